This is an optimization exercise on Yosys and OpenROAD, whose aim is small area, not a production implementation.
At most, simulation tests tie the RTL to the original design; equivalence was not proved.
Runs are listed by start time; runs that overlapped did not see each other's results, and the first one shown may already differ from the original design.
The series may have gaps, and a smaller design here may also do less where the tests do not look.
No functional check of the RTL was part of runs 2 to 4, 6, 7, 14, 19, 21, 28, 33, 35 and 39.

==> flow/design.v <==
module fir_filter (
    input CLK_Filter,
    input rst_n,
    input wire [7:0] filter_in,		 
    output reg [19:0] filter_out	 
);
    parameter word_width = 8;		  
    parameter order = 21;		 
    parameter output_width   = 20;
    integer i;
    reg[word_width-1:0] delay_pipeline[order:0];  
    wire[word_width-1:0] coef[order:0];
    assign coef[0]=2;
		assign coef[1]=10;
		assign coef[2]=16;
		assign coef[3]=28;
    assign coef[4]=44;
		assign coef[5]=60;
		assign coef[6]=78;
		assign coef[7]=95;
    assign coef[8]=111;
		assign coef[9]=122;
		assign coef[10]=128;
		assign coef[11]=128;
    assign coef[12]=122;
		assign coef[13]=111;
		assign coef[14]=95;
		assign coef[15]=78;
    assign coef[16]=60;
		assign coef[17]=44;
		assign coef[18]=28;
		assign coef[19]=16;
    assign coef[20]=10;
		assign coef[21]=2;
    reg [output_width-1:0] product [order:0];
    reg [output_width-1:0] sum_buf;
		reg [output_width-1:0] acc;  
    always @(posedge CLK_Filter or negedge rst_n) begin
        if (!rst_n) begin
            for (i = 0; i <= order; i = i + 1)
                delay_pipeline[i] <= 0;
        end else begin
            delay_pipeline[0] <= filter_in;
            for (i = 1; i <= order; i = i + 1)
                delay_pipeline[i] <= delay_pipeline[i - 1];
        end
    end
    always @(posedge CLK_Filter or negedge rst_n) begin
        if (!rst_n) begin
            for (i = 0; i <= order; i = i + 1)
                product[i] <= 0;
        end else begin
            for (i = 0; i <= order; i = i + 1)
                product[i] <= coef[i] * delay_pipeline[i];
        end
    end
    always @(posedge CLK_Filter or negedge rst_n) begin
    		if (!rst_n)
        sum_buf <= 0;
    		else begin
        		acc = 0;
        		for (i = 0; i <= order; i = i + 1)
            		acc = acc + product[i];
        		sum_buf <= acc;
    		end
		end
    always @(posedge CLK_Filter or negedge rst_n) begin
        if (!rst_n)
            filter_out <= 0;
        else
            filter_out <= sum_buf;
    end
endmodule
==> flow/run.sh <==
#!/bin/bash
# synth_recipe.tcl (not shown) runs the flow's synth.tcl, then flattens the netlist and writes it again
# the make line also repeats each setting of config.mk as NAME=value (left out here)
make -C /OpenROAD-flow-scripts/flow DESIGN_CONFIG=/design/flow/config.mk WORK_HOME=/design/flow/orfs CLKGATE_MAP_FILE= SYNTH_SCRIPT=/design/flow/synth_recipe.tcl finish
==> flow/config.mk <==
export PLATFORM = sky130hd
export DESIGN_NAME = fir_filter
export DESIGN_NICKNAME = fir_filter
export VERILOG_FILES = /design/flow/design.v
export SDC_FILE = /design/flow/constraint.sdc
export NUM_CORES = 4
export LEC_CHECK = 0
export CAP_MARGIN = 20
export CORE_MARGIN = 2
export CORE_UTILIZATION = 40
export SLEW_MARGIN = 20
==> flow/constraint.sdc <==
create_clock -name core_clock -period 8.0 [get_ports {CLK_Filter}]
set_input_delay 1.6000 -clock core_clock [delete_from_list [all_inputs] [get_ports {CLK_Filter}]]
set_output_delay 1.6000 -clock core_clock [all_outputs]
set_load 0.01 [all_outputs]
==> results.toml, run 1 <==
[worst_setup_path]
reg2regPathDepth = 18
worst_ep_arrival_time_ns = 6.52
cp-start-kind = "flip-flop"
cpMostUsedCell = "fa_1"
critical_path_class = "reg2reg"
critical_path_depth = 18
slowest_delay_ns = 0.52
critPathCaptureType = "flip-flop"
crit_fanout = 5
critPathBufInv = 4
crit_family = "adder cells"
slowest_stage = "fa_1"
path_cells = "inv_1, fa_1, fa_1, inv_1, fa_1, inv_1, fa_1, fa_1, inv_1, fa_1, ha_1, ha_1, fa_1, a21oi_1, o211ai_1, o221ai_1, nor4b_1, or3_1"
cp.required_ns = 8.46

[sta]
hold_violations = 0
finalSetupTns_ns = 0
setup_violations = 0
maxSlewViolCount = 0
min_period_ns = 6.05
min_period_over_period_pct = 75.7
clock_skew_ns = 0.0176
slew_headroom_pct = 41.9
worst_pin_slew_ns = 0.872
clock.fmax_mhz = 165
rsz0062_at_grt = "no"

[floorplanning]
row_count = 101
start_util_pct = 40.2
die_x_um = 280
dieArea_um2 = 78200
fp.coreArea_um2 = 75600
io_pins = 30
die_h_um = 280

[routing]
drc = 0
firstDrtPassIters = 5
drt_wl_total_um = 61900
vias = 17390
wl_per_cell_um = 17.0
via_per_inst = 4.79
ant_nets = 0
drt_iter0_drc = 790

[place]
globalplace.congestion = 0.854
dp.final_hpwl_um = 50200
io_buffers = 29

[cts]
cts_tree = "built"
clkSinkCount = 412
htreeDepth = 2
clockBufferDepth = 3
cts_root_buf = "clkbuf_16"
clk_pin_slew_ns = 0.07
postCtsSetupBuffers = 0
holdBufCountCts = 0
worst_skew_pair.late_latency_ns = 0.59
ctsResizeCount = 0
numCtsBuffers = 46

[global_routing]
first_global_vias = 19500
antenna_found_initial = 0
grt_max_degree = 156
grt.total_usage_pct = 16.9
grt_pass1_wl_um = 104000
grt_overflow_total = 0

[finish]
antenna_cells = 0
final_nets = 3453
syn2layout_area_growth_pct = 9.99
layout-drive-gt1-share_pct = 3.69
nFillCells = 6844

[synthesis]
synth-async-reset-ratio_pct = 100
seq_area_frac_synth_pct = 33.9
synth-edff-count = 0
yosysWarnings = 3
syn_inst = 2545
synth_area_um2 = 30400
ys_seq_elements = 412
syn_avg_cell_area_um2 = 11.9
yosys.cell_types.count = 59
yosys_most_used_dff = "dfrtp_1"

[flow_run]
maxCapViolCount = 0

[run_status]
status = "no timing/DRC/antenna violations"

[hold_path]
hold_path_class = "reg2reg"
holdPathStages = 0
-- flip-flops by register name (all words and copies together) (netlist names) --
| signal | count |
|---|---|
| product | 201 |
| delay_pipeline | 171 |
| sum_buf | 20 |
| filter_out | 20 |
-- cells in the mapped netlist (22+ instances only) --
cell type	instances	area share, %
fa_1	421	28
a21oi_1	83	1.4
inv_1	634	7.8
xnor2_1	88	2.5
nor2_1	97	1.2
ha_1	400	16
o21ai_0	39	0.64
nand3_1	37	0.61
nor2b_1	22	0.45
nor3_1	32	0.53
a21o_1	25	0.62
xor2_1	35	1.0
dfrtp_1	412	34
nand2_1	49	0.61
-- placed cells by master, fill, tap and decap left out, types with 4 or more instances in the layout --
master           count
a21boi_0             5
o211ai_1            16
o21a_1              10
dfrtp_1            412
inv_1              634
clkdlybuf4s50_1     28
a311oi_1             4
nand3b_1             4
clkbuf_16           46
o22ai_1              6
o21ai_0             39
a21o_1              25
or2_2                4
nor2b_1             22
fa_1               421
xnor2_1             88
o21bai_1            10
nor3_1              32
nand2_1             49
a211oi_1            16
nor2_1              97
clkinv_2            10
clkbuf_1             7
nand3_1             37
ha_1               400
a31o_2               6
and3_1               6
a21oi_1             83
o2111ai_1            8
or3_1               12
xor2_1              35
clkbuf_8            10
-- path summary, 6_finish.rpt --
path                                        from               endpoint  slack (ns)
min in group asynchronous                  rst_n   delay_pipeline[0][6]        1.03
max                        delay_pipeline[13][1]            sum_buf[19]        1.95
min reg2reg                delay_pipeline[19][2]  delay_pipeline[20][2]        0.34
max reg2reg                delay_pipeline[13][1]            sum_buf[19]        1.95
max in group asynchronous                  rst_n  delay_pipeline[14][6]        5.55
min                        delay_pipeline[19][2]  delay_pipeline[20][2]        0.34
-- stage by stage --
stage / cell area (um2) / hold slack, ns / util (%) / std cells / setup slack [ns]
2_1_floorplan: 30400 / 0.331 / - / 2545 / 2.44
3_3_place_gp: 31900 / 0.332 / 42.2 / 3552 / 2.09
3_5_place_dp: 31900 / 0.335 / 42.2 / 3552 / 1.97
4_1_cts: 33400 / 0.338 / 44.2 / 3633 / 1.99
5_1_grt: 33400 / 0.347 / 44.2 / 3633 / 1.67
6_report: 33400 / 0.340 / 44.2 / 3633 / 1.95
-- kinds of logic after synthesis --
logic type	Yosys count	share of synthesized area [%]
adder cells (fa/ha/maj)	821	44.2
buffers and inverters	636	7.86
AND/OR/NAND/NOR	280	4.35
AO/OA/AOI/OAI	269	5.93
flip-flops	412	33.9
multiplexers	4	0.140
XOR/XNOR	123	3.55
-- area by class of cell --
| type | instances | area [um2] | area share (%) |
|---|---|---|---|
| Tap cell | 978 | 1220 | 3.66 |
| Multi-Input combinational cell | 1497 | 17700 | 52.9 |
| Clock buffer | 63 | 1320 | 3.94 |
| Sequential cell | 412 | 10300 | 30.9 |
| Inverter | 634 | 2380 | 7.12 |
| Timing Repair Buffer | 31 | 335 | 1.00 |
| Clock inverter | 18 | 168 | 0.502 |
-- per-layer routing --
layer	track usage, %	part of all wire [%]	vias to the layer above
met2	28.5	49	236
li1	-	-	8140
met5	0	0	-
met1	23.2	46	8927
met3	1.90	2.6	87
met4	4.73	2.6	0
Power of run 1 is left out: the tool's default activity adds up to more than one toggle a clock period on the data nets, which glitch-free logic cannot reach.
==> run 2, diff against run 1 <==
==> flow/design.v (replaced) <==
module fir_filter (
    input CLK_Filter,
    input rst_n,
    input wire [7:0] filter_in,
    output reg [19:0] filter_out
);
  reg [7:0] d0;
  reg [7:0] d1;
  reg [7:0] d2;
  reg [7:0] d3;
  reg [7:0] d4;
  reg [7:0] d5;
  reg [7:0] d6;
  reg [7:0] d7;
  reg [7:0] d8;
  reg [7:0] d9;
  reg [7:0] d10;
  reg [7:0] d11;
  reg [7:0] d12;
  reg [7:0] d13;
  reg [7:0] d14;
  reg [7:0] d15;
  reg [7:0] d16;
  reg [7:0] d17;
  reg [7:0] d18;
  reg [7:0] d19;
  reg [7:0] d20;
  reg [7:0] d21;
  reg [7:0] d22;
  reg [7:0] d23;
  always @(posedge CLK_Filter or negedge rst_n) begin
    if (!rst_n) begin
      d0 <= 8'd0;
      d1 <= 8'd0;
      d2 <= 8'd0;
      d3 <= 8'd0;
      d4 <= 8'd0;
      d5 <= 8'd0;
      d6 <= 8'd0;
      d7 <= 8'd0;
      d8 <= 8'd0;
      d9 <= 8'd0;
      d10 <= 8'd0;
      d11 <= 8'd0;
      d12 <= 8'd0;
      d13 <= 8'd0;
      d14 <= 8'd0;
      d15 <= 8'd0;
      d16 <= 8'd0;
      d17 <= 8'd0;
      d18 <= 8'd0;
      d19 <= 8'd0;
      d20 <= 8'd0;
      d21 <= 8'd0;
      d22 <= 8'd0;
      d23 <= 8'd0;
    end else begin
      d0 <= filter_in;
      d1 <= d0;
      d2 <= d1;
      d3 <= d2;
      d4 <= d3;
      d5 <= d4;
      d6 <= d5;
      d7 <= d6;
      d8 <= d7;
      d9 <= d8;
      d10 <= d9;
      d11 <= d10;
      d12 <= d11;
      d13 <= d12;
      d14 <= d13;
      d15 <= d14;
      d16 <= d15;
      d17 <= d16;
      d18 <= d17;
      d19 <= d18;
      d20 <= d19;
      d21 <= d20;
      d22 <= d21;
      d23 <= d22;
    end
  end
  wire s0 = d3[0] ^ d22[0];
  wire c1 = d3[0] & d22[0];
  wire s2 = d3[1] ^ d22[1] ^ c1;
  wire c3 = (d3[1] & d22[1]) | (d3[1] & c1) | (d22[1] & c1);
  wire s4 = d3[2] ^ d22[2] ^ c3;
  wire c5 = (d3[2] & d22[2]) | (d3[2] & c3) | (d22[2] & c3);
  wire s6 = d3[3] ^ d22[3] ^ c5;
  wire c7 = (d3[3] & d22[3]) | (d3[3] & c5) | (d22[3] & c5);
  wire s8 = d3[4] ^ d22[4] ^ c7;
  wire c9 = (d3[4] & d22[4]) | (d3[4] & c7) | (d22[4] & c7);
  wire s10 = d3[5] ^ d22[5] ^ c9;
  wire c11 = (d3[5] & d22[5]) | (d3[5] & c9) | (d22[5] & c9);
  wire s12 = d3[6] ^ d22[6] ^ c11;
  wire c13 = (d3[6] & d22[6]) | (d3[6] & c11) | (d22[6] & c11);
  wire s14 = d3[7] ^ d22[7] ^ c13;
  wire c15 = (d3[7] & d22[7]) | (d3[7] & c13) | (d22[7] & c13);
  wire s16 = d5[0] ^ d20[0];
  wire c17 = d5[0] & d20[0];
  wire s18 = d5[1] ^ d20[1] ^ c17;
  wire c19 = (d5[1] & d20[1]) | (d5[1] & c17) | (d20[1] & c17);
  wire s20 = d5[2] ^ d20[2] ^ c19;
  wire c21 = (d5[2] & d20[2]) | (d5[2] & c19) | (d20[2] & c19);
  wire s22 = d5[3] ^ d20[3] ^ c21;
  wire c23 = (d5[3] & d20[3]) | (d5[3] & c21) | (d20[3] & c21);
  wire s24 = d5[4] ^ d20[4] ^ c23;
  wire c25 = (d5[4] & d20[4]) | (d5[4] & c23) | (d20[4] & c23);
  wire s26 = d5[5] ^ d20[5] ^ c25;
  wire c27 = (d5[5] & d20[5]) | (d5[5] & c25) | (d20[5] & c25);
  wire s28 = d5[6] ^ d20[6] ^ c27;
  wire c29 = (d5[6] & d20[6]) | (d5[6] & c27) | (d20[6] & c27);
  wire s30 = d5[7] ^ d20[7] ^ c29;
  wire c31 = (d5[7] & d20[7]) | (d5[7] & c29) | (d20[7] & c29);
  wire n32 = ~s16;
  wire n33 = ~s18;
  wire n34 = ~s20;
  wire n35 = ~s22;
  wire n36 = ~s24;
  wire n37 = ~s26;
  wire n38 = ~s28;
  wire n39 = ~s30;
  wire n40 = ~c31;
  wire s41 = d6[0] ^ d19[0];
  wire c42 = d6[0] & d19[0];
  wire s43 = d6[1] ^ d19[1] ^ c42;
  wire c44 = (d6[1] & d19[1]) | (d6[1] & c42) | (d19[1] & c42);
  wire s45 = d6[2] ^ d19[2] ^ c44;
  wire c46 = (d6[2] & d19[2]) | (d6[2] & c44) | (d19[2] & c44);
  wire s47 = d6[3] ^ d19[3] ^ c46;
  wire c48 = (d6[3] & d19[3]) | (d6[3] & c46) | (d19[3] & c46);
  wire s49 = d6[4] ^ d19[4] ^ c48;
  wire c50 = (d6[4] & d19[4]) | (d6[4] & c48) | (d19[4] & c48);
  wire s51 = d6[5] ^ d19[5] ^ c50;
  wire c52 = (d6[5] & d19[5]) | (d6[5] & c50) | (d19[5] & c50);
  wire s53 = d6[6] ^ d19[6] ^ c52;
  wire c54 = (d6[6] & d19[6]) | (d6[6] & c52) | (d19[6] & c52);
  wire s55 = d6[7] ^ d19[7] ^ c54;
  wire c56 = (d6[7] & d19[7]) | (d6[7] & c54) | (d19[7] & c54);
  wire s57 = d7[0] ^ d18[0];
  wire c58 = d7[0] & d18[0];
  wire s59 = d7[1] ^ d18[1] ^ c58;
  wire c60 = (d7[1] & d18[1]) | (d7[1] & c58) | (d18[1] & c58);
  wire s61 = d7[2] ^ d18[2] ^ c60;
  wire c62 = (d7[2] & d18[2]) | (d7[2] & c60) | (d18[2] & c60);
  wire s63 = d7[3] ^ d18[3] ^ c62;
  wire c64 = (d7[3] & d18[3]) | (d7[3] & c62) | (d18[3] & c62);
  wire s65 = d7[4] ^ d18[4] ^ c64;
  wire c66 = (d7[4] & d18[4]) | (d7[4] & c64) | (d18[4] & c64);
  wire s67 = d7[5] ^ d18[5] ^ c66;
  wire c68 = (d7[5] & d18[5]) | (d7[5] & c66) | (d18[5] & c66);
  wire s69 = d7[6] ^ d18[6] ^ c68;
  wire c70 = (d7[6] & d18[6]) | (d7[6] & c68) | (d18[6] & c68);
  wire s71 = d7[7] ^ d18[7] ^ c70;
  wire c72 = (d7[7] & d18[7]) | (d7[7] & c70) | (d18[7] & c70);
  wire n73 = ~s57;
  wire n74 = ~s59;
  wire n75 = ~s61;
  wire n76 = ~s63;
  wire n77 = ~s65;
  wire n78 = ~s67;
  wire n79 = ~s69;
  wire n80 = ~s71;
  wire n81 = ~c72;
  wire s82 = d8[0] ^ d17[0];
  wire c83 = d8[0] & d17[0];
  wire s84 = d8[1] ^ d17[1] ^ c83;
  wire c85 = (d8[1] & d17[1]) | (d8[1] & c83) | (d17[1] & c83);
  wire s86 = d8[2] ^ d17[2] ^ c85;
  wire c87 = (d8[2] & d17[2]) | (d8[2] & c85) | (d17[2] & c85);
  wire s88 = d8[3] ^ d17[3] ^ c87;
  wire c89 = (d8[3] & d17[3]) | (d8[3] & c87) | (d17[3] & c87);
  wire s90 = d8[4] ^ d17[4] ^ c89;
  wire c91 = (d8[4] & d17[4]) | (d8[4] & c89) | (d17[4] & c89);
  wire s92 = d8[5] ^ d17[5] ^ c91;
  wire c93 = (d8[5] & d17[5]) | (d8[5] & c91) | (d17[5] & c91);
  wire s94 = d8[6] ^ d17[6] ^ c93;
  wire c95 = (d8[6] & d17[6]) | (d8[6] & c93) | (d17[6] & c93);
  wire s96 = d8[7] ^ d17[7] ^ c95;
  wire c97 = (d8[7] & d17[7]) | (d8[7] & c95) | (d17[7] & c95);
  wire n98 = ~s82;
  wire n99 = ~s84;
  wire n100 = ~s86;
  wire n101 = ~s88;
  wire n102 = ~s90;
  wire n103 = ~s92;
  wire n104 = ~s94;
  wire n105 = ~s96;
  wire n106 = ~c97;
  wire s107 = d9[0] ^ d16[0];
  wire c108 = d9[0] & d16[0];
  wire s109 = d9[1] ^ d16[1] ^ c108;
  wire c110 = (d9[1] & d16[1]) | (d9[1] & c108) | (d16[1] & c108);
  wire s111 = d9[2] ^ d16[2] ^ c110;
  wire c112 = (d9[2] & d16[2]) | (d9[2] & c110) | (d16[2] & c110);
  wire s113 = d9[3] ^ d16[3] ^ c112;
  wire c114 = (d9[3] & d16[3]) | (d9[3] & c112) | (d16[3] & c112);
  wire s115 = d9[4] ^ d16[4] ^ c114;
  wire c116 = (d9[4] & d16[4]) | (d9[4] & c114) | (d16[4] & c114);
  wire s117 = d9[5] ^ d16[5] ^ c116;
  wire c118 = (d9[5] & d16[5]) | (d9[5] & c116) | (d16[5] & c116);
  wire s119 = d9[6] ^ d16[6] ^ c118;
  wire c120 = (d9[6] & d16[6]) | (d9[6] & c118) | (d16[6] & c118);
  wire s121 = d9[7] ^ d16[7] ^ c120;
  wire c122 = (d9[7] & d16[7]) | (d9[7] & c120) | (d16[7] & c120);
  wire n123 = ~s107;
  wire n124 = ~s109;
  wire n125 = ~s111;
  wire n126 = ~s113;
  wire n127 = ~s115;
  wire n128 = ~s117;
  wire n129 = ~s119;
  wire n130 = ~s121;
  wire n131 = ~c122;
  wire s132 = d10[0] ^ d15[0];
  wire c133 = d10[0] & d15[0];
  wire s134 = d10[1] ^ d15[1] ^ c133;
  wire c135 = (d10[1] & d15[1]) | (d10[1] & c133) | (d15[1] & c133);
  wire s136 = d10[2] ^ d15[2] ^ c135;
  wire c137 = (d10[2] & d15[2]) | (d10[2] & c135) | (d15[2] & c135);
  wire s138 = d10[3] ^ d15[3] ^ c137;
  wire c139 = (d10[3] & d15[3]) | (d10[3] & c137) | (d15[3] & c137);
  wire s140 = d10[4] ^ d15[4] ^ c139;
  wire c141 = (d10[4] & d15[4]) | (d10[4] & c139) | (d15[4] & c139);
  wire s142 = d10[5] ^ d15[5] ^ c141;
  wire c143 = (d10[5] & d15[5]) | (d10[5] & c141) | (d15[5] & c141);
  wire s144 = d10[6] ^ d15[6] ^ c143;
  wire c145 = (d10[6] & d15[6]) | (d10[6] & c143) | (d15[6] & c143);
  wire s146 = d10[7] ^ d15[7] ^ c145;
  wire c147 = (d10[7] & d15[7]) | (d10[7] & c145) | (d15[7] & c145);
  wire n148 = ~s132;
  wire n149 = ~s134;
  wire n150 = ~s136;
  wire n151 = ~s138;
  wire n152 = ~s140;
  wire n153 = ~s142;
  wire n154 = ~s144;
  wire n155 = ~s146;
  wire n156 = ~c147;
  wire s157 = d11[0] ^ d14[0];
  wire c158 = d11[0] & d14[0];
  wire s159 = d11[1] ^ d14[1] ^ c158;
  wire c160 = (d11[1] & d14[1]) | (d11[1] & c158) | (d14[1] & c158);
  wire s161 = d11[2] ^ d14[2] ^ c160;
  wire c162 = (d11[2] & d14[2]) | (d11[2] & c160) | (d14[2] & c160);
  wire s163 = d11[3] ^ d14[3] ^ c162;
  wire c164 = (d11[3] & d14[3]) | (d11[3] & c162) | (d14[3] & c162);
  wire s165 = d11[4] ^ d14[4] ^ c164;
  wire c166 = (d11[4] & d14[4]) | (d11[4] & c164) | (d14[4] & c164);
  wire s167 = d11[5] ^ d14[5] ^ c166;
  wire c168 = (d11[5] & d14[5]) | (d11[5] & c166) | (d14[5] & c166);
  wire s169 = d11[6] ^ d14[6] ^ c168;
  wire c170 = (d11[6] & d14[6]) | (d11[6] & c168) | (d14[6] & c168);
  wire s171 = d11[7] ^ d14[7] ^ c170;
  wire c172 = (d11[7] & d14[7]) | (d11[7] & c170) | (d14[7] & c170);
  wire n173 = ~s157;
  wire n174 = ~s159;
  wire n175 = ~s161;
  wire n176 = ~s163;
  wire n177 = ~s165;
  wire n178 = ~s167;
  wire n179 = ~s169;
  wire n180 = ~s171;
  wire n181 = ~c172;
  wire s182 = n123 ^ n148;
  wire c183 = n123 & n148;
  wire s184 = d2[0] ^ d23[0] ^ s0;
  wire c185 = (d2[0] & d23[0]) | (d2[0] & s0) | (d23[0] & s0);
  wire s186 = s157 ^ n98 ^ c183;
  wire c187 = (s157 & n98) | (s157 & c183) | (n98 & c183);
  wire s188 = s184 ^ n124 ^ n149;
  wire c189 = (s184 & n124) | (s184 & n149) | (n124 & n149);
  wire s190 = s186 ^ s188;
  wire c191 = s186 & s188;
  wire s192 = 1'b1 ^ d2[1] ^ d23[1];
  wire c193 = (1'b1 & d2[1]) | (1'b1 & d23[1]) | (d2[1] & d23[1]);
  wire s194 = s41 ^ n32 ^ n73;
  wire c195 = (s41 & n32) | (s41 & n73) | (n32 & n73);
  wire s196 = s192 ^ c185 ^ s2;
  wire c197 = (s192 & c185) | (s192 & s2) | (c185 & s2);
  wire s198 = s159 ^ n99 ^ s194;
  wire c199 = (s159 & n99) | (s159 & s194) | (n99 & s194);
  wire s200 = c187 ^ s196 ^ n125;
  wire c201 = (c187 & s196) | (c187 & n125) | (s196 & n125);
  wire s202 = n150 ^ c189 ^ s198;
  wire c203 = (n150 & c189) | (n150 & s198) | (c189 & s198);
  wire s204 = c191 ^ s200 ^ s202;
  wire c205 = (c191 & s200) | (c191 & s202) | (s200 & s202);
  wire s206 = d2[2] ^ d23[2] ^ s0;
  wire c207 = (d2[2] & d23[2]) | (d2[2] & s0) | (d23[2] & s0);
  wire s208 = s41 ^ n173 ^ c193;
  wire c209 = (s41 & n173) | (s41 & c193) | (n173 & c193);
  wire s210 = s43 ^ s206 ^ c195;
  wire c211 = (s43 & s206) | (s43 & c195) | (s206 & c195);
  wire s212 = n33 ^ n74 ^ s208;
  wire c213 = (n33 & n74) | (n33 & s208) | (n74 & s208);
  wire s214 = s4 ^ s161 ^ c197;
  wire c215 = (s4 & s161) | (s4 & c197) | (s161 & c197);
  wire s216 = n100 ^ c199 ^ s210;
  wire c217 = (n100 & c199) | (n100 & s210) | (c199 & s210);
  wire s218 = s212 ^ s214 ^ n126;
  wire c219 = (s212 & s214) | (s212 & n126) | (s214 & n126);
  wire s220 = n151 ^ c201 ^ c203;
  wire c221 = (n151 & c201) | (n151 & c203) | (c201 & c203);
  wire s222 = s216 ^ s218 ^ c205;
  wire c223 = (s216 & s218) | (s216 & c205) | (s218 & c205);
  wire s224 = s220 ^ s222;
  wire c225 = s220 & s222;
  wire s226 = d2[3] ^ d23[3] ^ d4[0];
  wire c227 = (d2[3] & d23[3]) | (d2[3] & d4[0]) | (d23[3] & d4[0]);
  wire s228 = d21[0] ^ s82 ^ n148;
  wire c229 = (d21[0] & s82) | (d21[0] & n148) | (s82 & n148);
  wire s230 = s226 ^ c207 ^ s2;
  wire c231 = (s226 & c207) | (s226 & s2) | (c207 & s2);
  wire s232 = s43 ^ n174 ^ c209;
  wire c233 = (s43 & n174) | (s43 & c209) | (n174 & c209);
  wire s234 = s228 ^ s45 ^ s230;
  wire c235 = (s228 & s45) | (s228 & s230) | (s45 & s230);
  wire s236 = c211 ^ n34 ^ n75;
  wire c237 = (c211 & n34) | (c211 & n75) | (n34 & n75);
  wire s238 = c213 ^ s232 ^ s6;
  wire c239 = (c213 & s232) | (c213 & s6) | (s232 & s6);
  wire s240 = s163 ^ c215 ^ n101;
  wire c241 = (s163 & c215) | (s163 & n101) | (c215 & n101);
  wire s242 = s234 ^ c217 ^ s236;
  wire c243 = (s234 & c217) | (s234 & s236) | (c217 & s236);
  wire s244 = s238 ^ n127 ^ n152;
  wire c245 = (s238 & n127) | (s238 & n152) | (n127 & n152);
  wire s246 = c219 ^ s240 ^ c221;
  wire c247 = (c219 & s240) | (c219 & c221) | (s240 & c221);
  wire s248 = s242 ^ s244 ^ c223;
  wire c249 = (s242 & s244) | (s242 & c223) | (s244 & c223);
  wire s250 = s246 ^ c225 ^ s248;
  wire c251 = (s246 & c225) | (s246 & s248) | (c225 & s248);
  wire s252 = 1'b1 ^ d2[4] ^ d23[4];
  wire c253 = (1'b1 & d2[4]) | (1'b1 & d23[4]) | (d2[4] & d23[4]);
  wire s254 = d4[1] ^ d21[1] ^ s16;
  wire c255 = (d4[1] & d21[1]) | (d4[1] & s16) | (d21[1] & s16);
  wire s256 = s41 ^ s107 ^ c227;
  wire c257 = (s41 & s107) | (s41 & c227) | (s107 & c227);
  wire s258 = s252 ^ s84 ^ s254;
  wire c259 = (s252 & s84) | (s252 & s254) | (s84 & s254);
  wire s260 = c229 ^ n149 ^ s256;
  wire c261 = (c229 & n149) | (c229 & s256) | (n149 & s256);
  wire s262 = s4 ^ s45 ^ c231;
  wire c263 = (s4 & s45) | (s4 & c231) | (s45 & c231);
  wire s264 = n175 ^ c233 ^ s258;
  wire c265 = (n175 & c233) | (n175 & s258) | (c233 & s258);
  wire s266 = s260 ^ s47 ^ c235;
  wire c267 = (s260 & s47) | (s260 & c235) | (s47 & c235);
  wire s268 = s262 ^ n35 ^ n76;
  wire c269 = (s262 & n35) | (s262 & n76) | (n35 & n76);
  wire s270 = c237 ^ s264 ^ s8;
  wire c271 = (c237 & s264) | (c237 & s8) | (s264 & s8);
  wire s272 = s165 ^ c239 ^ n102;
  wire c273 = (s165 & c239) | (s165 & n102) | (c239 & n102);
  wire s274 = c241 ^ s266 ^ c243;
  wire c275 = (c241 & s266) | (c241 & c243) | (s266 & c243);
  wire s276 = s268 ^ s270 ^ n128;
  wire c277 = (s268 & s270) | (s268 & n128) | (s270 & n128);
  wire s278 = n153 ^ c245 ^ s272;
  wire c279 = (n153 & c245) | (n153 & s272) | (c245 & s272);
  wire s280 = c247 ^ s274 ^ s276;
  wire c281 = (c247 & s274) | (c247 & s276) | (s274 & s276);
  wire s282 = s278 ^ c249 ^ s280;
  wire c283 = (s278 & c249) | (s278 & s280) | (c249 & s280);
  wire s284 = c251 ^ s282;
  wire c285 = c251 & s282;
  wire s286 = d2[5] ^ d23[5] ^ d4[2];
  wire c287 = (d2[5] & d23[5]) | (d2[5] & d4[2]) | (d23[5] & d4[2]);
  wire s288 = d21[2] ^ s57 ^ s82;
  wire c289 = (d21[2] & s57) | (d21[2] & s82) | (s57 & s82);
  wire s290 = s107 ^ c253 ^ s286;
  wire c291 = (s107 & c253) | (s107 & s286) | (c253 & s286);
  wire s292 = c255 ^ s18 ^ s43;
  wire c293 = (c255 & s18) | (c255 & s43) | (s18 & s43);
  wire s294 = s109 ^ s288 ^ c257;
  wire c295 = (s109 & s288) | (s109 & c257) | (s288 & c257);
  wire s296 = s290 ^ s86 ^ c259;
  wire c297 = (s290 & s86) | (s290 & c259) | (s86 & c259);
  wire s298 = s292 ^ n150 ^ c261;
  wire c299 = (s292 & n150) | (s292 & c261) | (n150 & c261);
  wire s300 = s294 ^ s6 ^ s47;
  wire c301 = (s294 & s6) | (s294 & s47) | (s6 & s47);
  wire s302 = c263 ^ n176 ^ c265;
  wire c303 = (c263 & n176) | (c263 & c265) | (n176 & c265);
  wire s304 = s296 ^ s298 ^ s49;
  wire c305 = (s296 & s298) | (s296 & s49) | (s298 & s49);
  wire s306 = c267 ^ s300 ^ n36;
  wire c307 = (c267 & s300) | (c267 & n36) | (s300 & n36);
  wire s308 = n77 ^ c269 ^ s302;
  wire c309 = (n77 & c269) | (n77 & s302) | (c269 & s302);
  wire s310 = s10 ^ s167 ^ c271;
  wire c311 = (s10 & s167) | (s10 & c271) | (s167 & c271);
  wire s312 = s304 ^ n103 ^ c273;
  wire c313 = (s304 & n103) | (s304 & c273) | (n103 & c273);
  wire s314 = c275 ^ s306 ^ s308;
  wire c315 = (c275 & s306) | (c275 & s308) | (s306 & s308);
  wire s316 = s310 ^ n129 ^ n154;
  wire c317 = (s310 & n129) | (s310 & n154) | (n129 & n154);
  wire s318 = c277 ^ c279 ^ s312;
  wire c319 = (c277 & c279) | (c277 & s312) | (c279 & s312);
  wire s320 = s314 ^ c281 ^ s316;
  wire c321 = (s314 & c281) | (s314 & s316) | (c281 & s316);
  wire s322 = s318 ^ c283 ^ s320;
  wire c323 = (s318 & c283) | (s318 & s320) | (c283 & s320);
  wire s324 = c285 ^ s322;
  wire c325 = c285 & s322;
  wire s326 = d2[6] ^ d23[6] ^ d4[3];
  wire c327 = (d2[6] & d23[6]) | (d2[6] & d4[3]) | (d23[6] & d4[3]);
  wire s328 = d21[3] ^ d12[0] ^ d13[0];
  wire c329 = (d21[3] & d12[0]) | (d21[3] & d13[0]) | (d12[0] & d13[0]);
  wire s330 = s132 ^ s157 ^ c287;
  wire c331 = (s132 & s157) | (s132 & c287) | (s157 & c287);
  wire s332 = s326 ^ s328 ^ c289;
  wire c333 = (s326 & s328) | (s326 & c289) | (s328 & c289);
  wire s334 = s59 ^ s84 ^ s109;
  wire c335 = (s59 & s84) | (s59 & s109) | (s84 & s109);
  wire s336 = c291 ^ s330 ^ s20;
  wire c337 = (c291 & s330) | (c291 & s20) | (s330 & s20);
  wire s338 = s45 ^ s111 ^ c293;
  wire c339 = (s45 & s111) | (s45 & c293) | (s111 & c293);
  wire s340 = s332 ^ s334 ^ c295;
  wire c341 = (s332 & s334) | (s332 & c295) | (s334 & c295);
  wire s342 = s88 ^ c297 ^ s336;
  wire c343 = (s88 & c297) | (s88 & s336) | (c297 & s336);
  wire s344 = s338 ^ n151 ^ c299;
  wire c345 = (s338 & n151) | (s338 & c299) | (n151 & c299);
  wire s346 = s340 ^ s8 ^ s49;
  wire c347 = (s340 & s8) | (s340 & s49) | (s8 & s49);
  wire s348 = c301 ^ n177 ^ c303;
  wire c349 = (c301 & n177) | (c301 & c303) | (n177 & c303);
  wire s350 = s342 ^ s344 ^ s51;
  wire c351 = (s342 & s344) | (s342 & s51) | (s344 & s51);
  wire s352 = c305 ^ s346 ^ n37;
  wire c353 = (c305 & s346) | (c305 & n37) | (s346 & n37);
  wire s354 = n78 ^ c307 ^ c309;
  wire c355 = (n78 & c307) | (n78 & c309) | (c307 & c309);
  wire s356 = s348 ^ s12 ^ s169;
  wire c357 = (s348 & s12) | (s348 & s169) | (s12 & s169);
  wire s358 = c311 ^ s350 ^ n104;
  wire c359 = (c311 & s350) | (c311 & n104) | (s350 & n104);
  wire s360 = c313 ^ s352 ^ c315;
  wire c361 = (c313 & s352) | (c313 & c315) | (s352 & c315);
  wire s362 = s354 ^ s356 ^ n130;
  wire c363 = (s354 & s356) | (s354 & n130) | (s356 & n130);
  wire s364 = n155 ^ c317 ^ c319;
  wire c365 = (n155 & c317) | (n155 & c319) | (c317 & c319);
  wire s366 = s358 ^ s360 ^ s362;
  wire c367 = (s358 & s360) | (s358 & s362) | (s360 & s362);
  wire s368 = c321 ^ s364 ^ c323;
  wire c369 = (c321 & s364) | (c321 & c323) | (s364 & c323);
  wire s370 = s366 ^ c325 ^ s368;
  wire c371 = (s366 & c325) | (s366 & s368) | (c325 & s368);
  wire s372 = d2[7] ^ d23[7] ^ d4[4];
  wire c373 = (d2[7] & d23[7]) | (d2[7] & d4[4]) | (d23[7] & d4[4]);
  wire s374 = d21[4] ^ d12[1] ^ d13[1];
  wire c375 = (d21[4] & d12[1]) | (d21[4] & d13[1]) | (d12[1] & d13[1]);
  wire s376 = c327 ^ c329 ^ s372;
  wire c377 = (c327 & c329) | (c327 & s372) | (c329 & s372);
  wire s378 = s374 ^ s134 ^ s159;
  wire c379 = (s374 & s134) | (s374 & s159) | (s134 & s159);
  wire s380 = c331 ^ s376 ^ c333;
  wire c381 = (c331 & s376) | (c331 & c333) | (s376 & c333);
  wire s382 = s61 ^ s86 ^ s111;
  wire c383 = (s61 & s86) | (s61 & s111) | (s86 & s111);
  wire s384 = c335 ^ s378 ^ s22;
  wire c385 = (c335 & s378) | (c335 & s22) | (s378 & s22);
  wire s386 = s47 ^ s113 ^ c337;
  wire c387 = (s47 & s113) | (s47 & c337) | (s113 & c337);
  wire s388 = c339 ^ s380 ^ s382;
  wire c389 = (c339 & s380) | (c339 & s382) | (s380 & s382);
  wire s390 = c341 ^ s90 ^ c343;
  wire c391 = (c341 & s90) | (c341 & c343) | (s90 & c343);
  wire s392 = s384 ^ s386 ^ n152;
  wire c393 = (s384 & s386) | (s384 & n152) | (s386 & n152);
  wire s394 = s388 ^ c345 ^ s10;
  wire c395 = (s388 & c345) | (s388 & s10) | (c345 & s10);
  wire s396 = s51 ^ c347 ^ n178;
  wire c397 = (s51 & c347) | (s51 & n178) | (c347 & n178);
  wire s398 = c349 ^ s390 ^ s392;
  wire c399 = (c349 & s390) | (c349 & s392) | (s390 & s392);
  wire s400 = s53 ^ c351 ^ s394;
  wire c401 = (s53 & c351) | (s53 & s394) | (c351 & s394);
  wire s402 = n38 ^ n79 ^ c353;
  wire c403 = (n38 & n79) | (n38 & c353) | (n79 & c353);
  wire s404 = s396 ^ c355 ^ s398;
  wire c405 = (s396 & c355) | (s396 & s398) | (c355 & s398);
  wire s406 = s14 ^ s171 ^ c357;
  wire c407 = (s14 & s171) | (s14 & c357) | (s171 & c357);
  wire s408 = n131 ^ n156 ^ n105;
  wire c409 = (n131 & n156) | (n131 & n105) | (n156 & n105);
  wire s410 = c359 ^ s400 ^ s402;
  wire c411 = (c359 & s400) | (c359 & s402) | (s400 & s402);
  wire s412 = c361 ^ s404 ^ s406;
  wire c413 = (c361 & s404) | (c361 & s406) | (s404 & s406);
  wire s414 = c363 ^ s408 ^ c365;
  wire c415 = (c363 & s408) | (c363 & c365) | (s408 & c365);
  wire s416 = s410 ^ s412 ^ c367;
  wire c417 = (s410 & s412) | (s410 & c367) | (s412 & c367);
  wire s418 = s414 ^ c369 ^ s416;
  wire c419 = (s414 & c369) | (s414 & s416) | (c369 & s416);
  wire s420 = c371 ^ s418;
  wire c421 = c371 & s418;
  wire s422 = d4[5] ^ d21[5] ^ d12[2];
  wire c423 = (d4[5] & d21[5]) | (d4[5] & d12[2]) | (d21[5] & d12[2]);
  wire s424 = d13[2] ^ c373 ^ c375;
  wire c425 = (d13[2] & c373) | (d13[2] & c375) | (c373 & c375);
  wire s426 = s422 ^ c377 ^ s424;
  wire c427 = (s422 & c377) | (s422 & s424) | (c377 & s424);
  wire s428 = s136 ^ s161 ^ c379;
  wire c429 = (s136 & s161) | (s136 & c379) | (s161 & c379);
  wire s430 = s426 ^ c381 ^ s63;
  wire c431 = (s426 & c381) | (s426 & s63) | (c381 & s63);
  wire s432 = s88 ^ s113 ^ c383;
  wire c433 = (s88 & s113) | (s88 & c383) | (s113 & c383);
  wire s434 = s428 ^ s24 ^ s49;
  wire c435 = (s428 & s24) | (s428 & s49) | (s24 & s49);
  wire s436 = s115 ^ c385 ^ c387;
  wire c437 = (s115 & c385) | (s115 & c387) | (c385 & c387);
  wire s438 = c389 ^ s430 ^ s432;
  wire c439 = (c389 & s430) | (c389 & s432) | (s430 & s432);
  wire s440 = s92 ^ c391 ^ s434;
  wire c441 = (s92 & c391) | (s92 & s434) | (c391 & s434);
  wire s442 = s436 ^ n153 ^ c393;
  wire c443 = (s436 & n153) | (s436 & c393) | (n153 & c393);
  wire s444 = s438 ^ s12 ^ s53;
  wire c445 = (s438 & s12) | (s438 & s53) | (s12 & s53);
  wire s446 = c395 ^ n179 ^ c397;
  wire c447 = (c395 & n179) | (c395 & c397) | (n179 & c397);
  wire s448 = s440 ^ c399 ^ s442;
  wire c449 = (s440 & c399) | (s440 & s442) | (c399 & s442);
  wire s450 = c15 ^ c172 ^ s55;
  wire c451 = (c15 & c172) | (c15 & s55) | (c172 & s55);
  wire s452 = n106 ^ c401 ^ s444;
  wire c453 = (n106 & c401) | (n106 & s444) | (c401 & s444);
  wire s454 = n39 ^ n80 ^ c403;
  wire c455 = (n39 & n80) | (n39 & c403) | (n80 & c403);
  wire s456 = s446 ^ s448 ^ c405;
  wire c457 = (s446 & s448) | (s446 & c405) | (s448 & c405);
  wire s458 = c407 ^ s450 ^ c409;
  wire c459 = (c407 & s450) | (c407 & c409) | (s450 & c409);
  wire s460 = s452 ^ c411 ^ s454;
  wire c461 = (s452 & c411) | (s452 & s454) | (c411 & s454);
  wire s462 = s456 ^ c413 ^ s458;
  wire c463 = (s456 & c413) | (s456 & s458) | (c413 & s458);
  wire s464 = c415 ^ s460 ^ c417;
  wire c465 = (c415 & s460) | (c415 & c417) | (s460 & c417);
  wire s466 = s462 ^ c419 ^ s464;
  wire c467 = (s462 & c419) | (s462 & s464) | (c419 & s464);
  wire s468 = c421 ^ s466;
  wire c469 = c421 & s466;
  wire s470 = d4[6] ^ d21[6] ^ d12[3];
  wire c471 = (d4[6] & d21[6]) | (d4[6] & d12[3]) | (d21[6] & d12[3]);
  wire s472 = d13[3] ^ c423 ^ s470;
  wire c473 = (d13[3] & c423) | (d13[3] & s470) | (c423 & s470);
  wire s474 = c425 ^ s472 ^ c427;
  wire c475 = (c425 & s472) | (c425 & c427) | (s472 & c427);
  wire s476 = s138 ^ s163 ^ c429;
  wire c477 = (s138 & s163) | (s138 & c429) | (s163 & c429);
  wire s478 = s474 ^ s65 ^ s90;
  wire c479 = (s474 & s65) | (s474 & s90) | (s65 & s90);
  wire s480 = s115 ^ c431 ^ c433;
  wire c481 = (s115 & c431) | (s115 & c433) | (c431 & c433);
  wire s482 = s476 ^ s26 ^ s51;
  wire c483 = (s476 & s26) | (s476 & s51) | (s26 & s51);
  wire s484 = s117 ^ c435 ^ c437;
  wire c485 = (s117 & c435) | (s117 & c437) | (c435 & c437);
  wire s486 = c439 ^ s478 ^ s480;
  wire c487 = (c439 & s478) | (c439 & s480) | (s478 & s480);
  wire s488 = s94 ^ c441 ^ s482;
  wire c489 = (s94 & c441) | (s94 & s482) | (c441 & s482);
  wire s490 = s484 ^ n154 ^ c443;
  wire c491 = (s484 & n154) | (s484 & c443) | (n154 & c443);
  wire s492 = s486 ^ c56 ^ s14;
  wire c493 = (s486 & c56) | (s486 & s14) | (c56 & s14);
  wire s494 = s55 ^ c445 ^ n40;
  wire c495 = (s55 & c445) | (s55 & n40) | (c445 & n40);
  wire s496 = n81 ^ n180 ^ c447;
  wire c497 = (n81 & n180) | (n81 & c447) | (n180 & c447);
  wire s498 = s488 ^ c449 ^ s490;
  wire c499 = (s488 & c449) | (s488 & s490) | (c449 & s490);
  wire s500 = c451 ^ c453 ^ s492;
  wire c501 = (c451 & c453) | (c451 & s492) | (c453 & s492);
  wire s502 = c455 ^ s494 ^ s496;
  wire c503 = (c455 & s494) | (c455 & s496) | (s494 & s496);
  wire s504 = s498 ^ c457 ^ c459;
  wire c505 = (s498 & c457) | (s498 & c459) | (c457 & c459);
  wire s506 = s500 ^ c461 ^ s502;
  wire c507 = (s500 & c461) | (s500 & s502) | (c461 & s502);
  wire s508 = c463 ^ s504 ^ s506;
  wire c509 = (c463 & s504) | (c463 & s506) | (s504 & s506);
  wire s510 = c465 ^ s508 ^ c467;
  wire c511 = (c465 & s508) | (c465 & c467) | (s508 & c467);
  wire s512 = c469 ^ s510;
  wire c513 = c469 & s510;
  wire s514 = 1'b1 ^ d4[7] ^ d21[7];
  wire c515 = (1'b1 & d4[7]) | (1'b1 & d21[7]) | (d4[7] & d21[7]);
  wire s516 = d12[4] ^ d13[4] ^ c471;
  wire c517 = (d12[4] & d13[4]) | (d12[4] & c471) | (d13[4] & c471);
  wire s518 = s514 ^ c473 ^ s516;
  wire c519 = (s514 & c473) | (s514 & s516) | (c473 & s516);
  wire s520 = s518 ^ c475 ^ s140;
  wire c521 = (s518 & c475) | (s518 & s140) | (c475 & s140);
  wire s522 = s165 ^ c477 ^ s67;
  wire c523 = (s165 & c477) | (s165 & s67) | (c477 & s67);
  wire s524 = s92 ^ s117 ^ c479;
  wire c525 = (s92 & s117) | (s92 & c479) | (s117 & c479);
  wire s526 = c481 ^ s520 ^ s28;
  wire c527 = (c481 & s520) | (c481 & s28) | (s520 & s28);
  wire s528 = s53 ^ s119 ^ c483;
  wire c529 = (s53 & s119) | (s53 & c483) | (s119 & c483);
  wire s530 = c485 ^ c487 ^ s522;
  wire c531 = (c485 & c487) | (c485 & s522) | (c487 & s522);
  wire s532 = s524 ^ c15 ^ c56;
  wire c533 = (s524 & c15) | (s524 & c56) | (c15 & c56);
  wire s534 = s96 ^ n181 ^ c489;
  wire c535 = (s96 & n181) | (s96 & c489) | (n181 & c489);
  wire s536 = s526 ^ s528 ^ n155;
  wire c537 = (s526 & s528) | (s526 & n155) | (s528 & n155);
  wire s538 = c491 ^ s530 ^ c493;
  wire c539 = (c491 & s530) | (c491 & c493) | (s530 & c493);
  wire s540 = s532 ^ c495 ^ c497;
  wire c541 = (s532 & c495) | (s532 & c497) | (c495 & c497);
  wire s542 = s534 ^ s536 ^ c499;
  wire c543 = (s534 & s536) | (s534 & c499) | (s536 & c499);
  wire s544 = c501 ^ s538 ^ c503;
  wire c545 = (c501 & s538) | (c501 & c503) | (s538 & c503);
  wire s546 = s540 ^ s542 ^ c505;
  wire c547 = (s540 & s542) | (s540 & c505) | (s542 & c505);
  wire s548 = c507 ^ s544 ^ s546;
  wire c549 = (c507 & s544) | (c507 & s546) | (s544 & s546);
  wire s550 = c509 ^ s548 ^ c511;
  wire c551 = (c509 & s548) | (c509 & c511) | (s548 & c511);
  wire s552 = c513 ^ s550;
  wire c553 = c513 & s550;
  wire s554 = 1'b1 ^ d12[5] ^ d13[5];
  wire c555 = (1'b1 & d12[5]) | (1'b1 & d13[5]) | (d12[5] & d13[5]);
  wire s556 = c515 ^ s554 ^ c517;
  wire c557 = (c515 & s554) | (c515 & c517) | (s554 & c517);
  wire s558 = c519 ^ s556 ^ s142;
  wire c559 = (c519 & s556) | (c519 & s142) | (s556 & s142);
  wire s560 = s167 ^ c521 ^ s69;
  wire c561 = (s167 & c521) | (s167 & s69) | (c521 & s69);
  wire s562 = s94 ^ s119 ^ c523;
  wire c563 = (s94 & s119) | (s94 & c523) | (s119 & c523);
  wire s564 = c525 ^ s558 ^ c97;
  wire c565 = (c525 & s558) | (c525 & c97) | (s558 & c97);
  wire s566 = s30 ^ s55 ^ s121;
  wire c567 = (s30 & s55) | (s30 & s121) | (s55 & s121);
  wire s568 = c527 ^ c529 ^ n156;
  wire c569 = (c527 & c529) | (c527 & n156) | (c529 & n156);
  wire s570 = c531 ^ s560 ^ s562;
  wire c571 = (c531 & s560) | (c531 & s562) | (s560 & s562);
  wire s572 = c533 ^ s564 ^ c535;
  wire c573 = (c533 & s564) | (c533 & c535) | (s564 & c535);
  wire s574 = s566 ^ c537 ^ s568;
  wire c575 = (s566 & c537) | (s566 & s568) | (c537 & s568);
  wire s576 = s570 ^ c539 ^ c541;
  wire c577 = (s570 & c539) | (s570 & c541) | (c539 & c541);
  wire s578 = s572 ^ c543 ^ s574;
  wire c579 = (s572 & c543) | (s572 & s574) | (c543 & s574);
  wire s580 = c545 ^ s576 ^ s578;
  wire c581 = (c545 & s576) | (c545 & s578) | (s576 & s578);
  wire s582 = c547 ^ s580 ^ c549;
  wire c583 = (c547 & s580) | (c547 & c549) | (s580 & c549);
  wire s584 = s582 ^ c551 ^ c553;
  wire c585 = (s582 & c551) | (s582 & c553) | (c551 & c553);
  wire s586 = 1'b1 ^ d12[6] ^ d13[6];
  wire c587 = (1'b1 & d12[6]) | (1'b1 & d13[6]) | (d12[6] & d13[6]);
  wire s588 = c555 ^ s586 ^ c557;
  wire c589 = (c555 & s586) | (c555 & c557) | (s586 & c557);
  wire s590 = s588 ^ s144 ^ s169;
  wire c591 = (s588 & s144) | (s588 & s169) | (s144 & s169);
  wire s592 = c559 ^ c31 ^ c56;
  wire c593 = (c559 & c31) | (c559 & c56) | (c31 & c56);
  wire s594 = c122 ^ s71 ^ s96;
  wire c595 = (c122 & s71) | (c122 & s96) | (s71 & s96);
  wire s596 = s121 ^ c561 ^ c563;
  wire c597 = (s121 & c561) | (s121 & c563) | (c561 & c563);
  wire s598 = s590 ^ c565 ^ c567;
  wire c599 = (s590 & c565) | (s590 & c567) | (c565 & c567);
  wire s600 = s592 ^ c569 ^ c571;
  wire c601 = (s592 & c569) | (s592 & c571) | (c569 & c571);
  wire s602 = s594 ^ s596 ^ c573;
  wire c603 = (s594 & s596) | (s594 & c573) | (s596 & c573);
  wire s604 = s598 ^ c575 ^ s600;
  wire c605 = (s598 & c575) | (s598 & s600) | (c575 & s600);
  wire s606 = c577 ^ s602 ^ c579;
  wire c607 = (c577 & s602) | (c577 & c579) | (s602 & c579);
  wire s608 = s604 ^ c581 ^ s606;
  wire c609 = (s604 & c581) | (s604 & s606) | (c581 & s606);
  wire s610 = s608 ^ c583 ^ c585;
  wire c611 = (s608 & c583) | (s608 & c585) | (c583 & c585);
  wire s612 = d12[7] ^ d13[7] ^ c587;
  wire c613 = (d12[7] & d13[7]) | (d12[7] & c587) | (d13[7] & c587);
  wire s614 = s612 ^ c589 ^ c72;
  wire c615 = (s612 & c589) | (s612 & c72) | (c589 & c72);
  wire s616 = c97 ^ c122 ^ s146;
  wire c617 = (c97 & c122) | (c97 & s146) | (c122 & s146);
  wire s618 = s171 ^ c591 ^ c593;
  wire c619 = (s171 & c591) | (s171 & c593) | (c591 & c593);
  wire s620 = c595 ^ c597 ^ s614;
  wire c621 = (c595 & c597) | (c595 & s614) | (c597 & s614);
  wire s622 = s616 ^ c599 ^ s618;
  wire c623 = (s616 & c599) | (s616 & s618) | (c599 & s618);
  wire s624 = c601 ^ s620 ^ c603;
  wire c625 = (c601 & s620) | (c601 & c603) | (s620 & c603);
  wire s626 = s622 ^ c605 ^ s624;
  wire c627 = (s622 & c605) | (s622 & s624) | (c605 & s624);
  wire s628 = c607 ^ s626 ^ c609;
  wire c629 = (c607 & s626) | (c607 & c609) | (s626 & c609);
  wire s630 = s628 ^ c611;
  wire c631 = s628 & c611;
  wire s632 = 1'b1 ^ c613 ^ c147;
  wire c633 = (1'b1 & c613) | (1'b1 & c147) | (c613 & c147);
  wire s634 = c172 ^ c615 ^ c617;
  wire c635 = (c172 & c615) | (c172 & c617) | (c615 & c617);
  wire s636 = s632 ^ c619 ^ c621;
  wire c637 = (s632 & c619) | (s632 & c621) | (c619 & c621);
  wire s638 = s634 ^ c623 ^ s636;
  wire c639 = (s634 & c623) | (s634 & s636) | (c623 & s636);
  wire s640 = c625 ^ s638 ^ c627;
  wire c641 = (c625 & s638) | (c625 & c627) | (s638 & c627);
  wire s642 = s640 ^ c629 ^ c631;
  wire c643 = (s640 & c629) | (s640 & c631) | (c629 & c631);
  wire s644 = 1'b1 ^ c633 ^ c635;
  wire c645 = (1'b1 & c633) | (1'b1 & c635) | (c633 & c635);
  wire s646 = c637 ^ s644 ^ c639;
  wire c647 = (c637 & s644) | (c637 & c639) | (s644 & c639);
  wire s648 = s646 ^ c641 ^ c643;
  wire c649 = (s646 & c641) | (s646 & c643) | (c641 & c643);
  wire s650 = 1'b1 ^ c645 ^ c647;
  wire c651 = (1'b1 & c645) | (1'b1 & c647) | (c645 & c647);
  wire s652 = s650 ^ c649;
  wire c653 = s650 & c649;
  wire s654 = 1'b1 ^ c651 ^ c653;
  wire c655 = (1'b1 & c651) | (1'b1 & c653) | (c651 & c653);
  wire s656 = 1'b1 ^ c655;
  wire c657 = 1'b1 & c655;
  wire [19:0] y = {s656, s654, s652, s648, s642, s630, s610, s584, s552, s512, s468, s420, s370, s324, s284, s250, s224, s204, s190, s182};
  always @(posedge CLK_Filter or negedge rst_n) begin
    if (!rst_n) filter_out <= 20'd0;
    else filter_out <= y;
  end
endmodule
==> run 2 against run 1 <==
Compared with the run above: synthesized cell count shrank 64%; largest cell class unchanged; die area shrank 58%; the layout now fails its checks (negative setup slack); utilization grew 4.3 points; maximum frequency shrank 33%.
==> results.toml, run 2 <==
[run_status]
status = "failed layout checks"
violations = "negative setup slack"

[worst_setup_path]
r2r_end = "filter_out[18]"
crit_fanout = 2
worst_ep_arrival_time_ns = 9.42
r2r_start = "d8[0]"
critPathCaptureType = "flip-flop"
reg2regPathDepth = 34
slowest_stage = "fa_1"
slowest_delay_ns = 0.55
cp.required_ns = 8.44
regToRegSetupSlack_ns = -0.99
cp-start-kind = "flip-flop"
critical_path_class = "reg2reg"

[sta]
min_period_ns = 8.99
setup_slack_ns = -0.986
clock_skew_ns = 0.0172
maxSlewViolCount = 0
hold_ws_ns = 0.346
clock.fmax_mhz = 111
rsz0062_at_grt = "yes"
hold_violations = 0
setup_violations = 5
worst_pin_slew_ns = 0.976
slew_headroom_pct = 35.0
min_period_over_period_pct = 112

[place]
dp_cells = 1448
dp.final_hpwl_um = 20100
io_buffers = 29
globalplace.congestion = 0.861

[routing]
firstDrtPassIters = 4
ant_nets = 0
drt_wl_total_um = 24800
drc = 0
wl_per_cell_um = 16.5
drt_iter0_drc = 245
via_per_inst = 4.15
vias = 6219

[synthesis]
synth_most_common_cell = "inv_1"
synth-simple-area-share_pct = 0.128
syn_avg_cell_area_um2 = 13.7
synth-compound-area-share_pct = 0.138
yosysWarnings = 1
synth.area.mux_share_pct = 0
synthTopCellsByCount = "395 x inv_1, 265 x fa_1, 212 x dfrtp_1"
seq_area_frac_synth_pct = 41.8
synth.largest_area_cell = "fa_1"
netlist.area_leader.share_pct = 41.8
synth_area_um2 = 12700
synth_adder_area_share_pct = 45.3
syn_inst = 927
synth.area.top_cells = "fa_1 42%, dfrtp_1 42%, inv_1 12%, ha_1 3.1%, xnor2_1 0.69%"
synth-edff-count = 0
synth-async-reset-ratio_pct = 100
synth-xor-area-share_pct = 0.898
synth_top_family_by_area = "adder cells"
yosys_most_used_dff = "dfrtp_1"
ys_seq_elements = 212
yosys.cell_types.count = 12

[flow_run]
maxCapViolCount = 0

[global_routing]
first_global_vias = 7603
antenna_found_initial = 0
grt_pass1_wl_um = 41800
grt_max_degree = 131
grt_overflow_total = 0
grt.total_usage_pct = 16.9

[cts]
cts_root_buf = "clkbuf_16"
clk_pin_slew_ns = 0.06
numCtsBuffers = 25
clockBufferDepth = 3
htreeDepth = 1
worst_skew_pair.late_latency_ns = 0.54
clkSinkCount = 212
cts_tree = "built"

[finish]
largest_reg_flops = 20
layout-drive-gt1-share_pct = 19.9
nFillCells = 2749
syn2layout_area_growth_pct = 20.1
largest_register = "filter_out"
final_common_cell = "inv_1"
antenna_cells = 0
final_cells = 1498
final_nets = 1384
layout_common_cells = "373 x inv_1, 216 x fa_1, 212 x dfrtp_1"

[floorplanning]
start_util_pct = 40.4
die_h_um = 182
fp.coreArea_um2 = 31400
die_x_um = 182
io_pins = 30
dieArea_um2 = 33100
row_count = 65

[hold_path]
min_from = "d1[5]"
hold_path_class = "reg2reg"
holdPathStages = 0
hold_end = "d2[5]"
-- run 2: cell types whose count changed after synthesis, moves of 32 or more --
| cell | delta |
|---|---|
| a21oi_1 | -83 |
| dfrtp_1 | -200 |
| fa_1 | -156 |
| ha_1 | -369 |
| inv_1 | -239 |
| nand2_1 | -49 |
| nand3_1 | -37 |
| nor2_1 | -96 |
| nor3_1 | -32 |
| o21ai_0 | -37 |
| xnor2_1 | -78 |
| xor2_1 | -32 |
-- run 2: routing by layer --
layer	wire, um	up-vias	track usage, %
li1	-	2759	-
met1	11300	3335	24.4
met2	11900	93	27.8
met3	1090	32	2.55
met4	410	0	3.42
met5	0	-	0
-- run 2: logic make-up after synthesis --
| logic type | count (synthesis) |
|---|---|
| compound gates | 3 |
| xor+xnor | 13 |
| fa+ha+maj | 301 |
| buf+inv | 395 |
| flops | 212 |
| simple gates | 3 |
-- run 2: repair_timing --
action	in CTS	in global routing
endpoints found under the setup margin	7	7
setup buffers	2	2
gates resized for setup	30	32
hold buffers	0	0
pin swaps	26	15
-- run 2: worst max-delay path, delay by kind of cell (launching register included) --
kind	cells	cell delay [ns]
flip-flops	1	0.41
adder cells (fa/ha/maj)	22	7.93
buffers and inverters	12	0.55
-- run 2: metrics by stage --
step	util (%)	worst slack (ns)	setup TNS, ns	instance area (um2)
5_1_grt	48.5	-1.28	-4.97	15200
6_report	48.5	-0.986	-3.62	15200
3_5_place_dp	45.3	-1.23	-5.02	14200
2_1_floorplan	-	-0.798	-2.77	12700
3_3_place_gp	45.3	-1.20	-4.80	14200
4_1_cts	48.2	-1.04	-3.94	15100
-- run 2: worst max path at each step --
stage / from / to / slack [ns] / cells after the start
floorplan: d17[0] / filter_out[18] / -0.80 / 34
global placement: d2[3] / filter_out[18] / -1.20 / 31
detailed placement: d2[3] / filter_out[18] / -1.23 / 31
CTS: d5[0] / filter_out[18] / -1.04 / 32
global route: d8[0] / filter_out[18] / -1.28 / 34
finish: d8[0] / filter_out[18] / -0.99 / 34
-- run 2: final cells by class --
cell class	count	area [um2]	area share, %
well taps	402	503	3.30
clock inverters	9	97.6	0.641
multi-input cells	320	6090	40.0
flip-flops and latches	212	5310	34.8
repair buffers	124	1030	6.75
clock buffers	36	717	4.71
inverters	395	1480	9.74
Power of run 2 is left out for the same reason.
==> run 3, diff against run 2 <==
--- a/flow/design.v
+++ b/flow/design.v
@@ -4,3 +4,3 @@
     input wire [7:0] filter_in,
-    output reg [19:0] filter_out
+    output wire [19:0] filter_out
 );
@@ -30,2 +30,3 @@
   reg [7:0] d23;
+  reg [7:0] d24;
   always @(posedge CLK_Filter or negedge rst_n) begin
@@ -56,2 +57,3 @@
       d23 <= 8'd0;
+      d24 <= 8'd0;
     end else begin
@@ -81,36 +83,37 @@
       d23 <= d22;
+      d24 <= d23;
     end
   end
-  wire s0 = d3[0] ^ d22[0];
-  wire c1 = d3[0] & d22[0];
-  wire s2 = d3[1] ^ d22[1] ^ c1;
-  wire c3 = (d3[1] & d22[1]) | (d3[1] & c1) | (d22[1] & c1);
-  wire s4 = d3[2] ^ d22[2] ^ c3;
-  wire c5 = (d3[2] & d22[2]) | (d3[2] & c3) | (d22[2] & c3);
-  wire s6 = d3[3] ^ d22[3] ^ c5;
-  wire c7 = (d3[3] & d22[3]) | (d3[3] & c5) | (d22[3] & c5);
-  wire s8 = d3[4] ^ d22[4] ^ c7;
-  wire c9 = (d3[4] & d22[4]) | (d3[4] & c7) | (d22[4] & c7);
-  wire s10 = d3[5] ^ d22[5] ^ c9;
-  wire c11 = (d3[5] & d22[5]) | (d3[5] & c9) | (d22[5] & c9);
-  wire s12 = d3[6] ^ d22[6] ^ c11;
-  wire c13 = (d3[6] & d22[6]) | (d3[6] & c11) | (d22[6] & c11);
-  wire s14 = d3[7] ^ d22[7] ^ c13;
-  wire c15 = (d3[7] & d22[7]) | (d3[7] & c13) | (d22[7] & c13);
-  wire s16 = d5[0] ^ d20[0];
-  wire c17 = d5[0] & d20[0];
-  wire s18 = d5[1] ^ d20[1] ^ c17;
-  wire c19 = (d5[1] & d20[1]) | (d5[1] & c17) | (d20[1] & c17);
-  wire s20 = d5[2] ^ d20[2] ^ c19;
-  wire c21 = (d5[2] & d20[2]) | (d5[2] & c19) | (d20[2] & c19);
-  wire s22 = d5[3] ^ d20[3] ^ c21;
-  wire c23 = (d5[3] & d20[3]) | (d5[3] & c21) | (d20[3] & c21);
-  wire s24 = d5[4] ^ d20[4] ^ c23;
-  wire c25 = (d5[4] & d20[4]) | (d5[4] & c23) | (d20[4] & c23);
-  wire s26 = d5[5] ^ d20[5] ^ c25;
-  wire c27 = (d5[5] & d20[5]) | (d5[5] & c25) | (d20[5] & c25);
-  wire s28 = d5[6] ^ d20[6] ^ c27;
-  wire c29 = (d5[6] & d20[6]) | (d5[6] & c27) | (d20[6] & c27);
-  wire s30 = d5[7] ^ d20[7] ^ c29;
-  wire c31 = (d5[7] & d20[7]) | (d5[7] & c29) | (d20[7] & c29);
+  wire s0 = d4[0] ^ d23[0];
+  wire c1 = d4[0] & d23[0];
+  wire s2 = d4[1] ^ d23[1] ^ c1;
+  wire c3 = (d4[1] & d23[1]) | (d4[1] & c1) | (d23[1] & c1);
+  wire s4 = d4[2] ^ d23[2] ^ c3;
+  wire c5 = (d4[2] & d23[2]) | (d4[2] & c3) | (d23[2] & c3);
+  wire s6 = d4[3] ^ d23[3] ^ c5;
+  wire c7 = (d4[3] & d23[3]) | (d4[3] & c5) | (d23[3] & c5);
+  wire s8 = d4[4] ^ d23[4] ^ c7;
+  wire c9 = (d4[4] & d23[4]) | (d4[4] & c7) | (d23[4] & c7);
+  wire s10 = d4[5] ^ d23[5] ^ c9;
+  wire c11 = (d4[5] & d23[5]) | (d4[5] & c9) | (d23[5] & c9);
+  wire s12 = d4[6] ^ d23[6] ^ c11;
+  wire c13 = (d4[6] & d23[6]) | (d4[6] & c11) | (d23[6] & c11);
+  wire s14 = d4[7] ^ d23[7] ^ c13;
+  wire c15 = (d4[7] & d23[7]) | (d4[7] & c13) | (d23[7] & c13);
+  wire s16 = d6[0] ^ d21[0];
+  wire c17 = d6[0] & d21[0];
+  wire s18 = d6[1] ^ d21[1] ^ c17;
+  wire c19 = (d6[1] & d21[1]) | (d6[1] & c17) | (d21[1] & c17);
+  wire s20 = d6[2] ^ d21[2] ^ c19;
+  wire c21 = (d6[2] & d21[2]) | (d6[2] & c19) | (d21[2] & c19);
+  wire s22 = d6[3] ^ d21[3] ^ c21;
+  wire c23 = (d6[3] & d21[3]) | (d6[3] & c21) | (d21[3] & c21);
+  wire s24 = d6[4] ^ d21[4] ^ c23;
+  wire c25 = (d6[4] & d21[4]) | (d6[4] & c23) | (d21[4] & c23);
+  wire s26 = d6[5] ^ d21[5] ^ c25;
+  wire c27 = (d6[5] & d21[5]) | (d6[5] & c25) | (d21[5] & c25);
+  wire s28 = d6[6] ^ d21[6] ^ c27;
+  wire c29 = (d6[6] & d21[6]) | (d6[6] & c27) | (d21[6] & c27);
+  wire s30 = d6[7] ^ d21[7] ^ c29;
+  wire c31 = (d6[7] & d21[7]) | (d6[7] & c29) | (d21[7] & c29);
   wire n32 = ~s16;
@@ -124,34 +127,34 @@
   wire n40 = ~c31;
-  wire s41 = d6[0] ^ d19[0];
-  wire c42 = d6[0] & d19[0];
-  wire s43 = d6[1] ^ d19[1] ^ c42;
-  wire c44 = (d6[1] & d19[1]) | (d6[1] & c42) | (d19[1] & c42);
-  wire s45 = d6[2] ^ d19[2] ^ c44;
-  wire c46 = (d6[2] & d19[2]) | (d6[2] & c44) | (d19[2] & c44);
-  wire s47 = d6[3] ^ d19[3] ^ c46;
-  wire c48 = (d6[3] & d19[3]) | (d6[3] & c46) | (d19[3] & c46);
-  wire s49 = d6[4] ^ d19[4] ^ c48;
-  wire c50 = (d6[4] & d19[4]) | (d6[4] & c48) | (d19[4] & c48);
-  wire s51 = d6[5] ^ d19[5] ^ c50;
-  wire c52 = (d6[5] & d19[5]) | (d6[5] & c50) | (d19[5] & c50);
-  wire s53 = d6[6] ^ d19[6] ^ c52;
-  wire c54 = (d6[6] & d19[6]) | (d6[6] & c52) | (d19[6] & c52);
-  wire s55 = d6[7] ^ d19[7] ^ c54;
-  wire c56 = (d6[7] & d19[7]) | (d6[7] & c54) | (d19[7] & c54);
-  wire s57 = d7[0] ^ d18[0];
-  wire c58 = d7[0] & d18[0];
-  wire s59 = d7[1] ^ d18[1] ^ c58;
-  wire c60 = (d7[1] & d18[1]) | (d7[1] & c58) | (d18[1] & c58);
-  wire s61 = d7[2] ^ d18[2] ^ c60;
-  wire c62 = (d7[2] & d18[2]) | (d7[2] & c60) | (d18[2] & c60);
-  wire s63 = d7[3] ^ d18[3] ^ c62;
-  wire c64 = (d7[3] & d18[3]) | (d7[3] & c62) | (d18[3] & c62);
-  wire s65 = d7[4] ^ d18[4] ^ c64;
-  wire c66 = (d7[4] & d18[4]) | (d7[4] & c64) | (d18[4] & c64);
-  wire s67 = d7[5] ^ d18[5] ^ c66;
-  wire c68 = (d7[5] & d18[5]) | (d7[5] & c66) | (d18[5] & c66);
-  wire s69 = d7[6] ^ d18[6] ^ c68;
-  wire c70 = (d7[6] & d18[6]) | (d7[6] & c68) | (d18[6] & c68);
-  wire s71 = d7[7] ^ d18[7] ^ c70;
-  wire c72 = (d7[7] & d18[7]) | (d7[7] & c70) | (d18[7] & c70);
+  wire s41 = d7[0] ^ d20[0];
+  wire c42 = d7[0] & d20[0];
+  wire s43 = d7[1] ^ d20[1] ^ c42;
+  wire c44 = (d7[1] & d20[1]) | (d7[1] & c42) | (d20[1] & c42);
+  wire s45 = d7[2] ^ d20[2] ^ c44;
+  wire c46 = (d7[2] & d20[2]) | (d7[2] & c44) | (d20[2] & c44);
+  wire s47 = d7[3] ^ d20[3] ^ c46;
+  wire c48 = (d7[3] & d20[3]) | (d7[3] & c46) | (d20[3] & c46);
+  wire s49 = d7[4] ^ d20[4] ^ c48;
+  wire c50 = (d7[4] & d20[4]) | (d7[4] & c48) | (d20[4] & c48);
+  wire s51 = d7[5] ^ d20[5] ^ c50;
+  wire c52 = (d7[5] & d20[5]) | (d7[5] & c50) | (d20[5] & c50);
+  wire s53 = d7[6] ^ d20[6] ^ c52;
+  wire c54 = (d7[6] & d20[6]) | (d7[6] & c52) | (d20[6] & c52);
+  wire s55 = d7[7] ^ d20[7] ^ c54;
+  wire c56 = (d7[7] & d20[7]) | (d7[7] & c54) | (d20[7] & c54);
+  wire s57 = d8[0] ^ d19[0];
+  wire c58 = d8[0] & d19[0];
+  wire s59 = d8[1] ^ d19[1] ^ c58;
+  wire c60 = (d8[1] & d19[1]) | (d8[1] & c58) | (d19[1] & c58);
+  wire s61 = d8[2] ^ d19[2] ^ c60;
+  wire c62 = (d8[2] & d19[2]) | (d8[2] & c60) | (d19[2] & c60);
+  wire s63 = d8[3] ^ d19[3] ^ c62;
+  wire c64 = (d8[3] & d19[3]) | (d8[3] & c62) | (d19[3] & c62);
+  wire s65 = d8[4] ^ d19[4] ^ c64;
+  wire c66 = (d8[4] & d19[4]) | (d8[4] & c64) | (d19[4] & c64);
+  wire s67 = d8[5] ^ d19[5] ^ c66;
+  wire c68 = (d8[5] & d19[5]) | (d8[5] & c66) | (d19[5] & c66);
+  wire s69 = d8[6] ^ d19[6] ^ c68;
+  wire c70 = (d8[6] & d19[6]) | (d8[6] & c68) | (d19[6] & c68);
+  wire s71 = d8[7] ^ d19[7] ^ c70;
+  wire c72 = (d8[7] & d19[7]) | (d8[7] & c70) | (d19[7] & c70);
   wire n73 = ~s57;
@@ -165,18 +168,18 @@
   wire n81 = ~c72;
-  wire s82 = d8[0] ^ d17[0];
-  wire c83 = d8[0] & d17[0];
-  wire s84 = d8[1] ^ d17[1] ^ c83;
-  wire c85 = (d8[1] & d17[1]) | (d8[1] & c83) | (d17[1] & c83);
-  wire s86 = d8[2] ^ d17[2] ^ c85;
-  wire c87 = (d8[2] & d17[2]) | (d8[2] & c85) | (d17[2] & c85);
-  wire s88 = d8[3] ^ d17[3] ^ c87;
-  wire c89 = (d8[3] & d17[3]) | (d8[3] & c87) | (d17[3] & c87);
-  wire s90 = d8[4] ^ d17[4] ^ c89;
-  wire c91 = (d8[4] & d17[4]) | (d8[4] & c89) | (d17[4] & c89);
-  wire s92 = d8[5] ^ d17[5] ^ c91;
-  wire c93 = (d8[5] & d17[5]) | (d8[5] & c91) | (d17[5] & c91);
-  wire s94 = d8[6] ^ d17[6] ^ c93;
-  wire c95 = (d8[6] & d17[6]) | (d8[6] & c93) | (d17[6] & c93);
-  wire s96 = d8[7] ^ d17[7] ^ c95;
-  wire c97 = (d8[7] & d17[7]) | (d8[7] & c95) | (d17[7] & c95);
+  wire s82 = d9[0] ^ d18[0];
+  wire c83 = d9[0] & d18[0];
+  wire s84 = d9[1] ^ d18[1] ^ c83;
+  wire c85 = (d9[1] & d18[1]) | (d9[1] & c83) | (d18[1] & c83);
+  wire s86 = d9[2] ^ d18[2] ^ c85;
+  wire c87 = (d9[2] & d18[2]) | (d9[2] & c85) | (d18[2] & c85);
+  wire s88 = d9[3] ^ d18[3] ^ c87;
+  wire c89 = (d9[3] & d18[3]) | (d9[3] & c87) | (d18[3] & c87);
+  wire s90 = d9[4] ^ d18[4] ^ c89;
+  wire c91 = (d9[4] & d18[4]) | (d9[4] & c89) | (d18[4] & c89);
+  wire s92 = d9[5] ^ d18[5] ^ c91;
+  wire c93 = (d9[5] & d18[5]) | (d9[5] & c91) | (d18[5] & c91);
+  wire s94 = d9[6] ^ d18[6] ^ c93;
+  wire c95 = (d9[6] & d18[6]) | (d9[6] & c93) | (d18[6] & c93);
+  wire s96 = d9[7] ^ d18[7] ^ c95;
+  wire c97 = (d9[7] & d18[7]) | (d9[7] & c95) | (d18[7] & c95);
   wire n98 = ~s82;
@@ -190,18 +193,18 @@
   wire n106 = ~c97;
-  wire s107 = d9[0] ^ d16[0];
-  wire c108 = d9[0] & d16[0];
-  wire s109 = d9[1] ^ d16[1] ^ c108;
-  wire c110 = (d9[1] & d16[1]) | (d9[1] & c108) | (d16[1] & c108);
-  wire s111 = d9[2] ^ d16[2] ^ c110;
-  wire c112 = (d9[2] & d16[2]) | (d9[2] & c110) | (d16[2] & c110);
-  wire s113 = d9[3] ^ d16[3] ^ c112;
-  wire c114 = (d9[3] & d16[3]) | (d9[3] & c112) | (d16[3] & c112);
-  wire s115 = d9[4] ^ d16[4] ^ c114;
-  wire c116 = (d9[4] & d16[4]) | (d9[4] & c114) | (d16[4] & c114);
-  wire s117 = d9[5] ^ d16[5] ^ c116;
-  wire c118 = (d9[5] & d16[5]) | (d9[5] & c116) | (d16[5] & c116);
-  wire s119 = d9[6] ^ d16[6] ^ c118;
-  wire c120 = (d9[6] & d16[6]) | (d9[6] & c118) | (d16[6] & c118);
-  wire s121 = d9[7] ^ d16[7] ^ c120;
-  wire c122 = (d9[7] & d16[7]) | (d9[7] & c120) | (d16[7] & c120);
+  wire s107 = d10[0] ^ d17[0];
+  wire c108 = d10[0] & d17[0];
+  wire s109 = d10[1] ^ d17[1] ^ c108;
+  wire c110 = (d10[1] & d17[1]) | (d10[1] & c108) | (d17[1] & c108);
+  wire s111 = d10[2] ^ d17[2] ^ c110;
+  wire c112 = (d10[2] & d17[2]) | (d10[2] & c110) | (d17[2] & c110);
+  wire s113 = d10[3] ^ d17[3] ^ c112;
+  wire c114 = (d10[3] & d17[3]) | (d10[3] & c112) | (d17[3] & c112);
+  wire s115 = d10[4] ^ d17[4] ^ c114;
+  wire c116 = (d10[4] & d17[4]) | (d10[4] & c114) | (d17[4] & c114);
+  wire s117 = d10[5] ^ d17[5] ^ c116;
+  wire c118 = (d10[5] & d17[5]) | (d10[5] & c116) | (d17[5] & c116);
+  wire s119 = d10[6] ^ d17[6] ^ c118;
+  wire c120 = (d10[6] & d17[6]) | (d10[6] & c118) | (d17[6] & c118);
+  wire s121 = d10[7] ^ d17[7] ^ c120;
+  wire c122 = (d10[7] & d17[7]) | (d10[7] & c120) | (d17[7] & c120);
   wire n123 = ~s107;
@@ -215,18 +218,18 @@
   wire n131 = ~c122;
-  wire s132 = d10[0] ^ d15[0];
-  wire c133 = d10[0] & d15[0];
-  wire s134 = d10[1] ^ d15[1] ^ c133;
-  wire c135 = (d10[1] & d15[1]) | (d10[1] & c133) | (d15[1] & c133);
-  wire s136 = d10[2] ^ d15[2] ^ c135;
-  wire c137 = (d10[2] & d15[2]) | (d10[2] & c135) | (d15[2] & c135);
-  wire s138 = d10[3] ^ d15[3] ^ c137;
-  wire c139 = (d10[3] & d15[3]) | (d10[3] & c137) | (d15[3] & c137);
-  wire s140 = d10[4] ^ d15[4] ^ c139;
-  wire c141 = (d10[4] & d15[4]) | (d10[4] & c139) | (d15[4] & c139);
-  wire s142 = d10[5] ^ d15[5] ^ c141;
-  wire c143 = (d10[5] & d15[5]) | (d10[5] & c141) | (d15[5] & c141);
-  wire s144 = d10[6] ^ d15[6] ^ c143;
-  wire c145 = (d10[6] & d15[6]) | (d10[6] & c143) | (d15[6] & c143);
-  wire s146 = d10[7] ^ d15[7] ^ c145;
-  wire c147 = (d10[7] & d15[7]) | (d10[7] & c145) | (d15[7] & c145);
+  wire s132 = d11[0] ^ d16[0];
+  wire c133 = d11[0] & d16[0];
+  wire s134 = d11[1] ^ d16[1] ^ c133;
+  wire c135 = (d11[1] & d16[1]) | (d11[1] & c133) | (d16[1] & c133);
+  wire s136 = d11[2] ^ d16[2] ^ c135;
+  wire c137 = (d11[2] & d16[2]) | (d11[2] & c135) | (d16[2] & c135);
+  wire s138 = d11[3] ^ d16[3] ^ c137;
+  wire c139 = (d11[3] & d16[3]) | (d11[3] & c137) | (d16[3] & c137);
+  wire s140 = d11[4] ^ d16[4] ^ c139;
+  wire c141 = (d11[4] & d16[4]) | (d11[4] & c139) | (d16[4] & c139);
+  wire s142 = d11[5] ^ d16[5] ^ c141;
+  wire c143 = (d11[5] & d16[5]) | (d11[5] & c141) | (d16[5] & c141);
+  wire s144 = d11[6] ^ d16[6] ^ c143;
+  wire c145 = (d11[6] & d16[6]) | (d11[6] & c143) | (d16[6] & c143);
+  wire s146 = d11[7] ^ d16[7] ^ c145;
+  wire c147 = (d11[7] & d16[7]) | (d11[7] & c145) | (d16[7] & c145);
   wire n148 = ~s132;
@@ -240,18 +243,18 @@
   wire n156 = ~c147;
-  wire s157 = d11[0] ^ d14[0];
-  wire c158 = d11[0] & d14[0];
-  wire s159 = d11[1] ^ d14[1] ^ c158;
-  wire c160 = (d11[1] & d14[1]) | (d11[1] & c158) | (d14[1] & c158);
-  wire s161 = d11[2] ^ d14[2] ^ c160;
-  wire c162 = (d11[2] & d14[2]) | (d11[2] & c160) | (d14[2] & c160);
-  wire s163 = d11[3] ^ d14[3] ^ c162;
-  wire c164 = (d11[3] & d14[3]) | (d11[3] & c162) | (d14[3] & c162);
-  wire s165 = d11[4] ^ d14[4] ^ c164;
-  wire c166 = (d11[4] & d14[4]) | (d11[4] & c164) | (d14[4] & c164);
-  wire s167 = d11[5] ^ d14[5] ^ c166;
-  wire c168 = (d11[5] & d14[5]) | (d11[5] & c166) | (d14[5] & c166);
-  wire s169 = d11[6] ^ d14[6] ^ c168;
-  wire c170 = (d11[6] & d14[6]) | (d11[6] & c168) | (d14[6] & c168);
-  wire s171 = d11[7] ^ d14[7] ^ c170;
-  wire c172 = (d11[7] & d14[7]) | (d11[7] & c170) | (d14[7] & c170);
+  wire s157 = d12[0] ^ d15[0];
+  wire c158 = d12[0] & d15[0];
+  wire s159 = d12[1] ^ d15[1] ^ c158;
+  wire c160 = (d12[1] & d15[1]) | (d12[1] & c158) | (d15[1] & c158);
+  wire s161 = d12[2] ^ d15[2] ^ c160;
+  wire c162 = (d12[2] & d15[2]) | (d12[2] & c160) | (d15[2] & c160);
+  wire s163 = d12[3] ^ d15[3] ^ c162;
+  wire c164 = (d12[3] & d15[3]) | (d12[3] & c162) | (d15[3] & c162);
+  wire s165 = d12[4] ^ d15[4] ^ c164;
+  wire c166 = (d12[4] & d15[4]) | (d12[4] & c164) | (d15[4] & c164);
+  wire s167 = d12[5] ^ d15[5] ^ c166;
+  wire c168 = (d12[5] & d15[5]) | (d12[5] & c166) | (d15[5] & c166);
+  wire s169 = d12[6] ^ d15[6] ^ c168;
+  wire c170 = (d12[6] & d15[6]) | (d12[6] & c168) | (d15[6] & c168);
+  wire s171 = d12[7] ^ d15[7] ^ c170;
+  wire c172 = (d12[7] & d15[7]) | (d12[7] & c170) | (d15[7] & c170);
   wire n173 = ~s157;
@@ -267,4 +270,4 @@
   wire c183 = n123 & n148;
-  wire s184 = d2[0] ^ d23[0] ^ s0;
-  wire c185 = (d2[0] & d23[0]) | (d2[0] & s0) | (d23[0] & s0);
+  wire s184 = d3[0] ^ d24[0] ^ s0;
+  wire c185 = (d3[0] & d24[0]) | (d3[0] & s0) | (d24[0] & s0);
   wire s186 = s157 ^ n98 ^ c183;
@@ -275,4 +278,4 @@
   wire c191 = s186 & s188;
-  wire s192 = 1'b1 ^ d2[1] ^ d23[1];
-  wire c193 = (1'b1 & d2[1]) | (1'b1 & d23[1]) | (d2[1] & d23[1]);
+  wire s192 = 1'b1 ^ d3[1] ^ d24[1];
+  wire c193 = (1'b1 & d3[1]) | (1'b1 & d24[1]) | (d3[1] & d24[1]);
   wire s194 = s41 ^ n32 ^ n73;
@@ -289,4 +292,4 @@
   wire c205 = (c191 & s200) | (c191 & s202) | (s200 & s202);
-  wire s206 = d2[2] ^ d23[2] ^ s0;
-  wire c207 = (d2[2] & d23[2]) | (d2[2] & s0) | (d23[2] & s0);
+  wire s206 = d3[2] ^ d24[2] ^ s0;
+  wire c207 = (d3[2] & d24[2]) | (d3[2] & s0) | (d24[2] & s0);
   wire s208 = s41 ^ n173 ^ c193;
@@ -309,6 +312,6 @@
   wire c225 = s220 & s222;
-  wire s226 = d2[3] ^ d23[3] ^ d4[0];
-  wire c227 = (d2[3] & d23[3]) | (d2[3] & d4[0]) | (d23[3] & d4[0]);
-  wire s228 = d21[0] ^ s82 ^ n148;
-  wire c229 = (d21[0] & s82) | (d21[0] & n148) | (s82 & n148);
+  wire s226 = d3[3] ^ d24[3] ^ d5[0];
+  wire c227 = (d3[3] & d24[3]) | (d3[3] & d5[0]) | (d24[3] & d5[0]);
+  wire s228 = d22[0] ^ s82 ^ n148;
+  wire c229 = (d22[0] & s82) | (d22[0] & n148) | (s82 & n148);
   wire s230 = s226 ^ c207 ^ s2;
@@ -335,6 +338,6 @@
   wire c251 = (s246 & c225) | (s246 & s248) | (c225 & s248);
-  wire s252 = 1'b1 ^ d2[4] ^ d23[4];
-  wire c253 = (1'b1 & d2[4]) | (1'b1 & d23[4]) | (d2[4] & d23[4]);
-  wire s254 = d4[1] ^ d21[1] ^ s16;
-  wire c255 = (d4[1] & d21[1]) | (d4[1] & s16) | (d21[1] & s16);
+  wire s252 = 1'b1 ^ d3[4] ^ d24[4];
+  wire c253 = (1'b1 & d3[4]) | (1'b1 & d24[4]) | (d3[4] & d24[4]);
+  wire s254 = d5[1] ^ d22[1] ^ s16;
+  wire c255 = (d5[1] & d22[1]) | (d5[1] & s16) | (d22[1] & s16);
   wire s256 = s41 ^ s107 ^ c227;
@@ -369,6 +372,6 @@
   wire c285 = c251 & s282;
-  wire s286 = d2[5] ^ d23[5] ^ d4[2];
-  wire c287 = (d2[5] & d23[5]) | (d2[5] & d4[2]) | (d23[5] & d4[2]);
-  wire s288 = d21[2] ^ s57 ^ s82;
-  wire c289 = (d21[2] & s57) | (d21[2] & s82) | (s57 & s82);
+  wire s286 = d3[5] ^ d24[5] ^ d5[2];
+  wire c287 = (d3[5] & d24[5]) | (d3[5] & d5[2]) | (d24[5] & d5[2]);
+  wire s288 = d22[2] ^ s57 ^ s82;
+  wire c289 = (d22[2] & s57) | (d22[2] & s82) | (s57 & s82);
   wire s290 = s107 ^ c253 ^ s286;
@@ -409,6 +412,6 @@
   wire c325 = c285 & s322;
-  wire s326 = d2[6] ^ d23[6] ^ d4[3];
-  wire c327 = (d2[6] & d23[6]) | (d2[6] & d4[3]) | (d23[6] & d4[3]);
-  wire s328 = d21[3] ^ d12[0] ^ d13[0];
-  wire c329 = (d21[3] & d12[0]) | (d21[3] & d13[0]) | (d12[0] & d13[0]);
+  wire s326 = d3[6] ^ d24[6] ^ d5[3];
+  wire c327 = (d3[6] & d24[6]) | (d3[6] & d5[3]) | (d24[6] & d5[3]);
+  wire s328 = d22[3] ^ d13[0] ^ d14[0];
+  wire c329 = (d22[3] & d13[0]) | (d22[3] & d14[0]) | (d13[0] & d14[0]);
   wire s330 = s132 ^ s157 ^ c287;
@@ -455,6 +458,6 @@
   wire c371 = (s366 & c325) | (s366 & s368) | (c325 & s368);
-  wire s372 = d2[7] ^ d23[7] ^ d4[4];
-  wire c373 = (d2[7] & d23[7]) | (d2[7] & d4[4]) | (d23[7] & d4[4]);
-  wire s374 = d21[4] ^ d12[1] ^ d13[1];
-  wire c375 = (d21[4] & d12[1]) | (d21[4] & d13[1]) | (d12[1] & d13[1]);
+  wire s372 = d3[7] ^ d24[7] ^ d5[4];
+  wire c373 = (d3[7] & d24[7]) | (d3[7] & d5[4]) | (d24[7] & d5[4]);
+  wire s374 = d22[4] ^ d13[1] ^ d14[1];
+  wire c375 = (d22[4] & d13[1]) | (d22[4] & d14[1]) | (d13[1] & d14[1]);
   wire s376 = c327 ^ c329 ^ s372;
@@ -505,6 +508,6 @@
   wire c421 = c371 & s418;
-  wire s422 = d4[5] ^ d21[5] ^ d12[2];
-  wire c423 = (d4[5] & d21[5]) | (d4[5] & d12[2]) | (d21[5] & d12[2]);
-  wire s424 = d13[2] ^ c373 ^ c375;
-  wire c425 = (d13[2] & c373) | (d13[2] & c375) | (c373 & c375);
+  wire s422 = d5[5] ^ d22[5] ^ d13[2];
+  wire c423 = (d5[5] & d22[5]) | (d5[5] & d13[2]) | (d22[5] & d13[2]);
+  wire s424 = d14[2] ^ c373 ^ c375;
+  wire c425 = (d14[2] & c373) | (d14[2] & c375) | (c373 & c375);
   wire s426 = s422 ^ c377 ^ s424;
@@ -553,6 +556,6 @@
   wire c469 = c421 & s466;
-  wire s470 = d4[6] ^ d21[6] ^ d12[3];
-  wire c471 = (d4[6] & d21[6]) | (d4[6] & d12[3]) | (d21[6] & d12[3]);
-  wire s472 = d13[3] ^ c423 ^ s470;
-  wire c473 = (d13[3] & c423) | (d13[3] & s470) | (c423 & s470);
+  wire s470 = d5[6] ^ d22[6] ^ d13[3];
+  wire c471 = (d5[6] & d22[6]) | (d5[6] & d13[3]) | (d22[6] & d13[3]);
+  wire s472 = d14[3] ^ c423 ^ s470;
+  wire c473 = (d14[3] & c423) | (d14[3] & s470) | (c423 & s470);
   wire s474 = c425 ^ s472 ^ c427;
@@ -597,6 +600,6 @@
   wire c513 = c469 & s510;
-  wire s514 = 1'b1 ^ d4[7] ^ d21[7];
-  wire c515 = (1'b1 & d4[7]) | (1'b1 & d21[7]) | (d4[7] & d21[7]);
-  wire s516 = d12[4] ^ d13[4] ^ c471;
-  wire c517 = (d12[4] & d13[4]) | (d12[4] & c471) | (d13[4] & c471);
+  wire s514 = 1'b1 ^ d5[7] ^ d22[7];
+  wire c515 = (1'b1 & d5[7]) | (1'b1 & d22[7]) | (d5[7] & d22[7]);
+  wire s516 = d13[4] ^ d14[4] ^ c471;
+  wire c517 = (d13[4] & d14[4]) | (d13[4] & c471) | (d14[4] & c471);
   wire s518 = s514 ^ c473 ^ s516;
@@ -637,4 +640,4 @@
   wire c553 = c513 & s550;
-  wire s554 = 1'b1 ^ d12[5] ^ d13[5];
-  wire c555 = (1'b1 & d12[5]) | (1'b1 & d13[5]) | (d12[5] & d13[5]);
+  wire s554 = 1'b1 ^ d13[5] ^ d14[5];
+  wire c555 = (1'b1 & d13[5]) | (1'b1 & d14[5]) | (d13[5] & d14[5]);
   wire s556 = c515 ^ s554 ^ c517;
@@ -669,4 +672,4 @@
   wire c585 = (s582 & c551) | (s582 & c553) | (c551 & c553);
-  wire s586 = 1'b1 ^ d12[6] ^ d13[6];
-  wire c587 = (1'b1 & d12[6]) | (1'b1 & d13[6]) | (d12[6] & d13[6]);
+  wire s586 = 1'b1 ^ d13[6] ^ d14[6];
+  wire c587 = (1'b1 & d13[6]) | (1'b1 & d14[6]) | (d13[6] & d14[6]);
   wire s588 = c555 ^ s586 ^ c557;
@@ -695,4 +698,4 @@
   wire c611 = (s608 & c583) | (s608 & c585) | (c583 & c585);
-  wire s612 = d12[7] ^ d13[7] ^ c587;
-  wire c613 = (d12[7] & d13[7]) | (d12[7] & c587) | (d13[7] & c587);
+  wire s612 = d13[7] ^ d14[7] ^ c587;
+  wire c613 = (d13[7] & d14[7]) | (d13[7] & c587) | (d14[7] & c587);
   wire s614 = s612 ^ c589 ^ c72;
@@ -742,6 +745,3 @@
   wire [19:0] y = {s656, s654, s652, s648, s642, s630, s610, s584, s552, s512, s468, s420, s370, s324, s284, s250, s224, s204, s190, s182};
-  always @(posedge CLK_Filter or negedge rst_n) begin
-    if (!rst_n) filter_out <= 20'd0;
-    else filter_out <= y;
-  end
+  assign filter_out = y;
 endmodule
==> run 3 against run 2 <==
Compared with the run above: still fails the layout checks on negative setup slack; utilization up 0.11 points; clock skew grew 0.0028 ns; cell area decreased by 1.8%; via count down 0.39%; largest cell class unchanged; clock-buffer cell count decreased by 19; synthesized cell count increased by 0.86%.
==> results.toml, run 3 <==
[run_status]
status = "failed layout checks"
violations = "negative setup slack"

[synthesis]
yosys.cell_types.count = 13
yosys_most_used_dff = "dfrtp_1"
syn_avg_cell_area_um2 = 13.4
synthTopCellsByCount = "395 x inv_1, 265 x fa_1, 200 x dfrtp_1"
ys_seq_elements = 200
synth.area.top_cells = "fa_1 42%, dfrtp_1 40%, inv_1 12%, ha_1 3.1%, buf_4 1.2%"
synth-edff-count = 0
synth_area_um2 = 12500
syn_inst = 935
yosysWarnings = 1
seq_area_frac_synth_pct = 39.9
netlist.area_leader.share_pct = 42.3
synth_most_common_cell = "inv_1"
synth-async-reset-ratio_pct = 100
synth.largest_area_cell = "fa_1"

[finish]
nFillCells = 2720
antenna_cells = 0
final_common_cell = "inv_1"
ff_latch_area_um2 = 5010
final_nets = 1399
layout-drive-gt1-share_pct = 21.5
layout_common_cells = "379 x inv_1, 232 x fa_1, 199 x dfrtp_1"
multi_input_area_um2 = 6070
syn2layout_area_growth_pct = 19.3

[worst_setup_path]
critPathBufInv = 13
cp.required_ns = 6.40
crit_fanout = 2
cp-start-kind = "flip-flop"
crit_family = "adder cells"
worst_ep_arrival_time_ns = 9.48
slowest_delay_ns = 0.58
critical_path_class = "reg2out"
slowest_stage = "fa_1"
critPathCaptureType = "primary output"
cpMostUsedCell = "fa_2"

[routing]
drt_wl_total_um = 24400
drc = 0
vias = 6195
wl_per_cell_um = 16.2
drt_iter0_drc = 316
ant_nets = 0
wl_met3_um = 986
met2WireLength_um = 12000
wl_met1_um = 11100
maxUsedRoutingLayer = "met4"
firstDrtPassIters = 4
via_per_inst = 4.12

[global_routing]
grt.total_usage_pct = 17.1
first_global_vias = 7731
grt_max_degree = 120
antenna_found_initial = 0
grt_pass1_wl_um = 41200
grt_overflow_total = 0

[sta]
clock_skew_ns = 0.0200
min_period_ns = 11.08
rsz0062_at_grt = "yes"
clock.fmax_mhz = 90.2
maxSlewViolCount = 0
slew_headroom_pct = 38.2
hold_violations = 0
setup_violations = 11
setup_slack_ns = -3.08
hold_ws_ns = 0.343
worst_pin_slew_ns = 0.927
min_period_over_period_pct = 139

[place]
io_buffers = 29
globalplace.congestion = 0.851
dp.final_hpwl_um = 20600

[floorplanning]
die_x_um = 181
dieArea_um2 = 32800
io_pins = 30
die_h_um = 181
start_util_pct = 40.8
fp.coreArea_um2 = 30700
row_count = 64

[hold_path]
hold_path_class = "reg2reg"

[cts]
cts_tree = "built"
numCtsBuffers = 17
clk_pin_slew_ns = 0.09
worst_skew_pair.late_latency_ns = 0.44
clockBufferDepth = 2
clkSinkCount = 200
cts_root_buf = "clkbuf_16"
holdBufCountCts = 0
htreeDepth = 4

[flow_run]
maxCapViolCount = 0
[run 3: through the flow]
step                      worst slack (ns)  instance area (um2)  instances  util (%)  setup TNS (ns)
after detailed placement             -3.19                14200       1466      46.2          -22.05
after global placement               -3.17                14200       1466      46.2          -21.99
after global routing                 -3.41                14900       1502      48.6          -24.63
after floorplan                      -2.40                12700        935         -          -14.59
final                                -3.08                14900       1502      48.6          -21.40
after CTS                            -3.16                14900       1501      48.5          -22.10
[run 3: layout make-up]
class | count | share of cell area (%)
Tap cell | 396 | 3.31
Sequential cell | 200 | 33.5
Multi-Input combinational cell | 320 | 40.6
Clock buffer | 17 | 2.85
Clock inverter | 15 | 1.41
Inverter | 395 | 9.92
Timing Repair Buffer | 159 | 8.42
[run 3: worst register-to-register path, delay by kind of cell (launching register included)]
| kind | cells | cell delay [ns] |
|---|---|---|
| buf+inv | 2 | 0.26 |
| flops | 1 | 0.41 |
[run 3: what timing repair did]
action	in CTS	in global routing
gates resized for setup	77	14
endpoints found under the hold margin	0	0
buffers inserted	3	1
pin swaps	24	3
endpoints found under the setup margin	13	13
[run 3: path summary, 6_finish.rpt]
path | startpoint | cells after the start | slack [ns] | endpoint
setup / recovery | d9[0] | 35 | -3.08 | filter_out[18]
hold / removal | d0[0] | 0 | 0.34 | d1[0]
setup reg to reg | d9[0] | 2 | 7.22 | d10[0]
hold reg to reg | d0[0] | 0 | 0.34 | d1[0]
max in group asynchronous | rst_n | 2 | 5.49 | d15[0]
min in group asynchronous | rst_n | 1 | 1.28 | d1[0]
[run 3: logic make-up after synthesis]
family	count (synthesis)	share of synthesized area, %
simple gates	3	0.130
compound gates	3	0.140
flops	200	39.9
xor+xnor	13	0.909
fa+ha+maj	301	45.9
buf+inv	415	13.0
[run 3: per-layer routing]
metal / vias up / global-route usage, %
met5: - / 0
met4: 0 / 3.90
met3: 19 / 3.23
met2: 76 / 28.5
met1: 3322 / 23.5
li1: 2778 / -
Power of run 3 is left out for the same reason.
--- run 4: outline of the changes from run 3 ---
flow/design.v: 747 -> 755 lines; modules unchanged: 0
  fir_filter: edited, 747 -> 747 lines, not shown
  fa_cell: new, 4 lines
  ha_cell: new, 4 lines
==> module fa_cell as of run 4 <==
module fa_cell (input a, input b, input c, output s, output co);
  assign s = a ^ b ^ c;
  assign co = (a & b) | (a & c) | (b & c);
endmodule
==> module ha_cell as of run 4 <==
module ha_cell (input a, input b, output s, output co);
  assign s = a ^ b;
  assign co = a & b;
endmodule
--- a/flow/config.mk
+++ b/flow/config.mk
@@ -11 +11,3 @@
 export SLEW_MARGIN = 20
+export SYNTH_HIERARCHICAL = 1
+export SYNTH_MINIMUM_KEEP_SIZE = 0
==> run 4 against run 3 <==
Compared with the run above: the layout still fails its checks (negative setup slack); non-clock buffer count is 46 lower; sequential share of layout area is 4.7 points higher; via count is 20% lower; wire length is 7.7% lower; clock-buffer cell count is 8 higher; clock skew is 0.0064 ns lower; setup slack better by 2.1 ns; cell area is 7.2% lower; maximum frequency is 23% higher; register-to-register slack worse by 8.2 ns; critical path depth is 12 lower; die area is 8.8% lower.
==> results.toml, run 4 <==
[run_status]
status = "failed layout checks"
violations = "negative setup slack"

[cts]
clk_pin_slew_ns = 0.06
clockBufferDepth = 3
worst_skew_pair.late_latency_ns = 0.53
numCtsBuffers = 23
holdBufCountCts = 0
clkSinkCount = 212
cts_tree = "built"
cts_root_buf = "clkbuf_16"
htreeDepth = 1

[worst_setup_path]
critical_path_class = "reg2reg"
crit_fanout = 3
regToRegSetupSlack_ns = -0.99
cp.required_ns = 8.46
reg2regPathDepth = 23
cp-start-kind = "flip-flop"
critPathCaptureType = "flip-flop"
worst_ep_arrival_time_ns = 9.45

[sta]
maxSlewViolCount = 0
setup_slack_ns = -0.988
setup_violations = 4
rsz0062_at_grt = "yes"
min_period_ns = 8.99
clock_skew_ns = 0.0136
clock.fmax_mhz = 111
worst_pin_slew_ns = 0.956
slew_headroom_pct = 36.2
hold_violations = 0
min_period_over_period_pct = 112

[finish]
ff_latch_area_um2 = 5310
largest_register = "filter_out"
multi_input_area_um2 = 6160
antenna_cells = 0
fin_area_um2 = 13900
largest_reg_flops = 20
layout_common_cells = "224 x fa_1, 212 x dfrtp_1, 83 x buf_4"
final_nets = 1028
nFillCells = 2325
layout-drive-gt1-share_pct = 26.6
final_common_cell = "fa_1"
syn2layout_area_growth_pct = 21.6

[floorplanning]
die_x_um = 173
io_pins = 30
die_h_um = 173
dieArea_um2 = 29900
row_count = 61
start_util_pct = 40.8
fp.coreArea_um2 = 27900

[routing]
wl_met3_um = 1040
drt_iter0_drc = 267
wl_met1_um = 9970
met2WireLength_um = 11100
via_per_inst = 4.45
drt_wl_total_um = 22500
ant_nets = 0
vias = 4949
firstDrtPassIters = 4
maxUsedRoutingLayer = "met4"
wl_per_cell_um = 20.3
drc = 0

[synthesis]
synth-edff-count = 0
netlist.area_leader.share_pct = 49.5
synth.area.top_cells = "fa_1 49%, dfrtp_1 47%, ha_1 2.2%, inv_1 1.8%, conb_1 0.033%"
synth_most_common_cell = "fa_1"
seq_area_frac_synth_pct = 46.5
synth_area_um2 = 11400
yosys_most_used_dff = "dfrtp_1"
ys_seq_elements = 212
synth-async-reset-ratio_pct = 100
syn_avg_cell_area_um2 = 20.0
syn_inst = 569
yosys.cell_types.count = 5
synthTopCellsByCount = "282 x fa_1, 212 x dfrtp_1, 54 x inv_1"
yosysWarnings = 7
synth.largest_area_cell = "fa_1"

[global_routing]
antenna_found_initial = 0
first_global_vias = 6391
grt_max_degree = 127
grt_pass1_wl_um = 36700
grt_overflow_total = 0
grt.total_usage_pct = 16.5

[place]
dp.final_hpwl_um = 19000
io_buffers = 29
dp_slack_ns = -1.24
place_area_um2 = 12900
globalplace.congestion = 0.860

[hold_path]
holdPathStages = 0
hold_path_class = "reg2reg"

[flow_run]
maxCapViolCount = 0
[run 4: cell count changes in the layout (fill, tap and decap cells not counted), moves of 6 or more]
cell	change
buf_6	-8
fa_1	-8
clkinv_8	-8
ha_1	-11
fa_2	+25
clkdlybuf4s50_1	+13
inv_2	-15
clkbuf_16	+6
inv_1	-326
xnor2_1	-10
buf_4	-46
conb_1	+10
dfrtp_1	+13
[run 4: path summary, 6_finish.rpt]
kind                             from        endpoint
worst max-delay path            d6[0]  filter_out[19]
worst max register to register  d6[0]  filter_out[19]
worst min-delay path            d1[6]           d2[6]
max in group asynchronous       rst_n          d13[0]
worst min register to register  d1[6]           d2[6]
min in group asynchronous       rst_n   filter_out[6]
[run 4: what timing repair did]
item / CTS / global route
gates resized for setup: 26 / 5
buffers inserted: 3 / 1
pin swaps: 18 / 2
endpoints found under the setup margin: 5 / 5
cloned: 0 / 0
[run 4: worst max-delay path, cell delays in order, from the launching register on]
cell and delay [ns]:
dfrtp_1 0.39, ha_1 0.21, fa_2 0.34, fa_2 0.37
fa_2 0.61, fa_1 0.43, fa_1 0.50, fa_1 0.53
fa_1 0.44, fa_1 0.55, fa_2 0.46, fa_2 0.37
fa_2 0.34, fa_2 0.34, fa_1 0.44, ha_2 0.19
fa_2 0.35, fa_2 0.36, ha_4 0.17, fa_2 0.33
fa_2 0.36, ha_4 0.17, fa_2 0.39, ha_4 0.27
[run 4: cell type report]
type	count	share of cell area [%]
Clock inverter	17	1.45
Inverter	54	1.46
Timing Repair Buffer	113	6.70
Multi-Input combinational cell	312	44.4
Clock buffer	25	4.35
Tap cell	378	3.41
Sequential cell	212	38.2
[run 4: logic make-up (layout without fill, tap and decap cells)]
| family | count (synthesis) | count (layout) | synth area share [%] |
|---|---|---|---|
| buf+inv | 54 | 209 | 1.78 |
| flops | 212 | 212 | 46.5 |
| fa+ha+maj | 302 | 302 | 51.7 |
| other cells | 1 | 10 | 0.0329 |
[run 4: per-stage QoR]
stage	utilization (%)	setup TNS, ns	cells	hold WS (ns)
floorplan	-	-0.435	578	0.331
detailed placement	46.3	-3.61	1065	0.335
global placement	46.3	-3.44	1065	0.336
CTS	49.5	-2.80	1110	0.349
global route	49.7	-3.61	1111	0.350
finish	49.7	-2.64	1111	0.347
[run 4: per-module statistics from Yosys (local to each module, per instance)]
module	times used	cells inside	flip-flops and latches	area, um2
fa_cell	282	1	0	20.0
ha_cell	20	1	0	12.5
fir_filter	1	267	212	5510
[run 4: metal layers]
| metal | up-vias | global-route usage (%) |
|---|---|---|
| li1 | 1996 | - |
| met1 | 2845 | 24.0 |
| met2 | 79 | 26.4 |
| met3 | 29 | 3.10 |
| met4 | 0 | 3.46 |
| met5 | - | 0 |
Power of run 4 is left out for the same reason.
--- run 5: outline of the changes from run 4 ---
flow/design.v: 755 -> 814 lines; modules unchanged: 0
  fir_filter: edited, 747 -> 806 lines, not shown
  fir_fa: new, 4 lines
  fir_ha: new, 4 lines
  removed: fa_cell, ha_cell
==> module fir_fa as of run 5 <==
module fir_fa (input a, input b, input ci, output s, output co);
  assign s = a ^ b ^ ci;
  assign co = (a & b) | (a & ci) | (b & ci);
endmodule
==> module fir_ha as of run 5 <==
module fir_ha (input a, input b, output s, output co);
  assign s = a ^ b;
  assign co = a & b;
endmodule
==> run 5 against run 4 <==
Compared with the run above: now clean on timing, DRC and antenna; wire length is 13% higher; hold slack worse by 0.0042 ns; register-to-register slack better by 1.3 ns; synthesized cell count grew 11%; die area grew 4.1%; clock skew grew 0.0035 ns; clock-buffer cell count is 7 higher; sequential share of layout area down 0.65 points; area after synthesis grew 4.2%; critical endpoint unchanged; utilization is 1.8 points lower; first-iteration DRC count decreased by 1.1%.
==> results.toml, run 5 <==
[run_status]
status = "no timing/DRC/antenna violations"

[cts]
clockBufferDepth = 3
cts_tree = "built"
worst_skew_pair.late_latency_ns = 0.52
numCtsBuffers = 24
clkSinkCount = 212
cts_root_buf = "clkbuf_16"
clk_pin_slew_ns = 0.06
htreeDepth = 1

[sta]
worst_pin_slew_ns = 0.907
clock_skew_ns = 0.0171
maxSlewViolCount = 0
min_period_ns = 7.70
rsz0062_at_grt = "no"
slew_headroom_pct = 39.5
clock.fmax_mhz = 130
hold_violations = 0
setup_violations = 0
min_period_over_period_pct = 96.3

[routing]
drt_iter0_drc = 264
ant_nets = 0
firstDrtPassIters = 4
wl_per_cell_um = 22.3
vias = 5146
via_per_inst = 4.49
drt_wl_total_um = 25500
drc = 0

[floorplanning]
io_pins = 30
dieArea_um2 = 31100
row_count = 63
fp.coreArea_um2 = 29500
die_h_um = 176
start_util_pct = 40.3
die_x_um = 176

[synthesis]
synthTopCellsByCount = "284 x fa_1, 212 x dfrtp_1, 92 x inv_1"
synth.largest_area_cell = "fa_1"
synth-edff-count = 0
synth.area.top_cells = "fa_1 48%, dfrtp_1 45%, ha_1 4.5%, inv_1 2.9%, xor2_1 0.074%"
synth_area_um2 = 11900
yosysWarnings = 7
synth_most_common_cell = "fa_1"
yosys.cell_types.count = 6
syn_avg_cell_area_um2 = 18.8
netlist.area_leader.share_pct = 47.8
synth-async-reset-ratio_pct = 100
yosys_most_used_dff = "dfrtp_1"
seq_area_frac_synth_pct = 44.6
syn_inst = 633
ys_seq_elements = 212

[global_routing]
grt_pass1_wl_um = 40700
grt_max_degree = 78
grt_overflow_total = 0
first_global_vias = 6691
grt.total_usage_pct = 18.1
antenna_found_initial = 0

[finish]
final_nets = 1078
final_common_cell = "fa_1"
layout_common_cells = "224 x fa_1, 212 x dfrtp_1, 89 x inv_1"
final_cells = 1147
largest_register = "filter_out"
largest_reg_flops = 20
antenna_cells = 0
syn2layout_area_growth_pct = 18.7
nFillCells = 2507
layout-drive-gt1-share_pct = 21.7

[worst_setup_path]
critPathCaptureType = "flip-flop"
r2r_start = "d10[3]"
reg2regPathDepth = 23
path_cells = "ha_1, fa_2, inv_1, fa_2, fa_2, fa_2, fa_2, fa_1, fa_1, fa_1, fa_1, fa_2, fa_2, fa_2, fa_1, ha_1, ha_1, or2_1, ha_1, ha_1, ha_1, ha_1, xor2_1"
slowest_stage = "fa_2"
cp.required_ns = 8.40
regToRegSetupSlack_ns = 0.30
startpoint = "d10[3]"
crit_fanout = 2
cpMostUsedCell = "fa_2"
slowest_delay_ns = 0.55
critical_path_class = "reg2reg"
worst_ep_arrival_time_ns = 8.10
r2r_end = "filter_out[19]"
endpoint = "filter_out[19]"
cp-start-kind = "flip-flop"

[hold_path]
hold_path_class = "reg2reg"

[place]
dp_cells = 1103
globalplace.congestion = 0.870
dp.final_hpwl_um = 21600
io_buffers = 29

[flow_run]
maxCapViolCount = 0
## run 5: cell count changes in the layout (fill, tap and decap cells not counted), moves of 2 or more
cell        change
clkinvlp_4      -2
inv_2           +2
clkbuf_8        +4
clkinv_2        -2
clkbuf_16       +2
conb_1         -10
fa_2            +2
ha_1           +26
inv_1          +36
buf_4          -30
ha_2            -2
## run 5: what timing repair did
action | 4_1_cts | 5_1_grt
setup endpoints to repair | 2 | 2
hold buffers | 0 | 0
endpoints found under the hold margin | 0 | 0
pin swaps | 3 | 8
resized for setup | 17 | 53
setup buffers | 0 | 2
## run 5: worst min path at each step
stage          cells past startpoint  start     to
6_report                           0  d0[2]  d1[2]
5_1_grt                            0  d0[5]  d1[5]
4_1_cts                            0  d0[2]  d1[2]
3_5_place_dp                       0  d0[2]  d1[2]
3_3_place_gp                       0  d1[7]  d2[7]
2_1_floorplan                      0  d0[0]  d1[0]
## run 5: final cells by class
type / instances / area [um2] / area share (%)
Multi-Input combinational cell: 329 / 6450 / 45.7
Sequential cell: 212 / 5310 / 37.6
Clock buffer: 32 / 712 / 5.04
Timing Repair Buffer: 82 / 693 / 4.91
Tap cell: 390 / 488 / 3.46
Inverter: 92 / 345 / 2.45
Clock inverter: 10 / 118 / 0.833
## run 5: critical path: cells and delay by family (launching register included)
kind	cells	cell delay, ns
XOR/XNOR	1	0.16
adder cells (fa/ha/maj)	20	6.67
buffers and inverters	1	0.11
flip-flops	1	0.40
AND/OR/NAND/NOR	1	0.24
## run 5: kinds of logic after synthesis
kind of cell               after synthesis  share of synthesized area, %
adders and majority gates              327                          52.3
DFF                                    212                          44.6
buffers and inverters                   92                          2.90
xor gates and xnor gates                 1                        0.0737
and+or+nand+nor                          1                        0.0527
## run 5: modules after synthesis, one instance, submodules excluded
module      flip-flops and latches  cell area [um2]
fir_filter                     212             5900
fir_fa                           0             20.0
fir_ha                           0             12.5
## run 5: metal layers
layer	wire (um)	vias up	track usage, %
li1	-	2101	-
met1	10900	2910	25.2
met4	552	0	4.10
met2	13100	106	30.3
met5	0	-	0
met3	1010	29	2.93
## run 5: through the flow
| stage | hold slack (ns) | util [%] | setup slack, ns | setup TNS (ns) | instance area, um2 |
|---|---|---|---|---|---|
| after global placement | 0.335 | 44.3 | -0.0807 | -0.0881 | 13100 |
| after CTS | 0.347 | 47.3 | 0.00200 | 0 | 13900 |
| after detailed placement | 0.335 | 44.3 | -0.156 | -0.234 | 13100 |
| after floorplan | 0.331 | - | 0.272 | 0 | 11900 |
| after global routing | 0.354 | 47.9 | 0.00776 | 0 | 14100 |
| final | 0.343 | 47.9 | 0.299 | 0 | 14100 |
Power of run 5 is left out for the same reason.
==> run 6: too many edits to list; what changed since run 5 <==
flow/design.v: 814 -> 768 lines; modules unchanged: 2
  fir_filter: edited, 806 -> 760 lines, not shown
==> run 6 against run 5 <==
Compared with the run above: now fails the layout checks on negative setup slack; maximum frequency down 7.3%; critical path depth up 1; clock skew up 0.0062 ns; die area down 3.2%; clock-buffer cell count up 3; final cell count down 1.6%; global-route usage down 1.1 points; cell area down 1.1%; area after synthesis down 3.2%; setup slack worse by 0.60 ns; hold slack better by 0.0021 ns; first-iteration DRC count down 18%; critical path type unchanged; highest routed layer unchanged.
==> results.toml, run 6 <==
[synthesis]
syn_inst = 603
synth-edff-count = 0
syn_avg_cell_area_um2 = 19.1
yosys.cell_types.count = 6
ys_seq_elements = 212
yosys_most_used_dff = "dfrtp_1"
synth-compound-area-share_pct = 0
synth_most_common_cell = "fa_1"
synth_adder_area_share_pct = 51.1
netlist.area_leader.share_pct = 47.2
synth-xor-area-share_pct = 0.0761
synth-async-reset-ratio_pct = 100
seq_area_frac_synth_pct = 46.1
yosysWarnings = 7
synth.area.top_cells = "fa_1 47%, dfrtp_1 46%, ha_1 3.9%, inv_1 2.7%, xor2_1 0.076%"
synth.largest_area_cell = "fa_1"
synthTopCellsByCount = "271 x fa_1, 212 x dfrtp_1, 82 x inv_1"
synth.area.mux_share_pct = 0
synth-simple-area-share_pct = 0.0544
synth_area_um2 = 11500
synth_top_family_by_area = "adder cells"

[sta]
worst_pin_slew_ns = 0.895
min_period_over_period_pct = 104
rsz0062_at_grt = "yes"
min_period_ns = 8.30
setup_violations = 3
hold_violations = 0
clock.fmax_mhz = 120
setup_slack_ns = -0.303
maxSlewViolCount = 0
clock_skew_ns = 0.0233
slew_headroom_pct = 40.3

[finish]
final_nets = 1044
final_cells = 1129
nFillCells = 2420
layout-drive-gt1-share_pct = 27.8
largest_reg_flops = 20
final_common_cell = "dfrtp_1"
syn2layout_area_growth_pct = 21.4
largest_register = "filter_out"
layout_common_cells = "212 x dfrtp_1, 191 x fa_1, 80 x fa_2"

[worst_setup_path]
crit_fanout = 2
cpMostUsedCell = "fa_2"
path_cells = "ha_1, fa_2, fa_2, fa_2, fa_2, fa_2, fa_2, fa_2, fa_2, fa_1, fa_1, fa_1, fa_2, fa_2, ha_4, fa_1, ha_2, or2_4, ha_4, ha_4, ha_4, ha_4, ha_4, xor2_1"
cp-start-kind = "flip-flop"
crit_family = "adder cells"
cp.required_ns = 8.42
critPathCaptureType = "flip-flop"
slowest_stage = "fa_2"
worst_ep_arrival_time_ns = 8.73
critPathBufInv = 0
critical_path_class = "reg2reg"
regToRegSetupSlack_ns = -0.30
slowest_delay_ns = 0.67

[floorplanning]
fp.coreArea_um2 = 28500
row_count = 62
io_pins = 30
die_x_um = 174
start_util_pct = 40.3
die_h_um = 174
dieArea_um2 = 30100

[cts]
holdBufCountCts = 0
htreeDepth = 1
clkSinkCount = 212
numCtsBuffers = 24
cts_root_buf = "clkbuf_16"
worst_skew_pair.late_latency_ns = 0.53
clockBufferDepth = 3
cts_tree = "built"
clk_pin_slew_ns = 0.06

[routing]
firstDrtPassIters = 4
via_per_inst = 4.40
met2WireLength_um = 11700
drc = 0
wl_per_cell_um = 20.6
drt_wl_total_um = 23300
vias = 4967
drt_iter0_drc = 217
maxUsedRoutingLayer = "met4"
wl_met3_um = 1180
ant_nets = 0
wl_met1_um = 10100

[global_routing]
antenna_found_initial = 0
first_global_vias = 6398
grt.total_usage_pct = 16.9
grt_pass1_wl_um = 37500
grt_max_degree = 83
grt_overflow_total = 0

[place]
io_buffers = 29
dp.final_hpwl_um = 20000
dp_cells = 1085
globalplace.congestion = 0.871

[run_status]
status = "failed layout checks"
violations = "negative setup slack"

[hold_path]
hold_path_class = "reg2reg"

[flow_run]
maxCapViolCount = 0
==> run 6: changes by cell type after synthesis, sizes merged <==
| cell | before | now |
|---|---|---|
| fa | 284 | 271 |
| ha | 43 | 36 |
| inv | 92 | 82 |
==> run 6: cell families after synthesis <==
group         Yosys count
buf+inv                82
xor+xnor                1
flops                 212
fa+ha+maj             307
simple gates            1
==> run 6: final cells by class <==
| type | count | area [um2] | area share, % |
|---|---|---|---|
| clock inverters | 8 | 130 | 0.932 |
| multi-input cells | 309 | 6210 | 44.5 |
| well taps | 384 | 480 | 3.44 |
| diodes | 1 | 2.50 | 0.0179 |
| inverters | 82 | 308 | 2.20 |
| flip-flops and latches | 212 | 5310 | 38.0 |
| clock buffers | 35 | 712 | 5.10 |
| repair buffers | 98 | 816 | 5.84 |
==> run 6: path summary, 6_finish.rpt <==
path	startpoint	endpoint	depth (start not counted)
max	d3[0]	filter_out[19]	24
max in group asynchronous	rst_n	d20[4]	2
max reg2reg	d3[0]	filter_out[19]	24
min reg2reg	d0[6]	d1[6]	0
min	d0[6]	d1[6]	0
min in group asynchronous	rst_n	filter_out[11]	1
==> run 6: through the flow <==
| step | setup slack, ns | setup TNS, ns | hold WS, ns | utilization (%) | instance area, um2 |
|---|---|---|---|---|---|
| 2_1_floorplan | -0.0636 | -0.0636 | 0.331 | - | 11700 |
| 3_3_place_gp | -0.572 | -1.54 | 0.335 | 45.5 | 13000 |
| 3_5_place_dp | -0.609 | -1.71 | 0.335 | 45.5 | 13000 |
| 4_1_cts | -0.365 | -0.748 | 0.346 | 48.8 | 13900 |
| 5_1_grt | -0.473 | -1.08 | 0.353 | 48.9 | 14000 |
| 6_report | -0.303 | -0.567 | 0.345 | 48.9 | 14000 |
==> run 6: timing repair <==
item | 4_1_cts | 5_1_grt
setup endpoints to repair | 5 | 4
buffers inserted | 0 | 0
gates resized for setup | 40 | 5
cloned | 0 | 0
pin swaps | 17 | 1
==> run 6: modules after synthesis (local to each module, per instance) <==
module / flops+latches / times used / cells inside / cell area [um2]
fir_ha: 0 / 16 / 1 / 12.5
fir_filter: 212 / 1 / 316 / 5880
fir_fa: 0 / 271 / 1 / 20.0
==> run 6: layer usage <==
metal | vias up | track usage, %
met5 | - | 0
met3 | 27 | 3.60
met1 | 2803 | 24.1
li1 | 2047 | -
met2 | 90 | 27.4
met4 | 0 | 3.50
Power of run 6 is left out for the same reason.
## Run 7: large edit since run 6, in outline
flow/design.v: 768 -> 827 lines; modules unchanged: 2
  fir_filter: edited, 760 -> 819 lines, not shown
==> run 7 against run 6 <==
Compared with the run above: the run now finishes clean; clock skew shrank 0.0056 ns; setup slack gained 0.57 ns; utilization shrank 0.79 points; flip-flop and latch count is the same; non-clock buffer count shrank 23; clock-buffer cell count shrank 2; register-to-register slack gained 0.57 ns; critical path depth shrank 2; cell area grew 1.9%; maximum frequency grew 7.4%; sequential share of layout area shrank 0.70 points; global-route usage grew 0.79 points; critical path type unchanged.
==> results.toml, run 7 <==
[flow_run]
maxCapViolCount = 0

[cts]
cts_tree = "built"
htreeDepth = 1
holdBufCountCts = 0
clk_pin_slew_ns = 0.06
cts_root_buf = "clkbuf_16"
numCtsBuffers = 25
clkSinkCount = 212
worst_skew_pair.late_latency_ns = 0.53
clockBufferDepth = 3

[synthesis]
synth.area.top_cells = "fa_1 47%, dfrtp_1 44%, ha_1 5.2%, inv_1 3.1%, or2_1 0.10%"
syn_avg_cell_area_um2 = 18.5
yosys_most_used_dff = "dfrtp_1"
ys_seq_elements = 212
netlist.area_leader.share_pct = 47.2
seq_area_frac_synth_pct = 44.2
yosys.cell_types.count = 6
synth_most_common_cell = "fa_1"
synth.largest_area_cell = "fa_1"
synth-edff-count = 0
yosysWarnings = 7
synth_area_um2 = 12000
synthTopCellsByCount = "283 x fa_1, 212 x dfrtp_1, 100 x inv_1"
synth-async-reset-ratio_pct = 100
syn_inst = 648

[sta]
min_period_over_period_pct = 96.6
clock.fmax_mhz = 129
setup_violations = 0
slew_headroom_pct = 49.0
hold_violations = 0
setup_slack_ns = 0.269
min_period_ns = 7.73
worst_pin_slew_ns = 0.765
hold_ws_ns = 0.345
maxSlewViolCount = 0
clock_skew_ns = 0.0177
finalSetupTns_ns = 0

[worst_setup_path]
crit_family = "adder cells"
critPathCaptureType = "flip-flop"
slowest_delay_ns = 0.51
crit_fanout = 2
critPathBufInv = 1
slowest_stage = "fa_1"
path_cells = "ha_1, fa_2, fa_2, fa_1, buf_4, fa_1, fa_2, fa_1, fa_1, fa_1, fa_2, fa_1, fa_1, ha_1, fa_1, fa_1, ha_1, or2_1, ha_1, ha_1, ha_1, xor2_1"
worst_ep_arrival_time_ns = 8.14
critical_path_class = "reg2reg"
cp-start-kind = "flip-flop"
cpMostUsedCell = "fa_1"
cp.required_ns = 8.41

[routing]
ant_nets = 0
wl_met1_um = 10300
drt_wl_total_um = 25000
vias = 5245
maxUsedRoutingLayer = "met4"
drc = 0
via_per_inst = 4.53
met2WireLength_um = 12900
wl_met3_um = 841
drt_iter0_drc = 277
wl_per_cell_um = 21.5
firstDrtPassIters = 4

[floorplanning]
io_pins = 30
dieArea_um2 = 31400
start_util_pct = 40.6
fp.coreArea_um2 = 29600
die_x_um = 177
die_h_um = 177
row_count = 63

[place]
dp.final_hpwl_um = 21100
globalplace.congestion = 0.890
io_buffers = 29
dp_slack_ns = -0.0501

[finish]
largest_reg_flops = 20
final_nets = 1093
layout_common_cells = "212 x fa_1, 212 x dfrtp_1, 97 x inv_1"
nFillCells = 2513
antenna_cells = 0
syn2layout_area_growth_pct = 18.6
largest_register = "filter_out"
layout-drive-gt1-share_pct = 22.5

[hold_path]
hold_path_class = "reg2reg"

[global_routing]
first_global_vias = 6808
grt_pass1_wl_um = 40300
grt_max_degree = 102
antenna_found_initial = 0
grt_overflow_total = 0
grt.total_usage_pct = 17.7

[run_status]
status = "no timing/DRC/antenna violations"
[run 7: cell count changes in the layout (fill, tap and decap cells not counted), sizes merged, moves of 3 or more]
cell | previous run | this run
buf | 69 | 47
inv | 82 | 104
ha | 36 | 50
fa | 271 | 283
clkbuf | 36 | 33
[run 7: logic make-up after synthesis]
group,Yosys count,synth area share (%)
adder cells (fa/ha/maj),333,52.5
flip-flops,212,44.2
buffers and inverters,100,3.13
AND/OR/NAND/NOR,2,0.104
XOR/XNOR,1,0.0730
[run 7: metal layers]
metal	vias up	GRT usage, %
li1	2138	-
met1	2971	24.2
met2	91	29.9
met3	45	2.13
met4	0	5.58
met5	-	0
[run 7: path summary, 6_finish.rpt]
kind / to / depth (start not counted) / from / slack, ns
setup / recovery: filter_out[19] / 22 / d9[0] / 0.27
hold / removal: d1[3] / 0 / d0[3] / 0.35
setup reg to reg: filter_out[19] / 22 / d9[0] / 0.27
hold reg to reg: d1[3] / 0 / d0[3] / 0.35
max in group asynchronous: d14[6] / 2 / rst_n / 5.67
min in group asynchronous: filter_out[10] / 1 / rst_n / 1.10
[run 7: layout make-up]
type | instances | area, um2 | share of cell area (%)
Clock inverter | 13 | 165 | 1.16
Timing Repair Buffer | 75 | 641 | 4.50
Sequential cell | 212 | 5310 | 37.3
Inverter | 100 | 375 | 2.64
Tap cell | 390 | 488 | 3.43
Multi-Input combinational cell | 336 | 6530 | 45.9
Clock buffer | 33 | 726 | 5.10
[run 7: modules after synthesis (local to each module, per instance)]
module | times used | cells inside | flops+latches | area, um2
fir_ha | 28 | 1 | 0 | 12.5
fir_fa | 283 | 1 | 0 | 20.0
fir_filter | 1 | 337 | 212 | 5980
[run 7: timing repair]
action / in CTS / in global routing
hold endpoints to repair: 0 / 0
pin swaps: 1 / 17
endpoints found under the setup margin: 2 / 3
resized for setup: 11 / 70
buffers inserted: 1 / 4
[run 7: worst reg2reg max path, cell delays in order, from the launching register on]
cell     delay [ns]
dfrtp_1        0.39
ha_1           0.22
fa_2           0.37
fa_2           0.37
fa_1           0.49
buf_4          0.17
fa_1           0.43
fa_2           0.40
fa_1           0.41
fa_1           0.47
fa_1           0.51
fa_2           0.36
fa_1           0.41
fa_1           0.44
ha_1           0.20
fa_1           0.37
fa_1           0.44
ha_1           0.20
or2_1          0.24
ha_1           0.19
ha_1           0.18
ha_1           0.18
xor2_1         0.16
[run 7: through the flow]
step	instances	area (um2)	utilization [%]
after floorplan	648	12000	-
final	1159	14200	48.1
after detailed placement	1108	13100	44.3
after global placement	1108	13100	44.3
after CTS	1155	14000	47.4
after global routing	1159	14200	48.1
Power of run 7 is left out for the same reason.
==> run 8, diff against run 7 <==
==> flow/design.v: back to that of run 5 <==
--- a/flow/config.mk
+++ b/flow/config.mk
@@ -9,3 +9,5 @@
 export CORE_MARGIN = 2
-export CORE_UTILIZATION = 40
+export CORE_UTILIZATION = 60
+export CTS_BUF_LIST = sky130_fd_sc_hd__clkbuf_4
+export GPL_TIMING_DRIVEN = 0
 export SLEW_MARGIN = 20
==> run 8 against run 7 <==
Compared with the run above: register-to-register slack about the same; final cell count fell by 11%; clock-buffer cell count increased by 41; die area down 33%; critical path type unchanged; non-clock buffer count fell by 26; sequential share of layout area rose by 1.9 points; maximum frequency about the same; via count down 1.1%; flip-flop and latch count did not move; wire length shrank 4.5%; utilization rose by 21 points; area after synthesis decreased by 0.87%.
==> results.toml, run 8 <==
[synthesis]
synth_area_um2 = 11900
syn_inst = 633
synth-async-reset-ratio_pct = 100
yosys_most_used_dff = "dfrtp_1"
yosysWarnings = 7
syn_avg_cell_area_um2 = 18.8
synth-edff-count = 0
synth.area.top_cells = "fa_1 48%, dfrtp_1 45%, ha_1 4.5%, inv_1 2.9%, xor2_1 0.074%"
netlist.area_leader.share_pct = 47.8
synth.largest_area_cell = "fa_1"
ys_seq_elements = 212
synth_most_common_cell = "fa_1"
seq_area_frac_synth_pct = 44.6
yosys.cell_types.count = 6
synthTopCellsByCount = "284 x fa_1, 212 x dfrtp_1, 92 x inv_1"

[finish]
utilization_pct = 69.6
final_common_cell = "fa_1"
largest_reg_flops = 20
largest_register = "filter_out"
layout-drive-gt1-share_pct = 21.7
syn2layout_area_growth_pct = 13.9
final_cells = 1035
layout_common_cells = "227 x fa_1, 212 x dfrtp_1, 89 x inv_1"
final_nets = 1074

[worst_setup_path]
reg2regPathDepth = 25
crit_fanout = 2
worst_ep_arrival_time_ns = 8.29
regToRegSetupSlack_ns = 0.26
cp.required_ns = 8.55
cp-start-kind = "flip-flop"
r2r_start = "d11[0]"
r2r_end = "filter_out[19]"
critPathCaptureType = "flip-flop"
critical_path_class = "reg2reg"

[cts]
worst_skew_pair.late_latency_ns = 0.66
clkSinkCount = 212
numCtsBuffers = 53
clockBufferDepth = 3
clk_pin_slew_ns = 0.06
holdBufCountCts = 0
cts_root_buf = "clkbuf_4"
htreeDepth = 2
cts_tree = "built"

[place]
dp_cells = 929
io_buffers = 29
dp.final_hpwl_um = 19900
globalplace.congestion = 0.924

[sta]
min_period_over_period_pct = 96.7
hold_ws_ns = 0.347
setup_violations = 0
slew_headroom_pct = 67.7
clock.fmax_mhz = 129
clock_skew_ns = 0.0338
worst_pin_slew_ns = 0.484
min_period_ns = 7.74
maxSlewViolCount = 0
hold_violations = 0

[floorplanning]
row_count = 51
die_x_um = 145
fp.coreArea_um2 = 19500
start_util_pct = 61.1
io_pins = 30
die_h_um = 145
dieArea_um2 = 21000

[hold_path]
hold_end = "d1[6]"
holdPathStages = 0
hold_path_class = "reg2reg"
min_from = "d0[6]"

[routing]
vias = 5185
firstDrtPassIters = 4
wl_per_cell_um = 23.0
drc = 0
drt_wl_total_um = 23800
via_per_inst = 5.01
wl_met1_um = 9180
ant_nets = 0
wl_met3_um = 1130
maxUsedRoutingLayer = "met4"
drt_iter0_drc = 218
met2WireLength_um = 12900

[flow_run]
maxCapViolCount = 0

[global_routing]
grt_overflow_total = 0
antenna_found_initial = 1
grt_max_degree = 81
grt.total_usage_pct = 25.9
first_global_vias = 6567
grt_pass1_wl_um = 37400

[run_status]
status = "no timing/DRC/antenna violations"
==> run 8: changes by cell type in the layout (fill, tap and decap cells not counted), sizes merged, moves of 2 or more <==
cell | before | now
clkinvlp | 4 | 0
bufinv | 3 | 1
ha | 50 | 43
clkinv | 2 | 10
inv | 104 | 94
clkbuf | 33 | 74
buf | 47 | 21
==> run 8: how the worst max path moves through the flow <==
stage	startpoint	to	slack, ns	cells past startpoint
global placement	rst_n	d0[5]	-2.97	1
finish	d11[0]	filter_out[19]	0.26	25
CTS	d16[3]	filter_out[19]	0.002	23
detailed placement	d9[3]	filter_out[19]	-0.27	23
global route	d11[0]	filter_out[19]	-0.02	25
floorplan	d3[3]	filter_out[19]	0.27	22
==> run 8: final cells by class <==
class | count | area [um2]
diodes | 1 | 2.50
fillers | 1283 | 5920
flip-flops and latches | 212 | 5310
inverters | 92 | 345
repair buffers | 49 | 485
clock buffers | 74 | 556
clock inverters | 13 | 82.6
well taps | 265 | 332
multi-input cells | 329 | 6440
==> run 8: cell families after synthesis <==
logic type    count (synthesis)  share of synthesized area [%]
buf+inv                      92                           2.90
xor+xnor                      1                         0.0737
simple gates                  1                         0.0527
fa+ha+maj                   327                           52.3
flops                       212                           44.6
==> run 8: stage by stage <==
stage / area, um2 / TNS, ns / setup WS [ns]
after global routing: 13500 / -0.0198 / -0.0198
after floorplan: 11900 / 0 / 0.272
after detailed placement: 12600 / -0.458 / -0.267
after CTS: 13400 / 0 / 0.00214
final: 13500 / 0 / 0.264
after global placement: 12500 / -627.19 / -2.97
==> run 8: critical path, stage by stage, from the launching register on <==
cell	delay [ns]
dfrtp_1	0.40
ha_1	0.23
fa_2	0.39
fa_2	0.48
buf_4	0.17
fa_1	0.39
fa_1	0.51
fa_1	0.43
fa_1	0.54
fa_1	0.42
ha_1	0.22
fa_1	0.38
fa_1	0.38
ha_1	0.21
fa_1	0.37
ha_1	0.20
ha_1	0.18
ha_1	0.21
ha_1	0.20
ha_1	0.17
or2_1	0.24
ha_1	0.19
ha_1	0.19
ha_1	0.18
ha_1	0.19
xor2_1	0.16
==> run 8: per-module statistics from Yosys (local to each module, per instance) <==
module / copies in the design / flip-flops and latches / cells
fir_ha: 24 / 0 / 1
fir_filter: 1 / 212 / 325
fir_fa: 284 / 0 / 1
==> run 8: metal layers <==
metal  GRT usage, %  vias up
met5              0        -
met2           43.8      111
li1               -     2113
met1           34.4     2927
met4           8.12        0
met3           5.73       34
==> run 8: repair_timing <==
item,in CTS,in global routing
endpoints found under the setup margin,3,2
setup buffers,12,6
resized for setup,39,31
pin swaps,13,11
Power of run 8 is left out for the same reason.
==> run 9, diff against run 8 <==
--- a/flow/config.mk
+++ b/flow/config.mk
@@ -10,3 +10,4 @@
 export CORE_UTILIZATION = 60
-export CTS_BUF_LIST = sky130_fd_sc_hd__clkbuf_4
+export CTS_BUF_LIST = sky130_fd_sc_hd__clkbuf_8
+export CTS_CLUSTER_SIZE = 40
 export GPL_TIMING_DRIVEN = 0
==> run 9 against run 8 <==
Compared with the run above: highest routed layer unchanged; critical path depth decreased by 4; largest cell class unchanged; cell area increased by 1.4%; still clean; non-clock buffer count increased by 1; die area unchanged.
==> results.toml, run 9 <==
[synthesis]
syn_inst = 633
ys_seq_elements = 212
synth-edff-count = 0
yosysWarnings = 7
yosys_most_used_dff = "dfrtp_1"
syn_avg_cell_area_um2 = 18.8
yosys.cell_types.count = 6
synthTopCellsByCount = "284 x fa_1, 212 x dfrtp_1, 92 x inv_1"
seq_area_frac_synth_pct = 44.6
synth_area_um2 = 11900
synth-async-reset-ratio_pct = 100
synth.largest_area_cell = "fa_1"
synth.area.top_cells = "fa_1 48%, dfrtp_1 45%, ha_1 4.5%, inv_1 2.9%, xor2_1 0.074%"
synth_most_common_cell = "fa_1"
netlist.area_leader.share_pct = 47.8

[finish]
final_common_cell = "fa_1"
largest_reg_flops = 20
layout_common_cells = "226 x fa_1, 212 x dfrtp_1, 96 x inv_1"
final_nets = 1058
largest_register = "filter_out"
layout-drive-gt1-share_pct = 19.7
syn2layout_area_growth_pct = 15.5
ff_latch_area_um2 = 5310
final_cells = 1012
multi_input_area_um2 = 6440
nFillCells = 1255
antenna_cells = 0

[floorplanning]
start_util_pct = 61.1
die_h_um = 145
io_pins = 30
dieArea_um2 = 21000
die_x_um = 145
row_count = 51
fp.coreArea_um2 = 19500

[worst_setup_path]
critPathCaptureType = "flip-flop"
crit_family = "adder cells"
slowest_stage = "fa_1"
worst_ep_arrival_time_ns = 8.18
cpMostUsedCell = "fa_1"
critPathBufInv = 0
slowest_delay_ns = 0.56
path_cells = "ha_1, fa_1, fa_1, fa_1, fa_1, fa_1, fa_1, fa_1, fa_1, fa_1, fa_2, fa_2, fa_2, ha_1, ha_1, or2_1, ha_1, ha_1, ha_1, ha_1, xor2_1"
cp.required_ns = 8.43
crit_fanout = 2
cp-start-kind = "flip-flop"
critical_path_class = "reg2reg"

[routing]
ant_nets = 0
via_per_inst = 5.08
drt_wl_total_um = 24000
wl_per_cell_um = 23.7
drc = 0
firstDrtPassIters = 4
drt_iter0_drc = 203
vias = 5140

[cts]
clkSinkCount = 212
clockBufferDepth = 3
cts_root_buf = "clkbuf_8"
htreeDepth = 2
numCtsBuffers = 36
worst_skew_pair.late_latency_ns = 0.55
clk_pin_slew_ns = 0.06
cts_tree = "built"

[sta]
clock.fmax_mhz = 129
slew_headroom_pct = 68.0
clock_skew_ns = 0.0304
min_period_over_period_pct = 96.8
setup_violations = 0
worst_pin_slew_ns = 0.480
min_period_ns = 7.75
hold_violations = 0
maxSlewViolCount = 0
rsz0062_at_grt = "yes"

[global_routing]
grt_pass1_wl_um = 37600
antenna_found_initial = 0
grt.total_usage_pct = 26.2
grt_max_degree = 81
first_global_vias = 6508
grt_overflow_total = 0

[place]
dp.final_hpwl_um = 19900
dp_cells = 929
globalplace.congestion = 0.924
io_buffers = 29

[run_status]
status = "no timing/DRC/antenna violations"

[flow_run]
maxCapViolCount = 0

[hold_path]
hold_path_class = "reg2reg"
-- run 9: cell counts after synthesis --
No cell type changed its count.
-- run 9: cell type report --
type,count,share of cell area (%)
repair buffers,50,3.59
well taps,265,2.41
multi-input cells,329,46.9
clock buffers,47,4.71
clock inverters,17,1.25
inverters,92,2.51
flip-flops and latches,212,38.6
-- run 9: final timing paths --
check / startpoint / to / slack, ns / cells after the start
max: d7[0] / filter_out[19] / 0.25 / 21
min: d1[7] / d2[7] / 0.35 / 0
max reg2reg: d7[0] / filter_out[19] / 0.25 / 21
min reg2reg: d1[7] / d2[7] / 0.35 / 0
max in group asynchronous: rst_n / d10[0] / 5.95 / 3
min in group asynchronous: rst_n / filter_out[12] / 0.97 / 1
-- run 9: repair_timing --
action / in CTS / in global routing
gates cloned: 0 / 0
buffers inserted: 11 / 8
pin swaps: 12 / 9
hold buffers: 0 / 0
gates resized for setup: 41 / 30
setup endpoints to repair: 3 / 3
endpoints found under the hold margin: 0 / 0
-- run 9: per-stage QoR --
step	util, %	cell area, um2	setup slack, ns	hold WS [ns]	TNS (ns)
after floorplan	-	11900	0.272	0.331	0
after global placement	64.3	12500	-2.97	0.332	-627.19
after global routing	70.6	13700	-0.0292	0.353	-0.0292
after detailed placement	64.6	12600	-0.267	0.336	-0.458
final	70.6	13700	0.255	0.348	0
after CTS	69.8	13600	0.00193	0.348	0
-- run 9: cells by family (layout without fill, tap and decap cells) --
group	count (synthesis)	after routing	share of synthesized area (%)
simple gates	1	1	0.0527
buf+inv	92	206	2.90
fa+ha+maj	327	327	52.3
xor+xnor	1	1	0.0737
flops	212	212	44.6
-- run 9: layer usage --
layer / GRT usage, % / routed length (um) / part of all wire, %
met1: 35.0 / 9370 / 39
met2: 44.4 / 13000 / 54
met3: 4.44 / 930 / 3.9
met4: 9.04 / 704 / 2.9
met5: 0 / 0 / 0
-- run 9: per-module statistics from Yosys (local to each module, per instance) --
| module | cells | flops+latches |
|---|---|---|
| fir_ha | 1 | 0 |
| fir_filter | 325 | 212 |
| fir_fa | 1 | 0 |
Power of run 9 is left out for the same reason.
==> run 10, diff against run 9 <==
--- a/flow/config.mk
+++ b/flow/config.mk
@@ -10,4 +10,5 @@
 export CORE_UTILIZATION = 60
-export CTS_BUF_LIST = sky130_fd_sc_hd__clkbuf_8
-export CTS_CLUSTER_SIZE = 40
+export CTS_BUF_LIST = sky130_fd_sc_hd__clkbuf_8 sky130_fd_sc_hd__clkbuf_16
+export CTS_CLUSTER_DIAMETER = 150
+export CTS_CLUSTER_SIZE = 30
 export GPL_TIMING_DRIVEN = 0
==> run 10 against run 9 <==
Compared with the run above: maximum frequency hardly changed; clock-buffer cell count decreased by 36; synthesized cell count unchanged; still clean; setup slack lost 0.0023 ns; critical path type unchanged; highest routed layer unchanged; non-clock buffer count is 3 higher; die area did not move.
==> results.toml, run 10 <==
[run_status]
status = "no timing/DRC/antenna violations"

[synthesis]
syn_inst = 633
synth_adder_area_share_pct = 52.3
ys_seq_elements = 212
synth-async-reset-ratio_pct = 100
seq_area_frac_synth_pct = 44.6
synth-simple-area-share_pct = 0.0526
synth.area.mux_share_pct = 0
yosysWarnings = 7
syn_avg_cell_area_um2 = 18.8
synth_most_common_cell = "fa_1"
synth-edff-count = 0
synth.area.top_cells = "fa_1 48%, dfrtp_1 45%, ha_1 4.5%, inv_1 2.9%, xor2_1 0.074%"
synth-compound-area-share_pct = 0
synth_top_family_by_area = "adder cells"
synthTopCellsByCount = "284 x fa_1, 212 x dfrtp_1, 92 x inv_1"
synth-xor-area-share_pct = 0.0737
yosys_most_used_dff = "dfrtp_1"
yosys.cell_types.count = 6
netlist.area_leader.share_pct = 47.8
synth_area_um2 = 11900
synth.largest_area_cell = "fa_1"

[flow_run]
maxCapViolCount = 0

[cts]
cts_tree = "built"
clkSinkCount = 212
worst_skew_pair.late_latency_ns = 0.48
cts_root_buf = "clkbuf_16"
numCtsBuffers = 11
htreeDepth = 1
clk_pin_slew_ns = 0.10
clockBufferDepth = 3
holdBufCountCts = 0

[worst_setup_path]
worst_ep_arrival_time_ns = 8.11
slowest_stage = "fa_2"
cp.required_ns = 8.37
crit_fanout = 2
critical_path_class = "reg2reg"
path_cells = "ha_4, fa_2, fa_2, inv_1, fa_1, fa_2, fa_2, fa_2, fa_1, fa_2, fa_2, fa_2, fa_2, fa_2, fa_2, ha_1, ha_1, or2_1, ha_1, ha_1, ha_1, ha_1, xor2_1"
cp-start-kind = "flip-flop"
cpMostUsedCell = "fa_2"
slowest_delay_ns = 0.60
critPathCaptureType = "flip-flop"

[global_routing]
grt_max_degree = 81
grt_overflow_total = 0
grt.total_usage_pct = 25.3
grt_pass1_wl_um = 36600
antenna_found_initial = 0
first_global_vias = 6216

[finish]
final_nets = 1036
syn2layout_area_growth_pct = 11.6
largest_reg_flops = 20
layout_common_cells = "220 x fa_1, 212 x dfrtp_1, 89 x inv_1"
final_cells = 964
nFillCells = 1302
fin_area_um2 = 13300
layout-drive-gt1-share_pct = 16.2
final_common_cell = "fa_1"
antenna_cells = 0
largest_register = "filter_out"

[sta]
clock_skew_ns = 0.0250
min_period_over_period_pct = 96.8
worst_pin_slew_ns = 0.475
min_period_ns = 7.75
maxSlewViolCount = 0
setup_slack_ns = 0.253
slew_headroom_pct = 68.3
hold_violations = 0
setup_violations = 0
clock.fmax_mhz = 129

[floorplanning]
row_count = 51
dieArea_um2 = 21000
io_pins = 30
die_x_um = 145
die_h_um = 145
start_util_pct = 61.1
fp.coreArea_um2 = 19500

[routing]
wl_per_cell_um = 24.2
ant_nets = 0
drt_iter0_drc = 208
vias = 4970
drt_wl_total_um = 23300
drc = 0
via_per_inst = 5.16
firstDrtPassIters = 4

[place]
dp_cells = 929
globalplace.congestion = 0.924
dp_slack_ns = -0.267
place_area_um2 = 12600
io_buffers = 29
dp.final_hpwl_um = 19900

[hold_path]
hold_path_class = "reg2reg"
## run 10: cell counts after synthesis
Identical to the previous run, type by type.
## run 10: cell type report
cell class                 count  area (um2)  area share [%]
clock buffer                  11         275            2.08
clock inverter                 2        32.5           0.245
inverter                      92         345            2.60
multi-input combinational    329        6460            48.7
sequential                   212        5310            40.0
tap                          265         332            2.50
timing repair buffer          53         515            3.89
## run 10: modules after synthesis (local to each module, per instance)
module / flip-flops and latches / cell area, um2
fir_filter: 212 / 5900
fir_fa: 0 / 20.0
fir_ha: 0 / 12.5
## run 10: stage by stage
stage                     util [%]  hold WS (ns)  TNS [ns]
after global placement        64.3         0.332   -627.19
after floorplan                  -         0.331         0
after CTS                     67.5         0.360         0
final                         68.2         0.358         0
after global routing          68.2         0.364   -0.0153
after detailed placement      64.6         0.336    -0.458
## run 10: cell families after synthesis
kind of cell             Yosys count
adder cells (fa/ha/maj)          327
flip-flops                       212
buffers and inverters             92
XOR/XNOR                           1
AND/OR/NAND/NOR                    1
## run 10: what timing repair did
item	CTS	global route
gates resized for setup	50	28
setup buffers	15	7
setup endpoints to repair	3	3
pin swaps	19	12
## run 10: worst max-delay path, delay by kind of cell (launching register included)
kind | cells | cell delay, ns
xor+xnor | 1 | 0.16
fa+ha+maj | 20 | 6.72
buf+inv | 1 | 0.08
flops | 1 | 0.43
simple gates | 1 | 0.24
## run 10: final timing paths
path	cells after the start	slack, ns	to	startpoint
worst max-delay path	23	0.25	filter_out[19]	d8[3]
worst min-delay path	0	0.36	d2[6]	d1[6]
worst max register to register	23	0.25	filter_out[19]	d8[3]
worst min register to register	0	0.36	d2[6]	d1[6]
max in group asynchronous	3	5.91	d20[3]	rst_n
min in group asynchronous	1	1.03	filter_out[9]	rst_n
## run 10: layer usage
metal  track usage (%)  part of all wire (%)  vias up
met5                 0                     0        -
met2              43.5                    54       85
li1                  -                     -     1999
met3              2.86                   3.3       33
met1              35.3                    40     2853
met4              6.95                   2.8        0
Power of run 10 is left out for the same reason.
## Run 11: large edit since run 10, in outline
flow/design.v: 814 -> 781 lines; modules unchanged: 2
  fir_filter: edited, 806 -> 773 lines, not shown
==> run 11 against run 10 <==
Compared with the run above: still clean; via count shrank 5.4%; clock-buffer cell count unchanged; non-clock buffer count down 16; hold slack worse by 0.00066 ns; wire length decreased by 12%; cell area fell by 4.7%; area after synthesis down 3.0%; critical path depth shrank 2; first-iteration DRC count rose by 29%; flip-flop and latch count did not move; largest cell class unchanged.
==> results.toml, run 11 <==
[worst_setup_path]
reg2regPathDepth = 21
worst_ep_arrival_time_ns = 8.11
crit_fanout = 3
cp-start-kind = "flip-flop"
critical_path_class = "reg2reg"
critPathCaptureType = "flip-flop"
cpMostUsedCell = "fa_2"
path_cells = "ha_4, fa_2, fa_1, fa_2, fa_2, fa_2, inv_2, fa_2, fa_1, fa_1, fa_1, fa_1, fa_1, fa_2, fa_2, fa_2, ha_4, and4_1, a221o_1, a31o_1, xnor2_2"
slowest_delay_ns = 0.60
cp.required_ns = 8.38
regToRegSetupSlack_ns = 0.28
slowest_stage = "fa_1"

[floorplanning]
row_count = 50
die_h_um = 143
fp.coreArea_um2 = 18800
die_x_um = 143
dieArea_um2 = 20300
start_util_pct = 61.4
io_pins = 30

[flow_run]
maxCapViolCount = 0

[place]
globalplace.congestion = 0.858
dp.final_hpwl_um = 17600
dp_slack_ns = -0.291
io_buffers = 29

[sta]
min_period_over_period_pct = 96.6
hold_ws_ns = 0.357
slew_headroom_pct = 70.6
clock.fmax_mhz = 129
rsz0062_at_grt = "no"
setup_violations = 0
setup_slack_ns = 0.275
hold_violations = 0
worst_pin_slew_ns = 0.440
clock_skew_ns = 0.0391
min_period_ns = 7.72
maxSlewViolCount = 0

[run_status]
status = "no timing/DRC/antenna violations"

[synthesis]
netlist.area_leader.share_pct = 46.7
synth.area.top_cells = "fa_1 47%, dfrtp_1 46%, ha_1 3.3%, inv_1 2.6%, xnor2_1 0.23%"
syn_inst = 613
ys_seq_elements = 212
synthTopCellsByCount = "269 x fa_1, 212 x dfrtp_1, 81 x inv_1"
synth-edff-count = 0
yosys_most_used_dff = "dfrtp_1"
synth_area_um2 = 11500
yosysWarnings = 7
synth_most_common_cell = "fa_1"
seq_area_frac_synth_pct = 46.0
yosys.cell_types.count = 18
synth.largest_area_cell = "fa_1"
syn_avg_cell_area_um2 = 18.8
synth-async-reset-ratio_pct = 100

[finish]
largest_register = "filter_out"
syn2layout_area_growth_pct = 9.63
final_nets = 972
antenna_cells = 0
layout-drive-gt1-share_pct = 9.05
final_common_cell = "fa_1"
largest_reg_flops = 20
utilization_pct = 67.3
nFillCells = 1264
layout_common_cells = "240 x fa_1, 212 x dfrtp_1, 80 x inv_1"

[routing]
via_per_inst = 5.24
drt_wl_total_um = 20400
firstDrtPassIters = 4
drc = 0
drt_iter0_drc = 268
wl_per_cell_um = 22.8
ant_nets = 0
vias = 4700

[hold_path]
hold_path_class = "reg2reg"
holdPathStages = 0

[cts]
worst_skew_pair.late_latency_ns = 0.48
clkSinkCount = 212
holdBufCountCts = 0
numCtsBuffers = 11
htreeDepth = 1
clk_pin_slew_ns = 0.11
cts_root_buf = "clkbuf_16"
cts_tree = "built"
clockBufferDepth = 3

[global_routing]
first_global_vias = 5849
grt_max_degree = 84
grt_pass1_wl_um = 33000
antenna_found_initial = 0
grt_overflow_total = 0
grt.total_usage_pct = 22.8
## run 11: path summary, 6_finish.rpt
kind | start | endpoint
setup / recovery | d10[0] | filter_out[17]
hold / removal | d1[5] | d2[5]
setup reg to reg | d10[0] | filter_out[17]
hold reg to reg | d1[5] | d2[5]
max in group asynchronous | rst_n | d23[4]
min in group asynchronous | rst_n | filter_out[17]
## run 11: final cells by class
| type | instances | area [um2] | share of cell area [%] |
|---|---|---|---|
| Sequential cell | 212 | 5310 | 42.0 |
| Clock buffer | 11 | 275 | 2.18 |
| Multi-Input combinational cell | 320 | 6030 | 47.7 |
| Timing Repair Buffer | 37 | 395 | 3.13 |
| Clock inverter | 2 | 38.8 | 0.307 |
| Inverter | 81 | 304 | 2.41 |
| Tap cell | 234 | 293 | 2.32 |
## run 11: cell families (layout without fill, tap and decap cells)
logic type / after synthesis / after routing / share of synthesized area [%]
AO/OA/AOI/OAI: 8 / 8 / 0.510
XOR/XNOR: 7 / 7 / 0.597
adder cells (fa/ha/maj): 299 / 299 / 50.0
buffers and inverters: 81 / 131 / 2.64
flip-flops: 212 / 212 / 46.0
AND/OR/NAND/NOR: 6 / 6 / 0.282
## run 11: repair_timing
action	in CTS	in global routing
hold endpoints to repair	0	0
pin swaps	6	6
gates resized for setup	19	18
gates cloned	0	0
setup endpoints to repair	5	5
buffers inserted	2	4
## run 11: through the flow
step           cell area (um2)  cells  setup TNS (ns)
6_report                 12600    897               0
5_1_grt                  12600    897               0
4_1_cts                  12600    893               0
3_5_place_dp             12200    878           -1.14
3_3_place_gp             12100    876         -621.32
2_1_floorplan            11500    613               0
## run 11: worst max-delay path, delay by kind of cell (launching register included)
kind            cells  cell delay (ns)
compound gates      2             0.65
flops               1             0.43
fa+ha+maj          16             6.13
buf+inv             1             0.08
simple gates        1             0.20
xor+xnor            1             0.14
## run 11: modules after synthesis, one instance, submodules excluded
module | times used | area [um2] | cells inside
fir_ha | 17 | 12.5 | 1
fir_filter | 1 | 5930 | 327
fir_fa | 269 | 20.0 | 1
## run 11: layer usage
metal  global-route usage [%]  wire length [um]  vias to the layer above
met4                     3.07               206                        0
met5                        0                 0                        -
met3                     2.82               883                       13
met2                     34.6              9740                       76
li1                         -                 -                     1918
met1                     37.9              9600                     2693
Power of run 11 is left out for the same reason.
--- run 12: outline of the changes from run 11 ---
flow/design.v: 781 -> 796 lines; modules unchanged: 2
  fir_filter: edited, 773 -> 788 lines, shown in part
==> module fir_filter, changes in run 12, first 56 of 1355 lines <==
@@ -30,54 +30,34 @@
   reg [7:0] d23;
+  reg [1:0] st;
   always @(posedge CLK_Filter or negedge rst_n) begin
-    if (!rst_n) begin
-      d0 <= 8'd0;
-      d1 <= 8'd0;
-      d2 <= 8'd0;
-      d3 <= 8'd0;
-      d4 <= 8'd0;
-      d5 <= 8'd0;
-      d6 <= 8'd0;
-      d7 <= 8'd0;
-      d8 <= 8'd0;
-      d9 <= 8'd0;
-      d10 <= 8'd0;
-      d11 <= 8'd0;
-      d12 <= 8'd0;
-      d13 <= 8'd0;
-      d14 <= 8'd0;
-      d15 <= 8'd0;
-      d16 <= 8'd0;
-      d17 <= 8'd0;
-      d18 <= 8'd0;
-      d19 <= 8'd0;
-      d20 <= 8'd0;
-      d21 <= 8'd0;
-      d22 <= 8'd0;
-      d23 <= 8'd0;
-    end else begin
-      d0 <= filter_in;
-      d1 <= d0;
-      d2 <= d1;
-      d3 <= d2;
-      d4 <= d3;
-      d5 <= d4;
-      d6 <= d5;
-      d7 <= d6;
-      d8 <= d7;
-      d9 <= d8;
-      d10 <= d9;
-      d11 <= d10;
-      d12 <= d11;
-      d13 <= d12;
-      d14 <= d13;
-      d15 <= d14;
-      d16 <= d15;
-      d17 <= d16;
-      d18 <= d17;
-      d19 <= d18;
-      d20 <= d19;
-      d21 <= d20;
-      d22 <= d21;
-      d23 <= d22;
-    end
+    if (!rst_n) st <= 2'd0;
==> run 12 against run 11 <==
Compared with the run above: critical path depth stayed put; first-iteration DRC count rose by 21%; flip-flop and latch count is 2 higher; clock skew fell by 0.0022 ns; non-clock buffer count increased by 1; maximum frequency fell by 0.57%; critical endpoint unchanged; sequential share of layout area fell by 5.9 points; area after synthesis shrank 2.4%; die area decreased by 2.3%; register-to-register slack worse by 0.04 ns; setup slack got worse by 0.044 ns; highest routed layer unchanged; hold slack worse by 0.022 ns.
==> results.toml, run 12 <==
[worst_setup_path]
crit_fanout = 3
critPathCaptureType = "flip-flop"
cp-start-kind = "flip-flop"
worst_ep_arrival_time_ns = 8.18
cp.required_ns = 8.41
critical_path_class = "reg2reg"

[routing]
vias = 5345
firstDrtPassIters = 4
drt_wl_total_um = 21700
via_per_inst = 5.14
wl_per_cell_um = 20.9
drc = 0
ant_nets = 0
drt_iter0_drc = 324

[finish]
final_common_cell = "fa_1"
multi_input_area_um2 = 6430
largest_reg_flops = 20
antenna_cells = 0
final_cells = 1040
layout-drive-gt1-share_pct = 4.22
nFillCells = 1379
final_nets = 1118
layout_common_cells = "255 x fa_1, 192 x dfxtp_1, 119 x inv_1"
ff_latch_area_um2 = 4390
largest_register = "filter_out"
syn2layout_area_growth_pct = 8.33

[synthesis]
yosysWarnings = 7
netlist.area_leader.share_pct = 47.3
synth.area.top_cells = "fa_1 47%, dfxtp_1 34%, dfrtp_1 4.9%, ha_1 4.0%, inv_1 4.0%"
seq_area_frac_synth_pct = 39.0
synth_area_um2 = 11300
synth-edff-count = 0
syn_avg_cell_area_um2 = 14.7
synth-async-reset-ratio_pct = 10.3
yosys.cell_types.count = 31
syn_inst = 764
synth_most_common_cell = "fa_1"
synthTopCellsByCount = "266 x fa_1, 192 x dfxtp_1, 120 x inv_1"
ys_seq_elements = 214
yosys_most_used_dff = "dfxtp_1"
synth.largest_area_cell = "fa_1"

[global_routing]
grt_overflow_total = 0
first_global_vias = 6419
grt_max_degree = 31
grt.total_usage_pct = 23.9
antenna_found_initial = 0
grt_pass1_wl_um = 34500

[floorplanning]
start_util_pct = 60.6
dieArea_um2 = 19900
die_x_um = 141
io_pins = 30
fp.coreArea_um2 = 18600
row_count = 50
die_h_um = 141

[cts]
numCtsBuffers = 11
htreeDepth = 1
cts_tree = "built"
worst_skew_pair.late_latency_ns = 0.48
clk_pin_slew_ns = 0.11
cts_root_buf = "clkbuf_16"
holdBufCountCts = 0
clkSinkCount = 214
clockBufferDepth = 3

[sta]
worst_pin_slew_ns = 0.906
clock.fmax_mhz = 129
maxSlewViolCount = 0
slew_headroom_pct = 39.4
setup_violations = 0
min_period_ns = 7.77
hold_violations = 0
rsz0062_at_grt = "no"
min_period_over_period_pct = 97.1
clock_skew_ns = 0.0369

[place]
globalplace.congestion = 0.918
dp_cells = 1027
io_buffers = 29
dp.final_hpwl_um = 19200

[run_status]
status = "no timing/DRC/antenna violations"

[hold_path]
hold_path_class = "reg2reg"

[flow_run]
maxCapViolCount = 0
run 12: changes by cell type after synthesis, moves of 3 or more:
cell	change
dfxtp_1	+192
dfrtp_1	-190
inv_1	+39
nor2_1	+37
nand2_1	+35
and3_1	+10
clkbuf_1	+9
ha_1	+6
fa_1	-3
nand2b_1	+3
xnor2_1	-3
run 12: layer usage:
metal | part of all wire (%) | up-vias | track usage [%]
li1 | - | 2342 | -
met1 | 47 | 2862 | 36.7
met2 | 47 | 116 | 37.7
met3 | 4.5 | 25 | 2.89
met4 | 2.0 | 0 | 5.37
met5 | 0 | - | 0
run 12: kinds of logic after synthesis:
family	after synthesis	synth area share, %
buffers and inverters	129	4.30
multiplexers	2	0.178
flip-flops	214	39.0
AND/OR/NAND/NOR	101	4.05
XOR/XNOR	3	0.233
adder cells (fa/ha/maj)	302	51.3
AO/OA/AOI/OAI	13	0.900
run 12: path summary, 6_finish.rpt:
| kind | startpoint | to | slack [ns] | cells after the start |
|---|---|---|---|---|
| min reg2reg | d1[4] | d2[4] | 0.34 | 0 |
| min | d1[4] | d2[4] | 0.34 | 0 |
| max reg2reg | d3[0] | filter_out[17] | 0.23 | 21 |
| min in group asynchronous | rst_n | filter_out[17] | 1.62 | 1 |
| max | d3[0] | filter_out[17] | 0.23 | 21 |
| max in group asynchronous | rst_n | filter_out[15] | 5.83 | 1 |
run 12: cell type report:
class	instances	share of cell area (%)
clock inverter	2	0.236
inverter	120	3.69
buffer	9	0.277
tap	234	2.40
timing repair buffer	29	2.38
sequential	214	36.0
clock buffer	11	2.26
multi-input combinational	421	52.7
run 12: modules after synthesis (local to each module, per instance):
module / copies in the design / cell area [um2] / flip-flops and latches / cells inside
fir_filter: 1 / 5680 / 214 / 478
fir_fa: 266 / 20.0 / 0 / 1
fir_ha: 20 / 12.5 / 0 / 1
run 12: what timing repair did:
action,CTS,global route
buffers inserted,0,0
pin swaps,0,0
gates resized for setup,2,16
setup endpoints to repair,3,4
run 12: per-stage QoR:
| step | TNS [ns] | setup slack (ns) | instance area [um2] | hold WS, ns | util (%) |
|---|---|---|---|---|---|
| after global routing | 0 | 0.00270 | 12200 | 0.335 | 65.6 |
| after detailed placement | -0.00790 | -0.00790 | 11800 | 0.313 | 63.7 |
| final | 0 | 0.231 | 12200 | 0.335 | 65.6 |
| after CTS | 0 | 0.00878 | 12100 | 0.337 | 65.4 |
| after global placement | 0 | 0.0965 | 11800 | 0.311 | 63.7 |
| after floorplan | 0 | 0.528 | 11300 | 0.310 | - |
run 12: critical path: stages, from the launching register on:
cell and delay [ns]:
dfxtp_1 0.35, ha_1 0.22, fa_1 0.38, fa_1 0.42
fa_1 0.41, fa_1 0.54, inv_1 0.10, fa_1 0.46
fa_1 0.44, fa_2 0.39, fa_1 0.43, fa_1 0.44
fa_1 0.42, fa_1 0.39, fa_1 0.39, fa_1 0.39
fa_1 0.39, ha_1 0.34, nand2_1 0.13, nor3b_2 0.06
or4_1 0.48, a21oi_2 0.14
Power of run 12 is left out for the same reason.
==> run 13, diff against run 12 <==
==> flow/flow/run.sh (new file) <==
#!/bin/bash
# The standard ORFS flow (standard.sh), with two placement/CTS arguments changed:
# the port buffers use the smallest buffer cell, and CTS inserts no dummy loads.
set -euo pipefail
bash standard.sh \
  'BUFFER_PORTS_ARGS=-buffer_cell sky130_fd_sc_hd__buf_1' \
  'CTS_ARGS=-sink_clustering_enable -repair_clock_nets -sink_clustering_size 30 -sink_clustering_max_diameter 150 -buf_list {sky130_fd_sc_hd__clkbuf_8 sky130_fd_sc_hd__clkbuf_16} -dont_use_dummy_load' \
  finish > standard.log 2>&1
==> flow/standard.sh (new file) <==
#!/bin/bash
# synth_recipe.tcl (not shown) runs the flow's synth.tcl, then flattens the netlist and writes it again
# the make line also repeats each setting of config.mk as NAME=value (left out here)
make -C /OpenROAD-flow-scripts/flow DESIGN_CONFIG=/design/flow/config.mk WORK_HOME=/design/flow/orfs CLKGATE_MAP_FILE= SYNTH_SCRIPT=/design/flow/synth_recipe.tcl "${@:-finish}"
removed: flow/run.sh
==> run 13 against run 12 <==
Compared with the run above: still clean; sequential share of layout area up 0.60 points; die area did not move; hold slack got worse by 0.0075 ns; flip-flop and latch count unchanged; non-clock buffer count stayed put; setup slack improved by 0.045 ns; utilization is 1.1 points lower; global-route usage rose by 0.24 points; synthesized cell count did not move; final cell count down 0.19%; area after synthesis is the same; highest routed layer unchanged.
==> results.toml, run 13 <==
[synthesis]
yosys.cell_types.count = 31
seq_area_frac_synth_pct = 39.0
synth.area.top_cells = "fa_1 47%, dfxtp_1 34%, dfrtp_1 4.9%, ha_1 4.0%, inv_1 4.0%"
synth_most_common_cell = "fa_1"
yosys_most_used_dff = "dfxtp_1"
ys_seq_elements = 214
netlist.area_leader.share_pct = 47.3
synth-async-reset-ratio_pct = 10.3
syn_avg_cell_area_um2 = 14.7
yosysWarnings = 7
syn_inst = 764
synth_area_um2 = 11300
synth.largest_area_cell = "fa_1"
synthTopCellsByCount = "266 x fa_1, 192 x dfxtp_1, 120 x inv_1"
synth-edff-count = 0

[finish]
largest_reg_flops = 20
final_common_cell = "fa_1"
final_nets = 1118
fin_area_um2 = 12000
largest_register = "filter_out"
antenna_cells = 0
syn2layout_area_growth_pct = 6.56
nFillCells = 1395
layout-drive-gt1-share_pct = 3.61
layout_common_cells = "260 x fa_1, 192 x dfxtp_1, 119 x inv_1"

[sta]
finalSetupTns_ns = 0
setup_violations = 0
clock_skew_ns = 0.0736
slew_headroom_pct = 38.9
hold_ws_ns = 0.328
rsz0062_at_grt = "no"
clock.fmax_mhz = 129
maxSlewViolCount = 0
worst_pin_slew_ns = 0.916
hold_violations = 0
min_period_ns = 7.72
min_period_over_period_pct = 96.5

[cts]
clkSinkCount = 214
worst_skew_pair.late_latency_ns = 0.48
htreeDepth = 1
cts_tree = "built"
holdBufCountCts = 0
numCtsBuffers = 11
clockBufferDepth = 3
clk_pin_slew_ns = 0.11
cts_root_buf = "clkbuf_16"

[floorplanning]
die_h_um = 141
dieArea_um2 = 19900
die_x_um = 141
fp.coreArea_um2 = 18600
io_pins = 30
row_count = 50
start_util_pct = 60.6

[global_routing]
first_global_vias = 6277
grt.total_usage_pct = 24.1
grt_pass1_wl_um = 34600
grt_max_degree = 31
antenna_found_initial = 0
grt_overflow_total = 0

[worst_setup_path]
slowest_delay_ns = 0.62
slowest_stage = "fa_2"
crit_fanout = 3
path_cells = "ha_1, fa_2, fa_2, inv_1, fa_1, fa_1, fa_1, fa_1, fa_1, fa_2, fa_1, fa_1, fa_1, fa_1, fa_1, fa_2, ha_4, a21oi_2, inv_1, or4_1, a21oi_1"
cp.required_ns = 8.40
critical_path_depth = 21
worst_ep_arrival_time_ns = 8.13
r2r_start = "d11[0]"
crit_family = "adder cells"
critical_path_class = "reg2reg"
cpMostUsedCell = "fa_1"
startpoint = "d11[0]"
cp-start-kind = "flip-flop"
critPathCaptureType = "flip-flop"
critPathBufInv = 2
reg2regPathDepth = 21

[routing]
drc = 0
maxUsedRoutingLayer = "met4"
wl_met3_um = 1630
ant_nets = 0
drt_iter0_drc = 311
vias = 5339
via_per_inst = 5.14
wl_met1_um = 9790
drt_wl_total_um = 22100
wl_per_cell_um = 21.3
met2WireLength_um = 10300
firstDrtPassIters = 7

[flow_run]
maxCapViolCount = 0

[hold_path]
min_from = "d13[4]"
hold_path_class = "reg2reg"
holdPathStages = 1

[place]
place_area_um2 = 11700
io_buffers = 29
dp.final_hpwl_um = 19400
globalplace.congestion = 0.917

[run_status]
status = "no timing/DRC/antenna violations"
[run 13: cell counts after synthesis]
No cell type changed its count.
[run 13: final cells by class]
class	count	area [um2]	area share, %
sequential	214	4390	36.6
buffer	9	33.8	0.282
multi-input combinational	421	6440	53.7
tap	234	293	2.44
inverter	120	450	3.76
clock buffer	11	275	2.29
timing repair buffer	29	110	0.918
[run 13: worst paths after layout]
path                                       end  slack, ns
worst max-delay path            filter_out[17]       0.28
worst max register to register  filter_out[17]       0.28
worst min-delay path                    d14[4]       0.33
min in group asynchronous       filter_out[19]       1.06
max in group asynchronous        filter_out[1]       6.61
worst min register to register          d14[4]       0.33
[run 13: per-layer routing]
layer  vias to the layer above  GRT usage (%)
met5                         -              0
met3                        25           3.84
met4                         0           4.21
met2                       128           38.6
li1                       2336              -
met1                      2850           36.4
[run 13: per-module statistics from Yosys (local to each module, per instance)]
module | times used | flip-flops and latches | cells inside
fir_filter | 1 | 214 | 478
fir_fa | 266 | 0 | 1
fir_ha | 20 | 0 | 1
[run 13: worst register-to-register path, stage by stage, from the launching register on]
cell,delay (ns)
dfxtp_1,0.34
ha_1,0.21
fa_2,0.35
fa_2,0.62
inv_1,0.14
fa_1,0.45
fa_1,0.40
fa_1,0.43
fa_1,0.40
fa_1,0.44
fa_2,0.39
fa_1,0.42
fa_1,0.42
fa_1,0.39
fa_1,0.40
fa_1,0.39
fa_2,0.38
ha_4,0.18
a21oi_2,0.16
inv_1,0.09
or4_1,0.50
a21oi_1,0.16
[run 13: cell families after synthesis]
group	count (synthesis)	synth area share [%]
AOI/OAI and AO/OA	13	0.900
xor gates and xnor gates	3	0.233
adders and majority gates	302	51.3
buffers and inverters	129	4.30
DFF	214	39.0
muxes	2	0.178
and+or+nand+nor	101	4.05
[run 13: stage by stage]
step | setup WS [ns] | std cells | util (%)
finish | 0.276 | 1038 | 64.6
global route | 0.000496 | 1038 | 64.6
CTS | 0.00661 | 1038 | 64.2
detailed placement | 0.00994 | 1027 | 62.7
global placement | 0.0908 | 1027 | 62.7
floorplan | 0.528 | 764 | -
[run 13: what timing repair did]
item	CTS	global route
buffers inserted	0	0
resized for setup	1	14
setup endpoints to repair	2	5
Power of run 13 is left out for the same reason.
--- run 14: outline of the changes from run 13 ---
flow/design.v: 796 -> 753 lines; modules unchanged: 2
  fir_filter: edited, 788 -> 745 lines, not shown
removed: flow/flow/run.sh
removed: flow/standard.sh
==> flow/run.sh (new file) <==
#!/bin/bash
# synth_recipe.tcl (not shown) runs the flow's synth.tcl, then flattens the netlist and writes it again
# the make line also repeats each setting of config.mk as NAME=value (left out here)
make -C /OpenROAD-flow-scripts/flow DESIGN_CONFIG=/design/flow/config.mk WORK_HOME=/design/flow/orfs CLKGATE_MAP_FILE= SYNTH_SCRIPT=/design/flow/synth_recipe.tcl finish
==> run 14 against run 13 <==
Compared with the run above: sequential share of layout area fell by 0.44 points; still clean; critical path type unchanged; via count fell by 3.4%; first-iteration DRC count is 21% lower; synthesized cell count decreased by 5.6%; critical path depth unchanged; largest cell class unchanged; clock skew shrank 0.048 ns; final cell count is 3.9% lower; clock-buffer cell count is 1 higher; register-to-register slack barely moved.
==> results.toml, run 14 <==
[synthesis]
yosys.cell_types.count = 31
synth.largest_area_cell = "fa_1"
synth_area_um2 = 11100
netlist.area_leader.share_pct = 48.0
synth.area.top_cells = "fa_1 48%, dfxtp_1 35%, dfrtp_1 5.0%, ha_1 4.1%, inv_1 2.6%"
synth-edff-count = 0
syn_inst = 721
synth-async-reset-ratio_pct = 10.3
ys_seq_elements = 214
yosys_most_used_dff = "dfxtp_1"
synthTopCellsByCount = "266 x fa_1, 192 x dfxtp_1, 77 x inv_1"
synth_most_common_cell = "fa_1"
yosysWarnings = 7
seq_area_frac_synth_pct = 39.6
syn_avg_cell_area_um2 = 15.4

[cts]
worst_skew_pair.late_latency_ns = 0.47
clk_pin_slew_ns = 0.11
cts_tree = "built"
clkSinkCount = 214
htreeDepth = 1
clockBufferDepth = 3
cts_root_buf = "clkbuf_16"
numCtsBuffers = 11

[worst_setup_path]
r2r_end = "filter_out[17]"
critical_path_class = "reg2reg"
r2r_start = "d11[0]"
critPathCaptureType = "flip-flop"
cp-start-kind = "flip-flop"
worst_ep_arrival_time_ns = 8.13
cp.required_ns = 8.39
reg2regPathDepth = 21
regToRegSetupSlack_ns = 0.26
crit_fanout = 3

[hold_path]
holdPathStages = 0
hold_end = "d1[3]"
hold_path_class = "reg2reg"
min_from = "d0[3]"

[sta]
rsz0062_at_grt = "no"
clock_skew_ns = 0.0258
clock.fmax_mhz = 129
setup_violations = 0
hold_violations = 0
slew_headroom_pct = 39.8
maxSlewViolCount = 0
worst_pin_slew_ns = 0.900
min_period_ns = 7.74
min_period_over_period_pct = 96.7

[routing]
vias = 5159
drt_wl_total_um = 21400
drc = 0
firstDrtPassIters = 4
drt_iter0_drc = 246
wl_per_cell_um = 21.4
ant_nets = 0
via_per_inst = 5.17

[global_routing]
grt_max_degree = 31
grt_pass1_wl_um = 33900
antenna_found_initial = 0
grt.total_usage_pct = 23.6
grt_overflow_total = 0
first_global_vias = 6099

[finish]
layout_common_cells = "248 x fa_1, 192 x dfxtp_1, 77 x inv_1"
syn2layout_area_growth_pct = 9.42
utilization_pct = 67.4
antenna_cells = 0
final_nets = 1081
multi_input_area_um2 = 6470
largest_register = "filter_out"
final_common_cell = "fa_1"
ff_latch_area_um2 = 4390
largest_reg_flops = 20
layout-drive-gt1-share_pct = 6.24
nFillCells = 1268

[floorplanning]
fp.coreArea_um2 = 18000
row_count = 49
start_util_pct = 61.6
die_h_um = 140
die_x_um = 140
io_pins = 30
dieArea_um2 = 19600

[flow_run]
maxCapViolCount = 0

[run_status]
status = "no timing/DRC/antenna violations"

[place]
dp.final_hpwl_um = 18700
globalplace.congestion = 0.871
io_buffers = 29
run 14: changes by cell type in the layout (fill, tap and decap cells not counted):
cell,change
ha_1,-1
ha_2,+1
buf_4,+6
clkdlybuf4s50_1,+29
inv_2,-1
fa_2,+12
inv_1,-42
fa_1,-12
buf_1,-28
clkinv_16,+1
clkbuf_2,-1
clkbuf_16,+1
run 14: kinds of logic after synthesis:
| logic type | Yosys count | share of synthesized area, % |
|---|---|---|
| adder cells (fa/ha/maj) | 302 | 52.1 |
| flip-flops | 214 | 39.6 |
| AND/OR/NAND/NOR | 101 | 4.10 |
| buffers and inverters | 86 | 2.91 |
| AO/OA/AOI/OAI | 13 | 0.913 |
| XOR/XNOR | 3 | 0.237 |
| multiplexers | 2 | 0.180 |
run 14: worst max-delay path by stage:
| stage | start | end | slack, ns | depth (start not counted) |
|---|---|---|---|---|
| floorplan | d2[3] | filter_out[17] | 0.34 | 22 |
| global placement | d8[0] | filter_out[17] | -0.04 | 20 |
| detailed placement | d8[0] | filter_out[16] | -0.11 | 22 |
| CTS | d9[0] | filter_out[17] | 0.004 | 21 |
| global route | d5[0] | filter_out[17] | 0.02 | 20 |
| finish | d11[0] | filter_out[17] | 0.26 | 21 |
run 14: what timing repair did:
action                     CTS  global route
setup buffers                0             6
setup endpoints to repair    3             5
resized for setup            6            21
hold buffers                 0             0
pin swaps                    0             3
run 14: cell type report:
cell class | count | share of cell area (%)
flip-flops and latches | 214 | 36.2
inverters | 77 | 2.38
well taps | 229 | 2.36
multi-input cells | 421 | 53.3
clock inverters | 1 | 0.247
clock buffers | 12 | 2.47
plain buffers | 9 | 0.278
repair buffers | 35 | 2.76
run 14: per-layer routing:
layer  global-route usage, %  wire, um  vias up  part of all wire [%]
li1                        -         -     2264                     -
met1                    36.1      9650     2780                    45
met2                    37.7     10300       96                    48
met3                    3.79      1230       19                   5.7
met4                    3.63       197        0                  0.92
met5                       0         0        -                     0
run 14: metrics by stage:
| stage | hold WS, ns | worst slack, ns | instance area [um2] | std cells | TNS [ns] |
|---|---|---|---|---|---|
| global placement | 0.310 | -0.0401 | 11700 | 979 | -0.0401 |
| detailed placement | 0.312 | -0.113 | 11700 | 979 | -0.250 |
| floorplan | 0.310 | 0.344 | 11100 | 721 | 0 |
| finish | 0.331 | 0.263 | 12100 | 998 | 0 |
| global route | 0.345 | 0.0226 | 12100 | 998 | 0 |
| CTS | 0.336 | 0.00382 | 12000 | 992 | 0 |
run 14: critical path, stage by stage (launching register included):
cell     delay [ns]
dfxtp_1        0.33
ha_1           0.22
fa_2           0.63
buf_4          0.14
fa_1           0.41
fa_1           0.40
fa_1           0.40
fa_1           0.41
fa_1           0.49
fa_2           0.41
fa_1           0.42
fa_1           0.39
fa_1           0.39
fa_1           0.40
fa_1           0.40
fa_1           0.41
fa_2           0.37
ha_4           0.17
a21oi_2        0.13
inv_1          0.08
or4_1          0.49
a21oi_1        0.17
run 14: per-module statistics from Yosys (local to each module, per instance):
module      flip-flops and latches  area, um2  cells
fir_filter                     214       5520    435
fir_fa                           0       20.0      1
fir_ha                           0       12.5      1
Power of run 14 is left out for the same reason.
==> run 15, diff against run 14 <==
==> flow/design.v: back to that of run 12 <==
==> flow/flow/run.sh (new file) <==
#!/bin/bash
# The standard ORFS flow (standard.sh) with two arguments changed:
# the port buffers use the smallest buffer cell, and the clock tree is built
# from smaller clusters of smaller buffers, without dummy loads.
set -euo pipefail
bash standard.sh \
  'BUFFER_PORTS_ARGS=-buffer_cell sky130_fd_sc_hd__buf_1' \
  'CTS_ARGS=-sink_clustering_enable -repair_clock_nets -sink_clustering_size 20 -sink_clustering_max_diameter 100 -sink_buffer_max_cap_derate 1.0 -buf_list {sky130_fd_sc_hd__clkbuf_8} -dont_use_dummy_load' \
  finish > standard.log 2>&1
==> flow/standard.sh (new file) <==
#!/bin/bash
# synth_recipe.tcl (not shown) runs the flow's synth.tcl, then flattens the netlist and writes it again
# the make line also repeats each setting of config.mk as NAME=value (left out here)
make -C /OpenROAD-flow-scripts/flow DESIGN_CONFIG=/design/flow/config.mk WORK_HOME=/design/flow/orfs CLKGATE_MAP_FILE= SYNTH_SCRIPT=/design/flow/synth_recipe.tcl "${@:-finish}"
removed: flow/run.sh
==> run 15 against run 14 <==
Compared with the run above: hold slack better by 0.0036 ns; non-clock buffer count is 5 lower; register-to-register slack worse by 0.02 ns; clock skew is 0.028 ns higher; area after synthesis is 1.5% higher; largest cell class unchanged.
==> results.toml, run 15 <==
[run_status]
status = "no timing/DRC/antenna violations"

[synthesis]
synth.area.top_cells = "fa_1 47%, dfxtp_1 34%, dfrtp_1 4.9%, ha_1 4.0%, inv_1 4.0%"
syn_inst = 764
seq_area_frac_synth_pct = 39.0
yosys.cell_types.count = 31
netlist.area_leader.share_pct = 47.3
synthTopCellsByCount = "266 x fa_1, 192 x dfxtp_1, 120 x inv_1"
syn_avg_cell_area_um2 = 14.7
synth-edff-count = 0
synth_area_um2 = 11300
yosys_most_used_dff = "dfxtp_1"
ys_seq_elements = 214
synth_most_common_cell = "fa_1"
synth.largest_area_cell = "fa_1"
synth-async-reset-ratio_pct = 10.3
yosysWarnings = 7

[finish]
final_nets = 1122
fin_area_um2 = 11900
nFillCells = 1409
largest_reg_flops = 20
layout_common_cells = "256 x fa_1, 192 x dfxtp_1, 119 x inv_1"
antenna_cells = 0
final_cells = 1042
largest_register = "filter_out"
syn2layout_area_growth_pct = 6.01
layout-drive-gt1-share_pct = 4.70
final_common_cell = "fa_1"

[worst_setup_path]
slowest_delay_ns = 0.65
cp-start-kind = "flip-flop"
slowest_stage = "fa_1"
path_cells = "ha_1, fa_2, fa_2, fa_2, fa_1, fa_2, fa_1, inv_1, fa_1, fa_2, fa_1, fa_1, fa_1, fa_1, fa_1, fa_2, ha_4, a21oi_2, inv_1, or4_1, a21oi_2"
crit_fanout = 3
cpMostUsedCell = "fa_1"
critical_path_class = "reg2reg"
cp.required_ns = 8.39
worst_ep_arrival_time_ns = 8.15
critPathCaptureType = "flip-flop"

[place]
place_area_um2 = 11700
dp.final_hpwl_um = 19400
globalplace.congestion = 0.917
dp_cells = 1027
dp_slack_ns = 0.00994
io_buffers = 29

[routing]
wl_met3_um = 1360
drt_wl_total_um = 22000
maxUsedRoutingLayer = "met4"
drt_iter0_drc = 291
firstDrtPassIters = 6
via_per_inst = 5.12
wl_per_cell_um = 21.1
drc = 0
ant_nets = 0
vias = 5332
wl_met1_um = 9950
met2WireLength_um = 10300

[sta]
setup_violations = 0
min_period_over_period_pct = 96.9
maxSlewViolCount = 0
min_period_ns = 7.75
worst_pin_slew_ns = 0.913
slew_headroom_pct = 39.1
clock_skew_ns = 0.0542
setup_slack_ns = 0.247
hold_violations = 0
clock.fmax_mhz = 129
hold_ws_ns = 0.335

[hold_path]
hold_path_class = "reg2reg"

[cts]
cts_root_buf = "clkbuf_8"
worst_skew_pair.late_latency_ns = 0.52
clockBufferDepth = 3
clkSinkCount = 214
numCtsBuffers = 14
htreeDepth = 1
cts_tree = "built"
clk_pin_slew_ns = 0.11

[floorplanning]
start_util_pct = 60.6
dieArea_um2 = 19900
die_x_um = 141
die_h_um = 141
row_count = 50
fp.coreArea_um2 = 18600
io_pins = 30

[global_routing]
grt_pass1_wl_um = 34800
grt_max_degree = 23
grt.total_usage_pct = 24.2
first_global_vias = 6335
antenna_found_initial = 0
grt_overflow_total = 0

[flow_run]
maxCapViolCount = 0
==> run 15: final cells by class <==
type / instances / area (um2) / area share, %
plain buffers: 9 / 33.8 / 0.283
clock buffers: 14 / 193 / 1.61
inverters: 120 / 450 / 3.77
multi-input cells: 421 / 6450 / 54.1
flip-flops and latches: 214 / 4390 / 36.8
well taps: 234 / 293 / 2.45
repair buffers: 30 / 118 / 0.986
==> run 15: metal layers <==
metal  vias up  GRT usage (%)
li1       2348              -
met1      2846           36.2
met2       115           38.9
met3        23           4.31
met4         0           4.11
met5         -              0
==> run 15: per-module statistics from Yosys, one instance, submodules excluded <==
module / times used / flops+latches / cells inside
fir_fa: 266 / 0 / 1
fir_ha: 20 / 0 / 1
fir_filter: 1 / 214 / 478
==> run 15: logic make-up (layout without fill, tap and decap cells) <==
family / count (synthesis) / in the layout / share of synthesized area [%]
compound gates: 13 / 13 / 0.900
buf+inv: 129 / 173 / 4.30
xor+xnor: 3 / 3 / 0.233
flops: 214 / 214 / 39.0
fa+ha+maj: 302 / 302 / 51.3
simple gates: 101 / 101 / 4.05
mux: 2 / 2 / 0.178
==> run 15: final timing paths <==
path	slack, ns	cells past startpoint	end	from
max	0.25	21	filter_out[17]	d11[0]
min	0.33	0	d2[3]	d1[3]
max reg2reg	0.25	21	filter_out[17]	d11[0]
min reg2reg	0.33	0	d2[3]	d1[3]
max in group asynchronous	6.58	1	filter_out[15]	rst_n
min in group asynchronous	1.06	1	filter_out[7]	rst_n
==> run 15: timing repair <==
action,CTS,global route
pin swaps,0,2
gates cloned,0,0
hold buffers,0,0
endpoints found under the setup margin,4,5
buffers inserted,0,1
gates resized for setup,6,14
==> run 15: through the flow <==
| stage | TNS, ns | utilization, % |
|---|---|---|
| 3_5_place_dp | 0 | 62.7 |
| 4_1_cts | 0 | 63.9 |
| 3_3_place_gp | 0 | 62.7 |
| 2_1_floorplan | 0 | - |
| 6_report | 0 | 64.2 |
| 5_1_grt | -0.00758 | 64.2 |
==> run 15: worst max-delay path: cells and delay by family (launching register included) <==
| kind | cells | cell delay (ns) |
|---|---|---|
| flops | 1 | 0.34 |
| fa+ha+maj | 16 | 6.20 |
| buf+inv | 2 | 0.26 |
| simple gates | 1 | 0.53 |
| compound gates | 2 | 0.31 |
Power of run 15 is left out for the same reason.
==> run 16, diff against run 15 <==
==> flow/flow/run.sh (replaced) <==
#!/bin/bash
# The standard ORFS flow (standard.sh) with two arguments changed:
# the port buffers use the smallest buffer cell, and the clock tree is built
# from smaller clusters of smaller buffers, without dummy loads.
set -euo pipefail
bash standard.sh \
  'BUFFER_PORTS_ARGS=-buffer_cell sky130_fd_sc_hd__buf_1' \
  'CTS_ARGS=-sink_clustering_enable -repair_clock_nets -sink_clustering_size 12 -sink_clustering_max_diameter 60 -sink_buffer_max_cap_derate 1.0 -buf_list {sky130_fd_sc_hd__clkbuf_4} -dont_use_dummy_load' \
  finish > standard.log 2>&1
==> run 16 against run 15 <==
Compared with the run above: via count rose by 1.7%; wire length up 0.40%; maximum frequency grew 0.42%; final cell count is 1.2% higher; critical path depth down 2; cell area increased by 0.15%; global-route usage rose by 0.12 points; die area stayed put; sequential share of layout area down 0.054 points; register-to-register slack better by 0.03 ns; critical path type unchanged; highest routed layer unchanged.
==> results.toml, run 16 <==
[run_status]
status = "no timing/DRC/antenna violations"

[finish]
syn2layout_area_growth_pct = 6.17
final_common_cell = "fa_1"
final_nets = 1133
layout_common_cells = "249 x fa_1, 192 x dfxtp_1, 118 x inv_1"
layout-drive-gt1-share_pct = 6.96
fin_area_um2 = 12000
largest_register = "filter_out"
largest_reg_flops = 20
utilization_pct = 64.3

[sta]
slew_headroom_pct = 42.1
clock_skew_ns = 0.0828
maxSlewViolCount = 0
setup_violations = 0
clock.fmax_mhz = 130
min_period_ns = 7.72
min_period_over_period_pct = 96.5
rsz0062_at_grt = "no"
worst_pin_slew_ns = 0.869
setup_slack_ns = 0.279
finalSetupTns_ns = 0
hold_violations = 0

[worst_setup_path]
regToRegSetupSlack_ns = 0.28
worst_ep_arrival_time_ns = 8.22
cpMostUsedCell = "fa_1"
crit_family = "adder cells"
r2r_end = "filter_out[17]"
critPathBufInv = 1
path_cells = "ha_1, fa_1, fa_1, fa_1, fa_1, fa_1, fa_1, fa_1, fa_1, fa_1, fa_1, fa_1, fa_1, fa_2, ha_4, a21oi_2, inv_1, or4_1, a21oi_2"
slowest_delay_ns = 0.58
cp.required_ns = 8.50
cp-start-kind = "flip-flop"
critical_path_class = "reg2reg"
r2r_start = "d6[0]"
slowest_stage = "fa_1"
critPathCaptureType = "flip-flop"
crit_fanout = 3
reg2regPathDepth = 19

[synthesis]
yosys.cell_types.count = 31
synth-compound-area-share_pct = 0.900
synth-xor-area-share_pct = 0.233
synth.area.top_cells = "fa_1 47%, dfxtp_1 34%, dfrtp_1 4.9%, ha_1 4.0%, inv_1 4.0%"
synth-async-reset-ratio_pct = 10.3
synthTopCellsByCount = "266 x fa_1, 192 x dfxtp_1, 120 x inv_1"
yosysWarnings = 7
seq_area_frac_synth_pct = 39.0
synth_most_common_cell = "fa_1"
syn_inst = 764
ys_seq_elements = 214
synth-edff-count = 0
synth_top_family_by_area = "adder cells"
yosys_most_used_dff = "dfxtp_1"
synth-simple-area-share_pct = 4.05
synth_area_um2 = 11300
synth_adder_area_share_pct = 51.3
syn_avg_cell_area_um2 = 14.7
synth.largest_area_cell = "fa_1"
synth.area.mux_share_pct = 0.178
netlist.area_leader.share_pct = 47.3

[routing]
firstDrtPassIters = 4
wl_per_cell_um = 20.9
vias = 5424
drt_iter0_drc = 231
drt_wl_total_um = 22100
ant_nets = 0
via_per_inst = 5.14
drc = 0

[cts]
clk_pin_slew_ns = 0.12
cts_root_buf = "clkbuf_4"
holdBufCountCts = 0
numCtsBuffers = 22
clkSinkCount = 214
cts_tree = "built"
worst_skew_pair.late_latency_ns = 0.66
clockBufferDepth = 3
htreeDepth = 1

[floorplanning]
die_x_um = 141
die_h_um = 141
fp.coreArea_um2 = 18600
start_util_pct = 60.6
io_pins = 30
row_count = 50
dieArea_um2 = 19900

[global_routing]
grt.total_usage_pct = 24.4
antenna_found_initial = 1
first_global_vias = 6389
grt_overflow_total = 0
grt_max_degree = 23
grt_pass1_wl_um = 34900

[hold_path]
holdPathStages = 0
min_from = "d21[4]"
hold_path_class = "reg2reg"
hold_end = "d22[4]"

[flow_run]
maxCapViolCount = 0

[place]
dp.final_hpwl_um = 19400
io_buffers = 29
dp_slack_ns = 0.00994
globalplace.congestion = 0.917
place_area_um2 = 11700
## run 16: modules after synthesis, one instance, submodules excluded
module      times used  cell area, um2  cells
fir_fa             266            20.0      1
fir_filter           1            5680    478
fir_ha              20            12.5      1
## run 16: kinds of logic after synthesis
family / count (synthesis)
compound gates: 13
fa+ha+maj: 302
mux: 2
buf+inv: 129
xor+xnor: 3
simple gates: 101
flops: 214
## run 16: worst max-delay path by stage
stage               depth (start not counted)  slack (ns)   start              to
global placement                           21        0.09   d8[0]  filter_out[17]
CTS                                        21        0.01  d11[0]  filter_out[17]
global route                               21       0.003   d2[3]  filter_out[17]
finish                                     19        0.28   d6[0]  filter_out[17]
detailed placement                         23        0.01   d8[0]  filter_out[16]
floorplan                                  21        0.53   d8[0]  filter_out[17]
## run 16: timing repair
action	in CTS	in global routing
setup endpoints to repair	4	6
pin swaps	0	4
buffers inserted	0	4
cloned	0	0
resized for setup	7	21
## run 16: area by class of cell
type                            instances  area [um2]
Buffer                                  9        33.8
Antenna cell                            2        5.00
Multi-Input combinational cell        421        6470
Tap cell                              234         293
Inverter                              120         450
Fill cell                            1410        6630
Timing Repair Buffer                   33         140
Clock buffer                           22         165
Sequential cell                       214        4390
## run 16: through the flow
step | hold WS, ns | std cells
floorplan | 0.310 | 764
global placement | 0.310 | 1027
detailed placement | 0.312 | 1027
CTS | 0.289 | 1049
global route | 0.297 | 1055
finish | 0.280 | 1055
## run 16: metal layers
| metal | wire length, um | part of all wire (%) | global-route usage [%] |
|---|---|---|---|
| met4 | 422 | 1.9 | 5.00 |
| met2 | 10300 | 47 | 39.1 |
| met5 | 0 | 0 | 0 |
| met1 | 10100 | 46 | 36.0 |
| met3 | 1230 | 5.6 | 4.28 |
Power of run 16 is left out for the same reason.
## Run 17: large edit since run 16, in outline
flow/design.v: 796 -> 743 lines; modules unchanged: 2
  fir_filter: edited, 788 -> 735 lines, not shown
==> flow/flow/run.sh (replaced) <==
#!/bin/bash
# The standard ORFS flow (standard.sh) with two arguments changed:
# the port buffers use the smallest buffer cell, and the clock tree is built
# from smaller clusters of smaller buffers, without dummy loads.
set -euo pipefail
bash standard.sh \
  'BUFFER_PORTS_ARGS=-buffer_cell sky130_fd_sc_hd__buf_1' \
  'CTS_ARGS=-sink_clustering_enable -repair_clock_nets -sink_clustering_size 16 -sink_clustering_max_diameter 80 -sink_buffer_max_cap_derate 1.0 -buf_list {sky130_fd_sc_hd__clkbuf_8} -dont_use_dummy_load' \
  finish > standard.log 2>&1
==> run 17 against run 16 <==
Compared with the run above: highest routed layer unchanged; non-clock buffer count increased by 10; die area decreased by 2.8%; synthesized cell count shrank 12%; area after synthesis is 2.9% lower; cell area decreased by 1.6%; still clean on timing, DRC and antenna; flip-flop and latch count stayed put; critical endpoint is now filter_out[18]; maximum frequency is 0.50% lower; clock-buffer cell count down 5.
==> results.toml, run 17 <==
[run_status]
status = "no timing/DRC/antenna violations"

[cts]
clockBufferDepth = 3
worst_skew_pair.late_latency_ns = 0.52
holdBufCountCts = 0
htreeDepth = 1
cts_tree = "built"
cts_root_buf = "clkbuf_8"
clkSinkCount = 214
numCtsBuffers = 17
clk_pin_slew_ns = 0.09

[global_routing]
grt.total_usage_pct = 24.1
grt_max_degree = 23
grt_overflow_total = 0
antenna_found_initial = 0
grt_pass1_wl_um = 34100
first_global_vias = 6214

[synthesis]
synthTopCellsByCount = "277 x fa_1, 192 x dfxtp_1, 41 x nor2_1"
syn_inst = 674
synth.largest_area_cell = "fa_1"
syn_avg_cell_area_um2 = 16.2
synth-edff-count = 0
netlist.area_leader.share_pct = 50.7
synth-async-reset-ratio_pct = 10.3
seq_area_frac_synth_pct = 40.2
synth_most_common_cell = "fa_1"
synth.area.top_cells = "fa_1 51%, dfxtp_1 35%, dfrtp_1 5.0%, ha_1 2.3%, nor2_1 1.4%"
synth_area_um2 = 10900
yosys.cell_types.count = 28
yosys_most_used_dff = "dfxtp_1"
yosysWarnings = 7
ys_seq_elements = 214

[finish]
final_cells = 971
layout_common_cells = "256 x fa_1, 192 x dfxtp_1, 41 x nor2_1"
nFillCells = 1351
multi_input_area_um2 = 6460
final_common_cell = "fa_1"
syn2layout_area_growth_pct = 7.56
largest_reg_flops = 20
ff_latch_area_um2 = 4390
final_nets = 1051
utilization_pct = 65.7
antenna_cells = 0
layout-drive-gt1-share_pct = 8.36
largest_register = "filter_out"

[hold_path]
hold_path_class = "reg2reg"
min_from = "d1[7]"
hold_end = "d2[7]"
holdPathStages = 0

[routing]
ant_nets = 0
wl_met3_um = 1250
wl_per_cell_um = 22.0
wl_met1_um = 9490
drt_iter0_drc = 295
met2WireLength_um = 10300
via_per_inst = 5.16
maxUsedRoutingLayer = "met4"
drc = 0
vias = 5010
firstDrtPassIters = 5
drt_wl_total_um = 21400

[place]
dp_cells = 941
io_buffers = 29
dp.final_hpwl_um = 18500
globalplace.congestion = 0.880

[sta]
clock.fmax_mhz = 129
hold_violations = 0
hold_ws_ns = 0.334
worst_pin_slew_ns = 0.936
maxSlewViolCount = 0
min_period_ns = 7.76
slew_headroom_pct = 37.6
clock_skew_ns = 0.0339
min_period_over_period_pct = 97.0
setup_violations = 0
rsz0062_at_grt = "no"

[worst_setup_path]
reg2regPathDepth = 22
regToRegSetupSlack_ns = 0.24
cp-start-kind = "flip-flop"
worst_ep_arrival_time_ns = 8.10
crit_fanout = 5
crit_family = "adder cells"
cpMostUsedCell = "fa_1"
r2r_end = "filter_out[18]"
critical_path_class = "reg2reg"
cp.required_ns = 8.34
critPathCaptureType = "flip-flop"
critPathBufInv = 2
path_cells = "ha_1, fa_1, fa_2, fa_1, fa_1, fa_1, fa_1, fa_1, fa_1, inv_1, fa_1, fa_1, fa_1, fa_2, fa_1, fa_1, ha_1, a21oi_2, inv_1, a211oi_4, o21a_2, nor3_2"
r2r_start = "d9[0]"
slowest_delay_ns = 0.62
slowest_stage = "fa_2"

[floorplanning]
io_pins = 30
fp.coreArea_um2 = 17900
start_util_pct = 61.1
dieArea_um2 = 19300
die_h_um = 139
row_count = 49
die_x_um = 139

[flow_run]
maxCapViolCount = 0
[run 17: routing by layer]
metal,track usage [%],vias to the layer above
li1,-,2163
met1,36.4,2707
met2,38.7,114
met3,3.90,26
met4,4.15,0
met5,0,-
[run 17: layout make-up]
| class | instances | share of cell area, % |
|---|---|---|
| Buffer | 10 | 0.319 |
| Clock buffer | 17 | 1.99 |
| Inverter | 38 | 1.21 |
| Multi-Input combinational cell | 421 | 54.9 |
| Sequential cell | 214 | 37.4 |
| Tap cell | 229 | 2.44 |
| Timing Repair Buffer | 42 | 1.77 |
[run 17: timing repair]
item                                    in CTS  in global routing
resized for setup                            5                 19
setup buffers                                0                 13
endpoints found under the setup margin       5                  5
pin swaps                                    1                 10
[run 17: logic make-up after synthesis]
| family | synth area share, % |
|---|---|
| AOI/OAI and AO/OA | 0.904 |
| xor gates and xnor gates | 0.400 |
| adders and majority gates | 53.0 |
| buffers and inverters | 1.65 |
| DFF | 40.2 |
| other | 0.0343 |
| and+or+nand+nor | 3.83 |
[run 17: stage by stage]
step	setup WS (ns)	setup TNS [ns]	area (um2)
final	0.241	0	11800
after global routing	0.0115	0	11800
after CTS	0.00117	0	11600
after detailed placement	-0.0777	-0.261	11400
after global placement	-0.000811	-0.000811	11400
after floorplan	0.422	0	11000
[run 17: worst max-delay path by stage]
stage,to,cells after the start,startpoint
floorplan,filter_out[17],23,d11[0]
global placement,filter_out[17],23,d11[0]
detailed placement,filter_out[17],23,d11[0]
CTS,filter_out[17],23,d11[0]
global route,filter_out[16],24,d3[0]
finish,filter_out[18],22,d9[0]
[run 17: worst register-to-register path, delay by kind of cell, from the launching register on]
kind,cells,cell delay (ns)
flops,1,0.33
simple gates,1,0.03
compound gates,3,0.57
fa+ha+maj,16,6.53
buf+inv,2,0.14
[run 17: modules after synthesis, one instance, submodules excluded]
module	flops+latches	times used	cells
fir_ha	0	16	1
fir_fa	0	277	1
fir_filter	214	1	381
Power of run 17 is left out for the same reason.
==> run 18, diff against run 17 <==
--- a/flow/config.mk
+++ b/flow/config.mk
@@ -9,6 +9,3 @@
 export CORE_MARGIN = 2
-export CORE_UTILIZATION = 60
-export CTS_BUF_LIST = sky130_fd_sc_hd__clkbuf_8 sky130_fd_sc_hd__clkbuf_16
-export CTS_CLUSTER_DIAMETER = 150
-export CTS_CLUSTER_SIZE = 30
+export CORE_UTILIZATION = 75
 export GPL_TIMING_DRIVEN = 0
==> run 18 against run 17 <==
Compared with the run above: still clean on timing, DRC and antenna; area after synthesis did not move; critical path depth unchanged; utilization rose by 15 points; maximum frequency up 0.23%; sequential share of layout area is 0.32 points higher; wire length is 1.7% higher; die area down 19%; critical path type unchanged.
==> results.toml, run 18 <==
[synthesis]
seq_area_frac_synth_pct = 40.2
yosysWarnings = 7
synth-edff-count = 0
synth.area.top_cells = "fa_1 51%, dfxtp_1 35%, dfrtp_1 5.0%, ha_1 2.3%, nor2_1 1.4%"
synthTopCellsByCount = "277 x fa_1, 192 x dfxtp_1, 41 x nor2_1"
netlist.area_leader.share_pct = 50.7
syn_avg_cell_area_um2 = 16.2
synth.largest_area_cell = "fa_1"
synth-async-reset-ratio_pct = 10.3
synth_most_common_cell = "fa_1"
syn_inst = 674
ys_seq_elements = 214
yosys.cell_types.count = 28
yosys_most_used_dff = "dfxtp_1"
synth_area_um2 = 10900

[finish]
utilization_pct = 81.2
layout_common_cells = "257 x fa_1, 192 x dfxtp_1, 41 x nor2_1"
ff_latch_area_um2 = 4390
final_cells = 921
multi_input_area_um2 = 6450
largest_register = "filter_out"
final_common_cell = "fa_1"
layout-drive-gt1-share_pct = 7.46
nFillCells = 748
largest_reg_flops = 20
syn2layout_area_growth_pct = 6.64
antenna_cells = 0
final_nets = 1046
fin_area_um2 = 11700

[cts]
cts_tree = "built"
clkSinkCount = 214
cts_root_buf = "clkbuf_8"
worst_skew_pair.late_latency_ns = 0.50
htreeDepth = 1
clockBufferDepth = 3
numCtsBuffers = 17
clk_pin_slew_ns = 0.10

[sta]
clock_skew_ns = 0.0192
min_period_ns = 7.74
finalSetupTns_ns = 0
min_period_over_period_pct = 96.8
maxSlewViolCount = 0
hold_violations = 0
slew_headroom_pct = 38.8
worst_pin_slew_ns = 0.918
setup_violations = 0
rsz0062_at_grt = "no"
clock.fmax_mhz = 129

[routing]
drc = 0
firstDrtPassIters = 4
via_per_inst = 5.60
drt_wl_total_um = 21700
ant_nets = 0
wl_per_cell_um = 23.6
drt_iter0_drc = 357
vias = 5156

[place]
dp_cells = 896
io_buffers = 29
dp.final_hpwl_um = 18600
globalplace.congestion = 0.903
place_area_um2 = 11300

[global_routing]
grt_max_degree = 23
grt_overflow_total = 0
first_global_vias = 6319
antenna_found_initial = 0
grt.total_usage_pct = 30.2
grt_pass1_wl_um = 34100

[worst_setup_path]
cpMostUsedCell = "fa_1"
critical_path_class = "reg2reg"
slowest_delay_ns = 0.60
crit_fanout = 5
slowest_stage = "fa_1"
crit_family = "adder cells"
critPathCaptureType = "flip-flop"
cp-start-kind = "flip-flop"
worst_ep_arrival_time_ns = 8.12
regToRegSetupSlack_ns = 0.26
critPathBufInv = 2
path_cells = "ha_1, fa_1, fa_2, fa_1, fa_1, fa_1, fa_1, fa_1, fa_1, fa_1, fa_1, inv_1, fa_1, fa_1, fa_1, fa_1, ha_1, a21oi_2, inv_1, a211oi_4, nor3_1, o21a_1"
cp.required_ns = 8.38

[flow_run]
maxCapViolCount = 0

[floorplanning]
die_h_um = 125
fp.coreArea_um2 = 14400
dieArea_um2 = 15600
die_x_um = 125
io_pins = 30
start_util_pct = 76.1
row_count = 44

[hold_path]
hold_path_class = "reg2reg"

[run_status]
status = "no timing/DRC/antenna violations"
run 18: cell types whose count changed in the layout (fill, tap and decap cells not counted), sizes merged:
cell	previous run	this run
buf	41	36
run 18: cell type report:
type / count / area share, %
buffer: 10 / 0.322
inverter: 38 / 1.22
sequential: 214 / 37.7
timing repair buffer: 37 / 1.46
clock buffer: 17 / 2.01
multi-input combinational: 421 / 55.3
tap: 184 / 1.97
run 18: kinds of logic (layout without fill, tap and decap cells):
family          Yosys count  count (layout)  share of synthesized area, %
other cells               1              10                        0.0343
compound gates           11              11                         0.904
xor+xnor                  5               5                         0.400
flops                   214             214                          40.2
simple gates             98              98                          3.83
fa+ha+maj               297             297                          53.0
buf+inv                  48             102                          1.65
run 18: Yosys stat by module, one instance, submodules excluded:
module      flops+latches  cell area (um2)  copies in the design
fir_ha                  0             12.5                    16
fir_fa                  0             20.0                   277
fir_filter            214             5190                     1
run 18: worst reg2reg max path, delay by kind of cell (launching register included):
kind            cells  cell delay, ns
flops               1            0.36
fa+ha+maj          16            6.46
compound gates      3            0.56
simple gates        1            0.09
buf+inv             2            0.15
run 18: stage by stage:
stage | hold slack, ns | setup WS, ns
5_1_grt | 0.339 | 0.00562
3_3_place_gp | 0.310 | 0.0398
6_report | 0.331 | 0.258
4_1_cts | 0.334 | 0.00307
3_5_place_dp | 0.312 | -0.0871
2_1_floorplan | 0.310 | 0.422
run 18: timing repair:
item                       CTS  global route
setup endpoints to repair    5             5
hold buffers                 0             0
pin swaps                    0             9
setup buffers                0             8
gates resized for setup      4            18
run 18: final timing paths:
| kind | from | endpoint | cells past startpoint |
|---|---|---|---|
| worst min-delay path | d0[7] | d1[7] | 0 |
| worst max-delay path | d5[0] | filter_out[17] | 22 |
| min in group asynchronous | rst_n | filter_out[9] | 1 |
| worst min register to register | d0[7] | d1[7] | 0 |
| max in group asynchronous | rst_n | filter_out[10] | 1 |
| worst max register to register | d5[0] | filter_out[17] | 22 |
run 18: layer usage:
metal	up-vias	global-route usage, %	wire length [um]
met5	-	0	0
met4	0	5.75	195
met3	14	6.36	1520
met2	149	48.9	11100
met1	2838	44.5	8870
li1	2155	-	-
Power of run 18 is left out for the same reason.
==> run 19: too many edits to list; what changed since run 18 <==
flow/design.v: 743 -> 739 lines; modules unchanged: 2
  fir_filter: edited, 735 -> 731 lines, not shown
==> run 19 against run 18 <==
Compared with the run above: via count is 7.6% higher; final cell count grew 0.87%; global-route usage is 2.1 points higher; utilization is 2.0 points higher; critical path depth fell by 1; non-clock buffer count increased by 12; critical path type unchanged; hold slack worse by 0.027 ns; die area fell by 0.24%.
==> results.toml, run 19 <==
[synthesis]
synth_area_um2 = 10900
ys_seq_elements = 214
synth.largest_area_cell = "fa_1"
syn_inst = 668
synth_most_common_cell = "fa_1"
yosys_most_used_dff = "dfxtp_1"
seq_area_frac_synth_pct = 40.3
synth-edff-count = 0
syn_avg_cell_area_um2 = 16.3
synthTopCellsByCount = "280 x fa_1, 192 x dfxtp_1, 38 x inv_1"
synth-async-reset-ratio_pct = 10.3
yosysWarnings = 7
yosys.cell_types.count = 27
synth.area.top_cells = "fa_1 51%, dfxtp_1 35%, dfrtp_1 5.0%, ha_1 1.8%, inv_1 1.3%"
netlist.area_leader.share_pct = 51.4

[finish]
final_common_cell = "fa_1"
layout_common_cells = "212 x fa_1, 187 x dfxtp_1, 68 x fa_2"
fin_area_um2 = 11900
syn2layout_area_growth_pct = 9.48
final_cells = 929
largest_reg_flops = 20
final_nets = 1053
layout-drive-gt1-share_pct = 16.8
largest_register = "filter_out"
antenna_cells = 0

[place]
dp_cells = 891
dp.final_hpwl_um = 18600
globalplace.congestion = 0.947
place_area_um2 = 11300
io_buffers = 29

[worst_setup_path]
cp-start-kind = "flip-flop"
cp.required_ns = 8.31
critical_path_class = "reg2reg"
critPathCaptureType = "flip-flop"
worst_ep_arrival_time_ns = 8.20
crit_fanout = 3
regToRegSetupSlack_ns = 0.11

[floorplanning]
io_pins = 30
dieArea_um2 = 15500
row_count = 44
fp.coreArea_um2 = 14400
die_x_um = 125
die_h_um = 125
start_util_pct = 75.9

[routing]
firstDrtPassIters = 5
drt_iter0_drc = 386
vias = 5546
ant_nets = 0
wl_per_cell_um = 27.4
drt_wl_total_um = 25400
via_per_inst = 5.97
drc = 0

[sta]
rsz0062_at_grt = "yes"
hold_violations = 0
setup_violations = 0
clock.fmax_mhz = 127
min_period_over_period_pct = 98.6
clock_skew_ns = 0.101
worst_pin_slew_ns = 0.772
min_period_ns = 7.89
maxSlewViolCount = 0
slew_headroom_pct = 48.5

[global_routing]
grt_overflow_total = 0
grt_max_degree = 23
grt.total_usage_pct = 32.3
first_global_vias = 6483
grt_pass1_wl_um = 36200
antenna_found_initial = 0

[cts]
cts_root_buf = "clkbuf_8"
clk_pin_slew_ns = 0.09
cts_tree = "built"
numCtsBuffers = 18
clockBufferDepth = 3
worst_skew_pair.late_latency_ns = 0.54
clkSinkCount = 214
htreeDepth = 1
holdBufCountCts = 0

[hold_path]
hold_path_class = "reg2reg"

[flow_run]
maxCapViolCount = 0

[run_status]
status = "no timing/DRC/antenna violations"
==> run 19: cell count changes after synthesis, sizes merged, moves of 3 or more <==
| cell | change |
|---|---|
| buf | +3 |
| clkbuf | -3 |
| fa | +3 |
| ha | -4 |
| nand4 | +3 |
| nor2 | -4 |
| o21a | -3 |
==> run 19: per-stage QoR <==
| stage | util, % | hold WS (ns) | worst slack (ns) | TNS (ns) |
|---|---|---|---|---|
| floorplan | - | 0.310 | 0.199 | 0 |
| global placement | 78.5 | 0.310 | -0.246 | -0.862 |
| detailed placement | 78.5 | 0.312 | -0.370 | -1.46 |
| CTS | 81.4 | 0.314 | 0.0146 | 0 |
| global route | 83.1 | 0.307 | -0.129 | -0.283 |
| finish | 83.1 | 0.304 | 0.109 | 0 |
==> run 19: area by class of cell <==
class / instances / area [um2]
Buffer: 10 / 41.3
Clock buffer: 18 / 248
Fill cell: 657 / 2430
Inverter: 38 / 143
Multi-Input combinational cell: 416 / 6590
Sequential cell: 214 / 4400
Tap cell: 184 / 230
Timing Repair Buffer: 49 / 289
==> run 19: critical path, cell delays in order (launching register included) <==
cell	delay [ns]
dfxtp_1	0.35
ha_1	0.22
fa_1	0.43
fa_1	0.41
fa_1	0.43
fa_1	0.45
fa_1	0.40
fa_1	0.42
fa_1	0.63
fa_1	0.49
fa_1	0.42
fa_1	0.46
fa_1	0.42
fa_2	0.36
fa_2	0.37
fa_2	0.62
nand4_1	0.18
o22ai_2	0.21
ha_2	0.20
nor2_1	0.05
xor2_1	0.13
nor2_1	0.05
==> run 19: worst paths after layout <==
check	startpoint	endpoint	cells after the start
worst max-delay path	d5[0]	filter_out[16]	21
worst min-delay path	d1[0]	d2[0]	0
worst max register to register	d5[0]	filter_out[16]	21
worst min register to register	d1[0]	d2[0]	0
max in group asynchronous	rst_n	filter_out[4]	1
min in group asynchronous	rst_n	filter_out[15]	1
==> run 19: modules after synthesis, one instance, submodules excluded <==
| module | cell area (um2) | cells inside | times used |
|---|---|---|---|
| fir_ha | 12.5 | 1 | 12 |
| fir_filter | 5150 | 376 | 1 |
| fir_fa | 20.0 | 1 | 280 |
==> run 19: kinds of logic after synthesis <==
family / Yosys count / synth area share [%]
buffers and inverters: 48 / 1.69
AOI/OAI and AO/OA: 7 / 0.436
other: 1 / 0.0344
adders and majority gates: 296 / 53.2
and+or+nand+nor: 98 / 4.01
DFF: 214 / 40.3
xor gates and xnor gates: 4 / 0.321
==> run 19: layer usage <==
layer	up-vias	global-route usage, %	part of all wire (%)
li1	2171	-	-
met1	3019	45.2	37
met2	279	52.9	50
met3	77	7.99	8.7
met4	0	8.00	4.0
met5	-	0	0
==> run 19: what timing repair did <==
item | CTS | global route
gates resized for setup | 29 | 53
endpoints found under the hold margin | 0 | 0
buffers inserted | 8 | 12
endpoints found under the setup margin | 7 | 6
pin swaps | 10 | 36
Power of run 19 is left out for the same reason.
==> run 20, diff against run 19 <==
==> flow/design.v: back to that of run 17 <==
--- a/flow/config.mk
+++ b/flow/config.mk
@@ -9,3 +9,3 @@
 export CORE_MARGIN = 2
-export CORE_UTILIZATION = 75
+export CORE_UTILIZATION = 85
 export GPL_TIMING_DRIVEN = 0
==> run 20 against run 19 <==
Compared with the run above: the flow now stops in 3_5_place_dp; area after synthesis up 0.25%; synthesized cell count grew 0.90%.
==> results.toml, run 20 <==
[run_status]
status = "aborted with a tool error"
haltStage = "3_5_place_dp"
firstError = "[ERROR DPL-0033] detailed placement checks failed during check placement."

[synthesis]
synthTopCellsByCount = "277 x fa_1, 192 x dfxtp_1, 41 x nor2_1"
synth.largest_area_cell = "fa_1"
yosys.cell_types.count = 28
netlist.area_leader.share_pct = 50.7
synth-edff-count = 0
synth-async-reset-ratio_pct = 10.3
yosysWarnings = 7
syn_inst = 674
ys_seq_elements = 214
yosys_most_used_dff = "dfxtp_1"
syn_avg_cell_area_um2 = 16.2
synth.area.top_cells = "fa_1 51%, dfxtp_1 35%, dfrtp_1 5.0%, ha_1 2.3%, nor2_1 1.4%"
synth_most_common_cell = "fa_1"
synth_area_um2 = 10900
seq_area_frac_synth_pct = 40.2

[floorplanning]
start_util_pct = 87.0
die_h_um = 117
row_count = 41
io_pins = 30
die_x_um = 117

[place]
dp.final_hpwl_um = 27300
globalplace.congestion = 0.913
io_buffers = 29
run 20: how the worst max path moves through the flow:
stage                               to  cells after the start
after floorplan         filter_out[17]                     23
after global placement  filter_out[17]                     23
run 20: cell families after synthesis:
family / after synthesis / share of synthesized area, %
fa+ha+maj: 297 / 53.0
flops: 214 / 40.2
simple gates: 98 / 3.83
buf+inv: 48 / 1.65
compound gates: 11 / 0.904
xor+xnor: 5 / 0.400
other cells: 1 / 0.0343
run 20: Yosys stat by module (local to each module, per instance):
module      cells inside  times used
fir_filter           381           1
fir_fa                 1         277
fir_ha                 1          16
run 20: stage by stage:
stage	instances	instance area, um2	hold slack [ns]	setup slack (ns)
3_3_place_gp	884	11300	0.310	0.0388
2_1_floorplan	683	11000	0.310	0.422
## Run 21: large edit since run 20, in outline
flow/design.v: 743 -> 732 lines; modules unchanged: 2
  fir_filter: edited, 735 -> 724 lines, shown in part
==> module fir_filter, changes in run 21, first 29 of 1043 lines <==
@@ -4,3 +4,3 @@
     input wire [7:0] filter_in,
-    output reg [19:0] filter_out
+    output wire [19:0] filter_out
 );
@@ -191,545 +191,534 @@
   fir_fa us126 (.a(d11[7]), .b(d14[7]), .ci(c125), .s(s126), .co(c127));
-  wire n128 = ~s0;
-  wire n129 = ~s64;
-  wire n130 = ~s112;
+  wire s128, c129;
+  fir_fa us128 (.a(s0), .b(s112), .ci(s64), .s(s128), .co(c129));
+  wire n130 = ~s128;
   wire s131, c132;
   fir_fa us131 (.a(s48), .b(s2), .ci(s114), .s(s131), .co(c132));
-  wire n133 = ~s66;
-  wire n134 = ~s131;
-  wire s135, c136;
-  fir_fa us135 (.a(s0), .b(s50), .ci(s4), .s(s135), .co(c136));
-  wire s137, c138;
-  fir_fa us137 (.a(s116), .b(c132), .ci(s68), .s(s137), .co(c138));
-  wire n139 = ~s135;
-  wire n140 = ~s137;
-  wire s141, c142;
-  fir_fa us141 (.a(d4[0]), .b(d21[0]), .ci(s2), .s(s141), .co(c142));
+  wire s133, c134;
+  fir_fa us133 (.a(s66), .b(c129), .ci(s131), .s(s133), .co(c134));
+  wire n135 = ~s133;
+  wire s136, c137;
--- a/flow/config.mk
+++ b/flow/config.mk
@@ -9,3 +9,3 @@
 export CORE_MARGIN = 2
-export CORE_UTILIZATION = 85
+export CORE_UTILIZATION = 75
 export GPL_TIMING_DRIVEN = 0
==> run 21 against run 20 <==
Compared with the run above: the layout now fails its checks (negative setup slack); area after synthesis down 1.2%; synthesized cell count down 2.2%.
==> results.toml, run 21 <==
[floorplanning]
die_h_um = 124
dieArea_um2 = 15400
io_pins = 30
fp.coreArea_um2 = 14000
die_x_um = 124
start_util_pct = 77.3
row_count = 43

[global_routing]
grt_overflow_total = 0
antenna_found_initial = 0
grt_max_degree = 17
use_met3_pct = 11.0
first_global_vias = 6404
grt.total_usage_pct = 35.2
grt.busiest_layer = "met2"
grt_pass1_wl_um = 36500
use_met2_pct = 58.7
grt_use_met1_pct = 44.2

[worst_setup_path]
slowest_delay_ns = 0.58
cp.required_ns = 8.40
critPathBufInv = 1
cp-start-kind = "flip-flop"
path_cells = "ha_1, fa_2, fa_1, fa_2, fa_2, fa_2, fa_2, fa_2, fa_2, fa_1, fa_2, fa_2, fa_2, fa_2, fa_1, inv_1, fa_2, fa_2, ha_4, nand4_4, o211ai_1, or2_1, xor2_1"
worst_ep_arrival_time_ns = 8.52
slowest_stage = "fa_2"
cpMostUsedCell = "fa_2"
crit_family = "adder cells"
crit_fanout = 3
critPathCaptureType = "flip-flop"
critical_path_class = "reg2reg"

[sta]
maxSlewViolCount = 0
rsz0062_at_grt = "yes"
setup_violations = 3
slew_headroom_pct = 49.7
min_period_ns = 8.12
min_period_over_period_pct = 102
setup_slack_ns = -0.125
worst_pin_slew_ns = 0.755
clock_skew_ns = 0.0348
hold_violations = 0
clock.fmax_mhz = 123
finalSetupTns_ns = -0.223

[place]
io_buffers = 29
dp.final_hpwl_um = 19200
globalplace.congestion = 0.893

[cts]
holdBufCountCts = 0
numCtsBuffers = 17
cts_root_buf = "clkbuf_8"
clockBufferDepth = 3
worst_skew_pair.late_latency_ns = 0.50
clkSinkCount = 215
cts_tree = "built"
htreeDepth = 1
clk_pin_slew_ns = 0.09

[finish]
antenna_cells = 0
layout_common_cells = "227 x fa_1, 210 x dfxtp_1, 50 x fa_2"
largest_reg_flops = 20
largest_register = "q"
final_nets = 1034
layout-drive-gt1-share_pct = 12.7
final_common_cell = "fa_1"
syn2layout_area_growth_pct = 8.12

[synthesis]
synth_area_um2 = 10800
synth-async-reset-ratio_pct = 1.40
synth.area.top_cells = "fa_1 51%, dfxtp_1 39%, ha_1 2.3%, nand2_1 1.3%, nor2_1 1.2%"
yosysWarnings = 7
ys_seq_elements = 215
syn_inst = 659
synth_top_family_by_area = "adder cells"
syn_avg_cell_area_um2 = 16.4
synth-compound-area-share_pct = 0.567
synth.largest_area_cell = "fa_1"
synth.area.mux_share_pct = 0
netlist.area_leader.share_pct = 51.3
synth-simple-area-share_pct = 4.17
synth_most_common_cell = "fa_1"
synthTopCellsByCount = "277 x fa_1, 212 x dfxtp_1, 36 x nand2_1"
synth-xor-area-share_pct = 0.567
synth_adder_area_share_pct = 53.6
synth-edff-count = 0
yosys_most_used_dff = "dfxtp_1"
seq_area_frac_synth_pct = 40.0
yosys.cell_types.count = 25

[run_status]
status = "failed layout checks"
violations = "negative setup slack"

[routing]
drt_wl_total_um = 25400
drc = 0
firstDrtPassIters = 5
via_per_inst = 5.88
ant_nets = 0
vias = 5322
wl_per_cell_um = 28.1
drt_iter0_drc = 349

[hold_path]
hold_path_class = "reg2reg"

[flow_run]
maxCapViolCount = 0
[run 21: cell types whose count changed after synthesis, moves of 2 or more]
cell and delta:
and2_1 +19, o21a_1 -2, and3_1 -12, clkbuf_1 -5, nand3_1 +2, dfxtp_1 +20
inv_1 -16, nor2_1 -6, dfrtp_1 -19, buf_2 +3, a21oi_1 +2, xnor2_1 +3
nor3_1 -3
[run 21: worst paths after layout]
check	from	to	slack, ns	depth (start not counted)
max	d11[0]	q[17]	-0.12	23
min	d0[5]	d1[5]	0.33	0
max reg2reg	d11[0]	q[17]	-0.12	23
min reg2reg	d0[5]	d1[5]	0.33	0
max in group asynchronous	rst_n	st[1]	6.91	1
min in group asynchronous	rst_n	en2	0.92	1
[run 21: what timing repair did]
item	in CTS	in global routing
setup buffers	6	5
endpoints found under the setup margin	5	5
gates resized for setup	44	12
pin swaps	22	6
[run 21: cells by family (layout without fill, tap and decap cells)]
group / Yosys count / count (layout)
AND/OR/NAND/NOR: 100 / 100
adder cells (fa/ha/maj): 297 / 297
AO/OA/AOI/OAI: 9 / 9
XOR/XNOR: 7 / 7
other: 1 / 10
flip-flops: 215 / 215
buffers and inverters: 30 / 87
[run 21: stage by stage]
| stage | std cells | hold slack [ns] | setup WS [ns] | util, % | area (um2) |
|---|---|---|---|---|---|
| 2_1_floorplan | 668 | 0.310 | 0.0235 | - | 10900 |
| 3_3_place_gp | 877 | 0.310 | -0.334 | 80.1 | 11200 |
| 3_5_place_dp | 877 | 0.314 | -0.479 | 80.1 | 11200 |
| 4_1_cts | 900 | 0.335 | -0.0426 | 82.9 | 11600 |
| 5_1_grt | 905 | 0.341 | -0.327 | 83.5 | 11700 |
| 6_report | 905 | 0.333 | -0.125 | 83.5 | 11700 |
[run 21: area by class of cell]
| type | count | area, um2 |
|---|---|---|
| Sequential cell | 215 | 4320 |
| Timing Repair Buffer | 40 | 191 |
| Buffer | 8 | 33.8 |
| Clock buffer | 17 | 234 |
| Fill cell | 635 | 2300 |
| Inverter | 22 | 82.6 |
| Multi-Input combinational cell | 423 | 6600 |
| Tap cell | 180 | 225 |
[run 21: modules after synthesis (local to each module, per instance)]
module      copies in the design  cells  cell area (um2)
fir_fa                       277      1             20.0
fir_filter                     1    366             5060
fir_ha                        16      1             12.5
[run 21: metal layers]
layer | up-vias | routed length [um]
li1 | 2127 | -
met1 | 2849 | 8900
met2 | 267 | 12800
met3 | 79 | 2560
met4 | 0 | 1120
met5 | - | 0
Power of run 21 is left out for the same reason.
## Run 22: large edit since run 21, in outline
flow/design.v: 732 -> 747 lines; modules unchanged: 2
  fir_filter: edited, 724 -> 739 lines, shown in part
==> module fir_filter, changes in run 22, first 31 of 1028 lines <==
@@ -191,526 +191,541 @@
   fir_fa us126 (.a(d11[7]), .b(d14[7]), .ci(c125), .s(s126), .co(c127));
-  wire s128, c129;
-  fir_fa us128 (.a(s0), .b(s112), .ci(s64), .s(s128), .co(c129));
-  wire n130 = ~s128;
+  wire n128 = ~s0;
+  wire n129 = ~s64;
+  wire n130 = ~s112;
   wire s131, c132;
   fir_fa us131 (.a(s48), .b(s2), .ci(s114), .s(s131), .co(c132));
-  wire s133, c134;
-  fir_fa us133 (.a(s66), .b(c129), .ci(s131), .s(s133), .co(c134));
-  wire n135 = ~s133;
-  wire s136, c137;
-  fir_fa us136 (.a(s0), .b(s50), .ci(s4), .s(s136), .co(c137));
-  wire s138, c139;
-  fir_fa us138 (.a(s116), .b(c132), .ci(s68), .s(s138), .co(c139));
-  wire s140, c141;
-  fir_fa us140 (.a(c134), .b(s136), .ci(s138), .s(s140), .co(c141));
-  wire n142 = ~s140;
+  wire n133 = ~s66;
+  wire n134 = ~s131;
+  wire s135, c136;
+  fir_fa us135 (.a(s0), .b(s50), .ci(s4), .s(s135), .co(c136));
+  wire s137, c138;
+  fir_fa us137 (.a(s116), .b(c132), .ci(s68), .s(s137), .co(c138));
+  wire n139 = ~s135;
+  wire n140 = ~s137;
+  wire s141, c142;
+  fir_fa us141 (.a(d4[0]), .b(d21[0]), .ci(s2), .s(s141), .co(c142));
   wire s143, c144;
==> run 22 against run 21 <==
Compared with the run above: the run now finishes clean; clock-buffer cell count unchanged; setup slack improved by 0.22 ns; cell area decreased by 0.20%; critical path depth decreased by 2; utilization decreased by 0.17 points; synthesized cell count increased by 2.3%; area after synthesis increased by 0.52%; hold slack about the same; non-clock buffer count unchanged; maximum frequency increased by 2.8%; global-route usage decreased by 1.7 points; first-iteration DRC count increased by 0.86%; critical endpoint unchanged; highest routed layer unchanged.
==> results.toml, run 22 <==
[run_status]
status = "no timing/DRC/antenna violations"

[sta]
hold_ws_ns = 0.333
clock.fmax_mhz = 127
setup_violations = 0
min_period_ns = 7.90
maxSlewViolCount = 0
worst_pin_slew_ns = 0.739
min_period_over_period_pct = 98.8
hold_violations = 0
slew_headroom_pct = 50.7
clock_skew_ns = 0.0311

[routing]
firstDrtPassIters = 4
drc = 0
vias = 5361
drt_iter0_drc = 352
ant_nets = 0
wl_per_cell_um = 26.6
drt_wl_total_um = 24500
via_per_inst = 5.82

[global_routing]
grt.total_usage_pct = 33.5
grt_overflow_total = 0
first_global_vias = 6643
grt_max_degree = 17
antenna_found_initial = 0
grt_pass1_wl_um = 37300

[finish]
nFillCells = 633
layout_common_cells = "244 x fa_1, 212 x dfxtp_1, 37 x inv_1"
utilization_pct = 83.4
layout-drive-gt1-share_pct = 9.59
fin_area_um2 = 11700
final_nets = 1049
largest_reg_flops = 20
final_common_cell = "fa_1"
syn2layout_area_growth_pct = 7.34
largest_register = "q"

[synthesis]
synth_most_common_cell = "fa_1"
synth.largest_area_cell = "fa_1"
synth.area.top_cells = "fa_1 51%, dfxtp_1 39%, ha_1 2.3%, inv_1 1.3%, nand2_1 1.2%"
synthTopCellsByCount = "277 x fa_1, 212 x dfxtp_1, 37 x inv_1"
syn_inst = 674
yosysWarnings = 7
seq_area_frac_synth_pct = 39.8
synth_area_um2 = 10900
netlist.area_leader.share_pct = 51.0
yosys.cell_types.count = 25
syn_avg_cell_area_um2 = 16.1
synth-edff-count = 0
ys_seq_elements = 215
yosys_most_used_dff = "dfxtp_1"
synth-async-reset-ratio_pct = 1.40

[floorplanning]
io_pins = 30
die_h_um = 124
start_util_pct = 77.7
row_count = 43
fp.coreArea_um2 = 14000
dieArea_um2 = 15500
die_x_um = 124

[worst_setup_path]
regToRegSetupSlack_ns = 0.1
slowest_delay_ns = 0.59
slowest_stage = "fa_1"
crit_fanout = 3
reg2regPathDepth = 21
cp.required_ns = 8.41
endpoint = "q[17]"
cp-start-kind = "flip-flop"
critical_path_class = "reg2reg"
startpoint = "d5[0]"
critPathCaptureType = "flip-flop"
path_cells = "ha_1, fa_2, fa_2, fa_1, fa_1, fa_1, fa_2, fa_1, fa_1, inv_1, fa_1, fa_1, fa_2, fa_2, fa_2, fa_2, ha_4, nand4_2, o211ai_1, or2_1, xor2_1"
r2r_start = "d5[0]"
worst_ep_arrival_time_ns = 8.31
r2r_end = "q[17]"

[place]
dp.final_hpwl_um = 19100
io_buffers = 29
place_area_um2 = 11200
globalplace.congestion = 0.901

[cts]
worst_skew_pair.late_latency_ns = 0.51
holdBufCountCts = 0
htreeDepth = 1
clkSinkCount = 215
cts_tree = "built"
clk_pin_slew_ns = 0.10
cts_root_buf = "clkbuf_8"
clockBufferDepth = 3
numCtsBuffers = 17

[flow_run]
maxCapViolCount = 0

[hold_path]
hold_path_class = "reg2reg"
-- run 22: layer usage --
metal	share of wire (%)	global-route usage [%]	vias up
li1	-	-	2160
met1	38	44.7	2871
met2	50	55.6	243
met3	7.4	6.74	87
met4	4.6	13.0	0
met5	0	0	-
-- run 22: logic make-up after synthesis --
family,synth area share (%)
compound gates,0.564
xor+xnor,0.564
fa+ha+maj,53.3
buf+inv,1.59
flops,39.8
other cells,0.0345
simple gates,4.15
-- run 22: how the worst min path moves through the flow --
stage | startpoint | end | slack, ns | cells after the start
2_1_floorplan | d0[0] | d1[0] | 0.31 | 0
3_3_place_gp | d0[3] | d1[3] | 0.31 | 0
3_5_place_dp | d1[4] | d2[4] | 0.31 | 0
4_1_cts | d0[7] | d1[7] | 0.33 | 0
5_1_grt | d1[5] | d2[5] | 0.34 | 0
6_report | d0[7] | d1[7] | 0.33 | 0
-- run 22: critical path: cells and delay by family, from the launching register on --
kind,cells,cell delay (ns)
adders and majority gates,16,6.67
DFF,1,0.35
and+or+nand+nor,2,0.29
AOI/OAI and AO/OA,1,0.27
xor gates and xnor gates,1,0.16
buffers and inverters,1,0.06
-- run 22: cell type report --
class | count | area, um2 | share of cell area [%]
Antenna cell | 1 | 2.50 | 0.0215
Buffer | 8 | 33.8 | 0.290
Clock buffer | 17 | 234 | 2.01
Inverter | 37 | 139 | 1.19
Multi-Input combinational cell | 423 | 6520 | 55.9
Sequential cell | 215 | 4320 | 37.0
Tap cell | 180 | 225 | 1.93
Timing Repair Buffer | 40 | 191 | 1.64
-- run 22: modules after synthesis (local to each module, per instance) --
module / cell area, um2 / cells inside
fir_filter: 5120 / 381
fir_fa: 20.0 / 1
fir_ha: 12.5 / 1
-- run 22: through the flow --
step	setup slack [ns]	instances	setup TNS [ns]
after floorplan	0.441	683	0
after global placement	0.0373	892	0
after detailed placement	-0.0596	892	-0.122
after CTS	0.00767	910	0
after global routing	-0.0794	920	-0.201
final	0.0997	921	0
-- run 22: what timing repair did --
item,CTS,global route
endpoints found under the setup margin,5,5
gates resized for setup,8,29
buffers inserted,1,10
pin swaps,2,15
Power of run 22 is left out for the same reason.
==> run 23, diff against run 22 <==
--- a/flow/config.mk
+++ b/flow/config.mk
@@ -9,3 +9,3 @@
 export CORE_MARGIN = 2
-export CORE_UTILIZATION = 75
+export CORE_UTILIZATION = 80
 export GPL_TIMING_DRIVEN = 0
==> run 23 against run 22 <==
Compared with the run above: the run now fails in 3_5_place_dp; area after synthesis unchanged; synthesized cell count unchanged.
==> results.toml, run 23 <==
[floorplanning]
die_h_um = 121
row_count = 42
start_util_pct = 82.0
die_x_um = 121
io_pins = 30

[run_status]
firstError = "[ERROR DPL-0033] detailed placement checks failed during check placement."
status = "aborted with a tool error"
haltStage = "3_5_place_dp"

[synthesis]
ys_seq_elements = 215
syn_inst = 674
synth.area.top_cells = "fa_1 51%, dfxtp_1 39%, ha_1 2.3%, inv_1 1.3%, nand2_1 1.2%"
yosys.cell_types.count = 25
synth_area_um2 = 10900
synth-async-reset-ratio_pct = 1.40
synthTopCellsByCount = "277 x fa_1, 212 x dfxtp_1, 37 x inv_1"
synth_most_common_cell = "fa_1"
synth-edff-count = 0
seq_area_frac_synth_pct = 39.8
syn_avg_cell_area_um2 = 16.1
netlist.area_leader.share_pct = 51.0
yosysWarnings = 7
synth.largest_area_cell = "fa_1"
yosys_most_used_dff = "dfxtp_1"

[place]
globalplace.congestion = 0.940
io_buffers = 29
dp.final_hpwl_um = 21900
==> run 23: how the worst max path moves through the flow <==
| stage | to | slack (ns) | cells past startpoint |
|---|---|---|---|
| global placement | q[18] | 0.06 | 22 |
| floorplan | q[18] | 0.44 | 22 |
==> run 23: per-module statistics from Yosys, one instance, submodules excluded <==
| module | flip-flops and latches | cell area, um2 |
|---|---|---|
| fir_filter | 215 | 5120 |
| fir_fa | 0 | 20.0 |
| fir_ha | 0 | 12.5 |
==> run 23: per-stage QoR <==
step / hold slack (ns) / instance area, um2 / setup slack, ns / std cells
floorplan: 0.310 / 10900 / 0.441 / 683
global placement: 0.310 / 11200 / 0.0599 / 888
==> run 23: logic make-up after synthesis <==
logic type / Yosys count / synth area share [%]
other: 1 / 0.0345
DFF: 215 / 39.8
AOI/OAI and AO/OA: 9 / 0.564
and+or+nand+nor: 100 / 4.15
adders and majority gates: 297 / 53.3
xor gates and xnor gates: 7 / 0.564
buffers and inverters: 45 / 1.59
==> run 24, diff against run 23 <==
--- a/flow/config.mk
+++ b/flow/config.mk
@@ -9,3 +9,3 @@
 export CORE_MARGIN = 2
-export CORE_UTILIZATION = 80
+export CORE_UTILIZATION = 70
 export GPL_TIMING_DRIVEN = 0
==> run 24 against run 23 <==
Compared with the run above: now clean on timing, DRC and antenna; area after synthesis did not move; synthesized cell count unchanged.
==> results.toml, run 24 <==
[sta]
rsz0062_at_grt = "no"
hold_ws_ns = 0.331
min_period_over_period_pct = 96.7
clock_skew_ns = 0.0248
maxSlewViolCount = 0
hold_violations = 0
setup_violations = 0
worst_pin_slew_ns = 0.743
clock.fmax_mhz = 129
slew_headroom_pct = 50.5
min_period_ns = 7.74

[routing]
via_per_inst = 5.36
firstDrtPassIters = 4
vias = 4956
drt_wl_total_um = 20200
drt_iter0_drc = 259
ant_nets = 0
wl_per_cell_um = 21.9
drc = 0

[worst_setup_path]
regToRegSetupSlack_ns = 0.26
cp.required_ns = 8.42
crit_fanout = 3
slowest_stage = "fa_1"
path_cells = "fa_1, fa_1, fa_1, fa_1, fa_1, fa_1, fa_2, fa_1, fa_1, inv_1, fa_1, fa_1, fa_1, fa_1, fa_1, fa_2, ha_4, nand4_2, o211ai_1, or2_1, xor2_1"
critical_path_class = "reg2reg"
critPathCaptureType = "flip-flop"
worst_ep_arrival_time_ns = 8.16
cpMostUsedCell = "fa_1"
slowest_delay_ns = 0.54
cp-start-kind = "flip-flop"
critPathBufInv = 1
crit_family = "adder cells"

[place]
dp.final_hpwl_um = 17900
io_buffers = 29
globalplace.congestion = 0.923

[synthesis]
netlist.area_leader.share_pct = 51.0
synthTopCellsByCount = "277 x fa_1, 212 x dfxtp_1, 37 x inv_1"
synth-async-reset-ratio_pct = 1.40
syn_avg_cell_area_um2 = 16.1
seq_area_frac_synth_pct = 39.8
yosys_most_used_dff = "dfxtp_1"
ys_seq_elements = 215
syn_inst = 674
yosysWarnings = 7
yosys.cell_types.count = 25
synth_area_um2 = 10900
synth_most_common_cell = "fa_1"
synth.largest_area_cell = "fa_1"
synth-edff-count = 0
synth.area.top_cells = "fa_1 51%, dfxtp_1 39%, ha_1 2.3%, inv_1 1.3%, nand2_1 1.2%"

[run_status]
status = "no timing/DRC/antenna violations"

[cts]
cts_tree = "built"
htreeDepth = 1
worst_skew_pair.late_latency_ns = 0.51
clockBufferDepth = 3
numCtsBuffers = 17
clk_pin_slew_ns = 0.09
clkSinkCount = 215
cts_root_buf = "clkbuf_8"

[finish]
ff_latch_area_um2 = 4320
antenna_cells = 0
layout-drive-gt1-share_pct = 7.07
final_common_cell = "fa_1"
multi_input_area_um2 = 6470
final_nets = 1045
nFillCells = 943
utilization_pct = 76.2
syn2layout_area_growth_pct = 6.69
largest_reg_flops = 20
largest_register = "q"
layout_common_cells = "257 x fa_1, 212 x dfxtp_1, 37 x inv_1"

[floorplanning]
fp.coreArea_um2 = 15200
row_count = 45
start_util_pct = 71.5
io_pins = 30
dieArea_um2 = 16500
die_x_um = 129
die_h_um = 129

[global_routing]
first_global_vias = 6016
grt.total_usage_pct = 27.1
antenna_found_initial = 0
grt_overflow_total = 0
grt_max_degree = 17
grt_pass1_wl_um = 31900

[hold_path]
hold_path_class = "reg2reg"

[flow_run]
maxCapViolCount = 0
[run 24: cell counts after synthesis]
Identical to the previous run, type by type.
[run 24: per-stage QoR]
step                      setup TNS [ns]  setup slack [ns]  instance area, um2  std cells
after floorplan                        0             0.441               10900        683
after global placement                 0            0.0258               11200        900
after detailed placement          -0.243            -0.122               11200        900
after CTS                              0            0.0560               11500        919
after global routing                   0           0.00808               11600        924
final                                  0             0.262               11600        924
[run 24: cell type report]
| class | instances | area share, % |
|---|---|---|
| well taps | 188 | 2.03 |
| multi-input cells | 423 | 55.8 |
| flip-flops and latches | 215 | 37.3 |
| clock buffers | 17 | 2.02 |
| repair buffers | 36 | 1.39 |
| plain buffers | 8 | 0.291 |
| inverters | 37 | 1.20 |
[run 24: modules after synthesis (local to each module, per instance)]
module,flops+latches,times used,cells
fir_fa,0,277,1
fir_ha,0,16,1
fir_filter,215,1,381
[run 24: layer usage]
metal / global-route usage [%] / share of wire, % / vias to the layer above
met2: 45.0 / 50 / 139
met3: 4.78 / 6.7 / 26
met4: 4.60 / 1.7 / 0
met1: 39.6 / 42 / 2642
met5: 0 / 0 / -
li1: - / - / 2149
[run 24: logic make-up (layout without fill, tap and decap cells)]
group | after synthesis | after routing | share of synthesized area (%)
other | 1 | 10 | 0.0345
AO/OA/AOI/OAI | 9 | 9 | 0.564
XOR/XNOR | 7 | 7 | 0.564
adder cells (fa/ha/maj) | 297 | 297 | 53.3
flip-flops | 215 | 215 | 39.8
buffers and inverters | 45 | 98 | 1.59
AND/OR/NAND/NOR | 100 | 100 | 4.15
[run 24: final timing paths]
path                       startpoint     to  cells past startpoint
max                             d7[0]  q[17]                     21
min                             d1[6]  d2[6]                      0
max reg2reg                     d7[0]  q[17]                     21
min reg2reg                     d1[6]  d2[6]                      0
max in group asynchronous       rst_n  st[1]                      1
min in group asynchronous       rst_n  st[0]                      1
[run 24: timing repair]
| item | in CTS | in global routing |
|---|---|---|
| buffers inserted | 2 | 5 |
| pin swaps | 2 | 8 |
| gates resized for setup | 6 | 16 |
| endpoints found under the setup margin | 3 | 5 |
| hold buffers | 0 | 0 |
Power of run 24 is left out for the same reason.
==> run 25, diff against run 24 <==
--- a/flow/config.mk
+++ b/flow/config.mk
@@ -10,3 +10,3 @@
 export CORE_UTILIZATION = 70
-export GPL_TIMING_DRIVEN = 0
+export GPL_TIMING_DRIVEN = 1
 export SLEW_MARGIN = 20
==> run 25 against run 24 <==
Compared with the run above: critical path depth fell by 2; setup slack got worse by 0.028 ns; maximum frequency fell by 0.36%; register-to-register slack got worse by 0.03 ns; cell area barely moved; synthesized cell count did not move; hold slack improved by 0.0023 ns; wire length rose by 1.2%; first-iteration DRC count rose by 37%; final cell count fell by 0.11%; largest cell class unchanged; highest routed layer unchanged.
==> results.toml, run 25 <==
[global_routing]
grt_pass1_wl_um = 32600
grt.total_usage_pct = 27.6
grt_overflow_total = 0
antenna_found_initial = 0
grt_max_degree = 34
first_global_vias = 5977

[sta]
min_period_ns = 7.77
clock.fmax_mhz = 129
hold_violations = 0
worst_pin_slew_ns = 0.734
slew_headroom_pct = 51.0
finalSetupTns_ns = 0
setup_slack_ns = 0.234
rsz0062_at_grt = "no"
setup_violations = 0
clock_skew_ns = 0.0342
maxSlewViolCount = 0
min_period_over_period_pct = 97.1

[synthesis]
yosys.cell_types.count = 25
synth_top_family_by_area = "adder cells"
synth-simple-area-share_pct = 4.15
synth_most_common_cell = "fa_1"
yosys_most_used_dff = "dfxtp_1"
synth.largest_area_cell = "fa_1"
synth-xor-area-share_pct = 0.564
ys_seq_elements = 215
synth_area_um2 = 10900
synthTopCellsByCount = "277 x fa_1, 212 x dfxtp_1, 37 x inv_1"
synth-compound-area-share_pct = 0.564
netlist.area_leader.share_pct = 51.0
synth-edff-count = 0
seq_area_frac_synth_pct = 39.8
yosysWarnings = 7
synth_adder_area_share_pct = 53.3
syn_avg_cell_area_um2 = 16.1
synth.area.top_cells = "fa_1 51%, dfxtp_1 39%, ha_1 2.3%, inv_1 1.3%, nand2_1 1.2%"
synth.area.mux_share_pct = 0
syn_inst = 674
synth-async-reset-ratio_pct = 1.40

[worst_setup_path]
cpMostUsedCell = "fa_1"
slowest_stage = "fa_2"
r2r_start = "d6[0]"
critical_path_class = "reg2reg"
worst_ep_arrival_time_ns = 8.12
cp.required_ns = 8.35
critPathCaptureType = "flip-flop"
regToRegSetupSlack_ns = 0.23
reg2regPathDepth = 19
r2r_end = "q[17]"
cp-start-kind = "flip-flop"
path_cells = "fa_1, fa_1, fa_2, fa_1, fa_1, fa_1, fa_1, fa_1, fa_1, fa_1, fa_1, fa_1, fa_1, fa_1, ha_1, a21oi_1, o211ai_1, or2_1, xor2_1"
slowest_delay_ns = 0.64
crit_fanout = 4

[cts]
clkSinkCount = 215
clk_pin_slew_ns = 0.09
clockBufferDepth = 3
holdBufCountCts = 0
cts_root_buf = "clkbuf_8"
htreeDepth = 1
cts_tree = "built"
worst_skew_pair.late_latency_ns = 0.49
numCtsBuffers = 17

[finish]
final_nets = 1044
antenna_cells = 0
final_common_cell = "fa_1"
layout_common_cells = "269 x fa_1, 212 x dfxtp_1, 37 x inv_1"
syn2layout_area_growth_pct = 6.59
layout-drive-gt1-share_pct = 5.99
fin_area_um2 = 11600
largest_reg_flops = 20
largest_register = "q"
final_cells = 923

[routing]
firstDrtPassIters = 4
ant_nets = 0
via_per_inst = 5.45
wl_per_cell_um = 22.2
drc = 0
drt_wl_total_um = 20500
drt_iter0_drc = 354
vias = 5030

[floorplanning]
dieArea_um2 = 16500
die_x_um = 129
die_h_um = 129
row_count = 45
io_pins = 30
fp.coreArea_um2 = 15200
start_util_pct = 71.5

[flow_run]
maxCapViolCount = 0

[run_status]
status = "no timing/DRC/antenna violations"

[place]
dp_cells = 905
dp_slack_ns = -0.00348
place_area_um2 = 11300
globalplace.congestion = 0.922
io_buffers = 29
dp.final_hpwl_um = 17900

[hold_path]
hold_path_class = "reg2reg"
holdPathStages = 0
min_from = "d1[3]"
hold_end = "d2[3]"
## run 25: cell types whose count changed in the layout (fill, tap and decap cells not counted)
cell      previous run  this run
buf_4                7        14
fa_1               257       269
o21ai_1              1         0
o21ai_0              0         1
fa_2                20         8
buf_2                3         0
clkbuf_1             5         0
## run 25: layout make-up
type | count | area [um2]
multi-input cells | 423 | 6440
flip-flops and latches | 215 | 4320
fillers | 918 | 3620
well taps | 188 | 235
clock buffers | 17 | 234
repair buffers | 43 | 214
inverters | 37 | 139
## run 25: critical path, delay by kind of cell (launching register included)
family,cells,cell delay [ns]
fa+ha+maj,15,6.56
flops,1,0.35
xor+xnor,1,0.14
simple gates,1,0.26
compound gates,2,0.32
## run 25: logic make-up after synthesis
group	Yosys count
DFF	215
AOI/OAI and AO/OA	9
xor gates and xnor gates	7
adders and majority gates	297
buffers and inverters	45
and+or+nand+nor	100
other	1
## run 25: worst max-delay path by stage
stage	start	cells after the start	to	slack [ns]
detailed placement	d3[0]	22	q[18]	-0.003
CTS	d3[0]	22	q[18]	0.01
global route	d11[0]	22	q[17]	0.001
floorplan	d11[0]	22	q[18]	0.44
global placement	d3[0]	22	q[18]	0.14
finish	d6[0]	19	q[17]	0.23
## run 25: Yosys stat by module (local to each module, per instance)
module      cell area [um2]  times used  flip-flops and latches
fir_fa                 20.0         277                       0
fir_filter             5120           1                     215
fir_ha                 12.5          16                       0
## run 25: timing repair
action / CTS / global route
pin swaps: 1 / 5
gates cloned: 0 / 0
endpoints found under the setup margin: 2 / 5
buffers inserted: 1 / 0
gates resized for setup: 2 / 7
## run 25: through the flow
step,utilization [%],hold WS [ns]
after floorplan,-,0.310
after global placement,74.4,0.310
after detailed placement,74.4,0.313
after CTS,76.1,0.335
after global routing,76.2,0.342
final,76.2,0.334
## run 25: layer usage
metal	GRT usage (%)	wire, um	part of all wire, %	vias up
met5	0	0	0	-
met4	4.41	288	1.4	0
met3	6.32	1420	6.9	23
met2	43.5	9750	48	143
met1	41.6	9020	44	2722
li1	-	-	-	2142
Power of run 25 is left out for the same reason.
==> run 26: too many edits to list; what changed since run 25 <==
flow/design.v: 747 -> 662 lines; modules unchanged: 2
  fir_filter: edited, 739 -> 654 lines, not shown
--- a/flow/config.mk
+++ b/flow/config.mk
@@ -9,4 +9,4 @@
 export CORE_MARGIN = 2
-export CORE_UTILIZATION = 70
-export GPL_TIMING_DRIVEN = 1
+export CORE_UTILIZATION = 75
+export GPL_TIMING_DRIVEN = 0
 export SLEW_MARGIN = 20
==> run 26 against run 25 <==
Compared with the run above: synthesized cell count fell by 1.3%; still clean on timing, DRC and antenna; hold slack got worse by 0.0050 ns; utilization rose by 5.1 points; die area fell by 10%; setup slack got worse by 0.067 ns; wire length rose by 13%; maximum frequency fell by 0.85%; clock skew rose by 0.028 ns; via count rose by 2.4%.
==> results.toml, run 26 <==
[run_status]
status = "no timing/DRC/antenna violations"

[place]
dp_cells = 881
dp_slack_ns = -0.201
globalplace.congestion = 0.930
io_buffers = 29
dp.final_hpwl_um = 19100

[global_routing]
antenna_found_initial = 0
grt_use_met1_pct = 43.3
grt_pass1_wl_um = 36100
first_global_vias = 6214
grt.total_usage_pct = 35.1
use_met3_pct = 5.43
grt_overflow_total = 0
grt.busiest_layer = "met2"
use_met2_pct = 59.5
grt_max_degree = 23

[finish]
antenna_cells = 0
largest_reg_flops = 20
layout-drive-gt1-share_pct = 8.01
multi_input_area_um2 = 5800
largest_register = "q"
final_common_cell = "fa_1"
final_cells = 904
syn2layout_area_growth_pct = 6.90
final_nets = 994
ff_latch_area_um2 = 4550
nFillCells = 694
layout_common_cells = "222 x fa_1, 200 x dfxtp_1, 45 x nand2_1"

[worst_setup_path]
r2r_end = "q[15]"
reg2regPathDepth = 21
startpoint = "d9[0]"
crit_fanout = 4
critPathCaptureType = "flip-flop"
critical_path_class = "reg2reg"
regToRegSetupSlack_ns = 0.17
cp-start-kind = "flip-flop"
r2r_start = "d9[0]"
cp.required_ns = 8.38
worst_ep_arrival_time_ns = 8.22

[cts]
clkSinkCount = 222
clk_pin_slew_ns = 0.10
htreeDepth = 1
numCtsBuffers = 18
clockBufferDepth = 3
cts_tree = "built"
cts_root_buf = "clkbuf_8"
holdBufCountCts = 0
worst_skew_pair.late_latency_ns = 0.54

[synthesis]
syn_avg_cell_area_um2 = 15.7
synth_adder_area_share_pct = 48.1
synth-async-reset-ratio_pct = 9.91
synth_area_um2 = 10400
synth.area.mux_share_pct = 0
synth-xor-area-share_pct = 0.252
yosys.cell_types.count = 37
yosys_most_used_dff = "dfxtp_1"
synth-simple-area-share_pct = 4.96
synth-edff-count = 0
synth.largest_area_cell = "fa_1"
yosysWarnings = 7
seq_area_frac_synth_pct = 43.7
synth-compound-area-share_pct = 1.28
netlist.area_leader.share_pct = 45.7
synth_most_common_cell = "fa_1"
synthTopCellsByCount = "238 x fa_1, 200 x dfxtp_1, 45 x nand2_1"
synth.area.top_cells = "fa_1 46%, dfxtp_1 38%, dfrtp_1 5.3%, ha_1 2.4%, nand2_1 1.6%"
syn_inst = 665
synth_top_family_by_area = "adder cells"
ys_seq_elements = 222

[routing]
drc = 0
via_per_inst = 5.70
drt_wl_total_um = 23100
wl_per_cell_um = 25.5
drt_iter0_drc = 309
firstDrtPassIters = 4
ant_nets = 0
vias = 5151

[sta]
clock_skew_ns = 0.0624
clock.fmax_mhz = 128
rsz0062_at_grt = "no"
min_period_ns = 7.83
hold_violations = 0
setup_violations = 0
setup_slack_ns = 0.167
slew_headroom_pct = 37.1
maxSlewViolCount = 0
min_period_over_period_pct = 97.9
worst_pin_slew_ns = 0.944

[floorplanning]
io_pins = 30
dieArea_um2 = 14900
row_count = 43
die_h_um = 122
die_x_um = 122
start_util_pct = 76.1
fp.coreArea_um2 = 13700

[flow_run]
maxCapViolCount = 0

[hold_path]
holdPathStages = 0
hold_end = "d4[3]"
min_from = "d3[3]"
hold_path_class = "reg2reg"
==> run 26: changes by cell type after synthesis, sizes merged, moves of 6 or more <==
cell,before,now
dfrtp,3,22
nand2,36,45
nor3,0,6
dfxtp,212,200
and3,0,12
fa,277,238
and2,20,1
==> run 26: worst max path at each step <==
stage | slack, ns | end | depth (start not counted)
after floorplan | 0.47 | q[19] | 20
after global placement | -0.06 | q[19] | 20
after detailed placement | -0.20 | q[19] | 20
after CTS | 0.01 | q[19] | 21
after global routing | 0.01 | q[16] | 22
final | 0.17 | q[15] | 21
==> run 26: layout make-up <==
cell class / instances / area share (%)
Clock buffer: 18 / 2.22
Tap cell: 180 / 2.02
Multi-Input combinational cell: 403 / 52.0
Sequential cell: 222 / 40.8
Buffer: 11 / 0.426
Timing Repair Buffer: 34 / 1.32
Inverter: 36 / 1.21
==> run 26: worst max-delay path, stage by stage (launching register included) <==
cell	delay, ns
dfxtp_1	0.33
ha_1	0.21
fa_1	0.45
fa_1	0.46
fa_1	0.40
fa_1	0.42
fa_1	0.40
fa_1	0.39
fa_1	0.50
fa_1	0.49
fa_1	0.55
inv_1	0.05
fa_1	0.42
fa_1	0.50
fa_1	0.51
ha_2	0.32
a21oi_4	0.22
a21oi_1	0.15
o21a_1	0.24
or2_1	0.25
ha_1	0.30
and3_1	0.15
==> run 26: cells by family (layout without fill, tap and decap cells) <==
family          count (synthesis)  in the layout
simple gates                  116            116
buf+inv                        47             99
flops                         222            222
fa+ha+maj                     258            258
compound gates                 18             18
xor+xnor                        3              3
other cells                     1              8
==> run 26: repair_timing <==
item | 4_1_cts | 5_1_grt
resized for setup | 6 | 15
buffers inserted | 1 | 4
endpoints found under the setup margin | 1 | 3
pin swaps | 1 | 7
==> run 26: metrics by stage <==
step	setup TNS (ns)	util, %	cell area, um2	hold slack, ns
6_report	0	81.3	11200	0.329
5_1_grt	0	81.3	11200	0.344
4_1_cts	0	80.7	11100	0.334
3_5_place_dp	-0.201	78.7	10800	0.313
3_3_place_gp	-0.0621	78.7	10800	0.310
2_1_floorplan	0	-	10500	0.310
==> run 26: per-module statistics from Yosys, one instance, submodules excluded <==
| module | copies in the design | flip-flops and latches |
|---|---|---|
| fir_filter | 1 | 222 |
| fir_ha | 16 | 0 |
| fir_fa | 238 | 0 |
==> run 26: routing by layer <==
layer	vias up	wire length, um
li1	2148	-
met1	2713	8110
met2	191	11900
met3	99	1280
met4	0	1780
met5	-	0
Power of run 26 is left out for the same reason.
==> run 27, diff against run 26 <==
--- a/flow/config.mk
+++ b/flow/config.mk
@@ -9,3 +9,3 @@
 export CORE_MARGIN = 2
-export CORE_UTILIZATION = 75
+export CORE_UTILIZATION = 70
 export GPL_TIMING_DRIVEN = 0
==> run 27 against run 26 <==
Compared with the run above: via count decreased by 4.3%; clock skew grew 0.011 ns; setup slack improved by 0.051 ns; register-to-register slack gained 0.05 ns; synthesized cell count is the same; critical path type unchanged; largest cell class unchanged.
==> results.toml, run 27 <==
[run_status]
status = "no timing/DRC/antenna violations"

[routing]
firstDrtPassIters = 4
wl_met3_um = 976
vias = 4928
drt_iter0_drc = 255
via_per_inst = 5.45
maxUsedRoutingLayer = "met4"
met2WireLength_um = 10600
ant_nets = 0
drc = 0
wl_per_cell_um = 23.0
wl_met1_um = 8480
drt_wl_total_um = 20800

[cts]
clkSinkCount = 222
clockBufferDepth = 3
cts_tree = "built"
numCtsBuffers = 18
clk_pin_slew_ns = 0.11
worst_skew_pair.late_latency_ns = 0.53
htreeDepth = 1
cts_root_buf = "clkbuf_8"
holdBufCountCts = 0

[place]
dp.final_hpwl_um = 17400
io_buffers = 29
globalplace.congestion = 0.886

[synthesis]
seq_area_frac_synth_pct = 43.7
yosys.cell_types.count = 37
synth-async-reset-ratio_pct = 9.91
ys_seq_elements = 222
synth-edff-count = 0
netlist.area_leader.share_pct = 45.7
synth_most_common_cell = "fa_1"
synthTopCellsByCount = "238 x fa_1, 200 x dfxtp_1, 45 x nand2_1"
yosysWarnings = 7
synth.largest_area_cell = "fa_1"
synth_area_um2 = 10400
syn_avg_cell_area_um2 = 15.7
synth.area.top_cells = "fa_1 46%, dfxtp_1 38%, dfrtp_1 5.3%, ha_1 2.4%, nand2_1 1.6%"
syn_inst = 665
yosys_most_used_dff = "dfxtp_1"

[floorplanning]
dieArea_um2 = 15900
start_util_pct = 71.8
die_h_um = 126
die_x_um = 126
io_pins = 30
row_count = 44
fp.coreArea_um2 = 14500

[finish]
utilization_pct = 76.4
antenna_cells = 0
largest_reg_flops = 20
multi_input_area_um2 = 5760
syn2layout_area_growth_pct = 6.39
final_nets = 991
ff_latch_area_um2 = 4550
layout_common_cells = "225 x fa_1, 200 x dfxtp_1, 45 x nand2_1"
layout-drive-gt1-share_pct = 6.80
final_common_cell = "fa_1"
largest_register = "q"
nFillCells = 913

[sta]
slew_headroom_pct = 35.8
worst_pin_slew_ns = 0.962
hold_violations = 0
hold_ws_ns = 0.331
min_period_ns = 7.78
min_period_over_period_pct = 97.3
rsz0062_at_grt = "no"
setup_violations = 0
clock_skew_ns = 0.0738
clock.fmax_mhz = 128
maxSlewViolCount = 0

[worst_setup_path]
critPathCaptureType = "flip-flop"
cp-start-kind = "flip-flop"
worst_ep_arrival_time_ns = 8.18
crit_fanout = 3
cp.required_ns = 8.40
critical_path_class = "reg2reg"

[global_routing]
grt.total_usage_pct = 29.0
grt_pass1_wl_um = 33300
first_global_vias = 6066
grt_overflow_total = 0
grt_max_degree = 23
antenna_found_initial = 0

[flow_run]
maxCapViolCount = 0

[hold_path]
hold_path_class = "reg2reg"
==> run 27: cell counts after synthesis <==
No cell type changed its count.
==> run 27: cells by family (layout without fill, tap and decap cells) <==
kind of cell,after synthesis,after routing,synth area share [%]
AOI/OAI and AO/OA,18,18,1.28
xor gates and xnor gates,3,3,0.252
adders and majority gates,258,258,48.1
buffers and inverters,47,96,1.75
DFF,222,222,43.7
other,1,8,0.0359
and+or+nand+nor,116,116,4.96
==> run 27: Yosys stat by module, one instance, submodules excluded <==
module / area [um2] / copies in the design / cells inside / flip-flops and latches
fir_filter: 5470 / 1 / 411 / 222
fir_ha: 12.5 / 16 / 1 / 0
fir_fa: 20.0 / 238 / 1 / 0
==> run 27: worst max-delay path, stage by stage (launching register included) <==
cell and delay, ns:
dfxtp_1 0.33, ha_1 0.22, fa_2 0.38, fa_1 0.43, fa_2 0.37, fa_2 0.37
fa_2 0.41, fa_2 0.50, fa_2 0.39, fa_1 0.41, fa_1 0.40, fa_2 0.39
fa_2 0.38, fa_1 0.43, fa_2 0.39, fa_1 0.43, fa_1 0.43, fa_1 0.57
inv_1 0.07, a211oi_2 0.23, a21oi_1 0.07, o211ai_1 0.09
==> run 27: repair_timing <==
action | 4_1_cts | 5_1_grt
setup endpoints to repair | 2 | 3
gates resized for setup | 8 | 6
cloned | 0 | 0
pin swaps | 1 | 1
setup buffers | 1 | 1
==> run 27: per-stage QoR <==
stage / std cells / setup slack [ns] / setup TNS (ns) / area (um2)
CTS: 904 / 0.0421 / 0 / 11100
global route: 905 / 0.00253 / 0 / 11100
global placement: 885 / -0.104 / -0.104 / 10800
finish: 905 / 0.217 / 0 / 11100
detailed placement: 885 / -0.301 / -0.301 / 10800
floorplan: 672 / 0.467 / 0 / 10500
==> run 27: area by class of cell <==
cell class | count | share of cell area [%]
buffer | 11 | 0.428
clock buffer | 18 | 2.23
timing repair buffer | 31 | 1.13
tap | 184 | 2.07
inverter | 36 | 1.22
multi-input combinational | 403 | 51.9
sequential | 222 | 41.0
==> run 27: worst paths after layout <==
path | endpoint | cells past startpoint | startpoint | slack, ns
hold / removal | d23[2] | 0 | d22[2] | 0.33
setup / recovery | q[19] | 21 | d8[0] | 0.22
min in group asynchronous | q[9] | 1 | rst_n | 1.07
hold reg to reg | d23[2] | 0 | d22[2] | 0.33
max in group asynchronous | q[17] | 1 | rst_n | 6.47
setup reg to reg | q[19] | 21 | d8[0] | 0.22
==> run 27: per-layer routing <==
layer,vias to the layer above,GRT usage (%)
met2,120,49.6
met4,0,9.11
met3,38,3.91
li1,2141,-
met5,-,0
met1,2629,39.5
Power of run 27 is left out for the same reason.
==> run 28: too many edits to list; what changed since run 27 <==
flow/design.v: 662 -> 654 lines; modules unchanged: 2
  fir_filter: edited, 654 -> 646 lines, shown in part
==> module fir_filter, changes in run 28, first 23 of 457 lines <==
@@ -99,3 +99,3 @@
   wire s32, c33;
-  fir_ha us32 (.a(d8[0]), .b(d18[0]), .s(s32), .co(c33));
+  fir_fa us32 (.a(d8[0]), .b(d18[0]), .ci(1'b1), .s(s32), .co(c33));
   wire s34, c35;
@@ -357,293 +357,285 @@
   wire s290, c291;
-  fir_fa us290 (.a(q[1]), .b(d2[0]), .ci(1'b1), .s(s290), .co(c291));
+  fir_fa us290 (.a(q[1]), .b(d2[0]), .ci(d24[0]), .s(s290), .co(c291));
   wire s292, c293;
-  fir_fa us292 (.a(d24[0]), .b(s32), .ci(s80), .s(s292), .co(c293));
+  fir_fa us292 (.a(s80), .b(s32), .ci(s290), .s(s292), .co(c293));
   wire s294, c295;
-  fir_fa us294 (.a(s290), .b(c289), .ci(n100), .s(s294), .co(c295));
+  fir_fa us294 (.a(c289), .b(n100), .ci(s292), .s(s294), .co(c295));
   wire s296, c297;
-  fir_fa us296 (.a(s292), .b(n101), .ci(s294), .s(s296), .co(c297));
+  fir_fa us296 (.a(q[2]), .b(d2[1]), .ci(d24[1]), .s(s296), .co(c297));
   wire s298, c299;
-  fir_fa us298 (.a(q[2]), .b(d2[1]), .ci(d24[1]), .s(s298), .co(c299));
+  fir_fa us298 (.a(s80), .b(c291), .ci(s296), .s(s298), .co(c299));
   wire s300, c301;
-  fir_fa us300 (.a(s80), .b(c291), .ci(s298), .s(s300), .co(c301));
==> run 28 against run 27 <==
Compared with the run above: maximum frequency hardly changed; setup slack better by 0.0012 ns; flip-flop and latch count stayed put; area after synthesis is 1.4% lower; clock-buffer cell count is 1 lower; register-to-register slack hardly changed; synthesized cell count is 3.6% lower; via count is 4.1% lower; global-route usage is 0.36 points lower; critical path type unchanged.
==> results.toml, run 28 <==
[run_status]
status = "no timing/DRC/antenna violations"

[global_routing]
grt_max_degree = 23
grt_overflow_total = 0
grt_pass1_wl_um = 32400
antenna_found_initial = 0
grt.total_usage_pct = 28.6
first_global_vias = 5828

[worst_setup_path]
worst_ep_arrival_time_ns = 8.16
regToRegSetupSlack_ns = 0.22
crit_fanout = 4
critPathCaptureType = "flip-flop"
cp-start-kind = "flip-flop"
r2r_end = "q[18]"
critical_path_class = "reg2reg"
cp.required_ns = 8.38
r2r_start = "d8[0]"
reg2regPathDepth = 22

[synthesis]
yosysWarnings = 7
synth-edff-count = 0
synth-async-reset-ratio_pct = 9.91
syn_inst = 641
synth.largest_area_cell = "fa_1"
synth.area.top_cells = "fa_1 47%, dfxtp_1 39%, dfrtp_1 5.4%, ha_1 2.3%, nand2_1 1.6%"
yosys.cell_types.count = 25
seq_area_frac_synth_pct = 44.3
synth_most_common_cell = "fa_1"
syn_avg_cell_area_um2 = 16.0
ys_seq_elements = 222
netlist.area_leader.share_pct = 46.5
synth_area_um2 = 10300
synthTopCellsByCount = "239 x fa_1, 200 x dfxtp_1, 43 x nand2_1"
yosys_most_used_dff = "dfxtp_1"

[sta]
setup_violations = 0
min_period_ns = 7.78
slew_headroom_pct = 37.5
hold_violations = 0
maxSlewViolCount = 0
min_period_over_period_pct = 97.3
clock_skew_ns = 0.0133
worst_pin_slew_ns = 0.937
clock.fmax_mhz = 129

[cts]
worst_skew_pair.late_latency_ns = 0.50
clockBufferDepth = 3
htreeDepth = 1
clk_pin_slew_ns = 0.10
holdBufCountCts = 0
numCtsBuffers = 17
cts_tree = "built"
cts_root_buf = "clkbuf_8"
clkSinkCount = 222

[hold_path]
hold_path_class = "reg2reg"
min_from = "d1[3]"
hold_end = "d2[3]"
holdPathStages = 0

[place]
globalplace.congestion = 0.890
dp_cells = 860
dp.final_hpwl_um = 17100
io_buffers = 29

[finish]
antenna_cells = 0
nFillCells = 858
utilization_pct = 76.1
layout-drive-gt1-share_pct = 7.59
syn2layout_area_growth_pct = 6.73
final_nets = 968
final_cells = 882
multi_input_area_um2 = 5640
final_common_cell = "fa_1"
largest_reg_flops = 20
largest_register = "q"
layout_common_cells = "216 x fa_1, 200 x dfxtp_1, 43 x nand2_1"
ff_latch_area_um2 = 4550

[routing]
ant_nets = 0
drt_iter0_drc = 226
via_per_inst = 5.36
wl_per_cell_um = 22.9
drt_wl_total_um = 20200
vias = 4726
firstDrtPassIters = 4
drc = 0

[floorplanning]
dieArea_um2 = 15700
die_h_um = 125
io_pins = 30
start_util_pct = 71.3
die_x_um = 125
fp.coreArea_um2 = 14400
row_count = 44

[flow_run]
maxCapViolCount = 0
-- run 28: changes by cell type after synthesis, sizes merged, moves of 3 or more --
| cell | change |
|---|---|
| nand3 | -3 |
| buf | -7 |
| nor3 | -6 |
| clkbuf | +6 |
| or2 | -3 |
-- run 28: layer usage --
layer,track usage [%],wire length (um),vias to the layer above
li1,-,-,2047
met1,37.7,7720,2552
met2,50.0,10900,87
met3,3.64,711,40
met4,10.3,876,0
met5,0,0,-
-- run 28: logic make-up after synthesis --
kind of cell / after synthesis / share of synthesized area [%]
AO/OA/AOI/OAI: 8 / 0.608
XOR/XNOR: 4 / 0.341
adder cells (fa/ha/maj): 258 / 48.8
buffers and inverters: 45 / 1.64
flip-flops: 222 / 44.3
other: 1 / 0.0365
AND/OR/NAND/NOR: 103 / 4.27
-- run 28: how the worst max path moves through the flow --
stage | from | to | slack [ns] | cells after the start
detailed placement | d8[0] | q[19] | -0.42 | 19
floorplan | d8[0] | q[19] | 0.21 | 19
CTS | d8[0] | q[19] | 0.009 | 19
finish | d8[0] | q[18] | 0.22 | 22
global route | d8[0] | q[18] | -0.03 | 22
global placement | d8[0] | q[19] | -0.34 | 19
-- run 28: metrics by stage --
| stage | hold WS (ns) | TNS, ns | setup slack [ns] | instance area, um2 |
|---|---|---|---|---|
| floorplan | 0.310 | 0 | 0.209 | 10300 |
| global placement | 0.310 | -0.343 | -0.343 | 10600 |
| detailed placement | 0.313 | -0.467 | -0.415 | 10600 |
| CTS | 0.334 | 0 | 0.00883 | 10900 |
| global route | 0.340 | -0.0250 | -0.0250 | 11000 |
| finish | 0.333 | 0 | 0.219 | 11000 |
-- run 28: final cells by class --
cell class | instances | share of cell area (%)
buffer | 10 | 0.342
clock buffer | 17 | 2.13
inverter | 35 | 1.20
multi-input combinational | 380 | 51.4
sequential | 222 | 41.5
tap | 184 | 2.10
timing repair buffer | 34 | 1.34
-- run 28: worst max-delay path, stage by stage (launching register included) --
cell and delay, ns:
dfxtp_1 0.34, fa_1 0.45, fa_2 0.36, fa_2 0.36
fa_2 0.62, fa_1 0.45, fa_1 0.39, fa_1 0.38
fa_1 0.41, fa_1 0.48, fa_1 0.54, fa_1 0.43
fa_1 0.40, fa_1 0.40, fa_1 0.40, ha_1 0.23
o211ai_2 0.17, a21oi_2 0.11, o21ai_2 0.21, nor2_1 0.08
ha_1 0.20, xnor2_1 0.16, nor2_1 0.06
-- run 28: what timing repair did --
action,4_1_cts,5_1_grt
resized for setup,9,14
buffers inserted,2,3
hold endpoints to repair,0,0
cloned,0,0
pin swaps,2,4
endpoints found under the setup margin,2,5
-- run 28: per-module statistics from Yosys (local to each module, per instance) --
module	times used	flip-flops and latches	area (um2)	cells
fir_fa	239	0	20.0	1
fir_filter	1	222	5310	387
fir_ha	15	0	12.5	1
Power of run 28 is left out for the same reason.
==> run 29, diff against run 28 <==
--- a/flow/design.v
+++ b/flow/design.v
@@ -99,3 +99,3 @@
   wire s32, c33;
-  fir_fa us32 (.a(d8[0]), .b(d18[0]), .ci(1'b1), .s(s32), .co(c33));
+  fir_ha us32 (.a(d8[0]), .b(d18[0]), .s(s32), .co(c33));
   wire s34, c35;
@@ -357,253 +357,253 @@
   wire s290, c291;
-  fir_fa us290 (.a(q[1]), .b(d2[0]), .ci(d24[0]), .s(s290), .co(c291));
+  fir_fa us290 (.a(q[1]), .b(d2[0]), .ci(1'b1), .s(s290), .co(c291));
   wire s292, c293;
-  fir_fa us292 (.a(s80), .b(s32), .ci(s290), .s(s292), .co(c293));
+  fir_fa us292 (.a(d24[0]), .b(s32), .ci(s80), .s(s292), .co(c293));
   wire s294, c295;
-  fir_fa us294 (.a(c289), .b(n100), .ci(s292), .s(s294), .co(c295));
+  fir_fa us294 (.a(s290), .b(c289), .ci(n100), .s(s294), .co(c295));
   wire s296, c297;
-  fir_fa us296 (.a(q[2]), .b(d2[1]), .ci(d24[1]), .s(s296), .co(c297));
+  fir_fa us296 (.a(s292), .b(n101), .ci(s294), .s(s296), .co(c297));
   wire s298, c299;
-  fir_fa us298 (.a(s80), .b(c291), .ci(s296), .s(s298), .co(c299));
+  fir_fa us298 (.a(q[2]), .b(d2[1]), .ci(d24[1]), .s(s298), .co(c299));
   wire s300, c301;
-  fir_fa us300 (.a(s82), .b(s34), .ci(c293), .s(s300), .co(c301));
+  fir_fa us300 (.a(s80), .b(c291), .ci(s298), .s(s300), .co(c301));
   wire s302, c303;
-  fir_fa us302 (.a(s298), .b(n106), .ci(n107), .s(s302), .co(c303));
+  fir_fa us302 (.a(c293), .b(s34), .ci(s82), .s(s302), .co(c303));
   wire s304, c305;
-  fir_fa us304 (.a(c295), .b(s300), .ci(n108), .s(s304), .co(c305));
+  fir_fa us304 (.a(s300), .b(n106), .ci(c295), .s(s304), .co(c305));
   wire s306, c307;
-  fir_fa us306 (.a(q[3]), .b(d2[2]), .ci(d24[2]), .s(s306), .co(c307));
+  fir_fa us306 (.a(s302), .b(n107), .ci(n108), .s(s306), .co(c307));
   wire s308, c309;
-  fir_fa us308 (.a(c297), .b(s306), .ci(s82), .s(s308), .co(c309));
+  fir_fa us308 (.a(c297), .b(s304), .ci(s306), .s(s308), .co(c309));
   wire s310, c311;
-  fir_fa us310 (.a(c299), .b(s84), .ci(s308), .s(s310), .co(c311));
+  fir_fa us310 (.a(q[3]), .b(d2[2]), .ci(d24[2]), .s(s310), .co(c311));
   wire s312, c313;
-  fir_fa us312 (.a(s36), .b(c301), .ci(c303), .s(s312), .co(c313));
+  fir_fa us312 (.a(c299), .b(s310), .ci(s82), .s(s312), .co(c313));
   wire s314, c315;
-  fir_fa us314 (.a(s310), .b(n119), .ci(c305), .s(s314), .co(c315));
+  fir_fa us314 (.a(c301), .b(s36), .ci(s84), .s(s314), .co(c315));
   wire s316, c317;
-  fir_fa us316 (.a(n120), .b(s312), .ci(s314), .s(s316), .co(c317));
+  fir_fa us316 (.a(c303), .b(s312), .ci(c305), .s(s316), .co(c317));
   wire s318, c319;
-  fir_fa us318 (.a(q[4]), .b(d2[3]), .ci(d24[3]), .s(s318), .co(c319));
+  fir_fa us318 (.a(s314), .b(n119), .ci(c307), .s(s318), .co(c319));
   wire s320, c321;
-  fir_fa us320 (.a(d6[0]), .b(d20[0]), .ci(d7[0]), .s(s320), .co(c321));
+  fir_fa us320 (.a(s316), .b(n120), .ci(c309), .s(s320), .co(c321));
   wire s322, c323;
-  fir_fa us322 (.a(d19[0]), .b(c307), .ci(s32), .s(s322), .co(c323));
+  fir_fa us322 (.a(q[4]), .b(d2[3]), .ci(1'b1), .s(s322), .co(c323));
   wire s324, c325;
-  fir_fa us324 (.a(s318), .b(s320), .ci(s322), .s(s324), .co(c325));
+  fir_fa us324 (.a(d24[3]), .b(d6[0]), .ci(d20[0]), .s(s324), .co(c325));
   wire s326, c327;
-  fir_fa us326 (.a(s84), .b(c309), .ci(s86), .s(s326), .co(c327));
+  fir_fa us326 (.a(d7[0]), .b(d19[0]), .ci(s32), .s(s326), .co(c327));
   wire s328, c329;
-  fir_fa us328 (.a(s324), .b(c311), .ci(s38), .s(s328), .co(c329));
+  fir_fa us328 (.a(c311), .b(s322), .ci(s324), .s(s328), .co(c329));
   wire s330, c331;
-  fir_fa us330 (.a(s326), .b(c313), .ci(s328), .s(s330), .co(c331));
+  fir_fa us330 (.a(s326), .b(s328), .ci(s84), .s(s330), .co(c331));
   wire s332, c333;
-  fir_fa us332 (.a(n137), .b(c315), .ci(s330), .s(s332), .co(c333));
+  fir_fa us332 (.a(c313), .b(s38), .ci(s86), .s(s332), .co(c333));
   wire s334, c335;
-  fir_fa us334 (.a(n138), .b(c317), .ci(s332), .s(s334), .co(c335));
+  fir_fa us334 (.a(c315), .b(s330), .ci(c317), .s(s334), .co(c335));
   wire s336, c337;
-  fir_fa us336 (.a(q[5]), .b(d2[4]), .ci(d24[4]), .s(s336), .co(c337));
+  fir_fa us336 (.a(s332), .b(n137), .ci(c319), .s(s336), .co(c337));
   wire s338, c339;
-  fir_fa us338 (.a(d6[1]), .b(d20[1]), .ci(d7[1]), .s(s338), .co(c339));
+  fir_fa us338 (.a(s334), .b(n138), .ci(c321), .s(s338), .co(c339));
   wire s340, c341;
-  fir_fa us340 (.a(d19[1]), .b(c319), .ci(c321), .s(s340), .co(c341));
+  fir_fa us340 (.a(q[5]), .b(d2[4]), .ci(d24[4]), .s(s340), .co(c341));
   wire s342, c343;
-  fir_fa us342 (.a(s336), .b(s338), .ci(s34), .s(s342), .co(c343));
+  fir_fa us342 (.a(d6[1]), .b(d20[1]), .ci(d7[1]), .s(s342), .co(c343));
   wire s344, c345;
-  fir_fa us344 (.a(c323), .b(s340), .ci(c325), .s(s344), .co(c345));
+  fir_fa us344 (.a(d19[1]), .b(c323), .ci(c325), .s(s344), .co(c345));
   wire s346, c347;
-  fir_fa us346 (.a(s342), .b(s86), .ci(s88), .s(s346), .co(c347));
+  fir_fa us346 (.a(s340), .b(s342), .ci(c327), .s(s346), .co(c347));
   wire s348, c349;
-  fir_fa us348 (.a(c327), .b(s344), .ci(s40), .s(s348), .co(c349));
+  fir_fa us348 (.a(s34), .b(c329), .ci(s344), .s(s348), .co(c349));
   wire s350, c351;
-  fir_fa us350 (.a(c329), .b(s346), .ci(c331), .s(s350), .co(c351));
+  fir_fa us350 (.a(s346), .b(s348), .ci(s86), .s(s350), .co(c351));
   wire s352, c353;
-  fir_fa us352 (.a(s348), .b(n157), .ci(n158), .s(s352), .co(c353));
+  fir_fa us352 (.a(c331), .b(s40), .ci(s88), .s(s352), .co(c353));
   wire s354, c355;
-  fir_fa us354 (.a(c333), .b(s350), .ci(n159), .s(s354), .co(c355));
+  fir_fa us354 (.a(c333), .b(s350), .ci(c335), .s(s354), .co(c355));
   wire s356, c357;
-  fir_fa us356 (.a(s352), .b(c335), .ci(s354), .s(s356), .co(c357));
+  fir_fa us356 (.a(s352), .b(n157), .ci(n158), .s(s356), .co(c357));
   wire s358, c359;
-  fir_fa us358 (.a(q[6]), .b(d2[5]), .ci(1'b1), .s(s358), .co(c359));
+  fir_fa us358 (.a(c337), .b(s354), .ci(n159), .s(s358), .co(c359));
   wire s360, c361;
-  fir_fa us360 (.a(d24[5]), .b(d6[2]), .ci(d20[2]), .s(s360), .co(c361));
+  fir_fa us360 (.a(c339), .b(s356), .ci(s358), .s(s360), .co(c361));
   wire s362, c363;
-  fir_fa us362 (.a(d7[2]), .b(d19[2]), .ci(c337), .s(s362), .co(c363));
+  fir_fa us362 (.a(q[6]), .b(d2[5]), .ci(1'b1), .s(s362), .co(c363));
   wire s364, c365;
-  fir_fa us364 (.a(c339), .b(s358), .ci(s360), .s(s364), .co(c365));
+  fir_fa us364 (.a(d24[5]), .b(d6[2]), .ci(d20[2]), .s(s364), .co(c365));
   wire s366, c367;
-  fir_fa us366 (.a(c341), .b(s362), .ci(s364), .s(s366), .co(c367));
+  fir_fa us366 (.a(d7[2]), .b(d19[2]), .ci(c341), .s(s366), .co(c367));
   wire s368, c369;
-  fir_fa us368 (.a(s36), .b(c343), .ci(s366), .s(s368), .co(c369));
+  fir_fa us368 (.a(c343), .b(s362), .ci(s364), .s(s368), .co(c369));
   wire s370, c371;
-  fir_fa us370 (.a(c345), .b(s88), .ci(s368), .s(s370), .co(c371));
+  fir_fa us370 (.a(c345), .b(s366), .ci(s368), .s(s370), .co(c371));
   wire s372, c373;
-  fir_fa us372 (.a(s90), .b(c347), .ci(s42), .s(s372), .co(c373));
+  fir_fa us372 (.a(c347), .b(s36), .ci(c349), .s(s372), .co(c373));
   wire s374, c375;
-  fir_fa us374 (.a(c349), .b(s370), .ci(c351), .s(s374), .co(c375));
+  fir_fa us374 (.a(s370), .b(s372), .ci(s88), .s(s374), .co(c375));
   wire s376, c377;
-  fir_fa us376 (.a(s372), .b(n180), .ci(c353), .s(s376), .co(c377));
+  fir_fa us376 (.a(c351), .b(s42), .ci(s90), .s(s376), .co(c377));
   wire s378, c379;
-  fir_fa us378 (.a(s374), .b(c355), .ci(n181), .s(s378), .co(c379));
+  fir_fa us378 (.a(c353), .b(s374), .ci(c355), .s(s378), .co(c379));
   wire s380, c381;
-  fir_fa us380 (.a(s376), .b(c357), .ci(s378), .s(s380), .co(c381));
+  fir_fa us380 (.a(s376), .b(n180), .ci(c357), .s(s380), .co(c381));
   wire s382, c383;
-  fir_fa us382 (.a(q[7]), .b(d2[6]), .ci(d24[6]), .s(s382), .co(c383));
+  fir_fa us382 (.a(s378), .b(c359), .ci(n181), .s(s382), .co(c383));
   wire s384, c385;
-  fir_fa us384 (.a(d6[3]), .b(d20[3]), .ci(d7[3]), .s(s384), .co(c385));
+  fir_fa us384 (.a(s380), .b(c361), .ci(s382), .s(s384), .co(c385));
   wire s386, c387;
-  fir_fa us386 (.a(d19[3]), .b(c359), .ci(c361), .s(s386), .co(c387));
+  fir_fa us386 (.a(q[7]), .b(d2[6]), .ci(d24[6]), .s(s386), .co(c387));
   wire s388, c389;
-  fir_fa us388 (.a(s382), .b(s384), .ci(c363), .s(s388), .co(c389));
+  fir_fa us388 (.a(d6[3]), .b(d20[3]), .ci(d7[3]), .s(s388), .co(c389));
   wire s390, c391;
-  fir_fa us390 (.a(c365), .b(s386), .ci(s388), .s(s390), .co(c391));
+  fir_fa us390 (.a(d19[3]), .b(c363), .ci(c365), .s(s390), .co(c391));
   wire s392, c393;
-  fir_fa us392 (.a(c367), .b(s38), .ci(s390), .s(s392), .co(c393));
+  fir_fa us392 (.a(s386), .b(s388), .ci(c367), .s(s392), .co(c393));
   wire s394, c395;
-  fir_fa us394 (.a(c369), .b(s90), .ci(s392), .s(s394), .co(c395));
+  fir_fa us394 (.a(c369), .b(s390), .ci(s392), .s(s394), .co(c395));
   wire s396, c397;
-  fir_fa us396 (.a(c371), .b(s92), .ci(s394), .s(s396), .co(c397));
+  fir_fa us396 (.a(c371), .b(s38), .ci(c373), .s(s396), .co(c397));
   wire s398, c399;
-  fir_fa us398 (.a(s44), .b(c373), .ci(c375), .s(s398), .co(c399));
+  fir_fa us398 (.a(s394), .b(s396), .ci(s90), .s(s398), .co(c399));
   wire s400, c401;
-  fir_fa us400 (.a(s396), .b(n202), .ci(n203), .s(s400), .co(c401));
+  fir_fa us400 (.a(c375), .b(s44), .ci(s92), .s(s400), .co(c401));
   wire s402, c403;
-  fir_fa us402 (.a(c377), .b(s398), .ci(n204), .s(s402), .co(c403));
+  fir_fa us402 (.a(c377), .b(s398), .ci(c379), .s(s402), .co(c403));
   wire s404, c405;
-  fir_fa us404 (.a(c379), .b(s400), .ci(s402), .s(s404), .co(c405));
+  fir_fa us404 (.a(s400), .b(n202), .ci(n203), .s(s404), .co(c405));
   wire s406, c407;
-  fir_fa us406 (.a(q[8]), .b(d2[7]), .ci(d24[7]), .s(s406), .co(c407));
+  fir_fa us406 (.a(c381), .b(s402), .ci(n204), .s(s406), .co(c407));
   wire s408, c409;
-  fir_fa us408 (.a(d6[4]), .b(d20[4]), .ci(d7[4]), .s(s408), .co(c409));
+  fir_fa us408 (.a(c383), .b(s404), .ci(s406), .s(s408), .co(c409));
   wire s410, c411;
-  fir_fa us410 (.a(d19[4]), .b(c383), .ci(c385), .s(s410), .co(c411));
+  fir_fa us410 (.a(q[8]), .b(d2[7]), .ci(d24[7]), .s(s410), .co(c411));
   wire s412, c413;
-  fir_fa us412 (.a(s406), .b(s408), .ci(c387), .s(s412), .co(c413));
+  fir_fa us412 (.a(d6[4]), .b(d20[4]), .ci(d7[4]), .s(s412), .co(c413));
   wire s414, c415;
-  fir_fa us414 (.a(s410), .b(c389), .ci(s412), .s(s414), .co(c415));
+  fir_fa us414 (.a(d19[4]), .b(c387), .ci(c389), .s(s414), .co(c415));
   wire s416, c417;
-  fir_fa us416 (.a(c391), .b(s414), .ci(s40), .s(s416), .co(c417));
+  fir_fa us416 (.a(s410), .b(s412), .ci(c391), .s(s416), .co(c417));
   wire s418, c419;
-  fir_fa us418 (.a(c393), .b(s416), .ci(s92), .s(s418), .co(c419));
+  fir_fa us418 (.a(s414), .b(c393), .ci(s416), .s(s418), .co(c419));
   wire s420, c421;
-  fir_fa us420 (.a(c395), .b(s94), .ci(s418), .s(s420), .co(c421));
+  fir_fa us420 (.a(c395), .b(s418), .ci(s40), .s(s420), .co(c421));
   wire s422, c423;
-  fir_fa us422 (.a(c397), .b(s46), .ci(s420), .s(s422), .co(c423));
+  fir_fa us422 (.a(c397), .b(s420), .ci(s92), .s(s422), .co(c423));
   wire s424, c425;
-  fir_fa us424 (.a(c399), .b(n225), .ci(n226), .s(s424), .co(c425));
+  fir_fa us424 (.a(c399), .b(c401), .ci(s46), .s(s424), .co(c425));
   wire s426, c427;
-  fir_fa us426 (.a(c401), .b(n227), .ci(s422), .s(s426), .co(c427));
+  fir_fa us426 (.a(s94), .b(s422), .ci(c403), .s(s426), .co(c427));
   wire s428, c429;
-  fir_fa us428 (.a(c403), .b(s424), .ci(s426), .s(s428), .co(c429));
+  fir_fa us428 (.a(s424), .b(n225), .ci(n226), .s(s428), .co(c429));
   wire s430, c431;
-  fir_fa us430 (.a(q[9]), .b(d6[5]), .ci(d20[5]), .s(s430), .co(c431));
+  fir_fa us430 (.a(c405), .b(s426), .ci(n227), .s(s430), .co(c431));
   wire s432, c433;
-  fir_fa us432 (.a(d7[5]), .b(d19[5]), .ci(c407), .s(s432), .co(c433));
+  fir_fa us432 (.a(c407), .b(s428), .ci(s430), .s(s432), .co(c433));
   wire s434, c435;
-  fir_fa us434 (.a(c409), .b(s430), .ci(c411), .s(s434), .co(c435));
+  fir_fa us434 (.a(q[9]), .b(d6[5]), .ci(d20[5]), .s(s434), .co(c435));
   wire s436, c437;
-  fir_fa us436 (.a(s432), .b(c413), .ci(s434), .s(s436), .co(c437));
+  fir_fa us436 (.a(d7[5]), .b(d19[5]), .ci(c411), .s(s436), .co(c437));
   wire s438, c439;
-  fir_fa us438 (.a(c415), .b(s436), .ci(s42), .s(s438), .co(c439));
+  fir_fa us438 (.a(c413), .b(s434), .ci(c415), .s(s438), .co(c439));
   wire s440, c441;
-  fir_fa us440 (.a(c417), .b(c95), .ci(s438), .s(s440), .co(c441));
+  fir_fa us440 (.a(s436), .b(c417), .ci(s438), .s(s440), .co(c441));
   wire s442, c443;
-  fir_fa us442 (.a(c419), .b(s94), .ci(c47), .s(s442), .co(c443));
+  fir_fa us442 (.a(c419), .b(s440), .ci(s42), .s(s442), .co(c443));
   wire s444, c445;
-  fir_fa us444 (.a(s440), .b(c421), .ci(s442), .s(s444), .co(c445));
+  fir_fa us444 (.a(c421), .b(s442), .ci(c47), .s(s444), .co(c445));
   wire s446, c447;
-  fir_fa us446 (.a(n246), .b(n247), .ci(c423), .s(s446), .co(c447));
+  fir_fa us446 (.a(c95), .b(c423), .ci(s94), .s(s446), .co(c447));
   wire s448, c449;
-  fir_fa us448 (.a(s444), .b(c425), .ci(n248), .s(s448), .co(c449));
+  fir_fa us448 (.a(c425), .b(s444), .ci(s446), .s(s448), .co(c449));
   wire s450, c451;
-  fir_fa us450 (.a(c427), .b(s446), .ci(s448), .s(s450), .co(c451));
+  fir_fa us450 (.a(c427), .b(n246), .ci(n247), .s(s450), .co(c451));
   wire s452, c453;
-  fir_fa us452 (.a(q[10]), .b(d6[6]), .ci(d20[6]), .s(s452), .co(c453));
+  fir_fa us452 (.a(s448), .b(c429), .ci(n248), .s(s452), .co(c453));
   wire s454, c455;
-  fir_fa us454 (.a(d7[6]), .b(d19[6]), .ci(c431), .s(s454), .co(c455));
+  fir_fa us454 (.a(c431), .b(s450), .ci(s452), .s(s454), .co(c455));
   wire s456, c457;
-  fir_fa us456 (.a(s452), .b(c433), .ci(s454), .s(s456), .co(c457));
+  fir_fa us456 (.a(q[10]), .b(d6[6]), .ci(d20[6]), .s(s456), .co(c457));
   wire s458, c459;
-  fir_fa us458 (.a(c435), .b(s456), .ci(c437), .s(s458), .co(c459));
+  fir_fa us458 (.a(d7[6]), .b(d19[6]), .ci(c435), .s(s458), .co(c459));
   wire s460, c461;
-  fir_fa us460 (.a(s458), .b(s44), .ci(c439), .s(s460), .co(c461));
+  fir_fa us460 (.a(s456), .b(c437), .ci(s458), .s(s460), .co(c461));
   wire s462, c463;
-  fir_fa us462 (.a(c95), .b(c441), .ci(s460), .s(s462), .co(c463));
+  fir_fa us462 (.a(c439), .b(s460), .ci(c441), .s(s462), .co(c463));
   wire s464, c465;
-  fir_fa us464 (.a(c443), .b(s462), .ci(c445), .s(s464), .co(c465));
+  fir_fa us464 (.a(s462), .b(s44), .ci(c443), .s(s464), .co(c465));
   wire s466, c467;
-  fir_fa us466 (.a(n265), .b(c447), .ci(s464), .s(s466), .co(c467));
+  fir_fa us466 (.a(c95), .b(s464), .ci(c445), .s(s466), .co(c467));
   wire s468, c469;
-  fir_fa us468 (.a(n266), .b(c449), .ci(s466), .s(s468), .co(c469));
+  fir_fa us468 (.a(c447), .b(s466), .ci(c449), .s(s468), .co(c469));
   wire s470, c471;
-  fir_fa us470 (.a(q[11]), .b(d6[7]), .ci(d20[7]), .s(s470), .co(c471));
+  fir_fa us470 (.a(n265), .b(c451), .ci(s468), .s(s470), .co(c471));
   wire s472, c473;
-  fir_fa us472 (.a(d7[7]), .b(d19[7]), .ci(c453), .s(s472), .co(c473));
+  fir_fa us472 (.a(n266), .b(c453), .ci(s470), .s(s472), .co(c473));
   wire s474, c475;
-  fir_fa us474 (.a(s470), .b(c455), .ci(s472), .s(s474), .co(c475));
+  fir_fa us474 (.a(q[11]), .b(d6[7]), .ci(d20[7]), .s(s474), .co(c475));
   wire s476, c477;
-  fir_fa us476 (.a(c457), .b(s474), .ci(c459), .s(s476), .co(c477));
+  fir_fa us476 (.a(d7[7]), .b(d19[7]), .ci(c457), .s(s476), .co(c477));
   wire s478, c479;
-  fir_fa us478 (.a(s476), .b(s46), .ci(c461), .s(s478), .co(c479));
+  fir_fa us478 (.a(s474), .b(c459), .ci(s476), .s(s478), .co(c479));
   wire s480, c481;
-  fir_fa us480 (.a(c463), .b(s478), .ci(n277), .s(s480), .co(c481));
+  fir_fa us480 (.a(c461), .b(s478), .ci(c463), .s(s480), .co(c481));
   wire s482, c483;
-  fir_fa us482 (.a(c465), .b(n278), .ci(n279), .s(s482), .co(c483));
+  fir_fa us482 (.a(s480), .b(c465), .ci(s46), .s(s482), .co(c483));
   wire s484, c485;
-  fir_fa us484 (.a(s480), .b(c467), .ci(s482), .s(s484), .co(c485));
+  fir_fa us484 (.a(s482), .b(c467), .ci(n277), .s(s484), .co(c485));
   wire s486, c487;
-  fir_fa us486 (.a(q[12]), .b(c471), .ci(c473), .s(s486), .co(c487));
+  fir_fa us486 (.a(c469), .b(n278), .ci(n279), .s(s486), .co(c487));
   wire s488, c489;
-  fir_fa us488 (.a(c475), .b(s486), .ci(c477), .s(s488), .co(c489));
+  fir_fa us488 (.a(s484), .b(c471), .ci(s486), .s(s488), .co(c489));
   wire s490, c491;
-  fir_fa us490 (.a(s488), .b(c47), .ci(c479), .s(s490), .co(c491));
+  fir_fa us490 (.a(q[12]), .b(c475), .ci(c477), .s(s490), .co(c491));
   wire s492, c493;
-  fir_fa us492 (.a(s490), .b(n284), .ci(n285), .s(s492), .co(c493));
+  fir_fa us492 (.a(c479), .b(s490), .ci(c481), .s(s492), .co(c493));
   wire s494, c495;
-  fir_fa us494 (.a(c481), .b(c483), .ci(s492), .s(s494), .co(c495));
+  fir_fa us494 (.a(c47), .b(s492), .ci(c483), .s(s494), .co(c495));
   wire s496, c497;
-  fir_fa us496 (.a(q[13]), .b(c487), .ci(c489), .s(s496), .co(c497));
+  fir_fa us496 (.a(s494), .b(n284), .ci(n285), .s(s496), .co(c497));
   wire s498, c499;
-  fir_fa us498 (.a(s496), .b(n286), .ci(c491), .s(s498), .co(c499));
+  fir_fa us498 (.a(c485), .b(c487), .ci(s496), .s(s498), .co(c499));
   wire s500, c501;
-  fir_fa us500 (.a(n287), .b(s498), .ci(c493), .s(s500), .co(c501));
+  fir_fa us500 (.a(q[13]), .b(c491), .ci(c493), .s(s500), .co(c501));
   wire s502, c503;
-  fir_fa us502 (.a(q[14]), .b(c497), .ci(c499), .s(s502), .co(c503));
+  fir_fa us502 (.a(s500), .b(n286), .ci(c495), .s(s502), .co(c503));
   wire s504, c505;
-  fir_fa us504 (.a(q[15]), .b(c503), .ci(1'b1), .s(s504), .co(c505));
+  fir_fa us504 (.a(n287), .b(s502), .ci(c497), .s(s504), .co(c505));
   wire s506, c507;
-  fir_fa us506 (.a(q[16]), .b(c505), .ci(1'b1), .s(s506), .co(c507));
+  fir_fa us506 (.a(q[14]), .b(c501), .ci(c503), .s(s506), .co(c507));
   wire s508, c509;
-  fir_fa us508 (.a(q[17]), .b(c507), .ci(1'b1), .s(s508), .co(c509));
+  fir_fa us508 (.a(q[15]), .b(c507), .ci(1'b1), .s(s508), .co(c509));
   wire s510, c511;
-  fir_fa us510 (.a(q[18]), .b(c509), .ci(1'b1), .s(s510), .co(c511));
+  fir_fa us510 (.a(q[16]), .b(c509), .ci(1'b1), .s(s510), .co(c511));
   wire s512, c513;
-  fir_fa us512 (.a(q[19]), .b(c511), .ci(1'b1), .s(s512), .co(c513));
+  fir_fa us512 (.a(q[17]), .b(c511), .ci(1'b1), .s(s512), .co(c513));
   wire s514, c515;
-  fir_ha us514 (.a(n101), .b(s294), .s(s514), .co(c515));
+  fir_fa us514 (.a(q[18]), .b(c513), .ci(1'b1), .s(s514), .co(c515));
   wire s516, c517;
-  fir_fa us516 (.a(c515), .b(s302), .ci(s304), .s(s516), .co(c517));
+  fir_fa us516 (.a(q[19]), .b(c515), .ci(1'b1), .s(s516), .co(c517));
   wire s518, c519;
-  fir_ha us518 (.a(c517), .b(s316), .s(s518), .co(c519));
+  fir_ha us518 (.a(s318), .b(s320), .s(s518), .co(c519));
   wire s520, c521;
-  fir_ha us520 (.a(c519), .b(s334), .s(s520), .co(c521));
+  fir_fa us520 (.a(s336), .b(c519), .ci(s338), .s(s520), .co(c521));
   wire s522, c523;
-  fir_ha us522 (.a(c521), .b(s356), .s(s522), .co(c523));
+  fir_ha us522 (.a(c521), .b(s360), .s(s522), .co(c523));
   wire s524, c525;
-  fir_ha us524 (.a(c523), .b(s380), .s(s524), .co(c525));
+  fir_ha us524 (.a(c523), .b(s384), .s(s524), .co(c525));
   wire s526, c527;
-  fir_fa us526 (.a(c381), .b(c525), .ci(s404), .s(s526), .co(c527));
+  fir_fa us526 (.a(c385), .b(c525), .ci(s408), .s(s526), .co(c527));
   wire s528, c529;
-  fir_fa us528 (.a(c405), .b(s428), .ci(c527), .s(s528), .co(c529));
+  fir_fa us528 (.a(c409), .b(s432), .ci(c527), .s(s528), .co(c529));
   wire s530, c531;
-  fir_fa us530 (.a(c429), .b(s450), .ci(c529), .s(s530), .co(c531));
+  fir_fa us530 (.a(c433), .b(s454), .ci(c529), .s(s530), .co(c531));
   wire s532, c533;
-  fir_ha us532 (.a(c451), .b(s468), .s(s532), .co(c533));
+  fir_ha us532 (.a(c455), .b(s472), .s(s532), .co(c533));
   wire s534, c535;
-  fir_ha us534 (.a(c469), .b(s484), .s(s534), .co(c535));
+  fir_ha us534 (.a(c473), .b(s488), .s(s534), .co(c535));
   wire s536, c537;
-  fir_ha us536 (.a(s494), .b(c485), .s(s536), .co(c537));
+  fir_ha us536 (.a(s498), .b(c489), .s(s536), .co(c537));
   wire s538, c539;
-  fir_ha us538 (.a(s500), .b(c495), .s(s538), .co(c539));
+  fir_ha us538 (.a(s504), .b(c499), .s(s538), .co(c539));
   wire s540, c541;
-  fir_ha us540 (.a(s502), .b(c501), .s(s540), .co(c541));
+  fir_ha us540 (.a(s506), .b(c505), .s(s540), .co(c541));
   wire g542 = c533 | (s532 & c531);
@@ -613,11 +613,11 @@
   wire a546 = s540 & s538;
-  wire a547 = s506 & s504;
-  wire a548 = s510 & s508;
+  wire a547 = s510 & s508;
+  wire a548 = s514 & s512;
   wire g549 = c535 | (s534 & g542);
   wire g550 = g543 | (a544 & g542);
-  wire a551 = s504 & g545;
-  wire a552 = s504 & a546;
+  wire a551 = s508 & g545;
+  wire a552 = s508 & a546;
   wire a553 = a547 & g545;
   wire a554 = a547 & a546;
-  wire a555 = s512 & a548;
+  wire a555 = s516 & a548;
   wire g556 = c539 | (s538 & g550);
@@ -626,3 +626,3 @@
   wire g559 = a553 | (a554 & g550);
-  wire a560 = s508 & g559;
+  wire a560 = s512 & g559;
   wire a561 = a548 & g559;
@@ -634,8 +634,8 @@
   wire o567 = s540 ^ g556;
-  wire o568 = s504 ^ g557;
-  wire o569 = s506 ^ g558;
-  wire o570 = s508 ^ g559;
-  wire o571 = s510 ^ a560;
-  wire o572 = s512 ^ a561;
-  wire [19:0] y = {o572, o571, o570, o569, o568, o567, o566, o565, o564, o563, s530, s528, s526, s524, s522, s520, s518, s516, s514, s288};
+  wire o568 = s508 ^ g557;
+  wire o569 = s510 ^ g558;
+  wire o570 = s512 ^ g559;
+  wire o571 = s514 ^ a560;
+  wire o572 = s516 ^ a561;
+  wire [19:0] y = {o572, o571, o570, o569, o568, o567, o566, o565, o564, o563, s530, s528, s526, s524, s522, s520, s518, s308, s296, s288};
   always @(posedge CLK_Filter or negedge rst_n) begin
==> run 29 against run 28 <==
Compared with the run above: die area about the same; clock skew increased by 0.030 ns; synthesized cell count unchanged; hold slack got worse by 0.016 ns; setup slack improved by 0.024 ns; flip-flop and latch count unchanged; critical path type unchanged; highest routed layer unchanged.
==> results.toml, run 29 <==
[run_status]
status = "no timing/DRC/antenna violations"

[worst_setup_path]
critical_path_class = "reg2reg"
cp.required_ns = 8.39
worst_ep_arrival_time_ns = 8.15
critPathCaptureType = "flip-flop"
regToRegSetupSlack_ns = 0.24
cp-start-kind = "flip-flop"
crit_fanout = 5

[cts]
cts_root_buf = "clkbuf_8"
clk_pin_slew_ns = 0.11
worst_skew_pair.late_latency_ns = 0.51
holdBufCountCts = 0
clockBufferDepth = 3
numCtsBuffers = 17
htreeDepth = 1
clkSinkCount = 222
cts_tree = "built"

[synthesis]
synth-async-reset-ratio_pct = 9.91
ys_seq_elements = 222
synthTopCellsByCount = "240 x fa_1, 200 x dfxtp_1, 43 x nand2_1"
netlist.area_leader.share_pct = 46.7
synth.area.top_cells = "fa_1 47%, dfxtp_1 39%, dfrtp_1 5.3%, ha_1 2.2%, nand2_1 1.6%"
seq_area_frac_synth_pct = 44.2
yosys.cell_types.count = 25
yosys_most_used_dff = "dfxtp_1"
synth-edff-count = 0
syn_inst = 641
synth_most_common_cell = "fa_1"
syn_avg_cell_area_um2 = 16.1
synth.largest_area_cell = "fa_1"
synth_area_um2 = 10300
yosysWarnings = 7

[routing]
drc = 0
ant_nets = 0
drt_iter0_drc = 256
drt_wl_total_um = 19100
via_per_inst = 5.27
vias = 4634
wl_per_cell_um = 21.7
firstDrtPassIters = 4

[sta]
setup_slack_ns = 0.243
slew_headroom_pct = 48.2
hold_violations = 0
clock_skew_ns = 0.0438
rsz0062_at_grt = "no"
min_period_ns = 7.76
finalSetupTns_ns = 0
worst_pin_slew_ns = 0.777
setup_violations = 0
min_period_over_period_pct = 97.0
clock.fmax_mhz = 129
maxSlewViolCount = 0

[floorplanning]
fp.coreArea_um2 = 14400
start_util_pct = 71.4
io_pins = 30
row_count = 44
dieArea_um2 = 15700
die_x_um = 125
die_h_um = 125

[finish]
largest_register = "q"
final_nets = 966
largest_reg_flops = 20
final_common_cell = "fa_1"
layout-drive-gt1-share_pct = 4.89
syn2layout_area_growth_pct = 6.20
antenna_cells = 0
layout_common_cells = "232 x fa_1, 200 x dfxtp_1, 43 x nand2_1"

[place]
dp.final_hpwl_um = 16600
globalplace.congestion = 0.943
io_buffers = 29
dp_slack_ns = -0.0892

[global_routing]
antenna_found_initial = 0
first_global_vias = 5727
grt_max_degree = 17
grt_overflow_total = 0
grt.total_usage_pct = 27.5
grt_pass1_wl_um = 31700

[flow_run]
maxCapViolCount = 0

[hold_path]
hold_path_class = "reg2reg"
[run 29: changes by cell type in the layout (fill, tap and decap cells not counted), sizes merged]
| cell | previous run | this run |
|---|---|---|
| ha | 19 | 18 |
| fa | 239 | 240 |
| conb | 7 | 8 |
| buf | 34 | 31 |
[run 29: path summary, 6_finish.rpt]
kind                       endpoint  startpoint  depth (start not counted)
setup / recovery              q[18]       d4[0]                         23
hold / removal                d2[4]       d1[4]                          0
setup reg to reg              q[18]       d4[0]                         23
hold reg to reg               d2[4]       d1[4]                          0
max in group asynchronous      q[1]       rst_n                          2
min in group asynchronous     q[19]       rst_n                          1
[run 29: layout make-up]
class,count,area [um2]
Multi-Input combinational cell,381,5620
Sequential cell,222,4550
Fill cell,916,3490
Clock buffer,17,234
Tap cell,184,230
Inverter,35,131
Timing Repair Buffer,31,128
Buffer,10,37.5
[run 29: cell families after synthesis]
| family | Yosys count | synth area share (%) |
|---|---|---|
| simple gates | 103 | 4.27 |
| fa+ha+maj | 258 | 48.9 |
| buf+inv | 45 | 1.64 |
| flops | 222 | 44.2 |
| compound gates | 8 | 0.608 |
| xor+xnor | 4 | 0.340 |
| other cells | 1 | 0.0364 |
[run 29: repair_timing]
action                                  in CTS  in global routing
pin swaps                                    0                  1
gates resized for setup                      3                  5
endpoints found under the setup margin       1                  3
setup buffers                                0                  1
[run 29: metal layers]
layer / part of all wire, % / track usage [%] / up-vias
met4: 4.0 / 8.56 / 0
li1: - / - / 2033
met1: 39 / 36.7 / 2481
met3: 2.9 / 3.81 / 36
met5: 0 / 0 / -
met2: 54 / 48.0 / 84
[run 29: modules after synthesis (local to each module, per instance)]
| module | times used | cells inside |
|---|---|---|
| fir_filter | 1 | 387 |
| fir_fa | 240 | 1 |
| fir_ha | 14 | 1 |
[run 29: per-stage QoR]
step / utilization (%) / instances / area [um2] / hold WS, ns
floorplan: - / 648 / 10300 / 0.310
global placement: 73.9 / 861 / 10700 / 0.310
detailed placement: 74.0 / 862 / 10700 / 0.312
CTS: 75.7 / 879 / 10900 / 0.307
global route: 75.8 / 880 / 10900 / 0.325
finish: 75.8 / 880 / 10900 / 0.317
[run 29: worst max-delay path: stages, from the launching register on]
cell and delay (ns):
dfxtp_1 0.32, ha_1 0.22, fa_1 0.38, fa_1 0.41
fa_1 0.40, fa_1 0.41, fa_1 0.44, fa_1 0.54
fa_1 0.46, fa_1 0.52, fa_1 0.54, inv_1 0.06
fa_1 0.50, fa_1 0.43, fa_1 0.42, fa_1 0.39
ha_1 0.23, o211ai_2 0.17, a21oi_2 0.09, o21ai_2 0.20
nor2_1 0.08, ha_1 0.19, xnor2_1 0.16, nor2_1 0.06
Power of run 29 is left out for the same reason.
==> run 30, diff against run 29 <==
==> flow/flow/run.sh (replaced) <==
#!/bin/bash
# The standard ORFS flow (standard.sh) with two arguments changed:
# the port buffers use the smallest buffer cell, and the clock tree is built
# from smaller clusters of smaller buffers, without dummy loads.
set -euo pipefail
bash standard.sh \
  'BUFFER_PORTS_ARGS=-buffer_cell sky130_fd_sc_hd__buf_1' \
  'CTS_ARGS=-sink_clustering_enable -repair_clock_nets -sink_clustering_size 20 -sink_clustering_max_diameter 100 -sink_buffer_max_cap_derate 1.0 -buf_list {sky130_fd_sc_hd__clkbuf_8} -dont_use_dummy_load' \
  finish > standard.log 2>&1
==> run 30 against run 29 <==
Compared with the run above: first-iteration DRC count fell by 29%; maximum frequency barely moved; critical path type unchanged; hold slack improved by 0.013 ns; via count rose by 0.50%; area after synthesis did not move; sequential share of layout area barely moved; cell area barely moved; die area did not move; highest routed layer unchanged; global-route usage rose by 0.072 points.
==> results.toml, run 30 <==
[run_status]
status = "no timing/DRC/antenna violations"

[floorplanning]
start_util_pct = 71.4
die_h_um = 125
dieArea_um2 = 15700
die_x_um = 125
row_count = 44
io_pins = 30
fp.coreArea_um2 = 14400

[worst_setup_path]
r2r_end = "q[18]"
worst_ep_arrival_time_ns = 8.11
critPathCaptureType = "flip-flop"
endpoint = "q[18]"
startpoint = "d4[0]"
cp-start-kind = "flip-flop"
r2r_start = "d4[0]"
critical_path_class = "reg2reg"
regToRegSetupSlack_ns = 0.23
reg2regPathDepth = 23
cp.required_ns = 8.34
crit_fanout = 5

[finish]
layout-drive-gt1-share_pct = 5.32
antenna_cells = 0
utilization_pct = 75.7
final_common_cell = "fa_1"
syn2layout_area_growth_pct = 6.10
largest_reg_flops = 20
final_nets = 965
layout_common_cells = "228 x fa_1, 200 x dfxtp_1, 43 x nand2_1"
largest_register = "q"

[sta]
hold_violations = 0
clock.fmax_mhz = 129
worst_pin_slew_ns = 0.776
slew_headroom_pct = 48.2
maxSlewViolCount = 0
min_period_over_period_pct = 97.1
setup_violations = 0
min_period_ns = 7.77
finalSetupTns_ns = 0
hold_ws_ns = 0.330
rsz0062_at_grt = "no"
clock_skew_ns = 0.0351

[cts]
worst_skew_pair.late_latency_ns = 0.50
clkSinkCount = 222
cts_root_buf = "clkbuf_8"
htreeDepth = 1
holdBufCountCts = 0
clk_pin_slew_ns = 0.12
cts_tree = "built"
clockBufferDepth = 3
numCtsBuffers = 15

[global_routing]
grt_overflow_total = 0
first_global_vias = 5704
grt_use_met1_pct = 36.7
grt_max_degree = 21
grt_pass1_wl_um = 31700
grt.busiest_layer = "met2"
use_met2_pct = 48.1
use_met3_pct = 3.59
antenna_found_initial = 0
grt.total_usage_pct = 27.6

[synthesis]
synth-edff-count = 0
synth_most_common_cell = "fa_1"
seq_area_frac_synth_pct = 44.2
synth_area_um2 = 10300
netlist.area_leader.share_pct = 46.7
ys_seq_elements = 222
syn_inst = 641
synth.largest_area_cell = "fa_1"
synth-async-reset-ratio_pct = 9.91
syn_avg_cell_area_um2 = 16.1
yosys_most_used_dff = "dfxtp_1"
synthTopCellsByCount = "240 x fa_1, 200 x dfxtp_1, 43 x nand2_1"
yosysWarnings = 7
synth.area.top_cells = "fa_1 47%, dfxtp_1 39%, dfrtp_1 5.3%, ha_1 2.2%, nand2_1 1.6%"
yosys.cell_types.count = 25

[routing]
via_per_inst = 5.30
drt_wl_total_um = 19100
vias = 4657
firstDrtPassIters = 4
drc = 0
ant_nets = 0
drt_iter0_drc = 181
wl_per_cell_um = 21.7

[flow_run]
maxCapViolCount = 0

[place]
globalplace.congestion = 0.943
dp.final_hpwl_um = 16600
io_buffers = 29

[hold_path]
hold_path_class = "reg2reg"
## run 30: cell types whose count changed in the layout (fill, tap and decap cells not counted), sizes merged
cell	before	now
buf	31	32
clkbuf	27	25
## run 30: worst min-delay path by stage
stage                      from     to  slack [ns]  depth (start not counted)
after detailed placement  d1[1]  d2[1]        0.31                          0
final                     d1[4]  d2[4]        0.33                          0
after CTS                 d1[4]  d2[4]        0.32                          0
after global placement    d0[3]  d1[3]        0.31                          0
after floorplan           d0[0]  d1[0]        0.31                          0
after global routing      d1[4]  d2[4]        0.34                          0
## run 30: what timing repair did
action | CTS | global route
buffers inserted | 0 | 2
pin swaps | 0 | 2
endpoints found under the setup margin | 1 | 3
resized for setup | 4 | 8
## run 30: cell type report
type / count / area (um2)
multi-input combinational: 381 / 5630
sequential: 222 / 4550
fill: 909 / 3500
tap: 184 / 230
clock buffer: 15 / 206
timing repair buffer: 32 / 135
inverter: 35 / 131
buffer: 10 / 37.5
## run 30: cells by family after synthesis
kind of cell             synth area share [%]
adder cells (fa/ha/maj)                  48.9
flip-flops                               44.2
AND/OR/NAND/NOR                          4.27
buffers and inverters                    1.64
AO/OA/AOI/OAI                           0.608
XOR/XNOR                                0.340
other                                  0.0364
## run 30: modules after synthesis, one instance, submodules excluded
module	cell area, um2	times used
fir_ha	12.5	14
fir_fa	20.0	240
fir_filter	5310	1
## run 30: stage by stage
step	worst slack (ns)	instance area (um2)	instances
after floorplan	0.428	10300	648
after global placement	0.00517	10700	861
after detailed placement	-0.0892	10700	862
after CTS	0.0293	10900	877
after global routing	0.00984	10900	879
final	0.235	10900	879
## run 30: per-layer routing
layer | vias to the layer above | routed length, um
met5 | - | 0
met4 | 0 | 813
met3 | 35 | 507
met2 | 78 | 10400
met1 | 2509 | 7350
li1 | 2035 | -
## run 30: critical path, stage by stage, from the launching register on
cell      delay [ns]
dfxtp_1         0.33
ha_1            0.22
fa_1            0.38
fa_1            0.42
fa_1            0.40
fa_1            0.41
fa_1            0.45
fa_2            0.48
fa_1            0.45
fa_1            0.52
fa_1            0.54
inv_1           0.06
fa_1            0.50
fa_1            0.44
fa_1            0.42
fa_1            0.39
ha_1            0.23
o211ai_2        0.18
a21oi_2         0.09
o21ai_2         0.20
nor2_1          0.07
ha_1            0.19
xnor2_1         0.16
nor2_1          0.06
Power of run 30 is left out for the same reason.
==> run 31, diff against run 30 <==
==> flow/flow/run.sh (replaced) <==
#!/bin/bash
# The standard ORFS flow (standard.sh) with two arguments changed:
# the port buffers use the smallest buffer cell, and the clock tree is built
# from smaller clusters of smaller buffers, without dummy loads.
set -euo pipefail
bash standard.sh \
  'BUFFER_PORTS_ARGS=-buffer_cell sky130_fd_sc_hd__buf_1' \
  'CTS_ARGS=-sink_clustering_enable -repair_clock_nets -sink_clustering_size 16 -sink_clustering_max_diameter 80 -sink_buffer_max_cap_derate 1.0 -buf_list {sky130_fd_sc_hd__clkbuf_8} -dont_use_dummy_load' \
  finish > standard.log 2>&1
--- a/flow/config.mk
+++ b/flow/config.mk
@@ -7,2 +7,3 @@
 export LEC_CHECK = 0
+export ABC_AREA = 1
 export CAP_MARGIN = 20
==> run 31 against run 30 <==
Compared with the run above: still clean on timing, DRC and antenna; hold slack worse by 0.0017 ns; final cell count rose by 3.2%; non-clock buffer count is 4 lower; die area rose by 0.75%; clock-buffer cell count up 2; via count up 2.7%; synthesized cell count is 4.5% higher; critical path type unchanged; largest cell class unchanged.
==> results.toml, run 31 <==
[run_status]
status = "no timing/DRC/antenna violations"

[floorplanning]
dieArea_um2 = 15800
start_util_pct = 71.6
die_x_um = 126
io_pins = 30
row_count = 44
die_h_um = 126
fp.coreArea_um2 = 14500

[sta]
clock.fmax_mhz = 128
min_period_over_period_pct = 97.8
setup_violations = 0
min_period_ns = 7.83
clock_skew_ns = 0.0228
hold_ws_ns = 0.328
worst_pin_slew_ns = 0.850
setup_slack_ns = 0.173
hold_violations = 0
maxSlewViolCount = 0
slew_headroom_pct = 43.3

[global_routing]
grt.total_usage_pct = 29.6
grt_pass1_wl_um = 33900
grt_overflow_total = 0
grt_max_degree = 23
antenna_found_initial = 0
first_global_vias = 6038

[finish]
layout-drive-gt1-share_pct = 5.26
layout_common_cells = "239 x fa_1, 200 x dfxtp_1, 57 x inv_1"
largest_register = "q"
fin_area_um2 = 11000
syn2layout_area_growth_pct = 5.81
antenna_cells = 0
largest_reg_flops = 20
final_nets = 993
final_common_cell = "fa_1"

[synthesis]
netlist.area_leader.share_pct = 46.3
ys_seq_elements = 222
yosys_most_used_dff = "dfxtp_1"
synthTopCellsByCount = "240 x fa_1, 200 x dfxtp_1, 57 x inv_1"
syn_inst = 670
synth_area_um2 = 10400
seq_area_frac_synth_pct = 43.9
synth-edff-count = 0
synth-async-reset-ratio_pct = 9.91
synth.area.top_cells = "fa_1 46%, dfxtp_1 39%, dfrtp_1 5.3%, ha_1 2.2%, inv_1 2.1%"
yosys.cell_types.count = 23
synth_most_common_cell = "fa_1"
yosysWarnings = 7
synth.largest_area_cell = "fa_1"
syn_avg_cell_area_um2 = 15.5

[place]
dp_slack_ns = 0.139
dp.final_hpwl_um = 17100
globalplace.congestion = 0.912
place_area_um2 = 10700
io_buffers = 29

[routing]
drc = 0
drt_wl_total_um = 20400
wl_per_cell_um = 22.5
vias = 4783
firstDrtPassIters = 4
drt_iter0_drc = 252
wl_met3_um = 916
met2WireLength_um = 10700
via_per_inst = 5.27
ant_nets = 0
wl_met1_um = 7430
maxUsedRoutingLayer = "met4"

[cts]
numCtsBuffers = 17
ctsResizeCount = 0
clkSinkCount = 222
htreeDepth = 1
worst_skew_pair.late_latency_ns = 0.51
holdBufCountCts = 0
postCtsSetupBuffers = 0
cts_tree = "built"
clk_pin_slew_ns = 0.10
clockBufferDepth = 3
cts_root_buf = "clkbuf_8"

[worst_setup_path]
worst_ep_arrival_time_ns = 8.23
critical_path_class = "reg2reg"
critPathCaptureType = "flip-flop"
cp.required_ns = 8.40
cp-start-kind = "flip-flop"
crit_fanout = 2

[flow_run]
maxCapViolCount = 0

[hold_path]
hold_path_class = "reg2reg"
[run 31: cell count changes in the layout (fill, tap and decap cells not counted), sizes merged, moves of 3 or more]
cell / before / now
nand2: 43 / 57
buf: 32 / 35
inv: 35 / 58
clkbuf: 25 / 20
and3: 14 / 0
nor2: 39 / 53
[run 31: cell families (layout without fill, tap and decap cells)]
group	count (synthesis)	in the layout	synth area share, %
xor gates and xnor gates	2	2	0.169
AOI/OAI and AO/OA	5	5	0.410
other	1	8	0.0361
buffers and inverters	67	113	2.52
adders and majority gates	258	258	48.5
and+or+nand+nor	115	115	4.47
DFF	222	222	43.9
[run 31: worst max-delay path, stage by stage (launching register included)]
cell and delay, ns:
dfxtp_1 0.33, ha_1 0.22, fa_1 0.39, fa_1 0.40
fa_1 0.42, fa_1 0.42, fa_1 0.54, fa_1 0.43
fa_1 0.40, fa_1 0.42, fa_1 0.42, fa_1 0.41
fa_1 0.41, fa_1 0.43, fa_1 0.45, fa_1 0.45
fa_1 0.43, fa_1 0.59, nand3_2 0.08, nand2_1 0.07
nor2_2 0.03
[run 31: metal layers]
metal | vias up | track usage (%)
li1 | 2078 | -
met1 | 2519 | 36.7
met2 | 125 | 50.7
met3 | 61 | 5.31
met4 | 0 | 15.2
met5 | - | 0
[run 31: worst paths after layout]
kind	start	endpoint	slack, ns	depth (start not counted)
hold reg to reg	d0[5]	d1[5]	0.33	0
hold / removal	d0[5]	d1[5]	0.33	0
max in group asynchronous	rst_n	q[8]	6.44	1
setup reg to reg	d8[0]	q[19]	0.17	20
setup / recovery	d8[0]	q[19]	0.17	20
min in group asynchronous	rst_n	q[7]	1.11	1
[run 31: modules after synthesis, one instance, submodules excluded]
module      flops+latches  cells  area (um2)  copies in the design
fir_ha                  0      1        12.5                    14
fir_fa                  0      1        20.0                   240
fir_filter            222    416        5390                     1
[run 31: layout make-up]
cell class	count	area [um2]
repair buffers	29	110
clock buffers	17	234
well taps	184	230
inverters	58	218
flip-flops and latches	222	4550
plain buffers	9	43.8
multi-input cells	388	5590
fillers	916	3500
[run 31: stage by stage]
stage / utilization (%) / TNS [ns] / std cells
finish: 75.8 / 0 / 907
global route: 75.8 / -0.0119 / 907
CTS: 75.8 / 0 / 907
detailed placement: 74.2 / 0 / 890
global placement: 74.2 / 0 / 890
floorplan: - / 0 / 677
Power of run 31 is left out for the same reason.
==> run 32, diff against run 31 <==
--- a/flow/design.v
+++ b/flow/design.v
@@ -575,9 +575,9 @@
   wire s508, c509;
-  fir_fa us508 (.a(q[15]), .b(c507), .ci(1'b1), .s(s508), .co(c509));
+  fir_ha us508 (.a(q[15]), .b(c507), .s(s508), .co(c509));
   wire s510, c511;
-  fir_fa us510 (.a(q[16]), .b(c509), .ci(1'b1), .s(s510), .co(c511));
+  fir_ha us510 (.a(q[16]), .b(c509), .s(s510), .co(c511));
   wire s512, c513;
-  fir_fa us512 (.a(q[17]), .b(c511), .ci(1'b1), .s(s512), .co(c513));
+  fir_ha us512 (.a(q[17]), .b(c511), .s(s512), .co(c513));
   wire s514, c515;
-  fir_fa us514 (.a(q[18]), .b(c513), .ci(1'b1), .s(s514), .co(c515));
+  fir_ha us514 (.a(q[18]), .b(c513), .s(s514), .co(c515));
   wire s516, c517;
@@ -608,34 +608,41 @@
   fir_ha us540 (.a(s506), .b(c505), .s(s540), .co(c541));
-  wire g542 = c533 | (s532 & c531);
-  wire g543 = c537 | (s536 & c535);
-  wire a544 = s536 & s534;
-  wire g545 = c541 | (s540 & c539);
-  wire a546 = s540 & s538;
-  wire a547 = s510 & s508;
-  wire a548 = s514 & s512;
-  wire g549 = c535 | (s534 & g542);
-  wire g550 = g543 | (a544 & g542);
-  wire a551 = s508 & g545;
-  wire a552 = s508 & a546;
-  wire a553 = a547 & g545;
-  wire a554 = a547 & a546;
-  wire a555 = s516 & a548;
-  wire g556 = c539 | (s538 & g550);
-  wire g557 = g545 | (a546 & g550);
-  wire g558 = a551 | (a552 & g550);
-  wire g559 = a553 | (a554 & g550);
-  wire a560 = s512 & g559;
-  wire a561 = a548 & g559;
-  wire a562 = a555 & g559;
-  wire o563 = s532 ^ c531;
-  wire o564 = s534 ^ g542;
-  wire o565 = s536 ^ g549;
-  wire o566 = s538 ^ g550;
-  wire o567 = s540 ^ g556;
-  wire o568 = s508 ^ g557;
-  wire o569 = s510 ^ g558;
-  wire o570 = s512 ^ g559;
-  wire o571 = s514 ^ a560;
-  wire o572 = s516 ^ a561;
-  wire [19:0] y = {o572, o571, o570, o569, o568, o567, o566, o565, o564, o563, s530, s528, s526, s524, s522, s520, s518, s308, s296, s288};
+  wire n542 = ~s508;
+  wire n543 = ~s510;
+  wire n544 = ~s512;
+  wire n545 = ~s514;
+  wire g546 = c533 | (s532 & c531);
+  wire g547 = c537 | (s536 & c535);
+  wire a548 = s536 & s534;
+  wire g549 = c541 | (s540 & c539);
+  wire a550 = s540 & s538;
+  wire g551 = s510 | (n543 & s508);
+  wire a552 = n543 & n542;
+  wire g553 = s514 | (n545 & s512);
+  wire a554 = n545 & n544;
+  wire g555 = c535 | (s534 & g546);
+  wire g556 = g547 | (a548 & g546);
+  wire g557 = s508 | (n542 & g549);
+  wire a558 = n542 & a550;
+  wire g559 = g551 | (a552 & g549);
+  wire a560 = a552 & a550;
+  wire a561 = s516 & g553;
+  wire a562 = s516 & a554;
+  wire g563 = c539 | (s538 & g556);
+  wire g564 = g549 | (a550 & g556);
+  wire g565 = g557 | (a558 & g556);
+  wire g566 = g559 | (a560 & g556);
+  wire g567 = s512 | (n544 & g566);
+  wire g568 = g553 | (a554 & g566);
+  wire g569 = a561 | (a562 & g566);
+  wire o570 = s532 ^ c531;
+  wire o571 = s534 ^ g546;
+  wire o572 = s536 ^ g555;
+  wire o573 = s538 ^ g556;
+  wire o574 = s540 ^ g563;
+  wire o575 = n542 ^ g564;
+  wire o576 = n543 ^ g565;
+  wire o577 = n544 ^ g566;
+  wire o578 = n545 ^ g567;
+  wire o579 = s516 ^ g568;
+  wire [19:0] y = {o579, o578, o577, o576, o575, o574, o573, o572, o571, o570, s530, s528, s526, s524, s522, s520, s518, s308, s296, s288};
   always @(posedge CLK_Filter or negedge rst_n) begin
--- a/flow/config.mk
+++ b/flow/config.mk
@@ -7,3 +7,2 @@
 export LEC_CHECK = 0
-export ABC_AREA = 1
 export CAP_MARGIN = 20
==> run 32 against run 31 <==
Compared with the run above: sequential share of layout area rose by 0.23 points; cell area fell by 0.56%; setup slack better by 0.045 ns; non-clock buffer count rose by 6; global-route usage down 0.51 points; synthesized cell count decreased by 4.0%; hold slack gained 0.0063 ns; final cell count decreased by 3.0%; maximum frequency up 0.58%; clock skew shrank 0.0038 ns; critical endpoint is now q[14]; highest routed layer unchanged.
==> results.toml, run 32 <==
[finish]
layout-drive-gt1-share_pct = 5.17
syn2layout_area_growth_pct = 6.11
layout_common_cells = "231 x fa_1, 200 x dfxtp_1, 43 x nand2_1"
antenna_cells = 0
final_common_cell = "fa_1"
largest_reg_flops = 20
largest_register = "q"
final_nets = 966
fin_area_um2 = 10900
nFillCells = 912

[sta]
rsz0062_at_grt = "no"
maxSlewViolCount = 0
setup_slack_ns = 0.219
clock.fmax_mhz = 129
min_period_over_period_pct = 97.3
finalSetupTns_ns = 0
hold_ws_ns = 0.334
worst_pin_slew_ns = 0.929
clock_skew_ns = 0.0189
hold_violations = 0
min_period_ns = 7.78
slew_headroom_pct = 38.1
setup_violations = 0

[global_routing]
grt_use_met1_pct = 36.0
grt.busiest_layer = "met2"
grt_pass1_wl_um = 33100
antenna_found_initial = 0
use_met2_pct = 51.3
grt_max_degree = 23
use_met3_pct = 3.72
first_global_vias = 5960
grt_overflow_total = 0
grt.total_usage_pct = 29.1

[worst_setup_path]
crit_fanout = 3
crit_family = "adder cells"
worst_ep_arrival_time_ns = 8.17
path_cells = "ha_1, fa_1, fa_2, fa_2, buf_4, fa_1, fa_1, fa_1, fa_1, fa_1, inv_1, fa_1, fa_1, fa_1, fa_1, fa_2, ha_1, o211ai_1, buf_4, nand2_1, ha_1, nor2_1, xor2_1, nor2_1"
cpMostUsedCell = "fa_1"
slowest_delay_ns = 0.51
slowest_stage = "fa_2"
startpoint = "d11[0]"
r2r_start = "d11[0]"
reg2regPathDepth = 24
cp.required_ns = 8.39
critPathBufInv = 3
critPathCaptureType = "flip-flop"
critical_path_class = "reg2reg"
critical_path_depth = 24
cp-start-kind = "flip-flop"

[synthesis]
syn_inst = 643
synth_most_common_cell = "fa_1"
syn_avg_cell_area_um2 = 16.0
yosysWarnings = 7
synth-edff-count = 0
yosys_most_used_dff = "dfxtp_1"
synth_area_um2 = 10300
netlist.area_leader.share_pct = 45.9
synth-async-reset-ratio_pct = 9.91
synth.area.top_cells = "fa_1 46%, dfxtp_1 39%, dfrtp_1 5.4%, ha_1 2.7%, nand2_1 1.6%"
synthTopCellsByCount = "236 x fa_1, 200 x dfxtp_1, 43 x nand2_1"
synth.largest_area_cell = "fa_1"
ys_seq_elements = 222
seq_area_frac_synth_pct = 44.3
yosys.cell_types.count = 27

[cts]
cts_tree = "built"
worst_skew_pair.late_latency_ns = 0.51
holdBufCountCts = 0
numCtsBuffers = 17
htreeDepth = 1
cts_root_buf = "clkbuf_8"
clk_pin_slew_ns = 0.09
clockBufferDepth = 3
clkSinkCount = 222

[floorplanning]
start_util_pct = 71.3
row_count = 44
fp.coreArea_um2 = 14400
io_pins = 30
die_x_um = 125
dieArea_um2 = 15700
die_h_um = 125

[place]
place_area_um2 = 10600
dp.final_hpwl_um = 17000
globalplace.congestion = 0.905
io_buffers = 29
dp_slack_ns = -0.0423

[flow_run]
maxCapViolCount = 0

[routing]
via_per_inst = 5.42
ant_nets = 0
firstDrtPassIters = 4
drt_wl_total_um = 20100
drc = 0
wl_per_cell_um = 22.8
vias = 4769
drt_iter0_drc = 190

[hold_path]
holdPathStages = 0
hold_path_class = "reg2reg"
min_from = "d1[2]"

[run_status]
status = "no timing/DRC/antenna violations"
[run 32: changes by cell type after synthesis, sizes merged, moves of 2 or more]
cell / previous run / this run
a21o: 0 / 2
and3: 0 / 13
buf: 6 / 2
clkbuf: 3 / 9
fa: 240 / 236
ha: 18 / 22
inv: 58 / 35
nand2: 57 / 43
nor2: 53 / 41
[run 32: stage by stage]
| stage | instances | util [%] |
|---|---|---|
| global route | 880 | 75.7 |
| floorplan | 646 | - |
| finish | 880 | 75.7 |
| CTS | 876 | 75.4 |
| detailed placement | 859 | 73.8 |
| global placement | 859 | 73.8 |
[run 32: final timing paths]
kind	to	slack, ns
min in group asynchronous	q[1]	1.12
worst min register to register	d2[2]	0.33
worst max register to register	q[14]	0.22
worst max-delay path	q[14]	0.22
worst min-delay path	d2[2]	0.33
max in group asynchronous	q[10]	6.40
[run 32: logic make-up (layout without fill, tap and decap cells)]
kind of cell	count (synthesis)	after routing	share of synthesized area (%)
buffers and inverters	46	96	1.69
xor gates and xnor gates	4	4	0.341
other	1	4	0.0365
adders and majority gates	258	258	48.6
DFF	222	222	44.3
AOI/OAI and AO/OA	7	7	0.499
and+or+nand+nor	105	105	4.56
[run 32: modules after synthesis (local to each module, per instance)]
module      area [um2]  flip-flops and latches
fir_fa            20.0                       0
fir_filter        5340                     222
fir_ha            12.5                       0
[run 32: routing by layer]
metal | part of all wire, % | vias up
li1 | - | 2049
met1 | 36 | 2561
met2 | 54 | 107
met3 | 3.6 | 52
met4 | 5.8 | 0
met5 | 0 | -
[run 32: cell type report]
cell class / count / area, um2 / area share [%]
Buffer: 11 / 42.5 / 0.390
Inverter: 35 / 131 / 1.20
Timing Repair Buffer: 33 / 140 / 1.28
Tap cell: 184 / 230 / 2.11
Clock buffer: 17 / 234 / 2.14
Sequential cell: 222 / 4550 / 41.7
Multi-Input combinational cell: 378 / 5580 / 51.1
[run 32: repair_timing]
item,CTS,global route
pin swaps,0,4
gates resized for setup,1,4
setup endpoints to repair,2,3
buffers inserted,0,4
Power of run 32 is left out for the same reason.
## Run 33: large edit since run 32, in outline
flow/design.v: 661 -> 650 lines; modules unchanged: 2
  fir_filter: edited, 653 -> 642 lines, shown in part
==> module fir_filter, changes in run 33, first 28 of 900 lines <==
@@ -172,5 +172,5 @@
   fir_fa us104 (.a(s66), .b(s52), .ci(s68), .s(s104), .co(c105));
-  wire n106 = ~c99;
-  wire n107 = ~s102;
-  wire n108 = ~s104;
+  wire s106, c107;
+  fir_fa us106 (.a(c99), .b(s102), .ci(s104), .s(s106), .co(c107));
+  wire n108 = ~s106;
   wire s109, c110;
@@ -185,464 +185,453 @@
   fir_fa us117 (.a(s70), .b(c105), .ci(s113), .s(s117), .co(c118));
-  wire n119 = ~s115;
-  wire n120 = ~s117;
-  wire s121, c122;
-  fir_fa us121 (.a(d3[1]), .b(d23[1]), .ci(d10[0]), .s(s121), .co(c122));
-  wire s123, c124;
-  fir_fa us123 (.a(d16[0]), .b(s48), .ci(s121), .s(s123), .co(c124));
-  wire s125, c126;
-  fir_fa us125 (.a(c110), .b(s18), .ci(s66), .s(s125), .co(c126));
-  wire s127, c128;
-  fir_fa us127 (.a(s123), .b(s4), .ci(s20), .s(s127), .co(c128));
-  wire s129, c130;
-  fir_fa us129 (.a(c112), .b(s125), .ci(s6), .s(s129), .co(c130));
-  wire s131, c132;
-  fir_fa us131 (.a(s70), .b(c114), .ci(s127), .s(s131), .co(c132));
-  wire s133, c134;
-  fir_fa us133 (.a(s56), .b(s72), .ci(c116), .s(s133), .co(c134));
-  wire s135, c136;
==> run 33 against run 32 <==
Compared with the run above: still clean; critical endpoint is now q[18]; critical path depth fell by 2; first-iteration DRC count fell by 2.6%; wire length fell by 6.6%.
==> results.toml, run 33 <==
[synthesis]
synth-async-reset-ratio_pct = 9.91
syn_avg_cell_area_um2 = 16.2
synth-edff-count = 0
synth_most_common_cell = "fa_1"
yosysWarnings = 7
synthTopCellsByCount = "236 x fa_1, 200 x dfxtp_1, 43 x nand2_1"
yosys_most_used_dff = "dfxtp_1"
synth.area.top_cells = "fa_1 46%, dfxtp_1 39%, dfrtp_1 5.4%, ha_1 2.7%, nand2_1 1.6%"
yosys.cell_types.count = 27
netlist.area_leader.share_pct = 46.1
seq_area_frac_synth_pct = 44.4
syn_inst = 632
synth_area_um2 = 10200
ys_seq_elements = 222
synth.largest_area_cell = "fa_1"

[run_status]
status = "no timing/DRC/antenna violations"

[worst_setup_path]
cpMostUsedCell = "fa_1"
critPathBufInv = 1
cp-start-kind = "flip-flop"
crit_family = "adder cells"
cp.required_ns = 8.37
critPathCaptureType = "flip-flop"
slowest_delay_ns = 0.59
slowest_stage = "fa_2"
path_cells = "ha_1, fa_1, fa_2, fa_2, fa_1, fa_1, fa_1, fa_1, fa_1, fa_1, inv_2, fa_1, fa_1, fa_1, fa_1, ha_1, o211ai_1, a21oi_2, nor4_4, ha_2, xnor2_1, nor2_1"
crit_fanout = 3
worst_ep_arrival_time_ns = 8.10
critical_path_class = "reg2reg"

[finish]
final_common_cell = "fa_1"
syn2layout_area_growth_pct = 6.35
fin_area_um2 = 10900
layout-drive-gt1-share_pct = 6.88
final_nets = 953
largest_register = "q"
utilization_pct = 75.5
layout_common_cells = "225 x fa_1, 199 x dfxtp_1, 43 x nand2_1"
largest_reg_flops = 20
antenna_cells = 0

[floorplanning]
die_h_um = 125
row_count = 44
die_x_um = 125
io_pins = 30
dieArea_um2 = 15600
fp.coreArea_um2 = 14400
start_util_pct = 71.0

[cts]
clockBufferDepth = 3
worst_skew_pair.late_latency_ns = 0.52
clk_pin_slew_ns = 0.10
holdBufCountCts = 0
cts_tree = "built"
numCtsBuffers = 17
htreeDepth = 1
clkSinkCount = 222
cts_root_buf = "clkbuf_8"

[routing]
wl_per_cell_um = 21.6
drc = 0
drt_iter0_drc = 185
ant_nets = 0
vias = 4588
via_per_inst = 5.29
drt_wl_total_um = 18700
firstDrtPassIters = 4

[place]
globalplace.congestion = 0.818
dp.final_hpwl_um = 16400
place_area_um2 = 10600
io_buffers = 29

[hold_path]
hold_path_class = "reg2reg"

[sta]
worst_pin_slew_ns = 0.620
min_period_over_period_pct = 96.7
hold_violations = 0
finalSetupTns_ns = 0
clock_skew_ns = 0.0489
clock.fmax_mhz = 129
setup_violations = 0
min_period_ns = 7.74
slew_headroom_pct = 58.6
maxSlewViolCount = 0

[global_routing]
first_global_vias = 5753
grt_max_degree = 23
antenna_found_initial = 0
grt_overflow_total = 0
grt.total_usage_pct = 27.5
grt_pass1_wl_um = 31800

[flow_run]
maxCapViolCount = 0
[run 33: cell count changes in the layout (fill, tap and decap cells not counted), sizes merged]
cell	delta
inv	-11
buf	-2
[run 33: Yosys stat by module (local to each module, per instance)]
| module | area (um2) | times used | cells | flops+latches |
|---|---|---|---|---|
| fir_fa | 20.0 | 236 | 1 | 0 |
| fir_filter | 5300 | 1 | 378 | 222 |
| fir_ha | 12.5 | 18 | 1 | 0 |
[run 33: logic make-up (layout without fill, tap and decap cells)]
family / after synthesis / after routing / synth area share (%)
fa+ha+maj: 258 / 258 / 48.8
flops: 222 / 222 / 44.4
simple gates: 105 / 105 / 4.58
buf+inv: 35 / 83 / 1.29
compound gates: 7 / 7 / 0.501
xor+xnor: 4 / 4 / 0.342
other cells: 1 / 4 / 0.0366
[run 33: cell type report]
cell class | instances | area [um2]
multi-input combinational | 378 | 5620
sequential | 222 | 4560
fill | 901 | 3530
clock buffer | 17 | 234
tap | 184 | 230
timing repair buffer | 31 | 125
inverter | 24 | 90.1
buffer | 11 | 42.5
[run 33: stage by stage]
| stage | worst slack [ns] | cells | hold slack (ns) |
|---|---|---|---|
| 2_1_floorplan | 0.537 | 635 | 0.310 |
| 3_3_place_gp | 0.0913 | 848 | 0.310 |
| 3_5_place_dp | 0.0259 | 848 | 0.312 |
| 4_1_cts | 0.0183 | 865 | 0.292 |
| 5_1_grt | -0.00119 | 867 | 0.303 |
| 6_report | 0.263 | 867 | 0.296 |
[run 33: final timing paths]
check / startpoint / endpoint / slack [ns] / depth (start not counted)
max reg2reg: d5[0] / q[18] / 0.26 / 22
min reg2reg: d0[5] / d1[5] / 0.30 / 0
max in group asynchronous: rst_n / q[12] / 6.54 / 1
max: d5[0] / q[18] / 0.26 / 22
min: d0[5] / d1[5] / 0.30 / 0
min in group asynchronous: rst_n / q[6] / 1.06 / 1
[run 33: layer usage]
metal	GRT usage, %	wire (um)	up-vias
li1	-	-	2013
met1	34.4	6880	2451
met2	49.5	10300	81
met3	3.81	590	43
met4	10.3	916	0
met5	0	0	-
[run 33: timing repair]
item,in CTS,in global routing
gates resized for setup,2,16
pin swaps,0,8
endpoints found under the hold margin,0,0
cloned,0,0
setup endpoints to repair,2,4
setup buffers,0,2
Power of run 33 is left out for the same reason.
==> run 34: too many edits to list; what changed since run 33 <==
flow/design.v: 650 -> 651 lines; modules unchanged: 2
  fir_filter: edited, 642 -> 643 lines, not shown
==> run 34 against run 33 <==
Compared with the run above: hold slack gained 0.022 ns; register-to-register slack lost 0.07 ns; maximum frequency shrank 0.92%; first-iteration DRC count shrank 1.1%; still clean; utilization shrank 0.078 points; critical path depth is the same; flip-flop and latch count is the same; clock skew shrank 0.011 ns; via count grew 0.70%; setup slack lost 0.072 ns; synthesized cell count grew 0.16%.
==> results.toml, run 34 <==
[run_status]
status = "no timing/DRC/antenna violations"

[worst_setup_path]
reg2regPathDepth = 22
r2r_start = "d5[0]"
cp-start-kind = "flip-flop"
regToRegSetupSlack_ns = 0.19
crit_fanout = 3
startpoint = "d5[0]"
critPathCaptureType = "flip-flop"
worst_ep_arrival_time_ns = 8.19
cp.required_ns = 8.38
r2r_end = "q[18]"
critical_path_class = "reg2reg"
endpoint = "q[18]"

[sta]
hold_violations = 0
rsz0062_at_grt = "yes"
min_period_ns = 7.81
clock_skew_ns = 0.0384
clock.fmax_mhz = 128
min_period_over_period_pct = 97.6
maxSlewViolCount = 0
setup_violations = 0
worst_pin_slew_ns = 0.628
slew_headroom_pct = 58.2

[synthesis]
ys_seq_elements = 222
synth-async-reset-ratio_pct = 9.91
syn_avg_cell_area_um2 = 16.2
synth.area.top_cells = "fa_1 46%, dfxtp_1 39%, dfrtp_1 5.4%, ha_1 2.7%, nand2_1 1.6%"
synth_most_common_cell = "fa_1"
yosys_most_used_dff = "dfxtp_1"
seq_area_frac_synth_pct = 44.4
synthTopCellsByCount = "236 x fa_1, 200 x dfxtp_1, 43 x nand2_1"
yosys.cell_types.count = 27
yosysWarnings = 7
synth_area_um2 = 10200
netlist.area_leader.share_pct = 46.1
synth-edff-count = 0
synth.largest_area_cell = "fa_1"
syn_inst = 633

[hold_path]
min_from = "d0[5]"
hold_path_class = "reg2reg"

[finish]
final_nets = 955
final_cells = 869
final_common_cell = "fa_1"
layout_common_cells = "225 x fa_1, 200 x dfxtp_1, 43 x nand2_1"
multi_input_area_um2 = 5600
layout-drive-gt1-share_pct = 5.99
largest_register = "q"
nFillCells = 910
largest_reg_flops = 20
antenna_cells = 0
ff_latch_area_um2 = 4550
syn2layout_area_growth_pct = 6.20

[routing]
drt_wl_total_um = 19500
ant_nets = 0
wl_per_cell_um = 22.4
drc = 0
vias = 4620
firstDrtPassIters = 4
via_per_inst = 5.32
drt_iter0_drc = 183

[floorplanning]
die_h_um = 125
dieArea_um2 = 15600
start_util_pct = 71.1
die_x_um = 125
row_count = 44
fp.coreArea_um2 = 14400
io_pins = 30

[place]
io_buffers = 29
dp_cells = 849
dp.final_hpwl_um = 17000
globalplace.congestion = 0.840

[cts]
cts_root_buf = "clkbuf_8"
holdBufCountCts = 0
htreeDepth = 1
worst_skew_pair.late_latency_ns = 0.52
clkSinkCount = 222
numCtsBuffers = 17
clockBufferDepth = 3
cts_tree = "built"
clk_pin_slew_ns = 0.10

[global_routing]
grt_pass1_wl_um = 33000
grt_max_degree = 23
antenna_found_initial = 0
grt_overflow_total = 0
grt.total_usage_pct = 28.7
first_global_vias = 5814

[flow_run]
maxCapViolCount = 0
[run 34: changes by cell type in the layout (fill, tap and decap cells not counted), sizes merged]
cell	change
inv	+1
buf	+1
[run 34: cell type report]
| class | instances | area share (%) |
|---|---|---|
| repair buffers | 32 | 1.22 |
| plain buffers | 11 | 0.391 |
| flip-flops and latches | 222 | 41.8 |
| inverters | 25 | 0.862 |
| well taps | 184 | 2.11 |
| clock buffers | 17 | 2.15 |
| multi-input cells | 378 | 51.4 |
[run 34: worst min-delay path by stage]
| stage | end | slack, ns | cells past startpoint |
|---|---|---|---|
| floorplan | d1[0] | 0.31 | 0 |
| global placement | d1[5] | 0.31 | 0 |
| detailed placement | d2[1] | 0.32 | 0 |
| CTS | d1[5] | 0.32 | 0 |
| global route | d1[5] | 0.32 | 0 |
| finish | d1[5] | 0.32 | 0 |
[run 34: metrics by stage]
step / setup TNS (ns) / hold WS [ns] / cell area, um2 / setup slack [ns] / utilization, %
after floorplan: 0 / 0.310 / 10300 / 0.590 / -
after global placement: 0 / 0.310 / 10600 / 0.0116 / 73.5
after detailed placement: -0.0515 / 0.315 / 10600 / -0.0515 / 73.5
after CTS: 0 / 0.322 / 10800 / 0.00131 / 75.1
after global routing: -0.153 / 0.323 / 10900 / -0.104 / 75.5
final: 0 / 0.317 / 10900 / 0.192 / 75.5
[run 34: routing by layer]
| layer | wire length [um] | part of all wire, % | global-route usage (%) | up-vias |
|---|---|---|---|---|
| met1 | 7240 | 37 | 36.6 | 2475 |
| li1 | - | - | - | 2022 |
| met5 | 0 | 0 | 0 | - |
| met4 | 831 | 4.3 | 9.35 | 0 |
| met2 | 10900 | 56 | 52.1 | 81 |
| met3 | 496 | 2.5 | 3.64 | 42 |
[run 34: cell families after synthesis]
logic type / count (synthesis) / synth area share, %
other: 1 / 0.0366
buffers and inverters: 36 / 1.33
adder cells (fa/ha/maj): 258 / 48.8
AO/OA/AOI/OAI: 7 / 0.500
flip-flops: 222 / 44.4
AND/OR/NAND/NOR: 105 / 4.58
XOR/XNOR: 4 / 0.342
[run 34: worst max-delay path, cell delays in order, from the launching register on]
cell and delay [ns]:
dfxtp_1 0.35, ha_1 0.23, fa_1 0.40, fa_2 0.58, fa_1 0.43, fa_1 0.46
fa_1 0.39, fa_1 0.57, inv_1 0.07, fa_1 0.38, fa_1 0.39, fa_1 0.40
fa_1 0.51, fa_1 0.44, fa_1 0.42, fa_1 0.40, ha_1 0.22, o211ai_1 0.26
a21oi_2 0.13, nor4_4 0.23, ha_1 0.22, xnor2_1 0.13, nor2_1 0.06
[run 34: repair_timing]
| item | in CTS | in global routing |
|---|---|---|
| pin swaps | 1 | 0 |
| endpoints found under the setup margin | 2 | 6 |
| gates resized for setup | 1 | 10 |
| setup buffers | 0 | 3 |
[run 34: modules after synthesis, one instance, submodules excluded]
module	flops+latches	cells inside	area, um2
fir_fa	0	1	20.0
fir_ha	0	1	12.5
fir_filter	222	379	5300
Power of run 34 is left out for the same reason.
==> run 35, diff against run 34 <==
--- a/flow/design.v
+++ b/flow/design.v
@@ -99,3 +99,3 @@
   wire s32, c33;
-  fir_ha us32 (.a(d8[0]), .b(d18[0]), .s(s32), .co(c33));
+  fir_fa us32 (.a(d8[0]), .b(d18[0]), .ci(1'b1), .s(s32), .co(c33));
   wire s34, c35;
@@ -367,237 +367,237 @@
   wire s300, c301;
-  fir_fa us300 (.a(q[1]), .b(d2[0]), .ci(1'b1), .s(s300), .co(c301));
+  fir_fa us300 (.a(q[1]), .b(d2[0]), .ci(d24[0]), .s(s300), .co(c301));
   wire s302, c303;
-  fir_fa us302 (.a(d24[0]), .b(s32), .ci(s80), .s(s302), .co(c303));
+  fir_fa us302 (.a(s80), .b(s32), .ci(s300), .s(s302), .co(c303));
   wire s304, c305;
-  fir_fa us304 (.a(s300), .b(c299), .ci(n100), .s(s304), .co(c305));
+  fir_fa us304 (.a(c299), .b(n100), .ci(s302), .s(s304), .co(c305));
   wire s306, c307;
-  fir_fa us306 (.a(s302), .b(n101), .ci(s304), .s(s306), .co(c307));
+  fir_fa us306 (.a(q[2]), .b(d2[1]), .ci(d24[1]), .s(s306), .co(c307));
   wire s308, c309;
-  fir_fa us308 (.a(q[2]), .b(d2[1]), .ci(d24[1]), .s(s308), .co(c309));
+  fir_fa us308 (.a(s80), .b(c301), .ci(s306), .s(s308), .co(c309));
   wire s310, c311;
-  fir_fa us310 (.a(s80), .b(c301), .ci(s308), .s(s310), .co(c311));
+  fir_fa us310 (.a(s82), .b(s34), .ci(c303), .s(s310), .co(c311));
   wire s312, c313;
-  fir_fa us312 (.a(c303), .b(s34), .ci(s82), .s(s312), .co(c313));
+  fir_fa us312 (.a(s308), .b(c305), .ci(s310), .s(s312), .co(c313));
   wire s314, c315;
-  fir_fa us314 (.a(s310), .b(c305), .ci(s312), .s(s314), .co(c315));
+  fir_fa us314 (.a(q[3]), .b(d2[2]), .ci(d24[2]), .s(s314), .co(c315));
   wire s316, c317;
-  fir_fa us316 (.a(c307), .b(s314), .ci(n108), .s(s316), .co(c317));
+  fir_fa us316 (.a(c307), .b(s314), .ci(s82), .s(s316), .co(c317));
   wire s318, c319;
-  fir_fa us318 (.a(q[3]), .b(d2[2]), .ci(d24[2]), .s(s318), .co(c319));
+  fir_fa us318 (.a(c309), .b(s84), .ci(s316), .s(s318), .co(c319));
   wire s320, c321;
-  fir_fa us320 (.a(c309), .b(s318), .ci(s82), .s(s320), .co(c321));
+  fir_fa us320 (.a(s36), .b(c311), .ci(s318), .s(s320), .co(c321));
   wire s322, c323;
-  fir_fa us322 (.a(c311), .b(s36), .ci(s84), .s(s322), .co(c323));
+  fir_fa us322 (.a(c313), .b(s320), .ci(n121), .s(s322), .co(c323));
   wire s324, c325;
-  fir_fa us324 (.a(c313), .b(s320), .ci(c315), .s(s324), .co(c325));
+  fir_fa us324 (.a(q[4]), .b(d2[3]), .ci(d24[3]), .s(s324), .co(c325));
   wire s326, c327;
-  fir_fa us326 (.a(s322), .b(s324), .ci(c317), .s(s326), .co(c327));
+  fir_fa us326 (.a(d6[0]), .b(d20[0]), .ci(d7[0]), .s(s326), .co(c327));
   wire s328, c329;
-  fir_fa us328 (.a(q[4]), .b(d2[3]), .ci(1'b1), .s(s328), .co(c329));
+  fir_fa us328 (.a(d19[0]), .b(c315), .ci(s32), .s(s328), .co(c329));
   wire s330, c331;
-  fir_fa us330 (.a(d24[3]), .b(d6[0]), .ci(d20[0]), .s(s330), .co(c331));
+  fir_fa us330 (.a(s324), .b(s326), .ci(s328), .s(s330), .co(c331));
   wire s332, c333;
-  fir_fa us332 (.a(d7[0]), .b(d19[0]), .ci(s32), .s(s332), .co(c333));
+  fir_fa us332 (.a(s84), .b(c317), .ci(s86), .s(s332), .co(c333));
   wire s334, c335;
-  fir_fa us334 (.a(c319), .b(s328), .ci(s330), .s(s334), .co(c335));
+  fir_fa us334 (.a(s330), .b(c319), .ci(s38), .s(s334), .co(c335));
   wire s336, c337;
-  fir_fa us336 (.a(s332), .b(s334), .ci(s84), .s(s336), .co(c337));
+  fir_fa us336 (.a(s332), .b(c321), .ci(s334), .s(s336), .co(c337));
   wire s338, c339;
-  fir_fa us338 (.a(c321), .b(s38), .ci(s86), .s(s338), .co(c339));
+  fir_fa us338 (.a(s336), .b(c323), .ci(n140), .s(s338), .co(c339));
   wire s340, c341;
-  fir_fa us340 (.a(c323), .b(s336), .ci(c325), .s(s340), .co(c341));
+  fir_fa us340 (.a(q[5]), .b(d2[4]), .ci(d24[4]), .s(s340), .co(c341));
   wire s342, c343;
-  fir_fa us342 (.a(s338), .b(s340), .ci(c327), .s(s342), .co(c343));
+  fir_fa us342 (.a(d6[1]), .b(d20[1]), .ci(d7[1]), .s(s342), .co(c343));
   wire s344, c345;
-  fir_fa us344 (.a(q[5]), .b(d2[4]), .ci(d24[4]), .s(s344), .co(c345));
+  fir_fa us344 (.a(d19[1]), .b(c325), .ci(c327), .s(s344), .co(c345));
   wire s346, c347;
-  fir_fa us346 (.a(d6[1]), .b(d20[1]), .ci(d7[1]), .s(s346), .co(c347));
+  fir_fa us346 (.a(s340), .b(s342), .ci(s34), .s(s346), .co(c347));
   wire s348, c349;
-  fir_fa us348 (.a(d19[1]), .b(c329), .ci(c331), .s(s348), .co(c349));
+  fir_fa us348 (.a(c329), .b(s344), .ci(c331), .s(s348), .co(c349));
   wire s350, c351;
-  fir_fa us350 (.a(s344), .b(s346), .ci(c333), .s(s350), .co(c351));
+  fir_fa us350 (.a(s346), .b(s86), .ci(s88), .s(s350), .co(c351));
   wire s352, c353;
-  fir_fa us352 (.a(s34), .b(c335), .ci(s348), .s(s352), .co(c353));
+  fir_fa us352 (.a(c333), .b(s348), .ci(s40), .s(s352), .co(c353));
   wire s354, c355;
-  fir_fa us354 (.a(s350), .b(s352), .ci(s86), .s(s354), .co(c355));
+  fir_fa us354 (.a(c335), .b(s350), .ci(c337), .s(s354), .co(c355));
   wire s356, c357;
-  fir_fa us356 (.a(c337), .b(s40), .ci(s88), .s(s356), .co(c357));
+  fir_fa us356 (.a(s352), .b(s354), .ci(n161), .s(s356), .co(c357));
   wire s358, c359;
-  fir_fa us358 (.a(c339), .b(s354), .ci(c341), .s(s358), .co(c359));
+  fir_fa us358 (.a(c339), .b(s356), .ci(n162), .s(s358), .co(c359));
   wire s360, c361;
-  fir_fa us360 (.a(s356), .b(s358), .ci(n161), .s(s360), .co(c361));
+  fir_fa us360 (.a(q[6]), .b(d2[5]), .ci(1'b1), .s(s360), .co(c361));
   wire s362, c363;
-  fir_fa us362 (.a(c343), .b(s360), .ci(n162), .s(s362), .co(c363));
+  fir_fa us362 (.a(d24[5]), .b(d6[2]), .ci(d20[2]), .s(s362), .co(c363));
   wire s364, c365;
-  fir_fa us364 (.a(q[6]), .b(d2[5]), .ci(1'b1), .s(s364), .co(c365));
+  fir_fa us364 (.a(d7[2]), .b(d19[2]), .ci(c341), .s(s364), .co(c365));
   wire s366, c367;
-  fir_fa us366 (.a(d24[5]), .b(d6[2]), .ci(d20[2]), .s(s366), .co(c367));
+  fir_fa us366 (.a(c343), .b(s360), .ci(s362), .s(s366), .co(c367));
   wire s368, c369;
-  fir_fa us368 (.a(d7[2]), .b(d19[2]), .ci(c345), .s(s368), .co(c369));
+  fir_fa us368 (.a(c345), .b(s364), .ci(s366), .s(s368), .co(c369));
   wire s370, c371;
-  fir_fa us370 (.a(c347), .b(s364), .ci(s366), .s(s370), .co(c371));
+  fir_fa us370 (.a(s36), .b(c347), .ci(s368), .s(s370), .co(c371));
   wire s372, c373;
-  fir_fa us372 (.a(c349), .b(s368), .ci(s370), .s(s372), .co(c373));
+  fir_fa us372 (.a(c349), .b(s88), .ci(s370), .s(s372), .co(c373));
   wire s374, c375;
-  fir_fa us374 (.a(c351), .b(s36), .ci(c353), .s(s374), .co(c375));
+  fir_fa us374 (.a(s90), .b(c351), .ci(s42), .s(s374), .co(c375));
   wire s376, c377;
-  fir_fa us376 (.a(s372), .b(s374), .ci(s88), .s(s376), .co(c377));
+  fir_fa us376 (.a(c353), .b(s372), .ci(c355), .s(s376), .co(c377));
   wire s378, c379;
-  fir_fa us378 (.a(c355), .b(s42), .ci(s90), .s(s378), .co(c379));
+  fir_fa us378 (.a(s374), .b(s376), .ci(c357), .s(s378), .co(c379));
   wire s380, c381;
-  fir_fa us380 (.a(c357), .b(s376), .ci(c359), .s(s380), .co(c381));
+  fir_fa us380 (.a(c359), .b(s378), .ci(n185), .s(s380), .co(c381));
   wire s382, c383;
-  fir_fa us382 (.a(s378), .b(s380), .ci(c361), .s(s382), .co(c383));
+  fir_fa us382 (.a(q[7]), .b(d2[6]), .ci(d24[6]), .s(s382), .co(c383));
   wire s384, c385;
-  fir_fa us384 (.a(c363), .b(s382), .ci(n185), .s(s384), .co(c385));
+  fir_fa us384 (.a(d6[3]), .b(d20[3]), .ci(d7[3]), .s(s384), .co(c385));
   wire s386, c387;
-  fir_fa us386 (.a(q[7]), .b(d2[6]), .ci(d24[6]), .s(s386), .co(c387));
+  fir_fa us386 (.a(d19[3]), .b(c361), .ci(c363), .s(s386), .co(c387));
   wire s388, c389;
-  fir_fa us388 (.a(d6[3]), .b(d20[3]), .ci(d7[3]), .s(s388), .co(c389));
+  fir_fa us388 (.a(s382), .b(s384), .ci(c365), .s(s388), .co(c389));
   wire s390, c391;
-  fir_fa us390 (.a(d19[3]), .b(c365), .ci(c367), .s(s390), .co(c391));
+  fir_fa us390 (.a(c367), .b(s386), .ci(s388), .s(s390), .co(c391));
   wire s392, c393;
-  fir_fa us392 (.a(s386), .b(s388), .ci(c369), .s(s392), .co(c393));
+  fir_fa us392 (.a(c369), .b(s38), .ci(s390), .s(s392), .co(c393));
   wire s394, c395;
-  fir_fa us394 (.a(c371), .b(s390), .ci(s392), .s(s394), .co(c395));
+  fir_fa us394 (.a(c371), .b(s90), .ci(s392), .s(s394), .co(c395));
   wire s396, c397;
-  fir_fa us396 (.a(c373), .b(s38), .ci(c375), .s(s396), .co(c397));
+  fir_fa us396 (.a(c373), .b(s92), .ci(s394), .s(s396), .co(c397));
   wire s398, c399;
-  fir_fa us398 (.a(s394), .b(s396), .ci(s90), .s(s398), .co(c399));
+  fir_fa us398 (.a(s44), .b(c375), .ci(c377), .s(s398), .co(c399));
   wire s400, c401;
-  fir_fa us400 (.a(c377), .b(s44), .ci(s92), .s(s400), .co(c401));
+  fir_fa us400 (.a(s396), .b(s398), .ci(c379), .s(s400), .co(c401));
   wire s402, c403;
-  fir_fa us402 (.a(c379), .b(s398), .ci(c381), .s(s402), .co(c403));
+  fir_fa us402 (.a(n208), .b(s400), .ci(n209), .s(s402), .co(c403));
   wire s404, c405;
-  fir_fa us404 (.a(s400), .b(s402), .ci(c383), .s(s404), .co(c405));
+  fir_fa us404 (.a(q[8]), .b(d2[7]), .ci(d24[7]), .s(s404), .co(c405));
   wire s406, c407;
-  fir_fa us406 (.a(n208), .b(s404), .ci(n209), .s(s406), .co(c407));
+  fir_fa us406 (.a(d6[4]), .b(d20[4]), .ci(d7[4]), .s(s406), .co(c407));
   wire s408, c409;
-  fir_fa us408 (.a(q[8]), .b(d2[7]), .ci(d24[7]), .s(s408), .co(c409));
+  fir_fa us408 (.a(d19[4]), .b(c383), .ci(c385), .s(s408), .co(c409));
   wire s410, c411;
-  fir_fa us410 (.a(d6[4]), .b(d20[4]), .ci(d7[4]), .s(s410), .co(c411));
+  fir_fa us410 (.a(s404), .b(s406), .ci(c387), .s(s410), .co(c411));
   wire s412, c413;
-  fir_fa us412 (.a(d19[4]), .b(c387), .ci(c389), .s(s412), .co(c413));
+  fir_fa us412 (.a(s408), .b(c389), .ci(s410), .s(s412), .co(c413));
   wire s414, c415;
-  fir_fa us414 (.a(s408), .b(s410), .ci(c391), .s(s414), .co(c415));
+  fir_fa us414 (.a(c391), .b(s412), .ci(s40), .s(s414), .co(c415));
   wire s416, c417;
-  fir_fa us416 (.a(s412), .b(c393), .ci(s414), .s(s416), .co(c417));
+  fir_fa us416 (.a(c393), .b(s414), .ci(s92), .s(s416), .co(c417));
   wire s418, c419;
-  fir_fa us418 (.a(c395), .b(s416), .ci(s40), .s(s418), .co(c419));
+  fir_fa us418 (.a(c395), .b(s94), .ci(s416), .s(s418), .co(c419));
   wire s420, c421;
-  fir_fa us420 (.a(c397), .b(s418), .ci(s92), .s(s420), .co(c421));
+  fir_fa us420 (.a(c397), .b(s46), .ci(s418), .s(s420), .co(c421));
   wire s422, c423;
-  fir_fa us422 (.a(c399), .b(c401), .ci(s46), .s(s422), .co(c423));
+  fir_fa us422 (.a(c399), .b(s420), .ci(c401), .s(s422), .co(c423));
   wire s424, c425;
-  fir_fa us424 (.a(s94), .b(s420), .ci(c403), .s(s424), .co(c425));
+  fir_fa us424 (.a(n232), .b(n233), .ci(s422), .s(s424), .co(c425));
   wire s426, c427;
-  fir_fa us426 (.a(s422), .b(s424), .ci(c405), .s(s426), .co(c427));
+  fir_fa us426 (.a(q[9]), .b(d6[5]), .ci(d20[5]), .s(s426), .co(c427));
   wire s428, c429;
-  fir_fa us428 (.a(n232), .b(n233), .ci(s426), .s(s428), .co(c429));
+  fir_fa us428 (.a(d7[5]), .b(d19[5]), .ci(c405), .s(s428), .co(c429));
   wire s430, c431;
-  fir_fa us430 (.a(q[9]), .b(d6[5]), .ci(d20[5]), .s(s430), .co(c431));
+  fir_fa us430 (.a(c407), .b(s426), .ci(c409), .s(s430), .co(c431));
   wire s432, c433;
-  fir_fa us432 (.a(d7[5]), .b(d19[5]), .ci(c409), .s(s432), .co(c433));
+  fir_fa us432 (.a(s428), .b(c411), .ci(s430), .s(s432), .co(c433));
   wire s434, c435;
-  fir_fa us434 (.a(c411), .b(s430), .ci(c413), .s(s434), .co(c435));
+  fir_fa us434 (.a(c413), .b(s432), .ci(s42), .s(s434), .co(c435));
   wire s436, c437;
-  fir_fa us436 (.a(s432), .b(c415), .ci(s434), .s(s436), .co(c437));
+  fir_fa us436 (.a(c415), .b(c95), .ci(s434), .s(s436), .co(c437));
   wire s438, c439;
-  fir_fa us438 (.a(c417), .b(s436), .ci(s42), .s(s438), .co(c439));
+  fir_fa us438 (.a(c417), .b(s94), .ci(c47), .s(s438), .co(c439));
   wire s440, c441;
-  fir_fa us440 (.a(c419), .b(s438), .ci(c47), .s(s440), .co(c441));
+  fir_fa us440 (.a(s436), .b(c419), .ci(s438), .s(s440), .co(c441));
   wire s442, c443;
-  fir_fa us442 (.a(c95), .b(c421), .ci(s94), .s(s442), .co(c443));
+  fir_fa us442 (.a(c421), .b(s440), .ci(n254), .s(s442), .co(c443));
   wire s444, c445;
-  fir_fa us444 (.a(c423), .b(s440), .ci(s442), .s(s444), .co(c445));
+  fir_fa us444 (.a(c423), .b(n255), .ci(s442), .s(s444), .co(c445));
   wire s446, c447;
-  fir_fa us446 (.a(c425), .b(s444), .ci(n254), .s(s446), .co(c447));
+  fir_fa us446 (.a(q[10]), .b(d6[6]), .ci(d20[6]), .s(s446), .co(c447));
   wire s448, c449;
-  fir_fa us448 (.a(c427), .b(n255), .ci(s446), .s(s448), .co(c449));
+  fir_fa us448 (.a(d7[6]), .b(d19[6]), .ci(c427), .s(s448), .co(c449));
   wire s450, c451;
-  fir_fa us450 (.a(q[10]), .b(d6[6]), .ci(d20[6]), .s(s450), .co(c451));
+  fir_fa us450 (.a(s446), .b(c429), .ci(s448), .s(s450), .co(c451));
   wire s452, c453;
-  fir_fa us452 (.a(d7[6]), .b(d19[6]), .ci(c431), .s(s452), .co(c453));
+  fir_fa us452 (.a(c431), .b(s450), .ci(c433), .s(s452), .co(c453));
   wire s454, c455;
-  fir_fa us454 (.a(s450), .b(c433), .ci(s452), .s(s454), .co(c455));
+  fir_fa us454 (.a(s452), .b(s44), .ci(c435), .s(s454), .co(c455));
   wire s456, c457;
-  fir_fa us456 (.a(c435), .b(s454), .ci(c437), .s(s456), .co(c457));
+  fir_fa us456 (.a(c95), .b(c437), .ci(s454), .s(s456), .co(c457));
   wire s458, c459;
-  fir_fa us458 (.a(s456), .b(s44), .ci(c439), .s(s458), .co(c459));
+  fir_fa us458 (.a(c439), .b(s456), .ci(c441), .s(s458), .co(c459));
   wire s460, c461;
-  fir_fa us460 (.a(c95), .b(s458), .ci(c441), .s(s460), .co(c461));
+  fir_fa us460 (.a(s458), .b(c443), .ci(n274), .s(s460), .co(c461));
   wire s462, c463;
-  fir_fa us462 (.a(c443), .b(s460), .ci(c445), .s(s462), .co(c463));
+  fir_fa us462 (.a(q[11]), .b(d6[7]), .ci(d20[7]), .s(s462), .co(c463));
   wire s464, c465;
-  fir_fa us464 (.a(s462), .b(c447), .ci(n274), .s(s464), .co(c465));
+  fir_fa us464 (.a(d7[7]), .b(d19[7]), .ci(c447), .s(s464), .co(c465));
   wire s466, c467;
-  fir_fa us466 (.a(q[11]), .b(d6[7]), .ci(d20[7]), .s(s466), .co(c467));
+  fir_fa us466 (.a(s462), .b(c449), .ci(s464), .s(s466), .co(c467));
   wire s468, c469;
-  fir_fa us468 (.a(d7[7]), .b(d19[7]), .ci(c451), .s(s468), .co(c469));
+  fir_fa us468 (.a(c451), .b(s466), .ci(c453), .s(s468), .co(c469));
   wire s470, c471;
-  fir_fa us470 (.a(s466), .b(c453), .ci(s468), .s(s470), .co(c471));
+  fir_fa us470 (.a(s468), .b(s46), .ci(c455), .s(s470), .co(c471));
   wire s472, c473;
-  fir_fa us472 (.a(c455), .b(s470), .ci(c457), .s(s472), .co(c473));
+  fir_fa us472 (.a(c457), .b(s470), .ci(c459), .s(s472), .co(c473));
   wire s474, c475;
-  fir_fa us474 (.a(s472), .b(c459), .ci(s46), .s(s474), .co(c475));
+  fir_fa us474 (.a(s472), .b(n287), .ci(n288), .s(s474), .co(c475));
   wire s476, c477;
-  fir_fa us476 (.a(s474), .b(c461), .ci(c463), .s(s476), .co(c477));
+  fir_fa us476 (.a(q[12]), .b(c463), .ci(c465), .s(s476), .co(c477));
   wire s478, c479;
-  fir_fa us478 (.a(s476), .b(n287), .ci(n288), .s(s478), .co(c479));
+  fir_fa us478 (.a(c467), .b(s476), .ci(c469), .s(s478), .co(c479));
   wire s480, c481;
-  fir_fa us480 (.a(q[12]), .b(c467), .ci(c469), .s(s480), .co(c481));
+  fir_fa us480 (.a(s478), .b(c47), .ci(c471), .s(s480), .co(c481));
   wire s482, c483;
-  fir_fa us482 (.a(c471), .b(s480), .ci(c473), .s(s482), .co(c483));
+  fir_fa us482 (.a(s480), .b(n293), .ci(n295), .s(s482), .co(c483));
   wire s484, c485;
-  fir_fa us484 (.a(c47), .b(s482), .ci(c475), .s(s484), .co(c485));
+  fir_fa us484 (.a(c473), .b(n294), .ci(s482), .s(s484), .co(c485));
   wire s486, c487;
-  fir_fa us486 (.a(s484), .b(n293), .ci(n295), .s(s486), .co(c487));
+  fir_fa us486 (.a(q[13]), .b(c477), .ci(c479), .s(s486), .co(c487));
   wire s488, c489;
-  fir_fa us488 (.a(c477), .b(n294), .ci(s486), .s(s488), .co(c489));
+  fir_fa us488 (.a(s486), .b(n296), .ci(c481), .s(s488), .co(c489));
   wire s490, c491;
-  fir_fa us490 (.a(q[13]), .b(c481), .ci(c483), .s(s490), .co(c491));
+  fir_fa us490 (.a(n297), .b(s488), .ci(c483), .s(s490), .co(c491));
   wire s492, c493;
-  fir_fa us492 (.a(s490), .b(n296), .ci(c485), .s(s492), .co(c493));
+  fir_fa us492 (.a(q[14]), .b(c487), .ci(c489), .s(s492), .co(c493));
   wire s494, c495;
-  fir_fa us494 (.a(n297), .b(s492), .ci(c487), .s(s494), .co(c495));
+  fir_ha us494 (.a(q[15]), .b(c493), .s(s494), .co(c495));
   wire s496, c497;
-  fir_fa us496 (.a(q[14]), .b(c491), .ci(c493), .s(s496), .co(c497));
+  fir_ha us496 (.a(q[16]), .b(c495), .s(s496), .co(c497));
   wire s498, c499;
-  fir_ha us498 (.a(q[15]), .b(c497), .s(s498), .co(c499));
+  fir_ha us498 (.a(q[17]), .b(c497), .s(s498), .co(c499));
   wire s500, c501;
-  fir_ha us500 (.a(q[16]), .b(c499), .s(s500), .co(c501));
+  fir_ha us500 (.a(q[18]), .b(c499), .s(s500), .co(c501));
   wire s502, c503;
-  fir_ha us502 (.a(q[17]), .b(c501), .s(s502), .co(c503));
+  fir_fa us502 (.a(q[19]), .b(c501), .ci(1'b1), .s(s502), .co(c503));
   wire s504, c505;
-  fir_ha us504 (.a(q[18]), .b(c503), .s(s504), .co(c505));
+  fir_ha us504 (.a(n101), .b(s304), .s(s504), .co(c505));
   wire s506, c507;
-  fir_fa us506 (.a(q[19]), .b(c505), .ci(1'b1), .s(s506), .co(c507));
+  fir_fa us506 (.a(c505), .b(s312), .ci(n108), .s(s506), .co(c507));
   wire s508, c509;
-  fir_ha us508 (.a(n121), .b(s326), .s(s508), .co(c509));
+  fir_ha us508 (.a(c507), .b(s322), .s(s508), .co(c509));
   wire s510, c511;
-  fir_fa us510 (.a(n140), .b(c509), .ci(s342), .s(s510), .co(c511));
+  fir_ha us510 (.a(c509), .b(s338), .s(s510), .co(c511));
   wire s512, c513;
-  fir_ha us512 (.a(c511), .b(s362), .s(s512), .co(c513));
+  fir_ha us512 (.a(c511), .b(s358), .s(s512), .co(c513));
   wire s514, c515;
-  fir_ha us514 (.a(c513), .b(s384), .s(s514), .co(c515));
+  fir_ha us514 (.a(c513), .b(s380), .s(s514), .co(c515));
   wire s516, c517;
-  fir_fa us516 (.a(c385), .b(c515), .ci(s406), .s(s516), .co(c517));
+  fir_fa us516 (.a(c381), .b(c515), .ci(s402), .s(s516), .co(c517));
   wire s518, c519;
-  fir_fa us518 (.a(c407), .b(s428), .ci(c517), .s(s518), .co(c519));
+  fir_fa us518 (.a(c403), .b(s424), .ci(c517), .s(s518), .co(c519));
   wire s520, c521;
-  fir_fa us520 (.a(c429), .b(s448), .ci(c519), .s(s520), .co(c521));
+  fir_fa us520 (.a(c425), .b(s444), .ci(c519), .s(s520), .co(c521));
   wire s522, c523;
-  fir_ha us522 (.a(c449), .b(s464), .s(s522), .co(c523));
+  fir_ha us522 (.a(c445), .b(s460), .s(s522), .co(c523));
   wire s524, c525;
-  fir_ha us524 (.a(c465), .b(s478), .s(s524), .co(c525));
+  fir_ha us524 (.a(c461), .b(s474), .s(s524), .co(c525));
   wire s526, c527;
-  fir_ha us526 (.a(c479), .b(s488), .s(s526), .co(c527));
+  fir_ha us526 (.a(c475), .b(s484), .s(s526), .co(c527));
   wire s528, c529;
-  fir_ha us528 (.a(s494), .b(c489), .s(s528), .co(c529));
+  fir_ha us528 (.a(s490), .b(c485), .s(s528), .co(c529));
   wire s530, c531;
-  fir_ha us530 (.a(s496), .b(c495), .s(s530), .co(c531));
-  wire n532 = ~s498;
-  wire n533 = ~s500;
-  wire n534 = ~s502;
-  wire n535 = ~s504;
+  fir_ha us530 (.a(s492), .b(c491), .s(s530), .co(c531));
+  wire n532 = ~s494;
+  wire n533 = ~s496;
+  wire n534 = ~s498;
+  wire n535 = ~s500;
   wire g536 = c523 | (s522 & c521);
@@ -607,5 +607,5 @@
   wire a540 = s530 & s528;
-  wire g541 = s500 | (n533 & s498);
+  wire g541 = s496 | (n533 & s494);
   wire a542 = n533 & n532;
-  wire g543 = s504 | (n535 & s502);
+  wire g543 = s500 | (n535 & s498);
   wire a544 = n535 & n534;
@@ -613,3 +613,3 @@
   wire g546 = g537 | (a538 & g536);
-  wire g547 = s498 | (n532 & g539);
+  wire g547 = s494 | (n532 & g539);
   wire a548 = n532 & a540;
@@ -617,4 +617,4 @@
   wire a550 = a542 & a540;
-  wire a551 = s506 & g543;
-  wire a552 = s506 & a544;
+  wire a551 = s502 & g543;
+  wire a552 = s502 & a544;
   wire g553 = c529 | (s528 & g546);
@@ -623,3 +623,3 @@
   wire g556 = g549 | (a550 & g546);
-  wire g557 = s502 | (n534 & g556);
+  wire g557 = s498 | (n534 & g556);
   wire g558 = g543 | (a544 & g556);
@@ -635,4 +635,4 @@
   wire o568 = n535 ^ g557;
-  wire o569 = s506 ^ g558;
-  wire [19:0] y = {o569, o568, o567, o566, o565, o564, o563, o562, o561, o560, s520, s518, s516, s514, s512, s510, s508, s316, s306, s298};
+  wire o569 = s502 ^ g558;
+  wire [19:0] y = {o569, o568, o567, o566, o565, o564, o563, o562, o561, o560, s520, s518, s516, s514, s512, s510, s508, s506, s504, s298};
   always @(posedge CLK_Filter or negedge rst_n) begin
==> run 35 against run 34 <==
Compared with the run above: cell area about the same; highest routed layer unchanged; register-to-register slack better by 0.05 ns; largest cell class unchanged; flip-flop and latch count unchanged; hold slack gained 0.016 ns; critical endpoint unchanged; first-iteration DRC count grew 22%.
==> results.toml, run 35 <==
[run_status]
status = "no timing/DRC/antenna violations"

[routing]
ant_nets = 0
firstDrtPassIters = 4
vias = 4558
drc = 0
wl_per_cell_um = 21.4
via_per_inst = 5.25
drt_iter0_drc = 224
drt_wl_total_um = 18600

[hold_path]
hold_end = "d2[7]"
hold_path_class = "reg2reg"
holdPathStages = 0
min_from = "d1[7]"

[sta]
worst_pin_slew_ns = 0.809
finalSetupTns_ns = 0
maxSlewViolCount = 0
clock.fmax_mhz = 129
min_period_over_period_pct = 96.9
hold_ws_ns = 0.333
clock_skew_ns = 0.00986
rsz0062_at_grt = "no"
hold_violations = 0
slew_headroom_pct = 46.1
min_period_ns = 7.75
setup_violations = 0

[global_routing]
first_global_vias = 5641
grt_pass1_wl_um = 31300
antenna_found_initial = 0
grt.total_usage_pct = 27.2
grt_overflow_total = 0
grt_max_degree = 23

[cts]
clockBufferDepth = 3
cts_root_buf = "clkbuf_8"
clk_pin_slew_ns = 0.10
clkSinkCount = 222
cts_tree = "built"
htreeDepth = 1
worst_skew_pair.late_latency_ns = 0.50
numCtsBuffers = 17

[floorplanning]
start_util_pct = 71.0
row_count = 44
die_x_um = 125
io_pins = 30
dieArea_um2 = 15600
die_h_um = 125
fp.coreArea_um2 = 14400

[synthesis]
synth.largest_area_cell = "fa_1"
synth_area_um2 = 10200
ys_seq_elements = 222
synthTopCellsByCount = "235 x fa_1, 200 x dfxtp_1, 43 x nand2_1"
yosys_most_used_dff = "dfxtp_1"
yosysWarnings = 7
netlist.area_leader.share_pct = 45.9
synth.area.top_cells = "fa_1 46%, dfxtp_1 39%, dfrtp_1 5.4%, ha_1 2.8%, nand2_1 1.6%"
syn_inst = 633
synth_most_common_cell = "fa_1"
synth-async-reset-ratio_pct = 9.91
yosys.cell_types.count = 27
seq_area_frac_synth_pct = 44.5
synth-edff-count = 0
syn_avg_cell_area_um2 = 16.2

[finish]
antenna_cells = 0
ff_latch_area_um2 = 4550
multi_input_area_um2 = 5590
layout-drive-gt1-share_pct = 6.28
final_nets = 955
largest_reg_flops = 20
nFillCells = 931
fin_area_um2 = 10900
layout_common_cells = "224 x fa_1, 200 x dfxtp_1, 43 x nand2_1"
largest_register = "q"
final_common_cell = "fa_1"
syn2layout_area_growth_pct = 6.27

[worst_setup_path]
critical_path_class = "reg2reg"
regToRegSetupSlack_ns = 0.25
cp-start-kind = "flip-flop"
r2r_start = "d8[0]"
worst_ep_arrival_time_ns = 8.14
crit_fanout = 3
critPathCaptureType = "flip-flop"
cp.required_ns = 8.38
r2r_end = "q[18]"
reg2regPathDepth = 21

[place]
place_area_um2 = 10600
dp.final_hpwl_um = 16200
io_buffers = 29
globalplace.congestion = 0.855

[flow_run]
maxCapViolCount = 0
## run 35: cell types whose count changed after synthesis
cell	before	now
fa_1	236	235
ha_1	22	23
## run 35: worst max path at each step
stage / startpoint / to / slack [ns] / cells after the start
after floorplan: d8[0] / q[18] / 0.54 / 21
after global placement: d11[0] / q[18] / 0.08 / 22
after detailed placement: d11[0] / q[18] / 0.04 / 22
after CTS: d11[0] / q[18] / 0.03 / 22
after global routing: d8[0] / q[18] / 0.001 / 21
final: d8[0] / q[18] / 0.25 / 21
## run 35: stage by stage
stage	instances	utilization, %	worst slack (ns)
floorplan	635	-	0.537
global placement	848	73.4	0.0822
detailed placement	848	73.4	0.0446
CTS	865	75.0	0.0250
global route	869	75.5	0.00120
finish	869	75.5	0.246
## run 35: what timing repair did
item,4_1_cts,5_1_grt
gates resized for setup,0,12
hold buffers,0,0
setup endpoints to repair,0,4
buffers inserted,0,4
## run 35: layer usage
layer,up-vias,global-route usage [%],wire length (um)
li1,2020,-,-
met1,2425,36.8,7220
met2,74,46.7,10000
met3,39,3.17,464
met4,0,10.1,839
met5,-,0,0
## run 35: critical path, cell delays in order (launching register included)
cell and delay (ns):
dfxtp_1 0.34, fa_1 0.46, fa_1 0.40, fa_2 0.37
fa_2 0.62, fa_1 0.44, fa_1 0.39, fa_1 0.39
fa_1 0.39, fa_1 0.47, fa_2 0.56, fa_1 0.43
fa_1 0.39, fa_1 0.39, fa_1 0.39, ha_1 0.23
o211ai_1 0.26, a21oi_2 0.14, nor4_4 0.19, ha_2 0.23
xnor2_1 0.11, nor2_1 0.06
## run 35: cell type report
type                            count  share of cell area [%]
Buffer                             11                   0.391
Sequential cell                   222                    41.8
Multi-Input combinational cell    377                    51.4
Clock buffer                       17                    2.15
Inverter                           25                   0.862
Tap cell                          184                    2.12
Timing Repair Buffer               33                    1.29
## run 35: modules after synthesis (local to each module, per instance)
| module | cell area (um2) | flops+latches |
|---|---|---|
| fir_filter | 5300 | 222 |
| fir_fa | 20.0 | 0 |
| fir_ha | 12.5 | 0 |
## run 35: logic make-up (layout without fill, tap and decap cells)
kind of cell | after synthesis | in the layout | share of synthesized area, %
xor gates and xnor gates | 4 | 4 | 0.342
adders and majority gates | 258 | 258 | 48.7
buffers and inverters | 36 | 86 | 1.33
AOI/OAI and AO/OA | 7 | 7 | 0.501
and+or+nand+nor | 105 | 105 | 4.58
other | 1 | 3 | 0.0366
DFF | 222 | 222 | 44.5
Power of run 35 is left out for the same reason.
==> run 36: too many edits to list; what changed since run 35 <==
flow/design.v: 651 -> 747 lines; modules unchanged: 2
  fir_filter: edited, 643 -> 739 lines, shown in part
==> module fir_filter, changes in run 36, first 41 of 1092 lines <==
@@ -30,10 +30,8 @@
   reg [7:0] d23;
-  reg [7:0] d24;
-  reg [19:0] q;
-  reg [1:0] st;
+  reg [2:0] st;
   always @(posedge CLK_Filter or negedge rst_n) begin
-    if (!rst_n) st <= 2'd0;
-    else st <= {st[1] | st[0], st[1] | ~st[0]};
+    if (!rst_n) st <= 3'd0;
+    else st <= {st[1:0], 1'b1};
   end
-  wire en = st[1] & st[0];
+  wire en = st[2];
   wire [7:0] en8 = {8{en}};
@@ -55,589 +53,687 @@
     d14 <= ~(d13 & en8);
-    d15 <= ~(d14 | ~en8);
+    d15 <= d14;
     d16 <= d15;
-    d17 <= d16;
-    d18 <= ~(d17 & en8);
+    d17 <= ~(d16 | ~en8);
+    d18 <= d17;
     d19 <= d18;
-    d20 <= d19;
-    d21 <= ~(d20 | ~en8);
+    d20 <= ~(d19 & en8);
+    d21 <= d20;
     d22 <= d21;
-    d23 <= d22;
-    d24 <= ~(d23 & en8);
+    d23 <= ~(d22 | ~en8);
   end
   wire s0, c1;
-  fir_ha us0 (.a(d4[0]), .b(d22[0]), .s(s0), .co(c1));
+  fir_ha us0 (.a(d3[0]), .b(d22[0]), .s(s0), .co(c1));
   wire s2, c3;
-  fir_fa us2 (.a(d4[1]), .b(d22[1]), .ci(c1), .s(s2), .co(c3));
+  fir_fa us2 (.a(d3[1]), .b(d22[1]), .ci(c1), .s(s2), .co(c3));
   wire s4, c5;
==> run 36 against run 35 <==
Compared with the run above: still clean on timing, DRC and antenna; first-iteration DRC count grew 33%; wire length rose by 16%; flip-flop and latch count decreased by 6; non-clock buffer count increased by 2; cell area increased by 7.9%; clock-buffer cell count grew 1; die area increased by 6.7%; synthesized cell count increased by 6.2%; hold slack worse by 0.029 ns; via count rose by 11%; largest cell class unchanged.
==> results.toml, run 36 <==
[run_status]
status = "no timing/DRC/antenna violations"

[cts]
cts_root_buf = "clkbuf_8"
numCtsBuffers = 18
clk_pin_slew_ns = 0.10
worst_skew_pair.late_latency_ns = 0.52
htreeDepth = 1
clkSinkCount = 216
cts_tree = "built"
clockBufferDepth = 3

[global_routing]
antenna_found_initial = 0
grt.total_usage_pct = 28.8
grt_pass1_wl_um = 33700
grt_overflow_total = 0
grt_max_degree = 17
first_global_vias = 6240

[hold_path]
holdPathStages = 0
hold_path_class = "reg2reg"

[synthesis]
synthTopCellsByCount = "277 x fa_1, 212 x dfxtp_1, 36 x inv_1"
syn_avg_cell_area_um2 = 16.3
yosys.cell_types.count = 22
synth-edff-count = 0
netlist.area_leader.share_pct = 50.6
yosys_most_used_dff = "dfxtp_1"
ys_seq_elements = 216
synth.area.top_cells = "fa_1 51%, dfxtp_1 39%, ha_1 2.3%, nor2b_1 1.9%, inv_1 1.2%"
synth-async-reset-ratio_pct = 1.85
yosysWarnings = 7
synth.largest_area_cell = "fa_1"
seq_area_frac_synth_pct = 39.7
syn_inst = 672
synth_area_um2 = 10900
synth_most_common_cell = "fa_1"

[worst_setup_path]
critPathCaptureType = "flip-flop"
cp-start-kind = "flip-flop"
cp.required_ns = 8.35
crit_fanout = 3
worst_ep_arrival_time_ns = 8.11
critical_path_class = "reg2reg"
reg2regPathDepth = 21

[finish]
final_common_cell = "fa_1"
layout_common_cells = "255 x fa_1, 212 x dfxtp_1, 36 x inv_1"
layout-drive-gt1-share_pct = 7.19
final_cells = 948
final_nets = 1046
largest_register = "q"
syn2layout_area_growth_pct = 7.29
nFillCells = 912
antenna_cells = 0
largest_reg_flops = 20

[routing]
ant_nets = 0
drc = 0
firstDrtPassIters = 4
wl_per_cell_um = 22.6
vias = 5074
drt_iter0_drc = 297
via_per_inst = 5.35
drt_wl_total_um = 21500

[place]
dp_cells = 922
io_buffers = 29
dp.final_hpwl_um = 18700
globalplace.congestion = 0.889

[sta]
min_period_ns = 7.76
min_period_over_period_pct = 97.0
rsz0062_at_grt = "no"
worst_pin_slew_ns = 0.720
slew_headroom_pct = 52.0
hold_ws_ns = 0.304
setup_violations = 0
maxSlewViolCount = 0
clock.fmax_mhz = 129
hold_violations = 0
clock_skew_ns = 0.0577

[floorplanning]
die_h_um = 129
dieArea_um2 = 16700
row_count = 45
io_pins = 30
fp.coreArea_um2 = 15300
die_x_um = 129
start_util_pct = 71.8

[flow_run]
maxCapViolCount = 0
## run 36: logic make-up (layout without fill, tap and decap cells)
| group | count (synthesis) | after routing | share of synthesized area (%) |
|---|---|---|---|
| AO/OA/AOI/OAI | 9 | 9 | 0.560 |
| adder cells (fa/ha/maj) | 297 | 297 | 52.9 |
| AND/OR/NAND/NOR | 97 | 97 | 4.70 |
| other | 1 | 11 | 0.0342 |
| flip-flops | 216 | 216 | 39.7 |
| buffers and inverters | 45 | 100 | 1.54 |
| XOR/XNOR | 7 | 7 | 0.560 |
## run 36: path summary, 6_finish.rpt
path | from | to | slack [ns]
setup / recovery | d7[0] | q[18] | 0.24
hold / removal | d1[0] | d2[0] | 0.30
setup reg to reg | d7[0] | q[18] | 0.24
hold reg to reg | d1[0] | d2[0] | 0.30
max in group asynchronous | rst_n | en2 | 6.86
min in group asynchronous | rst_n | st[1] | 0.95
## run 36: layer usage
metal	track usage, %	routed length [um]	vias up
met5	0	0	-
li1	-	-	2145
met4	6.01	465	0
met2	49.3	10700	195
met3	5.28	1630	38
met1	40.0	8630	2696
## run 36: layout make-up
class                      count  area, um2  area share [%]
tap                          211        264            2.25
inverter                      36        135            1.15
multi-input combinational    421       6550            55.8
buffer                         9       33.8           0.288
sequential                   216       4340            37.0
timing repair buffer          37        169            1.44
clock buffer                  18        248            2.11
## run 36: modules after synthesis, one instance, submodules excluded
| module | times used | cell area [um2] | cells |
|---|---|---|---|
| fir_filter | 1 | 5200 | 379 |
| fir_fa | 277 | 20.0 | 1 |
| fir_ha | 16 | 12.5 | 1 |
## run 36: metrics by stage
stage / worst slack (ns) / utilization [%] / cell area, um2 / setup TNS (ns)
4_1_cts: 0.0352 / 76.4 / 11700 / 0
3_3_place_gp: 0.0212 / 74.4 / 11400 / 0
3_5_place_dp: -0.210 / 74.4 / 11400 / -0.505
5_1_grt: 0.0276 / 77.0 / 11700 / 0
2_1_floorplan: 0.441 / - / 11000 / 0
6_report: 0.236 / 77.0 / 11700 / 0
## run 36: what timing repair did
| item | in CTS | in global routing |
|---|---|---|
| buffers inserted | 2 | 6 |
| hold endpoints to repair | 0 | 0 |
| resized for setup | 11 | 13 |
| hold buffers | 0 | 0 |
| pin swaps | 2 | 6 |
| setup endpoints to repair | 4 | 5 |
## run 36: worst max-delay path, cell delays in order (launching register included)
cell      delay, ns
dfxtp_1        0.35
fa_1           0.43
fa_1           0.40
fa_1           0.42
fa_2           0.36
fa_1           0.41
fa_2           0.36
fa_1           0.39
fa_1           0.49
fa_1           0.41
fa_1           0.47
fa_1           0.53
inv_1          0.07
fa_1           0.41
fa_2           0.37
fa_1           0.44
fa_2           0.39
ha_4           0.30
nand4_2        0.11
o211ai_1       0.22
o21ai_0        0.12
xor2_1         0.15
Power of run 36 is not shown: the default activity estimate is doubtful for this run.
==> run 37, diff against run 36 <==
==> flow/design.v: back to that of run 34 <==
==> flow/flow/run.sh (replaced) <==
#!/bin/bash
# The standard ORFS flow (standard.sh) with two arguments changed:
# the port buffers use the smallest buffer cell, and the clock tree is built
# from smaller clusters of smaller buffers, without dummy loads.
set -euo pipefail
bash standard.sh \
  'BUFFER_PORTS_ARGS=-buffer_cell sky130_fd_sc_hd__buf_1' \
  'CTS_ARGS=-sink_clustering_enable -repair_clock_nets -sink_clustering_size 10 -sink_clustering_max_diameter 60 -sink_buffer_max_cap_derate 1.0 -buf_list {sky130_fd_sc_hd__clkbuf_4} -dont_use_dummy_load' \
  finish > standard.log 2>&1
==> run 37 against run 36 <==
Compared with the run above: still clean on timing, DRC and antenna; critical path type unchanged; utilization down 1.8 points; global-route usage up 0.27 points; cell area down 7.7%; critical path depth up 1; synthesized cell count down 5.8%; hold slack better by 0.013 ns.
==> results.toml, run 37 <==
[synthesis]
synth-edff-count = 0
synth.largest_area_cell = "fa_1"
ys_seq_elements = 222
seq_area_frac_synth_pct = 44.4
synth-async-reset-ratio_pct = 9.91
synth_most_common_cell = "fa_1"
syn_avg_cell_area_um2 = 16.2
synthTopCellsByCount = "236 x fa_1, 200 x dfxtp_1, 43 x nand2_1"
yosys.cell_types.count = 27
yosysWarnings = 7
yosys_most_used_dff = "dfxtp_1"
synth.area.top_cells = "fa_1 46%, dfxtp_1 39%, dfrtp_1 5.4%, ha_1 2.7%, nand2_1 1.6%"
synth_area_um2 = 10200
syn_inst = 633
netlist.area_leader.share_pct = 46.1

[global_routing]
first_global_vias = 5927
grt_overflow_total = 0
grt_max_degree = 23
antenna_found_initial = 0
grt_pass1_wl_um = 33400
grt.total_usage_pct = 29.1

[cts]
clk_pin_slew_ns = 0.11
cts_root_buf = "clkbuf_4"
clkSinkCount = 222
clockBufferDepth = 3
htreeDepth = 1
cts_tree = "built"
numCtsBuffers = 26
worst_skew_pair.late_latency_ns = 0.63
holdBufCountCts = 0

[finish]
layout-drive-gt1-share_pct = 6.77
final_nets = 964
final_common_cell = "fa_1"
largest_reg_flops = 20
layout_common_cells = "228 x fa_1, 200 x dfxtp_1, 43 x nand2_1"
utilization_pct = 75.1
final_cells = 878
antenna_cells = 0
syn2layout_area_growth_pct = 5.75
largest_register = "q"

[sta]
min_period_ns = 7.80
worst_pin_slew_ns = 0.636
rsz0062_at_grt = "yes"
hold_ws_ns = 0.317
clock_skew_ns = 0.0554
slew_headroom_pct = 57.6
maxSlewViolCount = 0
clock.fmax_mhz = 128
min_period_over_period_pct = 97.5
setup_violations = 0
hold_violations = 0

[routing]
drt_iter0_drc = 176
vias = 4709
drc = 0
drt_wl_total_um = 19600
wl_per_cell_um = 22.3
via_per_inst = 5.36
ant_nets = 0
firstDrtPassIters = 4
maxUsedRoutingLayer = "met4"
wl_met3_um = 578
wl_met1_um = 7230
met2WireLength_um = 10800

[hold_path]
holdPathStages = 0
hold_path_class = "reg2reg"
hold_end = "d17[7]"
min_from = "d16[7]"

[worst_setup_path]
r2r_start = "d5[0]"
critPathCaptureType = "flip-flop"
regToRegSetupSlack_ns = 0.20
critical_path_class = "reg2reg"
cp-start-kind = "flip-flop"
worst_ep_arrival_time_ns = 8.32
reg2regPathDepth = 22
r2r_end = "q[18]"
path_cells = "ha_1, fa_1, fa_2, fa_1, fa_1, fa_1, fa_1, fa_1, fa_1, fa_1, inv_1, fa_1, fa_2, fa_1, fa_1, ha_1, o211ai_1, a21oi_2, nor4_4, ha_1, xnor2_1, nor2_1"
cpMostUsedCell = "fa_1"
slowest_stage = "fa_2"
crit_fanout = 3
slowest_delay_ns = 0.58
cp.required_ns = 8.52

[floorplanning]
start_util_pct = 71.1
die_x_um = 125
die_h_um = 125
row_count = 44
dieArea_um2 = 15600
fp.coreArea_um2 = 14400
io_pins = 30

[run_status]
status = "no timing/DRC/antenna violations"

[flow_run]
maxCapViolCount = 0

[place]
dp_cells = 849
dp.final_hpwl_um = 17000
globalplace.congestion = 0.840
io_buffers = 29
[run 37: changes by cell type after synthesis, sizes merged, moves of 12 or more]
cell   delta
dfxtp    -12
and2     -19
fa       -41
and3     +13
nor2b    -32
dfrtp    +18
nor2     +38
[run 37: per-layer routing]
metal	up-vias	global-route usage (%)
met5	-	0
met4	0	11.4
met3	52	4.02
met2	99	52.1
met1	2507	36.4
li1	2051	-
[run 37: critical path: cells and delay by family, from the launching register on]
family / cells / cell delay [ns]
adders and majority gates: 16 / 6.46
xor gates and xnor gates: 1 / 0.13
buffers and inverters: 1 / 0.07
and+or+nand+nor: 2 / 0.29
AOI/OAI and AO/OA: 2 / 0.39
DFF: 1 / 0.36
[run 37: through the flow]
stage,TNS [ns],cell area (um2),setup WS (ns)
after floorplan,0,10300,0.590
after global placement,0,10600,0.0116
after detailed placement,-0.0515,10600,-0.0515
after CTS,0,10800,0.0434
after global routing,-0.156,10800,-0.111
final,0,10800,0.203
[run 37: cell families after synthesis]
family                   count (synthesis)  synth area share, %
buffers and inverters                   36                 1.33
AO/OA/AOI/OAI                            7                0.500
AND/OR/NAND/NOR                        105                 4.58
XOR/XNOR                                 4                0.342
other                                    1               0.0366
adder cells (fa/ha/maj)                258                 48.8
flip-flops                             222                 44.4
[run 37: per-module statistics from Yosys, one instance, submodules excluded]
module / cells / flip-flops and latches
fir_filter: 379 / 222
fir_fa: 1 / 0
fir_ha: 1 / 0
[run 37: worst max-delay path by stage]
stage | startpoint | slack [ns] | endpoint | depth (start not counted)
6_report | d5[0] | 0.20 | q[18] | 22
5_1_grt | d9[0] | -0.11 | q[18] | 22
4_1_cts | d5[0] | 0.04 | q[18] | 22
3_5_place_dp | d11[0] | -0.05 | q[18] | 22
3_3_place_gp | d11[0] | 0.01 | q[18] | 22
2_1_floorplan | d11[0] | 0.59 | q[18] | 22
[run 37: what timing repair did]
action,4_1_cts,5_1_grt
setup buffers,0,3
pin swaps,1,0
setup endpoints to repair,2,5
gates resized for setup,1,7
[run 37: final cells by class]
| class | instances | area, um2 |
|---|---|---|
| plain buffers | 11 | 42.5 |
| clock buffers | 26 | 195 |
| fillers | 921 | 3580 |
| inverters | 25 | 93.8 |
| multi-input cells | 378 | 5590 |
| flip-flops and latches | 222 | 4550 |
| well taps | 184 | 230 |
| repair buffers | 32 | 133 |
Power of run 37 is not shown: default switching activity piles up to over one toggle a cycle in this logic, so the estimate is an artifact.
==> run 38, diff against run 37 <==
==> flow/design.v: back to that of run 36 <==
==> run 38 against run 37 <==
Compared with the run above: largest cell class unchanged; flip-flop and latch count decreased by 6; synthesized cell count increased by 6.2%; hold slack improved by 0.0089 ns; first-iteration DRC count increased by 90%.
==> results.toml, run 38 <==
[worst_setup_path]
crit_family = "adder cells"
worst_ep_arrival_time_ns = 8.25
critical_path_depth = 21
reg2regPathDepth = 21
startpoint = "d7[0]"
critPathCaptureType = "flip-flop"
cp-start-kind = "flip-flop"
critPathBufInv = 1
crit_fanout = 3
slowest_stage = "fa_1"
cp.required_ns = 8.48
r2r_end = "q[18]"
regToRegSetupSlack_ns = 0.23
path_cells = "fa_1, fa_1, fa_1, fa_2, fa_1, fa_2, fa_1, fa_1, fa_1, fa_1, fa_1, inv_1, fa_1, fa_2, fa_1, fa_2, ha_4, nand4_2, o211ai_1, o21ai_0, xor2_1"
r2r_start = "d7[0]"
slowest_delay_ns = 0.53
critical_path_class = "reg2reg"
endpoint = "q[18]"
cpMostUsedCell = "fa_1"

[global_routing]
first_global_vias = 6289
antenna_found_initial = 1
grt_pass1_wl_um = 33500
grt_overflow_total = 0
grt_max_degree = 14
grt.total_usage_pct = 28.7

[synthesis]
yosys_most_used_dff = "dfxtp_1"
ys_seq_elements = 216
seq_area_frac_synth_pct = 39.7
synth_most_common_cell = "fa_1"
synthTopCellsByCount = "277 x fa_1, 212 x dfxtp_1, 36 x inv_1"
synth_area_um2 = 10900
syn_avg_cell_area_um2 = 16.3
yosys.cell_types.count = 22
synth.largest_area_cell = "fa_1"
netlist.area_leader.share_pct = 50.6
syn_inst = 672
synth-async-reset-ratio_pct = 1.85
synth.area.top_cells = "fa_1 51%, dfxtp_1 39%, ha_1 2.3%, nor2b_1 1.9%, inv_1 1.2%"
synth-edff-count = 0
yosysWarnings = 7

[sta]
clock_skew_ns = 0.0617
min_period_ns = 7.77
setup_slack_ns = 0.234
finalSetupTns_ns = 0
clock.fmax_mhz = 129
setup_violations = 0
rsz0062_at_grt = "no"
hold_violations = 0
slew_headroom_pct = 52.2
maxSlewViolCount = 0
min_period_over_period_pct = 97.1
worst_pin_slew_ns = 0.717

[place]
place_area_um2 = 11400
dp_slack_ns = -0.210
dp_cells = 922
io_buffers = 29
globalplace.congestion = 0.889
dp.final_hpwl_um = 18700

[routing]
firstDrtPassIters = 4
via_per_inst = 5.32
drt_iter0_drc = 334
drt_wl_total_um = 21400
drc = 0
vias = 5088
ant_nets = 0
wl_per_cell_um = 22.4

[cts]
clk_pin_slew_ns = 0.10
cts_tree = "built"
clkSinkCount = 216
cts_root_buf = "clkbuf_4"
worst_skew_pair.late_latency_ns = 0.65
numCtsBuffers = 26
htreeDepth = 1
clockBufferDepth = 3

[finish]
layout_common_cells = "254 x fa_1, 212 x dfxtp_1, 36 x inv_1"
final_common_cell = "fa_1"
syn2layout_area_growth_pct = 6.74
final_nets = 1054
final_cells = 957
layout-drive-gt1-share_pct = 8.19
fin_area_um2 = 11700
largest_register = "q"
nFillCells = 926
largest_reg_flops = 20

[floorplanning]
dieArea_um2 = 16700
row_count = 45
io_pins = 30
fp.coreArea_um2 = 15300
start_util_pct = 71.8
die_x_um = 129
die_h_um = 129

[flow_run]
maxCapViolCount = 0

[hold_path]
hold_path_class = "reg2reg"
holdPathStages = 0
min_from = "d1[4]"

[run_status]
status = "no timing/DRC/antenna violations"
run 38: cell types whose count changed in the layout (fill, tap and decap cells not counted), moves of 12 or more:
cell     before  now
nor2_1       41    3
nor2b_1       1   33
fa_1        228  254
and2_1        1   20
dfrtp_1      22    4
fa_2          8   23
and3_1       13    0
dfxtp_1     200  212
run 38: timing repair:
action / CTS / global route
gates cloned: 0 / 0
gates resized for setup: 8 / 16
endpoints found under the setup margin: 4 / 5
buffers inserted: 2 / 6
hold buffers: 0 / 0
pin swaps: 2 / 6
run 38: layout make-up:
type / count / area, um2 / share of cell area [%]
multi-input combinational: 421 / 6540 / 56.0
sequential: 216 / 4340 / 37.2
tap: 211 / 264 / 2.26
clock buffer: 26 / 195 / 1.67
timing repair buffer: 37 / 169 / 1.45
inverter: 36 / 135 / 1.16
buffer: 9 / 33.8 / 0.289
antenna: 1 / 2.50 / 0.0214
run 38: layer usage:
metal / vias to the layer above / global-route usage (%) / part of all wire (%) / wire length, um
met2: 167 / 48.6 / 50 / 10800
li1: 2171 / - / - / -
met4: 0 / 7.23 / 1.9 / 400
met3: 33 / 4.75 / 7.5 / 1600
met5: - / 0 / 0 / 0
met1: 2717 / 40.1 / 40 / 8610
run 38: metrics by stage:
stage	hold slack (ns)	utilization (%)
finish	0.326	76.6
global route	0.340	76.6
CTS	0.330	76.0
detailed placement	0.312	74.4
global placement	0.310	74.4
floorplan	0.310	-
run 38: cell families after synthesis:
group | synth area share [%]
adder cells (fa/ha/maj) | 52.9
flip-flops | 39.7
AND/OR/NAND/NOR | 4.70
buffers and inverters | 1.54
AO/OA/AOI/OAI | 0.560
XOR/XNOR | 0.560
other | 0.0342
run 38: worst min path at each step:
stage | to | slack (ns)
final | d2[4] | 0.33
after global routing | d2[2] | 0.34
after CTS | d2[4] | 0.33
after detailed placement | d2[7] | 0.31
after global placement | d1[2] | 0.31
after floorplan | d1[0] | 0.31
run 38: modules after synthesis (local to each module, per instance):
module,times used,cells
fir_fa,277,1
fir_filter,1,379
fir_ha,16,1
Power of run 38 is not shown: the default activity estimate is doubtful for this run.
## Run 39: large edit since run 38, in outline
flow/design.v: 747 -> 646 lines; modules unchanged: 2
  fir_filter: edited, 739 -> 638 lines, shown in part
==> module fir_filter, changes in run 39, first 41 of 1200 lines <==
@@ -30,8 +30,10 @@
   reg [7:0] d23;
-  reg [2:0] st;
+  reg [7:0] d24;
+  reg [19:0] q;
+  reg [1:0] st;
   always @(posedge CLK_Filter or negedge rst_n) begin
-    if (!rst_n) st <= 3'd0;
-    else st <= {st[1:0], 1'b1};
+    if (!rst_n) st <= 2'd0;
+    else st <= {st[1] | st[0], st[1] | ~st[0]};
   end
-  wire en = st[2];
+  wire en = st[1] & st[0];
   wire [7:0] en8 = {8{en}};
@@ -53,687 +55,584 @@
     d14 <= ~(d13 & en8);
-    d15 <= d14;
+    d15 <= ~(d14 | ~en8);
     d16 <= d15;
-    d17 <= ~(d16 | ~en8);
-    d18 <= d17;
+    d17 <= d16;
+    d18 <= ~(d17 & en8);
     d19 <= d18;
-    d20 <= ~(d19 & en8);
-    d21 <= d20;
+    d20 <= d19;
+    d21 <= ~(d20 | ~en8);
     d22 <= d21;
-    d23 <= ~(d22 | ~en8);
+    d23 <= d22;
+    d24 <= ~(d23 & en8);
   end
   wire s0, c1;
-  fir_ha us0 (.a(d3[0]), .b(d22[0]), .s(s0), .co(c1));
+  fir_ha us0 (.a(d4[0]), .b(d22[0]), .s(s0), .co(c1));
   wire s2, c3;
-  fir_fa us2 (.a(d3[1]), .b(d22[1]), .ci(c1), .s(s2), .co(c3));
+  fir_fa us2 (.a(d4[1]), .b(d22[1]), .ci(c1), .s(s2), .co(c3));
   wire s4, c5;
==> run 39 against run 38 <==
Compared with the run above: still clean; cell area shrank 7.3%; clock skew grew 0.010 ns; synthesized cell count shrank 5.5%; die area shrank 7.1%; critical endpoint is now q[18]; highest routed layer unchanged.
==> results.toml, run 39 <==
[cts]
cts_root_buf = "clkbuf_4"
holdBufCountCts = 0
worst_skew_pair.late_latency_ns = 0.65
clockBufferDepth = 3
clk_pin_slew_ns = 0.11
clkSinkCount = 222
numCtsBuffers = 26
cts_tree = "built"
htreeDepth = 1

[floorplanning]
die_h_um = 124
fp.coreArea_um2 = 14000
dieArea_um2 = 15500
start_util_pct = 72.2
row_count = 43
die_x_um = 124
io_pins = 30

[sta]
min_period_over_period_pct = 97.4
min_period_ns = 7.79
clock_skew_ns = 0.0718
slew_headroom_pct = 51.6
finalSetupTns_ns = 0
clock.fmax_mhz = 128
worst_pin_slew_ns = 0.726
setup_slack_ns = 0.209
setup_violations = 0
rsz0062_at_grt = "yes"
maxSlewViolCount = 0
hold_violations = 0

[routing]
wl_met1_um = 7080
wl_met3_um = 544
wl_per_cell_um = 21.4
met2WireLength_um = 10500
vias = 4627
via_per_inst = 5.25
ant_nets = 0
drc = 0
firstDrtPassIters = 4
drt_wl_total_um = 18900
drt_iter0_drc = 148
maxUsedRoutingLayer = "met4"

[worst_setup_path]
cp.required_ns = 8.44
cp-start-kind = "flip-flop"
crit_fanout = 3
reg2regPathDepth = 23
critical_path_class = "reg2reg"
critPathCaptureType = "flip-flop"
worst_ep_arrival_time_ns = 8.23

[finish]
layout-drive-gt1-share_pct = 10.3
layout_common_cells = "207 x fa_1, 199 x dfxtp_1, 43 x nand2_1"
largest_register = "q"
final_common_cell = "fa_1"
largest_reg_flops = 20
fin_area_um2 = 10800
syn2layout_area_growth_pct = 6.82
final_nets = 964
antenna_cells = 0

[synthesis]
synth.largest_area_cell = "fa_1"
synth.area.top_cells = "fa_1 45%, dfxtp_1 39%, dfrtp_1 5.4%, ha_1 2.7%, nand2_1 1.6%"
yosysWarnings = 7
synth-async-reset-ratio_pct = 9.91
synthTopCellsByCount = "229 x fa_1, 200 x dfxtp_1, 43 x nand2_1"
yosys_most_used_dff = "dfxtp_1"
ys_seq_elements = 222
synth_most_common_cell = "fa_1"
netlist.area_leader.share_pct = 45.2
syn_avg_cell_area_um2 = 16.0
synth_area_um2 = 10100
synth-edff-count = 0
seq_area_frac_synth_pct = 44.9
yosys.cell_types.count = 26
syn_inst = 635

[run_status]
status = "no timing/DRC/antenna violations"

[hold_path]
hold_path_class = "reg2reg"
holdPathStages = 0

[global_routing]
grt.total_usage_pct = 27.9
grt_overflow_total = 0
grt_max_degree = 23
antenna_found_initial = 0
first_global_vias = 5787
grt_pass1_wl_um = 31800

[place]
dp_slack_ns = -0.351
globalplace.congestion = 0.869
io_buffers = 29
place_area_um2 = 10500
dp.final_hpwl_um = 16100

[flow_run]
maxCapViolCount = 0
==> run 39: changes by cell type after synthesis, moves of 8 or more <==
cell     previous run  this run
dfxtp_1           212       200
and2_1             20         1
fa_1              277       229
dfrtp_1             4        22
nor2b_1            33         1
nor2_1              3        41
nand2_1            35        43
and3_1              0        13
==> run 39: what timing repair did <==
item / 4_1_cts / 5_1_grt
endpoints found under the setup margin: 5 / 7
resized for setup: 11 / 19
setup buffers: 5 / 2
pin swaps: 8 / 14
gates cloned: 0 / 0
==> run 39: cells by family after synthesis <==
logic type,after synthesis,synth area share (%)
other,1,0.0370
and+or+nand+nor,105,4.63
AOI/OAI and AO/OA,7,0.506
DFF,222,44.9
buffers and inverters,45,1.68
xor gates and xnor gates,4,0.345
adders and majority gates,251,47.9
==> run 39: Yosys stat by module, one instance, submodules excluded <==
| module | flip-flops and latches | cells |
|---|---|---|
| fir_fa | 0 | 1 |
| fir_filter | 222 | 388 |
| fir_ha | 0 | 1 |
==> run 39: path summary, 6_finish.rpt <==
path                            slack [ns]  endpoint   start
worst max-delay path                  0.21     q[18]  d11[0]
worst min-delay path                  0.30    d11[6]  d10[6]
worst max register to register        0.21     q[18]  d11[0]
worst min register to register        0.30    d11[6]  d10[6]
max in group asynchronous             6.53     q[18]   rst_n
min in group asynchronous             0.95     st[0]   rst_n
==> run 39: cell type report <==
cell class                 count  area [um2]
tap                          180         225
multi-input combinational    372        5530
buffer                        11        42.5
sequential                   222        4560
inverter                      34         128
fill                         839        3210
timing repair buffer          36         163
clock buffer                  26         195
==> run 39: layer usage <==
layer | track usage [%] | vias up
li1 | - | 2056
met1 | 35.3 | 2448
met2 | 49.3 | 85
met3 | 4.12 | 38
met4 | 10.4 | 0
met5 | 0 | -
==> run 39: worst max-delay path, cell delays in order, from the launching register on <==
cell	delay, ns
dfxtp_1	0.34
ha_1	0.22
fa_2	0.35
fa_2	0.35
fa_2	0.35
fa_2	0.57
fa_1	0.45
fa_1	0.49
inv_1	0.06
fa_2	0.34
fa_2	0.44
fa_2	0.38
fa_2	0.37
fa_2	0.35
fa_1	0.49
fa_2	0.37
fa_2	0.38
ha_4	0.18
o211ai_1	0.23
a21oi_2	0.15
nor4_4	0.32
ha_2	0.25
xnor2_2	0.11
nor2_1	0.06
==> run 39: through the flow <==
| step | instances | hold WS [ns] | utilization, % |
|---|---|---|---|
| 2_1_floorplan | 639 | 0.310 | - |
| 3_3_place_gp | 848 | 0.310 | 74.7 |
| 3_5_place_dp | 848 | 0.312 | 74.7 |
| 4_1_cts | 879 | 0.304 | 76.6 |
| 5_1_grt | 881 | 0.303 | 77.2 |
| 6_report | 881 | 0.304 | 77.2 |
Power of run 39 is left out: the tool's default activity adds up to more than one toggle a clock period on the data nets, which glitch-free logic cannot reach.

==> afterwards: timing with drivers on the ports <==
How much do the figures lean on ideal ports? The routed layouts below were timed once more, with nothing changed but the port constraints.
Step 1: set_driving_cell puts a clkbuf_16 on CLK_Filter and a buf_2 on each other input, an assumption about the parent block.
Step 2, shift: input delay + t, output delay - t, t = (earliest + latest rising clock arrival at the registers) / 2. This alone moves slack from input paths to output paths.
Three values: ideal, step 1, step 2; two values: the first two.
run	t (ns)	slack for setup (ns)	worst setup path after step 2	clock arrival spread, ns	worst slew at a driven data input, ns
run 1	0.641	1.947 / 1.947 / 1.947	register to register	0.020 / 0.020	0.05
run 2	0.576	-0.986 / -0.986 / -0.986	register to register	0.017 / 0.018	0.05
run 3	0.484	-3.084 / -3.131 / -2.647	register to output	0.026 / 0.026	0.04
run 4	0.568	-0.988 / -0.988 / -0.988	register to register	0.013 / 0.014	0.05
run 5	0.556	0.299 / 0.299 / 0.299	register to register	0.020 / 0.020	0.05
run 6	0.572	-0.303 / -0.303 / -0.303	register to register	0.026 / 0.026	0.04
run 7	0.572	0.269 / 0.269 / 0.269	register to register	0.019 / 0.019	0.05
run 8	0.684	0.264 / 0.264 / 0.264	register to register	0.035 / 0.035	0.05
run 9	0.577	0.255 / 0.255 / 0.255	register to register	0.030 / 0.031	0.05
run 10	0.515	0.253 / 0.253 / 0.253	register to register	0.028 / 0.028	0.05
run 11	0.502	0.275 / 0.275 / 0.275	register to register	0.039 / 0.039	0.05
run 12	0.504	0.231 / 0.231 / 0.231	register to register	0.038 / 0.037	0.03
run 13	0.487	0.276 / 0.276 / 0.276	register to register	0.075 / 0.076	0.03
run 14	0.498	0.263 / 0.263 / 0.263	register to register	0.027 / 0.027	0.03
run 15	0.532	0.247 / 0.247 / 0.247	register to register	0.054 / 0.054	0.03
run 16	0.658	0.279 / 0.279 / 0.279	register to register	0.082 / 0.082	0.03
run 17	0.539	0.241 / 0.241 / 0.241	register to register	0.034 / 0.034	0.03
run 18	0.534	0.258 / 0.258 / 0.258	register to register	0.019 / 0.019	0.03
run 19	0.530	0.109 / 0.109 / 0.109	register to register	0.102 / 0.102	0.03
run 21	0.520	-0.125 / -0.125 / -0.125	register to register	0.035 / 0.035	0.03
run 22	0.530	0.100 / 0.100 / 0.100	register to register	0.031 / 0.031	0.04
run 24	0.528	0.262 / 0.262 / 0.262	register to register	0.025 / 0.025	0.03
run 25	0.511	0.234 / 0.234 / 0.234	register to register	0.035 / 0.034	0.03
run 26	0.546	0.167 / 0.167 / 0.167	register to register	0.070 / 0.070	0.04
run 27	0.531	0.217 / 0.217 / 0.217	register to register	0.074 / 0.074	0.03
run 28	0.540	0.219 / 0.219 / 0.219	register to register	0.016 / 0.016	0.03
run 29	0.530	0.243 / 0.243 / 0.243	register to register	0.044 / 0.045	0.03
run 30	0.518	0.235 / 0.235 / 0.235	register to register	0.035 / 0.035	0.03
run 31	0.540	0.173 / 0.173 / 0.173	register to register	0.023 / 0.023	0.03
run 32	0.541	0.219 / 0.219 / 0.219	register to register	0.020 / 0.020	0.03
run 33	0.530	0.263 / 0.263 / 0.263	register to register	0.052 / 0.052	0.03
run 34	0.530	0.192 / 0.192 / 0.192	register to register	0.041 / 0.040	0.03
run 35	0.536	0.246 / 0.246 / 0.246	register to register	0.010 / 0.011	0.03
run 36	0.527	0.236 / 0.236 / 0.236	register to register	0.058 / 0.058	0.03
run 37	0.640	0.203 / 0.203 / 0.203	register to register	0.056 / 0.056	0.03
run 38	0.654	0.234 / 0.234 / 0.234	register to register	0.062 / 0.062	0.03
run 39	0.652	0.209 / 0.209 / 0.209	register to register	0.071 / 0.071	0.03
